Background: an optimization exercise with open tools, aiming at small area, a short achievable clock period and few clock cycles. Do not read the settings as production practice. At most, simulation tests tie the RTL to the original design; equivalence was not proved. Order is by start time. A run may have started before the one above it ended, and the first run may already hold edits. The series may have gaps, and a smaller design here may also do less where the tests do not look. Function not checked in runs 3, 6, 11, 12, 15, 20 to 24 and 31: the RTL went through the layout flow alone. The clock cells of runs 21 to 33 come from the design's own scripts or RTL, not from TritonCTS. The flow treats the clock pin as an ideal source. Dropping or thinning the clock tree relies on that and would not hold on a real chip. Power and IR drop assume default switching activity.

==> flow/design.v <==
module PE_Result_Comparator(clk, reset, pe_result, i_valid, output_result, o_valid);
input clk;
input reset;
input [4  * (5 + 1) - 1 : 0] pe_result;
input i_valid;
output reg [5 - 1 : 0] output_result;
output reg o_valid;
reg [ 4 * (5 + 1) - 1 : 0] compare_buf;
reg [ 2 : 0] left_compare;
localparam NUM_STATE = 4;
reg [NUM_STATE - 2 : 0] current_st;
reg [NUM_STATE - 2 : 0] next_st;
  localparam IDLE = 3'b000;
  localparam LOAD_IN = 3'b001;
  localparam COMPARE = 3'b010;
  localparam DONE = 3'b100;
reg load_done;
reg compare_done;
integer i;
always@(*)
begin
  if(reset)
  begin
    next_st = IDLE;
  end
  else
  begin
    case(current_st)
    IDLE:begin if(i_valid) next_st = LOAD_IN; else next_st = IDLE; end
    LOAD_IN:begin if(load_done) next_st = COMPARE; else next_st = LOAD_IN; end
    COMPARE:begin if(compare_done) next_st = DONE; else next_st = COMPARE; end
    DONE:begin if(!i_valid) next_st = IDLE; else next_st = DONE; end
    default: next_st = IDLE;
    endcase
  end
end
always@(posedge clk)
begin
  if(reset)  current_st <= IDLE;
  else current_st <= next_st;
end
always@(posedge clk)
begin
  if(reset)
  begin
    output_result <= 0;
    o_valid <= 0;
    compare_buf <= 0;
    left_compare <= 4;
    load_done <= 0;
    compare_done <= 0;
  end
  else
  begin
    if(current_st == LOAD_IN)
    begin
      compare_buf <= pe_result;
      load_done <= 1;
    end
    else if(current_st == COMPARE)
    begin
      load_done <= 0;
      if(left_compare != 1)
      begin
        left_compare <= left_compare >> 1;
        for(i = 0; i < 4; i = i + 1)
        begin
            if((left_compare - 1 - i) >= 0)
            begin
            compare_buf[i * (5 + 1) +: (5 + 1)] <= 
            (compare_buf[i * (5 + 1) +: (5 + 1)] <= compare_buf[(left_compare - 1 - i) * (5 + 1) +: (5 + 1)])?
            compare_buf[i * (5 + 1) +: (5 + 1)] : compare_buf[(left_compare - 1 - i) * (5 + 1) +: (5 + 1)];
            end
            else begin compare_buf[i * (5 + 1) +: (5 + 1)] <= 0; end
        end
      end
      else
      begin
        compare_done <= 1;
        output_result <= compare_buf[0 +: 5];
      end
    end
    else if(current_st == DONE)
    begin
      left_compare <= 4;
      compare_done <= 0;
      o_valid <= 1;
    end
    else
    begin
      o_valid <= 0;
      output_result <= 0;
    end
  end
end
endmodule
module KMP_Control(clk, reset, input_valid, str_last_idx, pat_last_idx, i_match_valid ,i_match, i_match_idx, pe_valid, start_idx, process_2idx, o_match, o_valid, o_match_idx);
input clk;
input reset;
input input_valid;
input [5 - 1: 0] str_last_idx;
input [3 - 1: 0] pat_last_idx;  
input [4 - 1 : 0] i_match_valid;
input [4 - 1 : 0] i_match;
input [4  * 5 - 1 : 0] i_match_idx;
output reg pe_valid;
output reg [5 * 4 - 1 : 0] start_idx;
output reg [5 * 4 - 1 : 0] process_2idx;
output o_match;
output reg o_valid;
output reg [5 - 1 : 0] o_match_idx;
reg compare_valid;
reg pe_done_distri;
reg o_done;
reg o_sent;  
integer i, j;
wire [5 - 1: 0] num_part;
assign num_part = (str_last_idx + 1) >> 2;
wire [5 - 1: 0] remaining;
assign remaining = (str_last_idx + 1) - (num_part * 4);
assign o_match = (i_match == 0)?  0 : 1;
wire [4  * (5 + 1) - 1 : 0] match_idx_extension;
genvar g_i;
generate
  for(g_i = 0; g_i < 4; g_i = g_i + 1)
  begin
    assign match_idx_extension[(5 + 1) * g_i +: (5 + 1)] = { !i_match[g_i], i_match_idx[g_i * 5 +: 5] };
  end
endgenerate
wire [5 - 1 : 0] compare_result;
wire compare_done;
PE_Result_Comparator comp1(
  .clk(clk),
  .reset(reset),
  .pe_result(match_idx_extension),
  .i_valid(compare_valid),
  .output_result(compare_result),
  .o_valid(compare_done));
always@(posedge clk)
begin
  if(reset)
  begin
    pe_valid <= 0;
    start_idx <= 0;
    process_2idx <= 0;
    o_valid <= 0;
    o_match_idx <= 0;
    pe_done_distri <= 0;
    o_done <= 0;
    o_sent <= 0;
    compare_valid <= 0;
  end
  else
  begin
    if(input_valid)
    begin
      if(pe_done_distri)begin pe_valid <= 1; pe_done_distri <= 0; end else ;
      if(remaining > pat_last_idx)
      begin
        pe_done_distri <= 1;
        start_idx[0 * 5 +: 5] <= 0;
        for(i = 1; i < 4; i = i + 1)
        begin
          start_idx[i * 5 +: 5] <= i * num_part + remaining - pat_last_idx;
        end
        for(j = 0; j < 4; j = j + 1)
        begin
          process_2idx[j * 5 +: 5] <= (j+1) * num_part + remaining - 1;
        end
      end
      else
      begin
        pe_done_distri <= 1;
        for(i = 0; i < 4; i = i + 1)
        begin
          start_idx[i * 5 +: 5] <= i * num_part;
        end
        for(j = 0; j < 4 - 1; j = j + 1)
        begin
          process_2idx[j * 5 +: 5] <= ((j+1) * num_part + pat_last_idx - 1 > str_last_idx) ? str_last_idx : (j+1) * num_part + pat_last_idx - 1;
        end
        process_2idx[(4 - 1) * 5 +: 5] <= 4 * num_part + remaining - 1;
      end
    end
    else
    begin
      pe_valid <= 0;
      start_idx <= 0;
      process_2idx <= 0;
      pe_done_distri <= 0;
    end
    if(i_match_valid == {4{1'b1}} && input_valid)
    begin
      if(!o_match)
      begin
        if(!o_sent) o_done <= 1;
        o_match_idx <= 0;
      end
      else
      begin 
        compare_valid <= 1;
        if(compare_done && !o_sent)
        begin
          o_done <= 1;
          o_match_idx <= compare_result;
        end
      end
      if(o_done)begin o_valid <= 1; o_done <= 0; o_sent <= 1; end else o_valid <= 0;
    end
    else
    begin
      o_done <= 0;
      o_sent <= 0;
      o_valid <= 0;
      o_match_idx <= 0;
      compare_valid <= 0;
    end
  end
end
endmodule
module DP_FailFunc(clk, reset, i_valid, pattern, last_pat_idx, o_fail_func, o_valid);
  input clk;
  input reset;
  input i_valid;
  input [8 * 8 - 1 : 0] pattern;
  input [3 - 1: 0] last_pat_idx;
  output reg [3 * 8 - 1 : 0] o_fail_func;
  output reg o_valid;
  reg [3 - 1 : 0] process_idx;
  reg [3 - 1 : 0] last_ff_map;
  reg done_flag;
  localparam NUM_STATE = 2;
  reg [NUM_STATE - 1:0] current_st;
  reg [NUM_STATE - 1:0] next_st;
    localparam IDLE_ST = 2'b00;
    localparam CALCU_ST = 2'b01;
    localparam DONE_ST = 2'b10;
  integer i;
  always@(posedge clk)
  begin
    if(reset) current_st <= IDLE_ST;
    else current_st <= next_st;
  end
  always@(*)
  begin
    if(reset) next_st = IDLE_ST;
    else
    begin
      case(current_st)
        IDLE_ST : if(i_valid) next_st = CALCU_ST; else next_st = IDLE_ST;
        CALCU_ST : if(done_flag) next_st = DONE_ST; else next_st = CALCU_ST;
        DONE_ST : if(!i_valid) next_st = IDLE_ST; else next_st = DONE_ST;
        default : next_st = IDLE_ST;
      endcase
    end
  end
  always@(posedge clk)
  begin
    if(reset || (!i_valid) )
    begin
      o_valid <= 0;
    end
    else if(done_flag)
    begin
      o_valid <= 1;
    end
    else ; 
  end
  always@(posedge clk)
  begin
    if(reset)
    begin
      process_idx <= 0;
      done_flag <= 0;
      last_ff_map <= 0;
      for(i = 0; i < (3 * 8); i = i + 1)
      begin
        o_fail_func[i] <= 0;
      end
    end
    else if(current_st == CALCU_ST)
    begin
      if(!done_flag)
      begin
        if(process_idx == 0)
        begin
          o_fail_func[2:0] <= 0;
          last_ff_map <= 0;
          if(process_idx == last_pat_idx) done_flag <= 1; else process_idx <= process_idx + 1;
        end
        else if(pattern[last_ff_map * 8 +: 8] == pattern[process_idx * 8 +: 8])
        begin
          o_fail_func[process_idx * 3 +: 3] <= last_ff_map + 1;
          if(process_idx == last_pat_idx)begin process_idx <= 0; last_ff_map <= 0; done_flag <= 1; end
          else begin last_ff_map <= last_ff_map + 1; process_idx <= process_idx + 1; end
        end
        else if(last_ff_map != 0)
        begin
          last_ff_map <= o_fail_func[(last_ff_map - 1) * 3 +: 3];
        end
        else
        begin
          o_fail_func[process_idx * 3 +: 3] <= 0;
          if(process_idx == last_pat_idx)begin process_idx <= 0; last_ff_map <= 0; done_flag <= 1; end
          else process_idx <= process_idx + 1;
        end
      end
    end
    else
    begin
      process_idx <= 0;
      done_flag <= 0;
      last_ff_map <= 0;
    end
  end
endmodule
module KMP_pe(clk, reset, str_input, pat_input, input_valid, start_idx, process_2idx, pat_last_idx, ff_result, output_valid, match, match_idx);
  input clk;
  input reset;
  input [32 * 8 - 1 : 0] str_input;
  input [8 * 8 - 1 : 0] pat_input;
  input input_valid;
  input [5 - 1 : 0] start_idx;
  input [5 - 1 : 0] process_2idx;
  input [3 - 1 : 0] pat_last_idx;
  input [3 * 8 - 1 : 0] ff_result;
  output reg output_valid;
  output reg match;
  output reg [5 - 1 : 0] match_idx;
  localparam NUM_STATE = 4;
  reg [NUM_STATE - 2 : 0] current_st;
  reg [NUM_STATE - 2 : 0] next_st;
    localparam IDLE_ST = 3'b000;
    localparam INIT_PRO_IDX = 3'b001;
    localparam COM_ST = 3'b010;
    localparam DONE_ST = 3'b100;
  reg done;
  reg [5 - 1 : 0] str_pro_idx;
  reg [3 - 1 : 0] pat_pro_idx;
  always@(posedge clk)
  begin
    if(reset) current_st <= IDLE_ST;
    else current_st <= next_st;
  end
  always@(*)
  begin
    if(reset)  next_st = IDLE_ST;
    else
    begin
      case(current_st)
        IDLE_ST: if(input_valid) next_st = INIT_PRO_IDX; else next_st = IDLE_ST;
        INIT_PRO_IDX: next_st = COM_ST;
        COM_ST: if(done) next_st = DONE_ST; else next_st = COM_ST;
        DONE_ST: if(!input_valid) next_st = IDLE_ST; else next_st = DONE_ST;
        default : next_st = IDLE_ST;
      endcase
    end
  end
  always@(posedge clk)
  begin
    if(reset)
    begin
      output_valid <= 0;
      match <= 0;
      match_idx <= 0;
      str_pro_idx <= 0;
      pat_pro_idx <= 0;
    end
    else if(current_st == INIT_PRO_IDX)
    begin
      str_pro_idx <= start_idx;
      pat_pro_idx <= 0;
    end
    else if(current_st == COM_ST)
    begin
      if(str_input[str_pro_idx * 8 +: 8] == pat_input[pat_pro_idx * 8 +: 8])
      begin
        if(pat_pro_idx == pat_last_idx)
        begin
          done <= 1;
          match <= 1;
          match_idx <= str_pro_idx - pat_last_idx;
        end
        else if(str_pro_idx == process_2idx)
        begin
          done <= 1;
          match <= 0;
          match_idx <= 0;
        end
        else
        begin
          str_pro_idx <= str_pro_idx + 1;
          pat_pro_idx <= pat_pro_idx + 1;
        end
      end
      else
      begin
        if(str_pro_idx == process_2idx)
        begin
          done <= 1;
          match <= 0;
          match_idx <= 0;
        end
        else
        begin
          if(pat_pro_idx == 0) begin pat_pro_idx <= 0; str_pro_idx <= str_pro_idx + 1; end
          else pat_pro_idx <= ff_result[(pat_pro_idx - 1) * 3 +: 3];
        end
      end
    end
    else if(current_st == DONE_ST && input_valid)
    begin
      output_valid <= 1;
    end
    else
    begin
      done <= 0;
      output_valid <= 0;
      match <= 0;
      match_idx <= 0;
    end
  end
endmodule
module shared_memory(clk, reset, w_data, write, w_sel, str_reg, pat_reg, str_last_idx, pat_last_idx, ff_result, valid);
  input clk;
  input reset;
  input [8 - 1:0] w_data;
  input write;
  input w_sel;
  output reg [32 * 8 - 1 : 0] str_reg;
  output reg [8 * 8 - 1 : 0] pat_reg;
  output reg [5 - 1: 0] str_last_idx;
  output reg [3 - 1: 0] pat_last_idx;
  output [3 * 8 - 1 : 0] ff_result;
  output reg valid;
  integer i, j;
  parameter sel_str_reg = 0;
  parameter sel_pat_reg = 1;
  reg [5 - 1 : 0] s_index;
  reg [3 - 1 : 0] p_index;
  reg [1:0] active;
    localparam NON_READ = 0;
    localparam READING = 1;
    localparam FF_CAL = 2;
    localparam DONE = 3;
  reg read_done;
  wire ff_valid;
  DP_FailFunc dp1(.clk(clk), 
                  .reset(reset), 
                  .i_valid(read_done), 
                  .pattern(pat_reg), 
                  .last_pat_idx(pat_last_idx), 
                  .o_fail_func(ff_result), 
                  .o_valid(ff_valid));
  always@(posedge clk)
  begin
      if(reset)
      begin
        s_index <= 0;
        p_index <= 0;
        str_last_idx <= 0;
        pat_last_idx <= 0;
        active <= NON_READ;
        valid <= 0;
        read_done <= 0;
        for(i = 0; i < (32 * 8); i = i + 1)
        begin
          str_reg[i] <= 0;
        end
        for(j = 0; j < (8 * 8); j = j + 1)
        begin
          pat_reg[j] <= 0;
        end
      end
      else if(write)
      begin
        active <= READING;
        read_done <= 0;
        valid <= 0;
        case(w_sel)
          sel_str_reg : begin str_reg[s_index * 8 +: 8] <= w_data; s_index <= s_index + 1; str_last_idx <= s_index; p_index <= p_index; pat_last_idx <= pat_last_idx; end
          sel_pat_reg : begin pat_reg[p_index * 8 +: 8] <= w_data; p_index <= p_index + 1; pat_last_idx <= p_index; s_index <= s_index; str_last_idx <= str_last_idx; end
          default : ;
        endcase
      end
      else
      begin
        if(active == READING) begin active <= FF_CAL; read_done <= 1; end
        else if(active == FF_CAL)begin if(ff_valid) begin active <= DONE;  end end
        else if(active == DONE) begin active <= NON_READ; valid <= 1; end
        else begin active <= NON_READ; end
        s_index <= 0;
        p_index <= 0;
      end
end
endmodule
module SME(
  input clk,
  input reset,
  input [8 - 1 : 0] chardata,
  input isstring,
  input ispattern,
  output valid,
  output match,
  output [5 - 1 : 0] match_index
  );
  wire write;
  assign write = (ispattern || isstring)? 1:0;
  wire w_sel;
  assign w_sel = (ispattern)? 1:0;
  wire [32 * 8 - 1 : 0]str;
  wire [8 * 8 - 1 : 0] pat;
  wire [5 - 1: 0] str_last_index;
  wire [3 - 1: 0] pat_last_index;
  wire input_valid;
  wire [3 * 8 - 1 : 0] ff_result;
  wire pe_i_valid;
  wire [4 - 1 : 0] pe_o_valid;
  wire [4 - 1 : 0] pe_match;
  wire [4 * 5 - 1 : 0] pe_m_idx;
  wire [4 * 5  - 1 : 0] pe_start_idx;
  wire [4 * 5  - 1 : 0] pe_pro_2idx;
  KMP_Control control(.clk(clk),
                      .reset(reset),
                      .input_valid(input_valid),
                      .str_last_idx(str_last_index),
                      .pat_last_idx(pat_last_index),
                      .i_match_valid(pe_o_valid),
                      .i_match(pe_match),
                      .i_match_idx(pe_m_idx),
                      .pe_valid(pe_i_valid),
                      .start_idx(pe_start_idx),
                      .process_2idx(pe_pro_2idx),
                      .o_match(match),
                      .o_valid(valid),
                      .o_match_idx(match_index));
  shared_memory s1(.clk(clk), 
                   .reset(reset), 
                   .w_data(chardata), 
                   .write(write), 
                   .w_sel(w_sel), 
                   .str_reg(str), 
                   .pat_reg(pat), 
                   .str_last_idx(str_last_index), 
                   .pat_last_idx(pat_last_index), 
                   .ff_result(ff_result), 
                   .valid(input_valid));
  genvar i;
  generate
      for(i = 0; i < 4; i = i + 1)
      begin
      KMP_pe pe(.clk(clk),
                .reset(reset),
                .str_input(str), 
                .pat_input(pat),
                .input_valid(pe_i_valid),
                .start_idx( pe_start_idx[i * 5 +: 5] ),
                .process_2idx( pe_pro_2idx[i * 5 +: 5] ),
                .pat_last_idx(pat_last_index),
                .ff_result(ff_result),
                .output_valid( pe_o_valid[i] ),
                .match( pe_match[i] ),
                .match_idx(pe_m_idx[i * 5 +: 5]));
      end
  endgenerate
endmodule
==> flow/run.sh <==
#!/bin/bash
# synth_recipe.tcl (not shown) runs the flow's synth.tcl, then flattens the netlist and writes it again
# the make line also repeats each setting of config.mk as NAME=value (left out here)
make -C /OpenROAD-flow-scripts/flow DESIGN_CONFIG=/design/flow/config.mk WORK_HOME=/design/flow/orfs CLKGATE_MAP_FILE= SYNTH_SCRIPT=/design/flow/synth_recipe.tcl finish
==> flow/config.mk <==
export PLATFORM = sky130hd
export DESIGN_NAME = SME
export DESIGN_NICKNAME = SME
export VERILOG_FILES = /design/flow/design.v
export SDC_FILE = /design/flow/constraint.sdc
export NUM_CORES = 4
export LEC_CHECK = 0
export CAP_MARGIN = 20
export CORE_MARGIN = 2
export CORE_UTILIZATION = 40
export SLEW_MARGIN = 20
==> flow/constraint.sdc <==
create_clock -name core_clock -period 8.0 [get_ports {clk}]
set_input_delay 1.6000 -clock core_clock [delete_from_list [all_inputs] [get_ports {clk}]]
set_output_delay 1.6000 -clock core_clock [all_outputs]
set_load 0.01 [all_outputs]
==> results of run 1 <==
==> synth_stat cells, types with 18 or more instances <==
| cell type | count |
|---|---|
| sky130_fd_sc_hd__or3_1 | 21 |
| sky130_fd_sc_hd__nor2b_1 | 47 |
| sky130_fd_sc_hd__buf_1 | 34 |
| sky130_fd_sc_hd__o22ai_1 | 27 |
| sky130_fd_sc_hd__o221ai_1 | 24 |
| sky130_fd_sc_hd__and3_1 | 39 |
| sky130_fd_sc_hd__nand4_1 | 29 |
| sky130_fd_sc_hd__a211oi_1 | 58 |
| sky130_fd_sc_hd__dfxtp_1 | 529 |
| sky130_fd_sc_hd__a21o_1 | 44 |
| sky130_fd_sc_hd__xnor2_1 | 109 |
| sky130_fd_sc_hd__buf_4 | 24 |
| sky130_fd_sc_hd__inv_1 | 114 |
| sky130_fd_sc_hd__mux4_2 | 326 |
| sky130_fd_sc_hd__mux2i_1 | 321 |
| sky130_fd_sc_hd__and2_1 | 48 |
| sky130_fd_sc_hd__a21oi_1 | 226 |
| sky130_fd_sc_hd__nand3_1 | 85 |
| sky130_fd_sc_hd__a22oi_1 | 335 |
| sky130_fd_sc_hd__a31oi_1 | 33 |
| sky130_fd_sc_hd__o21ai_0 | 117 |
| sky130_fd_sc_hd__a221oi_1 | 41 |
| sky130_fd_sc_hd__clkbuf_1 | 254 |
| sky130_fd_sc_hd__mux2_2 | 50 |
| sky130_fd_sc_hd__nand2b_1 | 50 |
| sky130_fd_sc_hd__a32oi_1 | 46 |
| sky130_fd_sc_hd__nor2_1 | 596 |
| sky130_fd_sc_hd__nor4_1 | 18 |
| sky130_fd_sc_hd__buf_2 | 45 |
| sky130_fd_sc_hd__ha_1 | 162 |
| sky130_fd_sc_hd__fa_1 | 27 |
| sky130_fd_sc_hd__a22o_1 | 23 |
| sky130_fd_sc_hd__nor3_1 | 77 |
| sky130_fd_sc_hd__xor2_1 | 66 |
| sky130_fd_sc_hd__nand2_1 | 291 |
==> cell families (layout without fill, tap and decap cells) <==
group,Yosys count,count (layout)
AND/OR/NAND/NOR,1363,1363
AO/OA/AOI/OAI,1122,1122
multiplexers,704,704
flip-flops,533,533
buffers and inverters,494,338
adder cells (fa/ha/maj),189,189
XOR/XNOR,176,176
==> per-stage QoR <==
step	hold WS [ns]	area, sq um	setup WS, ns
finish	0.450	45400	0.986
detailed placement	0.438	43200	1.13
global placement	0.431	43200	1.21
floorplan	0.410	42200	1.33
CTS	0.452	45300	1.07
global route	0.456	45400	0.385
==> routing by layer <==
layer	up-vias	global-route usage [%]	share of wire, %
met5	-	0	0
met3	447	6.46	11
met1	18700	38.4	40
met2	2370	44.0	44
met4	0	13.5	5.2
li1	16900	-	-
==> power breakdown <==
group	leakage, nW	internal [mW]	switching (mW)
clock	1.03	1.76	1.29
sequential	4.31	2.66	0.0170
combinational	10.2	0.151	0.334
==> layout make-up <==
type | count | area [sq um] | area share (%)
clock inverter | 44 | 508 | 1.12
multi-input combinational | 3554 | 29500 | 65.0
clock buffer | 70 | 1630 | 3.59
tap | 1391 | 1740 | 3.84
timing repair buffer | 96 | 791 | 1.74
inverter | 128 | 480 | 1.06
sequential | 533 | 10700 | 23.7
==> final timing paths <==
path,slack (ns),from,to,depth (start not counted)
max,0.99,control.comp1.left_compare[1],control.comp1.compare_buf[15],26
min,0.45,control.pe_done_distri,control.pe_valid,2
max reg2reg,0.99,control.comp1.left_compare[1],control.comp1.compare_buf[15],26
min reg2reg,0.45,control.pe_done_distri,control.pe_valid,2
==> cells in the final DEF, fill, tap and decap left out, types with 66 or more instances in the layout <==
cell                      synthesis  routed
sky130_fd_sc_hd__nor2_1         596     593
sky130_fd_sc_hd__dfxtp_1        529     513
sky130_fd_sc_hd__a22oi_1        335     335
sky130_fd_sc_hd__mux4_2         326     326
sky130_fd_sc_hd__mux2i_1        321     321
sky130_fd_sc_hd__nand2_1        291     291
sky130_fd_sc_hd__a21oi_1        226     226
sky130_fd_sc_hd__ha_1           162     161
sky130_fd_sc_hd__o21ai_0        117     115
sky130_fd_sc_hd__inv_1          114     114
sky130_fd_sc_hd__xnor2_1        109     109
sky130_fd_sc_hd__nand3_1         85      85
sky130_fd_sc_hd__buf_4           24      75
sky130_fd_sc_hd__nor3_1          77      70
sky130_fd_sc_hd__xor2_1          66      66
==> worst max-delay path, stage by stage (launching register included) <==
cell and delay [ns]:
sky130_fd_sc_hd__dfxtp_1 0.58, sky130_fd_sc_hd__inv_1 0.15, sky130_fd_sc_hd__ha_2 0.26, sky130_fd_sc_hd__xor2_1 0.40, sky130_fd_sc_hd__inv_1 0.26, sky130_fd_sc_hd__ha_1 0.30
sky130_fd_sc_hd__inv_1 0.08, sky130_fd_sc_hd__ha_1 0.24, sky130_fd_sc_hd__ha_1 0.34, sky130_fd_sc_hd__inv_1 0.10, sky130_fd_sc_hd__o21bai_1 0.07, sky130_fd_sc_hd__a21oi_1 0.25
sky130_fd_sc_hd__xor2_1 0.65, sky130_fd_sc_hd__a211oi_1 0.17, sky130_fd_sc_hd__o311a_1 0.32, sky130_fd_sc_hd__or2_2 0.31, sky130_fd_sc_hd__a2bb2oi_1 0.14, sky130_fd_sc_hd__ha_1 0.33
sky130_fd_sc_hd__a21o_1 0.11, sky130_fd_sc_hd__a21o_1 0.11, sky130_fd_sc_hd__a221oi_1 0.08, sky130_fd_sc_hd__a311oi_1 0.81, sky130_fd_sc_hd__nor2_1 0.26, sky130_fd_sc_hd__a22oi_1 0.22
sky130_fd_sc_hd__nor2_1 0.06, sky130_fd_sc_hd__a41oi_1 0.19, sky130_fd_sc_hd__o21ai_0 0.11
==> metrics list, run 1 <==
* Result of the run: complete, no violations
- Y dimension of the die: ~330 um
- Vias in the first global route: 35400
* Synth Instances: 4581
* Yosys top cell area share: 25.1%
- Main combinational cell family by area after synthesis: multiplexers
- For this run, the number of Yosys warnings is 5.
* Layout net count: 4575
- The longest clock path from root to sink contains 3 buffers.
- Dividing the detail-routed via count by the number of cells gives 6.62.
* Syn nets: 4782
- Summed over all layers, the global routing overflow is 0.
* # Max-Cap Violations: 0
* Clock transition at path regs: 0.06 ns
- The pre-antenna-repair detailed-routing pass consisted of 8 iterations.
* Number of distinct library cells after synthesis: between 90 and 100
- For the finished layout, the period the worst path requires is 7.01 ns.
* Total Die Area: 0.108 sq mm
* Port Buf Inserts: 18
- The synthesized netlist devotes 14.8% of its cell area to simple gates.
- H-Tree Depth: 2
* Clock tree skew after final layout: 0.0450 ns
- Asr flop ratio synth: 0%
- Adder-cell share of the synthesized area: 6.09%
- Detailed Route WL: roughly 160000 um
* Arrival time of data at the critical path endpoint: 7.54 ns
* Final count of hold timing violations: 0
- Top fanout value on the critical path: 12
* Buffer cell driving the clock tree root: sky130_fd_sc_hd__clkbuf_16
- In this run the horizontal extent of the chip is 329 um.
* Final core utilization: 43.2%
- Across all layers, the routed design uses around 39000 vias.
- Final-layout fill cell count: a little over 10000
- Routed wirelength normalized by instance count: approximately 27 um
* Total routing usage reported by global routing: 28.7%
* Post-CTS setup buffer count: 0
* Leakage: 15.5 nW
* Sum of negative setup slack: 0 ns
- For this design, the CTS-stage hold fixing added 0 buffers.
- Once placement completed, the tool counted placed cells totaling 5701.
* Final routed DRC violation total: 0
- Measured against the total synthesized area, the mux share comes to a little over a quarter.
* #FFs+latches synth: 533
- Critical Path Source Type: register
- Top FF cell, synth: sky130_fd_sc_hd__dfxtp_1
- Number of gates resized after CTS: 0
* Min-Delay Path Class: register to register
- HPWL after detailed placement: about 110000 um
* Number of flip-flops in the largest register: 256
- Total number of placement rows: 119
- Biggest area consumer among synthesized cells: sky130_fd_sc_hd__dfxtp_1
* Sink Count: approximately 530
- Register area share after synthesis: 25.4%
- Fmax achieved: 143 MHz
- First-pass GRT wire length: 236000 um
- The final count of pins violating max slew came to 0.
- Power per Cell Area: 137 mW/mm^2
- Placer congestion estimate: 0.970
- Entering global routing, the biggest net connects 192 pins.
* EDFF count, synth: 4
- In this run the tightest slew margin relative to its limit is 18.3%.
- Worst-Margin Slew: approximately 1.2 ns
* Proportion of layout cells with a drive suffix above 1: 14.4%
* Final Total Pwr: around 6.2 mW
- Cell Count, Final, Fillers Out: 5816
- Clock latency on the worst-skew pair: 0.68 ns
- Synthesized-area fraction occupied by xor and xnor cells: 3.67%
* TritonCTS Buffers: 61
- Required time at the worst-slack endpoint: 8.53 ns
* Ranking of synthesized cells by area: sky130_fd_sc_hd__dfxtp_1, sky130_fd_sc_hd__mux4_2, sky130_fd_sc_hd__mux2i_1
- The average instance in the mapped netlist occupies 9.21 sq um.
- Number of diodes added for antenna fixing: 0
* Peak supply drop: approximately 0.00018 V
- Final count of negative-setup-slack endpoints: 0
- Synthesis-to-finish area growth: 7.56%
* Final period util: 87.7%
- The detail route stage leaves a number of antenna-violating nets equal to 0.
- Core Area: around 0.10 sq mm
* Synth Area in Compound Gates: 18.6%
* Effective utilization at floorplan: 40.2%
- Crit path capture type: register
- Initial DRC count: 5130
- TritonCTS built the clock tree.
- Worst setup path category: register to register
- Setup repair after global routing left no endpoint under its margin.
- The number of antenna violations at the first check in global routing is 1.
- Io pins: 19
- Synth Cell Area: 0.0422 sq mm
Testbench counts, summed over its fixed seeds: cycles 21,352.
==> run 2, diff against run 1 <==
==> flow/design.v (replaced) <==
module SME(
  input clk,
  input reset,
  input [7:0] chardata,
  input isstring,
  input ispattern,
  output valid,
  output match,
  output [4:0] match_index
  );
  reg [7:0]   b_r;       
  reg         s_r, p_r;  
  reg         s_prev, p_prev;
  reg [255:0] str;       
  reg [4:0]   lm1;       
  reg [4:0]   base;      
  reg [31:0]  m;
  reg         valid_r, match_r;
  reg [4:0]   idx_r;
  wire [31:0] in_str;
  wire [31:0] m_n;
  genvar q;
  generate
    for (q = 0; q < 32; q = q + 1) begin : g_slot
      assign in_str[q] = (q <= lm1);
      wire eq = (str[8*q +: 8] == b_r);
      if (q == 31)
        assign m_n[q] = eq & (~p_prev & in_str[q]);
      else
        assign m_n[q] = eq & (p_prev ? m[q+1] : in_str[q]);
    end
  endgenerate
  reg [4:0] top;
  integer i;
  always @(*) begin
    top = 5'd0;
    for (i = 0; i < 32; i = i + 1)
      if (m_n[i]) top = i;
  end
  wire any = |m_n;
  always @(posedge clk) begin
    b_r <= chardata;
    if (reset) begin
      s_r <= 1'b0;
      p_r <= 1'b0;
      s_prev <= 1'b0;
      p_prev <= 1'b0;
      valid_r <= 1'b0;
    end else begin
      s_r <= isstring;
      p_r <= ispattern;
      s_prev <= s_r;
      p_prev <= p_r;
      valid_r <= p_r & ~ispattern;
    end
    if (s_r) begin
      str <= {str[247:0], b_r};
      lm1 <= s_prev ? lm1 + 5'd1 : 5'd0;
      base <= s_prev ? lm1 + 5'd1 : 5'd0;
    end else if (p_r)
      base <= base - 5'd1;
    else
      base <= lm1;
    m <= m_n;
    match_r <= any;
    idx_r <= any ? base - top : 5'd0;
  end
  assign valid = valid_r;
  assign match = match_r;
  assign match_index = idx_r;
endmodule
==> run 2 against run 1 <==
- synthesized cell count down 79%
- largest cell class is now flip-flops and latches
- critical path depth down 11
- sequential power down 29%
- die area down 67%
==> metrics list, run 2 <==
* Internal power: 2.89 mW (was 4.57 mW)
* Routed wirelength normalized by instance count: 19.6 um (was 27.5 um)
- Number of distinct library cells after synthesis: 63 (was 92)
* Detailed Route WL: 28200 um (was 160000 um)
- The number of flip-flops in the largest register was 256 (unchanged).
* Post-CTS setup buffer count: 0 (unchanged)
- Biggest area consumer among synthesized cells: sky130_fd_sc_hd__edfxtp_1 (was sky130_fd_sc_hd__dfxtp_1)
- Max-slew headroom: 29.9% (was 18.3%)
- DR vias/cell: 5.13 (was 6.62)
- EDFF count, synth: 261 (was 4)
- The setup slack of the most critical reg-to-reg path was 3.55 ns (was 0.99 ns).
* Clock latency on the worst-skew pair: 0.50 ns (was 0.68 ns)
* Least setup slack across all paths after layout: 3.55 ns (was 0.986 ns)
- Place WS: 3.63 ns (was 1.13 ns)
- HPWL after detailed placement: 18200 um (was 110000 um)
- Final count of hold timing violations: 0 (unchanged)
* RSZ-0062 raised after global routing: no (unchanged)
- The startpoint type of the worst setup path is a register (unchanged).
- Count leader, synth: sky130_fd_sc_hd__edfxtp_1 (was sky130_fd_sc_hd__nor2_1)
- Sink Count: 316 (was 533)
- List of most frequent post-synthesis cells: sky130_fd_sc_hd__edfxtp_1, sky130_fd_sc_hd__xnor2_1, sky130_fd_sc_hd__dfxtp_1, sky130_fd_sc_hd__xor2_1, sky130_fd_sc_hd__nand4_1 (was sky130_fd_sc_hd__nor2_1, sky130_fd_sc_hd__dfxtp_1, sky130_fd_sc_hd__a22oi_1, sky130_fd_sc_hd__mux4_2, sky130_fd_sc_hd__mux2i_1).
- The main combinational cell family by area after synthesis was XOR/XNOR gates (was multiplexers).
- Required time at the worst-slack endpoint: 8.39 ns (was 8.53 ns)
- Asr flop ratio synth: 0% (unchanged)
- Number of diodes added for antenna fixing: 0 (unchanged)
* Delay of the slowest cell on the worst path: 0.93 ns (was 0.81 ns)
- The simple-gate share of the synthesized area is 8.08% (was 14.8%).
* Sum of negative setup slack: 0 ns (unchanged)
- The logic depth of the worst path, buffers included came to 15 (was 26).
- The predominant post-synthesis flop cell is sky130_fd_sc_hd__edfxtp_1 (was sky130_fd_sc_hd__dfxtp_1).
* Io pins: 19 (unchanged)
- The clock transition time at the flip-flop clock pins of the worst setup and hold paths is 0.06 ns (about the same).
- Final Total Pwr: 3.71 mW (was 6.22 mW)
- The sequential share of the synthesized area is 65.4% (was 25.4%).
* Crit path capture type: register (unchanged)
* Share of synthesized area spent on multiplexers: 0.0733% (was 26.6%)
- Share of total power consumed by net switching: 22.1% (was 26.5%)
- The combined global-route utilization of all metal layers is 16.1% (was 28.7%).
* Result of the run: complete, no violations (unchanged)
* Initial DRC count: 690 (was 5130)
- The cell depth of the worst hold path came to 0 (was 2).
- Y dimension of the die: 189 um (was 329 um)
* Most common cell after layout, fill and taps aside: sky130_fd_sc_hd__edfxtp_1 (was sky130_fd_sc_hd__nor2_1)
- The remaining number of nets flagged by the antenna check after routing was 0 (unchanged).
- Launch instance of the worst register-to-register path: p_prev (was control.comp1.left_compare[1])
- The critical path goes through nor2_1, a221o_1, nor3_1, o21ai_0, a21oi_1, o21ai_1, a31oi_1, ha_1, inv_1, fa_1, a21o_1, a21oi_1, xnor2_1, xnor2_1, nor2_1.
- The Yosys warning count is 1 (was 5).
* Worst setup path category: register to register (unchanged)
- Final count of negative-setup-slack endpoints: 0 (unchanged)
- Min-Delay Path Class: register to register (unchanged)
- Cell type of the slowest stage on the worst timing path: sky130_fd_sc_hd__dfxtp_1 (was sky130_fd_sc_hd__a311oi_1)
- The count of instances resized after the clock tree is built came to 0 (unchanged).
- Synthesized-area fraction occupied by xor and xnor cells: 16.9% (was 3.67%)
- Worst-case clock buffer depth: 3 (unchanged)
- Die Wd: 189 um (was 329 um)
* Adder-cell share of the synthesized area: 0.971% (was 6.09%)
- Syn nets: 972 (was 4782)
* Tmin final: 4.45 ns (was 7.01 ns)
* Placer congestion estimate: 0.844 (was 0.970)
- The fraction of layout instances using a drive strength above 1 came to 7.96% (was 14.4%).
- Total congestion overflow: 0 (unchanged)
- Most frequent cells in the layout: sky130_fd_sc_hd__edfxtp_1, sky130_fd_sc_hd__xnor2_1, sky130_fd_sc_hd__dfxtp_1, sky130_fd_sc_hd__xor2_1, sky130_fd_sc_hd__nand4_1 (was sky130_fd_sc_hd__nor2_1, sky130_fd_sc_hd__dfxtp_1, sky130_fd_sc_hd__a22oi_1, sky130_fd_sc_hd__mux4_2, sky130_fd_sc_hd__mux2i_1)
- Drt pass-1 iters: 7 (was 8)
- Vias in the first global route: 7594 (was 35400)
- Capturing element of the worst setup path: idx_r[4] (was control.comp1.compare_buf[15])
- The number of nets in the layout came to 991 (was 4575).
* Effective utilization at floorplan: 40.6% (was 40.2%)
- Buffer cell driving the clock tree root: sky130_fd_sc_hd__clkbuf_16 (unchanged)
- Total Die Area: 0.0357 sq mm (was 0.108 sq mm)
- The final count of pins violating max slew came to 0 (unchanged).
- CP Launch Point: p_prev (was control.comp1.left_compare[1])
- The worst reg-to-reg path cell count was 15 (was 26).
- The layout-stage area growth over the synthesis result was 11.1% (was 7.56%).
* Arrival time of data at the critical path endpoint: 4.83 ns (was 7.54 ns)
- The mean instance size in the synthesized netlist was 14.4 sq um (was 9.21 sq um).
- TritonCTS clock tree: done (unchanged)
* H-Tree Depth: 2 (unchanged)
- Port Buf Inserts: 18 (unchanged)
- Clock power share: 42.4% (was 49.1%)
* Worst-Margin Slew: 1.05 ns (was 1.22 ns)
- P_sw: 0.820 mW (was 1.64 mW)
- The number of remaining DRC errors was 0 (unchanged).
- The number of standard cells after synthesis was 950 (was 4581).
- The cell family contributing the most delay on the critical path is compound AO/OA/AOI/OAI gates (unchanged).
- Number of buffers and inverters on the critical path: 1 (was 4)
* Ranking of synthesized cells by area: sky130_fd_sc_hd__edfxtp_1, sky130_fd_sc_hd__xnor2_1, sky130_fd_sc_hd__dfxtp_1 (was sky130_fd_sc_hd__dfxtp_1, sky130_fd_sc_hd__mux4_2, sky130_fd_sc_hd__mux2i_1)
* Total number of vias: 7395 (was 38500)
- Leakage: 4.85 nW (was 15.5 nW)
- The maximum resistive drop on vdd was 0.000188 V (was 0.000181 V).
- Part of the total power dissipated in combinational logic: 6.6% (was 7.8%)
- The maximum clock frequency came to 225 MHz (was 143 MHz).
- The hold-fix buffer count after cts came to 0 (unchanged).
* Final period util: 55.6% (was 87.7%)
- Synth Cell Area: 0.0137 sq mm (was 0.0422 sq mm)
* Yosys top cell area share: 57.4% (was 25.1%)
- Synth Area in Compound Gates: 4.85% (was 18.6%)
- Power per Cell Area: 245 mW/mm^2 (was 137 mW/mm^2)
* Top fanout value on the critical path: 26 (was 12)
- The register bit count reported by yosys came to 316 (was 533).
* Register share of total power: 51.0% (was 43.1%)
* R2R Path End: idx_r[4] (was control.comp1.compare_buf[15])
* # Max-Cap Violations: 0 (unchanged)
- The first-pass GRT wire length was 43800 um (was 236000 um).
- The number of placement rows is 67 (was 119).
- Maximum number of pins on one net before global-route repair: 85 (was 192)
- The setup clock skew after layout was 0.0135 ns (was 0.0450 ns).
* Core Area: 0.0336 sq mm (was 0.105 sq mm)
- The number of clock buffers inserted by TritonCTS is 35 (was 61).
- The number of antenna violations at the first check in global routing was 0 (was 1).
## run 2: changes by cell type after synthesis, moves of 66 or more
cell,delta
sky130_fd_sc_hd__xnor2_1,+108
sky130_fd_sc_hd__mux4_2,-326
sky130_fd_sc_hd__nor2_1,-570
sky130_fd_sc_hd__o21ai_0,-83
sky130_fd_sc_hd__a22oi_1,-335
sky130_fd_sc_hd__dfxtp_1,-474
sky130_fd_sc_hd__edfxtp_1,+257
sky130_fd_sc_hd__mux2i_1,-320
sky130_fd_sc_hd__inv_1,-95
sky130_fd_sc_hd__clkbuf_1,-249
sky130_fd_sc_hd__nand2_1,-269
sky130_fd_sc_hd__ha_1,-153
sky130_fd_sc_hd__a21oi_1,-208
sky130_fd_sc_hd__nand3_1,-66
## run 2: cells by family (layout without fill, tap and decap cells)
group	count (synthesis)	after routing
compound gates	101	101
xor+xnor	263	263
fa+ha+maj	10	10
buf+inv	66	109
flops	316	316
mux	1	1
simple gates	193	193
## run 2: power groups by stage
stage / Combinational, mW / Clock (mW) / Sequential [mW]
after floorplan: 0.187 / 0 / 1.94
after global placement: 0.246 / 0 / 1.93
after detailed placement: 0.247 / 0 / 1.93
after CTS: 0.248 / 1.61 / 1.90
after global routing: 0.269 / 1.67 / 1.90
final: 0.244 / 1.57 / 1.90
## run 2: how the worst min path moves through the flow
stage	to	slack, ns	from
final	str[3]	0.46	b_r[3]
after global routing	str[98]	0.47	str[90]
after CTS	str[108]	0.46	str[100]
after detailed placement	str[3]	0.45	b_r[3]
after global placement	str[3]	0.45	b_r[3]
after floorplan	str[1]	0.40	b_r[1]
## run 2: layer usage
metal  part of all wire (%)  global-route usage [%]
met5                      0                       0
met4                    2.1                    4.21
met3                    5.3                    2.91
met2                     47                    26.2
met1                     45                    22.1
## run 2: area by class of cell
class	count	area (sq um)
Fill cell	2988	18400
Multi-Input combinational cell	568	4220
Inverter	19	71.3
Sequential cell	316	8950
Clock inverter	12	108
Clock buffer	49	1010
Tap cell	448	561
Timing Repair Buffer	29	263
## run 2: worst register-to-register path, stage by stage, from the launching register on
cell                      delay (ns)
sky130_fd_sc_hd__dfxtp_1        0.93
sky130_fd_sc_hd__nor2_1         0.34
sky130_fd_sc_hd__a221o_1        0.45
sky130_fd_sc_hd__nor3_1         0.57
sky130_fd_sc_hd__o21ai_0        0.19
sky130_fd_sc_hd__a21oi_1        0.27
sky130_fd_sc_hd__o21ai_1        0.14
sky130_fd_sc_hd__a31oi_1        0.16
sky130_fd_sc_hd__ha_1           0.17
sky130_fd_sc_hd__inv_1          0.05
sky130_fd_sc_hd__fa_1           0.39
sky130_fd_sc_hd__a21o_1         0.17
sky130_fd_sc_hd__a21oi_1        0.17
sky130_fd_sc_hd__xnor2_1        0.15
sky130_fd_sc_hd__xnor2_1        0.13
sky130_fd_sc_hd__nor2_1         0.05
## run 2: metrics by stage
step                cell area (sq um)  utilization (%)  std cells  hold slack (ns)
floorplan                       13700                -        950            0.403
global placement                14100             41.8       1380            0.445
detailed placement              14100             41.8       1380            0.447
CTS                             15200             45.2       1441            0.460
global route                    15200             45.2       1441            0.471
finish                          15200             45.2       1441            0.458
Testbench counts for the RTL of run 2, summed over its fixed seeds: cycles 4,687.
==> run 3, diff against run 2 <==
==> flow/design.v (replaced) <==
module SME(
  input clk,
  input reset,
  input [7:0] chardata,
  input isstring,
  input ispattern,
  output valid,
  output match,
  output [4:0] match_index
  );
  reg [7:0]   b_r;       
  reg         s_r, p_r;  
  reg         s_prev, p_prev;
  reg [255:0] ring;      
  reg [4:0]   z;         
  reg [4:0]   hi;        
  reg [4:0]   lo;        
  reg [31:0]  m;
  reg         valid_r, match_r;
  reg [4:0]   idx_r;
  wire s_first = s_r & ~s_prev;
  wire [4:0] z_n = s_first ? 5'd0 : z + 5'd1;
  wire wrap = (lo > hi);
  wire [31:0] m_n;
  wire [31:0] cand_a, cand_b;
  genvar q;
  generate
    for (q = 0; q < 32; q = q + 1) begin : g_slot
      wire eq = (ring[8*q +: 8] == b_r);
      assign m_n[q] = eq & (~p_prev | m[q]);
      wire le_hi = (q <= hi);
      wire ge_lo = (q >= lo);
      assign cand_a[q] = m_n[q] & le_hi & (ge_lo | wrap);
      assign cand_b[q] = m_n[q] & ~le_hi & ge_lo & wrap;
    end
  endgenerate
  reg [4:0] top_a, top_b;
  integer i;
  always @(*) begin
    top_a = 5'd0;
    top_b = 5'd0;
    for (i = 0; i < 32; i = i + 1) begin
      if (cand_a[i]) top_a = i;
      if (cand_b[i]) top_b = i;
    end
  end
  wire any_a = |cand_a;
  wire any = any_a | (|cand_b);
  wire [4:0] top = any_a ? top_a : top_b;
  always @(posedge clk) begin
    b_r <= chardata;
    if (reset) begin
      s_r <= 1'b0;
      p_r <= 1'b0;
      s_prev <= 1'b0;
      p_prev <= 1'b0;
      valid_r <= 1'b0;
    end else begin
      s_r <= isstring;
      p_r <= ispattern;
      s_prev <= s_r;
      p_prev <= p_r;
      valid_r <= p_r & ~ispattern;
    end
    ring <= {ring[247:0], s_r ? b_r : ring[255:248]};
    z <= z_n;
    if (!p_r) hi <= z_n;
    if (s_first) lo <= 5'd0;
    else if (!s_r) lo <= lo + 5'd1;
    m <= m_n;
    match_r <= any;
    idx_r <= any ? hi - top : 5'd0;
  end
  assign valid = valid_r;
  assign match = match_r;
  assign match_index = idx_r;
endmodule
--- a/flow/config.mk
+++ b/flow/config.mk
@@ -8,4 +8,5 @@
 export CAP_MARGIN = 20
 export CORE_MARGIN = 2
 export CORE_UTILIZATION = 40
+export SETUP_SLACK_MARGIN = 5
 export SLEW_MARGIN = 20
==> run 3 against run 2 <==
- design area rose by 5.0%
- setup slack improved by 0.0011 ns
- sequential cell count rose by 6
- core utilization grew 4.1 points
- wire length rose by 37%
- non-clock buffer count increased by 84
- synthesized area fell by 4.2%
- sequential share of layout area down 18 points
- combinational power grew to 6.4 times the previous value
- largest cell class unchanged
- highest routed layer is now met5
==> metrics list, run 3 <==
- Most frequent cells in the layout: sky130_fd_sc_hd__dfxtp_1, sky130_fd_sc_hd__xnor2_1, sky130_fd_sc_hd__xor2_1, sky130_fd_sc_hd__nor2_1, sky130_fd_sc_hd__buf_4 (was sky130_fd_sc_hd__edfxtp_1, sky130_fd_sc_hd__xnor2_1, sky130_fd_sc_hd__dfxtp_1, sky130_fd_sc_hd__xor2_1, sky130_fd_sc_hd__nand4_1).
* Result of the run: complete, no violations (unchanged)
- Clock latency on the worst-skew pair: 0.57 ns (was 0.50 ns)
- Required time at the worst-slack endpoint: 8.48 ns (was 8.39 ns)
- Ranking of synthesized cells by area: sky130_fd_sc_hd__dfxtp_1, sky130_fd_sc_hd__xnor2_1, sky130_fd_sc_hd__xor2_1 (was sky130_fd_sc_hd__edfxtp_1, sky130_fd_sc_hd__xnor2_1, sky130_fd_sc_hd__dfxtp_1)
* Synthesis-to-finish area growth: 21.7% (was 11.1%)
- The maximum number of buffers from clock root to sink is 3 (unchanged).
* Layout net count: 1366 (was 991)
- Met3 usage in global routing: 4.50% (was 2.91%)
- Launch instance of the worst register-to-register path: hi[4] (was p_prev)
* Hold Path End: ring[119] (was str[3])
- Top Usage Layer GRT: met2 (unchanged)
- # Max-Cap Violations: 0 (unchanged)
- Port Buf Inserts: 18 (unchanged)
- The most used standard cell by instance count after synthesis is sky130_fd_sc_hd__dfxtp_1 (was sky130_fd_sc_hd__edfxtp_1).
- Die Wd: 185 um (was 189 um)
- TritonCTS clock tree: done (unchanged)
* Cell-by-cell trace of the critical path: buf_12, inv_12, ha_4, and3_4, o21ai_4, buf_6, a32o_4, a21oi_2, nor3_2, a31oi_1, o211ai_1, a2111o_1, o211ai_1, mux2_4, ha_4, inv_4, fa_2, a21o_1, a21oi_2, xnor2_1, or4b_1, o21ai_1 (was nor2_1, a221o_1, nor3_1, o21ai_0, a21oi_1, o21ai_1, a31oi_1, ha_1, inv_1, fa_1, a21o_1, a21oi_1, xnor2_1, xnor2_1, nor2_1)
- The mean instance size in the synthesized netlist is 10.4 sq um (was 14.4 sq um).
- The H-tree depth came to 1 (was 2).
- Synth Cell Area: 0.0131 sq mm (was 0.0137 sq mm)
* Max-slew headroom: 40.8% (was 29.9%)
* Total number of vias: 9666 (was 7395)
- The maximum clock frequency is 225 MHz (about the same).
- Placer congestion estimate: 0.961 (was 0.844)
- The number of flip-flops in the largest register is 256 (unchanged).
* Met1 Resource Use GR: 30.5% (was 22.1%)
- The area inside the core boundary is 0.0324 sq mm (was 0.0336 sq mm).
- DR vias/cell: 5.35 (was 5.13)
- The iteration count of the initial detailed-routing pass is 6 (was 7).
- Buffer cell driving the clock tree root: sky130_fd_sc_hd__clkbuf_16 (unchanged)
- The worst reg-to-reg path cell count is 22 (was 15).
- The actual transition at the worst max-transition pin was 0.887 ns (was 1.05 ns).
* Maximum number of pins on one net before global-route repair: 33 (was 85)
- The share of the cycle needed by the critical path after routing was 55.6% (about the same).
- The total chip power came to 4.89 mW (was 3.71 mW).
- The endpoint of the lowest-slack register-to-register path is idx_r[4] (unchanged).
- The number of standard cells after synthesis was 1258 (was 950).
- Top FF cell, synth: sky130_fd_sc_hd__dfxtp_1 (was sky130_fd_sc_hd__edfxtp_1)
- The class of the tightest hold or removal check is register to register (unchanged).
- The overflow left after global routing is 0 (unchanged).
* Crit path capture type: register (unchanged)
- Register area share after synthesis: 49.6% (was 65.4%)
* Total number of placement rows: 66 (was 67)
- EDFF count, synth: 5 (was 261)
- The combined global-route utilization of all metal layers is 22.7% (was 16.1%).
- The die span in y was 185 um (was 189 um).
- Final count of hold timing violations: 0 (unchanged)
- The delay contributed by the slowest stage of the critical path came to 0.46 ns (was 0.93 ns).
- The wire length after detailed routing is 38700 um (was 28200 um).
- Simple-gate share of the synthesized area: 13.3% (was 8.08%)
* Clock transition at path regs: 0.06 ns (about the same)
- Power per Cell Area: 307 mW/mm^2 (was 245 mW/mm^2)
- #FFs+latches synth: 322 (was 316)
* First-pass GRT wire length: 58500 um (was 43800 um)
- RSZ-0062 raised after global routing: yes (was no).
- Main combinational cell family by area after synthesis: XOR/XNOR gates (unchanged)
- Routed Antenna Nets: 0 (unchanged)
- Synthesized-area fraction occupied by xor and xnor cells: 18.0% (was 16.9%)
- The worst setup path category is register to register (unchanged).
- Syn nets: 1284 (was 972)
* List of most frequent post-synthesis cells: sky130_fd_sc_hd__dfxtp_1, sky130_fd_sc_hd__xnor2_1, sky130_fd_sc_hd__xor2_1, sky130_fd_sc_hd__nor2_1, sky130_fd_sc_hd__o21ai_0 (was sky130_fd_sc_hd__edfxtp_1, sky130_fd_sc_hd__xnor2_1, sky130_fd_sc_hd__dfxtp_1, sky130_fd_sc_hd__xor2_1, sky130_fd_sc_hd__nand4_1)
- The startpoint type of the worst setup path was a register (unchanged).
- The adder and majority cell fraction of the synthesized area was 1.39% (was 0.971%).
- Total Die Area: 0.0342 sq mm (was 0.0357 sq mm)
- Proportion of layout cells with a drive suffix above 1: 19.2% (was 7.96%)
- The global-route track usage on met2 was 36.0% (was 26.2%).
* Peak supply drop: 0.000187 V (was 0.000188 V)
- The multiplexer area fraction after synthesis is 0.774% (was 0.0733%).
- Launch point of the worst hold path: ring[111] (was b_r[3])
- Final routed DRC violation total: 0 (unchanged)
* Final Slew Violations: 0 (unchanged)
- The setup clock skew after layout was 0.0238 ns (was 0.0135 ns).
- Quantity of hold-fixing buffers added after cts: 0 (unchanged)
* Effective utilization at floorplan: 40.5% (was 40.6%)
* Most common cell after layout, fill and taps aside: sky130_fd_sc_hd__dfxtp_1 (was sky130_fd_sc_hd__edfxtp_1)
* Biggest area consumer among synthesized cells: sky130_fd_sc_hd__dfxtp_1 (was sky130_fd_sc_hd__edfxtp_1)
- The number of antenna violations at the first check in global routing is 0 (unchanged).
- The number of clock buffers inserted by TritonCTS was 31 (was 35).
* Sink Count: 322 (was 316)
- Routed wirelength normalized by instance count: 21.4 um (was 19.6 um)
* Leakage: 6.23 nW (was 4.85 nW)
- HPWL after detailed placement: 26100 um (was 18200 um)
- Top fanout value on the critical path: 4 (was 26)
- The sum of negative setup slack came to 0 ns (unchanged).
- The count of routing violations after the opening detailed-route iteration came to 841 (was 690).
* Number of diodes added for antenna fixing: 0 (unchanged)
- Final count of negative-setup-slack endpoints: 0 (unchanged)
- Tmin final: 4.44 ns (was 4.45 ns)
- The area fraction in compound gates after synthesis came to 12.0% (was 4.85%).
* Total of warnings raised by yosys: 1 (unchanged)
* Arrival time of data at the critical path endpoint: 4.92 ns (was 4.83 ns)
* Yosys top cell area share: 48.5% (was 57.4%)
- The number of I/O pins is 19 (unchanged).
* Reg-to-reg slack, setup: 3.56 ns (was 3.55 ns)
* Vias in the first global route: 9723 (was 7594)
- Cell type of the slowest stage on the worst timing path: sky130_fd_sc_hd__or4b_1 (was sky130_fd_sc_hd__dfxtp_1)
- Min-Delay Path Depth: 0 (unchanged)
- The proportion of synthesized flip-flops having asynchronous set or reset was 0% (unchanged).
- The unique cell type count in the Yosys netlist came to 86 (was 63).
[run 3: changes by cell type in the layout (fill, tap and decap cells not counted), moves of 16 or more]
cell / change
sky130_fd_sc_hd__xnor2_1: -57
sky130_fd_sc_hd__nand3_1: +26
sky130_fd_sc_hd__nand2_1: +21
sky130_fd_sc_hd__dfxtp_1: +261
sky130_fd_sc_hd__nor3_1: +16
sky130_fd_sc_hd__edfxtp_1: -256
sky130_fd_sc_hd__a21oi_1: +17
sky130_fd_sc_hd__nor2_1: +46
sky130_fd_sc_hd__xor2_1: +57
sky130_fd_sc_hd__buf_4: +60
[run 3: cells by family after synthesis]
group           count (synthesis)
simple gates                  328
buf+inv                        94
mux                             9
flops                         322
xor+xnor                      266
compound gates                225
fa+ha+maj                      14
[run 3: cell type report]
| type | count | area, sq um |
|---|---|---|
| clock buffer | 48 | 1000 |
| clock inverter | 10 | 85.1 |
| multi-input combinational | 843 | 6490 |
| inverter | 29 | 143 |
| fill | 3007 | 16400 |
| sequential | 322 | 6530 |
| timing repair buffer | 113 | 1130 |
| tap | 442 | 553 |
[run 3: worst max-delay path: cells and delay by family, from the launching register on]
kind,cells,cell delay (ns)
buffers and inverters,4,0.33
DFF,1,0.40
and+or+nand+nor,3,0.75
AOI/OAI and AO/OA,10,1.83
adders and majority gates,3,0.74
xor gates and xnor gates,1,0.10
muxes,1,0.18
[run 3: stage by stage]
stage	hold slack (ns)	cells	worst slack, ns	cell area (sq um)	util (%)
4_1_cts	0.360	1801	3.64	15800	48.9
5_1_grt	0.365	1807	3.39	15900	49.2
3_3_place_gp	0.351	1671	2.64	13600	41.9
6_report	0.359	1807	3.56	15900	49.2
2_1_floorplan	0.349	1258	3.78	13300	-
3_5_place_dp	0.353	1671	2.50	13600	41.9
[run 3: repair_timing]
item | 4_1_cts | 5_1_grt
pin swaps | 36 | 20
buffers inserted | 67 | 6
setup endpoints to repair | 10 | 9
hold endpoints to repair | 0 | 0
gates cloned | 5 | 0
resized for setup | 127 | 17
[run 3: metal layers]
layer | vias to the layer above | share of wire [%]
li1 | 4594 | -
met1 | 4668 | 45
met2 | 324 | 44
met3 | 78 | 6.2
met4 | 2 | 3.9
met5 | - | 0.17
[run 3: how the worst max path moves through the flow]
| stage | start | endpoint | slack, ns | depth (start not counted) |
|---|---|---|---|---|
| 6_report | hi[4] | idx_r[4] | 3.56 | 22 |
| 5_1_grt | hi[1] | idx_r[4] | 3.39 | 18 |
| 4_1_cts | hi[4] | idx_r[4] | 3.64 | 22 |
| 3_5_place_dp | hi[3] | idx_r[4] | 2.50 | 17 |
| 3_3_place_gp | hi[3] | idx_r[4] | 2.64 | 20 |
| 2_1_floorplan | hi[2] | idx_r[4] | 3.78 | 23 |
[run 3: where the power goes]
part	leakage, nW	internal (mW)	switching (mW)
Sequential	2.67	1.72	0.0852
Clock	0.543	0.892	0.615
Combinational	3.01	0.667	0.908
Total	6.23	3.28	1.61
==> run 4, diff against run 3 <==
==> flow/design.v (replaced) <==
module SME(
  input clk,
  input reset,
  input [7:0] chardata,
  input isstring,
  input ispattern,
  output valid,
  output match,
  output [4:0] match_index
  );
  reg [7:0]   b_r;       
  reg         s_r, p_r;  
  reg         s_prev, p_prev;
  reg [255:0] str;       
  reg [4:0]   lm1;       
  reg [4:0]   base;      
  reg [31:0]  m;
  reg         valid_r, match_r;
  reg [4:0]   idx_r;
  wire [31:0] in_str;
  wire [31:0] m_n;
  genvar q;
  generate
    for (q = 0; q < 32; q = q + 1) begin : g_slot
      assign in_str[q] = (q <= lm1);
      wire eq = (str[8*q +: 8] == b_r);
      if (q == 31)
        assign m_n[q] = eq & (~p_prev & in_str[q]);
      else
        assign m_n[q] = eq & (p_prev ? m[q+1] : in_str[q]);
    end
  endgenerate
  reg [4:0] top;
  integer i;
  always @(*) begin
    top = 5'd0;
    for (i = 0; i < 32; i = i + 1)
      if (m_n[i]) top = i;
  end
  wire any = |m_n;
  always @(posedge clk) begin
    b_r <= chardata;
    if (reset) begin
      s_r <= 1'b0;
      p_r <= 1'b0;
      s_prev <= 1'b0;
      p_prev <= 1'b0;
      valid_r <= 1'b0;
    end else begin
      s_r <= isstring;
      p_r <= ispattern;
      s_prev <= s_r;
      p_prev <= p_r;
      valid_r <= p_r & ~ispattern;
    end
    if (s_r) begin
      str <= {str[247:0], b_r};
      lm1 <= s_prev ? lm1 + 5'd1 : 5'd0;
      base <= s_prev ? lm1 + 5'd1 : 5'd0;
    end else if (p_r)
      base <= base - 5'd1;
    else
      base <= lm1;
    m <= m_n;
    match_r <= any;
    idx_r <= any ? base - top : 5'd0;
  end
  assign valid = valid_r;
  assign match = match_r;
  assign match_index = idx_r;
endmodule
==> run 4 against run 3 <==
- register-to-register slack gained 0.84 ns
- still clean
- worst hold slack gained 0.10 ns
- first-iteration DRC count shrank 18%
- synthesized area grew 4.3%
- sequential cell count shrank 6
- design area grew 0.13%
- combinational power shrank 82%
- critical path depth shrank 4
- count of clock-buffer cells in the layout grew 5
- critical endpoint unchanged
==> metrics list, run 4 <==
- Result of the run: complete, no violations (unchanged).
- Biggest area consumer among synthesized cells: sky130_fd_sc_hd__edfxtp_1 (was sky130_fd_sc_hd__dfxtp_1)
* Maximum number of pins on one net before global-route repair: 80 (was 33)
* RSZ-0062 raised after global routing: yes (unchanged)
* Power per Cell Area: 230 mW/mm^2 (was 307 mW/mm^2)
- Drt pass-1 iters: 5 (was 6)
- # Max-Cap Violations: 0 (unchanged)
- The sum of negative setup slack was 0 ns (unchanged).
- The via count came to 7669 (was 9666).
* Layout net count: 1034 (was 1366)
* Final core utilization: 47.5% (was 49.2%)
- Total number of placement rows: 67 (was 66)
- Die Wd: 189 um (was 185 um)
* Worst-case clock buffer depth: 3 (unchanged)
- The class of the tightest hold or removal check was register to register (unchanged).
* Final Slew Violations: 0 (unchanged)
- The clock tree from TritonCTS is done (unchanged).
- The number of antenna violations at the first check in global routing is 0 (unchanged).
- Final routed DRC violation total: 0 (unchanged)
* Launch point of the worst hold path: str[40] (was ring[111])
* Ranking of synthesized cells by area: sky130_fd_sc_hd__edfxtp_1, sky130_fd_sc_hd__xnor2_1, sky130_fd_sc_hd__dfxtp_1 (was sky130_fd_sc_hd__dfxtp_1, sky130_fd_sc_hd__xnor2_1, sky130_fd_sc_hd__xor2_1)
* Vias in the first global route: 7903 (was 9723)
- Total of warnings raised by yosys: 1 (unchanged)
- The highest fanout seen on the critical path is 4 (unchanged).
* Internal power: 2.85 mW (was 3.28 mW)
- Sink Count: 316 (was 322)
- Top FF cell, synth: sky130_fd_sc_hd__edfxtp_1 (was sky130_fd_sc_hd__dfxtp_1)
- Peak supply drop: 0.000187 V (about the same)
- HPWL after detailed placement: 18000 um (was 26100 um)
* Count leader, synth: sky130_fd_sc_hd__edfxtp_1 (was sky130_fd_sc_hd__dfxtp_1)
- Buffer cell driving the clock tree root: sky130_fd_sc_hd__clkbuf_16 (unchanged)
- The number of nets produced by synthesis is 972 (was 1284).
- The sum of buffers and inverters on the critical path came to 3 (was 4).
- Proportion of layout cells with a drive suffix above 1: 17.0% (was 19.2%)
- The first-pass GRT wire length was 45900 um (was 58500 um).
* P_sw: 0.822 mW (was 1.61 mW)
- Part of the total power dissipated in combinational logic: 7.9% (was 32.2%)
- The number of clock buffers inserted by TritonCTS is 34 (was 31).
- Most frequent cells in the layout: sky130_fd_sc_hd__edfxtp_1, sky130_fd_sc_hd__xnor2_1, sky130_fd_sc_hd__xor2_1, sky130_fd_sc_hd__dfxtp_1, sky130_fd_sc_hd__nand4_1 (was sky130_fd_sc_hd__dfxtp_1, sky130_fd_sc_hd__xnor2_1, sky130_fd_sc_hd__xor2_1, sky130_fd_sc_hd__nor2_1, sky130_fd_sc_hd__buf_4)
* Synthesis-to-finish area growth: 16.8% (was 21.7%)
- Cell-by-cell trace of the critical path: buf_6, inv_6, ha_4, a21o_1, a21oi_4, buf_4, a2111oi_4, nor2_2, o31a_1, o211ai_1, a21oi_1, or3_4, fa_2, a21o_1, a21oi_2, xnor2_1, xnor2_1, nor2_1 (was buf_12, inv_12, ha_4, and3_4, o21ai_4, buf_6, a32o_4, a21oi_2, nor3_2, a31oi_1, o211ai_1, a2111o_1, o211ai_1, mux2_4, ha_4, inv_4, fa_2, a21o_1, a21oi_2, xnor2_1, or4b_1, o21ai_1).
- The die span in y came to 189 um (was 185 um).
* Number of flip-flops in the largest register: 256 (unchanged)
* Routed wirelength normalized by instance count: 20.0 um (was 21.4 um)
* Cell type of the slowest stage on the worst timing path: sky130_fd_sc_hd__edfxtp_1 (was sky130_fd_sc_hd__or4b_1)
* Clock latency on the worst-skew pair: 0.50 ns (was 0.57 ns)
- Final count of hold timing violations: 0 (unchanged)
* Detailed Route WL: 29700 um (was 38700 um)
* Tmin final: 3.61 ns (was 4.44 ns)
- Final Total Pwr: 3.67 mW (was 4.89 mW)
- The share of the cycle needed by the critical path after routing came to 45.1% (was 55.6%).
* Critical Path Source Type: register (unchanged)
- The routed via count divided by cell count was 5.16 (was 5.35).
- The remaining number of nets flagged by the antenna check after routing was 0 (unchanged).
- The leakage power total came to 5.14 nW (was 6.23 nW).
* Number of diodes added for antenna fixing: 0 (unchanged)
- Arrival time of data at the critical path endpoint: 4.01 ns (was 4.92 ns)
- The data required time of the critical path was 8.40 ns (was 8.48 ns).
- The share of power burned in registers is 51.6% (was 36.9%).
- The netlist area before placement was 0.0137 sq mm (was 0.0131 sq mm).
- EDFF count, synth: 261 (was 5)
- Launch instance of the worst register-to-register path: lm1[0] (was hi[4])
- The setup slack of the critical path after layout came to 4.39 ns (was 3.56 ns).
- The sequential share of the synthesized area came to 65.4% (was 49.6%).
* Final-layout fill cell count: 2914 (was 3007)
* Final Hold Slack: 0.464 ns (was 0.359 ns)
* Total Die Area: 0.0357 sq mm (was 0.0342 sq mm)
- The actual transition at the worst max-transition pin came to 1.02 ns (was 0.887 ns).
- #FFs+latches synth: 316 (was 322)
* Largest delay contributor family on the critical path: compound AO/OA/AOI/OAI gates (unchanged)
- Share of total power consumed by net switching: 22.4% (was 32.9%)
* Quantity of hold-fixing buffers added after cts: 0 (unchanged)
- Clock power share: 40.5% (was 30.8%)
* Asr flop ratio synth: 0% (unchanged)
- List of most frequent post-synthesis cells: sky130_fd_sc_hd__edfxtp_1, sky130_fd_sc_hd__xnor2_1, sky130_fd_sc_hd__dfxtp_1, sky130_fd_sc_hd__xor2_1, sky130_fd_sc_hd__nand4_1 (was sky130_fd_sc_hd__dfxtp_1, sky130_fd_sc_hd__xnor2_1, sky130_fd_sc_hd__xor2_1, sky130_fd_sc_hd__nor2_1, sky130_fd_sc_hd__o21ai_0).
* Port Buf Inserts: 18 (unchanged)
- The maximum clock frequency is 277 MHz (was 225 MHz).
- The area share of the largest cell type after synthesis is 57.4% (was 48.5%).
* Synth Instances: 950 (was 1258)
* Post-synthesis area per instance: 14.4 sq um (was 10.4 sq um)
* Io pins: 19 (unchanged)
- The most common cell after layout, fill and taps aside is sky130_fd_sc_hd__edfxtp_1 (was sky130_fd_sc_hd__dfxtp_1).
- The unique cell type count in the Yosys netlist is 63 (was 86).
* Total congestion overflow: 0 (unchanged)
- Clock transition at path regs: 0.06 ns (about the same)
- Core Area: 0.0336 sq mm (was 0.0324 sq mm)
* CP Launch Point: lm1[0] (was hi[4])
- Total routing usage reported by global routing: 16.8% (was 22.7%)
- Effective utilization at floorplan: 40.6% (was 40.5%)
* Delay of the slowest cell on the worst path: 0.46 ns (about the same)
- Clock tree skew after final layout: 0.0109 ns (was 0.0238 ns)
- H-Tree Depth: 2 (was 1)
* Place WS: 3.76 ns (was 2.50 ns)
* Max-slew headroom: 32.0% (was 40.8%)
- Placer congestion estimate: 0.852 (was 0.961)
- Final count of negative-setup-slack endpoints: 0 (unchanged)
- The worst setup path category was register to register (unchanged).
- The critical path capture point type is a register (unchanged).
* Initial DRC count: 692 (was 841)
==> run 4: cell count changes after synthesis, sizes merged, moves of 28 or more <==
cell | previous run | this run
dfxtp | 317 | 55
edfxtp | 5 | 261
xor2 | 105 | 45
xnor2 | 161 | 218
nor2 | 76 | 27
nand3 | 47 | 19
==> run 4: area by class of cell <==
type	count	area (sq um)	area share, %
Clock buffer	53	1010	6.35
Clock inverter	8	36.3	0.227
Inverter	19	80.1	0.502
Multi-Input combinational cell	568	4580	28.7
Sequential cell	316	8960	56.1
Tap cell	448	561	3.51
Timing Repair Buffer	72	724	4.54
Timing Repair inverter	1	7.51	0.0470
==> run 4: what timing repair did <==
item / 4_1_cts / 5_1_grt
setup endpoints to repair: 7 / 75
cloned: 2 / 0
pin swaps: 14 / 19
buffers inserted: 35 / 7
resized for setup: 67 / 24
==> run 4: metal layers <==
layer | vias up | wire length, um | track usage [%]
met4 | 0 | 807 | 5.35
met1 | 3884 | 13400 | 22.8
met2 | 157 | 14300 | 27.6
li1 | 3571 | - | -
met3 | 57 | 1210 | 2.91
met5 | - | 0 | 0
==> run 4: logic make-up after synthesis <==
logic type / after synthesis / share of synthesized area [%]
fa+ha+maj: 10 / 0.971
xor+xnor: 263 / 16.9
mux: 1 / 0.0733
compound gates: 101 / 4.85
flops: 316 / 65.4
buf+inv: 66 / 3.70
simple gates: 193 / 8.08
==> run 4: metrics by stage <==
stage | cell area (sq um) | instances
floorplan | 13800 | 950
global placement | 14200 | 1380
detailed placement | 14200 | 1380
CTS | 15800 | 1478
global route | 16000 | 1485
finish | 16000 | 1485
==> run 4: power groups by stage <==
stage	clock [mW]	sequential, mW	combinational, mW
floorplan	0	1.93	0.193
global placement	0	1.93	0.250
detailed placement	0	1.93	0.250
CTS	1.52	1.90	0.285
global route	1.59	1.90	0.315
finish	1.49	1.89	0.289
==> run 4: worst paths after layout <==
path	endpoint	slack, ns	cells past startpoint
worst min register to register	str[48]	0.46	0
worst max-delay path	idx_r[4]	4.39	18
worst min-delay path	str[48]	0.46	0
worst max register to register	idx_r[4]	4.39	18
==> run 4: worst reg2reg max path: cells and delay by family (launching register included) <==
family	cells	cell delay, ns
adder cells (fa/ha/maj)	2	0.51
AO/OA/AOI/OAI	8	1.37
AND/OR/NAND/NOR	3	0.52
flip-flops	1	0.46
buffers and inverters	3	0.38
XOR/XNOR	2	0.28
Testbench counts for the RTL of run 4, summed over its fixed seeds: cycles 4,687.
==> run 5, diff against run 4 <==
--- a/flow/config.mk
+++ b/flow/config.mk
@@ -5,6 +5,7 @@
 export SDC_FILE = /design/flow/constraint.sdc
 export NUM_CORES = 4
 export LEC_CHECK = 0
+export ABC_CLOCK_PERIOD_IN_PS = 2000
 export CAP_MARGIN = 20
 export CORE_MARGIN = 2
 export CORE_UTILIZATION = 40
==> run 5 against run 4 <==
- largest cell class unchanged
- synthesized area unchanged
- still clean
- critical endpoint unchanged
- critical path depth unchanged
- die area unchanged
==> metrics list, run 5 <==
- The setup clock skew after layout came to 0.0109 ns (unchanged).
- Worst setup path category: register to register (unchanged)
- The post-DP HPWL was 18000 um (unchanged).
- The number of flip-flops in the largest register came to 256 (unchanged).
* Total congestion overflow: 0 (unchanged)
* Final period util: 45.1% (unchanged)
- Routed wirelength normalized by instance count: 20.0 um (unchanged)
- Placer congestion estimate: 0.852 (unchanged)
- EDFF count, synth: 261 (unchanged)
- Count leader, synth: sky130_fd_sc_hd__edfxtp_1 (unchanged)
- The number of global-route vias before repair is 7903 (unchanged).
- List of most frequent post-synthesis cells: sky130_fd_sc_hd__edfxtp_1, sky130_fd_sc_hd__xnor2_1, sky130_fd_sc_hd__dfxtp_1, sky130_fd_sc_hd__xor2_1, sky130_fd_sc_hd__nand4_1 (unchanged)
- Final Slew Violations: 0 (unchanged)
* Total routing usage reported by global routing: 16.8% (unchanged)
* Fmax achieved: 277 MHz (unchanged)
- Post-synthesis area per instance: 14.4 sq um (unchanged)
- Ranking of synthesized cells by area: sky130_fd_sc_hd__edfxtp_1, sky130_fd_sc_hd__xnor2_1, sky130_fd_sc_hd__dfxtp_1 (unchanged).
- The via count was 7669 (unchanged).
* Clock power share: 40.5% (about the same)
* First-pass GRT wire length: 45900 um (unchanged)
* Effective utilization at floorplan: 40.6% (unchanged)
- The predominant post-synthesis flop cell is sky130_fd_sc_hd__edfxtp_1 (unchanged).
- The number of standard cells after synthesis is 950 (unchanged).
- The data arrival time of the critical path came to 4.01 ns (about the same).
- The internal power component was 2.85 mW (unchanged).
- The Yosys warning count came to 1 (unchanged).
* Power per Cell Area: 230 mW/mm^2 (unchanged)
- RSZ-0062 raised after global routing: yes (unchanged).
* # Max-Cap Violations: 0 (unchanged)
- TritonCTS Buffers: 34 (unchanged)
- The floorplan die area was 0.0357 sq mm (unchanged).
- Y dimension of the die: 189 um (unchanged)
- The proportion of synthesized flip-flops having asynchronous set or reset came to 0% (unchanged).
- Tmin final: 3.61 ns (unchanged)
- The number of nets in the layout is 1034 (unchanged).
- The data required time of the critical path is 8.40 ns (about the same).
* Number of diodes added for antenna fixing: 0 (unchanged)
* Leakage: 5.14 nW (unchanged)
- The layout-stage area growth over the synthesis result was 16.8% (unchanged).
- Port Buf Inserts: 18 (unchanged)
- The net switching fraction of the power came to 22.4% (unchanged).
- Proportion of layout cells with a drive suffix above 1: 17.0% (unchanged)
* Critical Path Source Type: register (unchanged)
* DR vias/cell: 5.16 (unchanged)
* P_sw: 0.822 mW (unchanged)
- Most common cell after layout, fill and taps aside: sky130_fd_sc_hd__edfxtp_1 (unchanged)
- Routed Antenna Nets: 0 (unchanged)
- H-Tree Depth: 2 (unchanged)
- The critical path capture point type is a register (unchanged).
* Clock transition at path regs: 0.06 ns (about the same)
- The headroom to the max-slew limit is 32.0% (unchanged).
- The iteration count of the initial detailed-routing pass was 5 (unchanged).
* Core Area: 0.0336 sq mm (unchanged)
- The class of the tightest hold or removal check was register to register (unchanged).
- The placed instance area is 0.0142 sq mm (unchanged).
- The actual transition at the worst max-transition pin came to 1.02 ns (unchanged).
* Part of the total power dissipated in combinational logic: 7.9% (about the same)
- Sink Count: 316 (unchanged)
- The sequential share of the synthesized area came to 65.4% (unchanged).
- Result of the run: complete, no violations (unchanged)
* Top fanout value on the critical path: 4 (unchanged)
* Detailed Route WL: 29700 um (unchanged)
* Register share of total power: 51.6% (about the same)
- The number of remaining DRC errors was 0 (unchanged).
- The unique cell type count in the Yosys netlist came to 63 (unchanged).
- Area of all placed cells without fillers: 0.0160 sq mm (unchanged)
- The top cell type by total area after synthesis is sky130_fd_sc_hd__edfxtp_1 (unchanged).
* Worst-case clock buffer depth: 3 (unchanged)
- Clock latency on the worst-skew pair: 0.50 ns (about the same)
- Buffer cell driving the clock tree root: sky130_fd_sc_hd__clkbuf_16 (unchanged)
* Sum of negative setup slack: 0 ns (unchanged)
- Total number of placement rows: 67 (unchanged)
- Yosys top cell area share: 57.4% (unchanged)
* Quantity of hold-fixing buffers added after cts: 0 (unchanged)
* #FFs+latches synth: 316 (unchanged)
* Syn nets: 972 (unchanged)
- Initial DRC count: 692 (unchanged)
* Final count of negative-setup-slack endpoints: 0 (unchanged)
* Synth Cell Area: 0.0137 sq mm (unchanged)
- Peak supply drop: 0.000187 V (unchanged)
* Maximum number of pins on one net before global-route repair: 80 (unchanged)
- The number of hold-slack violations in the final timing report was 0 (unchanged).
- Most frequent cells in the layout: sky130_fd_sc_hd__edfxtp_1, sky130_fd_sc_hd__xnor2_1, sky130_fd_sc_hd__xor2_1, sky130_fd_sc_hd__dfxtp_1, sky130_fd_sc_hd__nand4_1 (unchanged)
- The width of the die came to 189 um (unchanged).
- The clock tree from TritonCTS is done (unchanged).
- The number of I/O pins is 19 (unchanged).
- Antenna violations before repair: 0 (unchanged)
## run 5: timing repair
item | CTS | global route
endpoints found under the hold margin | 0 | 0
gates resized for setup | 67 | 24
endpoints found under the setup margin | 7 | 75
setup buffers | 35 | 7
pin swaps | 14 | 19
cloned | 2 | 0
## run 5: cell families (layout without fill, tap and decap cells)
family	after synthesis	in the layout	synth area share (%)
compound gates	101	101	4.85
xor+xnor	263	263	16.9
fa+ha+maj	10	10	0.971
buf+inv	66	153	3.70
flops	316	316	65.4
mux	1	1	0.0733
simple gates	193	193	8.08
## run 5: per-stage QoR
| step | total power [mW] | hold slack [ns] | worst slack (ns) | util, % | instances |
|---|---|---|---|---|---|
| global placement | 2.18 | 0.450 | 3.87 | 42.1 | 1380 |
| global route | 3.80 | 0.474 | 4.19 | 47.5 | 1485 |
| floorplan | 2.12 | 0.403 | 4.69 | - | 950 |
| CTS | 3.70 | 0.467 | 4.48 | 47.0 | 1478 |
| detailed placement | 2.18 | 0.454 | 3.76 | 42.1 | 1380 |
| finish | 3.67 | 0.464 | 4.39 | 47.5 | 1485 |
## run 5: critical path, cell delays in order, from the launching register on
cell and delay (ns):
sky130_fd_sc_hd__edfxtp_1 0.46, sky130_fd_sc_hd__buf_6 0.17, sky130_fd_sc_hd__inv_6 0.06, sky130_fd_sc_hd__ha_4 0.16, sky130_fd_sc_hd__a21o_1 0.15, sky130_fd_sc_hd__a21oi_4 0.08
sky130_fd_sc_hd__buf_4 0.15, sky130_fd_sc_hd__a2111oi_4 0.35, sky130_fd_sc_hd__nor2_2 0.09, sky130_fd_sc_hd__o31a_1 0.12, sky130_fd_sc_hd__o211ai_1 0.23, sky130_fd_sc_hd__a21oi_1 0.11
sky130_fd_sc_hd__or3_4 0.38, sky130_fd_sc_hd__fa_2 0.35, sky130_fd_sc_hd__a21o_1 0.19, sky130_fd_sc_hd__a21oi_2 0.13, sky130_fd_sc_hd__xnor2_1 0.14, sky130_fd_sc_hd__xnor2_1 0.14
sky130_fd_sc_hd__nor2_1 0.05
## run 5: path summary, 6_finish.rpt
check | slack, ns | from | cells past startpoint | to
setup reg to reg | 4.39 | lm1[0] | 18 | idx_r[4]
hold reg to reg | 0.46 | str[40] | 0 | str[48]
setup / recovery | 4.39 | lm1[0] | 18 | idx_r[4]
hold / removal | 0.46 | str[40] | 0 | str[48]
## run 5: cell type report
cell class,count,area [sq um]
clock buffer,53,1010
clock inverter,8,36.3
fill,2914,17700
inverter,19,80.1
multi-input combinational,568,4580
sequential,316,8960
tap,448,561
timing repair buffer,72,724
timing repair inverter,1,7.51
## run 5: power groups by stage
stage	Combinational [mW]	Clock, mW	Sequential [mW]
4_1_cts	0.285	1.52	1.90
5_1_grt	0.315	1.59	1.90
3_5_place_dp	0.250	0	1.93
3_3_place_gp	0.250	0	1.93
6_report	0.289	1.49	1.89
2_1_floorplan	0.193	0	1.93
## run 5: metal layers
layer	vias to the layer above	wire length [um]	track usage [%]
met4	0	807	5.35
met1	3884	13400	22.8
met3	57	1210	2.91
li1	3571	-	-
met2	157	14300	27.6
met5	-	0	0
==> run 6, diff against run 5 <==
==> flow/design.v (replaced) <==
module SME(
  input clk,
  input reset,
  input [7:0] chardata,
  input isstring,
  input ispattern,
  output valid,
  output match,
  output [4:0] match_index
  );
  reg [7:0]   b_r;       
  reg         s_r, p_r;  
  reg         s_prev, p_prev;
  reg [255:0] ring;      
  reg [4:0]   z;         
  reg [4:0]   hi;        
  reg [4:0]   lo;        
  reg [31:0]  m;
  reg         valid_r, match_r;
  reg [4:0]   idx_r;
  wire s_first = s_r & ~s_prev;
  wire [4:0] z_n = s_first ? 5'd0 : z + 5'd1;
  wire wrap = (lo > hi);
  wire [31:0] m_n;
  wire [31:0] cand_a, cand_b;
  genvar q;
  generate
    for (q = 0; q < 32; q = q + 1) begin : g_slot
      wire eq = (ring[8*q +: 8] == b_r);
      assign m_n[q] = eq & (~p_prev | m[q]);
      wire le_hi = (q <= hi);
      wire ge_lo = (q >= lo);
      assign cand_a[q] = m_n[q] & le_hi & (ge_lo | wrap);
      assign cand_b[q] = m_n[q] & ~le_hi & ge_lo & wrap;
    end
  endgenerate
  reg [4:0] top_a, top_b;
  integer i;
  always @(*) begin
    top_a = 5'd0;
    top_b = 5'd0;
    for (i = 0; i < 32; i = i + 1) begin
      if (cand_a[i]) top_a = i;
      if (cand_b[i]) top_b = i;
    end
  end
  wire any_a = |cand_a;
  wire any = any_a | (|cand_b);
  wire [4:0] top = any_a ? top_a : top_b;
  always @(posedge clk) begin
    b_r <= chardata;
    if (reset) begin
      s_r <= 1'b0;
      p_r <= 1'b0;
      s_prev <= 1'b0;
      p_prev <= 1'b0;
      valid_r <= 1'b0;
    end else begin
      s_r <= isstring;
      p_r <= ispattern;
      s_prev <= s_r;
      p_prev <= p_r;
      valid_r <= p_r & ~ispattern;
    end
    ring <= {ring[247:0], s_r ? b_r : ring[255:248]};
    z <= z_n;
    if (!p_r) hi <= z_n;
    if (s_first) lo <= 5'd0;
    else if (!s_r) lo <= lo + 5'd1;
    m <= m_n;
    match_r <= any;
    idx_r <= any ? hi - top : 5'd0;
  end
  assign valid = valid_r;
  assign match = match_r;
  assign match_index = idx_r;
endmodule
==> run 6 against run 5 <==
- wire length is 30% higher
- clock power hardly changed
- count of clock-buffer cells in the layout is 5 lower
- worst hold slack worse by 0.10 ns
- synthesized area is 4.2% lower
- largest cell class unchanged
- highest routed layer is now met5
==> metrics list, run 6 <==
- Result of the run: complete, no violations (unchanged)
- Worst-Margin Slew: 0.887 ns (was 1.02 ns)
* Crit path capture type: register (unchanged)
- The worst-case hold slack was 0.359 ns (was 0.464 ns).
- Ranking of synthesized cells by area: sky130_fd_sc_hd__dfxtp_1, sky130_fd_sc_hd__xnor2_1, sky130_fd_sc_hd__xor2_1 (was sky130_fd_sc_hd__edfxtp_1, sky130_fd_sc_hd__xnor2_1, sky130_fd_sc_hd__dfxtp_1)
- Leakage: 6.23 nW (was 5.14 nW)
* #FFs+latches synth: 322 (was 316)
- Total number of placement rows: 66 (was 67)
* Final count of negative-setup-slack endpoints: 0 (unchanged)
- The most used standard cell by instance count after synthesis is sky130_fd_sc_hd__dfxtp_1 (was sky130_fd_sc_hd__edfxtp_1).
- Final core utilization: 49.2% (was 47.5%)
- The total chip power was 4.89 mW (was 3.67 mW).
- Synth Cell Area: 0.0131 sq mm (was 0.0137 sq mm)
- Total routing usage reported by global routing: 22.7% (was 16.8%)
- The predominant post-synthesis flop cell was sky130_fd_sc_hd__dfxtp_1 (was sky130_fd_sc_hd__edfxtp_1).
* Fmax achieved: 225 MHz (was 277 MHz)
- The mean instance size in the synthesized netlist is 10.4 sq um (was 14.4 sq um).
- Effective utilization at floorplan: 40.5% (was 40.6%)
* RSZ-0062 raised after global routing: yes (unchanged)
- The first-pass GRT wire length came to 58500 um (was 45900 um).
- The floorplan die area came to 0.0342 sq mm (was 0.0357 sq mm).
- Critical Path Source Type: register (unchanged)
- The proportion of synthesized flip-flops having asynchronous set or reset is 0% (unchanged).
* Sink Count: 322 (was 316)
- Most frequent cells in the layout: sky130_fd_sc_hd__dfxtp_1, sky130_fd_sc_hd__xnor2_1, sky130_fd_sc_hd__xor2_1, sky130_fd_sc_hd__nor2_1, sky130_fd_sc_hd__buf_4 (was sky130_fd_sc_hd__edfxtp_1, sky130_fd_sc_hd__xnor2_1, sky130_fd_sc_hd__xor2_1, sky130_fd_sc_hd__dfxtp_1, sky130_fd_sc_hd__nand4_1).
* Io pins: 19 (unchanged)
- TritonCTS Buffers: 31 (was 34)
* Die Wd: 185 um (was 189 um)
- The top cell type by total area after synthesis is sky130_fd_sc_hd__dfxtp_1 (was sky130_fd_sc_hd__edfxtp_1).
- Clock latency on the worst-skew pair: 0.57 ns (was 0.50 ns)
- The post-DP HPWL was 26100 um (was 18000 um).
* Synth Instances: 1258 (was 950)
* Place WS: 2.50 ns (was 3.76 ns)
- The number of flip-flops in the largest register came to 256 (unchanged).
* Peak supply drop: 0.000187 V (about the same)
* Layout net count: 1366 (was 1034)
- Required time at the worst-slack endpoint: 8.48 ns (was 8.40 ns)
- The number of global-route vias before repair came to 9723 (was 7903).
* Y dimension of the die: 185 um (was 189 um)
- Most common cell after layout, fill and taps aside: sky130_fd_sc_hd__dfxtp_1 (was sky130_fd_sc_hd__edfxtp_1)
* Total number of vias: 9666 (was 7669)
* EDFF count, synth: 5 (was 261)
- TritonCTS clock tree: done (unchanged)
- Core Area: 0.0324 sq mm (was 0.0336 sq mm)
- The final count of pins violating max slew is 0 (unchanged).
* Buffer cell driving the clock tree root: sky130_fd_sc_hd__clkbuf_16 (unchanged)
- Number of diodes added for antenna fixing: 0 (unchanged)
- Top fanout value on the critical path: 4 (unchanged)
* Detailed Route WL: 38700 um (was 29700 um)
- Clock transition at path regs: 0.06 ns (about the same)
- Final routed DRC violation total: 0 (unchanged)
* List of most frequent post-synthesis cells: sky130_fd_sc_hd__dfxtp_1, sky130_fd_sc_hd__xnor2_1, sky130_fd_sc_hd__xor2_1, sky130_fd_sc_hd__nor2_1, sky130_fd_sc_hd__o21ai_0 (was sky130_fd_sc_hd__edfxtp_1, sky130_fd_sc_hd__xnor2_1, sky130_fd_sc_hd__dfxtp_1, sky130_fd_sc_hd__xor2_1, sky130_fd_sc_hd__nand4_1)
* H-Tree Depth: 1 (was 2)
- The number of antenna violations at the first check in global routing came to 0 (unchanged).
- Final period util: 55.6% (was 45.1%)
* Drt pass-1 iters: 6 (was 5)
* Total of warnings raised by yosys: 1 (unchanged)
- Max-slew headroom: 40.8% (was 32.0%)
- The hold-fix buffer count after cts was 0 (unchanged).
- The number of nets produced by synthesis is 1284 (was 972).
- Yosys top cell area share: 48.5% (was 57.4%)
- Least setup slack across all paths after layout: 3.56 ns (was 4.39 ns)
- The remaining number of nets flagged by the antenna check after routing is 0 (unchanged).
* Clock tree skew after final layout: 0.0238 ns (was 0.0109 ns)
- The maximum number of pins on one net before global-route repair was 33 (was 80).
* Final count of hold timing violations: 0 (unchanged)
- The count of buffers from port buffering was 18 (unchanged).
- Sum of negative setup slack: 0 ns (unchanged)
- # Max-Cap Violations: 0 (unchanged)
* Placer congestion estimate: 0.961 (was 0.852)
* Synthesis-to-finish area growth: 21.7% (was 16.8%)
- Register area share after synthesis: 49.6% (was 65.4%)
- DR vias/cell: 5.35 (was 5.16)
- The clock period minus final worst setup slack was 4.44 ns (was 3.61 ns).
* Worst-case clock buffer depth: 3 (unchanged)
- The fraction of layout instances using a drive strength above 1 is 19.2% (was 17.0%).
* Initial DRC count: 841 (was 692)
- The unique cell type count in the Yosys netlist is 86 (was 63).
- Routed wirelength normalized by instance count: 21.4 um (was 20.0 um)
- Worst setup path category: register to register (unchanged)
- The data arrival time of the critical path came to 4.92 ns (was 4.01 ns).
- Power per Cell Area: 307 mW/mm^2 (was 230 mW/mm^2)
* Total congestion overflow: 0 (unchanged)
* Min-Delay Path Class: register to register (unchanged)
==> run 6: final timing paths <==
| check | endpoint | cells after the start | slack, ns | startpoint |
|---|---|---|---|---|
| worst max-delay path | idx_r[4] | 22 | 3.56 | hi[4] |
| worst min-delay path | ring[119] | 0 | 0.36 | ring[111] |
| worst max register to register | idx_r[4] | 22 | 3.56 | hi[4] |
| worst min register to register | ring[119] | 0 | 0.36 | ring[111] |
==> run 6: stage by stage <==
stage                     instances  area (sq um)
after global placement         1671         13600
after floorplan                1258         13300
after detailed placement       1671         13600
after global routing           1807         15900
after CTS                      1801         15800
final                          1807         15900
==> run 6: cell type report <==
class / instances / area, sq um
clock buffer: 48 / 1000
clock inverter: 10 / 85.1
fill: 3007 / 16400
inverter: 29 / 143
multi-input combinational: 843 / 6490
sequential: 322 / 6530
tap: 442 / 553
timing repair buffer: 113 / 1130
==> run 6: layer usage <==
metal  GRT usage [%]  up-vias  wire length [um]
li1                -     4594                 -
met1            30.5     4668             17500
met2            36.0      324             17200
met3            4.50       78              2400
met4            7.81        2              1490
met5            1.48        -                65
==> run 6: report_power, final <==
group | switching, mW | internal (mW) | total, mW
clock network | 0.615 | 0.892 | 1.51
registers | 0.0852 | 1.72 | 1.81
logic | 0.908 | 0.667 | 1.57
total | 1.61 | 3.28 | 4.89
==> run 6: kinds of logic after synthesis <==
logic type | share of synthesized area (%)
buf+inv | 4.96
flops | 49.6
fa+ha+maj | 1.39
compound gates | 12.0
mux | 0.774
xor+xnor | 18.0
simple gates | 13.3
==> run 6: what timing repair did <==
action | 4_1_cts | 5_1_grt
buffers inserted | 67 | 6
setup endpoints to repair | 10 | 9
gates cloned | 5 | 0
resized for setup | 127 | 17
pin swaps | 36 | 20
==> run 6: critical path, stage by stage (launching register included) <==
cell                       delay, ns
sky130_fd_sc_hd__edfxtp_1       0.40
sky130_fd_sc_hd__buf_12         0.14
sky130_fd_sc_hd__inv_12         0.03
sky130_fd_sc_hd__ha_4           0.26
sky130_fd_sc_hd__and3_4         0.23
sky130_fd_sc_hd__o21ai_4        0.09
sky130_fd_sc_hd__buf_6          0.13
sky130_fd_sc_hd__a32o_4         0.30
sky130_fd_sc_hd__a21oi_2        0.15
sky130_fd_sc_hd__nor3_2         0.06
sky130_fd_sc_hd__a31oi_1        0.17
sky130_fd_sc_hd__o211ai_1       0.11
sky130_fd_sc_hd__a2111o_1       0.43
sky130_fd_sc_hd__o211ai_1       0.17
sky130_fd_sc_hd__mux2_4         0.18
sky130_fd_sc_hd__ha_4           0.13
sky130_fd_sc_hd__inv_4          0.03
sky130_fd_sc_hd__fa_2           0.35
sky130_fd_sc_hd__a21o_1         0.20
sky130_fd_sc_hd__a21oi_2        0.13
sky130_fd_sc_hd__xnor2_1        0.10
sky130_fd_sc_hd__or4b_1         0.46
sky130_fd_sc_hd__o21ai_1        0.08
==> run 7, diff against run 6 <==
==> flow/design.v (replaced) <==
module SME(
  input clk,
  input reset,
  input [7:0] chardata,
  input isstring,
  input ispattern,
  output valid,
  output match,
  output [4:0] match_index
  );
  reg         s_prev, p_prev;  
  reg [255:0] str;             
  reg [4:0]   lm1;             
  reg [4:0]   base;            
  reg [31:0]  m;
  reg         valid_r, match_r;
  reg [4:0]   idx_r;
  wire [31:0] m_n;
  genvar q;
  generate
    for (q = 0; q < 32; q = q + 1) begin : g_slot
      wire in_str = (q <= lm1);
      wire eq = (str[8*q +: 8] == chardata);
      if (q == 31)
        assign m_n[q] = eq & ~p_prev & in_str;
      else
        assign m_n[q] = eq & (p_prev ? m[q+1] : in_str);
    end
  endgenerate
  reg [4:0] top;
  integer i;
  always @(*) begin
    top = 5'd0;
    for (i = 0; i < 32; i = i + 1)
      if (m[i]) top = i;
  end
  wire any = |m;
  always @(posedge clk) begin
    if (reset) begin
      s_prev <= 1'b0;
      p_prev <= 1'b0;
      valid_r <= 1'b0;
    end else begin
      s_prev <= isstring;
      p_prev <= ispattern;
      valid_r <= p_prev & ~ispattern;
    end
    if (isstring) begin
      str <= {str[247:0], chardata};
      lm1 <= s_prev ? lm1 + 5'd1 : 5'd0;
    end
    if (ispattern)
      base <= p_prev ? base - 5'd1 : lm1;
    m <= m_n;
    match_r <= any;
    idx_r <= any ? base - top : 5'd0;
  end
  assign valid = valid_r;
  assign match = match_r;
  assign match_index = idx_r;
endmodule
--- a/flow/config.mk
+++ b/flow/config.mk
@@ -5,7 +5,6 @@
 export SDC_FILE = /design/flow/constraint.sdc
 export NUM_CORES = 4
 export LEC_CHECK = 0
-export ABC_CLOCK_PERIOD_IN_PS = 2000
 export CAP_MARGIN = 20
 export CORE_MARGIN = 2
 export CORE_UTILIZATION = 40
==> run 7 against run 6 <==
- power decreased by 25%
- non-clock buffer count shrank 86
- critical endpoint is now match
- largest cell class unchanged
- via count down 26%
- setup slack improved by 1.5 ns
- sequential share of layout area rose by 19 points
- wire length shrank 28%
- synthesized area hardly changed
- first-iteration DRC count fell by 22%
- count of clock-buffer cells in the layout is 2 lower
==> metrics list, run 7 <==
* Result of the run: complete, no violations (unchanged)
* Final Hold Slack: 0.465 ns (was 0.359 ns)
- Number of diodes added for antenna fixing: 0 (unchanged)
* Area of the multi-input gates: 0.00403 sq mm (was 0.00649 sq mm)
- Most frequent cells in the layout: sky130_fd_sc_hd__edfxtp_1, sky130_fd_sc_hd__xnor2_1, sky130_fd_sc_hd__xor2_1, sky130_fd_sc_hd__dfxtp_1, sky130_fd_sc_hd__clkbuf_16 (was sky130_fd_sc_hd__dfxtp_1, sky130_fd_sc_hd__xnor2_1, sky130_fd_sc_hd__xor2_1, sky130_fd_sc_hd__nor2_1, sky130_fd_sc_hd__buf_4).
* Arrival time of data at the critical path endpoint: 1.34 ns (was 4.92 ns)
- The fraction of layout instances using a drive strength above 1 came to 7.85% (was 19.2%).
- Final core utilization: 45.5% (was 49.2%)
- The number of setup buffers added after CTS came to 0 (was 67).
- The proportion of synthesized flip-flops having asynchronous set or reset was 0% (unchanged).
- The number of nets produced by synthesis was 923 (was 1284).
* Required time at the worst-slack endpoint: 6.40 ns (was 8.48 ns)
- Least setup slack across all paths after layout: 5.06 ns (was 3.56 ns)
- Layout net count: 940 (was 1366)
* Top fanout value on the critical path: 1 (was 4)
- The number of hold-slack violations in the final timing report is 0 (unchanged).
- Y dimension of the die: 185 um (about the same)
- The share of power burned in registers was 52.1% (was 36.9%).
- The total chip power is 3.65 mW (was 4.89 mW).
* Footprint of the flip-flops and latches: 0.00881 sq mm (was 0.00653 sq mm)
- The part of the total power dissipated in combinational logic came to 7.1% (was 32.2%).
- TritonCTS Buffers: 34 (was 31)
- The maximum resistive drop on vdd came to 0.000125 V (was 0.000187 V).
- Internal power: 2.83 mW (was 3.28 mW)
* DR vias/cell: 5.15 (was 5.35)
- Worst-case clock buffer depth: 3 (unchanged)
* Detailed Route WL: 27900 um (was 38700 um)
- Worst-Margin Slew: 1.02 ns (was 0.887 ns)
- # Max-Cap Violations: 0 (unchanged)
* Worst setup path category: register to output port (was register to register)
- Routed Antenna Nets: 0 (unchanged)
- Total congestion overflow: 0 (unchanged)
* Largest delay contributor family on the critical path: buffers and inverters (was compound AO/OA/AOI/OAI gates)
- First-pass GRT wire length: 43100 um (was 58500 um)
- Final Slew Violations: 0 (unchanged)
* Crit path capture type: output port (was register)
- The number of filler cells placed in the layout is 2900 (was 3007).
- Clock tree skew after final layout: 0.0159 ns (was 0.0238 ns)
- Vias in the first global route: 7214 (was 9723)
* Final count of negative-setup-slack endpoints: 0 (unchanged)
- Effective utilization at floorplan: 40.5% (about the same)
- Number of cells in the design after placement: 1324 (was 1671)
- Buffer cell driving the clock tree root: sky130_fd_sc_hd__clkbuf_16 (unchanged)
* Top Usage Layer GRT: met2 (unchanged)
* Top FF cell, synth: sky130_fd_sc_hd__edfxtp_1 (was sky130_fd_sc_hd__dfxtp_1)
- Leakage: 4.81 nW (was 6.23 nW)
- The post-DP HPWL was 17100 um (was 26100 um).
- #FFs+latches synth: 307 (was 322)
* Most common cell after layout, fill and taps aside: sky130_fd_sc_hd__edfxtp_1 (was sky130_fd_sc_hd__dfxtp_1)
* Max-slew headroom: 32.1% (was 40.8%)
- The global-route met3 utilization was 3.05% (was 4.50%).
* Die Wd: 185 um (about the same)
* RSZ-0062 raised after global routing: no (was yes)
* Total of warnings raised by yosys: 1 (unchanged)
- Sink Count: 307 (was 322)
* Total routing usage reported by global routing: 17.0% (was 22.7%)
* Number of distinct library cells after synthesis: 53 (was 86)
- The number of antenna violations at the first check in global routing is 1 (was 0).
* TritonCTS clock tree: done (unchanged)
- The worst-skew pair later-pin latency came to 0.51 ns (was 0.57 ns).
- Synth Cell Area: 0.0131 sq mm (about the same)
- H-Tree Depth: 2 (was 1)
* Biggest area consumer among synthesized cells: sky130_fd_sc_hd__edfxtp_1 (was sky130_fd_sc_hd__dfxtp_1)
- Port Buf Inserts: 18 (unchanged)
- Tmin final: 2.94 ns (was 4.44 ns)
- Synthesis-to-finish area growth: 12.4% (was 21.7%)
* EDFF count, synth: 266 (was 5)
- Clock power share: 40.9% (was 30.8%)
- Total number of placement rows: 66 (unchanged)
- Maximum number of pins on one net before global-route repair: 168 (was 33)
- The startpoint type of the worst setup path is a register (unchanged).
* Met1 Resource Use GR: 24.6% (was 30.5%)
* Total number of vias: 7126 (was 9666)
- The maximum clock frequency came to 340 MHz (was 225 MHz).
- Cell type of the slowest stage on the worst timing path: sky130_fd_sc_hd__clkdlybuf4s50_1 (was sky130_fd_sc_hd__or4b_1)
* Number of buffers and inverters on the critical path: 1 (was 4)
- Share of total power consumed by net switching: 22.5% (was 32.9%)
* Yosys top cell area share: 61.0% (was 48.5%)
* Cell Count, Final, Fillers Out: 1385 (was 1807)
* Routed wirelength normalized by instance count: 20.2 um (was 21.4 um)
* GR Layer Usage met2: 26.6% (was 36.0%)
- List of most frequent post-synthesis cells: sky130_fd_sc_hd__edfxtp_1, sky130_fd_sc_hd__xnor2_1, sky130_fd_sc_hd__xor2_1, sky130_fd_sc_hd__dfxtp_1 (was sky130_fd_sc_hd__dfxtp_1, sky130_fd_sc_hd__xnor2_1, sky130_fd_sc_hd__xor2_1, sky130_fd_sc_hd__nor2_1, sky130_fd_sc_hd__o21ai_0).
- The clock transition time at the flip-flop clock pins of the worst setup and hold paths is 0.06 ns (about the same).
- The final RePlAce weighted congestion came to 0.821 (was 0.961).
- Final period util: 36.7% (was 55.6%)
- Initial DRC count: 652 (was 841)
* Register area share after synthesis: 67.2% (was 49.6%)
* Delay of the slowest cell on the worst path: 0.52 ns (was 0.46 ns)
- The class of the tightest hold or removal check is register to register (unchanged).
- The area inside the core boundary was 0.0324 sq mm (unchanged).
* Number of flip-flops in the largest register: 256 (unchanged)
- The most used standard cell by instance count after synthesis is sky130_fd_sc_hd__edfxtp_1 (was sky130_fd_sc_hd__dfxtp_1).
- Drt pass-1 iters: 4 (was 6)
- The number of remaining DRC errors was 0 (unchanged).
- Total Die Area: 0.0342 sq mm (about the same)
- The summed area of non-filler cells in the final layout is 0.0147 sq mm (was 0.0159 sq mm).
- The number of I/O pins is 19 (unchanged).
- The placed instance area came to 0.0137 sq mm (was 0.0136 sq mm).
- The cell area power density was 248 mW/mm^2 (was 307 mW/mm^2).
- The number of standard cells after synthesis came to 901 (was 1258).
* Post-synthesis area per instance: 14.5 sq um (was 10.4 sq um)
* Ranking of synthesized cells by area: sky130_fd_sc_hd__edfxtp_1, sky130_fd_sc_hd__xnor2_1, sky130_fd_sc_hd__dfxtp_1 (was sky130_fd_sc_hd__dfxtp_1, sky130_fd_sc_hd__xnor2_1, sky130_fd_sc_hd__xor2_1)
- Cell-by-cell trace of the critical path: clkdlybuf4s50_1 (was buf_12, inv_12, ha_4, and3_4, o21ai_4, buf_6, a32o_4, a21oi_2, nor3_2, a31oi_1, o211ai_1, a2111o_1, o211ai_1, mux2_4, ha_4, inv_4, fa_2, a21o_1, a21oi_2, xnor2_1, or4b_1, o21ai_1).
- Sum of negative setup slack: 0 ns (unchanged)
* P_sw: 0.820 mW (was 1.61 mW)
* Place WS: 4.63 ns (was 2.50 ns)
==> run 7: cell count changes in the layout (fill, tap and decap cells not counted), moves of 18 or more <==
cell / before / now
sky130_fd_sc_hd__dfxtp_1: 307 / 41
sky130_fd_sc_hd__edfxtp_1: 5 / 266
sky130_fd_sc_hd__buf_4: 71 / 8
sky130_fd_sc_hd__nor2_1: 72 / 19
sky130_fd_sc_hd__nand2_1: 43 / 11
sky130_fd_sc_hd__nand3_1: 45 / 13
sky130_fd_sc_hd__nor4_1: 8 / 31
sky130_fd_sc_hd__o21ai_0: 36 / 18
==> run 7: logic make-up (layout without fill, tap and decap cells) <==
group,after synthesis,after routing,synth area share (%)
AO/OA/AOI/OAI,85,85,4.16
XOR/XNOR,263,263,17.6
adder cells (fa/ha/maj),10,10,1.01
buffers and inverters,59,101,2.00
flip-flops,307,307,67.2
multiplexers,2,2,0.153
AND/OR/NAND/NOR,175,175,7.86
==> run 7: worst paths after layout <==
kind	from	endpoint	slack, ns	cells past startpoint
max	match_r	match	5.06	1
min	str[89]	str[97]	0.46	0
max reg2reg	m[16]	idx_r[4]	5.30	10
min reg2reg	str[89]	str[97]	0.46	0
==> run 7: timing repair <==
| action | in CTS | in global routing |
|---|---|---|
| hold buffers | 0 | 0 |
| endpoints found under the setup margin | 0 | 1 |
| resized for setup | 0 | 1 |
==> run 7: metal layers <==
metal / vias to the layer above / part of all wire [%]
met2: 189 / 46
met4: 0 / 1.3
met1: 3569 / 47
met5: - / 0
met3: 31 / 5.9
li1: 3337 / -
==> run 7: final cells by class <==
cell class	instances	share of cell area, %
inverter	13	0.331
timing repair buffer	27	1.55
tap	442	3.75
clock inverter	15	0.849
multi-input combinational	535	27.4
sequential	307	59.8
clock buffer	46	6.36
==> run 7: power by group through the flow <==
stage	registers (mW)	clock network (mW)	logic, mW
global placement	1.93	0	0.257
floorplan	1.91	0	0.181
global route	1.91	1.59	0.285
CTS	1.90	1.53	0.262
detailed placement	1.93	0	0.260
finish	1.90	1.49	0.258
Testbench counts for the RTL of run 7, summed over its fixed seeds: cycles 4,687.
==> run 8, diff against run 7 <==
--- a/flow/config.mk
+++ b/flow/config.mk
@@ -8,5 +8,6 @@
 export CAP_MARGIN = 20
 export CORE_MARGIN = 2
 export CORE_UTILIZATION = 40
+export CTS_BUF_LIST = sky130_fd_sc_hd__clkbuf_4
 export SETUP_SLACK_MARGIN = 5
 export SLEW_MARGIN = 20
==> run 8 against run 7 <==
- sequential share of layout area decreased by 0.11 points
- still clean
- largest cell class unchanged
- first-iteration DRC count increased by 2.9%
- critical path depth unchanged
- largest power group unchanged
==> metrics list, run 8 <==
* Syn nets: 923 (unchanged)
- The layout-stage area growth over the synthesis result came to 12.6% (was 12.4%).
- The clock transition time at the flip-flop clock pins of the worst setup and hold paths was 0.06 ns (about the same).
- The initial core utilization is 40.5% (unchanged).
* Max-slew headroom: 28.8% (was 32.1%)
* Simple-gate share of the synthesized area: 7.86% (unchanged)
* Number of buffers and inverters on the critical path: 1 (unchanged)
* Drt pass-1 iters: 5 (was 4)
- Register area share after synthesis: 67.2% (unchanged)
- The per-cell routed wire length was 19.5 um (was 20.2 um).
- The start of the worst register-to-register path was m[18] (was m[16]).
* Final count of hold timing violations: 0 (unchanged)
- Most frequent cells in the layout: sky130_fd_sc_hd__edfxtp_1, sky130_fd_sc_hd__xnor2_1, sky130_fd_sc_hd__clkbuf_4, sky130_fd_sc_hd__xor2_1, sky130_fd_sc_hd__dfxtp_1 (was sky130_fd_sc_hd__edfxtp_1, sky130_fd_sc_hd__xnor2_1, sky130_fd_sc_hd__xor2_1, sky130_fd_sc_hd__dfxtp_1, sky130_fd_sc_hd__clkbuf_16)
* Crit path capture type: output port (unchanged)
* Asr flop ratio synth: 0% (unchanged)
* Ranking of synthesized cells by area: sky130_fd_sc_hd__edfxtp_1, sky130_fd_sc_hd__xnor2_1, sky130_fd_sc_hd__dfxtp_1 (unchanged)
- Count leader, synth: sky130_fd_sc_hd__edfxtp_1 (unchanged)
- Share of synthesized area spent on multiplexers: 0.153% (unchanged)
- The class of the tightest hold or removal check is register to register (unchanged).
* Core Area: 0.0324 sq mm (unchanged)
- Total Die Area: 0.0342 sq mm (unchanged)
* TritonCTS clock tree: done (unchanged)
* Maximum number of pins on one net before global-route repair: 168 (unchanged)
* Routed Antenna Nets: 0 (unchanged)
- The launch point of the worst hold path is str[169] (was str[89]).
- Die Wd: 185 um (unchanged)
- The total of max-cap violations is 0 (unchanged).
* Number of cells in the design after placement: 1324 (unchanged)
* DR vias/cell: 5.07 (was 5.15)
- TritonCTS Buffers: 80 (was 34)
- Antenna violations before repair: 1 (unchanged)
* Buffer cell driving the clock tree root: sky130_fd_sc_hd__clkbuf_4 (was sky130_fd_sc_hd__clkbuf_16)
* Total of warnings raised by yosys: 1 (unchanged)
- Placer congestion estimate: 0.821 (unchanged)
- Fmax achieved: 350 MHz (was 340 MHz)
- Peak supply drop: 0.000115 V (was 0.000125 V)
* Top fanout value on the critical path: 1 (unchanged)
- Result of the run: complete, no violations (unchanged)
- Layout net count: 986 (was 940)
- Top FF cell, synth: sky130_fd_sc_hd__edfxtp_1 (unchanged)
- Total routing usage reported by global routing: 17.5% (was 17.0%)
- The via count is 7458 (was 7126).
* Initial DRC count: 671 (was 652)
- The delay contributed by the slowest stage of the critical path came to 0.30 ns (was 0.52 ns).
* HPWL after detailed placement: 17100 um (unchanged)
* First-pass GRT wire length: 44300 um (was 43100 um)
* Cell Count, Final, Fillers Out: 1472 (was 1385)
* Final Slew Violations: 0 (unchanged)
* Adder-cell share of the synthesized area: 1.01% (unchanged)
- Post-place instance area: 0.0137 sq mm (unchanged)
* Total congestion overflow: 0 (unchanged)
- CP Launch Point: idx_r[3] (was match_r)
* Cell-by-cell trace of the critical path: dlygate4sd2_1 (was clkdlybuf4s50_1)
* Sink Count: 307 (unchanged)
* Main combinational cell family by area after synthesis: XOR/XNOR gates (unchanged)
* Synthesized-area fraction occupied by xor and xnor cells: 17.6% (unchanged)
- Yosys top cell area share: 61.0% (unchanged)
- Proportion of layout cells with a drive suffix above 1: 16.1% (was 7.85%)
- Synth Instances: 901 (unchanged)
* Clock tree skew after final layout: 0.0390 ns (was 0.0159 ns)
* Number of distinct library cells after synthesis: 53 (unchanged)
- Y dimension of the die: 185 um (unchanged)
- The number of remaining DRC errors came to 0 (unchanged).
- Synth Area in Compound Gates: 4.16% (unchanged)
* Quantity of hold-fixing buffers added after cts: 0 (unchanged)
- Clock latency on the worst-skew pair: 0.71 ns (was 0.51 ns)
- Largest delay contributor family on the critical path: flip-flops (was buffers and inverters)
- The data arrival time of the critical path came to 1.26 ns (was 1.34 ns).
* Power per Cell Area: 244 mW/mm^2 (was 248 mW/mm^2)
* Sum of negative setup slack: 0 ns (unchanged)
- Post-synthesis area per instance: 14.5 sq um (unchanged)
- RSZ-0062 raised after global routing: no (unchanged)
* Most common cell after layout, fill and taps aside: sky130_fd_sc_hd__edfxtp_1 (unchanged)
- Critical Path Source Type: register (unchanged)
- Worst-case clock buffer depth: 3 (unchanged)
* Io pins: 19 (unchanged)
- The number of placement rows is 66 (unchanged).
- The share of the core filled with cells in the final layout was 45.6% (was 45.5%).
- The highest-delay cell along the critical path is sky130_fd_sc_hd__dfxtp_1 (was sky130_fd_sc_hd__clkdlybuf4s50_1).
- Tmin final: 2.86 ns (was 2.94 ns)
* Synth Cell Area: 0.0131 sq mm (unchanged)
- The actual transition at the worst max-transition pin came to 1.07 ns (was 1.02 ns).
* Required time at the worst-slack endpoint: 6.40 ns (about the same)
- List of most frequent post-synthesis cells: sky130_fd_sc_hd__edfxtp_1, sky130_fd_sc_hd__xnor2_1, sky130_fd_sc_hd__xor2_1, sky130_fd_sc_hd__dfxtp_1 (unchanged).
- Detailed Route WL: 28700 um (was 27900 um)
* H-Tree Depth: 3 (was 2)
- The number of failing setup endpoints in the final timing report was 0 (unchanged).
- Biggest area consumer among synthesized cells: sky130_fd_sc_hd__edfxtp_1 (unchanged)
- The number of global-route vias before repair came to 7602 (was 7214).
- Final period util: 35.7% (was 36.7%)
- The summed area of non-filler cells in the final layout came to 0.0148 sq mm (was 0.0147 sq mm).
* Port Buf Inserts: 18 (unchanged)
- EDFF count, synth: 266 (unchanged)
* Worst setup path category: register to output port (unchanged)
* Leakage: 4.99 nW (was 4.81 nW)
- Number of flip-flops in the largest register: 256 (unchanged)
- #FFs+latches synth: 307 (unchanged)
## run 8: changes by cell type in the layout (fill, tap and decap cells not counted), sizes merged
cell / previous run / this run
buf: 17 / 18
clkbuf: 47 / 130
clkdlybuf4s50: 9 / 2
clkinv: 10 / 11
clkinvlp: 2 / 1
diode: 0 / 1
dlygate4sd2: 0 / 7
inv: 14 / 16
## run 8: per-stage QoR
stage               worst slack [ns]  power (mW)  hold slack, ns
floorplan                       5.19        2.09           0.447
global placement                4.64        2.19           0.451
detailed placement              4.63        2.19           0.454
CTS                             5.08        3.65           0.441
global route                    5.04        3.77           0.444
finish                          5.14        3.60           0.448
## run 8: per-layer routing
layer	global-route usage [%]	routed length, um	vias to the layer above	share of wire (%)
met5	0	0	-	0
met4	6.03	396	0	1.4
li1	-	-	3477	-
met2	26.6	13200	240	46
met3	4.66	2110	41	7.3
met1	24.4	13000	3700	45
## run 8: cell families (layout without fill, tap and decap cells)
logic type | count (synthesis) | count (layout)
muxes | 2 | 2
xor gates and xnor gates | 263 | 263
AOI/OAI and AO/OA | 85 | 85
adders and majority gates | 10 | 10
other | 0 | 1
and+or+nand+nor | 175 | 175
buffers and inverters | 59 | 187
DFF | 307 | 307
## run 8: final timing paths
check	to	slack, ns	cells past startpoint
worst max-delay path	match_index[3]	5.14	1
worst min register to register	str[177]	0.45	0
worst min-delay path	str[177]	0.45	0
worst max register to register	idx_r[4]	5.27	8
## run 8: layout make-up
type,instances,area (sq um)
diodes,1,2.50
clock buffers,130,976
clock inverters,17,121
fillers,2971,17600
inverters,13,48.8
multi-input cells,535,4030
flip-flops and latches,307,8810
well taps,442,553
repair buffers,27,216
## run 8: what timing repair did
action,CTS,global route
gates resized for setup,7,0
setup buffers,0,0
endpoints found under the setup margin,7,0
## run 8: report_power, final
| part | total, mW | switching (mW) | leakage, nW | internal (mW) |
|---|---|---|---|---|
| Sequential | 1.90 | 0.0638 | 2.94 | 1.84 |
| Combinational | 0.256 | 0.150 | 1.39 | 0.106 |
| Clock | 1.45 | 0.647 | 0.659 | 0.799 |
| Total | 3.60 | 0.861 | 4.99 | 2.74 |
==> run 9, diff against run 8 <==
--- a/flow/config.mk
+++ b/flow/config.mk
@@ -8,6 +8,7 @@
 export CAP_MARGIN = 20
 export CORE_MARGIN = 2
 export CORE_UTILIZATION = 40
-export CTS_BUF_LIST = sky130_fd_sc_hd__clkbuf_4
+export CTS_BUF_LIST = sky130_fd_sc_hd__clkbuf_8
+export CTS_CLUSTER_SIZE = 40
 export SETUP_SLACK_MARGIN = 5
 export SLEW_MARGIN = 20
==> run 9 against run 8 <==
- sequential share of layout area is 0.73 points higher
- non-clock buffer count stayed put
- still clean on timing, DRC and antenna
- first-iteration DRC count is 8.2% lower
- cell count is 3.9% lower
- setup slack better by 0.018 ns
- critical endpoint is now m[2]
- register-to-register slack better by 0.03 ns
- largest power group unchanged
==> metrics list, run 9 <==
- Cell depth of the worst flop-to-flop path: 10 (was 8)
- Post-synthesis area per instance: 14.5 sq um (unchanged)
- Main combinational cell family by area after synthesis: XOR/XNOR gates (unchanged)
- The H-tree depth is 2 (was 3).
- Synth Area in Compound Gates: 4.16% (unchanged)
- Max-slew headroom: 27.1% (was 28.8%)
- Antenna violations before repair: 1 (unchanged)
- RSZ-0062 raised after global routing: no (unchanged)
* Total congestion overflow: 0 (unchanged)
- The fraction of layout instances using a drive strength above 1 came to 9.46% (was 16.1%).
* Number of flip-flops in the largest register: 256 (unchanged)
- Synthesis-to-finish area growth: 11.3% (was 12.6%)
* Worst-Margin Slew: 1.09 ns (was 1.07 ns)
- Delay of the slowest cell on the worst path: 0.81 ns (was 0.30 ns)
- The area inside the core boundary is 0.0324 sq mm (unchanged).
- Synth Instances: 901 (unchanged)
- The number of nets in the layout was 956 (was 986).
- Die Wd: 185 um (unchanged)
- The iteration count of the initial detailed-routing pass came to 5 (unchanged).
* HPWL after detailed placement: 17100 um (unchanged)
- The most common cell after layout, fill and taps aside is sky130_fd_sc_hd__edfxtp_1 (unchanged).
- The simple-gate share of the synthesized area is 7.86% (unchanged).
- Register area share after synthesis: 67.2% (unchanged)
* Launch point of the worst hold path: str[212] (was str[169])
* Min-Delay Path Class: register to register (unchanged)
- Area of all placed cells without fillers: 0.0146 sq mm (was 0.0148 sq mm)
- The number of placement rows is 66 (unchanged).
- Leakage: 4.89 nW (was 4.99 nW)
* Effective utilization at floorplan: 40.5% (unchanged)
- The cell at the root of the clock tree is sky130_fd_sc_hd__clkbuf_8 (was sky130_fd_sc_hd__clkbuf_4).
- Yosys top cell area share: 61.0% (unchanged)
- The count of routing violations after the opening detailed-route iteration was 616 (was 671).
* Final Hold Slack: 0.463 ns (was 0.448 ns)
- Synth Cell Area: 0.0131 sq mm (unchanged)
- The number of clock buffers inserted by TritonCTS came to 50 (was 80).
* Fmax achieved: 352 MHz (was 350 MHz)
* Top fanout value on the critical path: 33 (was 1)
* Tmin final: 2.84 ns (was 2.86 ns)
- The share of the cycle needed by the critical path after routing is 35.5% (was 35.7%).
- Most frequent cells in the layout: sky130_fd_sc_hd__edfxtp_1, sky130_fd_sc_hd__xnor2_1, sky130_fd_sc_hd__xor2_1, sky130_fd_sc_hd__clkbuf_8, sky130_fd_sc_hd__dfxtp_1 (was sky130_fd_sc_hd__edfxtp_1, sky130_fd_sc_hd__xnor2_1, sky130_fd_sc_hd__clkbuf_4, sky130_fd_sc_hd__xor2_1, sky130_fd_sc_hd__dfxtp_1)
* Total of warnings raised by yosys: 1 (unchanged)
- Sum of negative setup slack: 0 ns (unchanged)
- The routed via count divided by cell count is 5.12 (was 5.07).
* Reg-to-reg slack, setup: 5.30 ns (was 5.27 ns)
- The first-pass GRT wire length was 43500 um (was 44300 um).
- The via count came to 7239 (was 7458).
- Cell type of the slowest stage on the worst timing path: sky130_fd_sc_hd__buf_2 (was sky130_fd_sc_hd__dfxtp_1)
- The predominant post-synthesis flop cell is sky130_fd_sc_hd__edfxtp_1 (unchanged).
- Port Buf Inserts: 18 (unchanged)
- The remaining number of nets flagged by the antenna check after routing was 0 (unchanged).
* Critical Path Source Type: primary input (was register)
- Adder-cell share of the synthesized area: 1.01% (unchanged)
- The number of I/O pins was 19 (unchanged).
- The cell family contributing the most delay on the critical path was buffers and inverters (was flip-flops).
- The maximum number of buffers from clock root to sink was 3 (unchanged).
* R2R Path End: idx_r[4] (unchanged)
- The clock transition time at the flip-flop clock pins of the worst setup and hold paths is 0.06 ns (about the same).
* Peak supply drop: 0.000139 V (was 0.000115 V)
- The critical path capture point type is a register (was output port).
- Launch instance of the worst register-to-register path: m[16] (was m[18])
* #FFs+latches synth: 307 (unchanged)
- Min-Delay Path Depth: 0 (unchanged)
- Total routing usage reported by global routing: 17.1% (was 17.5%)
- Worst setup path category: primary input to register (was register to output port)
- Biggest area consumer among synthesized cells: sky130_fd_sc_hd__edfxtp_1 (unchanged)
* Placer congestion estimate: 0.821 (unchanged)
* Cell with the most instances on the worst path: sky130_fd_sc_hd__nor4_1
* Cell-by-cell trace of the critical path: buf_2, xor2_1, nor4_1, o2111ai_1, nor4_1 (was dlygate4sd2_1)
* Total Die Area: 0.0342 sq mm (unchanged)
- Maximum number of pins on one net before global-route repair: 168 (unchanged)
* Required time at the worst-slack endpoint: 8.47 ns (was 6.40 ns)
- The number of global-route vias before repair came to 7345 (was 7602).
- Final count of hold timing violations: 0 (unchanged)
* Power per Cell Area: 235 mW/mm^2 (was 244 mW/mm^2)
* Asr flop ratio synth: 0% (unchanged)
- List of most frequent post-synthesis cells: sky130_fd_sc_hd__edfxtp_1, sky130_fd_sc_hd__xnor2_1, sky130_fd_sc_hd__xor2_1, sky130_fd_sc_hd__dfxtp_1 (unchanged).
* Count leader, synth: sky130_fd_sc_hd__edfxtp_1 (unchanged)
- The setup clock skew after layout is 0.0317 ns (was 0.0390 ns).
* EDFF count, synth: 266 (unchanged)
- Synthesized-area fraction occupied by xor and xnor cells: 17.6% (unchanged)
- The placed instance area was 0.0137 sq mm (unchanged).
- Hold Path End: str[220] (was str[177])
* Final count of negative-setup-slack endpoints: 0 (unchanged)
- The total of max-cap violations was 0 (unchanged).
- Routed wirelength normalized by instance count: 20.1 um (was 19.5 um)
- Result of the run: complete, no violations (unchanged)
- The number of remaining DRC errors was 0 (unchanged).
* Share of synthesized area spent on multiplexers: 0.153% (unchanged)
* Y dimension of the die: 185 um (unchanged)
- Clock latency on the worst-skew pair: 0.58 ns (was 0.71 ns)
- The clock tree from TritonCTS is done (unchanged).
- The final count of pins violating max slew came to 0 (unchanged).
* Sink Count: 307 (unchanged)
* Number of buffers and inverters on the critical path: 1 (unchanged)
- The wire length after detailed routing was 28400 um (was 28700 um).
- Ranking of synthesized cells by area: sky130_fd_sc_hd__edfxtp_1, sky130_fd_sc_hd__xnor2_1, sky130_fd_sc_hd__dfxtp_1 (unchanged)
- The number of nets produced by synthesis is 923 (unchanged).
- Arrival time of data at the critical path endpoint: 3.31 ns (was 1.26 ns)
- The unique cell type count in the Yosys netlist came to 53 (unchanged).
- The number of antenna cells inserted is 0 (was 1).
==> run 9: cell counts after synthesis <==
No cell type changed its count.
==> run 9: cells by family (layout without fill, tap and decap cells) <==
| logic type | Yosys count | in the layout |
|---|---|---|
| XOR/XNOR | 263 | 263 |
| buffers and inverters | 59 | 131 |
| multiplexers | 2 | 2 |
| AO/OA/AOI/OAI | 85 | 85 |
| AND/OR/NAND/NOR | 175 | 175 |
| flip-flops | 307 | 307 |
| adder cells (fa/ha/maj) | 10 | 10 |
==> run 9: routing by layer <==
metal	up-vias	track usage (%)	share of wire [%]
li1	3374	-	-
met1	3606	24.6	46
met2	211	26.6	45
met3	48	3.20	6.7
met4	0	4.70	1.8
met5	-	0	0
==> run 9: worst reg2reg max path, delay by kind of cell (launching register included) <==
family	cells	cell delay, ns
AOI/OAI and AO/OA	4	0.89
and+or+nand+nor	2	0.51
adders and majority gates	2	0.49
DFF	1	0.38
muxes	1	0.19
xor gates and xnor gates	1	0.18
==> run 9: power by group <==
group	switching [mW]	total (mW)	internal [mW]	leakage, nW
registers	0.0636	1.90	1.84	2.94
clock network	0.617	1.27	0.654	0.557
logic	0.151	0.257	0.106	1.39
total	0.831	3.43	2.60	4.89
==> run 9: final cells by class <==
cell class                 instances  area, sq um
clock buffer                      54          743
clock inverter                    37          179
fill                            2938        17800
inverter                          13         48.8
multi-input combinational        535         4030
sequential                       307         8810
tap                              442          553
timing repair buffer              27          216
==> run 9: metrics by stage <==
stage,power (mW),setup slack (ns),utilization [%],instances
detailed placement,2.19,4.63,42.2,1324
global route,3.56,5.08,45.0,1415
floorplan,2.09,5.19,-,901
finish,3.43,5.16,45.0,1415
global placement,2.19,4.64,42.2,1324
CTS,3.47,5.23,45.0,1415
==> run 9: how the worst max path moves through the flow <==
stage / start / end / slack (ns) / cells past startpoint
global route: chardata[0] / m[8] / 5.08 / 5
floorplan: chardata[5] / m[5] / 5.19 / 6
CTS: match_r / match / 5.23 / 1
finish: chardata[0] / m[2] / 5.16 / 5
global placement: isstring / str[100] / 4.64 / 2
detailed placement: isstring / str[100] / 4.63 / 2
==> run 9: timing repair <==
action	4_1_cts	5_1_grt
hold buffers	0	0
setup buffers	0	0
endpoints found under the setup margin	7	0
resized for setup	7	0
==> run 10, diff against run 9 <==
==> flow/flow/run.sh (new file) <==
#!/bin/bash
set -euo pipefail
bash standard.sh SETUP_SLACK_MARGIN=6.0 finish > standard_flow.log 2>&1
==> flow/standard.sh (new file) <==
#!/bin/bash
# synth_recipe.tcl (not shown) runs the flow's synth.tcl, then flattens the netlist and writes it again
# the make line also repeats each setting of config.mk as NAME=value (left out here)
make -C /OpenROAD-flow-scripts/flow DESIGN_CONFIG=/design/flow/config.mk WORK_HOME=/design/flow/orfs CLKGATE_MAP_FILE= SYNTH_SCRIPT=/design/flow/synth_recipe.tcl "${@:-finish}"
--- a/flow/config.mk
+++ b/flow/config.mk
@@ -8,7 +8,5 @@
 export CAP_MARGIN = 20
 export CORE_MARGIN = 2
 export CORE_UTILIZATION = 40
-export CTS_BUF_LIST = sky130_fd_sc_hd__clkbuf_8
-export CTS_CLUSTER_SIZE = 40
-export SETUP_SLACK_MARGIN = 5
+export CTS_BUF_LIST = sky130_fd_sc_hd__clkbuf_4
 export SLEW_MARGIN = 20
removed: flow/run.sh
==> run 10 against run 9 <==
- non-clock buffer count increased by 83
- highest routed layer unchanged
- sequential cell count unchanged
- count of clock-buffer cells in the layout grew 84
- setup slack improved by 0.11 ns
- first-iteration DRC count rose by 28%
- still clean
==> metrics list, run 10 <==
* First-pass GRT wire length: 51100 um (was 43500 um)
- The die span in y came to 185 um (unchanged).
- Port Buf Inserts: 18 (unchanged)
- The hold-fix buffer count after cts is 0 (unchanged).
- The data arrival time of the critical path was 1.13 ns (was 3.31 ns).
- Sum of negative setup slack: 0 ns (unchanged)
* Io pins: 19 (unchanged)
* Count leader, synth: sky130_fd_sc_hd__edfxtp_1 (unchanged)
- Clock power share: 39.1% (was 37.1%)
* Register area share after synthesis: 67.2% (unchanged)
- Cell-by-cell trace of the critical path: buf_2 (was buf_2, xor2_1, nor4_1, o2111ai_1, nor4_1)
- TritonCTS clock tree: done (unchanged)
- # Max-Cap Violations: 0 (unchanged)
- Clock transition at path regs: 0.08 ns (was 0.06 ns)
- The number of clock buffers inserted by TritonCTS was 83 (was 50).
- Number of buffers and inverters on the critical path: 1 (unchanged)
* Main combinational cell family by area after synthesis: XOR/XNOR gates (unchanged)
- Clock tree skew after final layout: 0.0576 ns (was 0.0317 ns)
* Drt pass-1 iters: 5 (unchanged)
- The class of the tightest hold or removal check is register to register (unchanged).
- Placer congestion estimate: 0.822 (was 0.821)
- The number of remaining DRC errors is 0 (unchanged).
* Syn nets: 923 (unchanged)
* Share of total power consumed by net switching: 24.6% (was 24.2%)
* Synth Instances: 901 (unchanged)
- List of most frequent post-synthesis cells: sky130_fd_sc_hd__edfxtp_1, sky130_fd_sc_hd__xnor2_1, sky130_fd_sc_hd__xor2_1, sky130_fd_sc_hd__dfxtp_1 (unchanged)
- The highest-delay cell along the critical path was sky130_fd_sc_hd__dfxtp_1 (was sky130_fd_sc_hd__buf_2).
* Area of all placed cells without fillers: 0.0169 sq mm (was 0.0146 sq mm)
- Biggest area consumer among synthesized cells: sky130_fd_sc_hd__edfxtp_1 (unchanged)
- The total clock sinks is 307 (unchanged).
- The number of global-route vias before repair came to 8299 (was 7345).
- The cell at the root of the clock tree is sky130_fd_sc_hd__clkbuf_4 (was sky130_fd_sc_hd__clkbuf_8).
* Core Area: 0.0324 sq mm (unchanged)
- Final period util: 34.1% (was 35.5%)
- Synthesized-area fraction occupied by xor and xnor cells: 17.6% (unchanged)
- H-Tree Depth: 3 (was 2)
- Routed Antenna Nets: 0 (unchanged)
* Part of the total power dissipated in combinational logic: 10.6% (was 7.5%)
- Adder-cell share of the synthesized area: 1.01% (unchanged)
* Leakage: 5.97 nW (was 4.89 nW)
- Most common cell after layout, fill and taps aside: sky130_fd_sc_hd__edfxtp_1 (unchanged)
* Final count of hold timing violations: 0 (unchanged)
- Asr flop ratio synth: 0% (unchanged)
* P_sw: 0.929 mW (was 0.831 mW)
- EDFF count, synth: 266 (unchanged)
* Clock latency on the worst-skew pair: 0.69 ns (was 0.58 ns)
- The width of the die was 185 um (unchanged).
- The share of power burned in registers was 50.3% (was 55.5%).
- Worst-Margin Slew: 0.837 ns (was 1.09 ns)
* Min-Delay Path Depth: 0 (unchanged)
- The cell area power density is 223 mW/mm^2 (was 235 mW/mm^2).
* Worst setup path category: register to output port (was primary input to register)
* Result of the run: complete, no violations (unchanged)
* Initial DRC count: 790 (was 616)
* Fmax achieved: 366 MHz (was 352 MHz)
- RSZ-0062 raised after global routing: yes (was no)
- Tmin final: 2.73 ns (was 2.84 ns)
- DR vias/cell: 5.28 (was 5.12)
- The placed instance area came to 0.0137 sq mm (about the same).
- The via count was 8241 (was 7239).
- Delay of the slowest cell on the worst path: 0.31 ns (was 0.81 ns)
* Required time at the worst-slack endpoint: 6.40 ns (was 8.47 ns)
* Total Die Area: 0.0342 sq mm (unchanged)
- Ranking of synthesized cells by area: sky130_fd_sc_hd__edfxtp_1, sky130_fd_sc_hd__xnor2_1, sky130_fd_sc_hd__dfxtp_1 (unchanged)
- The fraction of layout instances using a drive strength above 1 is 32.2% (was 9.46%).
- The setup slack of the critical path after layout is 5.27 ns (was 5.16 ns).
* Post-synthesis area per instance: 14.5 sq um (unchanged)
- The total chip power is 3.77 mW (was 3.43 mW).
- The unique cell type count in the Yosys netlist was 53 (unchanged).
- Top FF cell, synth: sky130_fd_sc_hd__edfxtp_1 (unchanged)
- The multiplexer area fraction after synthesis was 0.153% (unchanged).
- The worst setup timing slack at the placement stage came to 4.20 ns (was 4.63 ns).
- Final Slew Violations: 0 (unchanged)
- Routed wirelength normalized by instance count: 22.5 um (was 20.1 um)
- The number of nets in the layout came to 1072 (was 956).
- The number of failing setup endpoints in the final timing report came to 0 (unchanged).
- HPWL after detailed placement: 16900 um (was 17100 um)
- The initial core utilization came to 40.5% (unchanged).
- Peak supply drop: 0.000130 V (was 0.000139 V)
- Number of flip-flops in the largest register: 256 (unchanged)
- The simple-gate share of the synthesized area was 7.86% (unchanged).
- The register bit count reported by yosys was 307 (unchanged).
* Final core utilization: 52.2% (was 45.0%)
- WP depth: 1 (was 5)
- Synth Area in Compound Gates: 4.16% (unchanged)
* Worst-case clock buffer depth: 3 (unchanged)
- Total congestion overflow: 0 (unchanged)
- The critical path capture point type was an output port (was register).
* Yosys top cell area share: 61.0% (unchanged)
- The cell family contributing the most delay on the critical path is flip-flops (was buffers and inverters).
- The number of placement rows is 66 (unchanged).
- Detailed Route WL: 35100 um (was 28400 um)
- Critical Path Source Type: register (was primary input)
- Total routing usage reported by global routing: 20.9% (was 17.1%)
* Total of warnings raised by yosys: 1 (unchanged)
- Internal power: 2.84 mW (was 2.60 mW)
- Top fanout value on the critical path: 1 (was 33)
- Antenna violations before repair: 1 (unchanged)
- Most frequent cells in the layout: sky130_fd_sc_hd__edfxtp_1, sky130_fd_sc_hd__xnor2_1, sky130_fd_sc_hd__clkbuf_4, sky130_fd_sc_hd__xor2_1, sky130_fd_sc_hd__buf_4 (was sky130_fd_sc_hd__edfxtp_1, sky130_fd_sc_hd__xnor2_1, sky130_fd_sc_hd__xor2_1, sky130_fd_sc_hd__clkbuf_8, sky130_fd_sc_hd__dfxtp_1)
- The layout-stage area growth over the synthesis result was 29.0% (was 11.3%).
- The headroom to the max-slew limit was 44.2% (was 27.1%).
- The maximum number of pins on one net before global-route repair was 74 (was 168).
- The worst reg-to-reg path cell count came to 10 (unchanged).
- Synth Cell Area: 0.0131 sq mm (unchanged)
-- run 10: cell types whose count changed in the layout (fill, tap and decap cells not counted), moves of 8 or more --
cell | before | now
sky130_fd_sc_hd__inv_1 | 33 | 11
sky130_fd_sc_hd__buf_16 | 0 | 16
sky130_fd_sc_hd__nor4_1 | 31 | 15
sky130_fd_sc_hd__nor3_1 | 23 | 15
sky130_fd_sc_hd__xnor2_2 | 0 | 32
sky130_fd_sc_hd__clkbuf_8 | 54 | 0
sky130_fd_sc_hd__buf_8 | 1 | 10
sky130_fd_sc_hd__buf_4 | 8 | 40
sky130_fd_sc_hd__nor3_2 | 1 | 9
sky130_fd_sc_hd__buf_6 | 0 | 11
sky130_fd_sc_hd__buf_12 | 1 | 22
sky130_fd_sc_hd__clkbuf_4 | 0 | 138
sky130_fd_sc_hd__nor4_2 | 0 | 16
sky130_fd_sc_hd__xnor2_1 | 175 | 138
-- run 10: layer usage --
layer | GRT usage (%) | wire length, um
met5 | 0 | 0
met2 | 32.1 | 16100
met4 | 8.41 | 983
met1 | 28.0 | 14900
met3 | 5.88 | 3130
-- run 10: what timing repair did --
item,CTS,global route
gates resized for setup,170,70
pin swaps,57,54
cloned,16,2
setup endpoints to repair,306,49
setup buffers,42,21
-- run 10: logic make-up after synthesis --
| family | Yosys count |
|---|---|
| simple gates | 175 |
| xor+xnor | 263 |
| buf+inv | 59 |
| fa+ha+maj | 10 |
| compound gates | 85 |
| flops | 307 |
| mux | 2 |
-- run 10: worst paths after layout --
| path | slack [ns] | from | end |
|---|---|---|---|
| hold reg to reg | 0.44 | str[152] | str[160] |
| setup reg to reg | 5.59 | m[16] | idx_r[4] |
| setup / recovery | 5.27 | idx_r[3] | match_index[3] |
| hold / removal | 0.44 | str[152] | str[160] |
-- run 10: cell type report --
| class | count | area (sq um) |
|---|---|---|
| Inverter | 13 | 52.6 |
| Tap cell | 442 | 553 |
| Antenna cell | 1 | 2.50 |
| Fill cell | 2798 | 15500 |
| Sequential cell | 307 | 8820 |
| Clock inverter | 16 | 109 |
| Multi-Input combinational cell | 535 | 4680 |
| Timing Repair Buffer | 110 | 1640 |
| Clock buffer | 138 | 1040 |
-- run 10: worst reg2reg max path: cells and delay by family (launching register included) --
family	cells	cell delay, ns
compound gates	4	0.69
xor+xnor	1	0.14
fa+ha+maj	2	0.45
flops	1	0.37
mux	1	0.22
simple gates	2	0.53
-- run 10: power groups by stage --
stage	logic, mW	registers (mW)	clock network, mW
finish	0.399	1.90	1.47
global route	0.422	1.91	1.60
CTS	0.367	1.90	1.51
detailed placement	0.260	1.93	0
global placement	0.259	1.93	0
floorplan	0.194	1.91	0
-- run 10: metrics by stage --
stage	std cells	hold slack, ns
6_report	1562	0.444
2_1_floorplan	901	0.447
5_1_grt	1562	0.439
3_5_place_dp	1326	0.454
3_3_place_gp	1326	0.450
4_1_cts	1538	0.425
==> run 11, diff against run 10 <==
==> flow/design.v (replaced) <==
module SME(
  input clk,
  input reset,
  input [7:0] chardata,
  input isstring,
  input ispattern,
  output valid,
  output match,
  output [4:0] match_index
  );
  reg         s_prev, p_prev;  
  reg [255:0] ring;            
  reg [4:0]   z;               
  reg [4:0]   lo;              
  reg [4:0]   hi;              
  reg [31:0]  m;
  reg         valid_r, match_r;
  reg [4:0]   idx_r;
  wire [255:0] next_ring = {ring[247:0], isstring ? chardata : ring[255:248]};
  wire [31:0] m_n;
  wire [31:0] cand_a;
  genvar q;
  generate
    for (q = 0; q < 32; q = q + 1) begin : g_slot
      wire eq = (next_ring[8*q +: 8] == chardata);
      assign m_n[q] = eq & (~p_prev | m[q]);
      assign cand_a[q] = m[q] & (q <= hi);
    end
  endgenerate
  reg [4:0] top_a, top_all;
  integer i;
  always @(*) begin
    top_a = 5'd0;
    top_all = 5'd0;
    for (i = 0; i < 32; i = i + 1) begin
      if (cand_a[i]) top_a = i;
      if (m[i]) top_all = i;
    end
  end
  wire any_a = |cand_a;
  wire wrap = (lo > hi);
  wire hit_a = any_a & (wrap | (top_a >= lo));
  wire hit_b = ~any_a & (|m) & wrap & (top_all >= lo);
  wire any = hit_a | hit_b;
  wire [4:0] top = any_a ? top_a : top_all;
  wire s_first = isstring & ~s_prev;
  wire [4:0] z_n = s_first ? 5'd0 : z + 5'd1;
  always @(posedge clk) begin
    if (reset) begin
      s_prev <= 1'b0;
      p_prev <= 1'b0;
      valid_r <= 1'b0;
    end else begin
      s_prev <= isstring;
      p_prev <= ispattern;
      valid_r <= p_prev & ~ispattern;
    end
    ring <= next_ring;
    z <= z_n;
    if (s_first) lo <= 5'd0;
    else if (!isstring) lo <= lo + 5'd1;
    if (ispattern & ~p_prev) hi <= z_n;
    m <= m_n;
    match_r <= any;
    idx_r <= any ? hi - top : 5'd0;
  end
  assign valid = valid_r;
  assign match = match_r;
  assign match_index = idx_r;
endmodule
==> flow/flow/run.sh (replaced) <==
#!/bin/bash
set -euo pipefail
bash standard.sh SETUP_SLACK_MARGIN=5.5 finish > standard_flow.log 2>&1
==> run 11 against run 10 <==
- still clean on timing, DRC and antenna
- worst hold slack lost 0.12 ns
- synthesized cell count grew 16%
- sequential power shrank 8%
- clock skew shrank 0.013 ns
- core utilization shrank 3.1 points
- cell count grew 0.64%
- global-route usage shrank 1.4 points
- fmax shrank 26%
- via count shrank 2.4%
- critical path type is now register to register
- largest cell class unchanged
==> metrics list, run 11 <==
* Io pins: 19 (unchanged)
* Layout net count: 1172 (was 1072)
* Proportion of layout cells with a drive suffix above 1: 24.7% (was 32.2%)
- The most common cell after layout, fill and taps aside was sky130_fd_sc_hd__dfxtp_1 (was sky130_fd_sc_hd__edfxtp_1).
* Worst-Margin Slew: 0.839 ns (was 0.837 ns)
- The leakage power total is 5.56 nW (was 5.97 nW).
- Place WS: 4.11 ns (was 4.20 ns)
- Fmax achieved: 273 MHz (was 366 MHz)
- Critical Path Source Type: register (unchanged)
- The floorplan die area is 0.0302 sq mm (was 0.0342 sq mm).
- RSZ-0062 raised after global routing: yes (unchanged).
- Most frequent cells in the layout: sky130_fd_sc_hd__dfxtp_1, sky130_fd_sc_hd__xnor2_1, sky130_fd_sc_hd__clkbuf_4, sky130_fd_sc_hd__xnor2_2, sky130_fd_sc_hd__xor2_1 (was sky130_fd_sc_hd__edfxtp_1, sky130_fd_sc_hd__xnor2_1, sky130_fd_sc_hd__clkbuf_4, sky130_fd_sc_hd__xor2_1, sky130_fd_sc_hd__buf_4).
* Area of the multi-input gates: 0.00560 sq mm (was 0.00468 sq mm)
* Min-Delay Path Depth: 0 (unchanged)
- The number of filler cells placed in the layout is 2718 (was 2798).
* Y dimension of the die: 174 um (was 185 um)
- Routed wirelength normalized by instance count: 18.2 um (was 22.5 um)
- The share of power burned in registers is 51.2% (was 50.3%).
- The clock period minus final worst setup slack is 3.67 ns (was 2.73 ns).
- Total routing usage reported by global routing: 19.5% (was 20.9%)
- Antenna violations before repair: 1 (unchanged)
* Sink Count: 312 (was 307)
* Required time at the worst-slack endpoint: 8.59 ns (was 6.40 ns)
- The worst reg-to-reg path cell count came to 16 (was 10).
- The sum of negative setup slack was 0 ns (unchanged).
- The internal power component was 2.53 mW (was 2.84 mW).
- Final period util: 45.8% (was 34.1%)
* Clock latency on the worst-skew pair: 0.69 ns (about the same)
* Final count of negative-setup-slack endpoints: 0 (unchanged)
- Count leader, synth: sky130_fd_sc_hd__dfxtp_1 (was sky130_fd_sc_hd__edfxtp_1)
* Max-slew headroom: 42.6% (was 44.2%)
- The highest fanout seen on the critical path came to 4 (was 1).
* First-pass GRT wire length: 46100 um (was 51100 um)
- Port Buf Inserts: 18 (unchanged)
* Synth Cell Area: 0.0115 sq mm (was 0.0131 sq mm)
- The area inside the core boundary was 0.0285 sq mm (was 0.0324 sq mm).
* Clock tree skew after final layout: 0.0443 ns (was 0.0576 ns)
- The register bit count reported by yosys was 312 (was 307).
- The Yosys warning count is 1 (unchanged).
- Total number of vias: 8042 (was 8241)
- The hold-fix buffer count after cts was 0 (unchanged).
* Vias in the first global route: 8462 (was 8299)
- The proportion of synthesized flip-flops having asynchronous set or reset came to 0% (unchanged).
* Share of total power consumed by net switching: 26.2% (was 24.6%)
- Clock power share: 36.9% (was 39.1%)
* Buffer cell driving the clock tree root: sky130_fd_sc_hd__clkbuf_4 (unchanged)
- The net switching component of the power was 0.898 mW (was 0.929 mW).
- Total congestion overflow: 0 (unchanged)
- The number of placement rows was 62 (was 66).
* Footprint of the flip-flops and latches: 0.00630 sq mm (was 0.00882 sq mm)
* DR vias/cell: 5.12 (was 5.28)
- The number of remaining DRC errors came to 0 (unchanged).
- Final count of hold timing violations: 0 (unchanged)
- Power per Cell Area: 244 mW/mm^2 (was 223 mW/mm^2)
* Yosys top cell area share: 53.3% (was 61.0%)
- The clock transition time at the flip-flop clock pins of the worst setup and hold paths is 0.08 ns (about the same).
- The final RePlAce weighted congestion is 0.858 (was 0.822).
* Min-Delay Path Class: register to register (unchanged)
* Synthesis-to-finish area growth: 21.6% (was 29.0%)
- The number of standard cells after synthesis came to 1049 (was 901).
* Crit path capture type: register (was output port)
- List of most frequent post-synthesis cells: sky130_fd_sc_hd__dfxtp_1, sky130_fd_sc_hd__xnor2_1, sky130_fd_sc_hd__xor2_1, sky130_fd_sc_hd__nand3_1, sky130_fd_sc_hd__inv_1 (was sky130_fd_sc_hd__edfxtp_1, sky130_fd_sc_hd__xnor2_1, sky130_fd_sc_hd__xor2_1, sky130_fd_sc_hd__dfxtp_1)
- The clock tree from TritonCTS was done (unchanged).
- TritonCTS Buffers: 80 (was 83)
- Part of the total power dissipated in combinational logic: 12.0% (was 10.6%)
* Worst setup path category: register to register (was register to output port)
- Peak supply drop: 0.000166 V (was 0.000130 V)
- Result of the run: complete, no violations (unchanged)
- Register area share after synthesis: 54.6% (was 67.2%)
* Die Wd: 174 um (was 185 um)
- The final count of pins violating max slew is 0 (unchanged).
- The maximum number of buffers from clock root to sink came to 3 (unchanged).
- HPWL after detailed placement: 18200 um (was 16900 um)
* Biggest area consumer among synthesized cells: sky130_fd_sc_hd__dfxtp_1 (was sky130_fd_sc_hd__edfxtp_1)
- Least setup slack across all paths after layout: 4.33 ns (was 5.27 ns)
- Arrival time of data at the critical path endpoint: 4.26 ns (was 1.13 ns)
* H-Tree Depth: 3 (unchanged)
- The count of routing violations after the opening detailed-route iteration was 429 (was 790).
- The number of flip-flops in the largest register came to 256 (unchanged).
- The unique cell type count in the Yosys netlist came to 67 (was 53).
- The wire length after detailed routing is 28700 um (was 35100 um).
- Ranking of synthesized cells by area: sky130_fd_sc_hd__dfxtp_1, sky130_fd_sc_hd__xnor2_1, sky130_fd_sc_hd__xor2_1 (was sky130_fd_sc_hd__edfxtp_1, sky130_fd_sc_hd__xnor2_1, sky130_fd_sc_hd__dfxtp_1)
- The remaining number of nets flagged by the antenna check after routing is 0 (unchanged).
* # Max-Cap Violations: 0 (unchanged)
- The initial core utilization came to 40.4% (was 40.5%).
- The number of nets produced by synthesis is 1083 (was 923).
- The mean instance size in the synthesized netlist came to 11.0 sq um (was 14.5 sq um).
* Drt pass-1 iters: 5 (unchanged)
- The maximum number of pins on one net before global-route repair came to 35 (was 74).
- EDFF count, synth: 5 (was 266)
- The predominant post-synthesis flop cell is sky130_fd_sc_hd__dfxtp_1 (was sky130_fd_sc_hd__edfxtp_1).
## run 11: area by class of cell
cell class	instances	area share, %
flip-flops and latches	312	44.9
inverters	47	1.26
multi-input cells	639	39.9
clock buffers	113	6.05
repair buffers	58	3.81
clock inverters	18	0.598
diodes	1	0.0178
well taps	384	3.43
## run 11: power groups by stage
stage | clock [mW] | combinational [mW] | sequential, mW
4_1_cts | 1.31 | 0.404 | 1.75
3_3_place_gp | 0 | 0.357 | 1.79
6_report | 1.26 | 0.410 | 1.75
2_1_floorplan | 0 | 0.316 | 1.77
3_5_place_dp | 0 | 0.361 | 1.79
5_1_grt | 1.39 | 0.448 | 1.77
## run 11: timing repair
action,in CTS,in global routing
pin swaps,15,10
endpoints found under the setup margin,37,14
setup buffers,27,0
gates cloned,2,0
gates resized for setup,55,17
## run 11: path summary, 6_finish.rpt
kind / from / to / slack [ns]
worst min register to register: ring[0] / ring[8] / 0.32
worst min-delay path: ring[0] / ring[8] / 0.32
worst max-delay path: hi[1] / idx_r[4] / 4.33
worst max register to register: hi[1] / idx_r[4] / 4.33
## run 11: worst max-delay path: stages, from the launching register on
cell and delay [ns]:
sky130_fd_sc_hd__edfxtp_1 0.45, sky130_fd_sc_hd__buf_12 0.17, sky130_fd_sc_hd__and2_4 0.16, sky130_fd_sc_hd__o311a_1 0.36
sky130_fd_sc_hd__buf_4 0.14, sky130_fd_sc_hd__o21bai_1 0.16, sky130_fd_sc_hd__a221o_1 0.38, sky130_fd_sc_hd__a221oi_4 0.35
sky130_fd_sc_hd__o31ai_2 0.11, sky130_fd_sc_hd__ha_2 0.21, sky130_fd_sc_hd__fa_2 0.36, sky130_fd_sc_hd__nor2b_2 0.14
sky130_fd_sc_hd__o21ai_1 0.07, sky130_fd_sc_hd__nand2b_1 0.11, sky130_fd_sc_hd__xnor2_2 0.14, sky130_fd_sc_hd__a221oi_2 0.06
sky130_fd_sc_hd__a311oi_1 0.20
## run 11: through the flow
step           hold slack (ns)  instances  utilization [%]  power [mW]  area [sq um]
3_3_place_gp             0.353       1411             44.3        2.15         12700
2_1_floorplan            0.349       1049                -        2.08         12700
3_5_place_dp             0.355       1411             44.3        2.15         12700
4_1_cts                  0.315       1571             48.9        3.46         13900
6_report                 0.322       1572             49.1        3.43         14000
5_1_grt                  0.345       1572             49.1        3.60         14000
## run 11: metal layers
layer	global-route usage, %	part of all wire (%)
met2	29.4	44
met3	4.10	4.9
met1	27.3	49
met4	7.95	2.5
met5	0	0
## run 11: logic make-up after synthesis
family | share of synthesized area [%]
AND/OR/NAND/NOR | 8.93
buffers and inverters | 3.33
AO/OA/AOI/OAI | 10.2
XOR/XNOR | 19.6
multiplexers | 0.954
flip-flops | 54.6
adder cells (fa/ha/maj) | 2.45
==> run 12, diff against run 11 <==
==> flow/run.sh (new file) <==
#!/bin/bash
# synth_recipe.tcl (not shown) runs the flow's synth.tcl, then flattens the netlist and writes it again
# the make line also repeats each setting of config.mk as NAME=value (left out here)
make -C /OpenROAD-flow-scripts/flow DESIGN_CONFIG=/design/flow/config.mk WORK_HOME=/design/flow/orfs CLKGATE_MAP_FILE= SYNTH_SCRIPT=/design/flow/synth_recipe.tcl finish
--- a/flow/config.mk
+++ b/flow/config.mk
@@ -9,4 +9,5 @@
 export CORE_MARGIN = 2
 export CORE_UTILIZATION = 40
 export CTS_BUF_LIST = sky130_fd_sc_hd__clkbuf_4
+export SETUP_SLACK_MARGIN = 5
 export SLEW_MARGIN = 20
removed: flow/flow/run.sh
removed: flow/standard.sh
==> run 12 against run 11 <==
- still clean on timing, DRC and antenna
- synthesized cell count did not move
- wire length fell by 2.8%
- first-iteration DRC count fell by 15%
- via count fell by 2.4%
- synthesized area did not move
- critical endpoint unchanged
- largest power group unchanged
- highest routed layer is now met5
==> metrics list, run 12 <==
- Result of the run: complete, no violations (unchanged)
- The sum of negative setup slack is 0 ns (unchanged).
* Syn nets: 1083 (unchanged)
* Count leader, synth: sky130_fd_sc_hd__dfxtp_1 (unchanged)
* HPWL after detailed placement: 17700 um (was 18200 um)
- Most frequent cells in the layout: sky130_fd_sc_hd__dfxtp_1, sky130_fd_sc_hd__xnor2_1, sky130_fd_sc_hd__clkbuf_4, sky130_fd_sc_hd__xor2_1, sky130_fd_sc_hd__nand3_1 (was sky130_fd_sc_hd__dfxtp_1, sky130_fd_sc_hd__xnor2_1, sky130_fd_sc_hd__clkbuf_4, sky130_fd_sc_hd__xnor2_2, sky130_fd_sc_hd__xor2_1)
- Share of synthesized area spent on multiplexers: 0.954% (unchanged)
* Antenna violations before repair: 2 (was 1)
* Maximum number of pins on one net before global-route repair: 35 (unchanged)
- The main combinational cell family by area after synthesis is XOR/XNOR gates (unchanged).
- The worst-skew pair later-pin latency is 0.67 ns (was 0.69 ns).
* Synthesized-area fraction occupied by xor and xnor cells: 19.6% (unchanged)
* Final period util: 46.8% (was 45.8%)
- Drt pass-1 iters: 5 (unchanged)
- #FFs+latches synth: 312 (unchanged)
- The setup clock skew after layout is 0.0517 ns (was 0.0443 ns).
* Routed Antenna Nets: 0 (unchanged)
- The proportion of synthesized flip-flops having asynchronous set or reset is 0% (unchanged).
- The netlist area before placement was 0.0115 sq mm (unchanged).
- The delay contributed by the slowest stage of the critical path was 0.55 ns (was 0.45 ns).
- The total of max-cap violations was 0 (unchanged).
- The clock tree from TritonCTS is done (unchanged).
- The number of instances in the placed design came to 1407 (was 1411).
- The number of placement rows was 62 (unchanged).
- The data arrival time of the critical path was 4.28 ns (was 4.26 ns).
- Total Die Area: 0.0302 sq mm (unchanged)
* Min-Delay Path Class: register to register (unchanged)
- Top fanout value on the critical path: 7 (was 4)
- Number of flip-flops in the largest register: 256 (unchanged)
- Routed wirelength normalized by instance count: 17.9 um (was 18.2 um)
* Power per Cell Area: 248 mW/mm^2 (was 244 mW/mm^2)
- The via count is 7851 (was 8042).
* Detailed Route WL: 27900 um (was 28700 um)
* Synthesis-to-finish area growth: 14.8% (was 21.6%)
- List of most frequent post-synthesis cells: sky130_fd_sc_hd__dfxtp_1, sky130_fd_sc_hd__xnor2_1, sky130_fd_sc_hd__xor2_1, sky130_fd_sc_hd__nand3_1, sky130_fd_sc_hd__inv_1 (unchanged).
- Simple-gate share of the synthesized area: 8.93% (unchanged)
- The headroom to the max-slew limit came to 24.7% (was 42.6%).
- Core Area: 0.0285 sq mm (unchanged)
- Cell-by-cell trace of the critical path: buf_12, or4_4, o21ai_4, o2111ai_1, a221o_1, a221oi_4, o31ai_2, ha_2, fa_2, nor2b_2, o21ai_1, nand2b_1, xnor2_2, a221oi_1, a311oi_1 (was buf_12, and2_4, o311a_1, buf_4, o21bai_1, a221o_1, a221oi_4, o31ai_2, ha_2, fa_2, nor2b_2, o21ai_1, nand2b_1, xnor2_2, a221oi_2, a311oi_1)
- Top FF cell, synth: sky130_fd_sc_hd__dfxtp_1 (unchanged)
* Sink Count: 312 (unchanged)
- The most common cell after layout, fill and taps aside was sky130_fd_sc_hd__dfxtp_1 (unchanged).
- The number of standard cells after synthesis was 1049 (unchanged).
* RSZ-0062 raised after global routing: yes (unchanged)
* Clock transition at path regs: 0.07 ns (was 0.08 ns)
* H-Tree Depth: 3 (unchanged)
- Total of warnings raised by yosys: 1 (unchanged)
- The top cell type by total area after synthesis was sky130_fd_sc_hd__dfxtp_1 (unchanged).
* Total routing usage reported by global routing: 18.7% (was 19.5%)
- The sequential share of the synthesized area was 54.6% (unchanged).
- EDFF count, synth: 5 (unchanged)
- The number of nets in the layout came to 1168 (was 1172).
- Vias in the first global route: 8240 (was 8462)
- DR vias/cell: 5.03 (was 5.12)
- Crit path capture type: register (unchanged)
- The clock period minus final worst setup slack is 3.74 ns (was 3.67 ns).
- Fmax achieved: 267 MHz (was 273 MHz)
- The count of buffers from port buffering came to 18 (unchanged).
- Final count of hold timing violations: 0 (unchanged)
- Yosys top cell area share: 53.3% (unchanged)
* Final count of negative-setup-slack endpoints: 0 (unchanged)
- Initial DRC count: 365 (was 429)
- The number of cells in the finished layout apart from fillers is 1560 (was 1572).
- The worst setup path category is register to register (unchanged).
- The first-pass GRT wire length was 44600 um (was 46100 um).
* Buffer cell driving the clock tree root: sky130_fd_sc_hd__clkbuf_4 (unchanged)
- Placer congestion estimate: 0.878 (was 0.858)
- The width of the die came to 174 um (unchanged).
- Final core utilization: 46.4% (was 49.1%)
* Critical Path Source Type: register (unchanged)
- The adder and majority cell fraction of the synthesized area came to 2.45% (unchanged).
- The total chip power was 3.29 mW (was 3.43 mW).
- TritonCTS Buffers: 78 (was 80)
- The overflow left after global routing came to 0 (unchanged).
* Final Slew Violations: 0 (unchanged)
- Leakage: 5.03 nW (was 5.56 nW)
- Post-synthesis area per instance: 11.0 sq um (unchanged)
* Worst-case clock buffer depth: 3 (unchanged)
* Peak supply drop: 0.0000935 V (was 0.000166 V)
- The hold-fix buffer count after cts came to 0 (unchanged).
- Cell type of the slowest stage on the worst timing path: sky130_fd_sc_hd__or4_4 (was sky130_fd_sc_hd__edfxtp_1)
- Final routed DRC violation total: 0 (unchanged)
- Io pins: 19 (unchanged)
- Y dimension of the die: 174 um (unchanged)
- Ranking of synthesized cells by area: sky130_fd_sc_hd__dfxtp_1, sky130_fd_sc_hd__xnor2_1, sky130_fd_sc_hd__xor2_1 (unchanged)
- The initial core utilization is 40.4% (unchanged).
* Proportion of layout cells with a drive suffix above 1: 15.7% (was 24.7%)
* Required time at the worst-slack endpoint: 8.53 ns (was 8.59 ns)
* Worst-Margin Slew: 1.13 ns (was 0.839 ns)
- The area fraction in compound gates after synthesis is 10.2% (unchanged).
* Number of distinct library cells after synthesis: 67 (unchanged)
==> run 12: power by group <==
group          internal [mW]  leakage (nW)  switching [mW]
logic                  0.182          1.92           0.182
registers               1.67          2.61          0.0787
clock network          0.588         0.507           0.593
==> run 12: kinds of logic (layout without fill, tap and decap cells) <==
kind of cell	Yosys count	in the layout
AOI/OAI and AO/OA	160	160
xor gates and xnor gates	258	258
adders and majority gates	22	22
buffers and inverters	98	224
DFF	312	312
muxes	10	10
other	0	1
and+or+nand+nor	189	189
==> run 12: final cells by class <==
class	instances	area (sq um)
Fill cell	2716	15300
Clock buffer	102	766
Clock inverter	19	83.8
Inverter	47	176
Multi-Input combinational cell	639	4970
Sequential cell	312	6300
Tap cell	384	480
Antenna cell	1	2.50
Timing Repair Buffer	56	464
==> run 12: through the flow <==
stage / instance area [sq um] / setup slack [ns] / hold WS (ns)
floorplan: 11600 / 4.64 / 0.349
finish: 13200 / 4.26 / 0.324
global route: 13200 / 4.13 / 0.339
global placement: 12000 / 3.95 / 0.353
CTS: 13200 / 4.35 / 0.323
detailed placement: 12000 / 3.90 / 0.354
==> run 12: repair_timing <==
action | in CTS | in global routing
endpoints found under the setup margin | 13 | 6
cloned | 1 | 0
pin swaps | 16 | 6
resized for setup | 24 | 5
setup buffers | 28 | 2
==> run 12: worst paths after layout <==
check / start / end / slack [ns] / depth (start not counted)
min reg2reg: ring[160] / ring[168] / 0.32 / 0
max: hi[2] / idx_r[4] / 4.26 / 15
min: ring[160] / ring[168] / 0.32 / 0
max reg2reg: hi[2] / idx_r[4] / 4.26 / 15
==> run 12: per-layer routing <==
layer / global-route usage (%) / routed length (um) / up-vias / part of all wire [%]
li1: - / - / 3862 / -
met1: 24.5 / 12900 / 3727 / 46
met2: 30.0 / 12900 / 208 / 46
met3: 4.47 / 1490 / 52 / 5.3
met4: 6.93 / 596 / 2 / 2.1
met5: 0 / 13 / - / 0.047
==> run 12: critical path, delay by kind of cell, from the launching register on <==
kind	cells	cell delay (ns)
XOR/XNOR	1	0.08
adder cells (fa/ha/maj)	2	0.55
buffers and inverters	1	0.17
flip-flops	1	0.45
AND/OR/NAND/NOR	3	0.81
AO/OA/AOI/OAI	8	1.56
==> run 13, diff against run 12 <==
==> flow/design.v (replaced) <==
module SME(
  input clk,
  input reset,
  input [7:0] chardata,
  input isstring,
  input ispattern,
  output valid,
  output match,
  output [4:0] match_index
  );
  reg         s_prev, p_prev;  
  reg [255:0] str;             
  reg [4:0]   lm1;             
  reg [4:0]   base;            
  reg [31:0]  m;
  reg         valid_r, match_r;
  reg [4:0]   idx_r;
  wire [31:0] m_n;
  genvar q;
  generate
    for (q = 0; q < 32; q = q + 1) begin : g_slot
      wire in_str = (q <= lm1);
      wire eq = (str[8*q +: 8] == chardata);
      if (q == 31)
        assign m_n[q] = eq & ~p_prev & in_str;
      else
        assign m_n[q] = eq & (p_prev ? m[q+1] : in_str);
    end
  endgenerate
  reg [4:0] top;
  integer i;
  always @(*) begin
    top = 5'd0;
    for (i = 0; i < 32; i = i + 1)
      if (m[i]) top = i;
  end
  wire any = |m;
  always @(posedge clk) begin
    if (reset) begin
      s_prev <= 1'b0;
      p_prev <= 1'b0;
      valid_r <= 1'b0;
    end else begin
      s_prev <= isstring;
      p_prev <= ispattern;
      valid_r <= p_prev & ~ispattern;
    end
    if (isstring) begin
      str <= {str[247:0], chardata};
      lm1 <= s_prev ? lm1 + 5'd1 : 5'd0;
    end
    if (ispattern)
      base <= p_prev ? base - 5'd1 : lm1;
    m <= m_n;
    match_r <= any;
    idx_r <= any ? base - top : 5'd0;
  end
  assign valid = valid_r;
  assign match = match_r;
  assign match_index = idx_r;
endmodule
==> flow/flow/run.sh (new file) <==
#!/bin/bash
set -euo pipefail
bash standard.sh SETUP_SLACK_MARGIN=5.5 finish > standard_flow.log 2>&1
==> flow/standard.sh (new file) <==
#!/bin/bash
# synth_recipe.tcl (not shown) runs the flow's synth.tcl, then flattens the netlist and writes it again
# the make line also repeats each setting of config.mk as NAME=value (left out here)
make -C /OpenROAD-flow-scripts/flow DESIGN_CONFIG=/design/flow/config.mk WORK_HOME=/design/flow/orfs CLKGATE_MAP_FILE= SYNTH_SCRIPT=/design/flow/synth_recipe.tcl "${@:-finish}"
--- a/flow/config.mk
+++ b/flow/config.mk
@@ -9,5 +9,4 @@
 export CORE_MARGIN = 2
 export CORE_UTILIZATION = 40
 export CTS_BUF_LIST = sky130_fd_sc_hd__clkbuf_4
-export SETUP_SLACK_MARGIN = 5
 export SLEW_MARGIN = 20
removed: flow/run.sh
==> run 13 against run 12 <==
- wire length up 1.3%
- largest cell class unchanged
- power up 13%
- largest power group unchanged
- critical path type is now register to output port
- still clean
- clock power up 32%
- sequential share of layout area up 11 points
==> metrics list, run 13 <==
- Result of the run: complete, no violations (unchanged).
- The wire length after detailed routing came to 28300 um (was 27900 um).
* Synth Area in Compound Gates: 4.16% (was 10.2%)
- Vias in the first global route: 7583 (was 8240)
* RSZ-0062 raised after global routing: yes (unchanged)
* Top FF cell, synth: sky130_fd_sc_hd__edfxtp_1 (was sky130_fd_sc_hd__dfxtp_1)
* Top fanout value on the critical path: 1 (was 7)
- Leakage: 5.08 nW (was 5.03 nW)
* Number of distinct library cells after synthesis: 53 (was 67)
- Cell-by-cell trace of the critical path: buf_6 (was buf_12, or4_4, o21ai_4, o2111ai_1, a221o_1, a221oi_4, o31ai_2, ha_2, fa_2, nor2b_2, o21ai_1, nand2b_1, xnor2_2, a221oi_1, a311oi_1).
- Drt pass-1 iters: 5 (unchanged)
* # Max-Cap Violations: 0 (unchanged)
- The hold-fix buffer count after cts came to 0 (unchanged).
- Routed Antenna Nets: 0 (unchanged)
- The number of enable flip-flop cells after synthesis is 266 (was 5).
- Min-Delay Path Class: register to register (unchanged)
- The cell family contributing the most delay on the critical path is flip-flops (was compound AO/OA/AOI/OAI gates).
* First-pass GRT wire length: 43200 um (was 44600 um)
- Arrival time of data at the critical path endpoint: 1.13 ns (was 4.28 ns)
- Worst-case clock buffer depth: 3 (unchanged)
- Simple-gate share of the synthesized area: 7.86% (was 8.93%)
- The number of failing setup endpoints in the final timing report was 0 (unchanged).
- Total congestion overflow: 0 (unchanged)
- The share of the cycle needed by the critical path after routing is 34.1% (was 46.8%).
- The via count came to 7472 (was 7851).
- The final count of pins violating max slew came to 0 (unchanged).
- The adder and majority cell fraction of the synthesized area is 1.01% (was 2.45%).
- The delay contributed by the slowest stage of the critical path was 0.32 ns (was 0.55 ns).
- The critical path capture point type is an output port (was register).
* Main combinational cell family by area after synthesis: XOR/XNOR gates (unchanged)
- The area used by multi-input combinational logic was 0.00411 sq mm (was 0.00497 sq mm).
- Io pins: 19 (unchanged)
- The total clock sinks was 307 (was 312).
- Y dimension of the die: 185 um (was 174 um)
- Sum of negative setup slack: 0 ns (unchanged)
- The headroom to the max-slew limit came to 40.0% (was 24.7%).
* Tmin final: 2.73 ns (was 3.74 ns)
- The width of the die was 185 um (was 174 um).
- Internal power: 2.86 mW (was 2.44 mW)
* Buffer cell driving the clock tree root: sky130_fd_sc_hd__clkbuf_4 (unchanged)
* Final Hold Slack: 0.445 ns (was 0.324 ns)
* Footprint of the flip-flops and latches: 0.00882 sq mm (was 0.00630 sq mm)
- Most frequent cells in the layout: sky130_fd_sc_hd__edfxtp_1, sky130_fd_sc_hd__xnor2_1, sky130_fd_sc_hd__clkbuf_4, sky130_fd_sc_hd__xor2_1, sky130_fd_sc_hd__dfxtp_1 (was sky130_fd_sc_hd__dfxtp_1, sky130_fd_sc_hd__xnor2_1, sky130_fd_sc_hd__clkbuf_4, sky130_fd_sc_hd__xor2_1, sky130_fd_sc_hd__nand3_1).
- List of most frequent post-synthesis cells: sky130_fd_sc_hd__edfxtp_1, sky130_fd_sc_hd__xnor2_1, sky130_fd_sc_hd__xor2_1, sky130_fd_sc_hd__dfxtp_1 (was sky130_fd_sc_hd__dfxtp_1, sky130_fd_sc_hd__xnor2_1, sky130_fd_sc_hd__xor2_1, sky130_fd_sc_hd__nand3_1, sky130_fd_sc_hd__inv_1)
- Placer congestion estimate: 0.811 (was 0.878)
- The layout-stage area growth over the synthesis result came to 14.8% (about the same).
- Proportion of layout cells with a drive suffix above 1: 19.2% (was 15.7%)
* Initial DRC count: 573 (was 365)
- The mean instance size in the synthesized netlist is 14.5 sq um (was 11.0 sq um).
* Required time at the worst-slack endpoint: 6.40 ns (was 8.53 ns)
- The most used standard cell by instance count after synthesis is sky130_fd_sc_hd__edfxtp_1 (was sky130_fd_sc_hd__dfxtp_1).
- Synth Cell Area: 0.0131 sq mm (was 0.0115 sq mm)
- The actual transition at the worst max-transition pin was 0.899 ns (was 1.13 ns).
- Synthesized-area fraction occupied by xor and xnor cells: 17.6% (was 19.6%)
* Core Area: 0.0324 sq mm (was 0.0285 sq mm)
* Peak supply drop: 0.000143 V (was 0.0000935 V)
* Total Die Area: 0.0342 sq mm (was 0.0302 sq mm)
* Clock tree skew after final layout: 0.0489 ns (was 0.0517 ns)
- The part of the power in the clock network came to 42.0% (was 35.9%).
- #FFs+latches synth: 307 (was 312)
* Share of synthesized area spent on multiplexers: 0.153% (was 0.954%)
- The maximum clock frequency came to 367 MHz (was 267 MHz).
* Cell type of the slowest stage on the worst timing path: sky130_fd_sc_hd__dfxtp_2 (was sky130_fd_sc_hd__or4_4)
* Share of total power consumed by net switching: 23.1% (was 25.9%)
* Maximum number of pins on one net before global-route repair: 138 (was 35)
- Final routed DRC violation total: 0 (unchanged)
- Ranking of synthesized cells by area: sky130_fd_sc_hd__edfxtp_1, sky130_fd_sc_hd__xnor2_1, sky130_fd_sc_hd__dfxtp_1 (was sky130_fd_sc_hd__dfxtp_1, sky130_fd_sc_hd__xnor2_1, sky130_fd_sc_hd__xor2_1)
* Number of flip-flops in the largest register: 256 (unchanged)
- Number of buffers and inverters on the critical path: 1 (unchanged)
- Final-layout fill cell count: 2986 (was 2716)
* Register share of total power: 51.0% (was 53.0%)
- Total number of placement rows: 66 (was 62)
- The startpoint type of the worst setup path was a register (unchanged).
* Final count of hold timing violations: 0 (unchanged)
- The sequential share of the synthesized area is 67.2% (was 54.6%).
- The count of buffers from port buffering is 18 (unchanged).
* H-Tree Depth: 3 (unchanged)
- Layout net count: 993 (was 1168)
- The part of the total power dissipated in combinational logic came to 7.0% (was 11.1%).
* Clock transition at path regs: 0.07 ns (about the same)
- Total of warnings raised by yosys: 1 (unchanged)
* TritonCTS clock tree: done (unchanged)
- Biggest area consumer among synthesized cells: sky130_fd_sc_hd__edfxtp_1 (was sky130_fd_sc_hd__dfxtp_1)
- The routed via count divided by cell count came to 5.05 (was 5.03).
- The proportion of synthesized flip-flops having asynchronous set or reset was 0% (unchanged).
- The total chip power came to 3.72 mW (was 3.29 mW).
- The number of standard cells after synthesis is 901 (was 1049).
- The combined global-route utilization of all metal layers came to 16.9% (was 18.7%).
* P_sw: 0.858 mW (was 0.853 mW)
* Most common cell after layout, fill and taps aside: sky130_fd_sc_hd__edfxtp_1 (was sky130_fd_sc_hd__dfxtp_1)
- The number of clock buffers inserted by TritonCTS came to 81 (was 78).
* Yosys top cell area share: 61.0% (was 53.3%)
* Power per Cell Area: 247 mW/mm^2 (was 248 mW/mm^2)
- Effective utilization at floorplan: 40.5% (was 40.4%)
* HPWL after detailed placement: 17100 um (was 17700 um)
- Antenna violations before repair: 2 (unchanged)
* Worst setup path category: register to output port (was register to register)
- The number of nets produced by synthesis was 923 (was 1083).
- Clock latency on the worst-skew pair: 0.70 ns (was 0.67 ns)
- The per-cell routed wire length is 19.1 um (was 17.9 um).
## run 13: cell count changes in the layout (fill, tap and decap cells not counted), moves of 11 or more
cell,before,now
sky130_fd_sc_hd__xor2_1,61,88
sky130_fd_sc_hd__xnor2_1,196,175
sky130_fd_sc_hd__edfxtp_1,5,266
sky130_fd_sc_hd__nand3_1,48,13
sky130_fd_sc_hd__inv_1,45,12
sky130_fd_sc_hd__nor4_1,15,29
sky130_fd_sc_hd__clkbuf_4,102,134
sky130_fd_sc_hd__ha_1,19,8
sky130_fd_sc_hd__buf_4,35,5
sky130_fd_sc_hd__a2111oi_0,28,2
sky130_fd_sc_hd__dfxtp_1,307,36
## run 13: power groups by stage
stage / logic, mW / clock network (mW) / registers (mW)
after CTS: 0.260 / 1.61 / 1.90
after global placement: 0.254 / 0 / 1.93
after floorplan: 0.192 / 0 / 1.91
final: 0.259 / 1.56 / 1.90
after global routing: 0.284 / 1.70 / 1.91
after detailed placement: 0.257 / 0 / 1.93
## run 13: final timing paths
kind / from / endpoint / slack (ns) / cells past startpoint
setup / recovery: idx_r[2] / match_index[2] / 5.27 / 1
hold / removal: str[230] / str[238] / 0.45 / 0
setup reg to reg: m[18] / idx_r[4] / 5.53 / 8
hold reg to reg: str[230] / str[238] / 0.45 / 0
## run 13: cell type report
type,count,share of cell area [%]
Multi-Input combinational cell,535,27.3
Tap cell,442,3.68
Clock buffer,134,6.69
Inverter,13,0.324
Sequential cell,307,58.6
Timing Repair Buffer,33,2.04
Clock inverter,15,1.31
Antenna cell,2,0.0333
## run 13: per-layer routing
| layer | track usage (%) | share of wire (%) |
|---|---|---|
| met2 | 27.2 | 47 |
| met3 | 4.21 | 5.3 |
| met1 | 22.4 | 45 |
| met5 | 0 | 0 |
| met4 | 5.87 | 2.1 |
## run 13: logic make-up (layout without fill, tap and decap cells)
| logic type | after synthesis | after routing |
|---|---|---|
| buf+inv | 59 | 195 |
| xor+xnor | 263 | 263 |
| flops | 307 | 307 |
| fa+ha+maj | 10 | 10 |
| compound gates | 85 | 85 |
| mux | 2 | 2 |
| other cells | 0 | 2 |
| simple gates | 175 | 175 |
## run 13: what timing repair did
action | in CTS | in global routing
gates resized for setup | 51 | 23
pin swaps | 5 | 4
cloned | 0 | 0
buffers inserted | 2 | 2
setup endpoints to repair | 141 | 15
## run 13: metrics by stage
step,util [%],instance area [sq um],instances,worst slack (ns)
floorplan,-,13300,901,5.36
global placement,42.2,13700,1326,4.39
detailed placement,42.2,13700,1326,4.37
CTS,46.1,14900,1477,5.20
global route,46.5,15000,1481,5.19
finish,46.5,15000,1481,5.27
Testbench counts for the RTL of run 13, summed over its fixed seeds: cycles 4,687.
==> run 14, diff against run 13 <==
==> flow/flow/run.sh (replaced) <==
#!/bin/bash
set -euo pipefail
bash standard.sh SETUP_SLACK_MARGIN=5.5 "CTS_ARGS=-sink_clustering_enable -repair_clock_nets -buf_list sky130_fd_sc_hd__clkbuf_4 -dont_use_dummy_load" finish > standard_flow.log 2>&1
==> run 14 against run 13 <==
- still clean
- power down 15%
- clock skew increased by 0.024 ns
- setup slack improved by 0.026 ns
- global-route usage down 0.25 points
- non-clock buffer count shrank 3
- core utilization fell by 1.9 points
- die area unchanged
- critical path type unchanged
==> metrics list, run 14 <==
- Final count of negative-setup-slack endpoints: 0 (unchanged)
- The most used standard cell by instance count after synthesis is sky130_fd_sc_hd__edfxtp_1 (unchanged).
* Final Slew Violations: 0 (unchanged)
- The wire length after detailed routing is 27700 um (was 28300 um).
- Synthesis-to-finish area growth: 10.2% (was 14.8%)
- Total of warnings raised by yosys: 1 (unchanged)
* Min-Delay Path Class: register to register (unchanged)
- Required time at the worst-slack endpoint: 6.40 ns (about the same)
- Max-slew headroom: 42.0% (was 40.0%)
- The H-tree depth came to 3 (unchanged).
- Final Total Pwr: 3.16 mW (was 3.72 mW)
- The via count was 7286 (was 7472).
- The number of instances in the placed design is 1326 (unchanged).
* Launch instance of the worst register-to-register path: m[3] (was m[18])
* Final routed DRC violation total: 0 (unchanged)
- The clock tree from TritonCTS is done (unchanged).
- The maximum number of pins on one net before global-route repair was 138 (unchanged).
- Largest delay contributor family on the critical path: flip-flops (unchanged)
- The count of routing violations after the opening detailed-route iteration was 457 (was 573).
* Clock transition at path regs: 0.06 ns (was 0.07 ns)
- The startpoint type of the worst setup path was a register (unchanged).
- The width of the die came to 185 um (unchanged).
- Most frequent cells in the layout: sky130_fd_sc_hd__edfxtp_1, sky130_fd_sc_hd__xnor2_1, sky130_fd_sc_hd__xor2_1, sky130_fd_sc_hd__clkbuf_4, sky130_fd_sc_hd__dfxtp_1 (was sky130_fd_sc_hd__edfxtp_1, sky130_fd_sc_hd__xnor2_1, sky130_fd_sc_hd__clkbuf_4, sky130_fd_sc_hd__xor2_1, sky130_fd_sc_hd__dfxtp_1)
* Number of buffers and inverters on the critical path: 1 (unchanged)
* Fmax achieved: 370 MHz (was 367 MHz)
* Vias in the first global route: 7446 (was 7583)
- Hold Path End: str[34] (was str[238])
- Worst setup path category: register to output port (unchanged)
- Most common cell after layout, fill and taps aside: sky130_fd_sc_hd__edfxtp_1 (unchanged)
- The cell area power density is 219 mW/mm^2 (was 247 mW/mm^2).
- Quantity of hold-fixing buffers added after cts: 0 (unchanged)
* Port Buf Inserts: 18 (unchanged)
- Total routing usage reported by global routing: 16.7% (was 16.9%)
* Place WS: 4.37 ns (unchanged)
- The iteration count of the initial detailed-routing pass is 6 (was 5).
- The placed instance area came to 0.0137 sq mm (unchanged).
- Final-layout fill cell count: 2998 (was 2986)
- TritonCTS Buffers: 81 (unchanged)
* Asr flop ratio synth: 0% (unchanged)
- The cell at the root of the clock tree is sky130_fd_sc_hd__clkbuf_4 (unchanged).
- The predominant post-synthesis flop cell was sky130_fd_sc_hd__edfxtp_1 (unchanged).
- The number of I/O pins was 19 (unchanged).
- Register area share after synthesis: 67.2% (unchanged)
* Total congestion overflow: 0 (unchanged)
- RSZ-0062 raised after global routing: yes (unchanged).
* #FFs+latches synth: 307 (unchanged)
- The post-DP HPWL came to 17100 um (unchanged).
- The first-pass GRT wire length was 42500 um (was 43200 um).
* Clock tree skew after final layout: 0.0725 ns (was 0.0489 ns)
- The critical path capture point type is an output port (unchanged).
* Cell Count, Final, Fillers Out: 1410 (was 1481)
* Yosys top cell area share: 61.0% (unchanged)
* Number of distinct library cells after synthesis: 53 (unchanged)
* EDFF count, synth: 266 (unchanged)
* Leakage: 4.74 nW (was 5.08 nW)
- Ranking of synthesized cells by area: sky130_fd_sc_hd__edfxtp_1, sky130_fd_sc_hd__xnor2_1, sky130_fd_sc_hd__dfxtp_1 (unchanged).
- The maximum number of buffers from clock root to sink is 3 (unchanged).
- Result of the run: complete, no violations (unchanged).
- Final core utilization: 44.6% (was 46.5%)
- Min-Delay Path Depth: 0 (unchanged)
* Least setup slack across all paths after layout: 5.30 ns (was 5.27 ns)
- The number of nets in the layout came to 990 (was 993).
- The number of antenna violations at the first check in global routing was 2 (unchanged).
* Total Die Area: 0.0342 sq mm (unchanged)
* Tmin final: 2.70 ns (was 2.73 ns)
- List of most frequent post-synthesis cells: sky130_fd_sc_hd__edfxtp_1, sky130_fd_sc_hd__xnor2_1, sky130_fd_sc_hd__xor2_1, sky130_fd_sc_hd__dfxtp_1 (unchanged)
* Synth Cell Area: 0.0131 sq mm (unchanged)
- Placer congestion estimate: 0.811 (unchanged)
- Worst-Margin Slew: 0.870 ns (was 0.899 ns)
- Syn nets: 923 (unchanged)
* Core Area: 0.0324 sq mm (unchanged)
- The sum of negative setup slack was 0 ns (unchanged).
- The worst reg-to-reg path cell count is 9 (was 8).
* Proportion of layout cells with a drive suffix above 1: 14.1% (was 19.2%)
- Cell type of the slowest stage on the worst timing path: sky130_fd_sc_hd__dfxtp_2 (unchanged)
* Top fanout value on the critical path: 1 (unchanged)
- Final period util: 33.8% (was 34.1%)
* Total number of placement rows: 66 (unchanged)
- Area of all placed cells without fillers: 0.0144 sq mm (was 0.0150 sq mm)
* Biggest area consumer among synthesized cells: sky130_fd_sc_hd__edfxtp_1 (unchanged)
* Cell-by-cell trace of the critical path: buf_6 (unchanged)
* Launch point of the worst hold path: str[26] (was str[230])
- Sink Count: 307 (unchanged)
* R2R Path End: idx_r[3] (was idx_r[4])
- Clock latency on the worst-skew pair: 0.67 ns (was 0.70 ns)
* Routed Antenna Nets: 0 (unchanged)
* Peak supply drop: 0.000108 V (was 0.000143 V)
* Effective utilization at floorplan: 40.5% (unchanged)
- Y dimension of the die: 185 um (unchanged)
* Delay of the slowest cell on the worst path: 0.31 ns (was 0.32 ns)
* Number of flip-flops in the largest register: 256 (unchanged)
* Reg-to-reg slack, setup: 5.49 ns (was 5.53 ns)
* Final Hold Slack: 0.419 ns (was 0.445 ns)
- The number of hold-slack violations in the final timing report came to 0 (unchanged).
- The routed via count divided by cell count is 5.17 (was 5.05).
- The number of standard cells after synthesis is 901 (unchanged).
- The per-cell routed wire length is 19.7 um (was 19.1 um).
- # Max-Cap Violations: 0 (unchanged)
- Arrival time of data at the critical path endpoint: 1.10 ns (was 1.13 ns)
- The mean instance size in the synthesized netlist was 14.5 sq um (unchanged).
## run 14: cell type report
type	count	area [sq um]	area share, %
multi-input cells	535	4110	28.5
diodes	2	5.00	0.0347
clock buffers	81	608	4.21
inverters	13	48.8	0.338
well taps	442	553	3.83
flip-flops and latches	307	8810	61.0
repair buffers	30	302	2.09
## run 14: power breakdown
part | switching, mW | total (mW) | internal, mW
Sequential | 0.0630 | 1.90 | 1.84
Combinational | 0.148 | 0.259 | 0.112
Clock | 0.542 | 1.00 | 0.459
## run 14: repair_timing
action | 4_1_cts | 5_1_grt
endpoints found under the setup margin | 142 | 63
resized for setup | 50 | 27
pin swaps | 4 | 3
setup buffers | 0 | 1
## run 14: how the worst max path moves through the flow
| stage | from | to | slack [ns] | cells past startpoint |
|---|---|---|---|---|
| finish | valid_r | valid | 5.30 | 1 |
| global route | valid_r | valid | 5.20 | 1 |
| CTS | valid_r | valid | 5.21 | 1 |
| detailed placement | isstring | str[61] | 4.37 | 2 |
| global placement | isstring | str[61] | 4.39 | 2 |
| floorplan | chardata[4] | m[22] | 5.36 | 6 |
## run 14: cells by family (layout without fill, tap and decap cells)
logic type | Yosys count | in the layout | synth area share [%]
xor gates and xnor gates | 263 | 263 | 17.6
DFF | 307 | 307 | 67.2
buffers and inverters | 59 | 124 | 2.00
and+or+nand+nor | 175 | 175 | 7.86
muxes | 2 | 2 | 0.153
adders and majority gates | 10 | 10 | 1.01
other | 0 | 2 | 0
AOI/OAI and AO/OA | 85 | 85 | 4.16
## run 14: worst reg2reg max path: cells and delay by family (launching register included)
| family | cells | cell delay, ns |
|---|---|---|
| flip-flops | 1 | 0.38 |
| adder cells (fa/ha/maj) | 1 | 0.27 |
| AO/OA/AOI/OAI | 4 | 1.25 |
| AND/OR/NAND/NOR | 4 | 0.52 |
## run 14: per-layer routing
layer / vias up / GRT usage [%] / part of all wire, % / routed length (um)
met1: 3612 / 21.9 / 45 / 12300
met5: - / 0 / 0 / 0
met3: 48 / 4.38 / 5.7 / 1590
li1: 3434 / - / - / -
met4: 0 / 5.56 / 1.8 / 501
met2: 192 / 26.9 / 48 / 13300
==> run 15, diff against run 14 <==
==> flow/design.v (replaced) <==
module SME(
  input clk,
  input reset,
  input [7:0] chardata,
  input isstring,
  input ispattern,
  output valid,
  output match,
  output [4:0] match_index
  );
  reg         s_prev, p_prev;  
  reg [255:0] ring;            
  reg [4:0]   z;               
  reg [4:0]   lo;              
  reg [4:0]   hi;              
  reg [31:0]  fa, fb;
  reg         valid_r, match_r;
  reg [4:0]   idx_r;
  wire [255:0] next_ring = {ring[247:0], isstring ? chardata : ring[255:248]};
  wire [4:0] hi_first = z + 5'd1;
  wire [31:0] fa_n, fb_n;
  genvar q;
  generate
    for (q = 0; q < 32; q = q + 1) begin : g_slot
      wire eq = (next_ring[8*q +: 8] == chardata);
      wire in_a = (q <= hi_first);
      assign fa_n[q] = eq & (p_prev ? fa[q] : in_a);
      assign fb_n[q] = eq & (p_prev ? fb[q] : ~in_a);
    end
  endgenerate
  reg [4:0] top_a, top_b;
  integer i;
  always @(*) begin
    top_a = 5'd0;
    top_b = 5'd0;
    for (i = 0; i < 32; i = i + 1) begin
      if (fa[i]) top_a = i;
      if (fb[i]) top_b = i;
    end
  end
  wire any_a = |fa;
  wire any_b = |fb;
  wire wrap = (lo > hi);
  wire hit_a = any_a & (wrap | (top_a >= lo));
  wire hit_b = ~any_a & any_b & wrap & (top_b >= lo);
  wire [4:0] idx_a = hi - top_a;
  wire [4:0] idx_b = hi - top_b;
  wire s_first = isstring & ~s_prev;
  wire [4:0] z_n = s_first ? 5'd0 : z + 5'd1;
  always @(posedge clk) begin
    if (reset) begin
      s_prev <= 1'b0;
      p_prev <= 1'b0;
      valid_r <= 1'b0;
    end else begin
      s_prev <= isstring;
      p_prev <= ispattern;
      valid_r <= p_prev & ~ispattern;
    end
    ring <= next_ring;
    z <= z_n;
    if (s_first) lo <= 5'd0;
    else if (!isstring) lo <= lo + 5'd1;
    if (ispattern & ~p_prev) hi <= hi_first;
    fa <= fa_n;
    fb <= fb_n;
    match_r <= hit_a | hit_b;
    idx_r <= hit_a ? idx_a : hit_b ? idx_b : 5'd0;
  end
  assign valid = valid_r;
  assign match = match_r;
  assign match_index = idx_r;
endmodule
==> flow/flow/run.sh (replaced) <==
#!/bin/bash
set -euo pipefail
bash standard.sh SETUP_SLACK_MARGIN=5.5 finish > standard_flow.log 2>&1
==> run 15 against run 14 <==
- fmax is 1.5% lower
- core utilization increased by 1.9 points
- still clean on timing, DRC and antenna
- first-iteration DRC count is 27% lower
- design area grew 1.3%
- sequential power about the same
- combinational power grew 51%
- sequential cell count rose by 37
- critical path depth up 11
- critical endpoint is now idx_r[4]
==> metrics list, run 15 <==
* Final routed DRC violation total: 0 (unchanged)
* Least setup slack across all paths after layout: 5.26 ns (was 5.30 ns)
- The worst setup timing slack at the placement stage was 4.40 ns (was 4.37 ns).
- The post-DP HPWL was 19100 um (was 17100 um).
* Post-synthesis area per instance: 10.7 sq um (was 14.5 sq um)
- RSZ-0062 raised after global routing: yes (unchanged).
* Fmax achieved: 364 MHz (was 370 MHz)
* Post-place instance area: 0.0132 sq mm (was 0.0137 sq mm)
- Asr flop ratio synth: 0% (unchanged)
- Placer congestion estimate: 0.856 (was 0.811)
- The endpoint of the lowest-slack register-to-register path is idx_r[4] (was idx_r[3]).
- The number of flip-flops in the largest register came to 256 (unchanged).
- Delay of the slowest cell on the worst path: 0.40 ns (was 0.31 ns)
- Result of the run: complete, no violations (unchanged).
- The iteration count of the initial detailed-routing pass was 4 (was 6).
- The register bit count reported by yosys is 344 (was 307).
- The number of I/O pins is 19 (unchanged).
- TritonCTS Buffers: 87 (was 81)
- The class of the tightest hold or removal check is register to register (unchanged).
- The startpoint type of the worst setup path is a register (unchanged).
- The sequential share of the synthesized area was 54.5% (was 67.2%).
- Worst setup path category: register to register (was register to output port)
* Total of warnings raised by yosys: 1 (unchanged)
- The setup slack of the most critical reg-to-reg path is 5.26 ns (was 5.49 ns).
- Synth Instances: 1185 (was 901)
- Peak supply drop: 0.000158 V (was 0.000108 V)
* Proportion of layout cells with a drive suffix above 1: 17.0% (was 14.1%)
- Worst-Margin Slew: 0.853 ns (was 0.870 ns)
* Cell depth of the worst flop-to-flop path: 12 (was 9)
- The cell area power density was 253 mW/mm^2 (was 219 mW/mm^2).
* Cell type of the slowest stage on the worst timing path: sky130_fd_sc_hd__or3_4 (was sky130_fd_sc_hd__dfxtp_2)
* Count leader, synth: sky130_fd_sc_hd__dfxtp_1 (was sky130_fd_sc_hd__edfxtp_1)
- Total number of placement rows: 65 (was 66)
* Final count of negative-setup-slack endpoints: 0 (unchanged)
* Vias in the first global route: 8572 (was 7446)
- The area share of the largest cell type after synthesis was 53.3% (was 61.0%).
- Cell-by-cell trace of the critical path: or3_4, a221oi_4, o21ai_4, a21oi_2, ha_2, inv_1, fa_2, a21o_1, a21oi_2, xnor2_1, xnor2_1, o22ai_1 (was buf_6).
- Required time at the worst-slack endpoint: 8.56 ns (was 6.40 ns)
- The worst-case hold slack was 0.333 ns (was 0.419 ns).
- The number of cells in the finished layout apart from fillers came to 1716 (was 1410).
- The logic depth of the worst path, buffers included came to 12 (was 1).
* Total congestion overflow: 0 (unchanged)
* Final period util: 34.3% (was 33.8%)
- The clock tree from TritonCTS is done (unchanged).
* Largest delay contributor family on the critical path: compound AO/OA/AOI/OAI gates (was flip-flops)
- The clock transition time at the flip-flop clock pins of the worst setup and hold paths was 0.06 ns (about the same).
- The hold-fix buffer count after cts is 0 (unchanged).
* Leakage: 6.12 nW (was 4.74 nW)
* Y dimension of the die: 182 um (was 185 um)
- The most common cell after layout, fill and taps aside was sky130_fd_sc_hd__dfxtp_1 (was sky130_fd_sc_hd__edfxtp_1).
- Number of cells in the design after placement: 1557 (was 1326)
- Sum of negative setup slack: 0 ns (unchanged)
- The top cell type by total area after synthesis is sky130_fd_sc_hd__dfxtp_1 (was sky130_fd_sc_hd__edfxtp_1).
- The floorplan die area was 0.0332 sq mm (was 0.0342 sq mm).
* Syn nets: 1227 (was 923)
* Crit path capture type: register (was output port)
- The share of the core filled with cells in the final layout came to 46.5% (was 44.6%).
* Core Area: 0.0315 sq mm (was 0.0324 sq mm)
- Buffer cell driving the clock tree root: sky130_fd_sc_hd__clkbuf_4 (unchanged)
* Final Total Pwr: 3.70 mW (was 3.16 mW)
- Antenna violations before repair: 1 (was 2)
- The number of enable flip-flop cells after synthesis is 5 (was 266).
* Worst-case clock buffer depth: 3 (unchanged)
* Detailed Route WL: 28600 um (was 27700 um)
- Routed wirelength normalized by instance count: 16.7 um (was 19.7 um)
- Ranking of synthesized cells by area: sky130_fd_sc_hd__dfxtp_1, sky130_fd_sc_hd__xor2_1, sky130_fd_sc_hd__nor4_1 (was sky130_fd_sc_hd__edfxtp_1, sky130_fd_sc_hd__xnor2_1, sky130_fd_sc_hd__dfxtp_1)
- Synth Cell Area: 0.0127 sq mm (was 0.0131 sq mm)
* Top FF cell, synth: sky130_fd_sc_hd__dfxtp_1 (was sky130_fd_sc_hd__edfxtp_1)
- Routed Antenna Nets: 0 (unchanged)
- First-pass GRT wire length: 45100 um (was 42500 um)
* DR vias/cell: 4.94 (was 5.17)
- CP Launch Point: fb[12] (was valid_r)
- Top fanout value on the critical path: 4 (was 1)
* Clock latency on the worst-skew pair: 0.73 ns (was 0.67 ns)
- # Max-Cap Violations: 0 (unchanged)
* Initial DRC count: 334 (was 457)
- The width of the die is 182 um (was 185 um).
- The H-tree depth came to 3 (unchanged).
- The initial core utilization was 40.4% (was 40.5%).
* Maximum number of pins on one net before global-route repair: 74 (was 138)
- Final count of hold timing violations: 0 (unchanged)
- The number of nets in the layout came to 1292 (was 990).
- The total clock sinks is 344 (was 307).
* Total number of vias: 8470 (was 7286)
* Tmin final: 2.74 ns (was 2.70 ns)
* Clock tree skew after final layout: 0.0743 ns (was 0.0725 ns)
* Number of distinct library cells after synthesis: 45 (was 53)
- The combined global-route utilization of all metal layers came to 17.4% (was 16.7%).
* List of most frequent post-synthesis cells: sky130_fd_sc_hd__dfxtp_1, sky130_fd_sc_hd__xor2_1, sky130_fd_sc_hd__nor4_1, sky130_fd_sc_hd__nand2_1, sky130_fd_sc_hd__nor2_1 (was sky130_fd_sc_hd__edfxtp_1, sky130_fd_sc_hd__xnor2_1, sky130_fd_sc_hd__xor2_1, sky130_fd_sc_hd__dfxtp_1)
- Max-slew headroom: 43.1% (was 42.0%)
- Synthesis-to-finish area growth: 15.0% (was 10.2%)
* Capturing element of the worst setup path: idx_r[4] (was valid)
- Number of buffers and inverters on the critical path: 1 (unchanged)
- Launch instance of the worst register-to-register path: fb[12] (was m[3])
- Final Slew Violations: 0 (unchanged)
- Port Buf Inserts: 18 (unchanged)
- Arrival time of data at the critical path endpoint: 3.30 ns (was 1.10 ns)
* Area of all placed cells without fillers: 0.0146 sq mm (was 0.0144 sq mm)
- Most frequent cells in the layout: sky130_fd_sc_hd__dfxtp_1, sky130_fd_sc_hd__xor2_1, sky130_fd_sc_hd__clkbuf_4, sky130_fd_sc_hd__nor4_1, sky130_fd_sc_hd__nand2_1 (was sky130_fd_sc_hd__edfxtp_1, sky130_fd_sc_hd__xnor2_1, sky130_fd_sc_hd__xor2_1, sky130_fd_sc_hd__clkbuf_4, sky130_fd_sc_hd__dfxtp_1).
run 15: layout make-up:
type,instances,area (sq um)
inverters,49,188
fillers,2967,16800
flip-flops and latches,344,6950
clock inverters,28,116
diodes,1,2.50
clock buffers,124,931
well taps,402,503
repair buffers,26,214
multi-input cells,742,5730
run 15: worst min path at each step:
stage	start	end	slack [ns]	cells after the start
floorplan	ring[93]	ring[101]	0.35	0
global placement	ring[202]	ring[210]	0.35	0
detailed placement	ring[220]	ring[228]	0.35	0
CTS	ring[191]	ring[199]	0.33	0
global route	ring[191]	ring[199]	0.32	0
finish	ring[24]	ring[32]	0.33	0
run 15: worst register-to-register path, stage by stage, from the launching register on:
cell and delay (ns):
sky130_fd_sc_hd__dfxtp_4 0.37, sky130_fd_sc_hd__or3_4 0.40, sky130_fd_sc_hd__a221oi_4 0.25, sky130_fd_sc_hd__o21ai_4 0.13, sky130_fd_sc_hd__a21oi_2 0.15, sky130_fd_sc_hd__ha_2 0.17, sky130_fd_sc_hd__inv_1 0.05, sky130_fd_sc_hd__fa_2 0.35
sky130_fd_sc_hd__a21o_1 0.20, sky130_fd_sc_hd__a21oi_2 0.13, sky130_fd_sc_hd__xnor2_1 0.15, sky130_fd_sc_hd__xnor2_1 0.14, sky130_fd_sc_hd__o22ai_1 0.09
run 15: metal layers:
layer | routed length, um | GRT usage, % | part of all wire, % | vias up
li1 | - | - | - | 4210
met1 | 13700 | 22.7 | 48 | 4034
met2 | 13100 | 27.6 | 46 | 165
met3 | 990 | 4.17 | 3.5 | 61
met4 | 857 | 7.42 | 3.0 | 0
met5 | 0 | 0 | 0 | -
run 15: kinds of logic after synthesis:
family / synth area share (%)
fa+ha+maj: 3.07
buf+inv: 3.22
mux: 0.708
flops: 54.5
xor+xnor: 18.6
simple gates: 12.0
compound gates: 7.92
run 15: power breakdown:
part | leakage (nW) | internal [mW] | switching [mW] | total, mW
Combinational | 2.62 | 0.162 | 0.229 | 0.391
Sequential | 2.87 | 1.83 | 0.0804 | 1.91
Clock | 0.625 | 0.714 | 0.692 | 1.41
run 15: what timing repair did:
action | CTS | global route
gates resized for setup | 99 | 22
setup endpoints to repair | 79 | 46
buffers inserted | 4 | 2
pin swaps | 23 | 10
==> run 16, diff against run 15 <==
==> flow/design.v (replaced) <==
module SME(
  input clk,
  input reset,
  input [7:0] chardata,
  input isstring,
  input ispattern,
  output valid,
  output match,
  output [4:0] match_index
  );
  reg         s_prev, p_prev;  
  reg [255:0] str;             
  reg [4:0]   lm1;             
  reg [4:0]   base;            
  reg [31:0]  m;
  reg         valid_r, match_r;
  reg [4:0]   idx_r;
  wire [31:0] m_n;
  genvar q;
  generate
    for (q = 0; q < 32; q = q + 1) begin : g_slot
      wire in_str = (q <= lm1);
      wire eq = (str[8*q +: 8] == chardata);
      if (q == 31)
        assign m_n[q] = eq & ~p_prev & in_str;
      else
        assign m_n[q] = eq & (p_prev ? m[q+1] : in_str);
    end
  endgenerate
  reg [4:0] top;
  integer i;
  always @(*) begin
    top = 5'd0;
    for (i = 0; i < 32; i = i + 1)
      if (m[i]) top = i;
  end
  wire any = |m;
  always @(posedge clk) begin
    if (reset) begin
      s_prev <= 1'b0;
      p_prev <= 1'b0;
      valid_r <= 1'b0;
    end else begin
      s_prev <= isstring;
      p_prev <= ispattern;
      valid_r <= p_prev & ~ispattern;
    end
    if (isstring) begin
      str <= {str[247:0], chardata};
      lm1 <= s_prev ? lm1 + 5'd1 : 5'd0;
    end
    if (ispattern)
      base <= p_prev ? base - 5'd1 : lm1;
    m <= m_n;
    match_r <= any;
    idx_r <= any ? base - top : 5'd0;
  end
  assign valid = valid_r;
  assign match = match_r;
  assign match_index = idx_r;
endmodule
==> flow/flow/run.sh (replaced) <==
#!/bin/bash
set -euo pipefail
bash standard.sh SETUP_SLACK_MARGIN=5.5 "CTS_ARGS=-sink_clustering_enable -repair_clock_nets -buf_list sky130_fd_sc_hd__clkbuf_16 -sink_clustering_size 25 -sink_clustering_max_diameter 80 -dont_use_dummy_load" finish > standard_flow.log 2>&1
==> run 16 against run 15 <==
- wire length grew 7.8%
- power shrank 17%
- largest cell class unchanged
- die area grew 2.9%
- sequential cell count shrank 37
- critical path type is now register to output port
- setup slack gained 0.19 ns
- combinational power shrank 21%
- count of clock-buffer cells in the layout shrank 107
- worst hold slack gained 0.13 ns
- synthesized cell count shrank 24%
- critical path depth shrank 11
==> metrics list, run 16 <==
- The mean instance size in the synthesized netlist is 14.5 sq um (was 10.7 sq um).
* Met3 routed wirelength: 1770 um (was 990 um)
- HPWL after detailed placement: 17100 um (was 19100 um)
* Final routed DRC violation total: 0 (unchanged)
- The delay contributed by the slowest stage of the critical path is 0.33 ns (was 0.40 ns).
- The number of failing setup endpoints in the final timing report is 0 (unchanged).
* Total Die Area: 0.0342 sq mm (was 0.0332 sq mm)
- Share of synthesized area spent on multiplexers: 0.153% (was 0.708%)
* Cell-by-cell trace of the critical path: buf_6 (was or3_4, a221oi_4, o21ai_4, a21oi_2, ha_2, inv_1, fa_2, a21o_1, a21oi_2, xnor2_1, xnor2_1, o22ai_1)
- The clock tree from TritonCTS was done (unchanged).
- The initial core utilization came to 40.5% (was 40.4%).
- Most common cell after layout, fill and taps aside: sky130_fd_sc_hd__edfxtp_1 (was sky130_fd_sc_hd__dfxtp_1)
- The clock transition time at the flip-flop clock pins of the worst setup and hold paths is 0.10 ns (was 0.06 ns).
* Sink Count: 307 (was 344)
- Total routing usage reported by global routing: 16.2% (was 17.4%)
* Fmax achieved: 392 MHz (was 364 MHz)
* Worst-Margin Slew: 0.894 ns (was 0.853 ns)
* Total number of vias: 7241 (was 8470)
- Maximum number of pins on one net before global-route repair: 70 (was 74)
- Arrival time of data at the critical path endpoint: 0.95 ns (was 3.30 ns)
* Power per Cell Area: 206 mW/mm^2 (was 253 mW/mm^2)
- P_sw: 0.718 mW (was 1.00 mW)
- Final period util: 31.9% (was 34.3%)
- The sequential share of the synthesized area is 67.2% (was 54.5%).
- The overflow left after global routing was 0 (unchanged).
- List of most frequent post-synthesis cells: sky130_fd_sc_hd__edfxtp_1, sky130_fd_sc_hd__xnor2_1, sky130_fd_sc_hd__xor2_1, sky130_fd_sc_hd__dfxtp_1 (was sky130_fd_sc_hd__dfxtp_1, sky130_fd_sc_hd__xor2_1, sky130_fd_sc_hd__nor4_1, sky130_fd_sc_hd__nand2_1, sky130_fd_sc_hd__nor2_1)
- Min-Delay Path Class: register to register (unchanged)
- Synthesis-to-finish area growth: 14.1% (was 15.0%)
* Crit path capture type: output port (was register)
* DR vias/cell: 5.21 (was 4.94)
- Required time at the worst-slack endpoint: 6.40 ns (was 8.56 ns)
- Internal power: 2.36 mW (was 2.70 mW)
- Total number of placement rows: 66 (was 65)
- The number of antenna cells inserted was 0 (was 1).
- Wire length the detailed router placed on met1: 13800 um (was 13700 um)
- The number of nets produced by synthesis was 923 (was 1227).
- Main combinational cell family by area after synthesis: XOR/XNOR gates (unchanged)
- Worst-case clock buffer depth: 3 (unchanged)
* Register share of total power: 61.7% (was 51.5%)
* Post-place instance area: 0.0137 sq mm (was 0.0132 sq mm)
- The hold-fix buffer count after cts was 0 (unchanged).
* # Max-Cap Violations: 0 (unchanged)
* Drt pass-1 iters: 5 (was 4)
- The first-pass GRT wire length was 41700 um (was 45100 um).
* Total of warnings raised by yosys: 1 (unchanged)
* Asr flop ratio synth: 0% (unchanged)
- EDFF count, synth: 266 (was 5)
- The maximum resistive drop on vdd was 0.000154 V (was 0.000158 V).
- Placer congestion estimate: 0.811 (was 0.856)
* Tmin final: 2.55 ns (was 2.74 ns)
* RSZ-0062 raised after global routing: yes (unchanged)
* Core Area: 0.0324 sq mm (was 0.0315 sq mm)
* Io pins: 19 (unchanged)
* Synth Instances: 901 (was 1185)
- The count of routing violations after the opening detailed-route iteration came to 697 (was 334).
- Synthesized-area fraction occupied by xor and xnor cells: 17.6% (was 18.6%)
* Ranking of synthesized cells by area: sky130_fd_sc_hd__edfxtp_1, sky130_fd_sc_hd__xnor2_1, sky130_fd_sc_hd__dfxtp_1 (was sky130_fd_sc_hd__dfxtp_1, sky130_fd_sc_hd__xor2_1, sky130_fd_sc_hd__nor4_1)
- Routed wirelength normalized by instance count: 22.2 um (was 16.7 um)
- Leakage: 4.92 nW (was 6.12 nW)
* Y dimension of the die: 185 um (was 182 um)
- The number of flip-flops in the largest register was 256 (unchanged).
- The worst-case hold slack is 0.463 ns (was 0.333 ns).
- The fraction of layout instances using a drive strength above 1 was 13.8% (was 17.0%).
- Uppermost layer routed: met4 (unchanged)
- The unique cell type count in the Yosys netlist came to 53 (was 45).
* Met2 wire len: 14500 um (was 13100 um)
* Top FF cell, synth: sky130_fd_sc_hd__edfxtp_1 (was sky130_fd_sc_hd__dfxtp_1)
* Antenna violations before repair: 0 (was 1)
* Worst setup path category: register to output port (was register to register)
- Synth Cell Area: 0.0131 sq mm (was 0.0127 sq mm)
* Final count of hold timing violations: 0 (unchanged)
- H-Tree Depth: 1 (was 3)
- Adder-cell share of the synthesized area: 1.01% (was 3.07%)
- The number of nets in the layout came to 971 (was 1292).
- Number of buffers and inverters on the critical path: 1 (unchanged)
- Clock latency on the worst-skew pair: 0.52 ns (was 0.73 ns)
- Most frequent cells in the layout: sky130_fd_sc_hd__edfxtp_1, sky130_fd_sc_hd__xnor2_1, sky130_fd_sc_hd__xor2_1, sky130_fd_sc_hd__dfxtp_1, sky130_fd_sc_hd__buf_4 (was sky130_fd_sc_hd__dfxtp_1, sky130_fd_sc_hd__xor2_1, sky130_fd_sc_hd__clkbuf_4, sky130_fd_sc_hd__nor4_1, sky130_fd_sc_hd__nand2_1).
* Final Slew Violations: 0 (unchanged)
* Synth Area in Compound Gates: 4.16% (was 7.92%)
- The remaining number of nets flagged by the antenna check after routing is 0 (unchanged).
- Biggest area consumer among synthesized cells: sky130_fd_sc_hd__edfxtp_1 (was sky130_fd_sc_hd__dfxtp_1)
* Top fanout value on the critical path: 1 (was 4)
* Count leader, synth: sky130_fd_sc_hd__edfxtp_1 (was sky130_fd_sc_hd__dfxtp_1)
* Vias in the first global route: 6959 (was 8572)
- The simple-gate share of the synthesized area came to 7.86% (was 12.0%).
* #FFs+latches synth: 307 (was 344)
- Part of the total power dissipated in combinational logic: 10.0% (was 10.6%)
* Detailed Route WL: 30800 um (was 28600 um)
* Max-slew headroom: 40.3% (was 43.1%)
* Result of the run: complete, no violations (unchanged)
* Area of all placed cells without fillers: 0.0149 sq mm (was 0.0146 sq mm)
- Clock power share: 28.3% (was 38.0%)
- The number of clock buffers inserted by TritonCTS came to 17 (was 87).
- The count of buffers from port buffering is 18 (unchanged).
- The highest-delay cell along the critical path was sky130_fd_sc_hd__dfxtp_2 (was sky130_fd_sc_hd__or3_4).
* Largest delay contributor family on the critical path: flip-flops (was compound AO/OA/AOI/OAI gates)
- The setup clock skew after layout was 0.0412 ns (was 0.0743 ns).
* Critical Path Source Type: register (unchanged)
* Share of total power consumed by net switching: 23.4% (was 27.0%)
* Sum of negative setup slack: 0 ns (unchanged)
* Yosys top cell area share: 61.0% (was 53.3%)
- The width of the die was 185 um (was 182 um).
- The cell at the root of the clock tree is sky130_fd_sc_hd__clkbuf_16 (was sky130_fd_sc_hd__clkbuf_4).
==> run 16: cell families after synthesis <==
group | after synthesis
compound gates | 85
buf+inv | 59
fa+ha+maj | 10
mux | 2
simple gates | 175
xor+xnor | 263
flops | 307
==> run 16: timing repair <==
item / in CTS / in global routing
setup endpoints to repair: 151 / 19
hold endpoints to repair: 0 / 0
pin swaps: 7 / 12
buffers inserted: 2 / 36
gates resized for setup: 72 / 40
gates cloned: 1 / 7
==> run 16: power by group through the flow <==
stage | Clock, mW | Sequential (mW) | Combinational [mW]
after detailed placement | 0 | 1.93 | 0.257
final | 0.869 | 1.90 | 0.309
after global routing | 0.934 | 1.91 | 0.334
after floorplan | 0 | 1.91 | 0.192
after CTS | 0.889 | 1.90 | 0.268
after global placement | 0 | 1.93 | 0.254
==> run 16: worst paths after layout <==
kind / from / endpoint / slack (ns) / depth (start not counted)
min reg2reg: str[179] / str[187] / 0.46 / 0
max: valid_r / valid / 5.45 / 1
min: str[179] / str[187] / 0.46 / 0
max reg2reg: m[7] / idx_r[4] / 5.56 / 9
==> run 16: cell type report <==
class / count / area (sq um)
repair buffers: 75 / 888
fillers: 2915 / 17400
inverters: 13 / 48.8
flip-flops and latches: 307 / 8820
multi-input cells: 535 / 4210
well taps: 442 / 553
clock buffers: 17 / 425
==> run 16: through the flow <==
stage               utilization [%]  total power [mW]  std cells  setup slack, ns
finish                         46.2              3.07       1389             5.45
detailed placement             42.2              2.19       1326             4.37
global placement               42.2              2.19       1326             4.39
floorplan                         -              2.10        901             5.36
global route                   46.2              3.17       1389             5.41
CTS                            44.1              3.05       1346             5.42
==> run 16: layer usage <==
metal	vias to the layer above	global-route usage, %
met5	-	0
met3	45	3.22
met1	3666	22.1
met4	0	3.37
li1	3369	-
met2	161	27.1
Testbench counts for the RTL of run 16, summed over its fixed seeds: cycles 4,687.
==> run 17, diff against run 16 <==
==> flow/flow/run.sh (replaced) <==
#!/bin/bash
set -euo pipefail
bash standard.sh SETUP_SLACK_MARGIN=5.5 "CTS_ARGS=-sink_clustering_enable -repair_clock_nets -buf_list sky130_fd_sc_hd__clkbuf_8 -sink_clustering_size 16 -sink_clustering_max_diameter 60 -dont_use_dummy_load" finish > standard_flow.log 2>&1
--- a/flow/config.mk
+++ b/flow/config.mk
@@ -7,6 +7,6 @@
 export LEC_CHECK = 0
 export CAP_MARGIN = 20
 export CORE_MARGIN = 2
-export CORE_UTILIZATION = 40
+export CORE_UTILIZATION = 60
 export CTS_BUF_LIST = sky130_fd_sc_hd__clkbuf_4
 export SLEW_MARGIN = 20
==> run 17 against run 16 <==
- critical path depth unchanged
- wire length decreased by 11%
- clock skew grew 0.021 ns
- synthesized cell count unchanged
- sequential power about the same
- first-iteration DRC count decreased by 26%
- die area is 33% lower
- cell count is 14% lower
- via count down 1.3%
- register-to-register slack worse by 0.10 ns
- combinational power decreased by 11%
- setup slack got worse by 0.072 ns
- highest routed layer unchanged
==> metrics list, run 17 <==
- The register bit count reported by yosys came to 307 (unchanged).
* Clock latency on the worst-skew pair: 0.57 ns (was 0.52 ns)
- Cell Count, Final, Fillers Out: 1200 (was 1389)
- Core Area: 0.0216 sq mm (was 0.0324 sq mm)
* Total routing usage reported by global routing: 23.9% (was 16.2%)
- EDFF count, synth: 266 (unchanged)
* Clock transition at path regs: 0.09 ns (was 0.10 ns)
- Final Total Pwr: 2.94 mW (was 3.07 mW)
- Y dimension of the die: 152 um (was 185 um)
- Final routed DRC violation total: 0 (unchanged)
- Ranking of synthesized cells by area: sky130_fd_sc_hd__edfxtp_1, sky130_fd_sc_hd__xnor2_1, sky130_fd_sc_hd__dfxtp_1 (unchanged)
- The top cell type by total area after synthesis is sky130_fd_sc_hd__edfxtp_1 (unchanged).
- Synth Cell Area: 0.0131 sq mm (unchanged)
- Antenna violations before repair: 0 (unchanged)
* Total number of vias: 7146 (was 7241)
- Number of buffers and inverters on the critical path: 1 (unchanged)
- Asr flop ratio synth: 0% (unchanged)
- The first-pass GRT wire length was 41500 um (was 41700 um).
* Min-Delay Path Class: register to register (unchanged)
* Crit path capture type: output port (unchanged)
- Share of total power consumed by net switching: 23.6% (was 23.4%)
- Final-layout fill cell count: 1541 (was 2915)
- Die Wd: 152 um (was 185 um)
* Leakage: 4.64 nW (was 4.92 nW)
- TritonCTS Buffers: 26 (was 17)
- The number of nets in the layout was 944 (was 971).
- Total Die Area: 0.0230 sq mm (was 0.0342 sq mm)
- The maximum number of buffers from clock root to sink came to 3 (unchanged).
* Least setup slack across all paths after layout: 5.38 ns (was 5.45 ns)
- The delay contributed by the slowest stage of the critical path was 0.34 ns (was 0.33 ns).
* Total congestion overflow: 0 (unchanged)
* Part of the total power dissipated in combinational logic: 9.3% (was 10.0%)
- Worst-Margin Slew: 0.862 ns (was 0.894 ns)
* Internal power: 2.24 mW (was 2.36 mW)
* Critical Path Source Type: register (unchanged)
* Required time at the worst-slack endpoint: 6.40 ns (about the same)
- Quantity of hold-fixing buffers added after cts: 0 (unchanged)
- List of most frequent post-synthesis cells: sky130_fd_sc_hd__edfxtp_1, sky130_fd_sc_hd__xnor2_1, sky130_fd_sc_hd__xor2_1, sky130_fd_sc_hd__dfxtp_1 (unchanged).
- Peak supply drop: 0.000200 V (was 0.000154 V)
- Top FF cell, synth: sky130_fd_sc_hd__edfxtp_1 (unchanged)
- The highest fanout seen on the critical path came to 1 (unchanged).
- Final Slew Violations: 0 (unchanged)
- The Yosys warning count is 1 (unchanged).
- The most common cell after layout, fill and taps aside is sky130_fd_sc_hd__edfxtp_1 (unchanged).
- The maximum number of pins on one net before global-route repair was 128 (was 70).
* Max-slew headroom: 42.5% (was 40.3%)
- The mean instance size in the synthesized netlist is 14.5 sq um (unchanged).
* Routed Antenna Nets: 0 (unchanged)
- The number of failing setup endpoints in the final timing report is 0 (unchanged).
- The cell at the root of the clock tree is sky130_fd_sc_hd__clkbuf_8 (was sky130_fd_sc_hd__clkbuf_16).
* P_sw: 0.694 mW (was 0.718 mW)
- The wire length after detailed routing is 27600 um (was 30800 um).
- Synth Instances: 901 (unchanged)
- The part of the power in the clock network came to 26.0% (was 28.3%).
* Routed wirelength normalized by instance count: 23.0 um (was 22.2 um)
- Largest delay contributor family on the critical path: flip-flops (unchanged)
- The total clock sinks came to 307 (unchanged).
- Syn nets: 923 (unchanged)
* Count leader, synth: sky130_fd_sc_hd__edfxtp_1 (unchanged)
* Clock tree skew after final layout: 0.0618 ns (was 0.0412 ns)
* Number of cells in the design after placement: 1164 (was 1326)
* Register area share after synthesis: 67.2% (unchanged)
* HPWL after detailed placement: 17100 um (about the same)
* Place WS: 4.31 ns (was 4.37 ns)
- Fmax achieved: 381 MHz (was 392 MHz)
- The H-tree depth came to 1 (unchanged).
* Proportion of layout cells with a drive suffix above 1: 10.9% (was 13.8%)
- The number of placement rows was 54 (was 66).
* Register share of total power: 64.7% (was 61.7%)
- Port Buf Inserts: 18 (unchanged)
* Tmin final: 2.62 ns (was 2.55 ns)
* Drt pass-1 iters: 5 (unchanged)
- RSZ-0062 raised after global routing: yes (unchanged).
- Io pins: 19 (unchanged)
- TritonCTS clock tree: done (unchanged)
- The number of global-route vias before repair was 7129 (was 6959).
* Effective utilization at floorplan: 60.6% (was 40.5%)
* Sum of negative setup slack: 0 ns (unchanged)
- Placer congestion estimate: 0.859 (was 0.811)
* Cell-by-cell trace of the critical path: buf_6 (unchanged)
- # Max-Cap Violations: 0 (unchanged)
- DR vias/cell: 5.96 (was 5.21)
- Number of distinct library cells after synthesis: 53 (unchanged)
* Number of flip-flops in the largest register: 256 (unchanged)
* Yosys top cell area share: 61.0% (unchanged)
- Final Hold Slack: 0.416 ns (was 0.463 ns)
* Initial DRC count: 519 (was 697)
- Cell type of the slowest stage on the worst timing path: sky130_fd_sc_hd__dfxtp_1 (was sky130_fd_sc_hd__dfxtp_2)
- Arrival time of data at the critical path endpoint: 1.02 ns (was 0.95 ns)
- Final period util: 32.8% (was 31.9%)
- The worst setup path category is register to output port (unchanged).
- The number of antenna cells inserted came to 0 (unchanged).
- Result of the run: complete, no violations (unchanged).
* Power per Cell Area: 207 mW/mm^2 (was 206 mW/mm^2)
* Most frequent cells in the layout: sky130_fd_sc_hd__edfxtp_1, sky130_fd_sc_hd__xnor2_1, sky130_fd_sc_hd__xor2_1, sky130_fd_sc_hd__dfxtp_1, sky130_fd_sc_hd__nand4_1 (was sky130_fd_sc_hd__edfxtp_1, sky130_fd_sc_hd__xnor2_1, sky130_fd_sc_hd__xor2_1, sky130_fd_sc_hd__dfxtp_1, sky130_fd_sc_hd__buf_4)
- Final count of hold timing violations: 0 (unchanged)
* Synthesis-to-finish area growth: 8.32% (was 14.1%)
==> run 17: changes by cell type in the layout (fill, tap and decap cells not counted), moves of 2 or more <==
cell and change:
sky130_fd_sc_hd__a21oi_2 -2, sky130_fd_sc_hd__a221oi_2 +2, sky130_fd_sc_hd__a221oi_4 -2, sky130_fd_sc_hd__buf_12 -4, sky130_fd_sc_hd__buf_4 -26, sky130_fd_sc_hd__buf_6 -3
sky130_fd_sc_hd__buf_8 +3, sky130_fd_sc_hd__clkbuf_16 -23, sky130_fd_sc_hd__clkbuf_8 +26, sky130_fd_sc_hd__nor4_1 +3, sky130_fd_sc_hd__nor4_2 -3, sky130_fd_sc_hd__xor2_1 +2
sky130_fd_sc_hd__xor2_2 -2
==> run 17: what timing repair did <==
item                       4_1_cts  5_1_grt
setup buffers                    3        6
setup endpoints to repair      158       85
gates resized for setup         70       27
gates cloned                     0        1
pin swaps                        5        5
==> run 17: cell type report <==
class / instances / area [sq um] / share of cell area [%]
clock buffers: 26 / 358 / 2.52
multi-input cells: 535 / 4170 / 29.4
inverters: 13 / 48.8 / 0.344
flip-flops and latches: 307 / 8820 / 62.1
repair buffers: 39 / 447 / 3.15
well taps: 280 / 350 / 2.47
==> run 17: logic make-up (layout without fill, tap and decap cells) <==
kind of cell	Yosys count	in the layout	synth area share (%)
adder cells (fa/ha/maj)	10	10	1.01
AND/OR/NAND/NOR	175	175	7.86
AO/OA/AOI/OAI	85	85	4.16
multiplexers	2	2	0.153
buffers and inverters	59	78	2.00
flip-flops	307	307	67.2
XOR/XNOR	263	263	17.6
==> run 17: final timing paths <==
check           start             end  slack (ns)  cells after the start
max reg2reg      m[8]        idx_r[4]        5.46                      9
max          idx_r[4]  match_index[4]        5.38                      1
min          str[120]        str[128]        0.42                      0
min reg2reg  str[120]        str[128]        0.42                      0
==> run 17: per-layer routing <==
metal / global-route usage, % / up-vias / routed length [um]
li1: - / 3316 / -
met1: 34.4 / 3591 / 12500
met2: 38.5 / 193 / 13100
met3: 4.01 / 46 / 1410
met4: 5.83 / 0 / 578
met5: 0 / - / 0
==> run 17: per-stage QoR <==
| step | util [%] | area, sq um |
|---|---|---|
| floorplan | - | 13300 |
| global placement | 62.3 | 13500 |
| detailed placement | 62.3 | 13500 |
| CTS | 64.7 | 14000 |
| global route | 65.6 | 14200 |
| finish | 65.6 | 14200 |
==> run 17: power by group through the flow <==
stage	Clock [mW]	Sequential, mW	Combinational, mW
floorplan	0	1.91	0.192
global placement	0	1.93	0.251
global route	0.829	1.91	0.298
CTS	0.779	1.90	0.264
detailed placement	0	1.93	0.254
finish	0.764	1.90	0.274
==> run 18, diff against run 17 <==
==> flow/flow/run.sh (replaced) <==
#!/bin/bash
set -euo pipefail
bash standard.sh SETUP_SLACK_MARGIN=5.5 "CTS_ARGS=-sink_clustering_enable -repair_clock_nets -buf_list {sky130_fd_sc_hd__clkbuf_8 sky130_fd_sc_hd__clkbuf_16} -sink_clustering_size 20 -sink_clustering_max_diameter 60 -dont_use_dummy_load" finish > standard_flow.log 2>&1
--- a/flow/config.mk
+++ b/flow/config.mk
@@ -7,6 +7,6 @@
 export LEC_CHECK = 0
 export CAP_MARGIN = 20
 export CORE_MARGIN = 2
-export CORE_UTILIZATION = 60
+export CORE_UTILIZATION = 40
 export CTS_BUF_LIST = sky130_fd_sc_hd__clkbuf_4
 export SLEW_MARGIN = 20
==> run 18 against run 17 <==
- still clean on timing, DRC and antenna
- core utilization fell by 19 points
- non-clock buffer count up 34
- cell count is 16% higher
- via count increased by 2.2%
- die area is 49% higher
- count of clock-buffer cells in the layout increased by 1
- worst hold slack better by 0.033 ns
- synthesized cell count unchanged
- synthesized area unchanged
- register-to-register slack about the same
- sequential cell count stayed put
- largest power group unchanged
- highest routed layer unchanged
==> metrics list, run 18 <==
- Result of the run: complete, no violations (unchanged)
- Number of cells in the design after placement: 1326 (was 1164)
- Number of diodes added for antenna fixing: 0 (unchanged)
- Initial DRC count: 653 (was 519)
- The proportion of synthesized flip-flops having asynchronous set or reset came to 0% (unchanged).
- The highest-delay cell along the critical path is sky130_fd_sc_hd__dfxtp_2 (was sky130_fd_sc_hd__dfxtp_1).
- The setup clock skew after layout came to 0.0400 ns (was 0.0618 ns).
* Routed Antenna Nets: 0 (unchanged)
* TritonCTS clock tree: done (unchanged)
- The final RePlAce weighted congestion is 0.811 (was 0.859).
- The clock transition time at the flip-flop clock pins of the worst setup and hold paths is 0.08 ns (was 0.09 ns).
* Yosys top cell area share: 61.0% (unchanged)
* Die Wd: 185 um (was 152 um)
- Crit path capture type: output port (unchanged)
* Effective utilization at floorplan: 40.5% (was 60.6%)
- The unique cell type count in the Yosys netlist was 53 (unchanged).
* Routed wirelength normalized by instance count: 22.2 um (was 23.0 um)
- Sink Count: 307 (unchanged)
* Worst-Margin Slew: 0.867 ns (was 0.862 ns)
- Final count of negative-setup-slack endpoints: 0 (unchanged)
- Leakage: 4.99 nW (was 4.64 nW)
- Biggest area consumer among synthesized cells: sky130_fd_sc_hd__edfxtp_1 (unchanged)
- EDFF count, synth: 266 (unchanged)
* HPWL after detailed placement: 17100 um (about the same)
- Final count of hold timing violations: 0 (unchanged)
- The routed via count divided by cell count is 5.23 (was 5.96).
- Launch instance of the worst register-to-register path: m[3] (was m[8])
* Io pins: 19 (unchanged)
- Worst setup path category: register to output port (unchanged)
- The mean instance size in the synthesized netlist came to 14.5 sq um (unchanged).
* Total number of vias: 7306 (was 7146)
* Antenna violations before repair: 0 (unchanged)
- Proportion of layout cells with a drive suffix above 1: 13.9% (was 10.9%)
* List of most frequent post-synthesis cells: sky130_fd_sc_hd__edfxtp_1, sky130_fd_sc_hd__xnor2_1, sky130_fd_sc_hd__xor2_1, sky130_fd_sc_hd__dfxtp_1 (unchanged)
* Hold Path End: str[214] (was str[128])
- The layout-stage area growth over the synthesis result was 15.0% (was 8.32%).
- The wire length after detailed routing was 30900 um (was 27600 um).
- R2R Path End: idx_r[3] (was idx_r[4])
- The overflow left after global routing is 0 (unchanged).
- The sequential share of the synthesized area came to 67.2% (unchanged).
* Tmin final: 2.56 ns (was 2.62 ns)
* Fmax achieved: 391 MHz (was 381 MHz)
- Syn nets: 923 (unchanged)
* Reg-to-reg slack, setup: 5.46 ns (about the same)
- The class of the tightest hold or removal check is register to register (unchanged).
- The hold-fix buffer count after cts came to 0 (unchanged).
- Final Hold Slack: 0.449 ns (was 0.416 ns)
- #FFs+latches synth: 307 (unchanged)
* Synth Cell Area: 0.0131 sq mm (unchanged)
* TritonCTS Buffers: 27 (was 26)
- The Yosys warning count is 1 (unchanged).
- The predominant post-synthesis flop cell was sky130_fd_sc_hd__edfxtp_1 (unchanged).
- Total number of placement rows: 66 (was 54)
- The iteration count of the initial detailed-routing pass is 5 (unchanged).
* Number of flip-flops in the largest register: 256 (unchanged)
* Final period util: 32.0% (was 32.8%)
* Core Area: 0.0324 sq mm (was 0.0216 sq mm)
- Place WS: 4.37 ns (was 4.31 ns)
- Most frequent cells in the layout: sky130_fd_sc_hd__edfxtp_1, sky130_fd_sc_hd__xnor2_1, sky130_fd_sc_hd__xor2_1, sky130_fd_sc_hd__buf_4, sky130_fd_sc_hd__dfxtp_1 (was sky130_fd_sc_hd__edfxtp_1, sky130_fd_sc_hd__xnor2_1, sky130_fd_sc_hd__xor2_1, sky130_fd_sc_hd__dfxtp_1, sky130_fd_sc_hd__nand4_1)
- Max-slew headroom: 42.2% (was 42.5%)
- Least setup slack across all paths after layout: 5.44 ns (was 5.38 ns)
- The cell area power density is 220 mW/mm^2 (was 207 mW/mm^2).
- Port Buf Inserts: 18 (unchanged)
- Number of buffers and inverters on the critical path: 1 (unchanged)
* First-pass GRT wire length: 41600 um (was 41500 um)
* Y dimension of the die: 185 um (was 152 um)
* Clock latency on the worst-skew pair: 0.56 ns (was 0.57 ns)
- The worst reg-to-reg path cell count is 9 (unchanged).
- Buffer cell driving the clock tree root: sky130_fd_sc_hd__clkbuf_16 (was sky130_fd_sc_hd__clkbuf_8)
- The highest fanout seen on the critical path was 1 (unchanged).
- The total of max-cap violations was 0 (unchanged).
* Synth Instances: 901 (unchanged)
* Ranking of synthesized cells by area: sky130_fd_sc_hd__edfxtp_1, sky130_fd_sc_hd__xnor2_1, sky130_fd_sc_hd__dfxtp_1 (unchanged)
- H-Tree Depth: 1 (unchanged)
- Sum of negative setup slack: 0 ns (unchanged)
- The cell family contributing the most delay on the critical path was flip-flops (unchanged).
- The most used standard cell by instance count after synthesis is sky130_fd_sc_hd__edfxtp_1 (unchanged).
* Cell-by-cell trace of the critical path: buf_6 (unchanged)
* Final routed DRC violation total: 0 (unchanged)
- The delay contributed by the slowest stage of the critical path is 0.32 ns (was 0.34 ns).
- The maximum resistive drop on vdd was 0.000138 V (was 0.000200 V).
* Required time at the worst-slack endpoint: 6.40 ns (about the same)
- Total routing usage reported by global routing: 16.1% (was 23.9%)
* Launch point of the worst hold path: str[206] (was str[120])
* Critical Path Source Type: register (unchanged)
* Maximum number of pins on one net before global-route repair: 138 (was 128)
* Total Die Area: 0.0342 sq mm (was 0.0230 sq mm)
* Final Total Pwr: 3.32 mW (was 2.94 mW)
- Min-Delay Path Depth: 0 (unchanged)
- The most common cell after layout, fill and taps aside is sky130_fd_sc_hd__edfxtp_1 (unchanged).
- Final Slew Violations: 0 (unchanged)
- The data arrival time of the critical path came to 0.96 ns (was 1.02 ns).
- Worst-case clock buffer depth: 3 (unchanged)
- The number of nets in the layout was 979 (was 944).
* RSZ-0062 raised after global routing: yes (unchanged)
- Cell Count, Final, Fillers Out: 1397 (was 1200)
- The number of global-route vias before repair came to 7054 (was 7129).
==> run 18: cell counts after synthesis <==
No cell type changed its count.
==> run 18: per-stage QoR <==
step / util, % / instance area, sq um
after global routing: 46.5 / 15100
after floorplan: - / 13300
after detailed placement: 42.2 / 13700
after global placement: 42.2 / 13700
after CTS: 44.8 / 14500
final: 46.5 / 15100
==> run 18: how the worst max path moves through the flow <==
| stage | cells after the start | endpoint | slack, ns | from |
|---|---|---|---|---|
| 4_1_cts | 1 | valid | 5.41 | valid_r |
| 2_1_floorplan | 6 | m[22] | 5.36 | chardata[4] |
| 3_5_place_dp | 2 | str[61] | 4.37 | isstring |
| 6_report | 1 | valid | 5.44 | valid_r |
| 3_3_place_gp | 2 | str[61] | 4.39 | isstring |
| 5_1_grt | 1 | match_index[1] | 5.41 | idx_r[1] |
==> run 18: repair_timing <==
action	CTS	global route
pin swaps	6	11
buffers inserted	2	35
cloned	0	7
resized for setup	69	30
setup endpoints to repair	151	81
==> run 18: routing by layer <==
metal  track usage (%)  wire [um]
met4              4.00        853
met5                 0          0
met1              22.0      13800
met3              2.81       1740
met2              26.9      14600
==> run 18: kinds of logic (layout without fill, tap and decap cells) <==
logic type,Yosys count,count (layout),share of synthesized area (%)
adders and majority gates,10,10,1.01
and+or+nand+nor,175,175,7.86
muxes,2,2,0.153
DFF,307,307,67.2
xor gates and xnor gates,263,263,17.6
AOI/OAI and AO/OA,85,85,4.16
buffers and inverters,59,113,2.00
==> run 18: layout make-up <==
| cell class | count | area [sq um] |
|---|---|---|
| fillers | 2905 | 17300 |
| flip-flops and latches | 307 | 8820 |
| multi-input cells | 535 | 4150 |
| repair buffers | 73 | 818 |
| clock buffers | 27 | 676 |
| well taps | 442 | 553 |
| inverters | 13 | 48.8 |
==> run 18: where the power goes <==
part | leakage (nW) | internal (mW) | total [mW] | switching [mW]
Sequential | 2.94 | 1.84 | 1.90 | 0.0635
Clock | 0.333 | 0.590 | 1.12 | 0.526
Combinational | 1.71 | 0.135 | 0.301 | 0.166
Total | 4.99 | 2.56 | 3.32 | 0.756
==> run 19, diff against run 18 <==
==> flow/flow/run.sh (replaced) <==
#!/bin/bash
set -euo pipefail
bash standard.sh SETUP_SLACK_MARGIN=5.5 "CTS_ARGS=-sink_clustering_enable -repair_clock_nets -buf_list sky130_fd_sc_hd__clkbuf_8 -sink_clustering_size 16 -sink_clustering_max_diameter 60 -dont_use_dummy_load" finish > standard_flow.log 2>&1
==> run 19 against run 18 <==
- sequential share of layout area grew 3.3 points
- setup slack lost 0.049 ns
- fmax shrank 1.9%
- clock power shrank 29%
- still clean on timing, DRC and antenna
- via count shrank 3.4%
- synthesized cell count is the same
- critical path type unchanged
- register-to-register slack gained 0.02 ns
- largest power group unchanged
- sequential power is essentially flat
==> metrics list, run 19 <==
- The highest fanout seen on the critical path came to 1 (unchanged).
- The maximum clock frequency is 383 MHz (was 391 MHz).
- Final-layout fill cell count: 2985 (was 2905)
* Min-Delay Path Depth: 0 (unchanged)
- The combined global-route utilization of all metal layers was 16.1% (about the same).
- Most frequent cells in the layout: sky130_fd_sc_hd__edfxtp_1, sky130_fd_sc_hd__xnor2_1, sky130_fd_sc_hd__xor2_1, sky130_fd_sc_hd__dfxtp_1, sky130_fd_sc_hd__nand4_1 (was sky130_fd_sc_hd__edfxtp_1, sky130_fd_sc_hd__xnor2_1, sky130_fd_sc_hd__xor2_1, sky130_fd_sc_hd__buf_4, sky130_fd_sc_hd__dfxtp_1)
* Number of distinct library cells after synthesis: 53 (unchanged)
- #FFs+latches synth: 307 (unchanged)
- The iteration count of the initial detailed-routing pass was 5 (unchanged).
- The width of the die was 185 um (unchanged).
* Io pins: 19 (unchanged)
* Initial DRC count: 609 (was 653)
* Arrival time of data at the critical path endpoint: 1.01 ns (was 0.96 ns)
* RSZ-0062 raised after global routing: yes (unchanged)
- Ranking of synthesized cells by area: sky130_fd_sc_hd__edfxtp_1, sky130_fd_sc_hd__xnor2_1, sky130_fd_sc_hd__dfxtp_1 (unchanged).
* Detailed Route WL: 27200 um (was 30900 um)
- Result of the run: complete, no violations (unchanged).
- The area share of the largest cell type after synthesis came to 61.0% (unchanged).
* Final count of negative-setup-slack endpoints: 0 (unchanged)
* Required time at the worst-slack endpoint: 6.40 ns (about the same)
* Largest delay contributor family on the critical path: flip-flops (unchanged)
- Asr flop ratio synth: 0% (unchanged)
* Cell depth of the worst flop-to-flop path: 9 (unchanged)
* Final core utilization: 44.1% (was 46.5%)
- Footprint of the flip-flops and latches: 0.00882 sq mm (about the same)
- Number of cells in the design after placement: 1326 (unchanged)
- The setup slack of the most critical reg-to-reg path was 5.48 ns (was 5.46 ns).
* Proportion of layout cells with a drive suffix above 1: 9.51% (was 13.9%)
- Synthesized-area fraction occupied by xor and xnor cells: 17.6% (unchanged)
- Maximum number of pins on one net before global-route repair: 138 (unchanged)
- Total congestion overflow: 0 (unchanged)
- Area of all placed cells without fillers: 0.0143 sq mm (was 0.0151 sq mm)
- Final Hold Slack: 0.435 ns (was 0.449 ns)
- Main combinational cell family by area after synthesis: XOR/XNOR gates (unchanged)
- The adder and majority cell fraction of the synthesized area was 1.01% (unchanged).
* Clock latency on the worst-skew pair: 0.60 ns (was 0.56 ns)
- The endpoint of the lowest-slack register-to-register path is idx_r[3] (unchanged).
* Cell-by-cell trace of the critical path: buf_6 (unchanged)
- The routed via count divided by cell count was 5.20 (was 5.23).
* Leakage: 4.58 nW (was 4.99 nW)
- The area fraction in compound gates after synthesis is 4.16% (unchanged).
* First-pass GRT wire length: 41600 um (about the same)
* Synth Cell Area: 0.0131 sq mm (unchanged)
- The layout-stage area growth over the synthesis result is 8.88% (was 15.0%).
- The actual transition at the worst max-transition pin was 0.895 ns (was 0.867 ns).
* Least setup slack across all paths after layout: 5.39 ns (was 5.44 ns)
- The delay contributed by the slowest stage of the critical path is 0.33 ns (was 0.32 ns).
- Effective utilization at floorplan: 40.5% (unchanged)
- Placer congestion estimate: 0.811 (unchanged)
- The launch point of the worst hold path is str[206] (unchanged).
- Biggest area consumer among synthesized cells: sky130_fd_sc_hd__edfxtp_1 (unchanged)
- The sum of negative setup slack is 0 ns (unchanged).
* Vias in the first global route: 7092 (was 7054)
- Worst-case clock buffer depth: 3 (unchanged)
- Y dimension of the die: 185 um (unchanged)
* Layout net count: 939 (was 979)
- Post-synthesis area per instance: 14.5 sq um (unchanged)
- The hold-fix buffer count after cts is 0 (unchanged).
- The worst-case hold path end point is str[214] (unchanged).
- Cell type of the slowest stage on the worst timing path: sky130_fd_sc_hd__dfxtp_2 (unchanged)
- Count leader, synth: sky130_fd_sc_hd__edfxtp_1 (unchanged)
* Area of the multi-input gates: 0.00412 sq mm (was 0.00415 sq mm)
- Simple-gate share of the synthesized area: 7.86% (unchanged)
- The clock period minus final worst setup slack was 2.61 ns (was 2.56 ns).
- The number of placement rows is 66 (unchanged).
- Core Area: 0.0324 sq mm (unchanged)
- Top FF cell, synth: sky130_fd_sc_hd__edfxtp_1 (unchanged)
* TritonCTS clock tree: done (unchanged)
- Register area share after synthesis: 67.2% (unchanged)
* Final count of hold timing violations: 0 (unchanged)
- The remaining number of nets flagged by the antenna check after routing came to 0 (unchanged).
* Clock tree skew after final layout: 0.0408 ns (was 0.0400 ns)
- Final period util: 32.6% (was 32.0%)
- Launch instance of the worst register-to-register path: m[3] (unchanged)
* Power per Cell Area: 207 mW/mm^2 (was 220 mW/mm^2)
- The total chip power came to 2.95 mW (was 3.32 mW).
- Number of buffers and inverters on the critical path: 1 (unchanged)
* Peak supply drop: 0.000121 V (was 0.000138 V)
* Final routed DRC violation total: 0 (unchanged)
- Worst setup path category: register to output port (unchanged)
* Final Slew Violations: 0 (unchanged)
- Routed wirelength normalized by instance count: 20.1 um (was 22.2 um)
* TritonCTS Buffers: 28 (was 27)
* Post-place instance area: 0.0137 sq mm (unchanged)
* Clock transition at path regs: 0.09 ns (was 0.08 ns)
- Most common cell after layout, fill and taps aside: sky130_fd_sc_hd__edfxtp_1 (unchanged)
* H-Tree Depth: 1 (unchanged)
* Total Die Area: 0.0342 sq mm (unchanged)
- Syn nets: 923 (unchanged)
- Place WS: 4.37 ns (unchanged)
- Number of diodes added for antenna fixing: 0 (unchanged)
- The number of enable flip-flop cells after synthesis is 266 (unchanged).
- Total number of vias: 7058 (was 7306)
* Synth Instances: 901 (unchanged)
- Share of synthesized area spent on multiplexers: 0.153% (unchanged)
- # Max-Cap Violations: 0 (unchanged)
- Sink Count: 307 (unchanged)
- Buffer cell driving the clock tree root: sky130_fd_sc_hd__clkbuf_8 (was sky130_fd_sc_hd__clkbuf_16)
- The number of flip-flops in the largest register was 256 (unchanged).
* Cell Count, Final, Fillers Out: 1357 (was 1397)
- Critical Path Source Type: register (unchanged)
- Max-slew headroom: 40.2% (was 42.2%)
- Min-Delay Path Class: register to register (unchanged)
* Crit path capture type: output port (unchanged)
- Total of warnings raised by yosys: 1 (unchanged)
* Port Buf Inserts: 18 (unchanged)
* HPWL after detailed placement: 17100 um (unchanged)
* Antenna violations before repair: 0 (unchanged)
- List of most frequent post-synthesis cells: sky130_fd_sc_hd__edfxtp_1, sky130_fd_sc_hd__xnor2_1, sky130_fd_sc_hd__xor2_1, sky130_fd_sc_hd__dfxtp_1 (unchanged).
-- run 19: cell counts after synthesis --
Identical to the previous run, type by type.
-- run 19: layout make-up --
class | instances | share of cell area [%]
clock buffer | 28 | 2.70
tap | 442 | 3.88
sequential | 307 | 61.8
multi-input combinational | 535 | 28.9
inverter | 13 | 0.342
timing repair buffer | 32 | 2.37
-- run 19: cell families (layout without fill, tap and decap cells) --
kind of cell    count (synthesis)  count (layout)
compound gates                 85              85
xor+xnor                      263             263
fa+ha+maj                      10              10
buf+inv                        59              73
flops                         307             307
mux                             2               2
simple gates                  175             175
-- run 19: repair_timing --
item / 4_1_cts / 5_1_grt
cloned: 0 / 0
endpoints found under the setup margin: 149 / 66
pin swaps: 5 / 4
resized for setup: 62 / 21
buffers inserted: 2 / 1
-- run 19: routing by layer --
layer / up-vias / part of all wire [%] / wire length [um] / GRT usage, %
met2: 145 / 48 / 13000 / 26.8
met1: 3563 / 45 / 12200 / 21.8
met5: - / 0 / 0 / 0
met3: 48 / 4.8 / 1300 / 2.99
met4: 0 / 2.5 / 674 / 4.25
li1: 3302 / - / - / -
-- run 19: power breakdown --
| part | internal (mW) | switching, mW |
|---|---|---|
| logic | 0.113 | 0.149 |
| clock network | 0.311 | 0.484 |
| registers | 1.83 | 0.0633 |
-- run 19: worst max path at each step --
stage	cells after the start	endpoint	startpoint
2_1_floorplan	6	m[22]	chardata[4]
3_5_place_dp	2	str[61]	isstring
5_1_grt	1	match_index[4]	idx_r[4]
6_report	1	valid	valid_r
3_3_place_gp	2	str[61]	isstring
4_1_cts	1	valid	valid_r
==> run 20, diff against run 19 <==
--- a/flow/design.v
+++ b/flow/design.v
@@ -20,11 +20,8 @@
   generate
     for (q = 0; q < 32; q = q + 1) begin : g_slot
       wire in_str = (q <= lm1);
-      wire eq = (str[8*q +: 8] == chardata);
-      if (q == 31)
-        assign m_n[q] = eq & ~p_prev & in_str;
-      else
-        assign m_n[q] = eq & (p_prev ? m[q+1] : in_str);
+      wire go = (q == 31) ? (~p_prev & in_str) : (p_prev ? m[(q+1)%32] : in_str);
+      match9 cmp(.s(str[8*q +: 8]), .c(chardata), .en(go), .y(m_n[q]));
     end
   endgenerate
   reg [4:0] top;
@@ -59,3 +56,6 @@
   assign match = match_r;
   assign match_index = idx_r;
 endmodule
+module match9(input [7:0] s, input [7:0] c, input en, output y);
+  assign y = (s == c) & en;
+endmodule
--- a/flow/config.mk
+++ b/flow/config.mk
@@ -8,5 +8,6 @@
 export CAP_MARGIN = 20
 export CORE_MARGIN = 2
 export CORE_UTILIZATION = 40
-export CTS_BUF_LIST = sky130_fd_sc_hd__clkbuf_4
 export SLEW_MARGIN = 20
+export SYNTH_HIERARCHICAL = 1
+export SYNTH_MINIMUM_KEEP_SIZE = 0
==> run 20 against run 19 <==
- die area increased by 1.1%
- design area increased by 0.70%
- critical endpoint unchanged
- highest routed layer unchanged
- setup slack improved by 0.014 ns
- largest cell class unchanged
- largest power group unchanged
- still clean on timing, DRC and antenna
- combinational power about the same
- register-to-register slack improved by 0.04 ns
- core utilization increased by 0.084 points
- global-route usage decreased by 1.4 points
- sequential share of layout area decreased by 0.46 points
- first-iteration DRC count decreased by 19%
- power decreased by 1.5%
==> metrics list, run 20 <==
* Result of the run: complete, no violations (unchanged)
- Synthesized-area fraction occupied by xor and xnor cells: 17.4% (was 17.6%)
- The headroom to the max-slew limit is 31.2% (was 40.2%).
- The data arrival time of the critical path came to 1.00 ns (was 1.01 ns).
* Syn nets: 949 (was 923)
- The worst setup path category is register to output port (unchanged).
- Power per Cell Area: 202 mW/mm^2 (was 207 mW/mm^2)
- The combined global-route utilization of all metal layers came to 14.7% (was 16.1%).
- The start of the worst register-to-register path is m[18] (was m[3]).
* Most frequent cells in the layout: sky130_fd_sc_hd__edfxtp_1, sky130_fd_sc_hd__xnor2_1, sky130_fd_sc_hd__nand2_1, sky130_fd_sc_hd__dfxtp_1 (was sky130_fd_sc_hd__edfxtp_1, sky130_fd_sc_hd__xnor2_1, sky130_fd_sc_hd__xor2_1, sky130_fd_sc_hd__dfxtp_1, sky130_fd_sc_hd__nand4_1)
* Die Wd: 186 um (was 185 um)
* R2R Path End: idx_r[4] (was idx_r[3])
- Clock latency on the worst-skew pair: 0.58 ns (was 0.60 ns)
- The die span in y is 186 um (was 185 um).
- WP depth: 1 (unchanged)
- The post-DP HPWL was 15300 um (was 17100 um).
* Asr flop ratio synth: 0% (unchanged)
- The actual transition at the worst max-transition pin is 1.03 ns (was 0.895 ns).
- The total of max-cap violations came to 0 (unchanged).
- Final core utilization: 44.2% (was 44.1%)
- The launch point of the worst hold path was str[205] (was str[206]).
- The unique cell type count in the Yosys netlist came to 44 (was 53).
- The top routing layer in use is met4 (unchanged).
* Synth Area in Compound Gates: 3.47% (was 4.16%)
- The area share of the largest cell type after synthesis was 60.3% (was 61.0%).
- EDFF count, synth: 266 (unchanged)
- List of most frequent post-synthesis cells: sky130_fd_sc_hd__edfxtp_1, sky130_fd_sc_hd__xnor2_1, sky130_fd_sc_hd__nand2_1, sky130_fd_sc_hd__dfxtp_1 (was sky130_fd_sc_hd__edfxtp_1, sky130_fd_sc_hd__xnor2_1, sky130_fd_sc_hd__xor2_1, sky130_fd_sc_hd__dfxtp_1)
- Top FF cell, synth: sky130_fd_sc_hd__edfxtp_1 (unchanged)
- Sum of negative setup slack: 0 ns (unchanged)
- Count leader, synth: sky130_fd_sc_hd__edfxtp_1 (unchanged)
- Cell Count, Final, Fillers Out: 1403 (was 1357)
* Initial DRC count: 494 (was 609)
- Placer congestion estimate: 0.828 (was 0.811)
- The H-tree depth is 1 (unchanged).
- The met1 wire length came to 11600 um (was 12200 um).
- Vias in the first global route: 6965 (was 7092)
- The per-cell routed wire length was 17.4 um (was 20.1 um).
- Critical Path Source Type: register (unchanged)
- Post-synthesis area per instance: 14.3 sq um (was 14.5 sq um)
- The first-pass GRT wire length was 39700 um (was 41600 um).
- Final count of negative-setup-slack endpoints: 0 (unchanged)
- Cell depth of the worst flop-to-flop path: 8 (was 9)
- Number of buffers and inverters on the critical path: 1 (unchanged)
- Cell type of the slowest stage on the worst timing path: sky130_fd_sc_hd__dfxtp_1 (was sky130_fd_sc_hd__dfxtp_2)
- The main combinational cell family by area after synthesis is XOR/XNOR gates (unchanged).
- Reg-to-reg slack, setup: 5.52 ns (was 5.48 ns)
* Io pins: 19 (unchanged)
* Number of cells in the design after placement: 1375 (was 1326)
- The clock transition time at the flip-flop clock pins of the worst setup and hold paths came to 0.10 ns (was 0.09 ns).
- Detailed Route WL: 24500 um (was 27200 um)
- The routed via count divided by cell count came to 4.93 (was 5.20).
* Worst-case clock buffer depth: 3 (unchanged)
- Final Slew Violations: 0 (unchanged)
- Total congestion overflow: 0 (unchanged)
* Quantity of hold-fixing buffers added after cts: 0 (unchanged)
- Biggest area consumer among synthesized cells: sky130_fd_sc_hd__edfxtp_1 (unchanged)
- Peak supply drop: 0.000140 V (was 0.000121 V)
- The number of nets in the layout came to 985 (was 939).
- Total of warnings raised by yosys: 7 (was 1)
- Required time at the worst-slack endpoint: 6.40 ns (about the same)
* Total Die Area: 0.0346 sq mm (was 0.0342 sq mm)
- Crit path capture type: output port (unchanged)
* Share of synthesized area spent on multiplexers: 0.236% (was 0.153%)
* Place WS: 4.60 ns (was 4.37 ns)
* RSZ-0062 raised after global routing: yes (unchanged)
- Maximum number of pins on one net before global-route repair: 109 (was 138)
- Largest delay contributor family on the critical path: flip-flops (unchanged)
- The number of clock buffers inserted by TritonCTS is 25 (was 28).
- The area inside the core boundary is 0.0325 sq mm (was 0.0324 sq mm).
- Register area share after synthesis: 66.5% (was 67.2%)
- Cell-by-cell trace of the critical path: buf_2 (was buf_6).
* Top fanout value on the critical path: 1 (unchanged)
- Final Hold Slack: 0.432 ns (was 0.435 ns)
- Met2 wire len: 11700 um (was 13000 um)
- Buffer cell driving the clock tree root: sky130_fd_sc_hd__clkbuf_8 (unchanged)
- The iteration count of the initial detailed-routing pass came to 5 (unchanged).
* Routed Antenna Nets: 0 (unchanged)
* Antenna violations before repair: 0 (unchanged)
- The number of flip-flops in the largest register is 256 (unchanged).
- The clock tree from TritonCTS is done (unchanged).
- Ranking of synthesized cells by area: sky130_fd_sc_hd__edfxtp_1, sky130_fd_sc_hd__xnor2_1, sky130_fd_sc_hd__dfxtp_1 (unchanged)
- The register bit count reported by yosys was 307 (unchanged).
* Simple-gate share of the synthesized area: 10.4% (was 7.86%)
- Adder-cell share of the synthesized area: 1.00% (was 1.01%)
- Delay of the slowest cell on the worst path: 0.30 ns (was 0.33 ns)
* Met3 routed wirelength: 744 um (was 1300 um)
- The number of antenna cells inserted was 0 (unchanged).
- Proportion of layout cells with a drive suffix above 1: 10.5% (was 9.51%)
- Capturing element of the worst setup path: valid (unchanged)
- The class of the tightest hold or removal check was register to register (unchanged).
- The number of standard cells after synthesis was 927 (was 901).
* Total number of vias: 6921 (was 7058)
- The initial core utilization was 40.7% (was 40.5%).
- Least setup slack across all paths after layout: 5.40 ns (was 5.39 ns)
- The leakage power total came to 4.39 nW (was 4.58 nW).
- Final routed DRC violation total: 0 (unchanged)
- Final count of hold timing violations: 0 (unchanged)
- The clock period minus final worst setup slack came to 2.60 ns (was 2.61 ns).
* Fmax achieved: 385 MHz (was 383 MHz)
- The layout-stage area growth over the synthesis result came to 8.47% (was 8.88%).
* Clock tree skew after final layout: 0.0624 ns (was 0.0408 ns)
- CP Launch Point: valid_r (unchanged)
- The netlist area before placement is 0.0132 sq mm (was 0.0131 sq mm).
- Total number of placement rows: 66 (unchanged)
- Sink Count: 307 (unchanged)
* Most common cell after layout, fill and taps aside: sky130_fd_sc_hd__edfxtp_1 (unchanged)
- Final period util: 32.4% (was 32.6%)
- The count of buffers from port buffering is 18 (unchanged).
## run 20: layer usage
layer  GRT usage [%]  vias to the layer above
li1                -                     3396
met1            20.9                     3409
met2            24.4                       89
met3            1.88                       27
met4            2.68                        0
met5               0                        -
## run 20: cell families after synthesis
| family | count (synthesis) |
|---|---|
| compound gates | 77 |
| xor+xnor | 263 |
| fa+ha+maj | 10 |
| buf+inv | 33 |
| flops | 307 |
| mux | 3 |
| simple gates | 234 |
## run 20: Yosys stat by module, one instance, submodules excluded
module / flops+latches / cells / times used / cell area [sq um]
SME: 307 / 543 / 1 / 10200
match9: 0 / 12 / 32 / 95.1
## run 20: cell type report
type | count | area, sq um
repair buffers | 24 | 240
fillers | 2993 | 18200
well taps | 442 | 553
clock buffers | 25 | 344
multi-input cells | 587 | 4350
inverters | 18 | 67.6
flip-flops and latches | 307 | 8810
## run 20: through the flow
step                power [mW]  area [sq um]
floorplan                 2.08         13200
global placement          2.19         13900
detailed placement        2.20         13900
CTS                       2.95         14300
global route              3.04         14400
finish                    2.91         14400
## run 20: repair_timing
| action | CTS | global route |
|---|---|---|
| pin swaps | 3 | 1 |
| endpoints found under the setup margin | 165 | 33 |
| resized for setup | 38 | 10 |
| buffers inserted | 1 | 0 |
| gates cloned | 1 | 0 |
| hold endpoints to repair | 0 | 0 |
## run 20: worst min path at each step
stage,slack [ns],to,depth (start not counted)
floorplan,0.45,str[100],0
global placement,0.45,str[149],0
detailed placement,0.46,str[142],0
CTS,0.43,str[213],0
global route,0.45,str[213],0
finish,0.43,str[213],0
## run 20: where the power goes
group / internal (mW) / leakage, nW / total, mW / switching, mW
Clock: 0.279 / 0.180 / 0.749 / 0.470
Combinational: 0.121 / 1.27 / 0.263 / 0.142
Sequential: 1.83 / 2.94 / 1.90 / 0.0626
## run 20: worst reg2reg max path: stages (launching register included)
cell and delay [ns]:
sky130_fd_sc_hd__dfxtp_1 0.38, sky130_fd_sc_hd__or4_1 0.56, sky130_fd_sc_hd__a31oi_2 0.22, sky130_fd_sc_hd__o21ai_1 0.14
sky130_fd_sc_hd__fa_1 0.44, sky130_fd_sc_hd__nand2b_1 0.16, sky130_fd_sc_hd__a21oi_1 0.17, sky130_fd_sc_hd__xnor2_1 0.16
sky130_fd_sc_hd__mux2i_1 0.19
==> run 21, diff against run 20 <==
==> flow/flow/run.sh (replaced) <==
#!/bin/bash
set -euo pipefail
export PRE_CTS_TCL="$PWD/flow/cts_pre.tcl"
bash standard.sh SETUP_SLACK_MARGIN=5.6 finish > standard_flow.log 2>&1
==> flow/flow/cts_pre.tcl (new file) <==
# Sourced by ORFS's cts.tcl before clock_tree_synthesis (PRE_CTS_TCL): build
# the two-level clock tree here and turn that call into setting the clock
# propagated, which is all it would add once the tree exists.
source [file join [file dirname [info script]] two_level_cts.tcl]
two_level_clock_tree sky130_fd_sc_hd__clkbuf_8 sky130_fd_sc_hd__clkbuf_16 4 4
rename clock_tree_synthesis orfs_clock_tree_synthesis
proc clock_tree_synthesis { args } {
  puts "clock_tree_synthesis replaced by the two-level tree from cts_pre.tcl"
  set_propagated_clock [all_clocks]
}
==> flow/flow/two_level_cts.tcl (new file) <==
# A two-level clock tree in place of clock_tree_synthesis: one root buffer
# drives a leaf buffer per group of nearby flip-flops. Every flip-flop sees
# the same two buffers, so the tree stays balanced; it only has one buffer
# level fewer than the tree CTS builds for this small design.
proc two_level_clock_tree { leaf_master root_master ncols nrows } {
  set db [ord::get_db]
  set block [ord::get_db_block]
  set clk [$block findNet clk]
  set sinks {}
  foreach it [$clk getITerms] {
    set inst [$it getInst]
    set box [$inst getBBox]
    set x [expr {([$box xMin] + [$box xMax]) / 2}]
    set y [expr {([$box yMin] + [$box yMax]) / 2}]
    lappend sinks [list $x $y $it]
  }
  set n [llength $sinks]
  puts "two_level_clock_tree: $n sinks, $ncols x $nrows groups"
  # split into columns by x, then each column into rows by y
  set sinks [lsort -integer -index 0 $sinks]
  set groups {}
  for {set c 0} {$c < $ncols} {incr c} {
    set a [expr {$c * $n / $ncols}]
    set b [expr {($c + 1) * $n / $ncols - 1}]
    set col [lsort -integer -index 1 [lrange $sinks $a $b]]
    set m [llength $col]
    for {set r 0} {$r < $nrows} {incr r} {
      set a2 [expr {$r * $m / $nrows}]
      set b2 [expr {($r + 1) * $m / $nrows - 1}]
      lappend groups [lrange $col $a2 $b2]
    }
  }
  set lm [$db findMaster $leaf_master]
  set rm [$db findMaster $root_master]
  $clk setSigType CLOCK
  set i 0
  foreach g $groups {
    set c [expr {$i / $nrows}]
    if {$i % $nrows == 0} {
      set root($c) [odb::dbInst_create $block $rm clkbuf_root_$c]
      set rnet [odb::dbNet_create $block clknet_root_$c]
      $rnet setSigType CLOCK
      [$root($c) findITerm X] connect $rnet
      [$root($c) findITerm A] connect $clk
      set sx 0; set sy 0
    }
    set gx 0; set gy 0
    foreach s $g { incr gx [lindex $s 0]; incr gy [lindex $s 1] }
    set gx [expr {$gx / [llength $g]}]
    set gy [expr {$gy / [llength $g]}]
    incr sx $gx; incr sy $gy
    set leaf [odb::dbInst_create $block $lm clkbuf_leaf_$i]
    set lnet [odb::dbNet_create $block clknet_leaf_$i]
    $lnet setSigType CLOCK
    foreach s $g {
      set it [lindex $s 2]
      $it disconnect
      $it connect $lnet
    }
    [$leaf findITerm X] connect $lnet
    [$leaf findITerm A] connect $rnet
    $leaf setLocation $gx $gy
    $leaf setPlacementStatus PLACED
    incr i
    if {$i % $nrows == 0} {
      $root($c) setLocation [expr {$sx / $nrows}] [expr {$sy / $nrows}]
      $root($c) setPlacementStatus PLACED
    }
  }
  puts "two_level_clock_tree: [llength $groups] leaf buffers"
}
==> run 21 against run 20 <==
- worst hold slack improved by 0.032 ns
- register-to-register slack improved by 0.09 ns
- first-iteration DRC count decreased by 4.0%
- critical path type is now register to register
- critical endpoint is now idx_r[4]
- largest power group unchanged
==> metrics list, run 21 <==
- Routed wirelength normalized by instance count: 17.6 um (was 17.4 um)
- The total of max-cap violations is 0 (unchanged).
- Clock transition at path regs: 0.12 ns (was 0.10 ns)
- The placed instance area came to 0.0139 sq mm (unchanged).
- The start of the worst register-to-register path is m[16] (was m[18]).
- EDFF count, synth: 266 (unchanged)
- Yosys top cell area share: 60.3% (unchanged)
- RSZ-0062 raised after global routing: yes (unchanged)
- The top cell type by total area after synthesis is sky130_fd_sc_hd__edfxtp_1 (unchanged).
- The most common cell after layout, fill and taps aside was sky130_fd_sc_hd__edfxtp_1 (unchanged).
- Most frequent cells in the layout: sky130_fd_sc_hd__edfxtp_1, sky130_fd_sc_hd__xnor2_1, sky130_fd_sc_hd__nand2_1, sky130_fd_sc_hd__dfxtp_1 (unchanged).
* Layout net count: 984 (was 985)
* Total number of placement rows: 66 (unchanged)
- Worst-Margin Slew: 1.01 ns (was 1.03 ns)
* Peak supply drop: 0.000132 V (was 0.000140 V)
- Top FF cell, synth: sky130_fd_sc_hd__edfxtp_1 (unchanged)
- Arrival time of data at the critical path endpoint: 2.66 ns (was 1.00 ns)
* Register area share after synthesis: 66.5% (unchanged)
- The area inside the core boundary was 0.0325 sq mm (unchanged).
- The number of hold-slack violations in the final timing report was 0 (unchanged).
* Number of distinct library cells after synthesis: 44 (unchanged)
* Die Wd: 186 um (unchanged)
- Total number of vias: 6964 (was 6921)
* Sum of negative setup slack: 0 ns (unchanged)
- Detailed Route WL: 24700 um (was 24500 um)
- Required time at the worst-slack endpoint: 8.27 ns (was 6.40 ns)
- The register bit count reported by yosys came to 307 (unchanged).
- The initial core utilization came to 40.7% (unchanged).
* Cell depth of the worst flop-to-flop path: 10 (was 8)
- The number of standard cells after synthesis came to 927 (unchanged).
- The netlist area before placement came to 0.0132 sq mm (unchanged).
- The mean instance size in the synthesized netlist is 14.3 sq um (unchanged).
- Met1 Resource Use GR: 20.9% (about the same)
* Clock latency on the worst-skew pair: 0.32 ns (was 0.58 ns)
* Vias in the first global route: 6920 (was 6965)
- HPWL after detailed placement: 15300 um (unchanged)
- Routed Antenna Nets: 0 (unchanged)
* Count leader, synth: sky130_fd_sc_hd__edfxtp_1 (unchanged)
- The number of nets produced by synthesis came to 949 (unchanged).
* Total Die Area: 0.0346 sq mm (unchanged)
- The startpoint type of the worst setup path is a register (unchanged).
- Final count of negative-setup-slack endpoints: 0 (unchanged)
- The worst setup path category is register to register (was register to output port).
- Asr flop ratio synth: 0% (unchanged)
* Final routed DRC violation total: 0 (unchanged)
- Total of warnings raised by yosys: 7 (unchanged)
* List of most frequent post-synthesis cells: sky130_fd_sc_hd__edfxtp_1, sky130_fd_sc_hd__xnor2_1, sky130_fd_sc_hd__nand2_1, sky130_fd_sc_hd__dfxtp_1 (unchanged)
- The count of routing violations after the opening detailed-route iteration is 474 (was 494).
- Cell type of the slowest stage on the worst timing path: sky130_fd_sc_hd__or3_4 (was sky130_fd_sc_hd__dfxtp_1)
- Reg-to-reg slack, setup: 5.61 ns (was 5.52 ns)
- The die span in y was 186 um (unchanged).
- Io pins: 19 (unchanged)
- The most crowded layer after global routing is met2 (unchanged).
- Fmax achieved: 418 MHz (was 385 MHz)
* DR vias/cell: 4.97 (was 4.93)
- Result of the run: complete, no violations (unchanged).
- The delay contributed by the slowest stage of the critical path is 0.40 ns (was 0.30 ns).
- Met3 usage in global routing: 0.646% (was 1.88%)
- The number of antenna cells inserted came to 0 (unchanged).
* Total routing usage reported by global routing: 14.5% (was 14.7%)
* Antenna violations before repair: 0 (unchanged)
- The critical path capture point type is a register (was output port).
- R2R Path End: idx_r[4] (unchanged)
* Number of flip-flops in the largest register: 256 (unchanged)
- Cell-by-cell trace of the critical path: or3_4, a221oi_2, o21ai_2, a221oi_2, ha_2, fa_2, nand2b_4, a21oi_4, xnor2_2, mux2i_1 (was buf_2)
- Counting stages on the worst path, the most repeated cell is sky130_fd_sc_hd__a221oi_2.
- Maximum number of pins on one net before global-route repair: 79 (was 109)
* Ranking of synthesized cells by area: sky130_fd_sc_hd__edfxtp_1, sky130_fd_sc_hd__xnor2_1, sky130_fd_sc_hd__dfxtp_1 (unchanged)
* Total congestion overflow: 0 (unchanged)
- Proportion of layout cells with a drive suffix above 1: 11.1% (was 10.5%)
- The highest fanout seen on the critical path came to 4 (was 1).
- Tmin final: 2.39 ns (was 2.60 ns)
- The first-pass GRT wire length was 39800 um (was 39700 um).
* Drt pass-1 iters: 4 (was 5)
* Launch point of the worst hold path: str[19] (was str[205])
- GR Layer Usage met2: 24.6% (was 24.4%)
- The cell depth of the worst hold path is 0 (unchanged).
- The final RePlAce weighted congestion came to 0.828 (unchanged).
- Min-Delay Path Class: register to register (unchanged)
- The worst-case hold path end point is str[27] (was str[213]).
- Max-slew headroom: 32.4% (was 31.2%)
- Clock tree skew after final layout: 0.0180 ns (was 0.0624 ns)
- Port Buf Inserts: 18 (unchanged)
- Power per Cell Area: 199 mW/mm^2 (was 202 mW/mm^2)
* Final Slew Violations: 0 (unchanged)
* Area of all placed cells without fillers: 0.0145 sq mm (was 0.0144 sq mm)
- The leakage power total came to 4.43 nW (was 4.39 nW).
* CP Launch Point: m[16] (was valid_r)
- Synthesis-to-finish area growth: 9.39% (was 8.47%)
- The share of the cycle needed by the critical path after routing is 29.9% (was 32.4%).
## run 21: cell count changes in the layout (fill, tap and decap cells not counted), sizes merged
| cell | change |
|---|---|
| clkbuf | -9 |
| buf | +8 |
## run 21: cell families (layout without fill, tap and decap cells)
logic type,Yosys count,after routing,synth area share [%]
and+or+nand+nor,234,234,10.4
xor gates and xnor gates,263,263,17.4
adders and majority gates,10,10,1.00
buffers and inverters,33,66,0.935
DFF,307,307,66.5
AOI/OAI and AO/OA,77,77,3.47
muxes,3,3,0.236
## run 21: stage by stage
stage / worst slack [ns] / util [%] / power [mW] / instances / hold WS, ns
floorplan: 5.77 / - / 2.08 / 927 / 0.449
global route: 5.50 / 44.5 / 3.00 / 1402 / 0.489
CTS: 5.53 / 44.2 / 2.91 / 1399 / 0.470
finish: 5.61 / 44.5 / 2.89 / 1402 / 0.464
detailed placement: 4.60 / 42.8 / 2.20 / 1375 / 0.456
global placement: 4.63 / 42.8 / 2.19 / 1375 / 0.450
## run 21: worst max path at each step
stage / end / slack [ns]
floorplan: idx_r[4] / 5.77
global placement: str[172] / 4.63
detailed placement: str[184] / 4.60
CTS: idx_r[4] / 5.53
global route: idx_r[4] / 5.50
finish: idx_r[4] / 5.61
## run 21: power breakdown
group	internal [mW]	total (mW)	switching, mW	leakage (nW)
sequential	1.83	1.90	0.0629	2.94
clock	0.274	0.721	0.447	0.164
combinational	0.128	0.273	0.145	1.33
## run 21: repair_timing
| item | 4_1_cts | 5_1_grt |
|---|---|---|
| buffers inserted | 2 | 3 |
| endpoints found under the setup margin | 204 | 30 |
| hold buffers | 0 | 0 |
| pin swaps | 5 | 6 |
| resized for setup | 55 | 21 |
| cloned | 2 | 0 |
## run 21: worst max-delay path, delay by kind of cell, from the launching register on
family / cells / cell delay [ns]
compound gates: 4 / 0.66
flops: 1 / 0.37
xor+xnor: 1 / 0.14
fa+ha+maj: 2 / 0.45
simple gates: 2 / 0.53
mux: 1 / 0.19
## run 21: per-layer routing
| layer | share of wire (%) | wire (um) | up-vias |
|---|---|---|---|
| met1 | 48 | 11800 | 3432 |
| met5 | 0 | 0 | - |
| met3 | 2.6 | 641 | 27 |
| li1 | - | - | 3396 |
| met2 | 48 | 11800 | 109 |
| met4 | 2.1 | 525 | 0 |
## run 21: Yosys stat by module, one instance, submodules excluded
module	area, sq um	copies in the design	flip-flops and latches	cells inside
SME	10200	1	307	543
match9	95.1	32	0	12
## run 21: area by class of cell
type	count	area, sq um
Sequential cell	307	8820
Fill cell	2980	18000
Multi-Input combinational cell	587	4400
Inverter	18	67.6
Timing Repair Buffer	28	333
Buffer	20	320
Tap cell	442	553
==> run 22, diff against run 21 <==
==> flow/flow/run.sh (replaced) <==
#!/bin/bash
set -euo pipefail
export PRE_CTS_TCL="$PWD/flow/cts_pre.tcl"
bash standard.sh SETUP_SLACK_MARGIN=5.7 finish > standard_flow.log 2>&1
==> flow/flow/cts_pre.tcl (replaced) <==
# Sourced by ORFS's cts.tcl before clock_tree_synthesis (PRE_CTS_TCL): build
# the two-level clock tree here and turn that call into setting the clock
# propagated, which is all it would add once the tree exists.
source [file join [file dirname [info script]] two_level_cts.tcl]
two_level_clock_tree sky130_fd_sc_hd__clkbuf_16 sky130_fd_sc_hd__clkbuf_16 4 4
rename clock_tree_synthesis orfs_clock_tree_synthesis
proc clock_tree_synthesis { args } {
  puts "clock_tree_synthesis replaced by the two-level tree from cts_pre.tcl"
  set_propagated_clock [all_clocks]
}
==> run 22 against run 21 <==
- power grew 7.5%
- core utilization grew 1.5 points
- design area rose by 3.5%
- wire length rose by 7.2%
- sequential power barely moved
- sequential share of layout area fell by 2.0 points
- sequential cell count did not move
- clock power increased by 27%
- synthesized area stayed put
- cell count up 1.1%
- worst hold slack lost 0.0030 ns
- largest cell class unchanged
- largest power group unchanged
==> metrics list, run 22 <==
* Critical Path Source Type: register (unchanged)
- The floorplan die area was 0.0346 sq mm (unchanged).
* Clock latency on the worst-skew pair: 0.31 ns (was 0.32 ns)
* Synthesis-to-finish area growth: 13.2% (was 9.39%)
* Ranking of synthesized cells by area: sky130_fd_sc_hd__edfxtp_1, sky130_fd_sc_hd__xnor2_1, sky130_fd_sc_hd__dfxtp_1 (unchanged)
- Power per Cell Area: 207 mW/mm^2 (was 199 mW/mm^2)
* Core Area: 0.0325 sq mm (unchanged)
- The remaining number of nets flagged by the antenna check after routing was 0 (unchanged).
- Io pins: 19 (unchanged)
- Leakage: 4.68 nW (was 4.43 nW)
- Total number of vias: 7143 (was 6964)
- Final period util: 30.0% (was 29.9%)
- Final count of negative-setup-slack endpoints: 0 (unchanged)
* Arrival time of data at the critical path endpoint: 2.65 ns (was 2.66 ns)
- The per-cell routed wire length was 18.7 um (was 17.6 um).
- Detailed Route WL: 26500 um (was 24700 um)
* Antenna violations before repair: 0 (unchanged)
- Worst-Margin Slew: 1.01 ns (about the same)
- The number of cells in the finished layout apart from fillers was 1417 (was 1402).
- Placer congestion estimate: 0.828 (unchanged)
- The critical path capture point type is a register (unchanged).
- The worst reg-to-reg path cell count was 10 (unchanged).
* DR vias/cell: 5.04 (was 4.97)
- The number of enable flip-flop cells after synthesis came to 266 (unchanged).
* Launch instance of the worst register-to-register path: m[16] (unchanged)
* Most frequent cells in the layout: sky130_fd_sc_hd__edfxtp_1, sky130_fd_sc_hd__xnor2_1, sky130_fd_sc_hd__nand2_1, sky130_fd_sc_hd__dfxtp_1 (unchanged)
- The iteration count of the initial detailed-routing pass was 5 (was 4).
- The class of the tightest hold or removal check is register to register (unchanged).
- The die span in y was 186 um (unchanged).
* Number of flip-flops in the largest register: 256 (unchanged)
* Total of warnings raised by yosys: 7 (unchanged)
* Number of diodes added for antenna fixing: 0 (unchanged)
- Asr flop ratio synth: 0% (unchanged)
- The netlist area before placement is 0.0132 sq mm (unchanged).
- The destination of the critical timing path is idx_r[4] (unchanged).
- Final routed DRC violation total: 0 (unchanged)
* R2R Path End: idx_r[4] (unchanged)
* Total congestion overflow: 0 (unchanged)
- Final count of hold timing violations: 0 (unchanged)
* Maximum number of pins on one net before global-route repair: 65 (was 79)
- Most common cell after layout, fill and taps aside: sky130_fd_sc_hd__edfxtp_1 (unchanged)
- The number of filler cells placed in the layout was 2932 (was 2980).
* Post-synthesis area per instance: 14.3 sq um (unchanged)
- Area of all placed cells without fillers: 0.0150 sq mm (was 0.0145 sq mm)
* Final Slew Violations: 0 (unchanged)
- The sum of negative setup slack came to 0 ns (unchanged).
* Register area share after synthesis: 66.5% (unchanged)
* Final Hold Slack: 0.461 ns (was 0.464 ns)
- The area taken by flip-flops and latches is 0.00882 sq mm (unchanged).
* Area of the multi-input gates: 0.00441 sq mm (was 0.00440 sq mm)
- Total number of placement rows: 66 (unchanged)
- The highest fanout seen on the critical path is 5 (was 4).
- The worst setup timing slack at the placement stage is 4.60 ns (unchanged).
- Biggest area consumer among synthesized cells: sky130_fd_sc_hd__edfxtp_1 (unchanged)
* Vias in the first global route: 6938 (was 6920)
* Number of cells in the design after placement: 1375 (unchanged)
- Clock transition at path regs: 0.08 ns (was 0.12 ns)
- The count of routing violations after the opening detailed-route iteration came to 497 (was 474).
- Layout net count: 999 (was 984)
* Count leader, synth: sky130_fd_sc_hd__edfxtp_1 (unchanged)
- Syn nets: 949 (unchanged)
* HPWL after detailed placement: 15300 um (unchanged)
- Final Total Pwr: 3.11 mW (was 2.89 mW)
- Top FF cell, synth: sky130_fd_sc_hd__edfxtp_1 (unchanged)
* #FFs+latches synth: 307 (unchanged)
- RSZ-0062 raised after global routing: yes (unchanged)
* First-pass GRT wire length: 40500 um (was 39800 um)
- List of most frequent post-synthesis cells: sky130_fd_sc_hd__edfxtp_1, sky130_fd_sc_hd__xnor2_1, sky130_fd_sc_hd__nand2_1, sky130_fd_sc_hd__dfxtp_1 (unchanged)
- The hold-fix buffer count after cts was 0 (unchanged).
- Fmax achieved: 417 MHz (was 418 MHz)
* Total routing usage reported by global routing: 14.9% (was 14.5%)
* Min-Delay Path Depth: 0 (unchanged)
- The timing startpoint of the critical path is m[16] (unchanged).
* Reg-to-reg slack, setup: 5.60 ns (was 5.61 ns)
- Worst setup path category: register to register (unchanged)
- The setup slack of the critical path after layout was 5.60 ns (was 5.61 ns).
- The count of buffers from port buffering came to 18 (unchanged).
* Yosys top cell area share: 60.3% (unchanged)
* Clock tree skew after final layout: 0.0154 ns (was 0.0180 ns)
- Result of the run: complete, no violations (unchanged)
- Required time at the worst-slack endpoint: 8.25 ns (was 8.27 ns)
- Number of distinct library cells after synthesis: 44 (unchanged)
* Peak supply drop: 0.000149 V (was 0.000132 V)
* Proportion of layout cells with a drive suffix above 1: 12.7% (was 11.1%)
* Die Wd: 186 um (unchanged)
- Max-slew headroom: 32.3% (was 32.4%)
- # Max-Cap Violations: 0 (unchanged)
* Final core utilization: 46.1% (was 44.5%)
- The initial core utilization was 40.7% (unchanged).
* Tmin final: 2.40 ns (was 2.39 ns)
* Synth Instances: 927 (unchanged)
* Post-place instance area: 0.0139 sq mm (unchanged)
## run 22: cell counts after synthesis
Identical to the previous run, type by type.
## run 22: repair_timing
| action | 4_1_cts | 5_1_grt |
|---|---|---|
| setup endpoints to repair | 266 | 26 |
| resized for setup | 72 | 23 |
| gates cloned | 6 | 4 |
| pin swaps | 7 | 8 |
| setup buffers | 2 | 10 |
## run 22: logic make-up after synthesis
kind of cell	count (synthesis)	share of synthesized area, %
xor+xnor	263	17.4
mux	3	0.236
buf+inv	33	0.935
flops	307	66.5
simple gates	234	10.4
compound gates	77	3.47
fa+ha+maj	10	1.00
## run 22: how the worst min path moves through the flow
stage / from / end / slack (ns)
after floorplan: str[92] / str[100] / 0.45
after global placement: str[141] / str[149] / 0.45
after detailed placement: str[134] / str[142] / 0.46
after CTS: str[126] / str[134] / 0.47
after global routing: str[114] / str[122] / 0.47
final: str[19] / str[27] / 0.46
## run 22: per-layer routing
metal	global-route usage, %	up-vias	wire length (um)
li1	-	3434	-
met1	21.5	3574	12200
met2	25.4	108	12900
met3	0.724	27	905
met4	2.68	0	521
met5	0	-	0
## run 22: final cells by class
cell class / instances / share of cell area [%]
flip-flops and latches: 307 / 58.8
well taps: 442 / 3.69
plain buffers: 20 / 3.34
inverters: 18 / 0.451
repair buffers: 43 / 4.27
multi-input cells: 587 / 29.4
## run 22: power breakdown
part	total [mW]	internal, mW	switching (mW)	leakage (nW)
Combinational	0.299	0.143	0.155	1.49
Clock	0.913	0.448	0.465	0.246
Sequential	1.89	1.83	0.0619	2.94
## run 22: per-module statistics from Yosys (local to each module, per instance)
module / flip-flops and latches / area [sq um]
match9: 0 / 95.1
SME: 307 / 10200
## run 22: critical path, cell delays in order (launching register included)
cell and delay, ns:
sky130_fd_sc_hd__dfxtp_4 0.37, sky130_fd_sc_hd__or3_4 0.40, sky130_fd_sc_hd__a221oi_2 0.20, sky130_fd_sc_hd__o21ai_2 0.12
sky130_fd_sc_hd__a221oi_2 0.28, sky130_fd_sc_hd__ha_2 0.25, sky130_fd_sc_hd__fa_2 0.20, sky130_fd_sc_hd__nand2b_4 0.13
sky130_fd_sc_hd__a21oi_4 0.06, sky130_fd_sc_hd__xnor2_2 0.14, sky130_fd_sc_hd__mux2i_1 0.19
==> run 23, diff against run 22 <==
==> flow/flow/run.sh (replaced) <==
#!/bin/bash
set -euo pipefail
export PRE_CTS_TCL="$PWD/flow/cts_pre.tcl"
bash standard.sh SETUP_SLACK_MARGIN=5.8 finish > standard_flow.log 2>&1
==> run 23 against run 22 <==
- still clean on timing, DRC and antenna
- sequential power barely moved
- wire length rose by 2.1%
- core utilization rose by 1.2 points
- clock skew fell by 0.0025 ns
- setup slack barely moved
- critical path type unchanged
==> metrics list, run 23 <==
- Result of the run: complete, no violations (unchanged)
- Max-slew headroom: 31.1% (was 32.3%)
- The simple-gate share of the synthesized area was 10.4% (unchanged).
* Share of synthesized area spent on multiplexers: 0.236% (unchanged)
- The start of the worst register-to-register path is m[16] (unchanged).
* Crit path capture type: register (unchanged)
- Min-Delay Path Class: register to register (unchanged)
- Top fanout value on the critical path: 2 (was 5)
- Capturing element of the worst setup path: idx_r[4] (unchanged)
* WP depth: 10 (unchanged)
- Syn nets: 949 (unchanged)
- The worst-skew pair later-pin latency came to 0.31 ns (about the same).
- Final routed DRC violation total: 0 (unchanged)
- Fmax achieved: 417 MHz (about the same)
* # Max-Cap Violations: 0 (unchanged)
- The cell area power density was 204 mW/mm^2 (was 207 mW/mm^2).
- Number of diodes added for antenna fixing: 0 (unchanged)
- Maximum number of pins on one net before global-route repair: 65 (unchanged)
- The area share of the largest cell type after synthesis was 60.3% (unchanged).
* Most frequent cells in the layout: sky130_fd_sc_hd__edfxtp_1, sky130_fd_sc_hd__xnor2_1, sky130_fd_sc_hd__nand2_1, sky130_fd_sc_hd__dfxtp_1 (unchanged)
* CP Launch Point: m[16] (unchanged)
* Synth Area in Compound Gates: 3.47% (unchanged)
- Layout net count: 1007 (was 999)
- The routed via count divided by cell count was 5.06 (was 5.04).
- The floorplan die area was 0.0346 sq mm (unchanged).
- Number of buffers and inverters on the critical path: 0 (unchanged)
* Synth Cell Area: 0.0132 sq mm (unchanged)
* First-pass GRT wire length: 41500 um (was 40500 um)
- The part of the power in the clock network came to 29.3% (was 29.4%).
- The top cell type by total area after synthesis is sky130_fd_sc_hd__edfxtp_1 (unchanged).
- The number of flip-flops in the largest register was 256 (unchanged).
* Critical Path Source Type: register (unchanged)
- Clock transition at path regs: 0.08 ns (about the same)
- The main combinational cell family by area after synthesis is XOR/XNOR gates (unchanged).
* #FFs+latches synth: 307 (unchanged)
- The setup slack of the critical path after layout was 5.60 ns (about the same).
- The via count came to 7206 (was 7143).
* Top FF cell, synth: sky130_fd_sc_hd__edfxtp_1 (unchanged)
- The data arrival time of the critical path was 2.65 ns (about the same).
- The number of hold-slack violations in the final timing report came to 0 (unchanged).
- The clock period minus final worst setup slack came to 2.40 ns (about the same).
- The mean instance size in the synthesized netlist was 14.3 sq um (unchanged).
- Routed Antenna Nets: 0 (unchanged)
* Final count of negative-setup-slack endpoints: 0 (unchanged)
- The worst reg-to-reg path cell count was 10 (unchanged).
* Register share of total power: 60.4% (was 61.0%)
* Total routing usage reported by global routing: 15.5% (was 14.9%)
- The net switching component of the power came to 0.697 mW (was 0.682 mW).
- Number of distinct library cells after synthesis: 44 (unchanged)
- Asr flop ratio synth: 0% (unchanged)
- Drt pass-1 iters: 4 (was 5)
* Worst-Margin Slew: 1.03 ns (was 1.01 ns)
* Share of total power consumed by net switching: 22.2% (was 22.0%)
- Clock tree skew after final layout: 0.0129 ns (was 0.0154 ns)
* Total of warnings raised by yosys: 7 (unchanged)
- The cell family contributing the most delay on the critical path is compound AO/OA/AOI/OAI gates (unchanged).
* Total congestion overflow: 0 (unchanged)
- Min-Delay Path Depth: 0 (unchanged)
* Cell type of the slowest stage on the worst timing path: sky130_fd_sc_hd__or3_4 (unchanged)
* Leakage: 4.90 nW (was 4.68 nW)
- Final Slew Violations: 0 (unchanged)
- RSZ-0062 raised after global routing: yes (unchanged).
- Required time at the worst-slack endpoint: 8.24 ns (was 8.25 ns)
* R2R Path End: idx_r[4] (unchanged)
- The wire length after detailed routing came to 27100 um (was 26500 um).
- The final RePlAce weighted congestion is 0.820 (was 0.828).
- Final period util: 30.0% (about the same)
- The number of I/O pins is 19 (unchanged).
- Most common cell after layout, fill and taps aside: sky130_fd_sc_hd__edfxtp_1 (unchanged)
- Sum of negative setup slack: 0 ns (unchanged)
* Proportion of layout cells with a drive suffix above 1: 16.0% (was 12.7%)
- Place WS: 4.38 ns (was 4.60 ns)
- The XOR/XNOR share of the synthesized area is 17.4% (unchanged).
- The layout-stage area growth over the synthesis result was 16.1% (was 13.2%).
* Routed wirelength normalized by instance count: 19.0 um (was 18.7 um)
- Adder-cell share of the synthesized area: 1.00% (unchanged)
* Part of the total power dissipated in combinational logic: 10.3% (was 9.6%)
* Synth Instances: 927 (unchanged)
- The number of placement rows is 66 (unchanged).
- Internal power: 2.44 mW (was 2.42 mW)
- List of most frequent post-synthesis cells: sky130_fd_sc_hd__edfxtp_1, sky130_fd_sc_hd__xnor2_1, sky130_fd_sc_hd__nand2_1, sky130_fd_sc_hd__dfxtp_1 (unchanged).
- Y dimension of the die: 186 um (unchanged)
* EDFF count, synth: 266 (unchanged)
* Count leader, synth: sky130_fd_sc_hd__edfxtp_1 (unchanged)
- Effective utilization at floorplan: 40.7% (unchanged)
* Vias in the first global route: 7142 (was 6938)
- Final-layout fill cell count: 2879 (was 2932)
* Delay of the slowest cell on the worst path: 0.39 ns (was 0.40 ns)
- Final core utilization: 47.3% (was 46.1%)
- The number of antenna violations at the first check in global routing came to 0 (unchanged).
* Worst setup path category: register to register (unchanged)
- Initial DRC count: 516 (was 497)
- The setup slack of the most critical reg-to-reg path came to 5.60 ns (about the same).
* Die Wd: 186 um (unchanged)
- Ranking of synthesized cells by area: sky130_fd_sc_hd__edfxtp_1, sky130_fd_sc_hd__xnor2_1, sky130_fd_sc_hd__dfxtp_1 (unchanged).
* Port Buf Inserts: 18 (unchanged)
- The sequential share of the synthesized area came to 66.5% (unchanged).
* Core Area: 0.0325 sq mm (unchanged)
- The post-DP HPWL came to 15300 um (about the same).
- Peak supply drop: 0.000146 V (was 0.000149 V)
* Cell-by-cell trace of the critical path: or3_4, a221oi_4, o21ai_2, a221oi_2, ha_2, fa_2, nand2b_4, a21oi_2, xnor2_1, mux2i_1 (was or3_4, a221oi_2, o21ai_2, a221oi_2, ha_2, fa_2, nand2b_4, a21oi_4, xnor2_2, mux2i_1)
==> run 23: worst min path at each step <==
stage / endpoint / startpoint / slack (ns)
after floorplan: str[100] / str[92] / 0.45
after global placement: str[118] / str[110] / 0.45
after detailed placement: str[129] / str[121] / 0.46
final: str[25] / str[17] / 0.47
after CTS: str[25] / str[17] / 0.47
after global routing: str[93] / str[85] / 0.47
==> run 23: per-module statistics from Yosys (local to each module, per instance) <==
module	flip-flops and latches	cells	area (sq um)	times used
SME	307	543	10200	1
match9	0	12	95.1	32
==> run 23: per-stage QoR <==
step | total power [mW] | hold slack, ns | area (sq um) | cells
floorplan | 2.08 | 0.449 | 13200 | 927
global placement | 2.19 | 0.449 | 13900 | 1376
detailed placement | 2.20 | 0.456 | 13900 | 1376
CTS | 3.15 | 0.466 | 15000 | 1410
global route | 3.26 | 0.470 | 15400 | 1425
finish | 3.14 | 0.465 | 15400 | 1425
==> run 23: kinds of logic (layout without fill, tap and decap cells) <==
logic type | count (synthesis) | after routing
DFF | 307 | 307
xor gates and xnor gates | 263 | 263
and+or+nand+nor | 234 | 234
AOI/OAI and AO/OA | 77 | 77
buffers and inverters | 33 | 89
adders and majority gates | 10 | 10
muxes | 3 | 3
==> run 23: power groups by stage <==
| stage | combinational, mW | clock (mW) | sequential (mW) |
|---|---|---|---|
| after CTS | 0.305 | 0.946 | 1.90 |
| final | 0.322 | 0.920 | 1.90 |
| after detailed placement | 0.264 | 0 | 1.93 |
| after floorplan | 0.174 | 0 | 1.91 |
| after global routing | 0.353 | 0.996 | 1.91 |
| after global placement | 0.263 | 0 | 1.93 |
==> run 23: timing repair <==
item / 4_1_cts / 5_1_grt
buffers inserted: 4 / 13
setup endpoints to repair: 317 / 42
cloned: 10 / 2
hold buffers: 0 / 0
hold endpoints to repair: 0 / 0
pin swaps: 18 / 29
resized for setup: 102 / 36
==> run 23: cell type report <==
cell class,count,area [sq um],area share (%)
timing repair buffer,51,797,5.18
inverter,18,67.6,0.439
buffer,20,500,3.25
tap,442,553,3.60
multi-input combinational,587,4640,30.2
sequential,307,8810,57.3
==> run 23: routing by layer <==
metal	share of wire, %	global-route usage, %	wire length [um]	vias to the layer above
met5	0	0	0	-
met4	1.9	2.90	516	0
met3	2.7	0.822	732	28
met2	48	25.9	13000	128
met1	47	22.6	12800	3600
li1	-	-	-	3450
==> run 24, diff against run 23 <==
==> flow/flow/run.sh (replaced) <==
#!/bin/bash
set -euo pipefail
export PRE_CTS_TCL="$PWD/flow/cts_pre.tcl"
bash standard.sh SETUP_SLACK_MARGIN=5.6 finish > standard_flow.log 2>&1
==> run 24 against run 23 <==
- setup slack got worse by 0.0014 ns
- still clean on timing, DRC and antenna
- first-iteration DRC count decreased by 9.5%
- critical endpoint unchanged
- wire length is 8.7% lower
- largest power group unchanged
- power fell by 1.9%
- synthesized cell count unchanged
==> metrics list, run 24 <==
* Routed wirelength normalized by instance count: 17.7 um (was 19.0 um)
- Place WS: 4.60 ns (was 4.38 ns)
- Tmin final: 2.40 ns (about the same)
- The most numerous cell type found on the critical path is sky130_fd_sc_hd__a221oi_2.
* Core Area: 0.0325 sq mm (unchanged)
* List of most frequent post-synthesis cells: sky130_fd_sc_hd__edfxtp_1, sky130_fd_sc_hd__xnor2_1, sky130_fd_sc_hd__nand2_1, sky130_fd_sc_hd__dfxtp_1 (unchanged)
- Top FF cell, synth: sky130_fd_sc_hd__edfxtp_1 (unchanged)
- The share of the cycle needed by the critical path after routing is 30.0% (about the same).
- The area share of the largest cell type after synthesis came to 60.3% (unchanged).
- The wire length after detailed routing was 24700 um (was 27100 um).
* Number of flip-flops in the largest register: 256 (unchanged)
* Syn nets: 949 (unchanged)
- Most common cell after layout, fill and taps aside: sky130_fd_sc_hd__edfxtp_1 (unchanged)
* Layout net count: 981 (was 1007)
* Initial DRC count: 467 (was 516)
- The fraction of layout instances using a drive strength above 1 was 10.7% (was 16.0%).
* Quantity of hold-fixing buffers added after cts: 0 (unchanged)
- Sum of negative setup slack: 0 ns (unchanged)
- The remaining number of nets flagged by the antenna check after routing came to 0 (unchanged).
- The highest-delay cell along the critical path was sky130_fd_sc_hd__or3_4 (unchanged).
* Post-place instance area: 0.0139 sq mm (about the same)
* Total congestion overflow: 0 (unchanged)
- The total of max-cap violations was 0 (unchanged).
* Number of diodes added for antenna fixing: 0 (unchanged)
- The headroom to the max-slew limit is 32.7% (was 31.1%).
- Maximum number of pins on one net before global-route repair: 79 (was 65)
* Clock tree skew after final layout: 0.0160 ns (was 0.0129 ns)
- Clock latency on the worst-skew pair: 0.31 ns (about the same)
* Final count of negative-setup-slack endpoints: 0 (unchanged)
* Most frequent cells in the layout: sky130_fd_sc_hd__edfxtp_1, sky130_fd_sc_hd__xnor2_1, sky130_fd_sc_hd__nand2_1, sky130_fd_sc_hd__dfxtp_1 (unchanged)
- Final core utilization: 44.9% (was 47.3%)
- The setup slack of the critical path after layout is 5.60 ns (about the same).
* Count leader, synth: sky130_fd_sc_hd__edfxtp_1 (unchanged)
* Drt pass-1 iters: 4 (unchanged)
* Port Buf Inserts: 18 (unchanged)
* Worst setup path category: register to register (unchanged)
* Total number of placement rows: 66 (unchanged)
* Share of synthesized area spent on multiplexers: 0.236% (unchanged)
* Adder-cell share of the synthesized area: 1.00% (unchanged)
- The number of enable flip-flop cells after synthesis is 266 (unchanged).
- The cell area power density is 211 mW/mm^2 (was 204 mW/mm^2).
- Io pins: 19 (unchanged)
- The maximum clock frequency came to 416 MHz (was 417 MHz).
- Main combinational cell family by area after synthesis: XOR/XNOR gates (unchanged)
* Die Wd: 186 um (unchanged)
- The class of the tightest hold or removal check is register to register (unchanged).
- The area fraction in compound gates after synthesis is 3.47% (unchanged).
- The initial core utilization was 40.7% (unchanged).
- Synthesis-to-finish area growth: 10.4% (was 16.1%)
- The number of standard cells after synthesis is 927 (unchanged).
- The leakage power total came to 4.49 nW (was 4.90 nW).
* Ranking of synthesized cells by area: sky130_fd_sc_hd__edfxtp_1, sky130_fd_sc_hd__xnor2_1, sky130_fd_sc_hd__dfxtp_1 (unchanged)
- DR vias/cell: 5.01 (was 5.06)
- Crit path capture type: register (unchanged)
* Final count of hold timing violations: 0 (unchanged)
- Y dimension of the die: 186 um (unchanged)
- Final routed DRC violation total: 0 (unchanged)
* First-pass GRT wire length: 39900 um (was 41500 um)
- Post-synthesis area per instance: 14.3 sq um (unchanged)
- Total Die Area: 0.0346 sq mm (unchanged)
* RSZ-0062 raised after global routing: yes (unchanged)
- #FFs+latches synth: 307 (unchanged)
- Required time at the worst-slack endpoint: 8.25 ns (was 8.24 ns)
- Placer congestion estimate: 0.828 (was 0.820)
* Peak supply drop: 0.000156 V (was 0.000146 V)
- The data arrival time of the critical path came to 2.65 ns (about the same).
- The post-DP HPWL was 15300 um (about the same).
- Synthesized-area fraction occupied by xor and xnor cells: 17.4% (unchanged)
- The number of antenna violations at the first check in global routing is 0 (unchanged).
- Result of the run: complete, no violations (unchanged)
- The number of global-route vias before repair was 6934 (was 7142).
* Synth Cell Area: 0.0132 sq mm (unchanged)
- The simple-gate share of the synthesized area is 10.4% (unchanged).
- Critical Path Source Type: register (unchanged)
* Number of distinct library cells after synthesis: 44 (unchanged)
- Total routing usage reported by global routing: 14.6% (was 15.5%)
- The top cell type by total area after synthesis is sky130_fd_sc_hd__edfxtp_1 (unchanged).
- The proportion of synthesized flip-flops having asynchronous set or reset was 0% (unchanged).
- The sequential share of the synthesized area came to 66.5% (unchanged).
- The delay contributed by the slowest stage of the critical path was 0.40 ns (was 0.39 ns).
* Final Hold Slack: 0.463 ns (was 0.465 ns)
* Clock transition at path regs: 0.08 ns (about the same)
- Worst-Margin Slew: 1.01 ns (was 1.03 ns)
- The Yosys warning count came to 7 (unchanged).
* Area of all placed cells without fillers: 0.0146 sq mm (was 0.0154 sq mm)
- Total number of vias: 7007 (was 7206)
* Cell-by-cell trace of the critical path: or3_4, a221oi_2, o21ai_2, a221oi_2, ha_2, fa_2, nand2b_4, a21oi_4, xnor2_2, mux2i_1 (was or3_4, a221oi_4, o21ai_2, a221oi_2, ha_2, fa_2, nand2b_4, a21oi_2, xnor2_1, mux2i_1)
- The final count of pins violating max slew came to 0 (unchanged).
* Top fanout value on the critical path: 5 (was 2)
[run 24: changes by cell type in the layout (fill, tap and decap cells not counted), moves of 2 or more]
| cell | delta |
|---|---|
| sky130_fd_sc_hd__buf_12 | -6 |
| sky130_fd_sc_hd__buf_2 | +2 |
| sky130_fd_sc_hd__buf_4 | -15 |
| sky130_fd_sc_hd__buf_16 | -9 |
| sky130_fd_sc_hd__xnor2_2 | -22 |
| sky130_fd_sc_hd__clkbuf_16 | -2 |
| sky130_fd_sc_hd__buf_6 | +6 |
| sky130_fd_sc_hd__xnor2_1 | +25 |
| sky130_fd_sc_hd__xnor2_4 | -3 |
[run 24: area by class of cell]
| class | instances | area, sq um |
|---|---|---|
| buffer | 20 | 500 |
| sequential | 307 | 8810 |
| fill | 2967 | 17900 |
| timing repair buffer | 25 | 298 |
| tap | 442 | 553 |
| inverter | 18 | 67.6 |
| multi-input combinational | 587 | 4390 |
[run 24: what timing repair did]
action | CTS | global route
setup endpoints to repair | 205 | 27
pin swaps | 5 | 5
cloned | 2 | 0
buffers inserted | 2 | 0
resized for setup | 56 | 14
[run 24: final timing paths]
kind	startpoint	to	slack (ns)	cells past startpoint
setup / recovery	m[16]	idx_r[4]	5.60	10
setup reg to reg	m[16]	idx_r[4]	5.60	10
hold / removal	str[19]	str[27]	0.46	0
hold reg to reg	str[19]	str[27]	0.46	0
[run 24: modules after synthesis, one instance, submodules excluded]
module / cell area (sq um) / flops+latches / times used
SME: 10200 / 307 / 1
match9: 95.1 / 0 / 32
[run 24: routing by layer]
layer | vias up | GRT usage [%] | share of wire [%] | routed length, um
li1 | 3392 | - | - | -
met1 | 3499 | 20.8 | 46 | 11500
met2 | 88 | 24.7 | 48 | 11900
met3 | 28 | 1.13 | 3.1 | 754
met4 | 0 | 2.68 | 2.2 | 537
met5 | - | 0 | 0 | 0
[run 24: cells by family (layout without fill, tap and decap cells)]
family                   after synthesis  in the layout
XOR/XNOR                             263            263
flip-flops                           307            307
multiplexers                           3              3
buffers and inverters                 33             63
adder cells (fa/ha/maj)               10             10
AO/OA/AOI/OAI                         77             77
AND/OR/NAND/NOR                      234            234
[run 24: worst max-delay path: cells and delay by family, from the launching register on]
kind	cells	cell delay (ns)
AO/OA/AOI/OAI	4	0.65
flip-flops	1	0.37
multiplexers	1	0.19
adder cells (fa/ha/maj)	2	0.45
AND/OR/NAND/NOR	2	0.53
XOR/XNOR	1	0.14
[run 24: power breakdown]
group | internal (mW) | switching, mW | leakage, nW
sequential | 1.83 | 0.0628 | 2.94
clock | 0.448 | 0.464 | 0.246
combinational | 0.127 | 0.145 | 1.31
total | 2.41 | 0.672 | 4.49
[run 24: metrics by stage]
step | cells | total power [mW]
floorplan | 927 | 2.08
global placement | 1375 | 2.19
detailed placement | 1375 | 2.20
CTS | 1399 | 3.11
global route | 1399 | 3.20
finish | 1399 | 3.08
==> run 25, diff against run 24 <==
--- a/flow/design.v
+++ b/flow/design.v
@@ -11,7 +11,7 @@
   reg         s_prev, p_prev;  
   reg [255:0] str;             
   reg [4:0]   lm1;             
-  reg [4:0]   base;            
+  reg [4:0]   base1;           
   reg [31:0]  m;
   reg         valid_r, match_r;
   reg [4:0]   idx_r;
@@ -32,6 +32,16 @@
       if (m[i]) top = i;
   end
   wire any = |m;
+  wire [4:0] nt = ~top;
+  wire [4:0] g = base1 & nt;
+  wire [4:0] p = base1 ^ nt;
+  wire [4:0] c;
+  assign c[0] = 1'b0;
+  assign c[1] = g[0];
+  assign c[2] = g[1] | (p[1] & g[0]);
+  assign c[3] = g[2] | (p[2] & g[1]) | (p[2] & p[1] & g[0]);
+  assign c[4] = g[3] | (p[3] & g[2]) | (p[3] & p[2] & g[1]) | (p[3] & p[2] & p[1] & g[0]);
+  wire [4:0] idx_n = p ^ c;
   always @(posedge clk) begin
     if (reset) begin
       s_prev <= 1'b0;
@@ -47,10 +57,10 @@
       lm1 <= s_prev ? lm1 + 5'd1 : 5'd0;
     end
     if (ispattern)
-      base <= p_prev ? base - 5'd1 : lm1;
+      base1 <= p_prev ? base1 - 5'd1 : lm1 + 5'd1;
     m <= m_n;
     match_r <= any;
-    idx_r <= any ? base - top : 5'd0;
+    idx_r <= any ? idx_n : 5'd0;
   end
   assign valid = valid_r;
   assign match = match_r;
==> run 25 against run 24 <==
- worst hold slack improved by 0.0059 ns
- still clean
- power up 0.22%
- synthesized area hardly changed
- setup slack better by 0.063 ns
- critical endpoint is now match_index[2]
- largest cell class unchanged
- design area is essentially flat
- highest routed layer unchanged
==> metrics list, run 25 <==
* Result of the run: complete, no violations (unchanged)
- The per-cell routed wire length was 17.5 um (was 17.7 um).
- The worst reg-to-reg path cell count is 8 (was 10).
* Total of warnings raised by yosys: 7 (unchanged)
- Cell-by-cell trace of the critical path: buf_2 (was or3_4, a221oi_2, o21ai_2, a221oi_2, ha_2, fa_2, nand2b_4, a21oi_4, xnor2_2, mux2i_1).
- The total chip power came to 3.09 mW (was 3.08 mW).
* Clock tree skew after final layout: 0.0120 ns (was 0.0160 ns)
* Required time at the worst-slack endpoint: 6.40 ns (was 8.25 ns)
- The total of max-cap violations was 0 (unchanged).
- The net switching fraction of the power was 21.9% (was 21.8%).
- The number of instances in the placed design came to 1374 (was 1375).
- The wire length after detailed routing is 24500 um (was 24700 um).
- The maximum resistive drop on vdd is 0.000143 V (was 0.000156 V).
* Top FF cell, synth: sky130_fd_sc_hd__edfxtp_1 (unchanged)
- Sum of negative setup slack: 0 ns (unchanged)
- The number of hold-slack violations in the final timing report came to 0 (unchanged).
* Total number of placement rows: 66 (unchanged)
- Effective utilization at floorplan: 40.7% (about the same)
- The first-pass GRT wire length came to 40000 um (was 39900 um).
- The highest-delay cell along the critical path is sky130_fd_sc_hd__dfxtp_1 (was sky130_fd_sc_hd__or3_4).
- The number of global-route vias before repair was 7066 (was 6934).
- CP Launch Point: idx_r[2] (was m[16])
- Asr flop ratio synth: 0% (unchanged)
* Part of the total power dissipated in combinational logic: 9.0% (was 8.8%)
- The global-route track usage on met2 came to 25.0% (was 24.7%).
- The leakage power total is 4.53 nW (was 4.49 nW).
- Layout net count: 981 (unchanged)
* Most common cell after layout, fill and taps aside: sky130_fd_sc_hd__edfxtp_1 (unchanged)
- The number of standard cells after synthesis is 925 (was 927).
- Maximum number of pins on one net before global-route repair: 78 (was 79)
- Biggest area consumer among synthesized cells: sky130_fd_sc_hd__edfxtp_1 (unchanged)
- The maximum clock frequency came to 427 MHz (was 416 MHz).
- Routed Antenna Nets: 0 (unchanged)
- Total routing usage reported by global routing: 14.6% (about the same)
- The width of the die came to 186 um (about the same).
* Reg-to-reg slack, setup: 5.66 ns (was 5.60 ns)
- The worst setup path category is register to output port (was register to register).
- Delay of the slowest cell on the worst path: 0.30 ns (was 0.40 ns)
- EDFF count, synth: 266 (unchanged)
* Clock latency on the worst-skew pair: 0.31 ns (about the same)
- HPWL after detailed placement: 15200 um (was 15300 um)
* Proportion of layout cells with a drive suffix above 1: 11.2% (was 10.7%)
- The overflow left after global routing was 0 (unchanged).
- RSZ-0062 raised after global routing: yes (unchanged).
- Total Die Area: 0.0346 sq mm (about the same)
* Post-place instance area: 0.0139 sq mm (about the same)
- The startpoint type of the worst setup path is a register (unchanged).
* Launch point of the worst hold path: str[22] (was str[19])
- Number of buffers and inverters on the critical path: 1 (was 0)
* Tmin final: 2.34 ns (was 2.40 ns)
* #FFs+latches synth: 307 (unchanged)
- The number of antenna cells inserted came to 0 (unchanged).
- The share of the cycle needed by the critical path after routing was 29.2% (was 30.0%).
- R2R Path End: idx_r[4] (unchanged)
- Worst-Margin Slew: 0.764 ns (was 1.01 ns)
- Ranking of synthesized cells by area: sky130_fd_sc_hd__edfxtp_1, sky130_fd_sc_hd__xnor2_1, sky130_fd_sc_hd__dfxtp_1 (unchanged).
- The number of antenna violations at the first check in global routing was 0 (unchanged).
- Launch instance of the worst register-to-register path: m[20] (was m[16])
- Count leader, synth: sky130_fd_sc_hd__edfxtp_1 (unchanged)
- Most frequent cells in the layout: sky130_fd_sc_hd__edfxtp_1, sky130_fd_sc_hd__xnor2_1, sky130_fd_sc_hd__nand2_1, sky130_fd_sc_hd__nand4_1, sky130_fd_sc_hd__dfxtp_1 (was sky130_fd_sc_hd__edfxtp_1, sky130_fd_sc_hd__xnor2_1, sky130_fd_sc_hd__nand2_1, sky130_fd_sc_hd__dfxtp_1).
- List of most frequent post-synthesis cells: sky130_fd_sc_hd__edfxtp_1, sky130_fd_sc_hd__xnor2_1, sky130_fd_sc_hd__nand2_1, sky130_fd_sc_hd__dfxtp_1, sky130_fd_sc_hd__nand4_1 (was sky130_fd_sc_hd__edfxtp_1, sky130_fd_sc_hd__xnor2_1, sky130_fd_sc_hd__nand2_1, sky130_fd_sc_hd__dfxtp_1)
- Register area share after synthesis: 66.5% (about the same)
- Met3 usage in global routing: 0.567% (was 1.13%)
* Top fanout value on the critical path: 1 (was 5)
- The class of the tightest hold or removal check is register to register (unchanged).
- Least setup slack across all paths after layout: 5.66 ns (was 5.60 ns)
* Number of distinct library cells after synthesis: 49 (was 44)
* Largest delay contributor family on the critical path: flip-flops (was compound AO/OA/AOI/OAI gates)
* Initial DRC count: 616 (was 467)
- The destination of the critical timing path was match_index[2] (was idx_r[4]).
* Y dimension of the die: 186 um (about the same)
- Arrival time of data at the critical path endpoint: 0.74 ns (was 2.65 ns)
- The via count is 6947 (was 7007).
- Final-layout fill cell count: 2935 (was 2967)
* Final routed DRC violation total: 0 (unchanged)
- WP depth: 1 (was 10)
- Syn nets: 947 (was 949)
- Yosys top cell area share: 60.3% (about the same)
- The mean instance size in the synthesized netlist was 14.3 sq um (about the same).
- Clock power share: 29.7% (was 29.6%)
- Final count of negative-setup-slack endpoints: 0 (unchanged)
- Internal power: 2.41 mW (about the same)
* Final Slew Violations: 0 (unchanged)
- The iteration count of the initial detailed-routing pass was 6 (was 4).
- The count of buffers from port buffering was 18 (unchanged).
- The final RePlAce weighted congestion is 0.739 (was 0.828).
- Synthesis-to-finish area growth: 10.4% (about the same)
* Crit path capture type: output port (was register)
* DR vias/cell: 4.97 (was 5.01)
- Io pins: 19 (unchanged)
- The share of power burned in registers is 61.3% (was 61.6%).
- The headroom to the max-slew limit was 49.1% (was 32.7%).
* Clock transition at path regs: 0.08 ns (about the same)
- Top Usage Layer GRT: met2 (unchanged)
* Place WS: 4.59 ns (was 4.60 ns)
- The area inside the core boundary is 0.0325 sq mm (unchanged).
- The number of flip-flops in the largest register was 256 (unchanged).
- Final core utilization: 45.0% (was 44.9%)
- The number of cells in the finished layout apart from fillers was 1399 (unchanged).
- Area of all placed cells without fillers: 0.0146 sq mm (about the same)
- The netlist area before placement came to 0.0132 sq mm (about the same).
- The worst-case hold slack was 0.469 ns (was 0.463 ns).
- Met1 Resource Use GR: 21.0% (was 20.8%)
- The cell area power density was 211 mW/mm^2 (about the same).
- The net switching component of the power came to 0.676 mW (was 0.672 mW).
==> run 25: logic make-up (layout without fill, tap and decap cells) <==
kind of cell / count (synthesis) / after routing / synth area share [%]
AOI/OAI and AO/OA: 77 / 77 / 3.52
xor gates and xnor gates: 265 / 265 / 17.5
adders and majority gates: 10 / 10 / 0.945
buffers and inverters: 27 / 59 / 0.765
DFF: 307 / 307 / 66.5
muxes: 4 / 4 / 0.302
and+or+nand+nor: 235 / 235 / 10.4
==> run 25: modules after synthesis, one instance, submodules excluded <==
module  cells inside  copies in the design  cell area, sq um
match9            12                    32              95.1
SME              541                     1             10200
==> run 25: worst min-delay path by stage <==
stage	to	slack, ns	depth (start not counted)
2_1_floorplan	str[100]	0.45	0
3_3_place_gp	str[134]	0.45	0
3_5_place_dp	str[30]	0.46	0
4_1_cts	str[30]	0.47	0
6_report	str[30]	0.47	0
5_1_grt	str[86]	0.48	0
==> run 25: area by class of cell <==
cell class              instances  area [sq um]  share of cell area, %
well taps                     442           553                   3.78
flip-flops and latches        307          8820                   60.3
multi-input cells             591          4410                   30.2
inverters                      13          48.8                  0.334
plain buffers                  20           500                   3.42
repair buffers                 26           294                   2.01
==> run 25: power groups by stage <==
stage                     clock [mW]  sequential (mW)  combinational (mW)
after floorplan                    0             1.91               0.178
after global placement             0             1.93               0.271
after detailed placement           0             1.93               0.275
after CTS                      0.945             1.89               0.283
after global routing           0.995             1.90               0.311
final                          0.915             1.89               0.279
==> run 25: timing repair <==
item,in CTS,in global routing
resized for setup,56,12
gates cloned,2,0
endpoints found under the setup margin,202,28
buffers inserted,3,0
pin swaps,9,4
hold buffers,0,0
==> run 25: metal layers <==
metal  part of all wire, %  vias up
li1                      -     3395
met1                    47     3437
met2                    49       88
met3                   2.2       27
met4                   2.1        0
met5                     0        -
Testbench counts for the RTL of run 25, summed over its fixed seeds: cycles 4,687.
==> run 26, diff against run 25 <==
==> flow/flow/cts_pre.tcl (replaced) <==
# Sourced by ORFS's cts.tcl before clock_tree_synthesis (PRE_CTS_TCL): build
# the two-level clock tree here and turn that call into setting the clock
# propagated, which is all it would add once the tree exists.
source [file join [file dirname [info script]] two_level_cts.tcl]
two_level_clock_tree sky130_fd_sc_hd__clkbuf_8 sky130_fd_sc_hd__clkbuf_16 4 5
rename clock_tree_synthesis orfs_clock_tree_synthesis
proc clock_tree_synthesis { args } {
  puts "clock_tree_synthesis replaced by the two-level tree from cts_pre.tcl"
  set_propagated_clock [all_clocks]
}
--- a/flow/config.mk
+++ b/flow/config.mk
@@ -11,3 +11,4 @@
 export SLEW_MARGIN = 20
 export SYNTH_HIERARCHICAL = 1
 export SYNTH_MINIMUM_KEEP_SIZE = 0
+export TNS_END_PERCENT = 5
==> run 26 against run 25 <==
- synthesized cell count unchanged
- clock skew rose by 0.0060 ns
- register-to-register slack barely moved
- combinational power about the same
- via count up 0.83%
- critical path depth unchanged
- design area down 1.1%
- setup slack got worse by 0.15 ns
- worst hold slack got worse by 0.0082 ns
- wire length rose by 0.28%
- critical endpoint is now match_index[3]
- largest power group unchanged
==> metrics list, run 26 <==
- DR vias/cell: 4.99 (was 4.97)
- Number of distinct library cells after synthesis: 49 (unchanged)
- Number of cells in the design after placement: 1374 (unchanged)
* Final Hold Slack: 0.461 ns (was 0.469 ns)
* Biggest area consumer among synthesized cells: sky130_fd_sc_hd__edfxtp_1 (unchanged)
- The area taken by flip-flops and latches was 0.00882 sq mm (about the same).
* Antenna violations before repair: 0 (unchanged)
* Yosys top cell area share: 60.3% (unchanged)
- The setup slack of the critical path after layout came to 5.51 ns (was 5.66 ns).
* Adder-cell share of the synthesized area: 0.945% (unchanged)
* Detailed Route WL: 24500 um (about the same)
- The startpoint type of the worst setup path is a register (unchanged).
* Asr flop ratio synth: 0% (unchanged)
- Worst-Margin Slew: 0.740 ns (was 0.764 ns)
* Routed Antenna Nets: 0 (unchanged)
- Arrival time of data at the critical path endpoint: 0.89 ns (was 0.74 ns)
- Ranking of synthesized cells by area: sky130_fd_sc_hd__edfxtp_1, sky130_fd_sc_hd__xnor2_1, sky130_fd_sc_hd__dfxtp_1 (unchanged)
- Synthesized-area fraction occupied by xor and xnor cells: 17.5% (unchanged)
- The placed instance area came to 0.0139 sq mm (unchanged).
* Total Die Area: 0.0346 sq mm (unchanged)
* Proportion of layout cells with a drive suffix above 1: 10.6% (was 11.2%)
* Die Wd: 186 um (unchanged)
* First-pass GRT wire length: 39900 um (was 40000 um)
* Final count of hold timing violations: 0 (unchanged)
* Simple-gate share of the synthesized area: 10.4% (unchanged)
- Number of buffers and inverters on the critical path: 1 (unchanged)
- The register bit count reported by yosys was 307 (unchanged).
- Register share of total power: 64.5% (was 61.3%)
- The summed area of non-filler cells in the final layout was 0.0145 sq mm (was 0.0146 sq mm).
* Cell Count, Final, Fillers Out: 1403 (was 1399)
- The number of antenna cells inserted came to 0 (unchanged).
- Most frequent cells in the layout: sky130_fd_sc_hd__edfxtp_1, sky130_fd_sc_hd__xnor2_1, sky130_fd_sc_hd__nand2_1, sky130_fd_sc_hd__nand4_1, sky130_fd_sc_hd__dfxtp_1 (unchanged)
- The worst setup timing slack at the placement stage was 4.59 ns (unchanged).
- The count of buffers from port buffering was 18 (unchanged).
- Count leader, synth: sky130_fd_sc_hd__edfxtp_1 (unchanged)
- The cell area power density is 203 mW/mm^2 (was 211 mW/mm^2).
- HPWL after detailed placement: 15200 um (unchanged)
- Final count of negative-setup-slack endpoints: 0 (unchanged)
- The main combinational cell family by area after synthesis was XOR/XNOR gates (unchanged).
* Worst setup path category: register to output port (unchanged)
- The predominant post-synthesis flop cell is sky130_fd_sc_hd__edfxtp_1 (unchanged).
- RSZ-0062 raised after global routing: yes (unchanged).
- Effective utilization at floorplan: 40.7% (unchanged)
- Delay of the slowest cell on the worst path: 0.31 ns (was 0.30 ns)
- Total number of vias: 7005 (was 6947)
- The net switching component of the power is 0.657 mW (was 0.676 mW).
- Top fanout value on the critical path: 1 (unchanged)
* Min-Delay Path Class: register to register (unchanged)
* EDFF count, synth: 266 (unchanged)
- The share of the cycle needed by the critical path after routing came to 31.1% (was 29.2%).
- Io pins: 19 (unchanged)
- Total number of placement rows: 66 (unchanged)
* Required time at the worst-slack endpoint: 6.40 ns (about the same)
- Result of the run: complete, no violations (unchanged).
- Initial DRC count: 545 (was 616)
- # Max-Cap Violations: 0 (unchanged)
- Total congestion overflow: 0 (unchanged)
- Tmin final: 2.49 ns (was 2.34 ns)
- Most common cell after layout, fill and taps aside: sky130_fd_sc_hd__edfxtp_1 (unchanged)
- Synth Area in Compound Gates: 3.52% (unchanged)
- Core Area: 0.0325 sq mm (unchanged)
* Syn nets: 947 (unchanged)
* Maximum number of pins on one net before global-route repair: 78 (unchanged)
- The critical path capture point type is an output port (unchanged).
- List of most frequent post-synthesis cells: sky130_fd_sc_hd__edfxtp_1, sky130_fd_sc_hd__xnor2_1, sky130_fd_sc_hd__nand2_1, sky130_fd_sc_hd__dfxtp_1, sky130_fd_sc_hd__nand4_1 (unchanged).
- Internal power: 2.28 mW (was 2.41 mW)
* Drt pass-1 iters: 4 (was 6)
- The area used by multi-input combinational logic came to 0.00438 sq mm (was 0.00441 sq mm).
* Final Slew Violations: 0 (unchanged)
* Final routed DRC violation total: 0 (unchanged)
- The number of flip-flops in the largest register came to 256 (unchanged).
* Routed wirelength normalized by instance count: 17.5 um (about the same)
- Synth Cell Area: 0.0132 sq mm (unchanged)
- The final RePlAce weighted congestion came to 0.739 (unchanged).
- Clock tree skew after final layout: 0.0180 ns (was 0.0120 ns)
- Cell type of the slowest stage on the worst timing path: sky130_fd_sc_hd__dfxtp_1 (unchanged)
- Total routing usage reported by global routing: 14.6% (about the same)
- Cell-by-cell trace of the critical path: dlygate4sd2_1 (was buf_2).
* Synth Instances: 925 (unchanged)
- The net switching fraction of the power came to 22.4% (was 21.9%).
- The sum of negative setup slack is 0 ns (unchanged).
- Final-layout fill cell count: 2966 (was 2935)
- The part of the total power dissipated in combinational logic was 9.4% (was 9.0%).
- Quantity of hold-fixing buffers added after cts: 0 (unchanged)
- The headroom to the max-slew limit came to 50.7% (was 49.1%).
- The maximum clock frequency is 402 MHz (was 427 MHz).
- The mean instance size in the synthesized netlist was 14.3 sq um (unchanged).
- Share of synthesized area spent on multiplexers: 0.302% (unchanged)
- Clock power share: 26.1% (was 29.7%)
* Synthesis-to-finish area growth: 9.26% (was 10.4%)
- The sequential share of the synthesized area is 66.5% (unchanged).
- Largest delay contributor family on the critical path: flip-flops (unchanged)
- The leakage power total is 4.46 nW (was 4.53 nW).
- Final core utilization: 44.5% (was 45.0%)
- The maximum resistive drop on vdd was 0.000146 V (was 0.000143 V).
* Layout net count: 985 (was 981)
- The number of global-route vias before repair is 7072 (was 7066).
* Clock transition at path regs: 0.10 ns (was 0.08 ns)
- Total of warnings raised by yosys: 7 (unchanged)
- The total chip power was 2.93 mW (was 3.09 mW).
- Y dimension of the die: 186 um (unchanged)
* Clock latency on the worst-skew pair: 0.31 ns (about the same)
-- run 26: cell counts after synthesis --
No cell type changed its count.
-- run 26: final cells by class --
class	count	area share, %
Buffer	24	2.59
Tap cell	442	3.82
Timing Repair Buffer	26	2.04
Sequential cell	307	60.9
Multi-Input combinational cell	591	30.3
Inverter	13	0.337
-- run 26: timing repair --
action,4_1_cts,5_1_grt
setup endpoints to repair,202,41
setup buffers,0,3
gates cloned,2,0
pin swaps,2,6
gates resized for setup,22,19
-- run 26: power groups by stage --
| stage | registers, mW | clock network [mW] | logic [mW] |
|---|---|---|---|
| floorplan | 1.91 | 0 | 0.178 |
| global placement | 1.93 | 0 | 0.271 |
| detailed placement | 1.93 | 0 | 0.275 |
| CTS | 1.89 | 0.796 | 0.281 |
| global route | 1.90 | 0.845 | 0.309 |
| finish | 1.89 | 0.766 | 0.277 |
-- run 26: modules after synthesis (local to each module, per instance) --
module  cells  times used
SME       541           1
match9     12          32
-- run 26: path summary, 6_finish.rpt --
check | start | endpoint | slack (ns) | cells after the start
min | str[89] | str[97] | 0.46 | 0
max | idx_r[3] | match_index[3] | 5.51 | 1
max reg2reg | m[4] | idx_r[4] | 5.65 | 9
min reg2reg | str[89] | str[97] | 0.46 | 0
-- run 26: worst register-to-register path, delay by kind of cell (launching register included) --
family          cells  cell delay (ns)
xor+xnor            1             0.20
fa+ha+maj           1             0.30
mux                 1             0.20
compound gates      5             0.67
simple gates        1             0.56
flops               1             0.36
-- run 26: layer usage --
metal  vias to the layer above  part of all wire, %  track usage (%)
met4                         0                  2.2             2.77
met5                         -                    0                0
met3                        35                  2.0            0.626
met1                      3492                   48             20.8
met2                        79                   48             24.9
li1                       3399                    -                -
-- run 26: kinds of logic (layout without fill, tap and decap cells) --
group / Yosys count / after routing
AOI/OAI and AO/OA: 77 / 77
xor gates and xnor gates: 265 / 265
muxes: 4 / 4
and+or+nand+nor: 235 / 235
DFF: 307 / 307
buffers and inverters: 27 / 63
adders and majority gates: 10 / 10
==> run 27, diff against run 26 <==
==> flow/config.mk (replaced) <==
export PLATFORM = sky130hd
export DESIGN_NAME = SME
export DESIGN_NICKNAME = SME
export VERILOG_FILES = /design/flow/design.v
export SDC_FILE = /design/flow/constraint.sdc
export NUM_CORES = 4
export LEC_CHECK = 0
export CAP_MARGIN = 10
export CORE_MARGIN = 2
export CORE_UTILIZATION = 40
export SLEW_MARGIN = 10
export SYNTH_HIERARCHICAL = 1
export SYNTH_MINIMUM_KEEP_SIZE = 0
==> run 27 against run 26 <==
- still clean
- synthesized area unchanged
- sequential share of layout area shrank 0.11 points
- clock skew is essentially flat
- critical path depth is 7 higher
- worst hold slack is essentially flat
- wire length is 0.21% lower
- sequential cell count did not move
- power about the same
- sequential power hardly changed
- register-to-register slack hardly changed
- critical endpoint is now idx_r[4]
==> metrics list, run 27 <==
- Reg-to-reg slack, setup: 5.65 ns (about the same)
- R2R Path End: idx_r[4] (unchanged)
- The cell area power density is 202 mW/mm^2 (was 203 mW/mm^2).
- RSZ-0062 raised after global routing: yes (unchanged).
* Clock power share: 26.0% (was 26.1%)
* Die Wd: 186 um (unchanged)
- Fmax achieved: 426 MHz (was 402 MHz)
- Crit path capture type: register (was output port)
* Number of distinct library cells after synthesis: 49 (unchanged)
* Launch point of the worst hold path: str[89] (unchanged)
- Yosys top cell area share: 60.3% (unchanged)
- Top fanout value on the critical path: 4 (was 1)
- Number of cells in the design after placement: 1374 (unchanged)
* Proportion of layout cells with a drive suffix above 1: 11.7% (was 10.6%)
- The number of standard cells after synthesis was 925 (unchanged).
- The total of max-cap violations came to 0 (unchanged).
* P_sw: 0.656 mW (was 0.657 mW)
- Synth Cell Area: 0.0132 sq mm (unchanged)
* EDFF count, synth: 266 (unchanged)
* Drt pass-1 iters: 4 (unchanged)
- Peak supply drop: 0.000148 V (was 0.000146 V)
- The remaining number of nets flagged by the antenna check after routing is 0 (unchanged).
* Post-synthesis area per instance: 14.3 sq um (unchanged)
- Final Slew Violations: 0 (unchanged)
* Max-slew headroom: 49.5% (was 50.7%)
* Routed wirelength normalized by instance count: 17.4 um (was 17.5 um)
- Least setup slack across all paths after layout: 5.65 ns (was 5.51 ns)
- Required time at the worst-slack endpoint: 8.25 ns (was 6.40 ns)
* Top FF cell, synth: sky130_fd_sc_hd__edfxtp_1 (unchanged)
- Share of total power consumed by net switching: 22.3% (was 22.4%)
- The number of I/O pins is 19 (unchanged).
- The number of cells in the finished layout apart from fillers came to 1403 (unchanged).
* Most frequent cells in the layout: sky130_fd_sc_hd__edfxtp_1, sky130_fd_sc_hd__xnor2_1, sky130_fd_sc_hd__nand2_1, sky130_fd_sc_hd__nand4_1, sky130_fd_sc_hd__dfxtp_1 (unchanged)
* Min-Delay Path Depth: 0 (unchanged)
- The floorplan die area came to 0.0346 sq mm (unchanged).
* Vias in the first global route: 7101 (was 7072)
- Effective utilization at floorplan: 40.7% (unchanged)
* Internal power: 2.28 mW (about the same)
- Arrival time of data at the critical path endpoint: 2.60 ns (was 0.89 ns)
* Placer congestion estimate: 0.739 (unchanged)
- Among the stages of the critical path, the cell type that occurs most often is sky130_fd_sc_hd__o21bai_1.
- Worst setup path category: register to register (was register to output port)
* Register share of total power: 64.5% (about the same)
- Final count of hold timing violations: 0 (unchanged)
* Clock tree skew after final layout: 0.0182 ns (was 0.0180 ns)
- Number of flip-flops in the largest register: 256 (unchanged)
- Final period util: 29.3% (was 31.1%)
- Initial DRC count: 603 (was 545)
- The sum of negative setup slack is 0 ns (unchanged).
- Most common cell after layout, fill and taps aside: sky130_fd_sc_hd__edfxtp_1 (unchanged)
- Total routing usage reported by global routing: 14.6% (about the same)
* Clock latency on the worst-skew pair: 0.31 ns (about the same)
* Antenna violations before repair: 0 (unchanged)
- The worst-case hold path end point was str[97] (unchanged).
* Syn nets: 947 (unchanged)
* Min-Delay Path Class: register to register (unchanged)
- Maximum number of pins on one net before global-route repair: 78 (unchanged)
* Asr flop ratio synth: 0% (unchanged)
- First-pass GRT wire length: 39900 um (about the same)
* Final count of negative-setup-slack endpoints: 0 (unchanged)
- The actual transition at the worst max-transition pin was 0.758 ns (was 0.740 ns).
* Port Buf Inserts: 18 (unchanged)
- Final Total Pwr: 2.93 mW (about the same)
* Launch instance of the worst register-to-register path: m[23] (was m[4])
- DR vias/cell: 4.98 (was 4.99)
- Part of the total power dissipated in combinational logic: 9.5% (was 9.4%)
- Leakage: 4.48 nW (was 4.46 nW)
- Layout net count: 985 (unchanged)
* Total number of vias: 6981 (was 7005)
* Core Area: 0.0325 sq mm (unchanged)
- Ranking of synthesized cells by area: sky130_fd_sc_hd__edfxtp_1, sky130_fd_sc_hd__xnor2_1, sky130_fd_sc_hd__dfxtp_1 (unchanged)
* Clock transition at path regs: 0.10 ns (about the same)
* Number of diodes added for antenna fixing: 0 (unchanged)
* Delay of the slowest cell on the worst path: 0.60 ns (was 0.31 ns)
- The top cell type by total area after synthesis was sky130_fd_sc_hd__edfxtp_1 (unchanged).
- Tmin final: 2.35 ns (was 2.49 ns)
- List of most frequent post-synthesis cells: sky130_fd_sc_hd__edfxtp_1, sky130_fd_sc_hd__xnor2_1, sky130_fd_sc_hd__nand2_1, sky130_fd_sc_hd__dfxtp_1, sky130_fd_sc_hd__nand4_1 (unchanged).
- Total of warnings raised by yosys: 7 (unchanged)
- The most used standard cell by instance count after synthesis is sky130_fd_sc_hd__edfxtp_1 (unchanged).
- Final routed DRC violation total: 0 (unchanged)
- The sequential share of the synthesized area was 66.5% (unchanged).
* Synthesis-to-finish area growth: 9.53% (was 9.26%)
- Cell-by-cell trace of the critical path: or4_4, o21bai_1, a31oi_1, ha_1, o21ai_1, o21bai_1, xnor2_1, mux2i_1 (was dlygate4sd2_1)
- Place WS: 4.59 ns (unchanged)
* Total number of placement rows: 66 (unchanged)
* Y dimension of the die: 186 um (unchanged)
- The post-DP HPWL came to 15200 um (unchanged).
* Cell type of the slowest stage on the worst timing path: sky130_fd_sc_hd__or4_4 (was sky130_fd_sc_hd__dfxtp_1)
- The worst reg-to-reg path cell count came to 8 (was 9).
* #FFs+latches synth: 307 (unchanged)
* Result of the run: complete, no violations (unchanged)
- Total congestion overflow: 0 (unchanged)
- The startpoint type of the worst setup path is a register (unchanged).
- Detailed Route WL: 24500 um (about the same)
-- run 27: cell counts after synthesis --
No cell type changed its count.
-- run 27: through the flow --
| step | area, sq um | utilization [%] | hold WS, ns |
|---|---|---|---|
| final | 14500 | 44.6 | 0.461 |
| after global routing | 14500 | 44.6 | 0.469 |
| after CTS | 14400 | 44.4 | 0.465 |
| after detailed placement | 13900 | 42.8 | 0.456 |
| after global placement | 13900 | 42.8 | 0.449 |
| after floorplan | 13200 | - | 0.449 |
-- run 27: per-module statistics from Yosys, one instance, submodules excluded --
module | copies in the design | cell area (sq um) | flops+latches
SME | 1 | 10200 | 307
match9 | 32 | 95.1 | 0
-- run 27: worst max-delay path, delay by kind of cell, from the launching register on --
kind / cells / cell delay, ns
AO/OA/AOI/OAI: 4 / 0.65
AND/OR/NAND/NOR: 1 / 0.60
adder cells (fa/ha/maj): 1 / 0.28
XOR/XNOR: 1 / 0.20
multiplexers: 1 / 0.20
flip-flops: 1 / 0.37
-- run 27: kinds of logic after synthesis --
| logic type | synth area share (%) |
|---|---|
| flops | 66.5 |
| xor+xnor | 17.5 |
| simple gates | 10.4 |
| compound gates | 3.52 |
| buf+inv | 0.765 |
| fa+ha+maj | 0.945 |
| mux | 0.302 |
-- run 27: power groups by stage --
| stage | Clock, mW | Combinational (mW) | Sequential, mW |
|---|---|---|---|
| final | 0.764 | 0.279 | 1.89 |
| after global placement | 0 | 0.271 | 1.93 |
| after CTS | 0.796 | 0.283 | 1.89 |
| after global routing | 0.845 | 0.311 | 1.90 |
| after floorplan | 0 | 0.178 | 1.91 |
| after detailed placement | 0 | 0.275 | 1.93 |
-- run 27: repair_timing --
item	CTS	global route
hold buffers	0	0
pin swaps	9	5
gates resized for setup	57	13
setup endpoints to repair	202	25
buffers inserted	3	0
gates cloned	2	0
-- run 27: worst max path at each step --
stage,startpoint,to,slack [ns],cells past startpoint
4_1_cts,m[25],idx_r[4],5.60,8
5_1_grt,m[23],idx_r[4],5.54,8
3_5_place_dp,isstring,str[180],4.59,2
3_3_place_gp,isstring,str[160],4.63,2
6_report,m[23],idx_r[4],5.65,8
2_1_floorplan,m[24],idx_r[4],5.77,8
-- run 27: cell type report --
type,count,area [sq um]
Buffer,24,375
Timing Repair Buffer,26,294
Sequential cell,307,8820
Multi-Input combinational cell,591,4410
Fill cell,2962,18000
Inverter,13,48.8
Tap cell,442,553
-- run 27: layer usage --
layer,routed length [um],global-route usage [%],vias up
met2,11800,24.9,96
li1,-,-,3398
met3,577,0.626,37
met1,11500,20.9,3450
met4,575,2.90,0
met5,0,0,-
==> run 28, diff against run 27 <==
==> flow/flow/run.sh (replaced) <==
#!/bin/bash
set -euo pipefail
export PRE_CTS_TCL="$PWD/flow/cts_pre.tcl"
bash standard.sh SETUP_SLACK_MARGIN=5.55 finish > standard_flow.log 2>&1
--- a/flow/config.mk
+++ b/flow/config.mk
@@ -5,9 +5,9 @@
 export SDC_FILE = /design/flow/constraint.sdc
 export NUM_CORES = 4
 export LEC_CHECK = 0
-export CAP_MARGIN = 10
+export CAP_MARGIN = 20
 export CORE_MARGIN = 2
 export CORE_UTILIZATION = 40
-export SLEW_MARGIN = 10
+export SLEW_MARGIN = 20
 export SYNTH_HIERARCHICAL = 1
 export SYNTH_MINIMUM_KEEP_SIZE = 0
==> run 28 against run 27 <==
- combinational power hardly changed
- worst hold slack hardly changed
- critical endpoint unchanged
- synthesized cell count stayed put
- sequential power hardly changed
- clock skew hardly changed
- setup slack worse by 0.0039 ns
- power hardly changed
- fmax is 0.17% lower
- cell count stayed put
- die area stayed put
==> metrics list, run 28 <==
- The number of hold-slack violations in the final timing report came to 0 (unchanged).
* Final Slew Violations: 0 (unchanged)
- Synth Area in Compound Gates: 3.52% (unchanged)
* Post-synthesis area per instance: 14.3 sq um (unchanged)
- The count of routing violations after the opening detailed-route iteration came to 560 (was 603).
- Clock latency on the worst-skew pair: 0.31 ns (about the same)
* Worst-Margin Slew: 0.746 ns (was 0.758 ns)
* Peak supply drop: 0.000148 V (about the same)
* Leakage: 4.47 nW (was 4.48 nW)
- The maximum number of pins on one net before global-route repair is 78 (unchanged).
- RSZ-0062 raised after global routing: yes (unchanged).
- The floorplan die area came to 0.0346 sq mm (unchanged).
- Final Total Pwr: 2.94 mW (was 2.93 mW)
- The netlist area before placement came to 0.0132 sq mm (unchanged).
- Die Wd: 186 um (unchanged)
- The Yosys warning count came to 7 (unchanged).
- Launch point of the worst hold path: str[89] (unchanged)
* Synthesized-area fraction occupied by xor and xnor cells: 17.5% (unchanged)
- The timing startpoint of the critical path is m[20] (was m[23]).
- The share of the cycle needed by the critical path after routing came to 29.4% (was 29.3%).
- Top fanout value on the critical path: 4 (unchanged)
- The data arrival time of the critical path is 2.60 ns (about the same).
* Final routed DRC violation total: 0 (unchanged)
- Crit path capture type: register (unchanged)
- The number of nets in the layout came to 985 (unchanged).
- Effective utilization at floorplan: 40.7% (unchanged)
* Routed wirelength normalized by instance count: 17.5 um (was 17.4 um)
- The number of enable flip-flop cells after synthesis is 266 (unchanged).
- The simple-gate share of the synthesized area was 10.4% (unchanged).
* HPWL after detailed placement: 15200 um (unchanged)
- Result of the run: complete, no violations (unchanged)
* Drt pass-1 iters: 5 (was 4)
- The total of max-cap violations was 0 (unchanged).
- Clock tree skew after final layout: 0.0179 ns (was 0.0182 ns)
* Biggest area consumer among synthesized cells: sky130_fd_sc_hd__edfxtp_1 (unchanged)
- The routed via count divided by cell count was 5.00 (was 4.98).
* Vias in the first global route: 7089 (was 7101)
* Number of cells in the design after placement: 1374 (unchanged)
- Max-slew headroom: 50.3% (was 49.5%)
- Ranking of synthesized cells by area: sky130_fd_sc_hd__edfxtp_1, sky130_fd_sc_hd__xnor2_1, sky130_fd_sc_hd__dfxtp_1 (unchanged)
* Total number of vias: 7015 (was 6981)
- Share of synthesized area spent on multiplexers: 0.302% (unchanged)
* Sum of negative setup slack: 0 ns (unchanged)
* Required time at the worst-slack endpoint: 8.25 ns (about the same)
* Number of distinct library cells after synthesis: 49 (unchanged)
- Register area share after synthesis: 66.5% (unchanged)
- Io pins: 19 (unchanged)
- Launch instance of the worst register-to-register path: m[20] (was m[23])
* Core Area: 0.0325 sq mm (unchanged)
- Asr flop ratio synth: 0% (unchanged)
* Total congestion overflow: 0 (unchanged)
- The maximum clock frequency is 425 MHz (was 426 MHz).
- The number of standard cells after synthesis came to 925 (unchanged).
- The register bit count reported by yosys was 307 (unchanged).
* Y dimension of the die: 186 um (unchanged)
* Number of diodes added for antenna fixing: 0 (unchanged)
- The startpoint type of the worst setup path is a register (unchanged).
- Antenna violations before repair: 0 (unchanged)
* Detailed Route WL: 24500 um (about the same)
- Adder-cell share of the synthesized area: 0.945% (unchanged)
- The most common cell after layout, fill and taps aside is sky130_fd_sc_hd__edfxtp_1 (unchanged).
- Clock transition at path regs: 0.10 ns (about the same)
* Port Buf Inserts: 18 (unchanged)
- List of most frequent post-synthesis cells: sky130_fd_sc_hd__edfxtp_1, sky130_fd_sc_hd__xnor2_1, sky130_fd_sc_hd__nand2_1, sky130_fd_sc_hd__dfxtp_1, sky130_fd_sc_hd__nand4_1 (unchanged).
- The setup slack of the critical path after layout came to 5.65 ns (about the same).
* Place WS: 4.59 ns (unchanged)
- Most frequent cells in the layout: sky130_fd_sc_hd__edfxtp_1, sky130_fd_sc_hd__xnor2_1, sky130_fd_sc_hd__nand2_1, sky130_fd_sc_hd__nand4_1, sky130_fd_sc_hd__dfxtp_1 (unchanged).
* Count leader, synth: sky130_fd_sc_hd__edfxtp_1 (unchanged)
* Worst setup path category: register to register (unchanged)
* Main combinational cell family by area after synthesis: XOR/XNOR gates (unchanged)
- The class of the tightest hold or removal check is register to register (unchanged).
* Final count of negative-setup-slack endpoints: 0 (unchanged)
- The number of flip-flops in the largest register was 256 (unchanged).
- The remaining number of nets flagged by the antenna check after routing is 0 (unchanged).
- The predominant post-synthesis flop cell was sky130_fd_sc_hd__edfxtp_1 (unchanged).
* Placer congestion estimate: 0.739 (unchanged)
- The first-pass GRT wire length was 40000 um (was 39900 um).
- Quantity of hold-fixing buffers added after cts: 0 (unchanged)
- Syn nets: 947 (unchanged)
* Total routing usage reported by global routing: 14.6% (unchanged)
- Proportion of layout cells with a drive suffix above 1: 11.4% (was 11.7%)
- The cell area power density is 203 mW/mm^2 (was 202 mW/mm^2).
- The number of placement rows was 66 (unchanged).
- The area share of the largest cell type after synthesis came to 60.3% (unchanged).
* Cell Count, Final, Fillers Out: 1403 (unchanged)
* Tmin final: 2.35 ns (about the same)
* Synthesis-to-finish area growth: 9.35% (was 9.53%)
run 28: cell counts after synthesis:
No cell type changed its count.
run 28: cell families (layout without fill, tap and decap cells):
| kind of cell | count (synthesis) | after routing |
|---|---|---|
| XOR/XNOR | 265 | 265 |
| AND/OR/NAND/NOR | 235 | 235 |
| buffers and inverters | 27 | 63 |
| AO/OA/AOI/OAI | 77 | 77 |
| adder cells (fa/ha/maj) | 10 | 10 |
| flip-flops | 307 | 307 |
| multiplexers | 4 | 4 |
run 28: layer usage:
metal	GRT usage, %	part of all wire (%)	vias to the layer above
met4	2.90	2.3	0
met3	0.626	2.1	37
met2	24.9	48	90
met5	0	0	-
met1	20.9	47	3485
li1	-	-	3403
run 28: final timing paths:
path / slack (ns) / depth (start not counted) / end
worst min-delay path: 0.46 / 0 / str[97]
worst max-delay path: 5.65 / 8 / idx_r[4]
worst min register to register: 0.46 / 0 / str[97]
worst max register to register: 5.65 / 8 / idx_r[4]
run 28: worst max-delay path, stage by stage, from the launching register on:
cell                       delay, ns
sky130_fd_sc_hd__dfxtp_2        0.37
sky130_fd_sc_hd__or4_4          0.58
sky130_fd_sc_hd__o21bai_1       0.19
sky130_fd_sc_hd__a31oi_1        0.23
sky130_fd_sc_hd__ha_1           0.28
sky130_fd_sc_hd__o21ai_1        0.14
sky130_fd_sc_hd__o21bai_1       0.09
sky130_fd_sc_hd__xnor2_1        0.20
sky130_fd_sc_hd__mux2i_1        0.20
run 28: Yosys stat by module, one instance, submodules excluded:
module  cells inside  flops+latches  cell area, sq um
SME              541            307             10200
match9            12              0              95.1
run 28: final cells by class:
cell class / instances / area [sq um]
Fill cell: 2966 / 18100
Multi-Input combinational cell: 591 / 4390
Inverter: 13 / 48.8
Buffer: 24 / 375
Tap cell: 442 / 553
Sequential cell: 307 / 8820
Timing Repair Buffer: 26 / 294
run 28: timing repair:
item	CTS	global route
cloned	2	0
pin swaps	6	4
setup buffers	3	0
endpoints found under the setup margin	201	26
resized for setup	50	15
run 28: power by group:
group	switching, mW	total [mW]	internal [mW]	leakage [nW]
clock	0.448	0.765	0.317	0.193
combinational	0.150	0.278	0.129	1.33
sequential	0.0593	1.89	1.83	2.94
total	0.657	2.94	2.28	4.47
run 28: stage by stage:
step                area (sq um)  utilization (%)  hold slack (ns)
floorplan                  13200                -            0.449
global placement           13900             42.8            0.449
detailed placement         13900             42.8            0.456
CTS                        14400             44.3            0.465
global route               14500             44.5            0.469
finish                     14500             44.5            0.461
==> run 29, diff against run 28 <==
==> flow/flow/run.sh (replaced) <==
#!/bin/bash
set -euo pipefail
export PRE_CTS_TCL="$PWD/flow/cts_pre.tcl"
bash standard.sh SETUP_SLACK_MARGIN=5.65 finish > standard_flow.log 2>&1
==> run 29 against run 28 <==
- highest routed layer unchanged
- sequential cell count unchanged
- setup slack improved by 0.0039 ns
- via count about the same
- critical endpoint is now match_index[2]
==> metrics list, run 29 <==
- Top Usage Layer GRT: met2 (unchanged)
- Share of total power consumed by net switching: 22.5% (was 22.4%)
* R2R Path End: idx_r[4] (unchanged)
- Post-place instance area: 0.0139 sq mm (unchanged)
* Number of buffers and inverters on the critical path: 1 (was 0)
- Fmax achieved: 426 MHz (was 425 MHz)
* Count leader, synth: sky130_fd_sc_hd__edfxtp_1 (unchanged)
- The cell family contributing the most delay on the critical path was flip-flops (was compound AO/OA/AOI/OAI gates).
* Total congestion overflow: 0 (unchanged)
- Core Area: 0.0325 sq mm (unchanged)
- EDFF count, synth: 266 (unchanged)
- The headroom to the max-slew limit was 49.7% (was 50.3%).
- Syn nets: 947 (unchanged)
* Proportion of layout cells with a drive suffix above 1: 11.9% (was 11.4%)
- Leakage: 4.50 nW (was 4.47 nW)
- The number of global-route vias before repair came to 7110 (was 7089).
- The wire length after detailed routing came to 24700 um (was 24500 um).
- The net switching component of the power is 0.661 mW (was 0.657 mW).
* Cell type of the slowest stage on the worst timing path: sky130_fd_sc_hd__dfxtp_1 (was sky130_fd_sc_hd__or4_4)
- The share of the core filled with cells in the final layout is 44.7% (was 44.5%).
- The worst setup path category is register to output port (was register to register).
* Number of flip-flops in the largest register: 256 (unchanged)
* Io pins: 19 (unchanged)
- The Yosys warning count is 7 (unchanged).
- Crit path capture type: output port (was register)
- Routed wirelength normalized by instance count: 17.6 um (was 17.5 um)
- The summed area of non-filler cells in the final layout was 0.0145 sq mm (about the same).
- The floorplan die area is 0.0346 sq mm (unchanged).
- Die Wd: 186 um (unchanged)
* Final Slew Violations: 0 (unchanged)
- Synth Instances: 925 (unchanged)
- The unique cell type count in the Yosys netlist is 49 (unchanged).
- The layout-stage area growth over the synthesis result was 9.84% (was 9.35%).
- Delay of the slowest cell on the worst path: 0.32 ns (was 0.58 ns)
* Port Buf Inserts: 18 (unchanged)
* Launch point of the worst hold path: str[89] (unchanged)
- The data arrival time of the critical path was 0.75 ns (was 2.60 ns).
- The startpoint type of the worst setup path is a register (unchanged).
- The register bit count reported by yosys is 307 (unchanged).
- Ranking of synthesized cells by area: sky130_fd_sc_hd__edfxtp_1, sky130_fd_sc_hd__xnor2_1, sky130_fd_sc_hd__dfxtp_1 (unchanged).
* RSZ-0062 raised after global routing: yes (unchanged)
- The first-pass GRT wire length is 40000 um (about the same).
- The share of power burned in registers came to 64.3% (was 64.5%).
- Quantity of hold-fixing buffers added after cts: 0 (unchanged)
* Final count of negative-setup-slack endpoints: 0 (unchanged)
- Min-Delay Path Class: register to register (unchanged)
* Effective utilization at floorplan: 40.7% (unchanged)
- The most common cell after layout, fill and taps aside is sky130_fd_sc_hd__edfxtp_1 (unchanged).
- Clock latency on the worst-skew pair: 0.31 ns (about the same)
- Total number of placement rows: 66 (unchanged)
* Worst-Margin Slew: 0.754 ns (was 0.746 ns)
* Cell depth of the worst flop-to-flop path: 8 (unchanged)
- The share of the cycle needed by the critical path after routing was 29.3% (was 29.4%).
- The worst-case hold path end point was str[97] (unchanged).
- The number of nets in the layout was 987 (was 985).
* Drt pass-1 iters: 5 (unchanged)
- The die span in y was 186 um (unchanged).
- The combined global-route utilization of all metal layers came to 14.6% (about the same).
* Launch instance of the worst register-to-register path: m[21] (was m[20])
- Internal power: 2.28 mW (about the same)
* Required time at the worst-slack endpoint: 6.40 ns (was 8.25 ns)
- Final routed DRC violation total: 0 (unchanged)
* Most frequent cells in the layout: sky130_fd_sc_hd__edfxtp_1, sky130_fd_sc_hd__xnor2_1, sky130_fd_sc_hd__nand2_1, sky130_fd_sc_hd__nand4_1 (was sky130_fd_sc_hd__edfxtp_1, sky130_fd_sc_hd__xnor2_1, sky130_fd_sc_hd__nand2_1, sky130_fd_sc_hd__nand4_1, sky130_fd_sc_hd__dfxtp_1)
- The setup clock skew after layout came to 0.0189 ns (was 0.0179 ns).
* Clock transition at path regs: 0.10 ns (about the same)
* List of most frequent post-synthesis cells: sky130_fd_sc_hd__edfxtp_1, sky130_fd_sc_hd__xnor2_1, sky130_fd_sc_hd__nand2_1, sky130_fd_sc_hd__dfxtp_1, sky130_fd_sc_hd__nand4_1 (unchanged)
- Reg-to-reg slack, setup: 5.65 ns (about the same)
* Peak supply drop: 0.000146 V (was 0.000148 V)
- The top cell type by total area after synthesis is sky130_fd_sc_hd__edfxtp_1 (unchanged).
* Yosys top cell area share: 60.3% (unchanged)
- The global-route met3 utilization came to 0.646% (was 0.626%).
- The number of antenna cells inserted is 0 (unchanged).
* Final Hold Slack: 0.458 ns (was 0.461 ns)
- The part of the power in the clock network is 26.1% (about the same).
- The number of antenna violations at the first check in global routing is 0 (unchanged).
- HPWL after detailed placement: 15200 um (unchanged)
* Power per Cell Area: 202 mW/mm^2 (was 203 mW/mm^2)
- The sum of negative setup slack is 0 ns (unchanged).
- The predominant post-synthesis flop cell was sky130_fd_sc_hd__edfxtp_1 (unchanged).
- The total chip power is 2.94 mW (about the same).
- Synth Cell Area: 0.0132 sq mm (unchanged)
* Tmin final: 2.35 ns (about the same)
* GR Layer Usage met2: 25.0% (was 24.9%)
- Top fanout value on the critical path: 1 (was 4)
- Post-synthesis area per instance: 14.3 sq um (unchanged)
- The total of max-cap violations came to 0 (unchanged).
- The remaining number of nets flagged by the antenna check after routing is 0 (unchanged).
* Maximum number of pins on one net before global-route repair: 78 (unchanged)
- Cell-by-cell trace of the critical path: buf_2 (was or4_4, o21bai_1, a31oi_1, ha_1, o21ai_1, o21bai_1, xnor2_1, mux2i_1)
* Result of the run: complete, no violations (unchanged)
- The count of routing violations after the opening detailed-route iteration is 509 (was 560).
- The proportion of synthesized flip-flops having asynchronous set or reset was 0% (unchanged).
* Min-Delay Path Depth: 0 (unchanged)
- Part of the total power dissipated in combinational logic: 9.5% (about the same)
- The sequential share of the synthesized area is 66.5% (unchanged).
- Total number of vias: 7022 (was 7015)
- The number of hold-slack violations in the final timing report came to 0 (unchanged).
- The global routing met1 resource utilization was 20.9% (about the same).
- DR vias/cell: 5.00 (about the same)
- Placer congestion estimate: 0.739 (unchanged)
==> run 29: cell types whose count changed in the layout (fill, tap and decap cells not counted), sizes merged <==
cell / change
clkbuf: +2
==> run 29: layout make-up <==
class	count	area, sq um
Buffer	24	375
Fill cell	2956	18000
Inverter	13	48.8
Multi-Input combinational cell	591	4410
Sequential cell	307	8820
Tap cell	442	553
Timing Repair Buffer	28	333
==> run 29: worst max path at each step <==
stage                     cells past startpoint  slack [ns]        endpoint      from
after floorplan                               8        5.77        idx_r[4]     m[24]
after global placement                        2        4.63        str[160]  isstring
after detailed placement                      2        4.59        str[180]  isstring
after CTS                                     1        5.63  match_index[1]  idx_r[1]
after global routing                          9        5.53        idx_r[4]      m[4]
final                                         1        5.65  match_index[2]  idx_r[2]
==> run 29: power by group through the flow <==
stage	logic [mW]	clock network [mW]	registers, mW
2_1_floorplan	0.178	0	1.91
6_report	0.281	0.769	1.89
3_5_place_dp	0.275	0	1.93
5_1_grt	0.313	0.845	1.90
3_3_place_gp	0.271	0	1.93
4_1_cts	0.284	0.796	1.89
==> run 29: per-module statistics from Yosys, one instance, submodules excluded <==
module  flops+latches  cells inside  copies in the design  cell area [sq um]
match9              0            12                    32               95.1
SME               307           541                     1              10200
==> run 29: per-layer routing <==
| metal | wire length (um) | vias up |
|---|---|---|
| li1 | - | 3402 |
| met3 | 471 | 37 |
| met5 | 0 | - |
| met4 | 575 | 0 |
| met1 | 11800 | 3495 |
| met2 | 11900 | 88 |
==> run 29: cells by family after synthesis <==
family,share of synthesized area [%]
buf+inv,0.765
flops,66.5
simple gates,10.4
mux,0.302
fa+ha+maj,0.945
xor+xnor,17.5
compound gates,3.52
==> run 29: repair_timing <==
action,in CTS,in global routing
resized for setup,63,10
endpoints found under the setup margin,202,75
pin swaps,11,4
setup buffers,4,0
cloned,2,1
==> run 29: metrics by stage <==
| stage | worst slack, ns | std cells |
|---|---|---|
| after floorplan | 5.77 | 925 |
| after global placement | 4.63 | 1374 |
| after detailed placement | 4.59 | 1374 |
| after CTS | 5.63 | 1404 |
| after global routing | 5.53 | 1405 |
| final | 5.65 | 1405 |
==> run 30, diff against run 29 <==
==> flow/flow/run.sh (replaced) <==
#!/bin/bash
set -euo pipefail
export PRE_CTS_TCL="$PWD/flow/cts_pre.tcl"
bash standard.sh SETUP_SLACK_MARGIN=5.6 finish > standard_flow.log 2>&1
==> run 30 against run 29 <==
- power fell by 0.23%
- wire length shrank 0.97%
- critical path depth is 7 higher
- via count fell by 0.58%
- clock skew decreased by 0.00075 ns
- clock power is 0.7% lower
- register-to-register slack hardly changed
- still clean on timing, DRC and antenna
- highest routed layer unchanged
- setup slack stayed put
- global-route usage barely moved
- combinational power about the same
- design area down 0.28%
==> metrics list, run 30 <==
- The delay contributed by the slowest stage of the critical path came to 0.60 ns (was 0.32 ns).
- Tmin final: 2.35 ns (unchanged)
- The number of antenna violations at the first check in global routing is 0 (unchanged).
- The number of hold-slack violations in the final timing report is 0 (unchanged).
- Register area share after synthesis: 66.5% (unchanged)
- Cell depth of the worst flop-to-flop path: 8 (unchanged)
- Final period util: 29.3% (unchanged)
- Internal power: 2.28 mW (about the same)
- Peak supply drop: 0.000148 V (was 0.000146 V)
- Reg-to-reg slack, setup: 5.65 ns (about the same)
- Final core utilization: 44.6% (was 44.7%)
- Routed wirelength normalized by instance count: 17.4 um (was 17.6 um)
* First-pass GRT wire length: 39900 um (was 40000 um)
- Result of the run: complete, no violations (unchanged).
* Number of cells in the design after placement: 1374 (unchanged)
* Number of distinct library cells after synthesis: 49 (unchanged)
* HPWL after detailed placement: 15200 um (unchanged)
* Clock tree skew after final layout: 0.0182 ns (was 0.0189 ns)
- The predominant post-synthesis flop cell was sky130_fd_sc_hd__edfxtp_1 (unchanged).
- Initial DRC count: 603 (was 509)
* R2R Path End: idx_r[4] (unchanged)
* Register share of total power: 64.5% (was 64.3%)
- Cell-by-cell trace of the critical path: or4_4, o21bai_1, a31oi_1, ha_1, o21ai_1, o21bai_1, xnor2_1, mux2i_1 (was buf_2).
* Most frequent cells in the layout: sky130_fd_sc_hd__edfxtp_1, sky130_fd_sc_hd__xnor2_1, sky130_fd_sc_hd__nand2_1, sky130_fd_sc_hd__nand4_1, sky130_fd_sc_hd__dfxtp_1 (was sky130_fd_sc_hd__edfxtp_1, sky130_fd_sc_hd__xnor2_1, sky130_fd_sc_hd__nand2_1, sky130_fd_sc_hd__nand4_1)
- The floorplan die area came to 0.0346 sq mm (unchanged).
- Total of warnings raised by yosys: 7 (unchanged)
- The area inside the core boundary came to 0.0325 sq mm (unchanged).
- The highest fanout seen on the critical path was 4 (was 1).
* Required time at the worst-slack endpoint: 8.25 ns (was 6.40 ns)
* Proportion of layout cells with a drive suffix above 1: 11.7% (was 11.9%)
- The area share of the largest cell type after synthesis is 60.3% (unchanged).
- Power per Cell Area: 202 mW/mm^2 (about the same)
* Die Wd: 186 um (unchanged)
- Share of total power consumed by net switching: 22.3% (was 22.5%)
- Count leader, synth: sky130_fd_sc_hd__edfxtp_1 (unchanged)
* EDFF count, synth: 266 (unchanged)
- The worst-case hold slack is 0.461 ns (was 0.458 ns).
- Number of diodes added for antenna fixing: 0 (unchanged)
- The sum of negative setup slack came to 0 ns (unchanged).
* P_sw: 0.656 mW (was 0.661 mW)
- The via count came to 6981 (was 7022).
* # Max-Cap Violations: 0 (unchanged)
- The worst setup path category is register to register (was register to output port).
- Arrival time of data at the critical path endpoint: 2.60 ns (was 0.75 ns)
- The overflow left after global routing is 0 (unchanged).
- The timing startpoint of the critical path was m[23] (was idx_r[2]).
- Port Buf Inserts: 18 (unchanged)
- The critical path capture point type is a register (was output port).
- The hold-fix buffer count after cts came to 0 (unchanged).
* Cell with the most instances on the worst path: sky130_fd_sc_hd__o21bai_1
- Max-slew headroom: 49.5% (was 49.7%)
* Most common cell after layout, fill and taps aside: sky130_fd_sc_hd__edfxtp_1 (unchanged)
* Clock latency on the worst-skew pair: 0.31 ns (about the same)
- The top cell type by total area after synthesis was sky130_fd_sc_hd__edfxtp_1 (unchanged).
* Total routing usage reported by global routing: 14.6% (about the same)
* Clock power share: 26.0% (was 26.1%)
- The initial core utilization was 40.7% (unchanged).
* Capturing element of the worst setup path: idx_r[4] (was match_index[2])
- Leakage: 4.48 nW (was 4.50 nW)
* Vias in the first global route: 7101 (was 7110)
- The proportion of synthesized flip-flops having asynchronous set or reset was 0% (unchanged).
- The number of flip-flops in the largest register came to 256 (unchanged).
* Least setup slack across all paths after layout: 5.65 ns (unchanged)
- The startpoint type of the worst setup path is a register (unchanged).
- The start of the worst register-to-register path is m[23] (was m[21]).
- Synth Cell Area: 0.0132 sq mm (unchanged)
- Ranking of synthesized cells by area: sky130_fd_sc_hd__edfxtp_1, sky130_fd_sc_hd__xnor2_1, sky130_fd_sc_hd__dfxtp_1 (unchanged)
- RSZ-0062 raised after global routing: yes (unchanged)
* List of most frequent post-synthesis cells: sky130_fd_sc_hd__edfxtp_1, sky130_fd_sc_hd__xnor2_1, sky130_fd_sc_hd__nand2_1, sky130_fd_sc_hd__dfxtp_1, sky130_fd_sc_hd__nand4_1 (unchanged)
- The number of I/O pins was 19 (unchanged).
- DR vias/cell: 4.98 (was 5.00)
- Routed Antenna Nets: 0 (unchanged)
* Cell type of the slowest stage on the worst timing path: sky130_fd_sc_hd__or4_4 (was sky130_fd_sc_hd__dfxtp_1)
- Final Slew Violations: 0 (unchanged)
- Drt pass-1 iters: 4 (was 5)
* Synthesis-to-finish area growth: 9.53% (was 9.84%)
- Synth Instances: 925 (unchanged)
* #FFs+latches synth: 307 (unchanged)
- Clock transition at path regs: 0.10 ns (about the same)
* Worst-Margin Slew: 0.758 ns (was 0.754 ns)
- The maximum number of pins on one net before global-route repair was 78 (unchanged).
* Detailed Route WL: 24500 um (was 24700 um)
* Cell Count, Final, Fillers Out: 1403 (was 1405)
- Place WS: 4.59 ns (unchanged)
- Syn nets: 947 (unchanged)
* Placer congestion estimate: 0.739 (unchanged)
- The number of filler cells placed in the layout was 2962 (was 2956).
* Layout net count: 985 (was 987)
- The number of placement rows was 66 (unchanged).
- Final count of negative-setup-slack endpoints: 0 (unchanged)
- Final routed DRC violation total: 0 (unchanged)
- Min-Delay Path Class: register to register (unchanged)
* Part of the total power dissipated in combinational logic: 9.5% (about the same)
- Fmax achieved: 426 MHz (unchanged)
- Y dimension of the die: 186 um (unchanged)
- Post-synthesis area per instance: 14.3 sq um (unchanged)
## run 30: layer usage
layer  up-vias  routed length, um  GRT usage (%)
met3        37                577          0.626
met4         0                575           2.90
met2        96              11800           24.9
li1       3398                  -              -
met5         -                  0              0
met1      3450              11500           20.9
## run 30: power groups by stage
| stage | Sequential, mW | Clock [mW] | Combinational, mW |
|---|---|---|---|
| 2_1_floorplan | 1.91 | 0 | 0.178 |
| 3_3_place_gp | 1.93 | 0 | 0.271 |
| 3_5_place_dp | 1.93 | 0 | 0.275 |
| 4_1_cts | 1.89 | 0.796 | 0.283 |
| 5_1_grt | 1.90 | 0.845 | 0.311 |
| 6_report | 1.89 | 0.764 | 0.279 |
## run 30: cell families (layout without fill, tap and decap cells)
group	Yosys count	count (layout)	synth area share [%]
buffers and inverters	27	63	0.765
adder cells (fa/ha/maj)	10	10	0.945
AO/OA/AOI/OAI	77	77	3.52
multiplexers	4	4	0.302
flip-flops	307	307	66.5
XOR/XNOR	265	265	17.5
AND/OR/NAND/NOR	235	235	10.4
## run 30: timing repair
item                                    in CTS  in global routing
gates cloned                                 2                  0
gates resized for setup                     57                 13
endpoints found under the setup margin     202                 25
setup buffers                                3                  0
pin swaps                                    9                  5
## run 30: metrics by stage
step | cell area (sq um) | total power, mW
2_1_floorplan | 13200 | 2.09
3_3_place_gp | 13900 | 2.20
3_5_place_dp | 13900 | 2.20
4_1_cts | 14400 | 2.97
5_1_grt | 14500 | 3.06
6_report | 14500 | 2.93
## run 30: final cells by class
| type | count | area, sq um | area share, % |
|---|---|---|---|
| inverters | 13 | 48.8 | 0.336 |
| well taps | 442 | 553 | 3.81 |
| plain buffers | 24 | 375 | 2.59 |
| flip-flops and latches | 307 | 8820 | 60.8 |
| repair buffers | 26 | 294 | 2.03 |
| multi-input cells | 591 | 4410 | 30.4 |
## run 30: per-module statistics from Yosys (local to each module, per instance)
module / times used / flops+latches / area (sq um)
SME: 1 / 307 / 10200
match9: 32 / 0 / 95.1
## run 30: how the worst min path moves through the flow
stage                     endpoint     start  slack (ns)  cells after the start
after floorplan           str[100]   str[92]        0.45                      0
after global placement    str[134]  str[126]        0.45                      0
after detailed placement   str[30]   str[22]        0.46                      0
after CTS                  str[30]   str[22]        0.47                      0
after global routing       str[97]   str[89]        0.47                      0
final                      str[97]   str[89]        0.46                      0
## run 30: worst max-delay path: cells and delay by family, from the launching register on
| family | cells | cell delay (ns) |
|---|---|---|
| adder cells (fa/ha/maj) | 1 | 0.28 |
| XOR/XNOR | 1 | 0.20 |
| AND/OR/NAND/NOR | 1 | 0.60 |
| multiplexers | 1 | 0.20 |
| AO/OA/AOI/OAI | 4 | 0.65 |
| flip-flops | 1 | 0.37 |
==> run 31, diff against run 30 <==
--- a/flow/design.v
+++ b/flow/design.v
@@ -11,7 +11,7 @@
   reg         s_prev, p_prev;  
   reg [255:0] str;             
   reg [4:0]   lm1;             
-  reg [4:0]   base1;           
+  reg [4:0]   base;            
   reg [31:0]  m;
   reg         valid_r, match_r;
   reg [4:0]   idx_r;
@@ -27,20 +27,21 @@
   reg [4:0] top;
   integer i;
   always @(*) begin
-    top = 5'd0;
+    top = base;   
     for (i = 0; i < 32; i = i + 1)
       if (m[i]) top = i;
   end
   wire any = |m;
   wire [4:0] nt = ~top;
-  wire [4:0] g = base1 & nt;
-  wire [4:0] p = base1 ^ nt;
+  wire [4:0] g = base & nt;
+  wire [4:0] p = base ^ nt;
   wire [4:0] c;
-  assign c[0] = 1'b0;
-  assign c[1] = g[0];
-  assign c[2] = g[1] | (p[1] & g[0]);
-  assign c[3] = g[2] | (p[2] & g[1]) | (p[2] & p[1] & g[0]);
-  assign c[4] = g[3] | (p[3] & g[2]) | (p[3] & p[2] & g[1]) | (p[3] & p[2] & p[1] & g[0]);
+  assign c[0] = 1'b1;
+  assign c[1] = g[0] | p[0];
+  assign c[2] = g[1] | (p[1] & g[0]) | (p[1] & p[0]);
+  assign c[3] = g[2] | (p[2] & g[1]) | (p[2] & p[1] & g[0]) | (p[2] & p[1] & p[0]);
+  assign c[4] = g[3] | (p[3] & g[2]) | (p[3] & p[2] & g[1]) | (p[3] & p[2] & p[1] & g[0])
+              | (p[3] & p[2] & p[1] & p[0]);
   wire [4:0] idx_n = p ^ c;
   always @(posedge clk) begin
     if (reset) begin
@@ -57,10 +58,10 @@
       lm1 <= s_prev ? lm1 + 5'd1 : 5'd0;
     end
     if (ispattern)
-      base1 <= p_prev ? base1 - 5'd1 : lm1 + 5'd1;
+      base <= p_prev ? base - 5'd1 : lm1;
     m <= m_n;
     match_r <= any;
-    idx_r <= any ? idx_n : 5'd0;
+    idx_r <= idx_n;
   end
   assign valid = valid_r;
   assign match = match_r;
==> run 31 against run 30 <==
- still clean
- power grew 1.0%
- die area down 0.14%
- via count grew 0.93%
- worst hold slack better by 0.0052 ns
- sequential share of layout area decreased by 0.18 points
- synthesized area is 0.14% lower
- combinational power increased by 5%
- setup slack got worse by 0.19 ns
- core utilization is 0.17 points higher
- sequential cell count unchanged
- global-route usage is essentially flat
- critical endpoint is now idx_r[4]
- highest routed layer unchanged
==> metrics list, run 31 <==
* Result of the run: complete, no violations (unchanged)
- The number of enable flip-flop cells after synthesis was 266 (unchanged).
- Quantity of hold-fixing buffers added after cts: 0 (unchanged)
- Final period util: 31.7% (was 29.3%)
* Total number of placement rows: 66 (unchanged)
* Synth Cell Area: 0.0132 sq mm (about the same)
- The worst setup path category is register to register (unchanged).
* Clock transition at path regs: 0.10 ns (about the same)
- The routed via count divided by cell count was 4.98 (about the same).
- Asr flop ratio synth: 0% (unchanged)
- The maximum resistive drop on vdd is 0.000139 V (was 0.000148 V).
* Register area share after synthesis: 66.6% (was 66.5%)
- Detailed Route WL: 25000 um (was 24500 um)
- Final routed DRC violation total: 0 (unchanged)
- Required time at the worst-slack endpoint: 8.25 ns (about the same)
- Most common cell after layout, fill and taps aside: sky130_fd_sc_hd__edfxtp_1 (unchanged)
* Final count of negative-setup-slack endpoints: 0 (unchanged)
- The mean instance size in the synthesized netlist was 14.2 sq um (was 14.3 sq um).
- Io pins: 19 (unchanged)
- The maximum clock frequency is 395 MHz (was 426 MHz).
- The total of max-cap violations was 0 (unchanged).
* Synthesis-to-finish area growth: 10.1% (was 9.53%)
* Leakage: 4.50 nW (was 4.48 nW)
- Ranking of synthesized cells by area: sky130_fd_sc_hd__edfxtp_1, sky130_fd_sc_hd__xnor2_1, sky130_fd_sc_hd__dfxtp_1 (unchanged)
- The number of nets in the layout is 996 (was 985).
- Total routing usage reported by global routing: 14.6% (about the same)
* Total number of vias: 7046 (was 6981)
- The data arrival time of the critical path was 2.78 ns (was 2.60 ns).
- The unique cell type count in the Yosys netlist is 46 (was 49).
- Routed wirelength normalized by instance count: 17.6 um (was 17.4 um)
- The number of hold-slack violations in the final timing report came to 0 (unchanged).
* Antenna violations before repair: 0 (unchanged)
- The actual transition at the worst max-transition pin was 0.790 ns (was 0.758 ns).
* Count leader, synth: sky130_fd_sc_hd__edfxtp_1 (unchanged)
* Drt pass-1 iters: 5 (was 4)
- Vias in the first global route: 7136 (was 7101)
- Placer congestion estimate: 0.793 (was 0.739)
- The cell area power density was 204 mW/mm^2 (was 202 mW/mm^2).
* #FFs+latches synth: 307 (unchanged)
- Sum of negative setup slack: 0 ns (unchanged)
- Tmin final: 2.53 ns (was 2.35 ns)
* Crit path capture type: register (unchanged)
- The number of antenna cells inserted was 0 (unchanged).
- Number of flip-flops in the largest register: 256 (unchanged)
- The setup clock skew after layout is 0.0149 ns (was 0.0182 ns).
- The fraction of layout instances using a drive strength above 1 came to 11.9% (was 11.7%).
* Initial DRC count: 457 (was 603)
- Top fanout value on the critical path: 4 (unchanged)
- The floorplan die area was 0.0345 sq mm (was 0.0346 sq mm).
* HPWL after detailed placement: 15600 um (was 15200 um)
- Die Wd: 186 um (about the same)
* Post-place instance area: 0.0139 sq mm (about the same)
* Total of warnings raised by yosys: 7 (unchanged)
- The remaining number of nets flagged by the antenna check after routing was 0 (unchanged).
- Top FF cell, synth: sky130_fd_sc_hd__edfxtp_1 (unchanged)
* Yosys top cell area share: 60.4% (was 60.3%)
- Critical Path Source Type: register (unchanged)
- The number of nets produced by synthesis came to 956 (was 947).
- Port Buf Inserts: 18 (unchanged)
* Min-Delay Path Class: register to register (unchanged)
- RSZ-0062 raised after global routing: yes (unchanged).
- List of most frequent post-synthesis cells: sky130_fd_sc_hd__edfxtp_1, sky130_fd_sc_hd__xnor2_1, sky130_fd_sc_hd__nand2_1, sky130_fd_sc_hd__dfxtp_1, sky130_fd_sc_hd__nand3_1 (was sky130_fd_sc_hd__edfxtp_1, sky130_fd_sc_hd__xnor2_1, sky130_fd_sc_hd__nand2_1, sky130_fd_sc_hd__dfxtp_1, sky130_fd_sc_hd__nand4_1)
- The share of the core filled with cells in the final layout is 44.8% (was 44.6%).
- Synth Instances: 934 (was 925)
- The area inside the core boundary was 0.0325 sq mm (unchanged).
* Max-slew headroom: 47.3% (was 49.5%)
- Y dimension of the die: 186 um (about the same)
* Clock latency on the worst-skew pair: 0.31 ns (about the same)
- Final Slew Violations: 0 (unchanged)
- Most frequent cells in the layout: sky130_fd_sc_hd__edfxtp_1, sky130_fd_sc_hd__xnor2_1, sky130_fd_sc_hd__nand2_1, sky130_fd_sc_hd__nand3_1, sky130_fd_sc_hd__nor3_2 (was sky130_fd_sc_hd__edfxtp_1, sky130_fd_sc_hd__xnor2_1, sky130_fd_sc_hd__nand2_1, sky130_fd_sc_hd__nand4_1, sky130_fd_sc_hd__dfxtp_1)
- Effective utilization at floorplan: 40.6% (was 40.7%)
* Maximum number of pins on one net before global-route repair: 78 (unchanged)
* First-pass GRT wire length: 39900 um (unchanged)
* Total congestion overflow: 0 (unchanged)
* Biggest area consumer among synthesized cells: sky130_fd_sc_hd__edfxtp_1 (unchanged)
- The summed area of non-filler cells in the final layout is 0.0146 sq mm (was 0.0145 sq mm).
run 31: cell types whose count changed after synthesis, sizes merged, moves of 4 or more:
cell,before,now
mux2i,4,0
nand3,32,38
nor2,20,26
nor2b,11,6
a21oi,21,27
nand4,37,32
inv,13,18
run 31: report_power, final:
part / total (mW) / switching (mW) / internal, mW
registers: 1.90 / 0.0643 / 1.84
logic: 0.293 / 0.155 / 0.138
clock network: 0.771 / 0.453 / 0.317
total: 2.96 / 0.673 / 2.29
run 31: cell type report:
cell class / instances / area [sq um]
tap: 442 / 553
buffer: 24 / 375
sequential: 307 / 8830
fill: 2973 / 18000
timing repair buffer: 30 / 323
multi-input combinational: 593 / 4410
inverter: 18 / 67.6
run 31: repair_timing:
| action | in CTS | in global routing |
|---|---|---|
| buffers inserted | 4 | 5 |
| endpoints found under the setup margin | 190 | 81 |
| pin swaps | 7 | 8 |
| hold endpoints to repair | 0 | 0 |
| gates resized for setup | 58 | 18 |
| cloned | 1 | 0 |
run 31: worst paths after layout:
check	end	from	slack [ns]	depth (start not counted)
max	idx_r[4]	m[25]	5.47	10
min	str[115]	str[107]	0.47	0
max reg2reg	idx_r[4]	m[25]	5.47	10
min reg2reg	str[115]	str[107]	0.47	0
run 31: metal layers:
| metal | GRT usage (%) | wire length (um) |
|---|---|---|
| met2 | 25.3 | 12200 |
| met1 | 20.4 | 11600 |
| met3 | 0.587 | 589 |
| met4 | 3.21 | 604 |
| met5 | 0 | 0 |
run 31: cells by family after synthesis:
kind of cell,after synthesis,share of synthesized area (%)
AO/OA/AOI/OAI,83,3.92
XOR/XNOR,263,17.4
adder cells (fa/ha/maj),10,0.946
buffers and inverters,34,0.965
flip-flops,307,66.6
AND/OR/NAND/NOR,237,10.2
run 31: modules after synthesis, one instance, submodules excluded:
| module | area, sq um | flip-flops and latches | copies in the design |
|---|---|---|---|
| match9 | 95.1 | 0 | 32 |
| SME | 10200 | 307 | 1 |
run 31: stage by stage:
stage                     hold slack (ns)  setup slack (ns)  instances  total power [mW]
after floorplan                     0.449              5.57        934              2.10
final                               0.466              5.47       1414              2.96
after detailed placement            0.456              4.34       1380              2.23
after global routing                0.483              5.37       1414              3.09
after CTS                           0.471              5.37       1409              3.00
after global placement              0.449              4.37       1380              2.23
run 31: critical path, cell delays in order (launching register included):
cell                        delay, ns
sky130_fd_sc_hd__dfxtp_4         0.38
sky130_fd_sc_hd__a2111oi_4       0.38
sky130_fd_sc_hd__o2111ai_1       0.16
sky130_fd_sc_hd__a31o_2          0.27
sky130_fd_sc_hd__a31o_4          0.26
sky130_fd_sc_hd__ha_4            0.21
sky130_fd_sc_hd__o21a_1          0.18
sky130_fd_sc_hd__o21a_1          0.18
sky130_fd_sc_hd__o21a_1          0.18
sky130_fd_sc_hd__nor2_1          0.11
sky130_fd_sc_hd__xor2_1          0.15
==> run 32, diff against run 31 <==
--- a/flow/design.v
+++ b/flow/design.v
@@ -11,7 +11,7 @@
   reg         s_prev, p_prev;  
   reg [255:0] str;             
   reg [4:0]   lm1;             
-  reg [4:0]   base;            
+  reg [4:0]   base1;           
   reg [31:0]  m;
   reg         valid_r, match_r;
   reg [4:0]   idx_r;
@@ -27,21 +27,20 @@
   reg [4:0] top;
   integer i;
   always @(*) begin
-    top = base;   
+    top = 5'd0;
     for (i = 0; i < 32; i = i + 1)
       if (m[i]) top = i;
   end
   wire any = |m;
   wire [4:0] nt = ~top;
-  wire [4:0] g = base & nt;
-  wire [4:0] p = base ^ nt;
+  wire [4:0] g = base1 & nt;
+  wire [4:0] p = base1 ^ nt;
   wire [4:0] c;
-  assign c[0] = 1'b1;
-  assign c[1] = g[0] | p[0];
-  assign c[2] = g[1] | (p[1] & g[0]) | (p[1] & p[0]);
-  assign c[3] = g[2] | (p[2] & g[1]) | (p[2] & p[1] & g[0]) | (p[2] & p[1] & p[0]);
-  assign c[4] = g[3] | (p[3] & g[2]) | (p[3] & p[2] & g[1]) | (p[3] & p[2] & p[1] & g[0])
-              | (p[3] & p[2] & p[1] & p[0]);
+  assign c[0] = 1'b0;
+  assign c[1] = g[0];
+  assign c[2] = g[1] | (p[1] & g[0]);
+  assign c[3] = g[2] | (p[2] & g[1]) | (p[2] & p[1] & g[0]);
+  assign c[4] = g[3] | (p[3] & g[2]) | (p[3] & p[2] & g[1]) | (p[3] & p[2] & p[1] & g[0]);
   wire [4:0] idx_n = p ^ c;
   always @(posedge clk) begin
     if (reset) begin
@@ -58,10 +57,10 @@
       lm1 <= s_prev ? lm1 + 5'd1 : 5'd0;
     end
     if (ispattern)
-      base <= p_prev ? base - 5'd1 : lm1;
+      base1 <= p_prev ? base1 - 5'd1 : lm1 + 5'd1;
     m <= m_n;
     match_r <= any;
-    idx_r <= idx_n;
+    idx_r <= any ? idx_n : 5'd0;
   end
   assign valid = valid_r;
   assign match = match_r;
--- a/flow/config.mk
+++ b/flow/config.mk
@@ -7,7 +7,7 @@
 export LEC_CHECK = 0
 export CAP_MARGIN = 20
 export CORE_MARGIN = 2
-export CORE_UTILIZATION = 40
+export CORE_UTILIZATION = 30
 export SLEW_MARGIN = 20
 export SYNTH_HIERARCHICAL = 1
 export SYNTH_MINIMUM_KEEP_SIZE = 0
==> run 32 against run 31 <==
- sequential cell count did not move
- design area rose by 0.87%
- die area rose by 33%
- sequential share of layout area fell by 0.56 points
- cell count rose by 9.3%
- largest cell class unchanged
- largest power group unchanged
- highest routed layer is now met5
==> metrics list, run 32 <==
- Result of the run: complete, no violations (unchanged).
* Total Die Area: 0.0458 sq mm (was 0.0345 sq mm)
* Cell Count, Final, Fillers Out: 1545 (was 1414)
- The fraction of layout instances using a drive strength above 1 was 11.6% (was 11.9%).
* Part of the total power dissipated in combinational logic: 9.5% (was 9.9%)
- The startpoint type of the worst setup path is a register (unchanged).
- The number of hold-slack violations in the final timing report is 0 (unchanged).
- The unique cell type count in the Yosys netlist came to 49 (was 46).
- Most frequent cells in the layout: sky130_fd_sc_hd__edfxtp_1, sky130_fd_sc_hd__xnor2_1, sky130_fd_sc_hd__nand2_1, sky130_fd_sc_hd__nand4_1, sky130_fd_sc_hd__dfxtp_1 (was sky130_fd_sc_hd__edfxtp_1, sky130_fd_sc_hd__xnor2_1, sky130_fd_sc_hd__nand2_1, sky130_fd_sc_hd__nand3_1, sky130_fd_sc_hd__nor3_2).
- Final period util: 29.6% (was 31.7%)
* Io pins: 19 (unchanged)
- The class of the tightest hold or removal check is register to register (unchanged).
- RSZ-0062 raised after global routing: yes (unchanged)
- Fmax achieved: 422 MHz (was 395 MHz)
- # Max-Cap Violations: 0 (unchanged)
- The register bit count reported by yosys came to 307 (unchanged).
- The cell area power density is 200 mW/mm^2 (was 204 mW/mm^2).
* Cell-by-cell trace of the critical path: buf_2 (was a2111oi_4, o2111ai_1, a31o_2, a31o_4, ha_4, o21a_1, o21a_1, o21a_1, nor2_1, xor2_1)
- The setup clock skew after layout was 0.0158 ns (was 0.0149 ns).
* Total number of placement rows: 76 (was 66)
* Die Wd: 214 um (was 186 um)
- Tmin final: 2.37 ns (was 2.53 ns)
- The combined global-route utilization of all metal layers came to 10.6% (was 14.6%).
- Number of cells in the design after placement: 1517 (was 1380)
- Effective utilization at floorplan: 30.5% (was 40.6%)
* Synth Instances: 925 (was 934)
- The worst-skew pair later-pin latency came to 0.31 ns (about the same).
* Final Total Pwr: 2.94 mW (was 2.96 mW)
- Sum of negative setup slack: 0 ns (unchanged)
- Detailed Route WL: 25000 um (about the same)
* Biggest area consumer among synthesized cells: sky130_fd_sc_hd__edfxtp_1 (unchanged)
- Post-synthesis area per instance: 14.3 sq um (was 14.2 sq um)
- Total of warnings raised by yosys: 7 (unchanged)
- The clock transition time at the flip-flop clock pins of the worst setup and hold paths came to 0.11 ns (was 0.10 ns).
- Cell type of the slowest stage on the worst timing path: sky130_fd_sc_hd__dfxtp_2 (was sky130_fd_sc_hd__dfxtp_4)
- Required time at the worst-slack endpoint: 6.40 ns (was 8.25 ns)
- The net switching component of the power was 0.664 mW (was 0.673 mW).
* Clock power share: 26.1% (was 26.0%)
- Synth Cell Area: 0.0132 sq mm (about the same)
- Most common cell after layout, fill and taps aside: sky130_fd_sc_hd__edfxtp_1 (unchanged)
- Port Buf Inserts: 18 (unchanged)
- The iteration count of the initial detailed-routing pass is 4 (was 5).
- Number of diodes added for antenna fixing: 0 (unchanged)
- Y dimension of the die: 214 um (was 186 um)
- Asr flop ratio synth: 0% (unchanged)
* Max-slew headroom: 42.5% (was 47.3%)
- The routed via count divided by cell count was 4.56 (was 4.98).
- The via count is 7051 (was 7046).
* Share of total power consumed by net switching: 22.6% (was 22.7%)
- The number of nets in the layout came to 984 (was 996).
- Final Slew Violations: 0 (unchanged)
- Internal power: 2.28 mW (was 2.29 mW)
- The number of nets produced by synthesis is 947 (was 956).
- The layout-stage area growth over the synthesis result came to 10.9% (was 10.1%).
- The most used standard cell by instance count after synthesis was sky130_fd_sc_hd__edfxtp_1 (unchanged).
- The count of routing violations after the opening detailed-route iteration is 419 (was 457).
- HPWL after detailed placement: 15600 um (about the same)
- Antenna violations before repair: 1 (was 0)
* Largest delay contributor family on the critical path: flip-flops (was compound AO/OA/AOI/OAI gates)
* Delay of the slowest cell on the worst path: 0.33 ns (was 0.38 ns)
- Crit path capture type: output port (was register)
- First-pass GRT wire length: 40400 um (was 39900 um)
* Number of flip-flops in the largest register: 256 (unchanged)
* Final count of negative-setup-slack endpoints: 0 (unchanged)
- The share of power burned in registers came to 64.3% (was 64.1%).
* Top fanout value on the critical path: 1 (was 4)
- The overflow left after global routing is 0 (unchanged).
- The number of enable flip-flop cells after synthesis was 266 (unchanged).
- The sum of buffers and inverters on the critical path was 1 (was 0).
* Worst setup path category: register to output port (was register to register)
* Yosys top cell area share: 60.3% (was 60.4%)
- The number of global-route vias before repair was 7220 (was 7136).
* Routed Antenna Nets: 0 (unchanged)
- The maximum number of pins on one net before global-route repair came to 72 (was 78).
- Routed wirelength normalized by instance count: 16.2 um (was 17.6 um)
- Arrival time of data at the critical path endpoint: 0.77 ns (was 2.78 ns)
* Ranking of synthesized cells by area: sky130_fd_sc_hd__edfxtp_1, sky130_fd_sc_hd__xnor2_1, sky130_fd_sc_hd__dfxtp_1 (unchanged)
- List of most frequent post-synthesis cells: sky130_fd_sc_hd__edfxtp_1, sky130_fd_sc_hd__xnor2_1, sky130_fd_sc_hd__nand2_1, sky130_fd_sc_hd__dfxtp_1, sky130_fd_sc_hd__nand4_1 (was sky130_fd_sc_hd__edfxtp_1, sky130_fd_sc_hd__xnor2_1, sky130_fd_sc_hd__nand2_1, sky130_fd_sc_hd__dfxtp_1, sky130_fd_sc_hd__nand3_1)
* Final routed DRC violation total: 0 (unchanged)
* Worst-Margin Slew: 0.863 ns (was 0.790 ns)
* Peak supply drop: 0.000127 V (was 0.000139 V)
- The predominant post-synthesis flop cell is sky130_fd_sc_hd__edfxtp_1 (unchanged).
* Core Area: 0.0434 sq mm (was 0.0325 sq mm)
- Placer congestion estimate: 0.782 (was 0.793)
- The leakage power total is 4.48 nW (was 4.50 nW).
- The sequential share of the synthesized area is 66.5% (was 66.6%).
-- run 32: cell types whose count changed after synthesis, sizes merged, moves of 4 or more --
cell	change
mux2i	+4
nor2	-6
nor2b	+5
nand4	+5
nand3	-6
a21oi	-6
inv	-5
-- run 32: final timing paths --
| kind | from | endpoint | slack [ns] | cells past startpoint |
|---|---|---|---|---|
| setup / recovery | match_r | match | 5.63 | 1 |
| hold / removal | str[101] | str[109] | 0.47 | 0 |
| setup reg to reg | m[5] | idx_r[4] | 5.64 | 9 |
| hold reg to reg | str[101] | str[109] | 0.47 | 0 |
-- run 32: per-layer routing --
metal  vias up  track usage, %  routed length, um
met5         -               0                 13
met4         2            1.81                404
met3        32            1.05                697
met2       119            17.7              11700
met1      3497            15.1              12200
li1       3401               -                  -
-- run 32: power groups by stage --
| stage | clock (mW) | sequential [mW] | combinational, mW |
|---|---|---|---|
| detailed placement | 0 | 1.93 | 0.274 |
| global route | 0.849 | 1.91 | 0.310 |
| floorplan | 0 | 1.91 | 0.178 |
| finish | 0.769 | 1.89 | 0.280 |
| CTS | 0.802 | 1.89 | 0.281 |
| global placement | 0 | 1.93 | 0.272 |
-- run 32: modules after synthesis (local to each module, per instance) --
module	area (sq um)	flip-flops and latches
match9	95.1	0
SME	10200	307
-- run 32: through the flow --
stage	hold slack, ns	setup WS (ns)	cell area (sq um)	utilization (%)
5_1_grt	0.480	5.52	14700	33.9
3_3_place_gp	0.449	4.37	14100	32.5
4_1_cts	0.473	5.60	14600	33.6
3_5_place_dp	0.456	4.31	14100	32.5
2_1_floorplan	0.449	5.77	13200	-
6_report	0.470	5.63	14700	33.9
-- run 32: repair_timing --
action / in CTS / in global routing
hold buffers: 0 / 0
pin swaps: 4 / 7
gates cloned: 1 / 1
gates resized for setup: 60 / 16
buffers inserted: 1 / 1
endpoints found under the setup margin: 310 / 99
-- run 32: cell type report --
| type | count | area, sq um |
|---|---|---|
| fill | 4271 | 28700 |
| timing repair buffer | 25 | 300 |
| sequential | 307 | 8820 |
| tap | 585 | 732 |
| buffer | 24 | 375 |
| multi-input combinational | 591 | 4410 |
| inverter | 13 | 48.8 |
-- run 32: cell families after synthesis --
| family | count (synthesis) | synth area share [%] |
|---|---|---|
| muxes | 4 | 0.302 |
| AOI/OAI and AO/OA | 77 | 3.52 |
| and+or+nand+nor | 235 | 10.4 |
| xor gates and xnor gates | 265 | 17.5 |
| DFF | 307 | 66.5 |
| adders and majority gates | 10 | 0.945 |
| buffers and inverters | 27 | 0.765 |
Testbench counts for the RTL of run 32, summed over its fixed seeds: cycles 4,687.
==> run 33, diff against run 32 <==
--- a/flow/config.mk
+++ b/flow/config.mk
@@ -7,7 +7,7 @@
 export LEC_CHECK = 0
 export CAP_MARGIN = 20
 export CORE_MARGIN = 2
-export CORE_UTILIZATION = 30
+export CORE_UTILIZATION = 55
 export SLEW_MARGIN = 20
 export SYNTH_HIERARCHICAL = 1
 export SYNTH_MINIMUM_KEEP_SIZE = 0
==> run 33 against run 32 <==
- still clean
- worst hold slack worse by 0.0036 ns
- global-route usage up 9.1 points
- clock skew up 0.0020 ns
- power down 0.66%
- synthesized area unchanged
- die area down 45%
- register-to-register slack worse by 0.02 ns
- wire length down 0.75%
- critical path type is now register to register
==> metrics list, run 33 <==
* Core Area: 0.0235 sq mm (was 0.0434 sq mm)
* First-pass GRT wire length: 40500 um (was 40400 um)
- Leakage: 4.47 nW (was 4.48 nW)
* Power per Cell Area: 204 mW/mm^2 (was 200 mW/mm^2)
- The headroom to the max-slew limit is 47.7% (was 42.5%).
* Worst-Margin Slew: 0.784 ns (was 0.863 ns)
* Die Wd: 159 um (was 214 um)
* Sum of negative setup slack: 0 ns (unchanged)
- The mean instance size in the synthesized netlist came to 14.3 sq um (unchanged).
* Io pins: 19 (unchanged)
- The per-cell routed wire length came to 19.4 um (was 16.2 um).
* Total number of vias: 6952 (was 7051)
- The worst setup path category was register to register (was register to output port).
- Routed Antenna Nets: 0 (unchanged)
* Top fanout value on the critical path: 5 (was 1)
- The maximum number of pins on one net before global-route repair was 73 (was 72).
- The combined global-route utilization of all metal layers is 19.7% (was 10.6%).
- Crit path capture type: register (was output port)
- Part of the total power dissipated in combinational logic: 9.5% (about the same)
- The number of remaining DRC errors was 0 (unchanged).
* Result of the run: complete, no violations (unchanged)
- Most frequent cells in the layout: sky130_fd_sc_hd__edfxtp_1, sky130_fd_sc_hd__xnor2_1, sky130_fd_sc_hd__nand2_1, sky130_fd_sc_hd__nand4_1, sky130_fd_sc_hd__dfxtp_1 (unchanged)
- Synthesis-to-finish area growth: 8.28% (was 10.9%)
* Layout net count: 984 (unchanged)
- The most used standard cell by instance count after synthesis is sky130_fd_sc_hd__edfxtp_1 (unchanged).
- The data required time of the critical path came to 8.23 ns (was 6.40 ns).
- # Max-Cap Violations: 0 (unchanged)
* Area of the multi-input gates: 0.00440 sq mm (was 0.00441 sq mm)
* Clock tree skew after final layout: 0.0178 ns (was 0.0158 ns)
* Delay of the slowest cell on the worst path: 0.59 ns (was 0.33 ns)
- Effective utilization at floorplan: 56.3% (was 30.5%)
* Cell-by-cell trace of the critical path: or4_4, nor4_4, a21oi_2, ha_4, a211oi_2, o21bai_1, xnor2_1, mux2i_1 (was buf_2)
- The final RePlAce weighted congestion is 0.844 (was 0.782).
- Number of diodes added for antenna fixing: 0 (unchanged)
* Number of distinct library cells after synthesis: 49 (unchanged)
- Number of flip-flops in the largest register: 256 (unchanged)
- Proportion of layout cells with a drive suffix above 1: 11.1% (was 11.6%)
- The count of buffers from port buffering was 18 (unchanged).
- RSZ-0062 raised after global routing: yes (unchanged).
- The share of power burned in registers is 64.9% (was 64.3%).
- Final period util: 29.7% (was 29.6%)
* Synth Instances: 925 (unchanged)
- Clock power share: 25.6% (was 26.1%)
* Final count of negative-setup-slack endpoints: 0 (unchanged)
- The net switching component of the power came to 0.644 mW (was 0.664 mW).
* Largest delay contributor family on the critical path: simple AND/OR/NAND/NOR gates (was flip-flops)
- Cell type of the slowest stage on the worst timing path: sky130_fd_sc_hd__or4_4 (was sky130_fd_sc_hd__dfxtp_2)
* #FFs+latches synth: 307 (unchanged)
- Fmax achieved: 421 MHz (was 422 MHz)
* Tmin final: 2.38 ns (was 2.37 ns)
- Initial DRC count: 471 (was 419)
* Final-layout fill cell count: 1870 (was 4271)
* Detailed Route WL: 24800 um (was 25000 um)
- The floorplan die area came to 0.0253 sq mm (was 0.0458 sq mm).
- The total chip power was 2.92 mW (was 2.94 mW).
* Number of buffers and inverters on the critical path: 0 (was 1)
- The Yosys warning count was 7 (unchanged).
* DR vias/cell: 5.44 (was 4.56)
- The number of placement rows came to 56 (was 76).
- The hold-fix buffer count after cts came to 0 (unchanged).
* Most common cell after layout, fill and taps aside: sky130_fd_sc_hd__edfxtp_1 (unchanged)
* Yosys top cell area share: 60.3% (unchanged)
- Min-Delay Path Class: register to register (unchanged)
- List of most frequent post-synthesis cells: sky130_fd_sc_hd__edfxtp_1, sky130_fd_sc_hd__xnor2_1, sky130_fd_sc_hd__nand2_1, sky130_fd_sc_hd__dfxtp_1, sky130_fd_sc_hd__nand4_1 (unchanged)
- The startpoint type of the worst setup path is a register (unchanged).
- Share of total power consumed by net switching: 22.0% (was 22.6%)
* Biggest area consumer among synthesized cells: sky130_fd_sc_hd__edfxtp_1 (unchanged)
- Synth Cell Area: 0.0132 sq mm (unchanged)
- Register area share after synthesis: 66.5% (unchanged)
* Vias in the first global route: 7267 (was 7220)
- Internal power: 2.28 mW (about the same)
- Total congestion overflow: 0 (unchanged)
- The number of enable flip-flop cells after synthesis is 266 (unchanged).
* Asr flop ratio synth: 0% (unchanged)
- The number of antenna violations at the first check in global routing is 0 (was 1).
- The area taken by flip-flops and latches was 0.00882 sq mm (about the same).
- The number of nets produced by synthesis was 947 (unchanged).
- HPWL after detailed placement: 15400 um (was 15600 um)
- The maximum resistive drop on vdd came to 0.000145 V (was 0.000127 V).
- Final Slew Violations: 0 (unchanged)
* Drt pass-1 iters: 4 (unchanged)
- The predominant post-synthesis flop cell is sky130_fd_sc_hd__edfxtp_1 (unchanged).
- The worst-skew pair later-pin latency came to 0.31 ns (about the same).
- The number of hold-slack violations in the final timing report is 0 (unchanged).
* Clock transition at path regs: 0.09 ns (was 0.11 ns)
- Ranking of synthesized cells by area: sky130_fd_sc_hd__edfxtp_1, sky130_fd_sc_hd__xnor2_1, sky130_fd_sc_hd__dfxtp_1 (unchanged)
- Arrival time of data at the critical path endpoint: 2.61 ns (was 0.77 ns)
- Y dimension of the die: 159 um (was 214 um)
[run 33: changes by cell type in the layout (fill, tap and decap cells not counted)]
cell,previous run,this run
sky130_fd_sc_hd__dfxtp_1,33,37
sky130_fd_sc_hd__buf_12,1,0
sky130_fd_sc_hd__a31oi_2,0,1
sky130_fd_sc_hd__nor4_2,1,2
sky130_fd_sc_hd__nor4_4,3,2
sky130_fd_sc_hd__a31oi_1,5,4
sky130_fd_sc_hd__clkbuf_16,5,4
sky130_fd_sc_hd__dfxtp_4,2,1
sky130_fd_sc_hd__buf_16,2,3
sky130_fd_sc_hd__or4_4,5,4
sky130_fd_sc_hd__or4_1,0,1
sky130_fd_sc_hd__dfxtp_2,6,3
sky130_fd_sc_hd__buf_8,0,1
[run 33: final cells by class]
| type | instances | area share [%] |
|---|---|---|
| Inverter | 13 | 0.340 |
| Tap cell | 319 | 2.78 |
| Multi-Input combinational cell | 591 | 30.7 |
| Buffer | 24 | 2.62 |
| Sequential cell | 307 | 61.5 |
| Timing Repair Buffer | 25 | 2.08 |
[run 33: kinds of logic after synthesis]
kind of cell | count (synthesis) | share of synthesized area (%)
xor+xnor | 265 | 17.5
buf+inv | 27 | 0.765
mux | 4 | 0.302
compound gates | 77 | 3.52
fa+ha+maj | 10 | 0.945
simple gates | 235 | 10.4
flops | 307 | 66.5
[run 33: worst paths after layout]
| kind | from | end | slack (ns) | cells after the start |
|---|---|---|---|---|
| worst max-delay path | m[25] | idx_r[4] | 5.62 | 8 |
| worst min register to register | str[92] | str[100] | 0.47 | 0 |
| worst min-delay path | str[92] | str[100] | 0.47 | 0 |
| worst max register to register | m[25] | idx_r[4] | 5.62 | 8 |
[run 33: power groups by stage]
| stage | Sequential (mW) | Combinational, mW | Clock (mW) |
|---|---|---|---|
| after floorplan | 1.91 | 0.178 | 0 |
| after global placement | 1.93 | 0.263 | 0 |
| after detailed placement | 1.93 | 0.270 | 0 |
| after CTS | 1.90 | 0.281 | 0.777 |
| after global routing | 1.91 | 0.309 | 0.827 |
| final | 1.90 | 0.277 | 0.750 |
[run 33: timing repair]
| item | CTS | global route |
|---|---|---|
| resized for setup | 64 | 7 |
| gates cloned | 2 | 0 |
| endpoints found under the hold margin | 0 | 0 |
| pin swaps | 5 | 2 |
| buffers inserted | 2 | 0 |
| setup endpoints to repair | 309 | 65 |
[run 33: per-stage QoR]
stage	hold slack [ns]	setup WS, ns	utilization (%)	instances	instance area (sq um)
2_1_floorplan	0.449	5.77	-	925	13200
3_3_place_gp	0.450	4.28	58.4	1251	13800
3_5_place_dp	0.457	4.16	58.4	1251	13800
4_1_cts	0.464	5.60	60.8	1279	14300
5_1_grt	0.482	5.50	60.9	1279	14300
6_report	0.467	5.62	60.9	1279	14300
[run 33: modules after synthesis (local to each module, per instance)]
module  cells inside  flops+latches  cell area (sq um)
match9            12              0               95.1
SME              541            307              10200
[run 33: routing by layer]
layer | global-route usage [%] | up-vias | share of wire [%]
met1 | 28.3 | 3438 | 47
met2 | 33.5 | 79 | 49
li1 | - | 3397 | -
met5 | 0 | - | 0
met4 | 4.71 | 0 | 2.5
met3 | 0.808 | 38 | 1.9

## separate check: timing with driven ports
The results above use ideal ports. As a check the final layouts listed here were re-extracted and re-timed, cells and wires unchanged.
Step 1 assumes that a clkbuf_16 drives the clock port and a buf_2 every other input.
Step 2 times the ports against the registers' clock, not the clock port: input delays grow and output delays shrink by t, the midpoint of the rising clock arrivals with the driver on.
a / b / c = no drivers / after step 1 / after step 2; a / b = the first two.
run	t (ns)	setup WS [ns]	slew at the worst register clock pin (ns)	cell pins on the clock port's net
run 1	0.726	0.986 / 0.986 / 0.986	0.07 / 0.07	1
run 2	0.549	3.555 / 3.555 / 3.555	0.06 / 0.06	1
run 3	0.603	3.556 / 3.556 / 3.556	0.07 / 0.07	1
run 4	0.550	4.392 / 4.392 / 4.392	0.06 / 0.06	1
run 5	0.550	4.392 / 4.392 / 4.392	0.06 / 0.06	1
run 6	0.603	3.556 / 3.556 / 3.556	0.07 / 0.07	1
run 7	0.550	5.061 / 5.012 / 4.609	0.06 / 0.06	1
run 8	0.730	5.143 / 5.101 / 4.554	0.08 / 0.08	1
run 9	0.609	5.161 / 5.184 / 4.574	0.07 / 0.07	1
run 10	0.724	5.271 / 5.223 / 5.069	0.08 / 0.08	1
run 11	0.718	4.332 / 4.332 / 4.332	0.08 / 0.08	1
run 12	0.696	4.258 / 4.258 / 4.258	0.07 / 0.07	1
run 13	0.727	5.272 / 5.225 / 4.848	0.08 / 0.08	1
run 14	0.689	5.298 / 5.251 / 4.848	0.07 / 0.07	1
run 15	0.734	5.255 / 5.247 / 4.899	0.07 / 0.07	1
run 16	0.551	5.449 / 5.397 / 5.002	0.10 / 0.10	1
run 17	0.585	5.377 / 5.334 / 4.978	0.10 / 0.10	1
run 18	0.586	5.439 / 5.388 / 4.960	0.09 / 0.09	1
run 19	0.623	5.390 / 5.344 / 4.899	0.10 / 0.10	1
run 20	0.575	5.404 / 5.360 / 4.993	0.10 / 0.10	1
run 21	0.399	5.606 / 5.542 / 5.233	0.12 / 0.12	4
run 22	0.394	5.599 / 5.561 / 5.378	0.08 / 0.08	4
run 23	0.395	5.599 / 5.566 / 5.381	0.08 / 0.08	4
run 24	0.392	5.598 / 5.563 / 5.227	0.08 / 0.08	4
run 25	0.391	5.661 / 5.576 / 5.232	0.08 / 0.08	4
run 26	0.387	5.513 / 5.429 / 5.207	0.10 / 0.10	4
run 27	0.388	5.652 / 5.570 / 5.209	0.10 / 0.10	4
run 28	0.388	5.648 / 5.571 / 5.220	0.10 / 0.10	4
run 29	0.388	5.652 / 5.568 / 5.247	0.10 / 0.10	4
run 30	0.388	5.652 / 5.570 / 5.209	0.10 / 0.10	4
run 31	0.392	5.467 / 5.467 / 5.209	0.10 / 0.10	4
run 32	0.390	5.632 / 5.546 / 5.229	0.11 / 0.11	4
run 33	0.384	5.623 / 5.559 / 5.193	0.10 / 0.10	4
After both steps setup and hold are still met in every run listed. The setup slack of run 8, which loses most, moves by -0.042 ns with the drivers and by -0.589 ns with both steps.
